This is an optimization exercise on Yosys and OpenROAD, whose aim is small area, a short achievable clock period and few clock cycles per item, not a production implementation.
At most, simulation tests tie the RTL to the original design; equivalence was not proved.
The runs stand in the order in which they began. Some may have run side by side, so a run need not build on the results above it, and the first need not be the original design.
Not every run is shown, and edits may drop behaviour that the tests do not exercise.
The RTL of runs 1, 2, 8 to 10, 12 to 24, 26, 29 and 30 was laid out without a check of its function.
Power figures rest on the tool's default switching activity, not on a simulated workload.

==> design/flow/design.v <==
module Complex_Multiplier (
	input clk,
	input rst,
	input signed  [7:0] Re_in_1,
	input signed  [7:0] Im_in_1,
	input signed  [7:0] Re_in_2,
	input signed  [7:0] Im_in_2,
	input signed  [1:0] data_valid_in,
	output signed [15:0] Re_out,
	output signed [15:0] Im_out,
	output signed [1:0] data_valid_out
);
reg [15:0] re_q;
reg [15:0] im_q;
reg        vld_q;
wire signed [15:0] re_d = Re_in_1 * Re_in_2 - Im_in_1 * Im_in_2;
wire signed [15:0] im_d = Im_in_1 * Re_in_2 + Re_in_1 * Im_in_2;
always @(posedge clk) begin
	re_q  <= re_d;
	im_q  <= im_d;
	vld_q <= ~rst & (|data_valid_in);
end
assign Re_out = re_q;
assign Im_out = im_q;
assign data_valid_out = {1'b0, vld_q};
endmodule
==> design/flow/run.sh <==
#!/bin/bash
# synth_recipe.tcl (not shown) runs the flow's synth.tcl, then flattens the netlist and writes it again
# the make line also repeats each setting of config.mk as NAME=value (left out here)
make -C /OpenROAD-flow-scripts/flow DESIGN_CONFIG=/design/flow/config.mk WORK_HOME=/design/flow/orfs CLKGATE_MAP_FILE= SYNTH_SCRIPT=/design/flow/synth_recipe.tcl finish
==> design/flow/config.mk <==
export PLATFORM = sky130hd
export DESIGN_NAME = Complex_Multiplier
export DESIGN_NICKNAME = Complex_Multiplier
export VERILOG_FILES = /design/flow/design.v
export SDC_FILE = /design/flow/constraint.sdc
export NUM_CORES = 4
export LEC_CHECK = 0
export CAP_MARGIN = 20
export CORE_MARGIN = 2
export CORE_UTILIZATION = 40
export SLEW_MARGIN = 20
==> design/flow/constraint.sdc <==
create_clock -name core_clock -period 5.0 [get_ports {clk}]
set_input_delay 1.0000 -clock core_clock [delete_from_list [all_inputs] [get_ports {clk}]]
set_output_delay 1.0000 -clock core_clock [all_outputs]
set_load 0.01 [all_outputs]
==> impl_metrics.ini, run 1 <==
[synthesis]
yosysWarnings = 1
synth_flop_cell = dfxtp_1
ys_types = 41
synth.area.top_cells = fa_1 48%, ha_1 12%, inv_1 11%
synth-seq-cells = 33
syn_area_mm2 = 0.0111
async_flop_share_pct = 0
ys_seq_area_share_pct = 5.97
synth_top_area_share_pct = 47.8
synth.largest_area_cell = fa_1
synthCells = 1178
synth_edf_count = 0
syn_nets = 1586
syn_avg_cell_area_um2 = 9.39

[cts]
clockRootBuffer = clkbuf_16
h-tree-depth = 2
cts_buffer_depth = 2
clk_pin_slew_worst_paths_ns = 0.05
numCtsBuffers = 5
cts_sinks = 33
cts_tree = built

[routing]
first_iter_violations = 448
detail-route-antenna-nets = 0
wl_per_cell_um = 15.0
drcViolationCount = 0
via_per_inst = 4.67
dr_total_vias = 8282
wl_mm = 26.5
first_pass_iters = 4

[final_layout]
area_delta_synth_final_pct = 33.6
multi_input_area_mm2 = 0.00967
regArea_um2 = 661
final_common_cell = inv_1
n_antenna_cell = 0
drive_gt1_share_pct = 28.7
final_cell_mix = 296 x inv_1, 248 x fa_1, 147 x buf_4
num-fill-cells = 2464
fin_nets = 1838

[sta]
max_freq_ghz = 0.175
worst_slack_ns = -0.730
min_period_ns = 5.73
finalCritPeriodShare_pct = 115
tns_ns = -7.42
rsz0062_at_grt = true
slew_violations = 0
hold_violations = 0
finalSetupViolations = 17

[run_status]
violations = setup timing
status = complete, but fails checks

[hold_path]
min_path_cells = 2
hold_path.class = in2reg
hold_end = vld_q
min_from = rst

[grt]
grt_start_max_net_pins = 13
grt_first_pass_wirelength_mm = 44.9
grt_pass1_vias = 9178
grt_antenna_before_repair = 0
track_usage_pct = 19.9
grt-ovfl-total = 0

[floorplan]
die-area_mm2 = 0.0290
core_mm2 = 0.0270
rows = 60
io_pins = 70
start_util_pct = 40.9
die-height_um = 170
die_width_um = 170

[place]
io_buffers = 68
gp_congestion = 0.815
dp_hpwl_mm = 20.8
dpl_worst_slack_ns = -1.49

[worst_setup_path]
worstPathMaxFanout = 3
critPathKind = in2reg
critPathLaunchType = input pin
crit_path_end_kind = register
critPathArrivalTime_ns = 5.91
worstPathRequired_ns = 5.18

[flow_run]
maxCapViolCount = 0
[layout make-up]
class                      instances  area share [%]
tap                              341            2.89
sequential                        33            4.47
multi-input combinational        776            65.4
inverter                         333            8.54
clock buffer                       8           0.923
timing repair buffer             281            17.7
[how the worst max path moves through the flow]
stage / start / to / slack (ns) / depth (start not counted)
detailed placement: Im_in_1[5] / im_q[15] / -1.49 / 18
CTS: Re_in_1[3] / im_q[15] / -0.78 / 19
floorplan: Re_in_2[2] / im_q[15] / -0.57 / 18
global route: Re_in_2[4] / im_q[15] / -0.86 / 21
finish: Re_in_2[4] / im_q[15] / -0.73 / 21
global placement: Im_in_1[7] / re_q[13] / -1.46 / 19
[cells in the mapped netlist (all sizes together), types with 5 or more instances]
library cell	number
inv	333
fa	264
and2	148
ha	108
nand2	88
xnor2	42
clkbuf	33
dfxtp	33
nor2	32
o21ai	15
a21oi	14
xor2	11
nand2b	10
a21o	6
nor3	6
o21bai	5
[logic make-up after synthesis]
group	after synthesis	share of synthesized area, %
other	1	0.0339
XOR/XNOR	53	4.20
adder cells (fa/ha/maj)	372	60.0
AND/OR/NAND/NOR	297	14.1
buffers and inverters	369	12.6
AO/OA/AOI/OAI	53	3.03
flip-flops	33	5.97
[worst max-delay path, cell delays in order]
cell and delay, ns:
buf_6 0.10, buf_12 0.12, buf_12 0.12, buf_6 0.11, and2_4 0.13, fa_1 0.49
inv_2 0.05, fa_2 0.58, fa_2 0.44, inv_2 0.07, fa_2 0.43, fa_1 0.55
inv_2 0.04, fa_1 0.51, inv_2 0.05, ha_4 0.16, a21o_1 0.19, a21oi_2 0.15
o211ai_1 0.15, a221o_1 0.36, xnor2_1 0.12
[what timing repair did]
action	CTS	global route
cloned	4	0
gates resized for setup	188	165
hold buffers	0	0
endpoints found under the setup margin	22	21
buffers inserted	48	27
pin swaps	70	92
[state kept, by name, indices dropped and copies added, names as in the netlist]
name	flops
im_q	16
re_q	16
vld_q	1
[metal layers]
layer | vias up | GRT usage [%] | routed length, µm
li1 | 3881 | - | -
met1 | 4203 | 27.3 | 11700
met2 | 173 | 33.4 | 13000
met3 | 25 | 2.95 | 1450
met4 | 0 | 4.50 | 385
met5 | - | 0 | 0
[stage by stage]
stage	hold slack (ns)	utilization (%)	cell area (µm²)	instances
4_1_cts	1.22	53.0	14300	1753
6_report	1.23	54.7	14800	1772
3_3_place_gp	1.52	49.9	13500	1693
2_1_floorplan	1.07	-	11500	1178
3_5_place_dp	1.52	49.9	13500	1693
5_1_grt	1.23	54.7	14800	1772
Power of run 1 is left out: the tool's default activity adds up to more than one toggle a clock period on the data nets, which glitch-free logic cannot reach.
==> inputs of run 2 (changes only) <==
==> design/flow/design.v (replaced) <==
module Complex_Multiplier (
	input clk,
	input rst,
	input signed  [7:0] Re_in_1,
	input signed  [7:0] Im_in_1,
	input signed  [7:0] Re_in_2,
	input signed  [7:0] Im_in_2,
	input signed  [1:0] data_valid_in,
	output signed [15:0] Re_out,
	output signed [15:0] Im_out,
	output signed [1:0] data_valid_out
);
reg signed [7:0] a, b, c, d;
reg        vld_q;
always @(posedge clk) begin
	a <= Re_in_1;
	b <= Im_in_1;
	c <= Re_in_2;
	d <= Im_in_2;
	vld_q <= ~rst & (|data_valid_in);
end
assign Re_out = a * c - b * d;
assign Im_out = b * c + a * d;
assign data_valid_out = {1'b0, vld_q};
endmodule
==> impl_metrics.ini, run 2 <==
[run_status]
status = complete, but fails checks
violations = setup timing

[routing]
highest_layer = met4
drcViolationCount = 0
wl_met1_mm = 11.7
detail-route-antenna-nets = 0
met2_length_mm = 12.5
dr_total_vias = 8141
first_iter_violations = 278
via_per_inst = 4.60
wl_mm = 25.2
first_pass_iters = 4
routed-wl-met3_um = 880
wl_per_cell_um = 14.3

[worst_setup_path]
critPathArrivalTime_ns = 5.53
critPathKind = reg2out
worstPathMaxFanout = 3
critPathLaunchType = register
worstPathRequired_ns = 4.00
crit_path_end_kind = output pin

[cts]
cts_sinks = 33
cts_tree = built
clockRootBuffer = clkbuf_16
clk_pin_slew_worst_paths_ns = 0.06
numCtsBuffers = 5
cts_buffer_depth = 2
h-tree-depth = 2
postCtsHoldBufs = 0

[final_layout]
fin_nets = 1835
n_antenna_cell = 0
final_cell_mix = 289 x inv_1, 246 x fa_1, 153 x buf_4
area_delta_synth_final_pct = 34.7
num-fill-cells = 2430
final_common_cell = inv_1
drive_gt1_share_pct = 31.4

[grt]
grt_first_pass_wirelength_mm = 43.5
grt_antenna_before_repair = 0
track_usage_pct = 18.8
grt-ovfl-total = 0
grt_start_max_net_pins = 17
grt_pass1_vias = 8935

[synthesis]
async_flop_share_pct = 0
ys_top_cells_by_count = 333 x inv_1, 264 x fa_1, 148 x and2_1
yosysMostFrequentCell = inv_1
synth_top_area_share_pct = 47.8
synth_flop_cell = dfxtp_1
synth.largest_area_cell = fa_1
syn_avg_cell_area_um2 = 9.39
ys_types = 41
synth.area.top_cells = fa_1 48%, ha_1 12%, inv_1 11%
synth-seq-cells = 33
synthCells = 1178
ys_seq_area_share_pct = 5.97
syn_area_mm2 = 0.0111
synth_edf_count = 0
syn_nets = 1586
yosysWarnings = 1

[place]
dp_hpwl_mm = 20.4
gp_congestion = 0.815
io_buffers = 68

[sta]
max_freq_ghz = 0.153
finalCritPeriodShare_pct = 131
worst_slack_ns = -1.53
finalSetupViolations = 25
rsz0062_at_grt = true
min_period_ns = 6.53
slew_violations = 0
hold_violations = 0
tns_ns = -24.24

[hold_path]
hold_end = a[2]
hold_path.class = in2reg
min_path_cells = 1
min_from = Re_in_1[2]

[floorplan]
rows = 60
core_mm2 = 0.0270
die_width_um = 170
die-height_um = 170
io_pins = 70
start_util_pct = 40.9
die-area_mm2 = 0.0290

[flow_run]
maxCapViolCount = 0
==> run 2: cell counts after synthesis <==
Identical to the previous run, type by type.
==> run 2: metal layers <==
metal | vias to the layer above | track usage, %
met4 | 0 | 1.30
met3 | 11 | 2.19
li1 | 3877 | -
met1 | 4128 | 27.1
met2 | 125 | 31.9
met5 | - | 0
==> run 2: worst max path at each step <==
stage | start | cells after the start | to | slack [ns]
2_1_floorplan | a[6] | 18 | Im_out[15] | -0.88
3_5_place_dp | b[1] | 18 | Im_out[15] | -1.65
3_3_place_gp | b[4] | 19 | Im_out[15] | -1.64
4_1_cts | b[5] | 19 | Im_out[15] | -1.49
6_report | b[5] | 19 | Im_out[15] | -1.53
5_1_grt | b[4] | 19 | Im_out[15] | -1.69
==> run 2: what timing repair did <==
action / CTS / global route
gates cloned: 0 / 1
setup buffers: 38 / 22
setup endpoints to repair: 26 / 26
pin swaps: 81 / 65
gates resized for setup: 253 / 84
==> run 2: cells by family after synthesis <==
logic type / synth area share (%)
AOI/OAI and AO/OA: 3.03
DFF: 5.97
adders and majority gates: 60.0
other: 0.0339
buffers and inverters: 12.6
and+or+nand+nor: 14.1
xor gates and xnor gates: 4.20
==> run 2: stage by stage <==
stage | cell area [µm²] | std cells | hold WS, ns | util (%) | setup slack, ns
2_1_floorplan | 11600 | 1178 | 1.03 | - | -0.880
3_3_place_gp | 13600 | 1706 | 1.45 | 50.3 | -1.64
3_5_place_dp | 13600 | 1706 | 1.45 | 50.3 | -1.65
4_1_cts | 14500 | 1750 | 1.14 | 53.5 | -1.49
5_1_grt | 14900 | 1769 | 1.14 | 55.1 | -1.69
6_report | 14900 | 1769 | 1.14 | 55.1 | -1.53
==> run 2: layout make-up <==
| type | count | area (µm²) | area share (%) |
|---|---|---|---|
| multi-input cells | 776 | 9860 | 66.2 |
| repair buffers | 278 | 2460 | 16.5 |
| inverters | 333 | 1260 | 8.46 |
| flip-flops and latches | 33 | 747 | 5.01 |
| well taps | 341 | 427 | 2.86 |
| clock buffers | 6 | 129 | 0.865 |
| clock inverters | 2 | 10.0 | 0.0672 |
==> run 2: critical path, cell delays in order (launching register included) <==
cell and delay [ns]:
dfxtp_4 0.36, and2_4 0.16, fa_1 0.54, inv_2 0.04
fa_1 0.53, inv_1 0.05, fa_1 0.54, fa_2 0.44
fa_1 0.48, inv_1 0.05, fa_1 0.48, inv_2 0.04
ha_4 0.16, nor2_2 0.07, o211ai_1 0.16, a21oi_2 0.28
o211ai_1 0.16, a221o_1 0.40, xnor2_2 0.14, buf_2 0.13
Power of run 2 is left out for the same reason.
==> inputs of run 3 (changes only) <==
==> design/flow/design.v (replaced) <==
module Complex_Multiplier (
	input clk,
	input rst,
	input signed  [7:0] Re_in_1,
	input signed  [7:0] Im_in_1,
	input signed  [7:0] Re_in_2,
	input signed  [7:0] Im_in_2,
	input signed  [1:0] data_valid_in,
	output signed [15:0] Re_out,
	output signed [15:0] Im_out,
	output signed [1:0] data_valid_out
);
reg vld_q;
always @(posedge clk) vld_q <= ~rst & (|data_valid_in);
assign data_valid_out = {1'b0, vld_q};
wire cone1, ctwo2, cnz3, cnegn4, cone5, ctwo6, cnz7, cnegn8, cone9, ctwo10, cnz11, cnegn12, cone13, ctwo14, cnz15, cnegn16, done17, dtwo18, dnz19, dnegn20, done21, dtwo22, dnz23, dnegn24, done25, dtwo26, dnz27, dnegn28, done29, dtwo30, dnz31, dnegn32, pp33, pp34, pp35, pp36, pp37, pp38, pp39, pp40, pp41, pp42, pp43, pp44, pp45, pp46, pp47, pp48, pp49, pp50, pp51, pp52, pp53, pp54, pp55, pp56, pp57, pp58, pp59, pp60, pp61, pp62, pp63, pp64, pp65, pp66, pp67, pp68, pp69, pp70, pp71, pp72, pp73, pp74, pp75, pp76, pp77, pp78, pp79, pp80, pp81, pp82, pp83, pp84, pp85, pp86, pp87, pp88, pp89, pp90, pp91, pp92, pp93, pp94, pp95, pp96, pp97, pp98, pp99, pp100, pp101, pp102, pp103, pp104, ci105, ci106, ci107, ci108, res109, rec110, res111, rec112, res113, rec114, res115, rec116, res117, rec118, res119, rec120, res121, rec122, res123, rec124, res125, rec126, res127, rec128, res129, rec130, res131, rec132, res133, rec134, res135, rec136, res137, rec138, res139, rec140, res141, rec142, res143, rec144, res145, rec146, res147, rec148, res149, rec150, res151, rec152, res153, rec154, res155, rec156, res157, rec158, res159, rec160, res161, rec162, res163, rec164, res165, rec166, res167, rec168, res169, rec170, res171, rec172, res173, rec174, res175, rec176, res177, rec178, res179, rec180, res181, rec182, res183, rec184, res185, rec186, res187, rec188, res189, rec190, res191, rec192, res193, rec194, res195, rec196, res197, rec198, res199, rec200, res201, rec202, res203, rec204, res205, rec206, res207, rec208, res209, rec210, res211, rec212, res213, rec214, res215, rec216, res217, rec218, res219, rec220, res221, rec222, res223, rec224, res225, rec226, res227, rec228, res229, rec230, res231, rec232, res233, rec234, res235, rec236, res237, rec238, res239, rec240, res241, rec242, pp243, pp244, pp245, pp246, pp247, pp248, pp249, pp250, pp251, pp252, pp253, pp254, pp255, pp256, pp257, pp258, pp259, pp260, pp261, pp262, pp263, pp264, pp265, pp266, pp267, pp268, pp269, pp270, pp271, pp272, pp273, pp274, pp275, pp276, pp277, pp278, pp279, pp280, pp281, pp282, pp283, pp284, pp285, pp286, pp287, pp288, pp289, pp290, pp291, pp292, pp293, pp294, pp295, pp296, pp297, pp298, pp299, pp300, pp301, pp302, pp303, pp304, pp305, pp306, pp307, pp308, pp309, pp310, pp311, pp312, pp313, pp314, ci315, ci316, ci317, ci318, ims319, imc320, ims321, imc322, ims323, imc324, ims325, imc326, ims327, imc328, ims329, imc330, ims331, imc332, ims333, imc334, ims335, imc336, ims337, imc338, ims339, imc340, ims341, imc342, ims343, imc344, ims345, imc346, ims347, imc348, ims349, imc350, ims351, imc352, ims353, imc354, ims355, imc356, ims357, imc358, ims359, imc360, ims361, imc362, ims363, imc364, ims365, imc366, ims367, imc368, ims369, imc370, ims371, imc372, ims373, imc374, ims375, imc376, ims377, imc378, ims379, imc380, ims381, imc382, ims383, imc384, ims385, imc386, ims387, imc388, ims389, imc390, ims391, imc392, ims393, imc394, ims395, imc396, ims397, imc398, ims399, imc400, ims401, imc402, ims403, imc404, ims405, imc406, ims407, imc408, ims409, imc410, ims411, imc412, ims413, imc414, ims415, imc416, ims417, imc418, ims419, imc420, ims421, imc422, ims423, imc424, ims425, imc426, ims427, imc428, ims429, imc430, ims431, imc432, ims433, imc434, ims435, imc436, ims437, imc438, ims439, imc440, ims441, imc442, ims443, imc444, ims445, imc446, ims447, imc448, ims449, imc450, ims451, imc452;
assign cone1 = Re_in_2[0];
assign ctwo2 = Re_in_2[1] & ~Re_in_2[0];
assign cnz3 = Re_in_2[1] | Re_in_2[0];
assign cnegn4 = ~Re_in_2[1];
assign cone5 = Re_in_2[2] ^ Re_in_2[1];
assign ctwo6 = (Re_in_2[3] & ~Re_in_2[2] & ~Re_in_2[1]) | (~Re_in_2[3] & Re_in_2[2] & Re_in_2[1]);
assign cnz7 = ~(Re_in_2[3] & Re_in_2[2] & Re_in_2[1]) & (Re_in_2[3] | Re_in_2[2] | Re_in_2[1]);
assign cnegn8 = ~Re_in_2[3];
assign cone9 = Re_in_2[4] ^ Re_in_2[3];
assign ctwo10 = (Re_in_2[5] & ~Re_in_2[4] & ~Re_in_2[3]) | (~Re_in_2[5] & Re_in_2[4] & Re_in_2[3]);
assign cnz11 = ~(Re_in_2[5] & Re_in_2[4] & Re_in_2[3]) & (Re_in_2[5] | Re_in_2[4] | Re_in_2[3]);
assign cnegn12 = ~Re_in_2[5];
assign cone13 = Re_in_2[6] ^ Re_in_2[5];
assign ctwo14 = (Re_in_2[7] & ~Re_in_2[6] & ~Re_in_2[5]) | (~Re_in_2[7] & Re_in_2[6] & Re_in_2[5]);
assign cnz15 = ~(Re_in_2[7] & Re_in_2[6] & Re_in_2[5]) & (Re_in_2[7] | Re_in_2[6] | Re_in_2[5]);
assign cnegn16 = ~Re_in_2[7];
assign done17 = Im_in_2[0];
assign dtwo18 = Im_in_2[1] & ~Im_in_2[0];
assign dnz19 = Im_in_2[1] | Im_in_2[0];
assign dnegn20 = ~Im_in_2[1];
assign done21 = Im_in_2[2] ^ Im_in_2[1];
assign dtwo22 = (Im_in_2[3] & ~Im_in_2[2] & ~Im_in_2[1]) | (~Im_in_2[3] & Im_in_2[2] & Im_in_2[1]);
assign dnz23 = ~(Im_in_2[3] & Im_in_2[2] & Im_in_2[1]) & (Im_in_2[3] | Im_in_2[2] | Im_in_2[1]);
assign dnegn24 = ~Im_in_2[3];
assign done25 = Im_in_2[4] ^ Im_in_2[3];
assign dtwo26 = (Im_in_2[5] & ~Im_in_2[4] & ~Im_in_2[3]) | (~Im_in_2[5] & Im_in_2[4] & Im_in_2[3]);
assign dnz27 = ~(Im_in_2[5] & Im_in_2[4] & Im_in_2[3]) & (Im_in_2[5] | Im_in_2[4] | Im_in_2[3]);
assign dnegn28 = ~Im_in_2[5];
assign done29 = Im_in_2[6] ^ Im_in_2[5];
assign dtwo30 = (Im_in_2[7] & ~Im_in_2[6] & ~Im_in_2[5]) | (~Im_in_2[7] & Im_in_2[6] & Im_in_2[5]);
assign dnz31 = ~(Im_in_2[7] & Im_in_2[6] & Im_in_2[5]) & (Im_in_2[7] | Im_in_2[6] | Im_in_2[5]);
assign dnegn32 = ~Im_in_2[7];
cm_bsel1 u_pp33 (.e(cone1), .x(Re_in_1[0]), .n(Re_in_2[1]), .p(pp33));
cm_bsel2 u_pp34 (.e1(cone1), .x1(Re_in_1[1]), .e2(ctwo2), .x2(Re_in_1[0]), .n(Re_in_2[1]), .p(pp34));
cm_bsel2 u_pp35 (.e1(cone1), .x1(Re_in_1[2]), .e2(ctwo2), .x2(Re_in_1[1]), .n(Re_in_2[1]), .p(pp35));
cm_bsel2 u_pp36 (.e1(cone1), .x1(Re_in_1[3]), .e2(ctwo2), .x2(Re_in_1[2]), .n(Re_in_2[1]), .p(pp36));
cm_bsel2 u_pp37 (.e1(cone1), .x1(Re_in_1[4]), .e2(ctwo2), .x2(Re_in_1[3]), .n(Re_in_2[1]), .p(pp37));
cm_bsel2 u_pp38 (.e1(cone1), .x1(Re_in_1[5]), .e2(ctwo2), .x2(Re_in_1[4]), .n(Re_in_2[1]), .p(pp38));
cm_bsel2 u_pp39 (.e1(cone1), .x1(Re_in_1[6]), .e2(ctwo2), .x2(Re_in_1[5]), .n(Re_in_2[1]), .p(pp39));
cm_bsel2 u_pp40 (.e1(cone1), .x1(Re_in_1[7]), .e2(ctwo2), .x2(Re_in_1[6]), .n(Re_in_2[1]), .p(pp40));
cm_bsel1 u_pp41 (.e(cnz3), .x(Re_in_1[7]), .n(cnegn4), .p(pp41));
cm_bsel1 u_pp42 (.e(cone5), .x(Re_in_1[0]), .n(Re_in_2[3]), .p(pp42));
cm_bsel2 u_pp43 (.e1(cone5), .x1(Re_in_1[1]), .e2(ctwo6), .x2(Re_in_1[0]), .n(Re_in_2[3]), .p(pp43));
cm_bsel2 u_pp44 (.e1(cone5), .x1(Re_in_1[2]), .e2(ctwo6), .x2(Re_in_1[1]), .n(Re_in_2[3]), .p(pp44));
cm_bsel2 u_pp45 (.e1(cone5), .x1(Re_in_1[3]), .e2(ctwo6), .x2(Re_in_1[2]), .n(Re_in_2[3]), .p(pp45));
cm_bsel2 u_pp46 (.e1(cone5), .x1(Re_in_1[4]), .e2(ctwo6), .x2(Re_in_1[3]), .n(Re_in_2[3]), .p(pp46));
cm_bsel2 u_pp47 (.e1(cone5), .x1(Re_in_1[5]), .e2(ctwo6), .x2(Re_in_1[4]), .n(Re_in_2[3]), .p(pp47));
cm_bsel2 u_pp48 (.e1(cone5), .x1(Re_in_1[6]), .e2(ctwo6), .x2(Re_in_1[5]), .n(Re_in_2[3]), .p(pp48));
cm_bsel2 u_pp49 (.e1(cone5), .x1(Re_in_1[7]), .e2(ctwo6), .x2(Re_in_1[6]), .n(Re_in_2[3]), .p(pp49));
cm_bsel1 u_pp50 (.e(cnz7), .x(Re_in_1[7]), .n(cnegn8), .p(pp50));
cm_bsel1 u_pp51 (.e(cone9), .x(Re_in_1[0]), .n(Re_in_2[5]), .p(pp51));
cm_bsel2 u_pp52 (.e1(cone9), .x1(Re_in_1[1]), .e2(ctwo10), .x2(Re_in_1[0]), .n(Re_in_2[5]), .p(pp52));
cm_bsel2 u_pp53 (.e1(cone9), .x1(Re_in_1[2]), .e2(ctwo10), .x2(Re_in_1[1]), .n(Re_in_2[5]), .p(pp53));
cm_bsel2 u_pp54 (.e1(cone9), .x1(Re_in_1[3]), .e2(ctwo10), .x2(Re_in_1[2]), .n(Re_in_2[5]), .p(pp54));
cm_bsel2 u_pp55 (.e1(cone9), .x1(Re_in_1[4]), .e2(ctwo10), .x2(Re_in_1[3]), .n(Re_in_2[5]), .p(pp55));
cm_bsel2 u_pp56 (.e1(cone9), .x1(Re_in_1[5]), .e2(ctwo10), .x2(Re_in_1[4]), .n(Re_in_2[5]), .p(pp56));
cm_bsel2 u_pp57 (.e1(cone9), .x1(Re_in_1[6]), .e2(ctwo10), .x2(Re_in_1[5]), .n(Re_in_2[5]), .p(pp57));
cm_bsel2 u_pp58 (.e1(cone9), .x1(Re_in_1[7]), .e2(ctwo10), .x2(Re_in_1[6]), .n(Re_in_2[5]), .p(pp58));
cm_bsel1 u_pp59 (.e(cnz11), .x(Re_in_1[7]), .n(cnegn12), .p(pp59));
cm_bsel1 u_pp60 (.e(cone13), .x(Re_in_1[0]), .n(Re_in_2[7]), .p(pp60));
cm_bsel2 u_pp61 (.e1(cone13), .x1(Re_in_1[1]), .e2(ctwo14), .x2(Re_in_1[0]), .n(Re_in_2[7]), .p(pp61));
cm_bsel2 u_pp62 (.e1(cone13), .x1(Re_in_1[2]), .e2(ctwo14), .x2(Re_in_1[1]), .n(Re_in_2[7]), .p(pp62));
cm_bsel2 u_pp63 (.e1(cone13), .x1(Re_in_1[3]), .e2(ctwo14), .x2(Re_in_1[2]), .n(Re_in_2[7]), .p(pp63));
cm_bsel2 u_pp64 (.e1(cone13), .x1(Re_in_1[4]), .e2(ctwo14), .x2(Re_in_1[3]), .n(Re_in_2[7]), .p(pp64));
cm_bsel2 u_pp65 (.e1(cone13), .x1(Re_in_1[5]), .e2(ctwo14), .x2(Re_in_1[4]), .n(Re_in_2[7]), .p(pp65));
cm_bsel2 u_pp66 (.e1(cone13), .x1(Re_in_1[6]), .e2(ctwo14), .x2(Re_in_1[5]), .n(Re_in_2[7]), .p(pp66));
cm_bsel2 u_pp67 (.e1(cone13), .x1(Re_in_1[7]), .e2(ctwo14), .x2(Re_in_1[6]), .n(Re_in_2[7]), .p(pp67));
cm_bsel1 u_pp68 (.e(cnz15), .x(Re_in_1[7]), .n(cnegn16), .p(pp68));
cm_bsel1 u_pp69 (.e(done17), .x(Im_in_1[0]), .n(dnegn20), .p(pp69));
cm_bsel2 u_pp70 (.e1(done17), .x1(Im_in_1[1]), .e2(dtwo18), .x2(Im_in_1[0]), .n(dnegn20), .p(pp70));
cm_bsel2 u_pp71 (.e1(done17), .x1(Im_in_1[2]), .e2(dtwo18), .x2(Im_in_1[1]), .n(dnegn20), .p(pp71));
cm_bsel2 u_pp72 (.e1(done17), .x1(Im_in_1[3]), .e2(dtwo18), .x2(Im_in_1[2]), .n(dnegn20), .p(pp72));
cm_bsel2 u_pp73 (.e1(done17), .x1(Im_in_1[4]), .e2(dtwo18), .x2(Im_in_1[3]), .n(dnegn20), .p(pp73));
cm_bsel2 u_pp74 (.e1(done17), .x1(Im_in_1[5]), .e2(dtwo18), .x2(Im_in_1[4]), .n(dnegn20), .p(pp74));
cm_bsel2 u_pp75 (.e1(done17), .x1(Im_in_1[6]), .e2(dtwo18), .x2(Im_in_1[5]), .n(dnegn20), .p(pp75));
cm_bsel2 u_pp76 (.e1(done17), .x1(Im_in_1[7]), .e2(dtwo18), .x2(Im_in_1[6]), .n(dnegn20), .p(pp76));
cm_bsel1 u_pp77 (.e(dnz19), .x(Im_in_1[7]), .n(Im_in_2[1]), .p(pp77));
cm_bsel1 u_pp78 (.e(done21), .x(Im_in_1[0]), .n(dnegn24), .p(pp78));
cm_bsel2 u_pp79 (.e1(done21), .x1(Im_in_1[1]), .e2(dtwo22), .x2(Im_in_1[0]), .n(dnegn24), .p(pp79));
cm_bsel2 u_pp80 (.e1(done21), .x1(Im_in_1[2]), .e2(dtwo22), .x2(Im_in_1[1]), .n(dnegn24), .p(pp80));
cm_bsel2 u_pp81 (.e1(done21), .x1(Im_in_1[3]), .e2(dtwo22), .x2(Im_in_1[2]), .n(dnegn24), .p(pp81));
cm_bsel2 u_pp82 (.e1(done21), .x1(Im_in_1[4]), .e2(dtwo22), .x2(Im_in_1[3]), .n(dnegn24), .p(pp82));
cm_bsel2 u_pp83 (.e1(done21), .x1(Im_in_1[5]), .e2(dtwo22), .x2(Im_in_1[4]), .n(dnegn24), .p(pp83));
cm_bsel2 u_pp84 (.e1(done21), .x1(Im_in_1[6]), .e2(dtwo22), .x2(Im_in_1[5]), .n(dnegn24), .p(pp84));
cm_bsel2 u_pp85 (.e1(done21), .x1(Im_in_1[7]), .e2(dtwo22), .x2(Im_in_1[6]), .n(dnegn24), .p(pp85));
cm_bsel1 u_pp86 (.e(dnz23), .x(Im_in_1[7]), .n(Im_in_2[3]), .p(pp86));
cm_bsel1 u_pp87 (.e(done25), .x(Im_in_1[0]), .n(dnegn28), .p(pp87));
cm_bsel2 u_pp88 (.e1(done25), .x1(Im_in_1[1]), .e2(dtwo26), .x2(Im_in_1[0]), .n(dnegn28), .p(pp88));
cm_bsel2 u_pp89 (.e1(done25), .x1(Im_in_1[2]), .e2(dtwo26), .x2(Im_in_1[1]), .n(dnegn28), .p(pp89));
cm_bsel2 u_pp90 (.e1(done25), .x1(Im_in_1[3]), .e2(dtwo26), .x2(Im_in_1[2]), .n(dnegn28), .p(pp90));
cm_bsel2 u_pp91 (.e1(done25), .x1(Im_in_1[4]), .e2(dtwo26), .x2(Im_in_1[3]), .n(dnegn28), .p(pp91));
cm_bsel2 u_pp92 (.e1(done25), .x1(Im_in_1[5]), .e2(dtwo26), .x2(Im_in_1[4]), .n(dnegn28), .p(pp92));
cm_bsel2 u_pp93 (.e1(done25), .x1(Im_in_1[6]), .e2(dtwo26), .x2(Im_in_1[5]), .n(dnegn28), .p(pp93));
cm_bsel2 u_pp94 (.e1(done25), .x1(Im_in_1[7]), .e2(dtwo26), .x2(Im_in_1[6]), .n(dnegn28), .p(pp94));
cm_bsel1 u_pp95 (.e(dnz27), .x(Im_in_1[7]), .n(Im_in_2[5]), .p(pp95));
cm_bsel1 u_pp96 (.e(done29), .x(Im_in_1[0]), .n(dnegn32), .p(pp96));
cm_bsel2 u_pp97 (.e1(done29), .x1(Im_in_1[1]), .e2(dtwo30), .x2(Im_in_1[0]), .n(dnegn32), .p(pp97));
cm_bsel2 u_pp98 (.e1(done29), .x1(Im_in_1[2]), .e2(dtwo30), .x2(Im_in_1[1]), .n(dnegn32), .p(pp98));
cm_bsel2 u_pp99 (.e1(done29), .x1(Im_in_1[3]), .e2(dtwo30), .x2(Im_in_1[2]), .n(dnegn32), .p(pp99));
cm_bsel2 u_pp100 (.e1(done29), .x1(Im_in_1[4]), .e2(dtwo30), .x2(Im_in_1[3]), .n(dnegn32), .p(pp100));
cm_bsel2 u_pp101 (.e1(done29), .x1(Im_in_1[5]), .e2(dtwo30), .x2(Im_in_1[4]), .n(dnegn32), .p(pp101));
cm_bsel2 u_pp102 (.e1(done29), .x1(Im_in_1[6]), .e2(dtwo30), .x2(Im_in_1[5]), .n(dnegn32), .p(pp102));
cm_bsel2 u_pp103 (.e1(done29), .x1(Im_in_1[7]), .e2(dtwo30), .x2(Im_in_1[6]), .n(dnegn32), .p(pp103));
cm_bsel1 u_pp104 (.e(dnz31), .x(Im_in_1[7]), .n(Im_in_2[7]), .p(pp104));
assign ci105 = ~pp49;
assign ci106 = ~pp100;
assign ci107 = ~pp102;
assign ci108 = ~pp104;
cm_ha u_res109 (.a(Re_in_2[7]), .b(dnegn32), .s(res109), .co(rec110));
cm_fa u_res111 (.a(Re_in_2[5]), .b(dnegn28), .c(pp37), .s(res111), .co(rec112));
cm_ha u_res113 (.a(pp38), .b(pp45), .s(res113), .co(rec114));
cm_fa u_res115 (.a(res109), .b(pp39), .c(pp46), .s(res115), .co(rec116));
cm_fa u_res117 (.a(pp53), .b(pp60), .c(pp75), .s(res117), .co(rec118));
cm_fa u_res119 (.a(rec110), .b(pp40), .c(pp47), .s(res119), .co(rec120));
cm_fa u_res121 (.a(pp54), .b(pp61), .c(pp76), .s(res121), .co(rec122));
cm_ha u_res123 (.a(pp83), .b(pp90), .s(res123), .co(rec124));
cm_fa u_res125 (.a(pp41), .b(pp48), .c(pp55), .s(res125), .co(rec126));
cm_fa u_res127 (.a(pp62), .b(pp77), .c(pp84), .s(res127), .co(rec128));
cm_ha u_res129 (.a(pp91), .b(pp98), .s(res129), .co(rec130));
cm_fa u_res131 (.a(pp56), .b(pp63), .c(pp85), .s(res131), .co(rec132));
cm_ha u_res133 (.a(pp92), .b(pp99), .s(res133), .co(rec134));
cm_fa u_res135 (.a(pp49), .b(pp50), .c(pp57), .s(res135), .co(rec136));
cm_ha u_res137 (.a(pp64), .b(pp86), .s(res137), .co(rec138));
cm_ha u_res139 (.a(pp100), .b(pp101), .s(res139), .co(rec140));
cm_fa u_res141 (.a(Re_in_2[3]), .b(dnegn24), .c(pp35), .s(res141), .co(rec142));
cm_ha u_res143 (.a(pp36), .b(pp43), .s(res143), .co(rec144));
cm_fa u_res145 (.a(pp44), .b(pp51), .c(pp73), .s(res145), .co(rec146));
cm_ha u_res147 (.a(pp80), .b(pp87), .s(res147), .co(rec148));
cm_fa u_res149 (.a(pp52), .b(pp74), .c(pp81), .s(res149), .co(rec150));
cm_fa u_res151 (.a(pp88), .b(res113), .c(rec112), .s(res151), .co(rec152));
cm_fa u_res153 (.a(pp82), .b(pp89), .c(pp96), .s(res153), .co(rec154));
cm_fa u_res155 (.a(rec114), .b(res115), .c(res117), .s(res155), .co(rec156));
cm_fa u_res157 (.a(pp97), .b(res123), .c(rec116), .s(res157), .co(rec158));
cm_fa u_res159 (.a(rec118), .b(res119), .c(res121), .s(res159), .co(rec160));
cm_fa u_res161 (.a(rec124), .b(res129), .c(rec120), .s(res161), .co(rec162));
cm_fa u_res163 (.a(rec122), .b(res125), .c(res127), .s(res163), .co(rec164));
cm_fa u_res165 (.a(ci105), .b(rec130), .c(res133), .s(res165), .co(rec166));
cm_fa u_res167 (.a(rec126), .b(rec128), .c(res131), .s(res167), .co(rec168));
cm_fa u_res169 (.a(pp93), .b(ci106), .c(rec134), .s(res169), .co(rec170));
cm_fa u_res171 (.a(res137), .b(rec132), .c(res135), .s(res171), .co(rec172));
cm_fa u_res173 (.a(pp58), .b(pp65), .c(pp94), .s(res173), .co(rec174));
cm_fa u_res175 (.a(rec138), .b(res139), .c(rec136), .s(res175), .co(rec176));
cm_fa u_res177 (.a(pp59), .b(pp66), .c(pp95), .s(res177), .co(rec178));
cm_ha u_res179 (.a(ci107), .b(rec140), .s(res179), .co(rec180));
cm_ha u_res181 (.a(pp102), .b(pp103), .s(res181), .co(rec182));
cm_ha u_res183 (.a(Re_in_2[1]), .b(dnegn20), .s(res183), .co(rec184));
cm_ha u_res185 (.a(pp42), .b(pp71), .s(res185), .co(rec186));
cm_fa u_res187 (.a(pp72), .b(pp79), .c(res143), .s(res187), .co(rec188));
cm_fa u_res189 (.a(rec144), .b(res147), .c(res111), .s(res189), .co(rec190));
cm_fa u_res191 (.a(rec148), .b(rec146), .c(res149), .s(res191), .co(rec192));
cm_fa u_res193 (.a(rec150), .b(res153), .c(rec152), .s(res193), .co(rec194));
cm_fa u_res195 (.a(rec154), .b(rec156), .c(res157), .s(res195), .co(rec196));
cm_fa u_res197 (.a(rec158), .b(rec160), .c(res161), .s(res197), .co(rec198));
cm_fa u_res199 (.a(res165), .b(rec162), .c(rec164), .s(res199), .co(rec200));
cm_fa u_res201 (.a(rec166), .b(res169), .c(rec168), .s(res201), .co(rec202));
cm_fa u_res203 (.a(res173), .b(rec170), .c(rec172), .s(res203), .co(rec204));
cm_fa u_res205 (.a(rec174), .b(res179), .c(res177), .s(res205), .co(rec206));
cm_fa u_res207 (.a(pp67), .b(res181), .c(rec180), .s(res207), .co(rec208));
cm_ha u_res209 (.a(pp68), .b(ci108), .s(res209), .co(rec210));
cm_ha u_res211 (.a(res183), .b(pp33), .s(res211), .co(rec212));
cm_fa u_res213 (.a(rec184), .b(pp34), .c(pp70), .s(res213), .co(rec214));
cm_fa u_res215 (.a(pp78), .b(res185), .c(res141), .s(res215), .co(rec216));
cm_fa u_res217 (.a(rec186), .b(rec142), .c(res187), .s(res217), .co(rec218));
cm_fa u_res219 (.a(res145), .b(rec188), .c(res189), .s(res219), .co(rec220));
cm_fa u_res221 (.a(rec190), .b(res151), .c(res191), .s(res221), .co(rec222));
cm_fa u_res223 (.a(rec192), .b(res155), .c(res193), .s(res223), .co(rec224));
cm_fa u_res225 (.a(res159), .b(rec194), .c(res195), .s(res225), .co(rec226));
cm_fa u_res227 (.a(res163), .b(rec196), .c(res197), .s(res227), .co(rec228));
cm_fa u_res229 (.a(res167), .b(rec198), .c(res199), .s(res229), .co(rec230));
cm_fa u_res231 (.a(res171), .b(rec200), .c(res201), .s(res231), .co(rec232));
cm_fa u_res233 (.a(res175), .b(rec202), .c(res203), .s(res233), .co(rec234));
cm_fa u_res235 (.a(rec176), .b(res205), .c(rec204), .s(res235), .co(rec236));
cm_fa u_res237 (.a(rec178), .b(res207), .c(rec206), .s(res237), .co(rec238));
cm_fa u_res239 (.a(rec182), .b(res209), .c(rec208), .s(res239), .co(rec240));
cm_ha u_res241 (.a(pp104), .b(rec210), .s(res241), .co(rec242));
cm_bsel1 u_pp243 (.e(cone1), .x(Im_in_1[0]), .n(Re_in_2[1]), .p(pp243));
cm_bsel2 u_pp244 (.e1(cone1), .x1(Im_in_1[1]), .e2(ctwo2), .x2(Im_in_1[0]), .n(Re_in_2[1]), .p(pp244));
cm_bsel2 u_pp245 (.e1(cone1), .x1(Im_in_1[2]), .e2(ctwo2), .x2(Im_in_1[1]), .n(Re_in_2[1]), .p(pp245));
cm_bsel2 u_pp246 (.e1(cone1), .x1(Im_in_1[3]), .e2(ctwo2), .x2(Im_in_1[2]), .n(Re_in_2[1]), .p(pp246));
cm_bsel2 u_pp247 (.e1(cone1), .x1(Im_in_1[4]), .e2(ctwo2), .x2(Im_in_1[3]), .n(Re_in_2[1]), .p(pp247));
cm_bsel2 u_pp248 (.e1(cone1), .x1(Im_in_1[5]), .e2(ctwo2), .x2(Im_in_1[4]), .n(Re_in_2[1]), .p(pp248));
cm_bsel2 u_pp249 (.e1(cone1), .x1(Im_in_1[6]), .e2(ctwo2), .x2(Im_in_1[5]), .n(Re_in_2[1]), .p(pp249));
cm_bsel2 u_pp250 (.e1(cone1), .x1(Im_in_1[7]), .e2(ctwo2), .x2(Im_in_1[6]), .n(Re_in_2[1]), .p(pp250));
cm_bsel1 u_pp251 (.e(cnz3), .x(Im_in_1[7]), .n(cnegn4), .p(pp251));
cm_bsel1 u_pp252 (.e(cone5), .x(Im_in_1[0]), .n(Re_in_2[3]), .p(pp252));
cm_bsel2 u_pp253 (.e1(cone5), .x1(Im_in_1[1]), .e2(ctwo6), .x2(Im_in_1[0]), .n(Re_in_2[3]), .p(pp253));
cm_bsel2 u_pp254 (.e1(cone5), .x1(Im_in_1[2]), .e2(ctwo6), .x2(Im_in_1[1]), .n(Re_in_2[3]), .p(pp254));
cm_bsel2 u_pp255 (.e1(cone5), .x1(Im_in_1[3]), .e2(ctwo6), .x2(Im_in_1[2]), .n(Re_in_2[3]), .p(pp255));
cm_bsel2 u_pp256 (.e1(cone5), .x1(Im_in_1[4]), .e2(ctwo6), .x2(Im_in_1[3]), .n(Re_in_2[3]), .p(pp256));
cm_bsel2 u_pp257 (.e1(cone5), .x1(Im_in_1[5]), .e2(ctwo6), .x2(Im_in_1[4]), .n(Re_in_2[3]), .p(pp257));
cm_bsel2 u_pp258 (.e1(cone5), .x1(Im_in_1[6]), .e2(ctwo6), .x2(Im_in_1[5]), .n(Re_in_2[3]), .p(pp258));
cm_bsel2 u_pp259 (.e1(cone5), .x1(Im_in_1[7]), .e2(ctwo6), .x2(Im_in_1[6]), .n(Re_in_2[3]), .p(pp259));
cm_bsel1 u_pp260 (.e(cnz7), .x(Im_in_1[7]), .n(cnegn8), .p(pp260));
cm_bsel1 u_pp261 (.e(cone9), .x(Im_in_1[0]), .n(Re_in_2[5]), .p(pp261));
cm_bsel2 u_pp262 (.e1(cone9), .x1(Im_in_1[1]), .e2(ctwo10), .x2(Im_in_1[0]), .n(Re_in_2[5]), .p(pp262));
cm_bsel2 u_pp263 (.e1(cone9), .x1(Im_in_1[2]), .e2(ctwo10), .x2(Im_in_1[1]), .n(Re_in_2[5]), .p(pp263));
cm_bsel2 u_pp264 (.e1(cone9), .x1(Im_in_1[3]), .e2(ctwo10), .x2(Im_in_1[2]), .n(Re_in_2[5]), .p(pp264));
cm_bsel2 u_pp265 (.e1(cone9), .x1(Im_in_1[4]), .e2(ctwo10), .x2(Im_in_1[3]), .n(Re_in_2[5]), .p(pp265));
cm_bsel2 u_pp266 (.e1(cone9), .x1(Im_in_1[5]), .e2(ctwo10), .x2(Im_in_1[4]), .n(Re_in_2[5]), .p(pp266));
cm_bsel2 u_pp267 (.e1(cone9), .x1(Im_in_1[6]), .e2(ctwo10), .x2(Im_in_1[5]), .n(Re_in_2[5]), .p(pp267));
cm_bsel2 u_pp268 (.e1(cone9), .x1(Im_in_1[7]), .e2(ctwo10), .x2(Im_in_1[6]), .n(Re_in_2[5]), .p(pp268));
cm_bsel1 u_pp269 (.e(cnz11), .x(Im_in_1[7]), .n(cnegn12), .p(pp269));
cm_bsel1 u_pp270 (.e(cone13), .x(Im_in_1[0]), .n(Re_in_2[7]), .p(pp270));
cm_bsel2 u_pp271 (.e1(cone13), .x1(Im_in_1[1]), .e2(ctwo14), .x2(Im_in_1[0]), .n(Re_in_2[7]), .p(pp271));
cm_bsel2 u_pp272 (.e1(cone13), .x1(Im_in_1[2]), .e2(ctwo14), .x2(Im_in_1[1]), .n(Re_in_2[7]), .p(pp272));
cm_bsel2 u_pp273 (.e1(cone13), .x1(Im_in_1[3]), .e2(ctwo14), .x2(Im_in_1[2]), .n(Re_in_2[7]), .p(pp273));
cm_bsel2 u_pp274 (.e1(cone13), .x1(Im_in_1[4]), .e2(ctwo14), .x2(Im_in_1[3]), .n(Re_in_2[7]), .p(pp274));
cm_bsel2 u_pp275 (.e1(cone13), .x1(Im_in_1[5]), .e2(ctwo14), .x2(Im_in_1[4]), .n(Re_in_2[7]), .p(pp275));
cm_bsel2 u_pp276 (.e1(cone13), .x1(Im_in_1[6]), .e2(ctwo14), .x2(Im_in_1[5]), .n(Re_in_2[7]), .p(pp276));
cm_bsel2 u_pp277 (.e1(cone13), .x1(Im_in_1[7]), .e2(ctwo14), .x2(Im_in_1[6]), .n(Re_in_2[7]), .p(pp277));
cm_bsel1 u_pp278 (.e(cnz15), .x(Im_in_1[7]), .n(cnegn16), .p(pp278));
cm_bsel1 u_pp279 (.e(done17), .x(Re_in_1[0]), .n(Im_in_2[1]), .p(pp279));
cm_bsel2 u_pp280 (.e1(done17), .x1(Re_in_1[1]), .e2(dtwo18), .x2(Re_in_1[0]), .n(Im_in_2[1]), .p(pp280));
cm_bsel2 u_pp281 (.e1(done17), .x1(Re_in_1[2]), .e2(dtwo18), .x2(Re_in_1[1]), .n(Im_in_2[1]), .p(pp281));
cm_bsel2 u_pp282 (.e1(done17), .x1(Re_in_1[3]), .e2(dtwo18), .x2(Re_in_1[2]), .n(Im_in_2[1]), .p(pp282));
cm_bsel2 u_pp283 (.e1(done17), .x1(Re_in_1[4]), .e2(dtwo18), .x2(Re_in_1[3]), .n(Im_in_2[1]), .p(pp283));
cm_bsel2 u_pp284 (.e1(done17), .x1(Re_in_1[5]), .e2(dtwo18), .x2(Re_in_1[4]), .n(Im_in_2[1]), .p(pp284));
cm_bsel2 u_pp285 (.e1(done17), .x1(Re_in_1[6]), .e2(dtwo18), .x2(Re_in_1[5]), .n(Im_in_2[1]), .p(pp285));
cm_bsel2 u_pp286 (.e1(done17), .x1(Re_in_1[7]), .e2(dtwo18), .x2(Re_in_1[6]), .n(Im_in_2[1]), .p(pp286));
cm_bsel1 u_pp287 (.e(dnz19), .x(Re_in_1[7]), .n(dnegn20), .p(pp287));
cm_bsel1 u_pp288 (.e(done21), .x(Re_in_1[0]), .n(Im_in_2[3]), .p(pp288));
cm_bsel2 u_pp289 (.e1(done21), .x1(Re_in_1[1]), .e2(dtwo22), .x2(Re_in_1[0]), .n(Im_in_2[3]), .p(pp289));
cm_bsel2 u_pp290 (.e1(done21), .x1(Re_in_1[2]), .e2(dtwo22), .x2(Re_in_1[1]), .n(Im_in_2[3]), .p(pp290));
cm_bsel2 u_pp291 (.e1(done21), .x1(Re_in_1[3]), .e2(dtwo22), .x2(Re_in_1[2]), .n(Im_in_2[3]), .p(pp291));
cm_bsel2 u_pp292 (.e1(done21), .x1(Re_in_1[4]), .e2(dtwo22), .x2(Re_in_1[3]), .n(Im_in_2[3]), .p(pp292));
cm_bsel2 u_pp293 (.e1(done21), .x1(Re_in_1[5]), .e2(dtwo22), .x2(Re_in_1[4]), .n(Im_in_2[3]), .p(pp293));
cm_bsel2 u_pp294 (.e1(done21), .x1(Re_in_1[6]), .e2(dtwo22), .x2(Re_in_1[5]), .n(Im_in_2[3]), .p(pp294));
cm_bsel2 u_pp295 (.e1(done21), .x1(Re_in_1[7]), .e2(dtwo22), .x2(Re_in_1[6]), .n(Im_in_2[3]), .p(pp295));
cm_bsel1 u_pp296 (.e(dnz23), .x(Re_in_1[7]), .n(dnegn24), .p(pp296));
cm_bsel1 u_pp297 (.e(done25), .x(Re_in_1[0]), .n(Im_in_2[5]), .p(pp297));
cm_bsel2 u_pp298 (.e1(done25), .x1(Re_in_1[1]), .e2(dtwo26), .x2(Re_in_1[0]), .n(Im_in_2[5]), .p(pp298));
cm_bsel2 u_pp299 (.e1(done25), .x1(Re_in_1[2]), .e2(dtwo26), .x2(Re_in_1[1]), .n(Im_in_2[5]), .p(pp299));
cm_bsel2 u_pp300 (.e1(done25), .x1(Re_in_1[3]), .e2(dtwo26), .x2(Re_in_1[2]), .n(Im_in_2[5]), .p(pp300));
cm_bsel2 u_pp301 (.e1(done25), .x1(Re_in_1[4]), .e2(dtwo26), .x2(Re_in_1[3]), .n(Im_in_2[5]), .p(pp301));
cm_bsel2 u_pp302 (.e1(done25), .x1(Re_in_1[5]), .e2(dtwo26), .x2(Re_in_1[4]), .n(Im_in_2[5]), .p(pp302));
cm_bsel2 u_pp303 (.e1(done25), .x1(Re_in_1[6]), .e2(dtwo26), .x2(Re_in_1[5]), .n(Im_in_2[5]), .p(pp303));
cm_bsel2 u_pp304 (.e1(done25), .x1(Re_in_1[7]), .e2(dtwo26), .x2(Re_in_1[6]), .n(Im_in_2[5]), .p(pp304));
cm_bsel1 u_pp305 (.e(dnz27), .x(Re_in_1[7]), .n(dnegn28), .p(pp305));
cm_bsel1 u_pp306 (.e(done29), .x(Re_in_1[0]), .n(Im_in_2[7]), .p(pp306));
cm_bsel2 u_pp307 (.e1(done29), .x1(Re_in_1[1]), .e2(dtwo30), .x2(Re_in_1[0]), .n(Im_in_2[7]), .p(pp307));
cm_bsel2 u_pp308 (.e1(done29), .x1(Re_in_1[2]), .e2(dtwo30), .x2(Re_in_1[1]), .n(Im_in_2[7]), .p(pp308));
cm_bsel2 u_pp309 (.e1(done29), .x1(Re_in_1[3]), .e2(dtwo30), .x2(Re_in_1[2]), .n(Im_in_2[7]), .p(pp309));
cm_bsel2 u_pp310 (.e1(done29), .x1(Re_in_1[4]), .e2(dtwo30), .x2(Re_in_1[3]), .n(Im_in_2[7]), .p(pp310));
cm_bsel2 u_pp311 (.e1(done29), .x1(Re_in_1[5]), .e2(dtwo30), .x2(Re_in_1[4]), .n(Im_in_2[7]), .p(pp311));
cm_bsel2 u_pp312 (.e1(done29), .x1(Re_in_1[6]), .e2(dtwo30), .x2(Re_in_1[5]), .n(Im_in_2[7]), .p(pp312));
cm_bsel2 u_pp313 (.e1(done29), .x1(Re_in_1[7]), .e2(dtwo30), .x2(Re_in_1[6]), .n(Im_in_2[7]), .p(pp313));
cm_bsel1 u_pp314 (.e(dnz31), .x(Re_in_1[7]), .n(dnegn32), .p(pp314));
assign ci315 = ~pp259;
assign ci316 = ~pp259;
assign ci317 = ~pp269;
assign ci318 = ~pp278;
cm_ha u_ims319 (.a(Im_in_2[7]), .b(Re_in_2[7]), .s(ims319), .co(imc320));
cm_fa u_ims321 (.a(Im_in_2[5]), .b(Re_in_2[5]), .c(pp247), .s(ims321), .co(imc322));
cm_ha u_ims323 (.a(pp248), .b(pp255), .s(ims323), .co(imc324));
cm_fa u_ims325 (.a(ims319), .b(pp249), .c(pp256), .s(ims325), .co(imc326));
cm_fa u_ims327 (.a(pp263), .b(pp270), .c(pp285), .s(ims327), .co(imc328));
cm_fa u_ims329 (.a(imc320), .b(pp250), .c(pp257), .s(ims329), .co(imc330));
cm_fa u_ims331 (.a(pp264), .b(pp271), .c(pp286), .s(ims331), .co(imc332));
cm_ha u_ims333 (.a(pp293), .b(pp300), .s(ims333), .co(imc334));
cm_fa u_ims335 (.a(pp251), .b(pp258), .c(pp265), .s(ims335), .co(imc336));
cm_fa u_ims337 (.a(pp272), .b(pp287), .c(pp294), .s(ims337), .co(imc338));
cm_ha u_ims339 (.a(pp301), .b(pp308), .s(ims339), .co(imc340));
cm_fa u_ims341 (.a(pp266), .b(pp273), .c(pp295), .s(ims341), .co(imc342));
cm_ha u_ims343 (.a(pp302), .b(pp309), .s(ims343), .co(imc344));
cm_fa u_ims345 (.a(pp260), .b(pp267), .c(pp274), .s(ims345), .co(imc346));
cm_ha u_ims347 (.a(pp296), .b(pp303), .s(ims347), .co(imc348));
cm_ha u_ims349 (.a(pp259), .b(pp268), .s(ims349), .co(imc350));
cm_fa u_ims351 (.a(Im_in_2[3]), .b(Re_in_2[3]), .c(pp245), .s(ims351), .co(imc352));
cm_ha u_ims353 (.a(pp246), .b(pp253), .s(ims353), .co(imc354));
cm_fa u_ims355 (.a(pp254), .b(pp261), .c(pp283), .s(ims355), .co(imc356));
cm_ha u_ims357 (.a(pp290), .b(pp297), .s(ims357), .co(imc358));
cm_fa u_ims359 (.a(pp262), .b(pp284), .c(pp291), .s(ims359), .co(imc360));
cm_fa u_ims361 (.a(pp298), .b(ims323), .c(imc322), .s(ims361), .co(imc362));
cm_fa u_ims363 (.a(pp292), .b(pp299), .c(pp306), .s(ims363), .co(imc364));
cm_fa u_ims365 (.a(imc324), .b(ims325), .c(ims327), .s(ims365), .co(imc366));
cm_fa u_ims367 (.a(pp307), .b(ims333), .c(imc326), .s(ims367), .co(imc368));
cm_fa u_ims369 (.a(imc328), .b(ims329), .c(ims331), .s(ims369), .co(imc370));
cm_fa u_ims371 (.a(imc334), .b(ims339), .c(imc330), .s(ims371), .co(imc372));
cm_fa u_ims373 (.a(imc332), .b(ims335), .c(ims337), .s(ims373), .co(imc374));
cm_fa u_ims375 (.a(ci315), .b(imc340), .c(ims343), .s(ims375), .co(imc376));
cm_fa u_ims377 (.a(imc336), .b(imc338), .c(ims341), .s(ims377), .co(imc378));
cm_fa u_ims379 (.a(pp310), .b(ci316), .c(imc344), .s(ims379), .co(imc380));
cm_fa u_ims381 (.a(ims347), .b(imc342), .c(ims345), .s(ims381), .co(imc382));
cm_fa u_ims383 (.a(pp275), .b(pp304), .c(pp311), .s(ims383), .co(imc384));
cm_fa u_ims385 (.a(imc348), .b(ims349), .c(imc346), .s(ims385), .co(imc386));
cm_fa u_ims387 (.a(pp276), .b(pp305), .c(pp312), .s(ims387), .co(imc388));
cm_ha u_ims389 (.a(ci317), .b(imc350), .s(ims389), .co(imc390));
cm_ha u_ims391 (.a(pp269), .b(pp277), .s(ims391), .co(imc392));
cm_ha u_ims393 (.a(Im_in_2[1]), .b(Re_in_2[1]), .s(ims393), .co(imc394));
cm_ha u_ims395 (.a(pp252), .b(pp281), .s(ims395), .co(imc396));
cm_fa u_ims397 (.a(pp282), .b(pp289), .c(ims353), .s(ims397), .co(imc398));
cm_fa u_ims399 (.a(imc354), .b(ims357), .c(ims321), .s(ims399), .co(imc400));
cm_fa u_ims401 (.a(imc358), .b(imc356), .c(ims359), .s(ims401), .co(imc402));
cm_fa u_ims403 (.a(imc360), .b(ims363), .c(imc362), .s(ims403), .co(imc404));
cm_fa u_ims405 (.a(imc364), .b(imc366), .c(ims367), .s(ims405), .co(imc406));
cm_fa u_ims407 (.a(imc368), .b(imc370), .c(ims371), .s(ims407), .co(imc408));
cm_fa u_ims409 (.a(ims375), .b(imc372), .c(imc374), .s(ims409), .co(imc410));
cm_fa u_ims411 (.a(imc376), .b(ims379), .c(imc378), .s(ims411), .co(imc412));
cm_fa u_ims413 (.a(ims383), .b(imc380), .c(imc382), .s(ims413), .co(imc414));
cm_fa u_ims415 (.a(imc384), .b(ims389), .c(ims387), .s(ims415), .co(imc416));
cm_fa u_ims417 (.a(pp313), .b(ims391), .c(imc390), .s(ims417), .co(imc418));
cm_ha u_ims419 (.a(pp314), .b(ci318), .s(ims419), .co(imc420));
cm_ha u_ims421 (.a(ims393), .b(pp243), .s(ims421), .co(imc422));
cm_fa u_ims423 (.a(imc394), .b(pp244), .c(pp280), .s(ims423), .co(imc424));
cm_fa u_ims425 (.a(pp288), .b(ims395), .c(ims351), .s(ims425), .co(imc426));
cm_fa u_ims427 (.a(imc396), .b(imc352), .c(ims397), .s(ims427), .co(imc428));
cm_fa u_ims429 (.a(ims355), .b(imc398), .c(ims399), .s(ims429), .co(imc430));
cm_fa u_ims431 (.a(imc400), .b(ims361), .c(ims401), .s(ims431), .co(imc432));
cm_fa u_ims433 (.a(imc402), .b(ims365), .c(ims403), .s(ims433), .co(imc434));
cm_fa u_ims435 (.a(ims369), .b(imc404), .c(ims405), .s(ims435), .co(imc436));
cm_fa u_ims437 (.a(ims373), .b(imc406), .c(ims407), .s(ims437), .co(imc438));
cm_fa u_ims439 (.a(ims377), .b(imc408), .c(ims409), .s(ims439), .co(imc440));
cm_fa u_ims441 (.a(ims381), .b(imc410), .c(ims411), .s(ims441), .co(imc442));
cm_fa u_ims443 (.a(ims385), .b(imc412), .c(ims413), .s(ims443), .co(imc444));
cm_fa u_ims445 (.a(imc386), .b(ims415), .c(imc414), .s(ims445), .co(imc446));
cm_fa u_ims447 (.a(imc388), .b(ims417), .c(imc416), .s(ims447), .co(imc448));
cm_fa u_ims449 (.a(imc392), .b(ims419), .c(imc418), .s(ims449), .co(imc450));
cm_ha u_ims451 (.a(pp278), .b(imc420), .s(ims451), .co(imc452));
wire [15:0] re_r0 = {res241, res239, res237, rec234, rec232, rec230, rec228, rec226, rec224, rec222, rec220, rec218, rec216, rec214, rec212, pp69};
wire [15:0] re_r1 = {rec240, rec238, rec236, res235, res233, res231, res229, res227, res225, res223, res221, res219, res217, res215, res213, res211};
reg re_q0_0;
always @(posedge clk) re_q0_0 <= pp69;
reg re_q0_1;
always @(posedge clk) re_q0_1 <= rec212;
reg re_q0_2;
always @(posedge clk) re_q0_2 <= rec214;
reg re_q0_3;
always @(posedge clk) re_q0_3 <= rec216;
reg re_q0_4;
always @(posedge clk) re_q0_4 <= rec218;
reg re_q0_5;
always @(posedge clk) re_q0_5 <= rec220;
reg re_q0_6;
always @(posedge clk) re_q0_6 <= rec222;
reg re_q0_7;
always @(posedge clk) re_q0_7 <= rec224;
reg re_q0_8;
always @(posedge clk) re_q0_8 <= rec226;
reg re_q0_9;
always @(posedge clk) re_q0_9 <= rec228;
reg re_q0_10;
always @(posedge clk) re_q0_10 <= rec230;
reg re_q0_11;
always @(posedge clk) re_q0_11 <= rec232;
reg re_q0_12;
always @(posedge clk) re_q0_12 <= rec234;
reg re_q0_13;
always @(posedge clk) re_q0_13 <= res237;
reg re_q0_14;
always @(posedge clk) re_q0_14 <= res239;
reg re_q0_15;
always @(posedge clk) re_q0_15 <= res241;
reg re_q1_0;
always @(posedge clk) re_q1_0 <= res211;
reg re_q1_1;
always @(posedge clk) re_q1_1 <= res213;
reg re_q1_2;
always @(posedge clk) re_q1_2 <= res215;
reg re_q1_3;
always @(posedge clk) re_q1_3 <= res217;
reg re_q1_4;
always @(posedge clk) re_q1_4 <= res219;
reg re_q1_5;
always @(posedge clk) re_q1_5 <= res221;
reg re_q1_6;
always @(posedge clk) re_q1_6 <= res223;
reg re_q1_7;
always @(posedge clk) re_q1_7 <= res225;
reg re_q1_8;
always @(posedge clk) re_q1_8 <= res227;
reg re_q1_9;
always @(posedge clk) re_q1_9 <= res229;
reg re_q1_10;
always @(posedge clk) re_q1_10 <= res231;
reg re_q1_11;
always @(posedge clk) re_q1_11 <= res233;
reg re_q1_12;
always @(posedge clk) re_q1_12 <= res235;
reg re_q1_13;
always @(posedge clk) re_q1_13 <= rec236;
reg re_q1_14;
always @(posedge clk) re_q1_14 <= rec238;
reg re_q1_15;
always @(posedge clk) re_q1_15 <= rec240;
assign Re_out = {re_q0_15, re_q0_14, re_q0_13, re_q0_12, re_q0_11, re_q0_10, re_q0_9, re_q0_8, re_q0_7, re_q0_6, re_q0_5, re_q0_4, re_q0_3, re_q0_2, re_q0_1, re_q0_0} + {re_q1_15, re_q1_14, re_q1_13, re_q1_12, re_q1_11, re_q1_10, re_q1_9, re_q1_8, re_q1_7, re_q1_6, re_q1_5, re_q1_4, re_q1_3, re_q1_2, re_q1_1, re_q1_0};
wire [15:0] im_r0 = {ims451, ims449, ims447, imc444, imc442, imc440, imc438, imc436, imc434, imc432, imc430, imc428, imc426, imc424, imc422, pp279};
wire [15:0] im_r1 = {imc450, imc448, imc446, ims445, ims443, ims441, ims439, ims437, ims435, ims433, ims431, ims429, ims427, ims425, ims423, ims421};
reg im_q0_0;
always @(posedge clk) im_q0_0 <= pp279;
reg im_q0_1;
always @(posedge clk) im_q0_1 <= imc422;
reg im_q0_2;
always @(posedge clk) im_q0_2 <= imc424;
reg im_q0_3;
always @(posedge clk) im_q0_3 <= imc426;
reg im_q0_4;
always @(posedge clk) im_q0_4 <= imc428;
reg im_q0_5;
always @(posedge clk) im_q0_5 <= imc430;
reg im_q0_6;
always @(posedge clk) im_q0_6 <= imc432;
reg im_q0_7;
always @(posedge clk) im_q0_7 <= imc434;
reg im_q0_8;
always @(posedge clk) im_q0_8 <= imc436;
reg im_q0_9;
always @(posedge clk) im_q0_9 <= imc438;
reg im_q0_10;
always @(posedge clk) im_q0_10 <= imc440;
reg im_q0_11;
always @(posedge clk) im_q0_11 <= imc442;
reg im_q0_12;
always @(posedge clk) im_q0_12 <= imc444;
reg im_q0_13;
always @(posedge clk) im_q0_13 <= ims447;
reg im_q0_14;
always @(posedge clk) im_q0_14 <= ims449;
reg im_q0_15;
always @(posedge clk) im_q0_15 <= ims451;
reg im_q1_0;
always @(posedge clk) im_q1_0 <= ims421;
reg im_q1_1;
always @(posedge clk) im_q1_1 <= ims423;
reg im_q1_2;
always @(posedge clk) im_q1_2 <= ims425;
reg im_q1_3;
always @(posedge clk) im_q1_3 <= ims427;
reg im_q1_4;
always @(posedge clk) im_q1_4 <= ims429;
reg im_q1_5;
always @(posedge clk) im_q1_5 <= ims431;
reg im_q1_6;
always @(posedge clk) im_q1_6 <= ims433;
reg im_q1_7;
always @(posedge clk) im_q1_7 <= ims435;
reg im_q1_8;
always @(posedge clk) im_q1_8 <= ims437;
reg im_q1_9;
always @(posedge clk) im_q1_9 <= ims439;
reg im_q1_10;
always @(posedge clk) im_q1_10 <= ims441;
reg im_q1_11;
always @(posedge clk) im_q1_11 <= ims443;
reg im_q1_12;
always @(posedge clk) im_q1_12 <= ims445;
reg im_q1_13;
always @(posedge clk) im_q1_13 <= imc446;
reg im_q1_14;
always @(posedge clk) im_q1_14 <= imc448;
reg im_q1_15;
always @(posedge clk) im_q1_15 <= imc450;
assign Im_out = {im_q0_15, im_q0_14, im_q0_13, im_q0_12, im_q0_11, im_q0_10, im_q0_9, im_q0_8, im_q0_7, im_q0_6, im_q0_5, im_q0_4, im_q0_3, im_q0_2, im_q0_1, im_q0_0} + {im_q1_15, im_q1_14, im_q1_13, im_q1_12, im_q1_11, im_q1_10, im_q1_9, im_q1_8, im_q1_7, im_q1_6, im_q1_5, im_q1_4, im_q1_3, im_q1_2, im_q1_1, im_q1_0};
endmodule
module cm_fa (input a, input b, input c, output s, output co);
  assign s = a ^ b ^ c;
  assign co = (a & b) | (a & c) | (b & c);
endmodule
module cm_bsel1 (input e, input x, input n, output p);
  assign p = (e & x) ^ n;
endmodule
module cm_bsel2 (input e1, input x1, input e2, input x2, input n, output p);
  assign p = ((e1 & x1) | (e2 & x2)) ^ n;
endmodule
module cm_ha (input a, input b, output s, output co);
  assign s = a ^ b;
  assign co = a & b;
endmodule
==> design/flow/flow/run.sh (new file) <==
#!/bin/bash
# The standard ORFS flow (standard.sh) with two changes:
#  - port buffers are sky130_fd_sc_hd__buf_2 cells instead of the default
#    delay buffers;
#  - before floorplanning, combinational cells start at drive strength 1
#    (flow/downsize.tcl); the flow's repair steps upsize where needed.
# Each tool's log stays under orfs/logs/; make's own output goes to run_make.log.
set -euo pipefail
here=$(pwd)
bash standard.sh \
  "BUFFER_PORTS_ARGS=-buffer_cell sky130_fd_sc_hd__buf_2" \
  "PRE_FLOORPLAN_TCL=$here/flow/downsize.tcl" \
  finish > run_make.log 2>&1
==> design/flow/flow/downsize.tcl (new file) <==
# PRE_FLOORPLAN hook: start every combinational cell of the synthesized netlist
# at drive strength 1; the flow's own repair steps upsize cells where timing
# or slew needs it. Flip-flops keep the cell synthesis gave them.
set n_down 0
foreach inst [get_cells *] {
  set ref [get_property $inst ref_name]
  if { [regexp {^(sky130_fd_sc_hd__[a-z0-9]+)_([0-9]+)$} $ref -> base size] } {
    if { $size <= 1 || [string match "*__df*" $base] || [string match "*__conb*" $base] } {
      continue
    }
    set cand [get_lib_cells -quiet */${base}_1]
    if { [llength $cand] > 0 } {
      replace_cell $inst [lindex $cand 0]
      incr n_down
    }
  }
}
puts "downsize.tcl: $n_down cells set to drive strength 1"
==> design/flow/standard.sh (new file) <==
#!/bin/bash
# synth_recipe.tcl (not shown) runs the flow's synth.tcl, then flattens the netlist and writes it again
# the make line also repeats each setting of config.mk as NAME=value (left out here)
make -C /OpenROAD-flow-scripts/flow DESIGN_CONFIG=/design/flow/config.mk WORK_HOME=/design/flow/orfs CLKGATE_MAP_FILE= SYNTH_SCRIPT=/design/flow/synth_recipe.tcl "${@:-finish}"
--- a/design/flow/config.mk
+++ b/design/flow/config.mk
@@ -11 +11,2 @@
 export SLEW_MARGIN = 20
+export SYNTH_HIERARCHICAL = 1
removed: design/flow/run.sh
==> impl_metrics.ini, run 3 <==
[cts]
clockRootBuffer = clkbuf_16
postCtsHoldBufs = 0
numCtsBuffers = 9
clk_pin_slew_worst_paths_ns = 0.05
ctsResizeCount = 0
cts_tree = built
cts_buffer_depth = 2
h-tree-depth = 3
cts_sinks = 65
cts_setup_buffers = 0

[sta]
hold_violations = 0
min_period_ns = 4.17
fin_hold_ws_ns = 0.805
finalSetupViolations = 0
tns_ns = 0
finalCritPeriodShare_pct = 83.4
max_freq_ghz = 0.240
maxSlewHeadroom_pct = 38.5
rsz0062_at_grt = false
worst_pin_slew_ns = 0.912
slew_violations = 0

[place]
gp_congestion = 0.833
io_buffers = 68
dp_hpwl_mm = 13.4

[worst_setup_path]
crit_path_end_kind = register
worstPathMaxFanout = 8
worstPathRequired_ns = 5.22
critPathArrivalTime_ns = 4.39
setup.worst_path.start = Re_in_2[4]
cp_cell_sequence = buf_2 > nand2b_1 > o21ai_0 > buf_4 > a22oi_1 > xnor2_1 > fa_1 > fa_1 > fa_1 > fa_1
critPathKind = in2reg
cp_slowest_stage_delay_ns = 0.71
critPathLaunchType = input pin
cp_common_cell = fa_1
crit_slowest_cell = o21ai_0

[routing]
first_pass_iters = 5
dr_total_vias = 5935
first_iter_violations = 485
drcViolationCount = 0
wl_mm = 18.1
via_per_inst = 5.58
detail-route-antenna-nets = 0
wl_per_cell_um = 17.0

[floorplan]
core_mm2 = 0.0187
start_util_pct = 40.7
rows = 50
die_width_um = 142
die-height_um = 142
io_pins = 70
die-area_mm2 = 0.0202

[hold_path]
min_from = rst
hold_path.class = in2reg
min_path_cells = 2
hold_end = vld_q

[grt]
track_usage_pct = 18.7
grt_antenna_before_repair = 0
grt_first_pass_wirelength_mm = 29.6
grt_start_max_net_pins = 26
grt_pass1_vias = 5841
grt-ovfl-total = 0

[final_layout]
fin_nets = 1028
final_common_cell = xnor2_1
num-fill-cells = 1798
drive_gt1_share_pct = 12.7
utilization_pct = 46.5
regArea_mm2 = 0.00130
multi_input_area_mm2 = 0.00621
final_cell_mix = 163 x xnor2_1, 112 x a22oi_1, 104 x fa_1
n_antenna_cell = 0

[synthesis]
syn_nets = 932
synthCells = 730
yosysWarnings = 7

[flow_run]
maxCapViolCount = 0

[power_and_ir_drop]
powerDensity_mw_per_mm2 = 594
leakagePower_nw = 3.55
irDropWorstVdd_mv = 0.282
p_total_mw = 5.17

[run_status]
status = finished clean
[run 3: cell count changes in the layout (fill, tap and decap cells not counted), sizes merged, moves of 12 or more]
| cell | change |
|---|---|
| inv | -311 |
| buf | -143 |
| dfxtp | +32 |
| ha | -46 |
| a22oi | +111 |
| and2 | -148 |
| nand3 | +12 |
| xnor2 | +121 |
| nand2 | -48 |
| clkdlybuf4s50 | -42 |
| nor2 | -14 |
| fa | -160 |
[run 3: critical path: cells and delay by family]
family                   cells  cell delay, ns
AO/OA/AOI/OAI                2            0.80
buffers and inverters        2            0.42
XOR/XNOR                     1            0.18
AND/OR/NAND/NOR              1            0.13
adder cells (fa/ha/maj)      4            1.86
[run 3: report_power, final]
part	total, mW	switching, mW	leakage [nW]	internal [mW]
sequential	0.868	0.0692	0.548	0.798
clock	0.628	0.218	0.142	0.410
combinational	3.67	1.99	2.86	1.68
total	5.17	2.28	3.55	2.89
[run 3: cell type report]
type	instances	share of cell area (%)
multi-input cells	636	71.3
clock buffers	13	2.99
repair buffers	92	5.98
clock inverters	2	0.431
flip-flops and latches	65	14.9
inverters	22	0.948
well taps	234	3.36
[run 3: worst max path at each step]
stage	slack, ns	endpoint	cells after the start
4_1_cts	0.82	im_q1_8	10
6_report	0.83	im_q1_8	10
5_1_grt	0.66	im_q1_7	10
3_3_place_gp	0.55	im_q1_8	10
3_5_place_dp	0.46	im_q1_8	10
2_1_floorplan	0.59	im_q1_8	9
[run 3: per-layer routing]
metal  GRT usage [%]  up-vias  wire [µm]  part of all wire [%]
li1                -     2789          -                     -
met1            27.6     2912       8610                    48
met2            27.1      214       7820                    43
met3            4.00       20       1320                   7.3
met4            5.79        0        306                   1.7
met5               0        -          0                     0
[run 3: per-stage QoR]
stage / cell area (µm²) / worst slack (ns) / instances
floorplan: 7620 / 0.590 / 730
global placement: 8410 / 0.552 / 1049
detailed placement: 8410 / 0.458 / 1049
CTS: 8710 / 0.821 / 1064
global route: 8710 / 0.660 / 1064
finish: 8710 / 0.828 / 1064
Testbench counts for the RTL of run 3, summed over its fixed seeds: cycles 2,400, items 2,400.
==> inputs of run 4 (changes only) <==
--- a/design/flow/config.mk
+++ b/design/flow/config.mk
@@ -10,2 +10,3 @@
 export CORE_UTILIZATION = 40
+export CTS_BUF_LIST = sky130_fd_sc_hd__clkbuf_4 sky130_fd_sc_hd__clkbuf_8
 export SLEW_MARGIN = 20
==> impl_metrics.ini, run 4 <==
[run_status]
status = finished clean

[worst_setup_path]
critPathKind = in2reg
critPathArrivalTime_ns = 4.41
worstPathRequired_ns = 5.25
crit_path_end_kind = register
critPathLaunchType = input pin
worstPathMaxFanout = 8

[routing]
first_pass_iters = 6
via_per_inst = 5.53
wl_mm = 18.1
drcViolationCount = 0
detail-route-antenna-nets = 0
first_iter_violations = 417
wl_per_cell_um = 17.0
dr_total_vias = 5889

[final_layout]
n_antenna_cell = 0
layout.cells.non_filler = 1064
fin_nets = 1028
fin_area_mm2 = 0.00861
utilization_pct = 46.0
drive_gt1_share_pct = 12.9
num-fill-cells = 1811
final_common_cell = xnor2_1
final_cell_mix = 163 x xnor2_1, 112 x a22oi_1, 104 x fa_1

[place]
place_area_mm2 = 0.00841
dp_hpwl_mm = 13.4
gp_congestion = 0.833
dp_cells = 1049
io_buffers = 68
dpl_worst_slack_ns = 0.458

[power_and_ir_drop]
powerDensity_mw_per_mm2 = 581
leakagePower_nw = 3.51
irDropWorstVdd_mv = 0.282
p_total_mw = 5.00

[grt]
grt_start_max_net_pins = 26
grt_antenna_before_repair = 0
grt_first_pass_wirelength_mm = 29.6
grt-ovfl-total = 0
track_usage_pct = 18.6
grt_pass1_vias = 5875

[synthesis]
synthCells = 730
yosysWarnings = 7
syn_nets = 932

[sta]
finalCritPeriodShare_pct = 83.3
hold_violations = 0
finalSetupViolations = 0
tns_ns = 0
rsz0062_at_grt = false
maxSlewHeadroom_pct = 36.6
worst_pin_slew_ns = 0.942
max_freq_ghz = 0.240
fin_hold_ws_ns = 0.777
min_period_ns = 4.17
worst_slack_ns = 0.834
slew_violations = 0

[floorplan]
io_pins = 70
die_width_um = 142
core_mm2 = 0.0187
rows = 50
die-height_um = 142
die-area_mm2 = 0.0202
start_util_pct = 40.7

[cts]
h-tree-depth = 3
clockRootBuffer = clkbuf_8
numCtsBuffers = 9
cts_tree = built
clk_pin_slew_worst_paths_ns = 0.07
cts_sinks = 65
cts_buffer_depth = 2
cts_setup_buffers = 0
postCtsHoldBufs = 0
ctsResizeCount = 0

[flow_run]
maxCapViolCount = 0

[hold_path]
hold_path.class = in2reg
run 4: cell count changes in the layout (fill, tap and decap cells not counted):
cell	change
clkbuf_1	-2
clkbuf_16	-9
clkbuf_4	+2
clkbuf_8	+9
run 4: layout make-up:
cell class / instances / area, µm² / area share (%)
Multi-Input combinational cell: 636 / 6210 / 72.1
Inverter: 22 / 82.6 / 0.959
Timing Repair Buffer: 92 / 520 / 6.04
Clock inverter: 2 / 37.5 / 0.436
Tap cell: 234 / 293 / 3.40
Sequential cell: 65 / 1300 / 15.1
Clock buffer: 13 / 166 / 1.93
run 4: worst paths after layout:
check  startpoint       to  slack, ns  cells after the start
min           rst    vld_q       0.78                      2
max    Re_in_2[4]  im_q1_8       0.83                     10
run 4: critical path, stage by stage:
cell and delay, ns:
buf_2 0.13, nand2b_1 0.13, o21ai_0 0.73, buf_4 0.30
a22oi_1 0.09, xnor2_1 0.18, fa_1 0.46, fa_1 0.46
fa_1 0.54, fa_1 0.40
run 4: power breakdown:
group	internal [mW]	leakage [nW]	total, mW	switching, mW
Sequential	0.797	0.548	0.867	0.0694
Combinational	1.68	2.86	3.67	1.99
Clock	0.266	0.103	0.462	0.196
Total	2.74	3.51	5.00	2.26
run 4: metal layers:
layer | global-route usage, % | vias to the layer above | wire [µm]
met5 | 0 | - | 0
met4 | 5.05 | 0 | 291
met3 | 4.07 | 19 | 1520
met2 | 27.3 | 229 | 7850
met1 | 27.5 | 2848 | 8420
li1 | - | 2793 | -
==> inputs of run 5 (changes only) <==
--- a/design/flow/config.mk
+++ b/design/flow/config.mk
@@ -11,2 +11,3 @@
 export CTS_BUF_LIST = sky130_fd_sc_hd__clkbuf_4 sky130_fd_sc_hd__clkbuf_8
+export SETUP_SLACK_MARGIN = 1.2
 export SLEW_MARGIN = 20
==> impl_metrics.ini, run 5 <==
[final_layout]
utilization_pct = 48.2
final_cell_mix = 163 x xnor2_1, 111 x a22oi_1, 104 x fa_1
num-fill-cells = 1769
multi_input_area_mm2 = 0.00646
fin_nets = 1037
drive_gt1_share_pct = 16.9
regArea_mm2 = 0.00130
final_common_cell = xnor2_1

[floorplan]
die-height_um = 142
core_mm2 = 0.0187
rows = 50
die_width_um = 142
io_pins = 70
start_util_pct = 40.7
die-area_mm2 = 0.0202

[routing]
drcViolationCount = 0
dr_total_vias = 6055
first_pass_iters = 5
first_iter_violations = 554
detail-route-antenna-nets = 0
wl_mm = 18.7
wl_per_cell_um = 17.4
via_per_inst = 5.63

[sta]
finalSetupViolations = 0
rsz0062_at_grt = false
min_period_ns = 3.74
max_freq_ghz = 0.268
finalCritPeriodShare_pct = 74.7
worst_pin_slew_ns = 0.542
slew_violations = 0
worst_slack_ns = 1.26
hold_violations = 0
maxSlewHeadroom_pct = 63.8
tns_ns = 0

[place]
io_buffers = 68
dpl_worst_slack_ns = 0.582
dp_hpwl_mm = 13.8
gp_congestion = 0.839

[worst_setup_path]
critical_path.top_delay_family = adder cells
cp_common_cell = fa_1
crit_buf_inv = 2
cp_cell_sequence = buf_2 > nand2b_1 > o21ai_4 > buf_4 > a22oi_2 > xnor2_1 > fa_1 > fa_1 > fa_1 > fa_1
crit_path_end_kind = register
cp_num_cells = 10
critPathLaunchType = input pin
crit_slowest_cell = fa_1
worstPathRequired_ns = 5.24
cp_slowest_stage_delay_ns = 0.50
critPathArrivalTime_ns = 3.98
worstPathMaxFanout = 7
critPathKind = in2reg

[cts]
numCtsBuffers = 9
clockRootBuffer = clkbuf_8
clk_pin_slew_worst_paths_ns = 0.07
cts_tree = built
cts_sinks = 65
h-tree-depth = 3
postCtsHoldBufs = 0
cts_buffer_depth = 2

[grt]
grt_start_max_net_pins = 20
globalRoute.busiestLayer = met2
grt-ovfl-total = 0
grt_first_pass_wirelength_mm = 30.5
track_usage_pct = 19.3
grt_util_met2_pct = 28.5
use_met1_pct = 27.6
grt_pass1_vias = 5942
grt_antenna_before_repair = 2
grt_use_met3_pct = 5.85

[hold_path]
min_path_cells = 2
hold_path.class = in2reg

[synthesis]
yosysWarnings = 7
syn_nets = 932
synthCells = 730

[run_status]
status = finished clean

[power_and_ir_drop]
powerDensity_mw_per_mm2 = 566
leakagePower_nw = 3.62
irDropWorstVdd_mv = 0.223

[flow_run]
maxCapViolCount = 0
run 5: layer usage:
layer,vias to the layer above,wire [µm]
met5,-,0
met4,0,194
met3,15,1480
met2,228,8390
met1,2994,8690
li1,2818,-
run 5: stage by stage:
stage / cell area, µm² / hold WS, ns / power, mW / cells
3_3_place_gp: 8460 / 1.16 / 4.59 / 1037
4_1_cts: 8730 / 0.745 / 5.15 / 1053
5_1_grt: 9020 / 0.760 / 5.74 / 1074
2_1_floorplan: 7770 / 1.07 / 3.55 / 730
3_5_place_dp: 8460 / 1.16 / 4.64 / 1037
6_report: 9020 / 0.783 / 5.11 / 1076
run 5: repair_timing:
action,4_1_cts,5_1_grt
buffers inserted,0,20
gates resized for setup,11,22
gates cloned,0,1
pin swaps,0,11
endpoints found under the setup margin,20,23
run 5: worst paths after layout:
check,endpoint,start,slack [ns]
max,re_q1_11,Re_in_2[4],1.26
min,vld_q,rst,0.78
run 5: report_power, final:
part	internal [mW]	switching, mW	total (mW)
Combinational	1.73	2.03	3.76
Sequential	0.797	0.0718	0.869
Clock	0.270	0.207	0.477
Total	2.80	2.31	5.11
run 5: area by class of cell:
class / count / share of cell area (%)
inverters: 22 / 1.04
well taps: 234 / 3.24
clock inverters: 4 / 0.555
flip-flops and latches: 65 / 14.4
diodes: 2 / 0.0555
clock buffers: 12 / 1.83
multi-input cells: 637 / 71.6
repair buffers: 100 / 7.28
==> inputs of run 6 (changes only) <==
--- a/design/flow/config.mk
+++ b/design/flow/config.mk
@@ -11,3 +11,3 @@
 export CTS_BUF_LIST = sky130_fd_sc_hd__clkbuf_4 sky130_fd_sc_hd__clkbuf_8
-export SETUP_SLACK_MARGIN = 1.2
+export SETUP_SLACK_MARGIN = 1.6
 export SLEW_MARGIN = 20
==> impl_metrics.ini, run 6 <==
[grt]
grt_antenna_before_repair = 1
grt-ovfl-total = 0
track_usage_pct = 20.5
grt_first_pass_wirelength_mm = 32.5
grt_pass1_vias = 6321
grt_start_max_net_pins = 20

[place]
gp_congestion = 0.819
io_buffers = 68
dp_hpwl_mm = 13.8
place_area_mm2 = 0.00863

[synthesis]
yosysWarnings = 7
synthCells = 730
syn_nets = 932

[floorplan]
die-area_mm2 = 0.0202
die_width_um = 142
rows = 50
die-height_um = 142
start_util_pct = 40.7
core_mm2 = 0.0187
io_pins = 70

[sta]
rsz0062_at_grt = true
slew_violations = 0
tns_ns = 0
finalCritPeriodShare_pct = 69.2
min_period_ns = 3.46
finalSetupViolations = 0
hold_violations = 0
max_freq_ghz = 0.289

[worst_setup_path]
crit_slowest_cell = fa_1
worstPathRequired_ns = 5.26
cp_common_cell = fa_2
crit_end = im_q1_8
critPathLaunchType = input pin
critPathKind = in2reg
worstPathMaxFanout = 13
cp_slowest_stage_delay_ns = 0.51
critPathArrivalTime_ns = 3.71
setup.worst_path.start = Re_in_2[5]
crit_path_end_kind = register
cp_cell_sequence = buf_16 > inv_2 > nand3_2 > o21ai_4 > buf_12 > buf_6 > a22oi_2 > xnor2_2 > fa_2 > fa_2 > fa_1 > fa_2

[cts]
cts_buffer_depth = 2
clockRootBuffer = clkbuf_8
cts_tree = built
numCtsBuffers = 9
postCtsHoldBufs = 0
clk_pin_slew_worst_paths_ns = 0.07
h-tree-depth = 3
cts_sinks = 65

[final_layout]
final_cell_mix = 151 x xnor2_1, 87 x a22oi_1, 77 x fa_1
regArea_mm2 = 0.00131
num-fill-cells = 1700
final_common_cell = xnor2_1
drive_gt1_share_pct = 32.0
multi_input_area_mm2 = 0.00695
fin_nets = 1069
fin_area_mm2 = 0.00989

[routing]
wl_per_cell_um = 18.1
first_iter_violations = 431
via_per_inst = 5.64
wl_mm = 20.0
drcViolationCount = 0
dr_total_vias = 6248
detail-route-antenna-nets = 0
first_pass_iters = 5

[power_and_ir_drop]
leakagePower_nw = 3.91
powerDensity_mw_per_mm2 = 558
irDropWorstVdd_mv = 0.300

[flow_run]
maxCapViolCount = 0

[run_status]
status = finished clean

[hold_path]
hold_path.class = in2reg
run 6: critical path, delay by kind of cell:
family	cells	cell delay, ns
AO/OA/AOI/OAI	2	0.25
buffers and inverters	4	0.47
adder cells (fa/ha/maj)	4	1.75
XOR/XNOR	1	0.14
AND/OR/NAND/NOR	1	0.09
run 6: routing by layer:
layer | vias to the layer above | global-route usage (%) | wire (µm)
met5 | - | 0 | 0
met4 | 0 | 4.95 | 299
met3 | 20 | 3.97 | 1450
met2 | 214 | 31.8 | 9200
met1 | 3133 | 29.5 | 9050
li1 | 2881 | - | -
run 6: how the worst min path moves through the flow:
| stage | startpoint | end | slack, ns | cells after the start |
|---|---|---|---|---|
| floorplan | rst | vld_q | 1.07 | 1 |
| global placement | rst | vld_q | 1.16 | 2 |
| detailed placement | rst | vld_q | 1.16 | 2 |
| CTS | rst | vld_q | 0.75 | 2 |
| global route | rst | vld_q | 0.77 | 2 |
| finish | rst | vld_q | 0.77 | 2 |
run 6: final cells by class:
class,instances,share of cell area [%]
Sequential cell,65,13.2
Multi-Input combinational cell,637,70.3
Antenna cell,1,0.0253
Clock inverter,6,0.354
Timing Repair Buffer,132,10.7
Tap cell,234,2.96
Inverter,22,1.14
Clock buffer,10,1.33
run 6: stage by stage:
step                      hold WS, ns  std cells  utilization [%]  total power, mW  worst slack, ns
after detailed placement         1.16       1037             46.1             4.70            0.724
after global placement           1.16       1037             46.1             4.64            0.760
after CTS                       0.755       1098             51.0             5.41             1.56
final                           0.772       1107             52.9             5.52             1.54
after floorplan                  1.07        730                -             3.59             1.28
after global routing            0.766       1106             52.9             6.16             1.45
run 6: what timing repair did:
item                                    4_1_cts  5_1_grt
cloned                                        3        0
buffers inserted                             42        8
endpoints found under the setup margin       42       33
pin swaps                                    58       33
gates resized for setup                      83       59
run 6: power breakdown:
group / switching [mW] / internal (mW)
clock: 0.213 / 0.181
sequential: 0.0791 / 0.799
combinational: 2.25 / 2.00
total: 2.54 / 2.98
==> inputs of run 7 (changes only) <==
--- a/design/flow/design.v
+++ b/design/flow/design.v
@@ -12,37 +12,18 @@
 );
-reg vld_q;
-always @(posedge clk) vld_q <= ~rst & (|data_valid_in);
-assign data_valid_out = {1'b0, vld_q};
-wire cone1, ctwo2, cnz3, cnegn4, cone5, ctwo6, cnz7, cnegn8, cone9, ctwo10, cnz11, cnegn12, cone13, ctwo14, cnz15, cnegn16, done17, dtwo18, dnz19, dnegn20, done21, dtwo22, dnz23, dnegn24, done25, dtwo26, dnz27, dnegn28, done29, dtwo30, dnz31, dnegn32, pp33, pp34, pp35, pp36, pp37, pp38, pp39, pp40, pp41, pp42, pp43, pp44, pp45, pp46, pp47, pp48, pp49, pp50, pp51, pp52, pp53, pp54, pp55, pp56, pp57, pp58, pp59, pp60, pp61, pp62, pp63, pp64, pp65, pp66, pp67, pp68, pp69, pp70, pp71, pp72, pp73, pp74, pp75, pp76, pp77, pp78, pp79, pp80, pp81, pp82, pp83, pp84, pp85, pp86, pp87, pp88, pp89, pp90, pp91, pp92, pp93, pp94, pp95, pp96, pp97, pp98, pp99, pp100, pp101, pp102, pp103, pp104, ci105, ci106, ci107, ci108, res109, rec110, res111, rec112, res113, rec114, res115, rec116, res117, rec118, res119, rec120, res121, rec122, res123, rec124, res125, rec126, res127, rec128, res129, rec130, res131, rec132, res133, rec134, res135, rec136, res137, rec138, res139, rec140, res141, rec142, res143, rec144, res145, rec146, res147, rec148, res149, rec150, res151, rec152, res153, rec154, res155, rec156, res157, rec158, res159, rec160, res161, rec162, res163, rec164, res165, rec166, res167, rec168, res169, rec170, res171, rec172, res173, rec174, res175, rec176, res177, rec178, res179, rec180, res181, rec182, res183, rec184, res185, rec186, res187, rec188, res189, rec190, res191, rec192, res193, rec194, res195, rec196, res197, rec198, res199, rec200, res201, rec202, res203, rec204, res205, rec206, res207, rec208, res209, rec210, res211, rec212, res213, rec214, res215, rec216, res217, rec218, res219, rec220, res221, rec222, res223, rec224, res225, rec226, res227, rec228, res229, rec230, res231, rec232, res233, rec234, res235, rec236, res237, rec238, res239, rec240, res241, rec242, pp243, pp244, pp245, pp246, pp247, pp248, pp249, pp250, pp251, pp252, pp253, pp254, pp255, pp256, pp257, pp258, pp259, pp260, pp261, pp262, pp263, pp264, pp265, pp266, pp267, pp268, pp269, pp270, pp271, pp272, pp273, pp274, pp275, pp276, pp277, pp278, pp279, pp280, pp281, pp282, pp283, pp284, pp285, pp286, pp287, pp288, pp289, pp290, pp291, pp292, pp293, pp294, pp295, pp296, pp297, pp298, pp299, pp300, pp301, pp302, pp303, pp304, pp305, pp306, pp307, pp308, pp309, pp310, pp311, pp312, pp313, pp314, ci315, ci316, ci317, ci318, ims319, imc320, ims321, imc322, ims323, imc324, ims325, imc326, ims327, imc328, ims329, imc330, ims331, imc332, ims333, imc334, ims335, imc336, ims337, imc338, ims339, imc340, ims341, imc342, ims343, imc344, ims345, imc346, ims347, imc348, ims349, imc350, ims351, imc352, ims353, imc354, ims355, imc356, ims357, imc358, ims359, imc360, ims361, imc362, ims363, imc364, ims365, imc366, ims367, imc368, ims369, imc370, ims371, imc372, ims373, imc374, ims375, imc376, ims377, imc378, ims379, imc380, ims381, imc382, ims383, imc384, ims385, imc386, ims387, imc388, ims389, imc390, ims391, imc392, ims393, imc394, ims395, imc396, ims397, imc398, ims399, imc400, ims401, imc402, ims403, imc404, ims405, imc406, ims407, imc408, ims409, imc410, ims411, imc412, ims413, imc414, ims415, imc416, ims417, imc418, ims419, imc420, ims421, imc422, ims423, imc424, ims425, imc426, ims427, imc428, ims429, imc430, ims431, imc432, ims433, imc434, ims435, imc436, ims437, imc438, ims439, imc440, ims441, imc442, ims443, imc444, ims445, imc446, ims447, imc448, ims449, imc450, ims451, imc452;
-assign cone1 = Re_in_2[0];
-assign ctwo2 = Re_in_2[1] & ~Re_in_2[0];
-assign cnz3 = Re_in_2[1] | Re_in_2[0];
+wire cone1, ctwo2, cnz3, cnegn4, cone5, ctwo6, cnz7, cnegn8, cone9, ctwo10, cnz11, cnegn12, cone13, ctwo14, cnz15, cnegn16, done17, dtwo18, dnz19, dnegn20, done21, dtwo22, dnz23, dnegn24, done25, dtwo26, dnz27, dnegn28, done29, dtwo30, dnz31, dnegn32, pp33, pp34, pp35, pp36, pp37, pp38, pp39, pp40, pp41, pp42, pp43, pp44, pp45, pp46, pp47, pp48, pp49, pp50, pp51, pp52, pp53, pp54, pp55, pp56, pp57, pp58, pp59, pp60, pp61, pp62, pp63, pp64, pp65, pp66, pp67, pp68, pp69, pp70, pp71, pp72, pp73, pp74, pp75, pp76, pp77, pp78, pp79, pp80, pp81, pp82, pp83, pp84, pp85, pp86, pp87, pp88, pp89, pp90, pp91, pp92, pp93, pp94, pp95, pp96, pp97, pp98, pp99, pp100, pp101, pp102, pp103, pp104, ci105, ci106, ci107, ci108, res109, rec110, res111, rec112, res113, rec114, res115, rec116, res117, rec118, res119, rec120, res121, rec122, res123, rec124, res125, rec126, res127, rec128, res129, rec130, res131, rec132, res133, rec134, res135, rec136, res137, rec138, res139, rec140, res141, rec142, res143, rec144, res145, rec146, res147, rec148, res149, rec150, res151, rec152, res153, rec154, res155, rec156, res157, rec158, res159, rec160, res161, rec162, res163, rec164, res165, rec166, res167, rec168, res169, rec170, res171, rec172, res173, rec174, res175, rec176, res177, rec178, res179, rec180, res181, rec182, res183, rec184, res185, rec186, res187, rec188, res189, rec190, res191, rec192, res193, rec194, res195, rec196, res197, rec198, res199, rec200, res201, rec202, res203, rec204, res205, rec206, res207, rec208, res209, rec210, res211, rec212, res213, rec214, res215, rec216, res217, rec218, res219, rec220, res221, rec222, res223, rec224, res225, rec226, res227, rec228, res229, rec230, res231, rec232, res233, rec234, res235, rec236, res237, rec238, res239, rec240, res241, rec242, pp243, pp244, pp245, pp246, pp247, pp248, pp249, pp250, pp251, pp252, pp253, pp254, pp255, pp256, pp257, pp258, pp259, pp260, pp261, pp262, pp263, pp264, pp265, pp266, pp267, pp268, pp269, pp270, pp271, pp272, pp273, pp274, pp275, pp276, pp277, pp278, pp279, pp280, pp281, pp282, pp283, pp284, pp285, pp286, pp287, pp288, pp289, pp290, pp291, pp292, pp293, pp294, pp295, pp296, pp297, pp298, pp299, pp300, pp301, pp302, pp303, pp304, pp305, pp306, pp307, pp308, pp309, pp310, pp311, pp312, pp313, pp314, ci315, ci316, ci317, ci318, ims319, imc320, ims321, imc322, ims323, imc324, ims325, imc326, ims327, imc328, ims329, imc330, ims331, imc332, ims333, imc334, ims335, imc336, ims337, imc338, ims339, imc340, ims341, imc342, ims343, imc344, ims345, imc346, ims347, imc348, ims349, imc350, ims351, imc352, ims353, imc354, ims355, imc356, ims357, imc358, ims359, imc360, ims361, imc362, ims363, imc364, ims365, imc366, ims367, imc368, ims369, imc370, ims371, imc372, ims373, imc374, ims375, imc376, ims377, imc378, ims379, imc380, ims381, imc382, ims383, imc384, ims385, imc386, ims387, imc388, ims389, imc390, ims391, imc392, ims393, imc394, ims395, imc396, ims397, imc398, ims399, imc400, ims401, imc402, ims403, imc404, ims405, imc406, ims407, imc408, ims409, imc410, ims411, imc412, ims413, imc414, ims415, imc416, ims417, imc418, ims419, imc420, ims421, imc422, ims423, imc424, ims425, imc426, ims427, imc428, ims429, imc430, ims431, imc432, ims433, imc434, ims435, imc436, ims437, imc438, ims439, imc440, ims441, imc442, ims443, imc444, ims445, imc446, ims447, imc448, ims449, imc450, ims451, imc452, relos453, reloc454, relos455, reloc456, relos457, reloc458, relos459, reloc460, imlos461, imloc462, imlos463, imloc464, imlos465, imloc466, imlos467, imloc468;
+cm_benc0 u_cone1 (.y1(Re_in_2[1]), .y0(Re_in_2[0]), .one(cone1), .two(ctwo2), .nz(cnz3));
 assign cnegn4 = ~Re_in_2[1];
-assign cone5 = Re_in_2[2] ^ Re_in_2[1];
-assign ctwo6 = (Re_in_2[3] & ~Re_in_2[2] & ~Re_in_2[1]) | (~Re_in_2[3] & Re_in_2[2] & Re_in_2[1]);
-assign cnz7 = ~(Re_in_2[3] & Re_in_2[2] & Re_in_2[1]) & (Re_in_2[3] | Re_in_2[2] | Re_in_2[1]);
+cm_benc u_cone5 (.y1(Re_in_2[3]), .y0(Re_in_2[2]), .ym(Re_in_2[1]), .one(cone5), .two(ctwo6), .nz(cnz7));
 assign cnegn8 = ~Re_in_2[3];
-assign cone9 = Re_in_2[4] ^ Re_in_2[3];
-assign ctwo10 = (Re_in_2[5] & ~Re_in_2[4] & ~Re_in_2[3]) | (~Re_in_2[5] & Re_in_2[4] & Re_in_2[3]);
-assign cnz11 = ~(Re_in_2[5] & Re_in_2[4] & Re_in_2[3]) & (Re_in_2[5] | Re_in_2[4] | Re_in_2[3]);
+cm_benc u_cone9 (.y1(Re_in_2[5]), .y0(Re_in_2[4]), .ym(Re_in_2[3]), .one(cone9), .two(ctwo10), .nz(cnz11));
 assign cnegn12 = ~Re_in_2[5];
-assign cone13 = Re_in_2[6] ^ Re_in_2[5];
-assign ctwo14 = (Re_in_2[7] & ~Re_in_2[6] & ~Re_in_2[5]) | (~Re_in_2[7] & Re_in_2[6] & Re_in_2[5]);
-assign cnz15 = ~(Re_in_2[7] & Re_in_2[6] & Re_in_2[5]) & (Re_in_2[7] | Re_in_2[6] | Re_in_2[5]);
+cm_benc u_cone13 (.y1(Re_in_2[7]), .y0(Re_in_2[6]), .ym(Re_in_2[5]), .one(cone13), .two(ctwo14), .nz(cnz15));
 assign cnegn16 = ~Re_in_2[7];
-assign done17 = Im_in_2[0];
-assign dtwo18 = Im_in_2[1] & ~Im_in_2[0];
-assign dnz19 = Im_in_2[1] | Im_in_2[0];
+cm_benc0 u_done17 (.y1(Im_in_2[1]), .y0(Im_in_2[0]), .one(done17), .two(dtwo18), .nz(dnz19));
 assign dnegn20 = ~Im_in_2[1];
-assign done21 = Im_in_2[2] ^ Im_in_2[1];
-assign dtwo22 = (Im_in_2[3] & ~Im_in_2[2] & ~Im_in_2[1]) | (~Im_in_2[3] & Im_in_2[2] & Im_in_2[1]);
-assign dnz23 = ~(Im_in_2[3] & Im_in_2[2] & Im_in_2[1]) & (Im_in_2[3] | Im_in_2[2] | Im_in_2[1]);
+cm_benc u_done21 (.y1(Im_in_2[3]), .y0(Im_in_2[2]), .ym(Im_in_2[1]), .one(done21), .two(dtwo22), .nz(dnz23));
 assign dnegn24 = ~Im_in_2[3];
-assign done25 = Im_in_2[4] ^ Im_in_2[3];
-assign dtwo26 = (Im_in_2[5] & ~Im_in_2[4] & ~Im_in_2[3]) | (~Im_in_2[5] & Im_in_2[4] & Im_in_2[3]);
-assign dnz27 = ~(Im_in_2[5] & Im_in_2[4] & Im_in_2[3]) & (Im_in_2[5] | Im_in_2[4] | Im_in_2[3]);
+cm_benc u_done25 (.y1(Im_in_2[5]), .y0(Im_in_2[4]), .ym(Im_in_2[3]), .one(done25), .two(dtwo26), .nz(dnz27));
 assign dnegn28 = ~Im_in_2[5];
-assign done29 = Im_in_2[6] ^ Im_in_2[5];
-assign dtwo30 = (Im_in_2[7] & ~Im_in_2[6] & ~Im_in_2[5]) | (~Im_in_2[7] & Im_in_2[6] & Im_in_2[5]);
-assign dnz31 = ~(Im_in_2[7] & Im_in_2[6] & Im_in_2[5]) & (Im_in_2[7] | Im_in_2[6] | Im_in_2[5]);
+cm_benc u_done29 (.y1(Im_in_2[7]), .y0(Im_in_2[6]), .ym(Im_in_2[5]), .one(done29), .two(dtwo30), .nz(dnz31));
 assign dnegn32 = ~Im_in_2[7];
@@ -334,12 +315,17 @@
 cm_ha u_ims451 (.a(pp278), .b(imc420), .s(ims451), .co(imc452));
+cm_ha u_relos453 (.a(pp69), .b(res211), .s(relos453), .co(reloc454));
+cm_fa u_relos455 (.a(rec212), .b(res213), .c(reloc454), .s(relos455), .co(reloc456));
+cm_fa u_relos457 (.a(rec214), .b(res215), .c(reloc456), .s(relos457), .co(reloc458));
+cm_fa u_relos459 (.a(rec216), .b(res217), .c(reloc458), .s(relos459), .co(reloc460));
+cm_ha u_imlos461 (.a(pp279), .b(ims421), .s(imlos461), .co(imloc462));
+cm_fa u_imlos463 (.a(imc422), .b(ims423), .c(imloc462), .s(imlos463), .co(imloc464));
+cm_fa u_imlos465 (.a(imc424), .b(ims425), .c(imloc464), .s(imlos465), .co(imloc466));
+cm_fa u_imlos467 (.a(imc426), .b(ims427), .c(imloc466), .s(imlos467), .co(imloc468));
+reg vld_q;
+always @(posedge clk) vld_q <= ~rst & (|data_valid_in);
+assign data_valid_out = {1'b0, vld_q};
 wire [15:0] re_r0 = {res241, res239, res237, rec234, rec232, rec230, rec228, rec226, rec224, rec222, rec220, rec218, rec216, rec214, rec212, pp69};
 wire [15:0] re_r1 = {rec240, rec238, rec236, res235, res233, res231, res229, res227, res225, res223, res221, res219, res217, res215, res213, res211};
-reg re_q0_0;
-always @(posedge clk) re_q0_0 <= pp69;
-reg re_q0_1;
-always @(posedge clk) re_q0_1 <= rec212;
-reg re_q0_2;
-always @(posedge clk) re_q0_2 <= rec214;
-reg re_q0_3;
-always @(posedge clk) re_q0_3 <= rec216;
+reg [3:0] re_lo_q;
+always @(posedge clk) re_lo_q <= {relos459, relos457, relos455, relos453};
 reg re_q0_4;
@@ -368,10 +354,2 @@
 always @(posedge clk) re_q0_15 <= res241;
-reg re_q1_0;
-always @(posedge clk) re_q1_0 <= res211;
-reg re_q1_1;
-always @(posedge clk) re_q1_1 <= res213;
-reg re_q1_2;
-always @(posedge clk) re_q1_2 <= res215;
-reg re_q1_3;
-always @(posedge clk) re_q1_3 <= res217;
 reg re_q1_4;
@@ -400,13 +378,9 @@
 always @(posedge clk) re_q1_15 <= rec240;
-assign Re_out = {re_q0_15, re_q0_14, re_q0_13, re_q0_12, re_q0_11, re_q0_10, re_q0_9, re_q0_8, re_q0_7, re_q0_6, re_q0_5, re_q0_4, re_q0_3, re_q0_2, re_q0_1, re_q0_0} + {re_q1_15, re_q1_14, re_q1_13, re_q1_12, re_q1_11, re_q1_10, re_q1_9, re_q1_8, re_q1_7, re_q1_6, re_q1_5, re_q1_4, re_q1_3, re_q1_2, re_q1_1, re_q1_0};
+reg re_cy_q;
+always @(posedge clk) re_cy_q <= reloc460;
+assign Re_out = {{re_q0_15, re_q0_14, re_q0_13, re_q0_12, re_q0_11, re_q0_10, re_q0_9, re_q0_8, re_q0_7, re_q0_6, re_q0_5, re_q0_4} + {re_q1_15, re_q1_14, re_q1_13, re_q1_12, re_q1_11, re_q1_10, re_q1_9, re_q1_8, re_q1_7, re_q1_6, re_q1_5, re_q1_4} + re_cy_q, re_lo_q};
 wire [15:0] im_r0 = {ims451, ims449, ims447, imc444, imc442, imc440, imc438, imc436, imc434, imc432, imc430, imc428, imc426, imc424, imc422, pp279};
 wire [15:0] im_r1 = {imc450, imc448, imc446, ims445, ims443, ims441, ims439, ims437, ims435, ims433, ims431, ims429, ims427, ims425, ims423, ims421};
-reg im_q0_0;
-always @(posedge clk) im_q0_0 <= pp279;
-reg im_q0_1;
-always @(posedge clk) im_q0_1 <= imc422;
-reg im_q0_2;
-always @(posedge clk) im_q0_2 <= imc424;
-reg im_q0_3;
-always @(posedge clk) im_q0_3 <= imc426;
+reg [3:0] im_lo_q;
+always @(posedge clk) im_lo_q <= {imlos467, imlos465, imlos463, imlos461};
 reg im_q0_4;
@@ -435,10 +409,2 @@
 always @(posedge clk) im_q0_15 <= ims451;
-reg im_q1_0;
-always @(posedge clk) im_q1_0 <= ims421;
-reg im_q1_1;
-always @(posedge clk) im_q1_1 <= ims423;
-reg im_q1_2;
-always @(posedge clk) im_q1_2 <= ims425;
-reg im_q1_3;
-always @(posedge clk) im_q1_3 <= ims427;
 reg im_q1_4;
@@ -467,3 +433,5 @@
 always @(posedge clk) im_q1_15 <= imc450;
-assign Im_out = {im_q0_15, im_q0_14, im_q0_13, im_q0_12, im_q0_11, im_q0_10, im_q0_9, im_q0_8, im_q0_7, im_q0_6, im_q0_5, im_q0_4, im_q0_3, im_q0_2, im_q0_1, im_q0_0} + {im_q1_15, im_q1_14, im_q1_13, im_q1_12, im_q1_11, im_q1_10, im_q1_9, im_q1_8, im_q1_7, im_q1_6, im_q1_5, im_q1_4, im_q1_3, im_q1_2, im_q1_1, im_q1_0};
+reg im_cy_q;
+always @(posedge clk) im_cy_q <= imloc468;
+assign Im_out = {{im_q0_15, im_q0_14, im_q0_13, im_q0_12, im_q0_11, im_q0_10, im_q0_9, im_q0_8, im_q0_7, im_q0_6, im_q0_5, im_q0_4} + {im_q1_15, im_q1_14, im_q1_13, im_q1_12, im_q1_11, im_q1_10, im_q1_9, im_q1_8, im_q1_7, im_q1_6, im_q1_5, im_q1_4} + im_cy_q, im_lo_q};
 endmodule
@@ -479,2 +447,12 @@
 endmodule
+module cm_benc (input y1, input y0, input ym, output one, output two, output nz);
+  assign one = y0 ^ ym;
+  assign two = (y1 & ~y0 & ~ym) | (~y1 & y0 & ym);
+  assign nz = ~(y1 & y0 & ym) & (y1 | y0 | ym);
+endmodule
+module cm_benc0 (input y1, input y0, output one, output two, output nz);
+  assign one = y0;
+  assign two = y1 & ~y0;
+  assign nz = y1 | y0;
+endmodule
 module cm_ha (input a, input b, output s, output co);
--- a/design/flow/config.mk
+++ b/design/flow/config.mk
@@ -11,3 +11,3 @@
 export CTS_BUF_LIST = sky130_fd_sc_hd__clkbuf_4 sky130_fd_sc_hd__clkbuf_8
-export SETUP_SLACK_MARGIN = 1.6
+export SETUP_SLACK_MARGIN = 1.2
 export SLEW_MARGIN = 20
==> impl_metrics.ini, run 7 <==
[sta]
worst_slack_ns = 1.28
rsz0062_at_grt = false
min_period_ns = 3.72
finalSetupViolations = 0
finalCritPeriodShare_pct = 74.5
maxSlewHeadroom_pct = 59.9
slew_violations = 0
max_freq_ghz = 0.269
hold_violations = 0
worst_pin_slew_ns = 0.600
tns_ns = 0

[final_layout]
reg_top3 = im_lo_q: 4 flops, re_lo_q: 4 flops
drive_gt1_share_pct = 18.5
final_common_cell = xnor2_1
fin_area_mm2 = 0.00857
fin_nets = 988
n_antenna_cell = 0
final_cell_mix = 156 x xnor2_1, 112 x a22oi_1, 105 x fa_1
utilization_pct = 47.9
num-fill-cells = 1706

[synthesis]
yosysWarnings = 7
syn_nets = 879
synthCells = 677

[floorplan]
start_util_pct = 40.8
die_width_um = 139
core_mm2 = 0.0179
io_pins = 70
rows = 49
die-area_mm2 = 0.0193
die-height_um = 139

[worst_setup_path]
worstPathRequired_ns = 5.24
cp_slowest_stage_delay_ns = 0.54
critPathLaunchType = input pin
crit_slowest_cell = fa_1
setup.worst_path.start = Re_in_2[3]
critPathArrivalTime_ns = 3.96
crit_path_end_kind = register
worstPathMaxFanout = 10
cp_cell_sequence = buf_6 > buf_8 > nand2b_4 > o21ai_4 > buf_6 > a22oi_1 > xnor2_1 > fa_2 > fa_2 > fa_1 > fa_1
crit_buf_inv = 3
critPathKind = in2reg
critical_path.top_delay_family = adder cells

[routing]
first_pass_iters = 6
first_iter_violations = 462
wl_mm = 18.7
via_per_inst = 5.56
wl_per_cell_um = 18.4
detail-route-antenna-nets = 0
dr_total_vias = 5674
drcViolationCount = 0

[hold_path]
min_from = rst
hold_path.class = in2reg

[power_and_ir_drop]
comb_power_share_pct = 73.5
switching_share_pct = 44.9
clockPowerShare_pct = 8.8
irDropWorstVdd_mv = 0.554
powerDensity_mw_per_mm2 = 546
p_switching_mw = 2.10
seqPwrFrac_pct = 17.7
leakagePower_nw = 3.46
intPower_mw = 2.58

[grt]
track_usage_pct = 19.7
grt_antenna_before_repair = 0
grt_start_max_net_pins = 29
grt-ovfl-total = 0
grt_first_pass_wirelength_mm = 30.3
grt_pass1_vias = 5936

[cts]
cts_buffer_depth = 2
h-tree-depth = 3
clockRootBuffer = clkbuf_8
cts_sinks = 59
cts_tree = built
postCtsHoldBufs = 0
numCtsBuffers = 9
clk_pin_slew_worst_paths_ns = 0.07

[place]
gp_congestion = 0.876
place_area_mm2 = 0.00818
dpl_worst_slack_ns = 0.489
dp_hpwl_mm = 14.0
io_buffers = 68

[run_status]
status = finished clean

[flow_run]
maxCapViolCount = 0
-- run 7: cell count changes in the layout (fill, tap and decap cells not counted), moves of 6 or more --
| cell | delta |
|---|---|
| a22oi_1 | +25 |
| a22oi_2 | -25 |
| inv_1 | +10 |
| nand3b_1 | +6 |
| buf_4 | -19 |
| buf_12 | -8 |
| fa_2 | -20 |
| buf_2 | +8 |
| xnor2_2 | -10 |
| fa_1 | +28 |
-- run 7: what timing repair did --
item	4_1_cts	5_1_grt
endpoints found under the setup margin	22	20
gates cloned	0	1
setup buffers	2	5
pin swaps	1	23
resized for setup	6	27
-- run 7: power by group through the flow --
stage	clock network, mW	logic [mW]	registers (mW)
2_1_floorplan	0	2.40	0.844
3_3_place_gp	0	3.39	0.843
3_5_place_dp	0	3.47	0.845
4_1_cts	0.431	3.49	0.835
5_1_grt	0.452	3.94	0.854
6_report	0.410	3.44	0.829
-- run 7: per-layer routing --
| metal | global-route usage [%] | routed length (µm) |
|---|---|---|
| met1 | 28.4 | 8460 |
| met5 | 0 | 0 |
| met3 | 3.83 | 1430 |
| met2 | 30.6 | 8600 |
| met4 | 5.32 | 248 |
-- run 7: through the flow --
stage / std cells / hold slack, ns / power, mW
after floorplan: 677 / 1.07 / 3.25
after global placement: 996 / 1.16 / 4.23
after detailed placement: 996 / 1.17 / 4.32
after CTS: 1014 / 0.767 / 4.76
after global routing: 1020 / 0.779 / 5.25
final: 1020 / 0.787 / 4.68
-- run 7: final cells by class --
cell class              instances  area [µm²]  area share [%]
flip-flops and latches         59        1180            13.8
well taps                     229         287            3.34
repair buffers                104         647            7.55
clock inverters                 2        10.0           0.117
inverters                      25        93.8            1.09
multi-input cells             587        6180            72.1
clock buffers                  14         174            2.03
-- run 7: final timing paths --
kind | endpoint | slack, ns | cells past startpoint
worst max-delay path | re_q1_9 | 1.28 | 11
worst min-delay path | vld_q | 0.79 | 2
Testbench counts for the RTL of run 7, summed over its fixed seeds: cycles 2,400, items 2,400.
==> inputs of run 8 (changes only) <==
--- a/design/flow/design.v
+++ b/design/flow/design.v
@@ -12,3 +12,3 @@
 );
-wire cone1, ctwo2, cnz3, cnegn4, cone5, ctwo6, cnz7, cnegn8, cone9, ctwo10, cnz11, cnegn12, cone13, ctwo14, cnz15, cnegn16, done17, dtwo18, dnz19, dnegn20, done21, dtwo22, dnz23, dnegn24, done25, dtwo26, dnz27, dnegn28, done29, dtwo30, dnz31, dnegn32, pp33, pp34, pp35, pp36, pp37, pp38, pp39, pp40, pp41, pp42, pp43, pp44, pp45, pp46, pp47, pp48, pp49, pp50, pp51, pp52, pp53, pp54, pp55, pp56, pp57, pp58, pp59, pp60, pp61, pp62, pp63, pp64, pp65, pp66, pp67, pp68, pp69, pp70, pp71, pp72, pp73, pp74, pp75, pp76, pp77, pp78, pp79, pp80, pp81, pp82, pp83, pp84, pp85, pp86, pp87, pp88, pp89, pp90, pp91, pp92, pp93, pp94, pp95, pp96, pp97, pp98, pp99, pp100, pp101, pp102, pp103, pp104, ci105, ci106, ci107, ci108, res109, rec110, res111, rec112, res113, rec114, res115, rec116, res117, rec118, res119, rec120, res121, rec122, res123, rec124, res125, rec126, res127, rec128, res129, rec130, res131, rec132, res133, rec134, res135, rec136, res137, rec138, res139, rec140, res141, rec142, res143, rec144, res145, rec146, res147, rec148, res149, rec150, res151, rec152, res153, rec154, res155, rec156, res157, rec158, res159, rec160, res161, rec162, res163, rec164, res165, rec166, res167, rec168, res169, rec170, res171, rec172, res173, rec174, res175, rec176, res177, rec178, res179, rec180, res181, rec182, res183, rec184, res185, rec186, res187, rec188, res189, rec190, res191, rec192, res193, rec194, res195, rec196, res197, rec198, res199, rec200, res201, rec202, res203, rec204, res205, rec206, res207, rec208, res209, rec210, res211, rec212, res213, rec214, res215, rec216, res217, rec218, res219, rec220, res221, rec222, res223, rec224, res225, rec226, res227, rec228, res229, rec230, res231, rec232, res233, rec234, res235, rec236, res237, rec238, res239, rec240, res241, rec242, pp243, pp244, pp245, pp246, pp247, pp248, pp249, pp250, pp251, pp252, pp253, pp254, pp255, pp256, pp257, pp258, pp259, pp260, pp261, pp262, pp263, pp264, pp265, pp266, pp267, pp268, pp269, pp270, pp271, pp272, pp273, pp274, pp275, pp276, pp277, pp278, pp279, pp280, pp281, pp282, pp283, pp284, pp285, pp286, pp287, pp288, pp289, pp290, pp291, pp292, pp293, pp294, pp295, pp296, pp297, pp298, pp299, pp300, pp301, pp302, pp303, pp304, pp305, pp306, pp307, pp308, pp309, pp310, pp311, pp312, pp313, pp314, ci315, ci316, ci317, ci318, ims319, imc320, ims321, imc322, ims323, imc324, ims325, imc326, ims327, imc328, ims329, imc330, ims331, imc332, ims333, imc334, ims335, imc336, ims337, imc338, ims339, imc340, ims341, imc342, ims343, imc344, ims345, imc346, ims347, imc348, ims349, imc350, ims351, imc352, ims353, imc354, ims355, imc356, ims357, imc358, ims359, imc360, ims361, imc362, ims363, imc364, ims365, imc366, ims367, imc368, ims369, imc370, ims371, imc372, ims373, imc374, ims375, imc376, ims377, imc378, ims379, imc380, ims381, imc382, ims383, imc384, ims385, imc386, ims387, imc388, ims389, imc390, ims391, imc392, ims393, imc394, ims395, imc396, ims397, imc398, ims399, imc400, ims401, imc402, ims403, imc404, ims405, imc406, ims407, imc408, ims409, imc410, ims411, imc412, ims413, imc414, ims415, imc416, ims417, imc418, ims419, imc420, ims421, imc422, ims423, imc424, ims425, imc426, ims427, imc428, ims429, imc430, ims431, imc432, ims433, imc434, ims435, imc436, ims437, imc438, ims439, imc440, ims441, imc442, ims443, imc444, ims445, imc446, ims447, imc448, ims449, imc450, ims451, imc452, relos453, reloc454, relos455, reloc456, relos457, reloc458, relos459, reloc460, imlos461, imloc462, imlos463, imloc464, imlos465, imloc466, imlos467, imloc468;
+wire cone1, ctwo2, cnz3, cnegn4, cone5, ctwo6, cnz7, cnegn8, cone9, ctwo10, cnz11, cnegn12, cone13, ctwo14, cnz15, cnegn16, done17, dtwo18, dnz19, dnegn20, done21, dtwo22, dnz23, dnegn24, done25, dtwo26, dnz27, dnegn28, done29, dtwo30, dnz31, dnegn32, pp33, pp34, pp35, pp36, pp37, pp38, pp39, pp40, pp41, pp42, pp43, pp44, pp45, pp46, pp47, pp48, pp49, pp50, pp51, pp52, pp53, pp54, pp55, pp56, pp57, pp58, pp59, pp60, pp61, pp62, pp63, pp64, pp65, pp66, pp67, pp68, pp69, pp70, pp71, pp72, pp73, pp74, pp75, pp76, pp77, pp78, pp79, pp80, pp81, pp82, pp83, pp84, pp85, pp86, pp87, pp88, pp89, pp90, pp91, pp92, pp93, pp94, pp95, pp96, pp97, pp98, pp99, pp100, pp101, pp102, pp103, pp104, ci105, ci106, ci107, ci108, res109, rec110, res111, rec112, res113, rec114, res115, rec116, res117, rec118, res119, rec120, res121, rec122, res123, rec124, res125, rec126, res127, rec128, res129, rec130, res131, rec132, res133, rec134, res135, rec136, res137, rec138, res139, rec140, res141, rec142, res143, rec144, res145, rec146, res147, rec148, res149, rec150, res151, rec152, res153, rec154, res155, rec156, res157, rec158, res159, rec160, res161, rec162, res163, rec164, res165, rec166, res167, rec168, res169, rec170, res171, rec172, res173, rec174, res175, rec176, res177, rec178, res179, rec180, res181, rec182, res183, rec184, res185, rec186, res187, rec188, res189, rec190, res191, rec192, res193, rec194, res195, rec196, res197, rec198, res199, rec200, res201, rec202, res203, rec204, res205, rec206, res207, rec208, res209, rec210, res211, rec212, res213, rec214, res215, rec216, res217, rec218, res219, rec220, res221, rec222, res223, rec224, res225, rec226, res227, rec228, res229, rec230, res231, rec232, res233, rec234, res235, rec236, res237, rec238, res239, rec240, res241, rec242, pp243, pp244, pp245, pp246, pp247, pp248, pp249, pp250, pp251, pp252, pp253, pp254, pp255, pp256, pp257, pp258, pp259, pp260, pp261, pp262, pp263, pp264, pp265, pp266, pp267, pp268, pp269, pp270, pp271, pp272, pp273, pp274, pp275, pp276, pp277, pp278, pp279, pp280, pp281, pp282, pp283, pp284, pp285, pp286, pp287, pp288, pp289, pp290, pp291, pp292, pp293, pp294, pp295, pp296, pp297, pp298, pp299, pp300, pp301, pp302, pp303, pp304, pp305, pp306, pp307, pp308, pp309, pp310, pp311, pp312, pp313, pp314, ci315, ci316, ci317, ci318, ims319, imc320, ims321, imc322, ims323, imc324, ims325, imc326, ims327, imc328, ims329, imc330, ims331, imc332, ims333, imc334, ims335, imc336, ims337, imc338, ims339, imc340, ims341, imc342, ims343, imc344, ims345, imc346, ims347, imc348, ims349, imc350, ims351, imc352, ims353, imc354, ims355, imc356, ims357, imc358, ims359, imc360, ims361, imc362, ims363, imc364, ims365, imc366, ims367, imc368, ims369, imc370, ims371, imc372, ims373, imc374, ims375, imc376, ims377, imc378, ims379, imc380, ims381, imc382, ims383, imc384, ims385, imc386, ims387, imc388, ims389, imc390, ims391, imc392, ims393, imc394, ims395, imc396, ims397, imc398, ims399, imc400, ims401, imc402, ims403, imc404, ims405, imc406, ims407, imc408, ims409, imc410, ims411, imc412, ims413, imc414, ims415, imc416, ims417, imc418, ims419, imc420, ims421, imc422, ims423, imc424, ims425, imc426, ims427, imc428, ims429, imc430, ims431, imc432, ims433, imc434, ims435, imc436, ims437, imc438, ims439, imc440, ims441, imc442, ims443, imc444, ims445, imc446, ims447, imc448, ims449, imc450, ims451, imc452, relos453, reloc454, relos455, reloc456, relos457, reloc458, relos459, reloc460, relos461, reloc462, relos463, reloc464, imlos465, imloc466, imlos467, imloc468, imlos469, imloc470, imlos471, imloc472, imlos473, imloc474, imlos475, imloc476;
 cm_benc0 u_cone1 (.y1(Re_in_2[1]), .y0(Re_in_2[0]), .one(cone1), .two(ctwo2), .nz(cnz3));
@@ -319,6 +319,10 @@
 cm_fa u_relos459 (.a(rec216), .b(res217), .c(reloc458), .s(relos459), .co(reloc460));
-cm_ha u_imlos461 (.a(pp279), .b(ims421), .s(imlos461), .co(imloc462));
-cm_fa u_imlos463 (.a(imc422), .b(ims423), .c(imloc462), .s(imlos463), .co(imloc464));
-cm_fa u_imlos465 (.a(imc424), .b(ims425), .c(imloc464), .s(imlos465), .co(imloc466));
-cm_fa u_imlos467 (.a(imc426), .b(ims427), .c(imloc466), .s(imlos467), .co(imloc468));
+cm_fa u_relos461 (.a(rec218), .b(res219), .c(reloc460), .s(relos461), .co(reloc462));
+cm_fa u_relos463 (.a(rec220), .b(res221), .c(reloc462), .s(relos463), .co(reloc464));
+cm_ha u_imlos465 (.a(pp279), .b(ims421), .s(imlos465), .co(imloc466));
+cm_fa u_imlos467 (.a(imc422), .b(ims423), .c(imloc466), .s(imlos467), .co(imloc468));
+cm_fa u_imlos469 (.a(imc424), .b(ims425), .c(imloc468), .s(imlos469), .co(imloc470));
+cm_fa u_imlos471 (.a(imc426), .b(ims427), .c(imloc470), .s(imlos471), .co(imloc472));
+cm_fa u_imlos473 (.a(imc428), .b(ims429), .c(imloc472), .s(imlos473), .co(imloc474));
+cm_fa u_imlos475 (.a(imc430), .b(ims431), .c(imloc474), .s(imlos475), .co(imloc476));
 reg vld_q;
@@ -328,8 +332,4 @@
 wire [15:0] re_r1 = {rec240, rec238, rec236, res235, res233, res231, res229, res227, res225, res223, res221, res219, res217, res215, res213, res211};
-reg [3:0] re_lo_q;
-always @(posedge clk) re_lo_q <= {relos459, relos457, relos455, relos453};
-reg re_q0_4;
-always @(posedge clk) re_q0_4 <= rec218;
-reg re_q0_5;
-always @(posedge clk) re_q0_5 <= rec220;
+reg [5:0] re_lo_q;
+always @(posedge clk) re_lo_q <= {relos463, relos461, relos459, relos457, relos455, relos453};
 reg re_q0_6;
@@ -354,6 +354,2 @@
 always @(posedge clk) re_q0_15 <= res241;
-reg re_q1_4;
-always @(posedge clk) re_q1_4 <= res219;
-reg re_q1_5;
-always @(posedge clk) re_q1_5 <= res221;
 reg re_q1_6;
@@ -379,12 +375,8 @@
 reg re_cy_q;
-always @(posedge clk) re_cy_q <= reloc460;
-assign Re_out = {{re_q0_15, re_q0_14, re_q0_13, re_q0_12, re_q0_11, re_q0_10, re_q0_9, re_q0_8, re_q0_7, re_q0_6, re_q0_5, re_q0_4} + {re_q1_15, re_q1_14, re_q1_13, re_q1_12, re_q1_11, re_q1_10, re_q1_9, re_q1_8, re_q1_7, re_q1_6, re_q1_5, re_q1_4} + re_cy_q, re_lo_q};
+always @(posedge clk) re_cy_q <= reloc464;
+assign Re_out = {{re_q0_15, re_q0_14, re_q0_13, re_q0_12, re_q0_11, re_q0_10, re_q0_9, re_q0_8, re_q0_7, re_q0_6} + {re_q1_15, re_q1_14, re_q1_13, re_q1_12, re_q1_11, re_q1_10, re_q1_9, re_q1_8, re_q1_7, re_q1_6} + re_cy_q, re_lo_q};
 wire [15:0] im_r0 = {ims451, ims449, ims447, imc444, imc442, imc440, imc438, imc436, imc434, imc432, imc430, imc428, imc426, imc424, imc422, pp279};
 wire [15:0] im_r1 = {imc450, imc448, imc446, ims445, ims443, ims441, ims439, ims437, ims435, ims433, ims431, ims429, ims427, ims425, ims423, ims421};
-reg [3:0] im_lo_q;
-always @(posedge clk) im_lo_q <= {imlos467, imlos465, imlos463, imlos461};
-reg im_q0_4;
-always @(posedge clk) im_q0_4 <= imc428;
-reg im_q0_5;
-always @(posedge clk) im_q0_5 <= imc430;
+reg [5:0] im_lo_q;
+always @(posedge clk) im_lo_q <= {imlos475, imlos473, imlos471, imlos469, imlos467, imlos465};
 reg im_q0_6;
@@ -409,6 +401,2 @@
 always @(posedge clk) im_q0_15 <= ims451;
-reg im_q1_4;
-always @(posedge clk) im_q1_4 <= ims429;
-reg im_q1_5;
-always @(posedge clk) im_q1_5 <= ims431;
 reg im_q1_6;
@@ -434,4 +422,4 @@
 reg im_cy_q;
-always @(posedge clk) im_cy_q <= imloc468;
-assign Im_out = {{im_q0_15, im_q0_14, im_q0_13, im_q0_12, im_q0_11, im_q0_10, im_q0_9, im_q0_8, im_q0_7, im_q0_6, im_q0_5, im_q0_4} + {im_q1_15, im_q1_14, im_q1_13, im_q1_12, im_q1_11, im_q1_10, im_q1_9, im_q1_8, im_q1_7, im_q1_6, im_q1_5, im_q1_4} + im_cy_q, im_lo_q};
+always @(posedge clk) im_cy_q <= imloc476;
+assign Im_out = {{im_q0_15, im_q0_14, im_q0_13, im_q0_12, im_q0_11, im_q0_10, im_q0_9, im_q0_8, im_q0_7, im_q0_6} + {im_q1_15, im_q1_14, im_q1_13, im_q1_12, im_q1_11, im_q1_10, im_q1_9, im_q1_8, im_q1_7, im_q1_6} + im_cy_q, im_lo_q};
 endmodule
==> impl_metrics.ini, run 8 <==
[worst_setup_path]
crit_path_end_kind = register
critPathLaunchType = input pin
worstPathRequired_ns = 5.24
critPathArrivalTime_ns = 4.14
worstPathMaxFanout = 7
critPathKind = in2reg

[sta]
min_period_ns = 3.91
max_freq_ghz = 0.256
rsz0062_at_grt = true
fin_hold_ws_ns = 0.814
hold_violations = 0
finalCritPeriodShare_pct = 78.1
finalSetupViolations = 0
slew_violations = 0
tns_ns = 0

[floorplan]
start_util_pct = 41.2
core_mm2 = 0.0174
die-area_mm2 = 0.0190
io_pins = 70
die-height_um = 138
rows = 48
die_width_um = 138

[cts]
cts_sinks = 55
cts_buffer_depth = 2
h-tree-depth = 2
cts_tree = built
clk_pin_slew_worst_paths_ns = 0.11
clockRootBuffer = clkbuf_8
numCtsBuffers = 5

[final_layout]
drive_gt1_share_pct = 21.7
regArea_mm2 = 0.00110
multi_input_area_mm2 = 0.00620
reg_top3 = im_lo_q: 6 flops, re_lo_q: 6 flops
final_cell_mix = 154 x xnor2_1, 107 x a22oi_1, 102 x fa_1
n_antenna_cell = 0
fin_nets = 994
final_common_cell = xnor2_1
utilization_pct = 49.9
num-fill-cells = 1623

[routing]
first_iter_violations = 444
wl_per_cell_um = 19.0
first_pass_iters = 5
dr_total_vias = 5546
drcViolationCount = 0
via_per_inst = 5.45
detail-route-antenna-nets = 0
wl_mm = 19.3

[grt]
track_usage_pct = 21.5
grt_pass1_vias = 6087
grt_antenna_before_repair = 1
grt-ovfl-total = 0
grt_first_pass_wirelength_mm = 31.3
grt_start_max_net_pins = 21

[flow_run]
maxCapViolCount = 0

[synthesis]
yosysWarnings = 7
synthCells = 666
syn_nets = 868

[power_and_ir_drop]
irDropWorstVdd_mv = 0.541
leakagePower_nw = 3.53
powerDensity_mw_per_mm2 = 528
p_total_mw = 4.59

[hold_path]
min_path_cells = 2
hold_path.class = in2reg

[place]
dp_hpwl_mm = 14.7
gp_congestion = 0.851
io_buffers = 68

[run_status]
status = finished clean
## run 8: repair_timing
| action | 4_1_cts | 5_1_grt |
|---|---|---|
| setup endpoints to repair | 18 | 16 |
| pin swaps | 14 | 22 |
| resized for setup | 33 | 26 |
| buffers inserted | 14 | 11 |
| hold buffers | 0 | 0 |
## run 8: area by class of cell
| class | instances | share of cell area, % |
|---|---|---|
| flip-flops and latches | 55 | 12.7 |
| well taps | 225 | 3.24 |
| inverters | 32 | 1.43 |
| multi-input cells | 575 | 71.4 |
| repair buffers | 123 | 9.92 |
| clock buffers | 6 | 0.951 |
| clock inverters | 2 | 0.403 |
## run 8: per-stage QoR
stage | worst slack, ns | instances | area, µm²
after detailed placement | 0.293 | 985 | 8130
after floorplan | 0.881 | 666 | 7300
after global placement | 0.393 | 985 | 8130
after CTS | 1.09 | 1007 | 8480
after global routing | 0.985 | 1018 | 8690
final | 1.09 | 1018 | 8690
## run 8: routing by layer
metal  routed length, µm  GRT usage, %  share of wire [%]
met5                   0             0                  0
met3                 811          2.89                4.2
met4                 296          5.33                1.5
met2                9970          39.0                 52
met1                8230          26.9                 43
## run 8: final timing paths
check / to / from / slack (ns)
worst min-delay path: vld_q / rst / 0.81
worst max-delay path: im_lo_q[5] / Re_in_2[1] / 1.09
## run 8: report_power, final
part,total [mW],internal (mW),switching (mW),leakage (nW)
clock network,0.327,0.162,0.164,0.0612
logic,3.48,1.63,1.85,3.01
registers,0.783,0.713,0.0703,0.464
## run 8: worst max-delay path, cell delays in order
cell	delay [ns]
buf_12	0.10
nor2b_4	0.24
buf_6	0.14
a22oi_1	0.07
xnor2_1	0.21
ha_1	0.27
fa_1	0.46
fa_1	0.51
fa_2	0.36
fa_2	0.34
fa_1	0.43
==> inputs of run 9 (changes only) <==
--- a/design/flow/design.v
+++ b/design/flow/design.v
@@ -12,3 +12,3 @@
 );
-wire cone1, ctwo2, cnz3, cnegn4, cone5, ctwo6, cnz7, cnegn8, cone9, ctwo10, cnz11, cnegn12, cone13, ctwo14, cnz15, cnegn16, done17, dtwo18, dnz19, dnegn20, done21, dtwo22, dnz23, dnegn24, done25, dtwo26, dnz27, dnegn28, done29, dtwo30, dnz31, dnegn32, pp33, pp34, pp35, pp36, pp37, pp38, pp39, pp40, pp41, pp42, pp43, pp44, pp45, pp46, pp47, pp48, pp49, pp50, pp51, pp52, pp53, pp54, pp55, pp56, pp57, pp58, pp59, pp60, pp61, pp62, pp63, pp64, pp65, pp66, pp67, pp68, pp69, pp70, pp71, pp72, pp73, pp74, pp75, pp76, pp77, pp78, pp79, pp80, pp81, pp82, pp83, pp84, pp85, pp86, pp87, pp88, pp89, pp90, pp91, pp92, pp93, pp94, pp95, pp96, pp97, pp98, pp99, pp100, pp101, pp102, pp103, pp104, ci105, ci106, ci107, ci108, res109, rec110, res111, rec112, res113, rec114, res115, rec116, res117, rec118, res119, rec120, res121, rec122, res123, rec124, res125, rec126, res127, rec128, res129, rec130, res131, rec132, res133, rec134, res135, rec136, res137, rec138, res139, rec140, res141, rec142, res143, rec144, res145, rec146, res147, rec148, res149, rec150, res151, rec152, res153, rec154, res155, rec156, res157, rec158, res159, rec160, res161, rec162, res163, rec164, res165, rec166, res167, rec168, res169, rec170, res171, rec172, res173, rec174, res175, rec176, res177, rec178, res179, rec180, res181, rec182, res183, rec184, res185, rec186, res187, rec188, res189, rec190, res191, rec192, res193, rec194, res195, rec196, res197, rec198, res199, rec200, res201, rec202, res203, rec204, res205, rec206, res207, rec208, res209, rec210, res211, rec212, res213, rec214, res215, rec216, res217, rec218, res219, rec220, res221, rec222, res223, rec224, res225, rec226, res227, rec228, res229, rec230, res231, rec232, res233, rec234, res235, rec236, res237, rec238, res239, rec240, res241, rec242, pp243, pp244, pp245, pp246, pp247, pp248, pp249, pp250, pp251, pp252, pp253, pp254, pp255, pp256, pp257, pp258, pp259, pp260, pp261, pp262, pp263, pp264, pp265, pp266, pp267, pp268, pp269, pp270, pp271, pp272, pp273, pp274, pp275, pp276, pp277, pp278, pp279, pp280, pp281, pp282, pp283, pp284, pp285, pp286, pp287, pp288, pp289, pp290, pp291, pp292, pp293, pp294, pp295, pp296, pp297, pp298, pp299, pp300, pp301, pp302, pp303, pp304, pp305, pp306, pp307, pp308, pp309, pp310, pp311, pp312, pp313, pp314, ci315, ci316, ci317, ci318, ims319, imc320, ims321, imc322, ims323, imc324, ims325, imc326, ims327, imc328, ims329, imc330, ims331, imc332, ims333, imc334, ims335, imc336, ims337, imc338, ims339, imc340, ims341, imc342, ims343, imc344, ims345, imc346, ims347, imc348, ims349, imc350, ims351, imc352, ims353, imc354, ims355, imc356, ims357, imc358, ims359, imc360, ims361, imc362, ims363, imc364, ims365, imc366, ims367, imc368, ims369, imc370, ims371, imc372, ims373, imc374, ims375, imc376, ims377, imc378, ims379, imc380, ims381, imc382, ims383, imc384, ims385, imc386, ims387, imc388, ims389, imc390, ims391, imc392, ims393, imc394, ims395, imc396, ims397, imc398, ims399, imc400, ims401, imc402, ims403, imc404, ims405, imc406, ims407, imc408, ims409, imc410, ims411, imc412, ims413, imc414, ims415, imc416, ims417, imc418, ims419, imc420, ims421, imc422, ims423, imc424, ims425, imc426, ims427, imc428, ims429, imc430, ims431, imc432, ims433, imc434, ims435, imc436, ims437, imc438, ims439, imc440, ims441, imc442, ims443, imc444, ims445, imc446, ims447, imc448, ims449, imc450, ims451, imc452, relos453, reloc454, relos455, reloc456, relos457, reloc458, relos459, reloc460, relos461, reloc462, relos463, reloc464, imlos465, imloc466, imlos467, imloc468, imlos469, imloc470, imlos471, imloc472, imlos473, imloc474, imlos475, imloc476;
+wire cone1, ctwo2, cnz3, cnegn4, cone5, ctwo6, cnz7, cnegn8, cone9, ctwo10, cnz11, cnegn12, cone13, ctwo14, cnz15, cnegn16, done17, dtwo18, dnz19, dnegn20, done21, dtwo22, dnz23, dnegn24, done25, dtwo26, dnz27, dnegn28, done29, dtwo30, dnz31, dnegn32, pp33, pp34, pp35, pp36, pp37, pp38, pp39, pp40, pp41, pp42, pp43, pp44, pp45, pp46, pp47, pp48, pp49, pp50, pp51, pp52, pp53, pp54, pp55, pp56, pp57, pp58, pp59, pp60, pp61, pp62, pp63, pp64, pp65, pp66, pp67, pp68, pp69, pp70, pp71, pp72, pp73, pp74, pp75, pp76, pp77, pp78, pp79, pp80, pp81, pp82, pp83, pp84, pp85, pp86, pp87, pp88, pp89, pp90, pp91, pp92, pp93, pp94, pp95, pp96, pp97, pp98, pp99, pp100, pp101, pp102, pp103, pp104, ci105, ci106, ci107, ci108, res109, rec110, res111, rec112, res113, rec114, res115, rec116, res117, rec118, res119, rec120, res121, rec122, res123, rec124, res125, rec126, res127, rec128, res129, rec130, res131, rec132, res133, rec134, res135, rec136, res137, rec138, res139, rec140, res141, rec142, res143, rec144, res145, rec146, res147, rec148, res149, rec150, res151, rec152, res153, rec154, res155, rec156, res157, rec158, res159, rec160, res161, rec162, res163, rec164, res165, rec166, res167, rec168, res169, rec170, res171, rec172, res173, rec174, res175, rec176, res177, rec178, res179, rec180, res181, rec182, res183, rec184, res185, rec186, res187, rec188, res189, rec190, res191, rec192, res193, rec194, res195, rec196, res197, rec198, res199, rec200, res201, rec202, res203, rec204, res205, rec206, res207, rec208, res209, rec210, res211, rec212, res213, rec214, res215, rec216, res217, rec218, res219, rec220, res221, rec222, res223, rec224, res225, rec226, res227, rec228, res229, rec230, res231, rec232, res233, rec234, res235, rec236, res237, rec238, res239, rec240, res241, rec242, pp243, pp244, pp245, pp246, pp247, pp248, pp249, pp250, pp251, pp252, pp253, pp254, pp255, pp256, pp257, pp258, pp259, pp260, pp261, pp262, pp263, pp264, pp265, pp266, pp267, pp268, pp269, pp270, pp271, pp272, pp273, pp274, pp275, pp276, pp277, pp278, pp279, pp280, pp281, pp282, pp283, pp284, pp285, pp286, pp287, pp288, pp289, pp290, pp291, pp292, pp293, pp294, pp295, pp296, pp297, pp298, pp299, pp300, pp301, pp302, pp303, pp304, pp305, pp306, pp307, pp308, pp309, pp310, pp311, pp312, pp313, pp314, ci315, ci316, ci317, ci318, ims319, imc320, ims321, imc322, ims323, imc324, ims325, imc326, ims327, imc328, ims329, imc330, ims331, imc332, ims333, imc334, ims335, imc336, ims337, imc338, ims339, imc340, ims341, imc342, ims343, imc344, ims345, imc346, ims347, imc348, ims349, imc350, ims351, imc352, ims353, imc354, ims355, imc356, ims357, imc358, ims359, imc360, ims361, imc362, ims363, imc364, ims365, imc366, ims367, imc368, ims369, imc370, ims371, imc372, ims373, imc374, ims375, imc376, ims377, imc378, ims379, imc380, ims381, imc382, ims383, imc384, ims385, imc386, ims387, imc388, ims389, imc390, ims391, imc392, ims393, imc394, ims395, imc396, ims397, imc398, ims399, imc400, ims401, imc402, ims403, imc404, ims405, imc406, ims407, imc408, ims409, imc410, ims411, imc412, ims413, imc414, ims415, imc416, ims417, imc418, ims419, imc420, ims421, imc422, ims423, imc424, ims425, imc426, ims427, imc428, ims429, imc430, ims431, imc432, ims433, imc434, ims435, imc436, ims437, imc438, ims439, imc440, ims441, imc442, ims443, imc444, ims445, imc446, ims447, imc448, ims449, imc450, ims451, imc452, relos453, reloc454, relos455, reloc456, relos457, reloc458, relos459, reloc460, imlos461, imloc462, imlos463, imloc464, imlos465, imloc466, imlos467, imloc468;
 cm_benc0 u_cone1 (.y1(Re_in_2[1]), .y0(Re_in_2[0]), .one(cone1), .two(ctwo2), .nz(cnz3));
@@ -319,10 +319,6 @@
 cm_fa u_relos459 (.a(rec216), .b(res217), .c(reloc458), .s(relos459), .co(reloc460));
-cm_fa u_relos461 (.a(rec218), .b(res219), .c(reloc460), .s(relos461), .co(reloc462));
-cm_fa u_relos463 (.a(rec220), .b(res221), .c(reloc462), .s(relos463), .co(reloc464));
-cm_ha u_imlos465 (.a(pp279), .b(ims421), .s(imlos465), .co(imloc466));
-cm_fa u_imlos467 (.a(imc422), .b(ims423), .c(imloc466), .s(imlos467), .co(imloc468));
-cm_fa u_imlos469 (.a(imc424), .b(ims425), .c(imloc468), .s(imlos469), .co(imloc470));
-cm_fa u_imlos471 (.a(imc426), .b(ims427), .c(imloc470), .s(imlos471), .co(imloc472));
-cm_fa u_imlos473 (.a(imc428), .b(ims429), .c(imloc472), .s(imlos473), .co(imloc474));
-cm_fa u_imlos475 (.a(imc430), .b(ims431), .c(imloc474), .s(imlos475), .co(imloc476));
+cm_ha u_imlos461 (.a(pp279), .b(ims421), .s(imlos461), .co(imloc462));
+cm_fa u_imlos463 (.a(imc422), .b(ims423), .c(imloc462), .s(imlos463), .co(imloc464));
+cm_fa u_imlos465 (.a(imc424), .b(ims425), .c(imloc464), .s(imlos465), .co(imloc466));
+cm_fa u_imlos467 (.a(imc426), .b(ims427), .c(imloc466), .s(imlos467), .co(imloc468));
 reg vld_q;
@@ -332,4 +328,8 @@
 wire [15:0] re_r1 = {rec240, rec238, rec236, res235, res233, res231, res229, res227, res225, res223, res221, res219, res217, res215, res213, res211};
-reg [5:0] re_lo_q;
-always @(posedge clk) re_lo_q <= {relos463, relos461, relos459, relos457, relos455, relos453};
+reg [3:0] re_lo_q;
+always @(posedge clk) re_lo_q <= {relos459, relos457, relos455, relos453};
+reg re_q0_4;
+always @(posedge clk) re_q0_4 <= rec218;
+reg re_q0_5;
+always @(posedge clk) re_q0_5 <= rec220;
 reg re_q0_6;
@@ -354,2 +354,6 @@
 always @(posedge clk) re_q0_15 <= res241;
+reg re_q1_4;
+always @(posedge clk) re_q1_4 <= res219;
+reg re_q1_5;
+always @(posedge clk) re_q1_5 <= res221;
 reg re_q1_6;
@@ -375,8 +379,12 @@
 reg re_cy_q;
-always @(posedge clk) re_cy_q <= reloc464;
-assign Re_out = {{re_q0_15, re_q0_14, re_q0_13, re_q0_12, re_q0_11, re_q0_10, re_q0_9, re_q0_8, re_q0_7, re_q0_6} + {re_q1_15, re_q1_14, re_q1_13, re_q1_12, re_q1_11, re_q1_10, re_q1_9, re_q1_8, re_q1_7, re_q1_6} + re_cy_q, re_lo_q};
+always @(posedge clk) re_cy_q <= reloc460;
+assign Re_out = {{re_q0_15, re_q0_14, re_q0_13, re_q0_12, re_q0_11, re_q0_10, re_q0_9, re_q0_8, re_q0_7, re_q0_6, re_q0_5, re_q0_4} + {re_q1_15, re_q1_14, re_q1_13, re_q1_12, re_q1_11, re_q1_10, re_q1_9, re_q1_8, re_q1_7, re_q1_6, re_q1_5, re_q1_4} + re_cy_q, re_lo_q};
 wire [15:0] im_r0 = {ims451, ims449, ims447, imc444, imc442, imc440, imc438, imc436, imc434, imc432, imc430, imc428, imc426, imc424, imc422, pp279};
 wire [15:0] im_r1 = {imc450, imc448, imc446, ims445, ims443, ims441, ims439, ims437, ims435, ims433, ims431, ims429, ims427, ims425, ims423, ims421};
-reg [5:0] im_lo_q;
-always @(posedge clk) im_lo_q <= {imlos475, imlos473, imlos471, imlos469, imlos467, imlos465};
+reg [3:0] im_lo_q;
+always @(posedge clk) im_lo_q <= {imlos467, imlos465, imlos463, imlos461};
+reg im_q0_4;
+always @(posedge clk) im_q0_4 <= imc428;
+reg im_q0_5;
+always @(posedge clk) im_q0_5 <= imc430;
 reg im_q0_6;
@@ -401,2 +409,6 @@
 always @(posedge clk) im_q0_15 <= ims451;
+reg im_q1_4;
+always @(posedge clk) im_q1_4 <= ims429;
+reg im_q1_5;
+always @(posedge clk) im_q1_5 <= ims431;
 reg im_q1_6;
@@ -422,4 +434,4 @@
 reg im_cy_q;
-always @(posedge clk) im_cy_q <= imloc476;
-assign Im_out = {{im_q0_15, im_q0_14, im_q0_13, im_q0_12, im_q0_11, im_q0_10, im_q0_9, im_q0_8, im_q0_7, im_q0_6} + {im_q1_15, im_q1_14, im_q1_13, im_q1_12, im_q1_11, im_q1_10, im_q1_9, im_q1_8, im_q1_7, im_q1_6} + im_cy_q, im_lo_q};
+always @(posedge clk) im_cy_q <= imloc468;
+assign Im_out = {{im_q0_15, im_q0_14, im_q0_13, im_q0_12, im_q0_11, im_q0_10, im_q0_9, im_q0_8, im_q0_7, im_q0_6, im_q0_5, im_q0_4} + {im_q1_15, im_q1_14, im_q1_13, im_q1_12, im_q1_11, im_q1_10, im_q1_9, im_q1_8, im_q1_7, im_q1_6, im_q1_5, im_q1_4} + im_cy_q, im_lo_q};
 endmodule
@@ -445,2 +457,11 @@
 endmodule
+module cm_ao21 (input a, input b, input c, output y);
+  assign y = (a & b) | c;
+endmodule
+module cm_and2 (input a, input b, output y);
+  assign y = a & b;
+endmodule
+module cm_xor2 (input a, input b, output y);
+  assign y = a ^ b;
+endmodule
 module cm_ha (input a, input b, output s, output co);
--- a/design/flow/config.mk
+++ b/design/flow/config.mk
@@ -9,5 +9,5 @@
 export CORE_MARGIN = 2
-export CORE_UTILIZATION = 40
+export CORE_UTILIZATION = 60
 export CTS_BUF_LIST = sky130_fd_sc_hd__clkbuf_4 sky130_fd_sc_hd__clkbuf_8
-export SETUP_SLACK_MARGIN = 1.2
+export SETUP_SLACK_MARGIN = 1.0
 export SLEW_MARGIN = 20
==> impl_metrics.ini, run 9 <==
[grt]
grt_antenna_before_repair = 0
grt-ovfl-total = 0
grt_start_max_net_pins = 27
grt_pass1_vias = 5690
track_usage_pct = 29.0
grt_first_pass_wirelength_mm = 29.1

[sta]
hold_violations = 0
worst_pin_slew_ns = 0.728
max_freq_ghz = 0.257
finalCritPeriodShare_pct = 77.7
rsz0062_at_grt = false
min_period_ns = 3.89
fin_hold_ws_ns = 0.789
tns_ns = 0
maxSlewHeadroom_pct = 51.5
slew_violations = 0
finalSetupViolations = 0

[final_layout]
layout.cells.non_filler = 924
multi_input_area_mm2 = 0.00603
n_antenna_cell = 0
reg_top3 = im_lo_q: 4 flops, re_lo_q: 4 flops
fin_nets = 975
drive_gt1_share_pct = 14.2
fin_area_mm2 = 0.00819
regArea_mm2 = 0.00118
final_cell_mix = 157 x xnor2_1, 112 x fa_1, 112 x a22oi_1
num-fill-cells = 1017
final_common_cell = xnor2_1

[cts]
cts_sinks = 59
cts_buffer_depth = 2
numCtsBuffers = 9
cts_tree = built
clk_pin_slew_worst_paths_ns = 0.07
cts_setup_buffers = 0
postCtsHoldBufs = 0
clockRootBuffer = clkbuf_8
h-tree-depth = 3

[floorplan]
rows = 40
start_util_pct = 61.0
core_mm2 = 0.0120
io_pins = 70
die_width_um = 114
die-area_mm2 = 0.0131
die-height_um = 114

[worst_setup_path]
crit_buf_inv = 1
worstPathMaxFanout = 14
critPathKind = in2reg
cp_common_cell = fa_1
crit_path_end_kind = register
cp_cell_sequence = buf_2 > nand2b_1 > o21ai_2 > a22oi_1 > xnor2_1 > ha_1 > fa_1 > fa_1 > fa_1
cp_slowest_stage_delay_ns = 0.57
worstPathRequired_ns = 5.24
critPathLaunchType = input pin
crit_slowest_cell = o21ai_2
critical_path.top_delay_family = adder cells
critPathArrivalTime_ns = 4.12

[run_status]
status = finished clean

[routing]
dr_total_vias = 5664
first_pass_iters = 5
first_iter_violations = 479
wl_mm = 17.7
detail-route-antenna-nets = 0
via_per_inst = 6.13
drcViolationCount = 0
wl_per_cell_um = 19.1

[power_and_ir_drop]
leakagePower_nw = 3.35
irDropWorstVdd_mv = 0.618
seqPwrFrac_pct = 17.9
comb_power_share_pct = 73.1
powerDensity_mw_per_mm2 = 567
clockPowerShare_pct = 9.0
switching_share_pct = 45.0
p_switching_mw = 2.09
intPower_mw = 2.56

[synthesis]
synthCells = 677
syn_nets = 879
yosysWarnings = 7

[place]
dp_cells = 909
gp_congestion = 0.926
dp_hpwl_mm = 13.0
io_buffers = 68
place_area_mm2 = 0.00797

[flow_run]
maxCapViolCount = 0

[hold_path]
hold_path.class = in2reg
## run 9: metrics by stage
stage | util [%] | power [mW] | worst slack (ns)
after detailed placement | 66.6 | 4.27 | 0.384
after floorplan | - | 3.24 | 1.04
after global placement | 66.6 | 4.14 | 0.442
final | 68.5 | 4.65 | 1.11
after CTS | 68.3 | 4.72 | 1.01
after global routing | 68.5 | 5.19 | 1.01
## run 9: layout make-up
class	count	area share [%]
multi-input combinational	587	73.6
sequential	59	14.4
timing repair buffer	91	6.42
tap	147	2.25
clock buffer	9	1.51
inverter	25	1.15
clock inverter	6	0.703
## run 9: repair_timing
action,CTS,global route
endpoints found under the setup margin,24,23
resized for setup,3,7
pin swaps,0,1
## run 9: final timing paths
path	from	slack [ns]	cells after the start	to
max	Im_in_2[3]	1.11	9	im_q1_9
min	rst	0.79	2	vld_q
## run 9: layer usage
layer	global-route usage, %	wire length [µm]	vias to the layer above
met5	0	0	-
met4	7.80	238	0
met3	6.03	1700	20
met2	44.6	8200	290
met1	41.8	7540	2780
li1	-	-	2574
## run 9: power groups by stage
| stage | registers (mW) | logic, mW | clock network [mW] |
|---|---|---|---|
| after CTS | 0.834 | 3.45 | 0.434 |
| after global routing | 0.856 | 3.88 | 0.452 |
| after global placement | 0.837 | 3.31 | 0 |
| final | 0.831 | 3.40 | 0.419 |
| after floorplan | 0.844 | 2.40 | 0 |
| after detailed placement | 0.845 | 3.43 | 0 |
==> inputs of run 10 (changes only) <==
--- a/design/flow/config.mk
+++ b/design/flow/config.mk
@@ -9,5 +9,5 @@
 export CORE_MARGIN = 2
-export CORE_UTILIZATION = 60
+export CORE_UTILIZATION = 75
 export CTS_BUF_LIST = sky130_fd_sc_hd__clkbuf_4 sky130_fd_sc_hd__clkbuf_8
-export SETUP_SLACK_MARGIN = 1.0
+export SETUP_SLACK_MARGIN = 1.2
 export SLEW_MARGIN = 20
==> impl_metrics.ini, run 10 <==
[sta]
slew_violations = 0
finalCritPeriodShare_pct = 78.0
finalSetupViolations = 0
max_freq_ghz = 0.257
tns_ns = 0
min_period_ns = 3.90
worst_pin_slew_ns = 0.771
maxSlewHeadroom_pct = 48.5
rsz0062_at_grt = true
hold_violations = 0

[worst_setup_path]
critPathKind = in2reg
crit_slowest_cell = fa_1
cp_cell_sequence = buf_16 > buf_12 > nand3b_1 > buf_4 > o21ai_4 > a22oi_1 > xnor2_1 > fa_1 > fa_1 > fa_1 > fa_1
critical_path.top_delay_family = adder cells
worstPathRequired_ns = 5.23
worstPathMaxFanout = 13
cp_common_cell = fa_1
critPathLaunchType = input pin
crit_path_end_kind = register
critPathArrivalTime_ns = 4.13
crit_buf_inv = 3
cp_slowest_stage_delay_ns = 0.54

[power_and_ir_drop]
comb_power_share_pct = 72.9
leakagePower_nw = 3.58
seqPwrFrac_pct = 15.9
powerDensity_mw_per_mm2 = 612
irDropWorstVdd_mv = 0.602
switching_share_pct = 46.7
clockPowerShare_pct = 11.2
intPower_mw = 2.83
p_switching_mw = 2.48
p_total_mw = 5.31

[cts]
clockRootBuffer = clkbuf_8
numCtsBuffers = 9
postCtsHoldBufs = 0
clk_pin_slew_worst_paths_ns = 0.08
cts_sinks = 59
h-tree-depth = 3
cts_tree = built
cts_buffer_depth = 2

[grt]
track_usage_pct = 42.3
grt-ovfl-total = 0
grt_first_pass_wirelength_mm = 33.5
grt_antenna_before_repair = 0
grt_start_max_net_pins = 21
grt_pass1_vias = 6761

[floorplan]
rows = 35
start_util_pct = 78.2
die_width_um = 103
die-area_mm2 = 0.0105
core_mm2 = 0.00933
io_pins = 70
die-height_um = 103

[routing]
via_per_inst = 7.36
detail-route-antenna-nets = 0
first_pass_iters = 7
drcViolationCount = 0
first_iter_violations = 1061
wl_per_cell_um = 26.5
wl_mm = 24.6
dr_total_vias = 6848

[final_layout]
regArea_mm2 = 0.00118
n_antenna_cell = 0
drive_gt1_share_pct = 19.0
num-fill-cells = 316
multi_input_area_mm2 = 0.00620
final_common_cell = xnor2_1
reg_top3 = im_lo_q: 4 flops, re_lo_q: 4 flops
fin_nets = 998
final_cell_mix = 154 x xnor2_1, 110 x fa_1, 110 x a22oi_1

[run_status]
status = finished clean

[synthesis]
yosysWarnings = 7
syn_nets = 879
synthCells = 677

[place]
gp_congestion = 0.945
io_buffers = 68
dp_hpwl_mm = 14.3

[hold_path]
hold_path.class = in2reg

[flow_run]
maxCapViolCount = 0
==> run 10: layout make-up <==
type / count / share of cell area, %
Clock buffer: 12 / 1.91
Clock inverter: 4 / 1.10
Inverter: 25 / 1.08
Multi-Input combinational cell: 588 / 71.5
Sequential cell: 59 / 13.6
Tap cell: 129 / 1.86
Timing Repair Buffer: 113 / 8.93
==> run 10: power by group through the flow <==
| stage | registers (mW) | clock network, mW | logic, mW |
|---|---|---|---|
| after floorplan | 0.844 | 0 | 2.40 |
| after global placement | 0.836 | 0 | 3.24 |
| after detailed placement | 0.848 | 0 | 3.51 |
| after CTS | 0.838 | 0.593 | 3.56 |
| after global routing | 0.862 | 0.610 | 4.19 |
| final | 0.843 | 0.596 | 3.87 |
==> run 10: final timing paths <==
kind | startpoint | to | slack [ns] | depth (start not counted)
setup / recovery | Re_in_2[3] | re_q1_7 | 1.10 | 11
hold / removal | rst | vld_q | 0.80 | 2
==> run 10: stage by stage <==
| stage | util [%] | cells | setup WS, ns | hold WS, ns | instance area [µm²] |
|---|---|---|---|---|---|
| floorplan | - | 677 | 1.21 | 1.07 | 7360 |
| global route | 92.9 | 930 | 1.05 | 0.801 | 8670 |
| global placement | 85.8 | 889 | 0.553 | 1.16 | 8000 |
| CTS | 89.9 | 910 | 1.21 | 0.801 | 8380 |
| detailed placement | 85.8 | 889 | 0.304 | 1.17 | 8000 |
| finish | 92.9 | 930 | 1.10 | 0.805 | 8670 |
==> run 10: timing repair <==
| action | CTS | global route |
|---|---|---|
| cloned | 0 | 1 |
| setup endpoints to repair | 30 | 23 |
| setup buffers | 5 | 19 |
| pin swaps | 3 | 15 |
| resized for setup | 14 | 21 |
==> run 10: layer usage <==
layer,track usage (%),part of all wire (%),wire [µm]
met1,51.9,32,7890
met2,68.7,46,11300
met3,8.41,14,3350
met4,26.9,8.3,2040
met5,0,0,0
==> inputs of run 11 (changes only) <==
--- a/design/flow/design.v
+++ b/design/flow/design.v
@@ -457,11 +457,2 @@
 endmodule
-module cm_ao21 (input a, input b, input c, output y);
-  assign y = (a & b) | c;
-endmodule
-module cm_and2 (input a, input b, output y);
-  assign y = a & b;
-endmodule
-module cm_xor2 (input a, input b, output y);
-  assign y = a ^ b;
-endmodule
 module cm_ha (input a, input b, output s, output co);
--- a/design/flow/config.mk
+++ b/design/flow/config.mk
@@ -9,3 +9,3 @@
 export CORE_MARGIN = 2
-export CORE_UTILIZATION = 75
+export CORE_UTILIZATION = 60
 export CTS_BUF_LIST = sky130_fd_sc_hd__clkbuf_4 sky130_fd_sc_hd__clkbuf_8
==> impl_metrics.ini, run 11 <==
[routing]
wl_mm = 18.4
drcViolationCount = 0
first_iter_violations = 451
dr_total_vias = 5725
first_pass_iters = 6
wl_per_cell_um = 19.7
via_per_inst = 6.15
detail-route-antenna-nets = 0

[final_layout]
reg_top3 = im_lo_q: 4 flops, re_lo_q: 4 flops
drive_gt1_share_pct = 16.2
final_common_cell = xnor2_1
final_cell_mix = 157 x xnor2_1, 112 x a22oi_1, 111 x fa_1
num-fill-cells = 952
fin_nets = 981
n_antenna_cell = 0

[synthesis]
synthCells = 677
yosysWarnings = 7
syn_nets = 879

[worst_setup_path]
cp_common_cell = fa_1
critPathArrivalTime_ns = 3.95
critical_path.top_delay_family = adder cells
crit_path_end_kind = register
cp_num_cells = 11
crit_buf_inv = 3
worstPathMaxFanout = 14
critPathKind = in2reg
crit_slowest_cell = fa_1
worstPathRequired_ns = 5.24
cp_slowest_stage_delay_ns = 0.53
critPathLaunchType = input pin
cp_cell_sequence = buf_6 > buf_8 > nand3b_1 > o21ai_2 > buf_6 > a22oi_1 > xnor2_1 > fa_1 > fa_1 > fa_1 > fa_1

[grt]
grt_first_pass_wirelength_mm = 29.6
track_usage_pct = 29.9
grt_antenna_before_repair = 0
grt-ovfl-total = 0
grt_pass1_vias = 5817
grt_start_max_net_pins = 21

[floorplan]
rows = 40
die-area_mm2 = 0.0131
die-height_um = 114
die_width_um = 114
core_mm2 = 0.0120
io_pins = 70
start_util_pct = 61.0

[cts]
postCtsHoldBufs = 0
cts_buffer_depth = 2
h-tree-depth = 3
numCtsBuffers = 9
clockRootBuffer = clkbuf_8
cts_tree = built
cts_sinks = 59
clk_pin_slew_worst_paths_ns = 0.07

[place]
io_buffers = 68
gp_congestion = 0.913
dp_hpwl_mm = 13.6

[sta]
slew_violations = 0
max_freq_ghz = 0.270
rsz0062_at_grt = true
tns_ns = 0
finalSetupViolations = 0
worst_pin_slew_ns = 0.625
maxSlewHeadroom_pct = 58.3
min_period_ns = 3.71
finalCritPeriodShare_pct = 74.2
hold_violations = 0

[power_and_ir_drop]
p_total_mw = 4.74
leakagePower_nw = 3.41
powerDensity_mw_per_mm2 = 566
irDropWorstVdd_mv = 0.466

[flow_run]
maxCapViolCount = 0

[hold_path]
min_path_cells = 2
hold_path.class = in2reg

[run_status]
status = finished clean
==> run 11: timing repair <==
action | in CTS | in global routing
pin swaps | 0 | 7
gates resized for setup | 6 | 12
setup endpoints to repair | 18 | 19
buffers inserted | 0 | 1
==> run 11: cell type report <==
class | instances | area [µm²] | share of cell area (%)
Clock inverter | 7 | 92.6 | 1.10
Inverter | 25 | 93.8 | 1.12
Multi-Input combinational cell | 587 | 6110 | 72.9
Tap cell | 147 | 184 | 2.19
Timing Repair Buffer | 97 | 593 | 7.08
Clock buffer | 9 | 124 | 1.48
Sequential cell | 59 | 1180 | 14.1
==> run 11: metrics by stage <==
| step | instance area [µm²] | hold WS, ns | cells | util, % | worst slack (ns) |
|---|---|---|---|---|---|
| 6_report | 8380 | 0.775 | 931 | 70.1 | 1.29 |
| 5_1_grt | 8380 | 0.755 | 931 | 70.1 | 1.18 |
| 4_1_cts | 8330 | 0.751 | 930 | 69.6 | 1.20 |
| 3_5_place_dp | 8080 | 1.16 | 914 | 67.5 | 0.644 |
| 3_3_place_gp | 8080 | 1.16 | 914 | 67.5 | 0.747 |
| 2_1_floorplan | 7360 | 1.07 | 677 | - | 1.21 |
==> run 11: where the power goes <==
group          leakage (nW)  total [mW]  internal [mW]  switching [mW]
Combinational          2.81        3.42           1.59            1.83
Clock                 0.101       0.488          0.278           0.210
Sequential            0.498       0.831          0.755          0.0768
Total                  3.41        4.74           2.62            2.12
==> run 11: worst paths after layout <==
| kind | start | end | slack (ns) |
|---|---|---|---|
| max | Re_in_2[3] | im_q1_8 | 1.29 |
| min | rst | vld_q | 0.77 |
==> run 11: per-layer routing <==
| layer | vias up | share of wire, % | GRT usage, % |
|---|---|---|---|
| met1 | 2846 | 43 | 41.9 |
| li1 | 2576 | - | - |
| met3 | 25 | 9.3 | 7.46 |
| met5 | - | 0 | 0 |
| met2 | 278 | 46 | 46.3 |
| met4 | 0 | 1.6 | 8.94 |
Testbench counts for the RTL of run 11, summed over its fixed seeds: cycles 2,400, items 2,400.
==> inputs of run 12 (changes only) <==
--- a/design/flow/design.v
+++ b/design/flow/design.v
@@ -12,3 +12,3 @@
 );
-wire cone1, ctwo2, cnz3, cnegn4, cone5, ctwo6, cnz7, cnegn8, cone9, ctwo10, cnz11, cnegn12, cone13, ctwo14, cnz15, cnegn16, done17, dtwo18, dnz19, dnegn20, done21, dtwo22, dnz23, dnegn24, done25, dtwo26, dnz27, dnegn28, done29, dtwo30, dnz31, dnegn32, pp33, pp34, pp35, pp36, pp37, pp38, pp39, pp40, pp41, pp42, pp43, pp44, pp45, pp46, pp47, pp48, pp49, pp50, pp51, pp52, pp53, pp54, pp55, pp56, pp57, pp58, pp59, pp60, pp61, pp62, pp63, pp64, pp65, pp66, pp67, pp68, pp69, pp70, pp71, pp72, pp73, pp74, pp75, pp76, pp77, pp78, pp79, pp80, pp81, pp82, pp83, pp84, pp85, pp86, pp87, pp88, pp89, pp90, pp91, pp92, pp93, pp94, pp95, pp96, pp97, pp98, pp99, pp100, pp101, pp102, pp103, pp104, ci105, ci106, ci107, ci108, res109, rec110, res111, rec112, res113, rec114, res115, rec116, res117, rec118, res119, rec120, res121, rec122, res123, rec124, res125, rec126, res127, rec128, res129, rec130, res131, rec132, res133, rec134, res135, rec136, res137, rec138, res139, rec140, res141, rec142, res143, rec144, res145, rec146, res147, rec148, res149, rec150, res151, rec152, res153, rec154, res155, rec156, res157, rec158, res159, rec160, res161, rec162, res163, rec164, res165, rec166, res167, rec168, res169, rec170, res171, rec172, res173, rec174, res175, rec176, res177, rec178, res179, rec180, res181, rec182, res183, rec184, res185, rec186, res187, rec188, res189, rec190, res191, rec192, res193, rec194, res195, rec196, res197, rec198, res199, rec200, res201, rec202, res203, rec204, res205, rec206, res207, rec208, res209, rec210, res211, rec212, res213, rec214, res215, rec216, res217, rec218, res219, rec220, res221, rec222, res223, rec224, res225, rec226, res227, rec228, res229, rec230, res231, rec232, res233, rec234, res235, rec236, res237, rec238, res239, rec240, res241, rec242, pp243, pp244, pp245, pp246, pp247, pp248, pp249, pp250, pp251, pp252, pp253, pp254, pp255, pp256, pp257, pp258, pp259, pp260, pp261, pp262, pp263, pp264, pp265, pp266, pp267, pp268, pp269, pp270, pp271, pp272, pp273, pp274, pp275, pp276, pp277, pp278, pp279, pp280, pp281, pp282, pp283, pp284, pp285, pp286, pp287, pp288, pp289, pp290, pp291, pp292, pp293, pp294, pp295, pp296, pp297, pp298, pp299, pp300, pp301, pp302, pp303, pp304, pp305, pp306, pp307, pp308, pp309, pp310, pp311, pp312, pp313, pp314, ci315, ci316, ci317, ci318, ims319, imc320, ims321, imc322, ims323, imc324, ims325, imc326, ims327, imc328, ims329, imc330, ims331, imc332, ims333, imc334, ims335, imc336, ims337, imc338, ims339, imc340, ims341, imc342, ims343, imc344, ims345, imc346, ims347, imc348, ims349, imc350, ims351, imc352, ims353, imc354, ims355, imc356, ims357, imc358, ims359, imc360, ims361, imc362, ims363, imc364, ims365, imc366, ims367, imc368, ims369, imc370, ims371, imc372, ims373, imc374, ims375, imc376, ims377, imc378, ims379, imc380, ims381, imc382, ims383, imc384, ims385, imc386, ims387, imc388, ims389, imc390, ims391, imc392, ims393, imc394, ims395, imc396, ims397, imc398, ims399, imc400, ims401, imc402, ims403, imc404, ims405, imc406, ims407, imc408, ims409, imc410, ims411, imc412, ims413, imc414, ims415, imc416, ims417, imc418, ims419, imc420, ims421, imc422, ims423, imc424, ims425, imc426, ims427, imc428, ims429, imc430, ims431, imc432, ims433, imc434, ims435, imc436, ims437, imc438, ims439, imc440, ims441, imc442, ims443, imc444, ims445, imc446, ims447, imc448, ims449, imc450, ims451, imc452, relos453, reloc454, relos455, reloc456, relos457, reloc458, relos459, reloc460, imlos461, imloc462, imlos463, imloc464, imlos465, imloc466, imlos467, imloc468;
+wire cone1, ctwo2, cnz3, cnegn4, cone5, ctwo6, cnz7, cnegn8, cone9, ctwo10, cnz11, cnegn12, cone13, ctwo14, cnz15, cnegn16, done17, dtwo18, dnz19, dnegn20, done21, dtwo22, dnz23, dnegn24, done25, dtwo26, dnz27, dnegn28, done29, dtwo30, dnz31, dnegn32, pp33, pp34, pp35, pp36, pp37, pp38, pp39, pp40, pp41, pp42, pp43, pp44, pp45, pp46, pp47, pp48, pp49, pp50, pp51, pp52, pp53, pp54, pp55, pp56, pp57, pp58, pp59, pp60, pp61, pp62, pp63, pp64, pp65, pp66, pp67, pp68, pp69, pp70, pp71, pp72, pp73, pp74, pp75, pp76, pp77, pp78, pp79, pp80, pp81, pp82, pp83, pp84, pp85, pp86, pp87, pp88, pp89, pp90, pp91, pp92, pp93, pp94, pp95, pp96, pp97, pp98, pp99, pp100, pp101, pp102, pp103, pp104, ci105, ci106, ci107, ci108, res109, rec110, res111, rec112, res113, rec114, res115, rec116, res117, rec118, res119, rec120, res121, rec122, res123, rec124, res125, rec126, res127, rec128, res129, rec130, res131, rec132, res133, rec134, res135, rec136, res137, rec138, res139, rec140, res141, rec142, res143, rec144, res145, rec146, res147, rec148, res149, rec150, res151, rec152, res153, rec154, res155, rec156, res157, rec158, res159, rec160, res161, rec162, res163, rec164, res165, rec166, res167, rec168, res169, rec170, res171, rec172, res173, rec174, res175, rec176, res177, rec178, res179, rec180, res181, rec182, res183, rec184, res185, rec186, res187, rec188, res189, rec190, res191, rec192, res193, rec194, res195, rec196, res197, rec198, res199, rec200, res201, rec202, res203, rec204, res205, rec206, res207, rec208, res209, rec210, res211, rec212, res213, rec214, res215, rec216, res217, rec218, res219, rec220, res221, rec222, res223, rec224, res225, rec226, res227, rec228, res229, rec230, res231, rec232, res233, rec234, res235, rec236, res237, rec238, res239, rec240, res241, rec242, pp243, pp244, pp245, pp246, pp247, pp248, pp249, pp250, pp251, pp252, pp253, pp254, pp255, pp256, pp257, pp258, pp259, pp260, pp261, pp262, pp263, pp264, pp265, pp266, pp267, pp268, pp269, pp270, pp271, pp272, pp273, pp274, pp275, pp276, pp277, pp278, pp279, pp280, pp281, pp282, pp283, pp284, pp285, pp286, pp287, pp288, pp289, pp290, pp291, pp292, pp293, pp294, pp295, pp296, pp297, pp298, pp299, pp300, pp301, pp302, pp303, pp304, pp305, pp306, pp307, pp308, pp309, pp310, pp311, pp312, pp313, pp314, ci315, ci316, ci317, ci318, ims319, imc320, ims321, imc322, ims323, imc324, ims325, imc326, ims327, imc328, ims329, imc330, ims331, imc332, ims333, imc334, ims335, imc336, ims337, imc338, ims339, imc340, ims341, imc342, ims343, imc344, ims345, imc346, ims347, imc348, ims349, imc350, ims351, imc352, ims353, imc354, ims355, imc356, ims357, imc358, ims359, imc360, ims361, imc362, ims363, imc364, ims365, imc366, ims367, imc368, ims369, imc370, ims371, imc372, ims373, imc374, ims375, imc376, ims377, imc378, ims379, imc380, ims381, imc382, ims383, imc384, ims385, imc386, ims387, imc388, ims389, imc390, ims391, imc392, ims393, imc394, ims395, imc396, ims397, imc398, ims399, imc400, ims401, imc402, ims403, imc404, ims405, imc406, ims407, imc408, ims409, imc410, ims411, imc412, ims413, imc414, ims415, imc416, ims417, imc418, ims419, imc420, ims421, imc422, ims423, imc424, ims425, imc426, ims427, imc428, ims429, imc430, ims431, imc432, ims433, imc434, ims435, imc436, ims437, imc438, ims439, imc440, ims441, imc442, ims443, imc444, ims445, imc446, ims447, imc448, ims449, imc450, ims451, imc452, relos453, reloc454, relos455, reloc456, relos457, reloc458, relos459, reloc460, rex15461, imlos462, imloc463, imlos464, imloc465, imlos466, imloc467, imlos468, imloc469, imx15470;
 cm_benc0 u_cone1 (.y1(Re_in_2[1]), .y0(Re_in_2[0]), .one(cone1), .two(ctwo2), .nz(cnz3));
@@ -319,6 +319,8 @@
 cm_fa u_relos459 (.a(rec216), .b(res217), .c(reloc458), .s(relos459), .co(reloc460));
-cm_ha u_imlos461 (.a(pp279), .b(ims421), .s(imlos461), .co(imloc462));
-cm_fa u_imlos463 (.a(imc422), .b(ims423), .c(imloc462), .s(imlos463), .co(imloc464));
-cm_fa u_imlos465 (.a(imc424), .b(ims425), .c(imloc464), .s(imlos465), .co(imloc466));
-cm_fa u_imlos467 (.a(imc426), .b(ims427), .c(imloc466), .s(imlos467), .co(imloc468));
+cm_xor2 u_rex15461 (.a(res241), .b(rec240), .y(rex15461));
+cm_ha u_imlos462 (.a(pp279), .b(ims421), .s(imlos462), .co(imloc463));
+cm_fa u_imlos464 (.a(imc422), .b(ims423), .c(imloc463), .s(imlos464), .co(imloc465));
+cm_fa u_imlos466 (.a(imc424), .b(ims425), .c(imloc465), .s(imlos466), .co(imloc467));
+cm_fa u_imlos468 (.a(imc426), .b(ims427), .c(imloc467), .s(imlos468), .co(imloc469));
+cm_xor2 u_imx15470 (.a(ims451), .b(imc450), .y(imx15470));
 reg vld_q;
@@ -353,3 +355,3 @@
 reg re_q0_15;
-always @(posedge clk) re_q0_15 <= res241;
+always @(posedge clk) re_q0_15 <= rex15461;
 reg re_q1_4;
@@ -376,7 +378,5 @@
 always @(posedge clk) re_q1_14 <= rec238;
-reg re_q1_15;
-always @(posedge clk) re_q1_15 <= rec240;
 reg re_cy_q;
 always @(posedge clk) re_cy_q <= reloc460;
-assign Re_out = {{re_q0_15, re_q0_14, re_q0_13, re_q0_12, re_q0_11, re_q0_10, re_q0_9, re_q0_8, re_q0_7, re_q0_6, re_q0_5, re_q0_4} + {re_q1_15, re_q1_14, re_q1_13, re_q1_12, re_q1_11, re_q1_10, re_q1_9, re_q1_8, re_q1_7, re_q1_6, re_q1_5, re_q1_4} + re_cy_q, re_lo_q};
+assign Re_out = {{re_q0_15, re_q0_14, re_q0_13, re_q0_12, re_q0_11, re_q0_10, re_q0_9, re_q0_8, re_q0_7, re_q0_6, re_q0_5, re_q0_4} + {1'b0, re_q1_14, re_q1_13, re_q1_12, re_q1_11, re_q1_10, re_q1_9, re_q1_8, re_q1_7, re_q1_6, re_q1_5, re_q1_4} + re_cy_q, re_lo_q};
 wire [15:0] im_r0 = {ims451, ims449, ims447, imc444, imc442, imc440, imc438, imc436, imc434, imc432, imc430, imc428, imc426, imc424, imc422, pp279};
@@ -384,3 +384,3 @@
 reg [3:0] im_lo_q;
-always @(posedge clk) im_lo_q <= {imlos467, imlos465, imlos463, imlos461};
+always @(posedge clk) im_lo_q <= {imlos468, imlos466, imlos464, imlos462};
 reg im_q0_4;
@@ -408,3 +408,3 @@
 reg im_q0_15;
-always @(posedge clk) im_q0_15 <= ims451;
+always @(posedge clk) im_q0_15 <= imx15470;
 reg im_q1_4;
@@ -431,7 +431,5 @@
 always @(posedge clk) im_q1_14 <= imc448;
-reg im_q1_15;
-always @(posedge clk) im_q1_15 <= imc450;
 reg im_cy_q;
-always @(posedge clk) im_cy_q <= imloc468;
-assign Im_out = {{im_q0_15, im_q0_14, im_q0_13, im_q0_12, im_q0_11, im_q0_10, im_q0_9, im_q0_8, im_q0_7, im_q0_6, im_q0_5, im_q0_4} + {im_q1_15, im_q1_14, im_q1_13, im_q1_12, im_q1_11, im_q1_10, im_q1_9, im_q1_8, im_q1_7, im_q1_6, im_q1_5, im_q1_4} + im_cy_q, im_lo_q};
+always @(posedge clk) im_cy_q <= imloc469;
+assign Im_out = {{im_q0_15, im_q0_14, im_q0_13, im_q0_12, im_q0_11, im_q0_10, im_q0_9, im_q0_8, im_q0_7, im_q0_6, im_q0_5, im_q0_4} + {1'b0, im_q1_14, im_q1_13, im_q1_12, im_q1_11, im_q1_10, im_q1_9, im_q1_8, im_q1_7, im_q1_6, im_q1_5, im_q1_4} + im_cy_q, im_lo_q};
 endmodule
@@ -457,2 +455,11 @@
 endmodule
+module cm_ao21 (input a, input b, input c, output y);
+  assign y = (a & b) | c;
+endmodule
+module cm_and2 (input a, input b, output y);
+  assign y = a & b;
+endmodule
+module cm_xor2 (input a, input b, output y);
+  assign y = a ^ b;
+endmodule
 module cm_ha (input a, input b, output s, output co);
==> impl_metrics.ini, run 12 <==
[final_layout]
utilization_pct = 70.7
fin_nets = 995
final_common_cell = xnor2_1
num-fill-cells = 940
n_antenna_cell = 0
reg_top3 = im_lo_q: 4 flops, re_lo_q: 4 flops
drive_gt1_share_pct = 17.9
final_cell_mix = 153 x xnor2_1, 112 x a22oi_1, 105 x fa_1

[run_status]
status = finished clean

[sta]
rsz0062_at_grt = false
finalCritPeriodShare_pct = 74.3
worst_pin_slew_ns = 0.618
hold_violations = 0
maxSlewHeadroom_pct = 58.7
finalSetupViolations = 0
max_freq_ghz = 0.269
slew_violations = 0
min_period_ns = 3.72
tns_ns = 0

[grt]
grt_pass1_vias = 5768
grt_start_max_net_pins = 23
track_usage_pct = 29.2
grt-ovfl-total = 0
grt_first_pass_wirelength_mm = 29.0
grt_antenna_before_repair = 0

[worst_setup_path]
setup.worst_path.start = Re_in_2[3]
worstPathRequired_ns = 5.24
critPathArrivalTime_ns = 3.96
worstPathMaxFanout = 11
critPathKind = in2reg
critPathLaunchType = input pin
crit_path_end_kind = register

[place]
gp_congestion = 0.932
dp_hpwl_mm = 13.4
io_buffers = 68

[synthesis]
yosysWarnings = 7
syn_nets = 884
synthCells = 682

[power_and_ir_drop]
leakagePower_nw = 3.44
irDropWorstVdd_mv = 0.548
powerDensity_mw_per_mm2 = 550

[routing]
via_per_inst = 6.13
first_pass_iters = 5
first_iter_violations = 398
wl_mm = 18.1
dr_total_vias = 5785
detail-route-antenna-nets = 0
wl_per_cell_um = 19.2
drcViolationCount = 0

[floorplan]
rows = 40
io_pins = 70
die-height_um = 114
start_util_pct = 61.1
core_mm2 = 0.0119
die-area_mm2 = 0.0130
die_width_um = 114

[cts]
cts_buffer_depth = 2
h-tree-depth = 3
numCtsBuffers = 9
cts_sinks = 57
cts_tree = built
clk_pin_slew_worst_paths_ns = 0.06
clockRootBuffer = clkbuf_8
postCtsHoldBufs = 0

[flow_run]
maxCapViolCount = 0

[hold_path]
hold_path.class = in2reg
min_from = rst
## run 12: final timing paths
| check | cells after the start | slack, ns | end |
|---|---|---|---|
| worst min-delay path | 2 | 0.78 | vld_q |
| worst max-delay path | 11 | 1.28 | im_q1_9 |
## run 12: metal layers
metal	vias to the layer above	wire length (µm)	track usage, %
li1	2616	-	-
met1	2915	8050	41.6
met2	218	8300	44.4
met3	36	1290	6.88
met4	0	453	9.51
met5	-	0	0
## run 12: layout make-up
class / instances / area, µm² / share of cell area (%)
Multi-Input combinational cell: 596 / 6190 / 73.5
Sequential cell: 57 / 1140 / 13.5
Timing Repair Buffer: 105 / 656 / 7.78
Tap cell: 147 / 184 / 2.18
Clock buffer: 11 / 145 / 1.72
Inverter: 24 / 90.1 / 1.07
Clock inverter: 4 / 20.0 / 0.238
## run 12: worst max-delay path, stage by stage
cell and delay [ns]:
buf_6 0.13, buf_12 0.15, nand2b_1 0.15, o21ai_2 0.21
buf_6 0.17, a22oi_1 0.08, xnor2_1 0.27, fa_2 0.47
fa_2 0.36, fa_1 0.54, fa_1 0.40
## run 12: metrics by stage
step                      instance area [µm²]  worst slack [ns]  hold WS, ns  instances  power [mW]
after global placement                   8060             0.520         1.16        920        4.11
after floorplan                          7340              1.21         1.07        682        3.22
after CTS                                8260              1.20        0.772        935        4.66
after detailed placement                 8060             0.422         1.17        920        4.24
final                                    8430              1.28        0.784        944        4.64
after global routing                     8430              1.20        0.774        944        5.16
## run 12: timing repair
item,CTS,global route
endpoints found under the setup margin,29,20
resized for setup,8,23
pin swaps,0,17
gates cloned,0,1
buffers inserted,0,8
hold endpoints to repair,0,0
## run 12: power breakdown
| group | switching (mW) | internal [mW] | leakage (nW) |
|---|---|---|---|
| clock network | 0.194 | 0.192 | 0.0921 |
| registers | 0.0759 | 0.738 | 0.481 |
| logic | 1.85 | 1.59 | 2.87 |
| total | 2.12 | 2.52 | 3.44 |
==> inputs of run 13 (changes only) <==
--- a/design/flow/config.mk
+++ b/design/flow/config.mk
@@ -11,2 +11,4 @@
 export CTS_BUF_LIST = sky130_fd_sc_hd__clkbuf_4 sky130_fd_sc_hd__clkbuf_8
+export CTS_CLUSTER_DIAMETER = 80
+export CTS_CLUSTER_SIZE = 30
 export SETUP_SLACK_MARGIN = 1.2
==> impl_metrics.ini, run 13 <==
[final_layout]
final_cell_mix = 153 x xnor2_1, 112 x a22oi_1, 105 x fa_1
fin_nets = 995
num-fill-cells = 940
n_antenna_cell = 0
regArea_mm2 = 0.00114
final_common_cell = xnor2_1
reg_top3 = im_lo_q: 4 flops, re_lo_q: 4 flops
drive_gt1_share_pct = 17.9
fin_area_mm2 = 0.00843
multi_input_area_mm2 = 0.00619

[worst_setup_path]
crit_end = im_q1_9
worstPathMaxFanout = 11
crit_path_end_kind = register
crit_slowest_cell = fa_1
setup.worst_path.start = Re_in_2[3]
critPathArrivalTime_ns = 3.96
critical_path.top_delay_family = adder cells
cp_cell_sequence = buf_6 > buf_12 > nand2b_1 > o21ai_2 > buf_6 > a22oi_1 > xnor2_1 > fa_2 > fa_2 > fa_1 > fa_1
critPathKind = in2reg
crit_buf_inv = 3
worstPathRequired_ns = 5.24
cp_num_cells = 11
critPathLaunchType = input pin
cp_slowest_stage_delay_ns = 0.54

[place]
gp_congestion = 0.932
place_area_mm2 = 0.00806
io_buffers = 68
dp_hpwl_mm = 13.4

[routing]
first_iter_violations = 398
wl_met1_mm = 8.05
routed-wl-met3_mm = 1.29
first_pass_iters = 5
drcViolationCount = 0
wl_per_cell_um = 19.2
detail-route-antenna-nets = 0
highest_layer = met4
wl_mm = 18.1
dr_total_vias = 5785
via_per_inst = 6.13
met2_length_mm = 8.30

[synthesis]
synthCells = 682
syn_nets = 884
yosysWarnings = 7

[sta]
tns_ns = 0
finalSetupViolations = 0
worst_pin_slew_ns = 0.618
min_period_ns = 3.72
slew_violations = 0
finalCritPeriodShare_pct = 74.3
rsz0062_at_grt = false
max_freq_ghz = 0.269
hold_violations = 0
maxSlewHeadroom_pct = 58.7
fin_hold_ws_ns = 0.784

[cts]
h-tree-depth = 3
clockRootBuffer = clkbuf_8
numCtsBuffers = 9
cts_tree = built
cts_sinks = 57
clk_pin_slew_worst_paths_ns = 0.06
postCtsHoldBufs = 0
cts_buffer_depth = 2

[power_and_ir_drop]
leakagePower_nw = 3.44
powerDensity_mw_per_mm2 = 550
irDropWorstVdd_mv = 0.548

[run_status]
status = finished clean

[floorplan]
die-height_um = 114
die-area_mm2 = 0.0130
start_util_pct = 61.1
rows = 40
core_mm2 = 0.0119
die_width_um = 114
io_pins = 70

[grt]
grt_start_max_net_pins = 23
grt_antenna_before_repair = 0
grt_first_pass_wirelength_mm = 29.0
grt-ovfl-total = 0
grt_pass1_vias = 5768
track_usage_pct = 29.2

[hold_path]
hold_path.class = in2reg

[flow_run]
maxCapViolCount = 0
[run 13: worst min path at each step]
stage | start | end | slack, ns | cells after the start
after global routing | rst | vld_q | 0.77 | 2
final | rst | vld_q | 0.78 | 2
after global placement | rst | vld_q | 1.16 | 2
after CTS | rst | vld_q | 0.77 | 2
after detailed placement | rst | vld_q | 1.17 | 2
after floorplan | rst | vld_q | 1.07 | 1
[run 13: through the flow]
stage	worst slack (ns)	instances	power [mW]	util, %
3_5_place_dp	0.422	920	4.24	67.6
5_1_grt	1.20	944	5.16	70.7
6_report	1.28	944	4.64	70.7
4_1_cts	1.20	935	4.66	69.4
3_3_place_gp	0.520	920	4.11	67.6
2_1_floorplan	1.21	682	3.22	-
[run 13: cell type report]
| class | instances | area share, % |
|---|---|---|
| Sequential cell | 57 | 13.5 |
| Timing Repair Buffer | 105 | 7.78 |
| Inverter | 24 | 1.07 |
| Multi-Input combinational cell | 596 | 73.5 |
| Tap cell | 147 | 2.18 |
| Clock buffer | 11 | 1.72 |
| Clock inverter | 4 | 0.238 |
[run 13: metal layers]
layer / GRT usage, % / vias to the layer above
met5: 0 / -
met4: 9.51 / 0
met3: 6.88 / 36
met2: 44.4 / 218
met1: 41.6 / 2915
li1: - / 2616
[run 13: report_power, final]
part / total [mW] / internal, mW / switching [mW]
Sequential: 0.814 / 0.738 / 0.0759
Combinational: 3.44 / 1.59 / 1.85
Clock: 0.386 / 0.192 / 0.194
[run 13: timing repair]
item	4_1_cts	5_1_grt
gates cloned	0	1
endpoints found under the setup margin	29	20
pin swaps	0	17
resized for setup	8	23
setup buffers	0	8
==> inputs of run 14 (changes only) <==
==> design/flow/design.v: back to that of run 9 <==
--- a/design/flow/config.mk
+++ b/design/flow/config.mk
@@ -11,5 +11,3 @@
 export CTS_BUF_LIST = sky130_fd_sc_hd__clkbuf_4 sky130_fd_sc_hd__clkbuf_8
-export CTS_CLUSTER_DIAMETER = 80
-export CTS_CLUSTER_SIZE = 30
-export SETUP_SLACK_MARGIN = 1.2
+export SETUP_SLACK_MARGIN = 1.1
 export SLEW_MARGIN = 20
==> impl_metrics.ini, run 14 <==
[cts]
cts_sinks = 59
h-tree-depth = 3
cts_tree = built
clockRootBuffer = clkbuf_8
numCtsBuffers = 9
postCtsHoldBufs = 0
cts_buffer_depth = 2
clk_pin_slew_worst_paths_ns = 0.06

[final_layout]
fin_nets = 976
final_cell_mix = 157 x xnor2_1, 112 x fa_1, 112 x a22oi_1
reg_top3 = im_lo_q: 4 flops, re_lo_q: 4 flops
n_antenna_cell = 0
final_common_cell = xnor2_1
drive_gt1_share_pct = 14.9

[worst_setup_path]
crit_buf_inv = 3
worstPathMaxFanout = 19
critical_path.top_delay_family = adder cells
cp_num_cells = 10
cp_cell_sequence = buf_2 > buf_8 > nor2b_1 > buf_4 > a22oi_1 > xnor2_1 > fa_1 > fa_1 > fa_1 > fa_1
crit_slowest_cell = fa_1
critPathArrivalTime_ns = 4.03
crit_path_end_kind = register
critPathLaunchType = input pin
worstPathRequired_ns = 5.24
critPathKind = in2reg
cp_common_cell = fa_1
cp_slowest_stage_delay_ns = 0.55

[hold_path]
min_path_cells = 2
hold_path.class = in2reg

[sta]
rsz0062_at_grt = true
maxSlewHeadroom_pct = 60.5
slew_violations = 0
finalSetupViolations = 0
finalCritPeriodShare_pct = 75.9
tns_ns = 0
worst_slack_ns = 1.21
worst_pin_slew_ns = 0.591
max_freq_ghz = 0.264
hold_violations = 0
min_period_ns = 3.79

[routing]
detail-route-antenna-nets = 0
first_pass_iters = 6
wl_per_cell_um = 19.9
via_per_inst = 6.23
wl_mm = 18.4
dr_total_vias = 5773
drcViolationCount = 0
first_iter_violations = 454

[run_status]
status = finished clean

[floorplan]
rows = 40
start_util_pct = 61.0
io_pins = 70
die-area_mm2 = 0.0131
die-height_um = 114
die_width_um = 114
core_mm2 = 0.0120

[place]
io_buffers = 68
gp_congestion = 0.918
dpl_worst_slack_ns = 0.446
dp_hpwl_mm = 13.3

[power_and_ir_drop]
irDropWorstVdd_mv = 0.523
leakagePower_nw = 3.38
powerDensity_mw_per_mm2 = 567

[flow_run]
maxCapViolCount = 0

[grt]
grt_start_max_net_pins = 20
grt_antenna_before_repair = 0
grt_first_pass_wirelength_mm = 30.1
grt-ovfl-total = 0
track_usage_pct = 30.0
grt_pass1_vias = 5879

[synthesis]
synthCells = 677
syn_nets = 879
yosysWarnings = 7
run 14: worst paths after layout:
check       to        from  slack (ns)
max    re_q1_8  Re_in_2[1]        1.21
min      vld_q         rst        0.79
run 14: power by group:
part	switching, mW	leakage (nW)	internal [mW]
clock network	0.190	0.108	0.266
registers	0.0783	0.498	0.755
logic	1.83	2.78	1.58
total	2.10	3.38	2.60
run 14: routing by layer:
layer / track usage (%) / up-vias / routed length [µm]
met5: 0 / - / 0
met1: 41.7 / 2887 / 7900
met2: 47.7 / 278 / 8620
li1: - / 2578 / -
met4: 9.92 / 0 / 414
met3: 5.61 / 30 / 1470
run 14: area by class of cell:
| cell class | count | area [µm²] |
|---|---|---|
| Tap cell | 147 | 184 |
| Sequential cell | 59 | 1180 |
| Multi-Input combinational cell | 587 | 6070 |
| Clock buffer | 14 | 168 |
| Inverter | 25 | 93.8 |
| Timing Repair Buffer | 92 | 546 |
| Fill cell | 970 | 3680 |
| Clock inverter | 2 | 35.0 |
run 14: repair_timing:
action,CTS,global route
resized for setup,3,10
pin swaps,0,2
endpoints found under the setup margin,21,19
setup buffers,0,1
run 14: through the flow:
| step | cell area [µm²] | hold WS [ns] | util, % | instances | power [mW] |
|---|---|---|---|---|---|
| 4_1_cts | 8230 | 0.771 | 68.8 | 925 | 4.76 |
| 3_5_place_dp | 8010 | 1.16 | 66.9 | 909 | 4.27 |
| 6_report | 8280 | 0.792 | 69.2 | 926 | 4.70 |
| 3_3_place_gp | 8010 | 1.16 | 66.9 | 909 | 4.14 |
| 5_1_grt | 8280 | 0.777 | 69.2 | 926 | 5.23 |
| 2_1_floorplan | 7330 | 1.07 | - | 677 | 3.24 |
==> inputs of run 15 (changes only) <==
--- a/design/flow/config.mk
+++ b/design/flow/config.mk
@@ -11,3 +11,3 @@
 export CTS_BUF_LIST = sky130_fd_sc_hd__clkbuf_4 sky130_fd_sc_hd__clkbuf_8
-export SETUP_SLACK_MARGIN = 1.1
+export SETUP_SLACK_MARGIN = 1.35
 export SLEW_MARGIN = 20
==> impl_metrics.ini, run 15 <==
[routing]
wl_mm = 18.5
wl_per_cell_um = 19.5
first_iter_violations = 502
first_pass_iters = 6
via_per_inst = 6.15
detail-route-antenna-nets = 0
dr_total_vias = 5859
drcViolationCount = 0

[grt]
grt_start_max_net_pins = 24
grt_pass1_vias = 6147
grt-ovfl-total = 0
grt_antenna_before_repair = 0
grt_first_pass_wirelength_mm = 30.6
track_usage_pct = 30.5

[cts]
clk_pin_slew_worst_paths_ns = 0.07
cts_buffer_depth = 2
clockRootBuffer = clkbuf_8
postCtsHoldBufs = 0
cts_sinks = 59
h-tree-depth = 3
numCtsBuffers = 9
cts_tree = built

[worst_setup_path]
crit_path_end_kind = output pin
cp_slowest_stage_delay_ns = 0.39
worstPathMaxFanout = 2
cp_common_cell = fa_2
critPathArrivalTime_ns = 2.58
critPathLaunchType = register
critPathKind = reg2out
cp_cell_sequence = fa_2 > inv_1 > fa_2 > nor2b_1 > o31a_1 > or2_1 > a221o_1 > xor2_1 > buf_2
crit_slowest_cell = fa_2
worstPathRequired_ns = 4.00

[synthesis]
syn_nets = 879
yosysWarnings = 7
synthCells = 677

[floorplan]
die-height_um = 114
rows = 40
die_width_um = 114
core_mm2 = 0.0120
die-area_mm2 = 0.0131
start_util_pct = 61.0
io_pins = 70

[sta]
finalCritPeriodShare_pct = 71.7
finalSetupViolations = 0
worst_slack_ns = 1.42
min_period_ns = 3.58
rsz0062_at_grt = true
worst_pin_slew_ns = 0.648
maxSlewHeadroom_pct = 56.8
slew_violations = 0
tns_ns = 0
fin_hold_ws_ns = 0.788
hold_violations = 0
max_freq_ghz = 0.279

[final_layout]
final_common_cell = xnor2_1
final_cell_mix = 157 x xnor2_1, 111 x a22oi_1, 103 x fa_1
n_antenna_cell = 0
drive_gt1_share_pct = 20.1
reg_top3 = im_lo_q: 4 flops, re_lo_q: 4 flops
fin_nets = 1004
utilization_pct = 73.0

[power_and_ir_drop]
irDropWorstVdd_mv = 0.484
leakagePower_nw = 3.57
powerDensity_mw_per_mm2 = 551
p_total_mw = 4.81

[place]
gp_congestion = 0.905
dpl_worst_slack_ns = 0.481
dp_hpwl_mm = 13.2
io_buffers = 68

[run_status]
status = finished clean

[hold_path]
hold_path.class = in2reg

[flow_run]
maxCapViolCount = 0
[run 15: cell type report]
class | count | area, µm²
flip-flops and latches | 59 | 1180
well taps | 147 | 184
clock buffers | 12 | 165
fillers | 911 | 3230
inverters | 25 | 97.6
clock inverters | 2 | 35.0
repair buffers | 120 | 863
multi-input cells | 587 | 6200
[run 15: per-layer routing]
metal	track usage, %	up-vias	share of wire, %
li1	-	2630	-
met1	41.7	2927	42
met2	47.9	262	47
met3	6.25	40	7.6
met4	12.4	0	3.3
met5	0	-	0
[run 15: stage by stage]
stage	cells	cell area [µm²]
2_1_floorplan	677	7430
3_3_place_gp	904	8060
3_5_place_dp	904	8060
4_1_cts	948	8620
5_1_grt	952	8730
6_report	952	8730
[run 15: repair_timing]
| action | in CTS | in global routing |
|---|---|---|
| setup buffers | 30 | 4 |
| setup endpoints to repair | 32 | 23 |
| gates resized for setup | 18 | 21 |
| pin swaps | 10 | 14 |
[run 15: worst paths after layout]
path,end,slack [ns],cells past startpoint,from
hold / removal,vld_q,0.79,2,rst
setup / recovery,Im_out[12],1.42,9,im_q0_4
[run 15: report_power, final]
part	total [mW]	switching (mW)	internal, mW
clock network	0.456	0.192	0.264
logic	3.52	1.86	1.66
registers	0.835	0.0797	0.755
[run 15: critical path, delay by kind of cell, from the launching register on]
family / cells / cell delay (ns)
AO/OA/AOI/OAI: 2 / 0.64
adder cells (fa/ha/maj): 2 / 0.60
flip-flops: 1 / 0.32
AND/OR/NAND/NOR: 2 / 0.32
buffers and inverters: 2 / 0.23
XOR/XNOR: 1 / 0.14
==> inputs of run 16 (changes only) <==
--- a/design/flow/config.mk
+++ b/design/flow/config.mk
@@ -9,5 +9,5 @@
 export CORE_MARGIN = 2
-export CORE_UTILIZATION = 60
+export CORE_UTILIZATION = 55
 export CTS_BUF_LIST = sky130_fd_sc_hd__clkbuf_4 sky130_fd_sc_hd__clkbuf_8
-export SETUP_SLACK_MARGIN = 1.35
+export SETUP_SLACK_MARGIN = 1.2
 export SLEW_MARGIN = 20
==> impl_metrics.ini, run 16 <==
[sta]
hold_violations = 0
fin_hold_ws_ns = 0.786
finalCritPeriodShare_pct = 74.4
min_period_ns = 3.72
rsz0062_at_grt = true
max_freq_ghz = 0.269
maxSlewHeadroom_pct = 59.2
finalSetupViolations = 0
tns_ns = 0
slew_violations = 0
worst_pin_slew_ns = 0.612

[cts]
clockRootBuffer = clkbuf_8
cts_sinks = 59
h-tree-depth = 3
clk_pin_slew_worst_paths_ns = 0.07
cts_buffer_depth = 2
cts_tree = built
numCtsBuffers = 9

[final_layout]
fin_nets = 991
reg_top3 = im_lo_q: 4 flops, re_lo_q: 4 flops
multi_input_area_mm2 = 0.00613
final_cell_mix = 156 x xnor2_1, 109 x fa_1, 109 x a22oi_1
final_common_cell = xnor2_1
n_antenna_cell = 0
num-fill-cells = 1099
regArea_mm2 = 0.00118
drive_gt1_share_pct = 18.1

[floorplan]
die-area_mm2 = 0.0142
start_util_pct = 55.8
core_mm2 = 0.0131
die_width_um = 119
rows = 42
die-height_um = 119
io_pins = 70

[grt]
grt_antenna_before_repair = 0
grt_first_pass_wirelength_mm = 30.4
grt_pass1_vias = 5933
track_usage_pct = 27.8
grt_start_max_net_pins = 29
grt-ovfl-total = 0

[flow_run]
maxCapViolCount = 0

[routing]
first_pass_iters = 5
dr_total_vias = 5700
wl_mm = 18.2
drcViolationCount = 0
wl_per_cell_um = 18.7
first_iter_violations = 409
detail-route-antenna-nets = 0
via_per_inst = 5.88

[worst_setup_path]
worstPathRequired_ns = 5.23
crit_buf_inv = 3
cp_common_cell = fa_1
critPathArrivalTime_ns = 3.95
cp_cell_sequence = buf_2 > buf_6 > xor2_2 > buf_4 > a22oi_1 > xnor2_1 > ha_1 > fa_1 > fa_1 > fa_1
critical_path.top_delay_family = adder cells
critPathLaunchType = input pin
crit_path_end_kind = register
critPathKind = in2reg
crit_slowest_cell = fa_1
cp_slowest_stage_delay_ns = 0.56
worstPathMaxFanout = 13

[power_and_ir_drop]
p_switching_mw = 2.07
seqPwrFrac_pct = 17.8
intPower_mw = 2.59
powerDensity_mw_per_mm2 = 547
clockPowerShare_pct = 9.4
comb_power_share_pct = 72.8
p_total_mw = 4.66
switching_share_pct = 44.4
irDropWorstVdd_mv = 0.447
leakagePower_nw = 3.48

[synthesis]
syn_nets = 879
yosysWarnings = 7
synthCells = 677

[place]
dp_hpwl_mm = 13.7
gp_congestion = 0.873
io_buffers = 68

[run_status]
status = finished clean

[hold_path]
hold_path.class = in2reg
==> run 16: path summary, 6_finish.rpt <==
path	from	end	slack, ns	cells after the start
worst max-delay path	Im_in_2[3]	re_q1_9	1.28	10
worst min-delay path	rst	vld_q	0.79	2
==> run 16: final cells by class <==
cell class	count	area share [%]
Clock buffer	11	1.70
Inverter	25	1.14
Clock inverter	5	0.616
Multi-Input combinational cell	587	71.9
Sequential cell	59	13.9
Tap cell	176	2.58
Timing Repair Buffer	107	8.22
==> run 16: routing by layer <==
metal	routed length [µm]	vias up	track usage, %
met4	406	0	9.23
met3	1490	26	5.51
met1	7880	2824	39.8
met5	0	-	0
met2	8400	247	42.2
li1	-	2603	-
==> run 16: through the flow <==
stage | utilization [%] | instance area [µm²] | instances | setup WS (ns)
2_1_floorplan | - | 7360 | 677 | 1.21
3_3_place_gp | 62.1 | 8120 | 943 | 0.677
3_5_place_dp | 62.1 | 8120 | 943 | 0.631
4_1_cts | 63.9 | 8370 | 960 | 1.21
5_1_grt | 65.1 | 8520 | 970 | 1.19
6_report | 65.1 | 8520 | 970 | 1.28
==> run 16: what timing repair did <==
item                       in CTS  in global routing
pin swaps                       0                  8
gates resized for setup         4                 19
setup buffers                   0                 10
hold buffers                    0                  0
setup endpoints to repair      25                 17
gates cloned                    1                  0
==> run 16: power by group through the flow <==
| stage | Clock (mW) | Combinational [mW] | Sequential [mW] |
|---|---|---|---|
| 2_1_floorplan | 0 | 2.40 | 0.844 |
| 3_3_place_gp | 0 | 3.34 | 0.838 |
| 3_5_place_dp | 0 | 3.42 | 0.845 |
| 4_1_cts | 0.456 | 3.43 | 0.835 |
| 5_1_grt | 0.478 | 3.89 | 0.853 |
| 6_report | 0.438 | 3.40 | 0.831 |
==> inputs of run 17 (changes only) <==
--- a/design/flow/config.mk
+++ b/design/flow/config.mk
@@ -9,3 +9,3 @@
 export CORE_MARGIN = 2
-export CORE_UTILIZATION = 55
+export CORE_UTILIZATION = 65
 export CTS_BUF_LIST = sky130_fd_sc_hd__clkbuf_4 sky130_fd_sc_hd__clkbuf_8
==> impl_metrics.ini, run 17 <==
[cts]
cts_buffer_depth = 2
cts_sinks = 59
postCtsHoldBufs = 0
clockRootBuffer = clkbuf_8
clk_pin_slew_worst_paths_ns = 0.07
numCtsBuffers = 9
h-tree-depth = 3
cts_tree = built

[final_layout]
drive_gt1_share_pct = 16.6
n_antenna_cell = 0
final_common_cell = xnor2_1
fin_nets = 985
reg_top3 = im_lo_q: 4 flops, re_lo_q: 4 flops
fin_area_mm2 = 0.00839
final_cell_mix = 156 x xnor2_1, 112 x fa_1, 112 x a22oi_1

[floorplan]
core_mm2 = 0.0109
io_pins = 70
die-height_um = 110
die_width_um = 110
start_util_pct = 67.0
rows = 38
die-area_mm2 = 0.0121

[flow_run]
maxCapViolCount = 0

[synthesis]
yosysWarnings = 7
syn_nets = 879
synthCells = 677

[power_and_ir_drop]
p_total_mw = 4.65
leakagePower_nw = 3.45
irDropWorstVdd_mv = 0.600
powerDensity_mw_per_mm2 = 554

[place]
place_area_mm2 = 0.00805
dp_hpwl_mm = 13.4
io_buffers = 68
gp_congestion = 0.928
dpl_worst_slack_ns = 0.599

[routing]
first_pass_iters = 5
drcViolationCount = 0
via_per_inst = 6.22
wl_per_cell_um = 19.6
dr_total_vias = 5762
detail-route-antenna-nets = 0
wl_mm = 18.1
first_iter_violations = 499

[worst_setup_path]
crit_path_end_kind = register
worstPathRequired_ns = 5.23
worstPathMaxFanout = 18
critPathKind = in2reg
critPathArrivalTime_ns = 3.98
critPathLaunchType = input pin

[run_status]
status = finished clean

[grt]
grt_antenna_before_repair = 0
grt_first_pass_wirelength_mm = 29.5
grt_pass1_vias = 5976
grt_start_max_net_pins = 21
grt-ovfl-total = 0
track_usage_pct = 32.8

[sta]
min_period_ns = 3.75
worst_slack_ns = 1.25
tns_ns = 0
hold_violations = 0
rsz0062_at_grt = false
slew_violations = 0
maxSlewHeadroom_pct = 59.9
worst_pin_slew_ns = 0.601
finalCritPeriodShare_pct = 75.0
max_freq_ghz = 0.267
fin_hold_ws_ns = 0.785
finalSetupViolations = 0

[hold_path]
hold_path.class = in2reg
run 17: path summary, 6_finish.rpt:
kind / to / startpoint / slack (ns) / cells past startpoint
worst max-delay path: re_q1_10 / Re_in_2[5] / 1.25 / 10
worst min-delay path: vld_q / rst / 0.78 / 2
run 17: area by class of cell:
class                           instances  area (µm²)
Multi-Input combinational cell        587        6120
Clock inverter                          3        15.0
Timing Repair Buffer                  101         652
Clock buffer                           12         153
Tap cell                              140         175
Inverter                               25        93.8
Fill cell                             785        2500
Sequential cell                        59        1180
run 17: power by group:
group          internal [mW]  switching (mW)  leakage (nW)  total (mW)
combinational           1.60            1.83          2.86        3.43
clock                  0.199           0.187        0.0928       0.386
sequential             0.755          0.0799         0.498       0.835
total                   2.55            2.10          3.45        4.65
run 17: routing by layer:
layer | vias up | part of all wire (%) | GRT usage [%]
met3 | 30 | 8.7 | 7.94
met2 | 291 | 47 | 51.0
met5 | - | 0 | 0
li1 | 2589 | - | -
met1 | 2852 | 42 | 44.7
met4 | 0 | 1.9 | 11.7
run 17: repair_timing:
action                     4_1_cts  5_1_grt
setup endpoints to repair       22       18
buffers inserted                 4        3
gates resized for setup          6       12
pin swaps                        3        6
gates cloned                     0        0
run 17: critical path, cell delays in order:
cell and delay [ns]:
buf_4 0.20, nand2b_1 0.21, o21ai_4 0.19, buf_4 0.19, a22oi_1 0.09, xnor2_1 0.25, fa_1 0.49, fa_1 0.43
fa_1 0.52, fa_1 0.41
run 17: metrics by stage:
| stage | std cells | util [%] |
|---|---|---|
| 6_report | 927 | 77.1 |
| 5_1_grt | 927 | 77.1 |
| 4_1_cts | 924 | 76.4 |
| 3_5_place_dp | 905 | 73.9 |
| 3_3_place_gp | 905 | 73.9 |
| 2_1_floorplan | 677 | - |
==> inputs of run 18 (changes only) <==
==> design/flow/flow/run.sh (replaced) <==
#!/bin/bash
# The standard ORFS flow (standard.sh) with these changes:
#  - port buffers are sky130_fd_sc_hd__buf_2 cells instead of the default
#    delay buffers;
#  - before floorplanning, combinational cells start at drive strength 1
#    (flow/downsize.tcl); the flow's repair steps upsize where needed;
#  - extra make variables, one per line, from flow/make_args.txt if present.
# Each tool's log stays under orfs/logs/; make's own output goes to run_make.log.
set -euo pipefail
here=$(pwd)
extra=()
if [[ -f flow/make_args.txt ]]; then
  while IFS= read -r line; do
    [[ -n "$line" ]] && extra+=("$line")
  done < flow/make_args.txt
fi
bash standard.sh \
  "BUFFER_PORTS_ARGS=-buffer_cell sky130_fd_sc_hd__buf_2" \
  "PRE_FLOORPLAN_TCL=$here/flow/downsize.tcl" \
  "${extra[@]}" \
  finish > run_make.log 2>&1
==> design/flow/flow/make_args.txt (new file) <==
RECOVER_POWER=100
--- a/design/flow/config.mk
+++ b/design/flow/config.mk
@@ -9,3 +9,3 @@
 export CORE_MARGIN = 2
-export CORE_UTILIZATION = 65
+export CORE_UTILIZATION = 60
 export CTS_BUF_LIST = sky130_fd_sc_hd__clkbuf_4 sky130_fd_sc_hd__clkbuf_8
==> impl_metrics.ini, run 18 <==
[routing]
first_iter_violations = 500
wl_per_cell_um = 19.7
dr_total_vias = 5692
first_pass_iters = 6
via_per_inst = 6.11
wl_mm = 18.4
drcViolationCount = 0
detail-route-antenna-nets = 0

[sta]
max_freq_ghz = 0.236
maxSlewHeadroom_pct = 47.0
finalCritPeriodShare_pct = 84.9
hold_violations = 0
finalSetupViolations = 0
min_period_ns = 4.24
rsz0062_at_grt = true
slew_violations = 0
worst_pin_slew_ns = 0.794
tns_ns = 0
worst_slack_ns = 0.756

[floorplan]
start_util_pct = 61.0
die-height_um = 114
die_width_um = 114
die-area_mm2 = 0.0131
rows = 40
io_pins = 70
core_mm2 = 0.0120

[worst_setup_path]
critPathArrivalTime_ns = 4.48
critPathKind = in2reg
worstPathMaxFanout = 12
crit_path_end_kind = register
worstPathRequired_ns = 5.24
critPathLaunchType = input pin

[run_status]
status = finished clean

[final_layout]
final_cell_mix = 158 x xnor2_1, 112 x a22oi_1, 111 x fa_1
layout.cells.non_filler = 931
drive_gt1_share_pct = 11.2
final_common_cell = xnor2_1
fin_area_mm2 = 0.00830
reg_top3 = im_lo_q: 4 flops, re_lo_q: 4 flops
fin_nets = 981
n_antenna_cell = 0

[power_and_ir_drop]
leakagePower_nw = 3.29
powerDensity_mw_per_mm2 = 560
p_total_mw = 4.65
irDropWorstVdd_mv = 0.461

[cts]
cts_sinks = 59
clk_pin_slew_worst_paths_ns = 0.07
clockRootBuffer = clkbuf_8
cts_tree = built
h-tree-depth = 3
numCtsBuffers = 9
cts_buffer_depth = 2

[hold_path]
min_path_cells = 2
hold_path.class = in2reg

[flow_run]
maxCapViolCount = 0

[grt]
grt_pass1_vias = 5817
grt-ovfl-total = 0
grt_first_pass_wirelength_mm = 29.6
grt_antenna_before_repair = 0
grt_start_max_net_pins = 21
track_usage_pct = 29.9

[place]
dp_hpwl_mm = 13.6
place_area_mm2 = 0.00808
dpl_worst_slack_ns = 0.644
gp_congestion = 0.913
io_buffers = 68
dp_cells = 914

[synthesis]
yosysWarnings = 7
syn_nets = 879
synthCells = 677
-- run 18: worst paths after layout --
check                 endpoint  startpoint
worst max-delay path   im_q1_7  Re_in_2[7]
worst min-delay path     vld_q         rst
-- run 18: metrics by stage --
step,utilization [%],hold WS [ns]
after detailed placement,67.5,1.16
after global placement,67.5,1.16
after CTS,69.6,0.751
final,69.4,0.774
after floorplan,-,1.07
after global routing,69.4,0.755
-- run 18: critical path, stage by stage --
cell and delay [ns]:
clkbuf_1 0.58, clkbuf_1 0.63, ha_1 0.39, fa_1 0.52, fa_2 0.39, fa_1 0.54
fa_1 0.42
-- run 18: layout make-up --
class	instances	area, µm²
Clock inverter	7	92.6
Clock buffer	9	124
Inverter	25	93.8
Sequential cell	59	1180
Multi-Input combinational cell	587	6090
Timing Repair Buffer	97	531
Fill cell	976	3660
Tap cell	147	184
-- run 18: power by group --
group | switching, mW | total [mW] | internal, mW
Sequential | 0.0779 | 0.833 | 0.755
Clock | 0.212 | 0.490 | 0.278
Combinational | 1.84 | 3.33 | 1.48
Total | 2.13 | 4.65 | 2.52
-- run 18: what timing repair did --
action	in CTS	in global routing
gates resized for setup	6	12
pin swaps	0	7
setup endpoints to repair	18	19
setup buffers	0	1
hold buffers	0	0
-- run 18: metal layers --
| metal | share of wire (%) | GRT usage [%] | up-vias | wire length, µm |
|---|---|---|---|---|
| met1 | 43 | 41.9 | 2813 | 7910 |
| met2 | 46 | 46.3 | 268 | 8420 |
| li1 | - | - | 2579 | - |
| met3 | 9.2 | 7.46 | 32 | 1700 |
| met5 | 0 | 0 | - | 0 |
| met4 | 1.9 | 8.94 | 0 | 343 |
==> inputs of run 19 (changes only) <==
--- a/design/flow/config.mk
+++ b/design/flow/config.mk
@@ -11,3 +11,3 @@
 export CTS_BUF_LIST = sky130_fd_sc_hd__clkbuf_4 sky130_fd_sc_hd__clkbuf_8
-export SETUP_SLACK_MARGIN = 1.2
+export SETUP_SLACK_MARGIN = 1.5
 export SLEW_MARGIN = 20
==> impl_metrics.ini, run 19 <==
[synthesis]
syn_nets = 879
synthCells = 677
yosysWarnings = 7

[sta]
max_freq_ghz = 0.238
worst_slack_ns = 0.796
worst_pin_slew_ns = 0.969
slew_violations = 0
finalSetupViolations = 0
min_period_ns = 4.20
rsz0062_at_grt = true
finalCritPeriodShare_pct = 84.1
hold_violations = 0
tns_ns = 0
maxSlewHeadroom_pct = 35.4

[grt]
grt_first_pass_wirelength_mm = 31.3
grt_antenna_before_repair = 0
grt-ovfl-total = 0
track_usage_pct = 31.5
grt_pass1_vias = 6178
grt_start_max_net_pins = 21

[routing]
via_per_inst = 6.24
first_pass_iters = 5
drcViolationCount = 0
detail-route-antenna-nets = 0
wl_per_cell_um = 20.8
wl_mm = 20.5
dr_total_vias = 6133
first_iter_violations = 552

[worst_setup_path]
worstPathMaxFanout = 14
crit_path_end_kind = register
critPathKind = in2reg
worstPathRequired_ns = 5.24
critPathLaunchType = input pin
critPathArrivalTime_ns = 4.44
setup.worst_path.start = Im_in_2[7]

[hold_path]
min_path_cells = 2
hold_path.class = in2reg
min_from = rst

[floorplan]
io_pins = 70
die-height_um = 114
rows = 40
die_width_um = 114
core_mm2 = 0.0120
start_util_pct = 61.0
die-area_mm2 = 0.0131

[final_layout]
layout.cells.non_filler = 983
multi_input_area_mm2 = 0.00647
fin_nets = 1033
n_antenna_cell = 0
num-fill-cells = 823
final_common_cell = xnor2_1
regArea_mm2 = 0.00118
drive_gt1_share_pct = 25.0
final_cell_mix = 147 x xnor2_1, 95 x fa_1, 90 x a22oi_1
reg_top3 = im_lo_q: 4 flops, re_lo_q: 4 flops

[place]
io_buffers = 68
dp_cells = 902
gp_congestion = 0.943
dp_hpwl_mm = 13.6
dpl_worst_slack_ns = 0.690

[flow_run]
maxCapViolCount = 0

[power_and_ir_drop]
leakagePower_nw = 3.76
p_total_mw = 4.93
powerDensity_mw_per_mm2 = 531
irDropWorstVdd_mv = 0.466

[run_status]
status = finished clean

[cts]
postCtsHoldBufs = 0
clk_pin_slew_worst_paths_ns = 0.07
cts_tree = built
clockRootBuffer = clkbuf_8
h-tree-depth = 3
cts_buffer_depth = 2
numCtsBuffers = 9
cts_sinks = 59
## run 19: layout make-up
| class | instances | area share, % |
|---|---|---|
| multi-input combinational | 587 | 69.6 |
| sequential | 59 | 12.7 |
| timing repair buffer | 149 | 12.2 |
| tap | 147 | 1.98 |
| clock buffer | 11 | 1.63 |
| inverter | 25 | 1.01 |
| clock inverter | 5 | 0.808 |
## run 19: per-layer routing
layer / up-vias / global-route usage [%] / wire length, µm / share of wire, %
li1: 2697 / - / - / -
met1: 3058 / 42.8 / 8320 / 41
met2: 332 / 50.5 / 9870 / 48
met3: 46 / 7.15 / 1750 / 8.6
met4: 0 / 9.84 / 530 / 2.6
met5: - / 0 / 0 / 0
## run 19: worst paths after layout
check                     end  slack [ns]
worst max-delay path  im_q1_9        0.80
worst min-delay path    vld_q        0.79
## run 19: critical path, cell delays in order
cell      delay, ns
clkbuf_1       0.10
clkbuf_1       0.73
nand3b_1       0.20
o21ai_0        0.11
clkbuf_1       0.19
a22oi_2        0.19
xnor2_1        0.09
ha_1           0.35
fa_1           0.49
fa_1           0.56
fa_1           0.40
## run 19: report_power, final
| group | internal, mW | switching, mW |
|---|---|---|
| registers | 0.756 | 0.0790 |
| clock network | 0.305 | 0.208 |
| logic | 1.67 | 1.92 |
## run 19: stage by stage
stage	utilization [%]	hold slack [ns]	area, µm²
global route	77.7	0.781	9290
global placement	68.5	1.16	8190
detailed placement	68.5	1.16	8190
floorplan	-	1.07	7570
finish	77.7	0.788	9290
CTS	73.6	0.767	8800
## run 19: timing repair
item / CTS / global route
gates resized for setup: 30 / 81
pin swaps: 9 / 48
gates cloned: 0 / 1
buffers inserted: 31 / 33
setup endpoints to repair: 40 / 35
hold endpoints to repair: 0 / 0
==> inputs of run 20 (changes only) <==
--- a/design/flow/design.v
+++ b/design/flow/design.v
@@ -452,2 +452,29 @@
 endmodule
+module cm_bencp (input y1, input y0, input ym, output one, output two, output nz, output ne);
+  assign one = y0 ^ ym;
+  assign two = (y1 & ~y0 & ~ym) | (~y1 & y0 & ym);
+  assign nz = ~(y1 & y0 & ym) & (y1 | y0 | ym);
+  assign ne = y1 & ~(y0 & ym);
+endmodule
+module cm_bencm (input y1, input y0, input ym, output one, output two, output nz, output ne);
+  assign one = y0 ^ ym;
+  assign two = (y1 & ~y0 & ~ym) | (~y1 & y0 & ym);
+  assign nz = ~(y1 & y0 & ym) & (y1 | y0 | ym);
+  assign ne = ~y1 & (y0 | ym);
+endmodule
+module cm_benc0p (input y1, input y0, output one, output two, output nz, output ne);
+  assign one = y0;
+  assign two = y1 & ~y0;
+  assign nz = y1 | y0;
+  assign ne = y1;
+endmodule
+module cm_benc0m (input y1, input y0, output one, output two, output nz, output ne);
+  assign one = y0;
+  assign two = y1 & ~y0;
+  assign nz = y1 | y0;
+  assign ne = ~y1 & y0;
+endmodule
+module cm_bsel1n (input e, input x, input n, output p);
+  assign p = ~((e & x) ^ n);
+endmodule
 module cm_benc0 (input y1, input y0, output one, output two, output nz);
--- a/design/flow/config.mk
+++ b/design/flow/config.mk
@@ -11,3 +11,2 @@
 export CTS_BUF_LIST = sky130_fd_sc_hd__clkbuf_4 sky130_fd_sc_hd__clkbuf_8
-export SETUP_SLACK_MARGIN = 1.5
 export SLEW_MARGIN = 20
removed: design/flow/flow/make_args.txt
==> impl_metrics.ini, run 20 <==
[sta]
finalCritPeriodShare_pct = 85.6
hold_violations = 0
maxSlewHeadroom_pct = 29.8
worst_pin_slew_ns = 1.05
finalSetupViolations = 0
min_period_ns = 4.28
max_freq_ghz = 0.234
tns_ns = 0
slew_violations = 0
rsz0062_at_grt = false

[grt]
grt-ovfl-total = 0
track_usage_pct = 29.0
grt_antenna_before_repair = 0
grt_pass1_vias = 5714
grt_start_max_net_pins = 27
grt_first_pass_wirelength_mm = 29.1

[cts]
cts_tree = built
cts_sinks = 59
clk_pin_slew_worst_paths_ns = 0.07
h-tree-depth = 3
ctsResizeCount = 0
postCtsHoldBufs = 0
numCtsBuffers = 9
cts_setup_buffers = 0
clockRootBuffer = clkbuf_8
cts_buffer_depth = 2

[place]
dp_hpwl_mm = 13.0
gp_congestion = 0.926
io_buffers = 68

[final_layout]
final_common_cell = xnor2_1
reg_top3 = im_lo_q: 4 flops, re_lo_q: 4 flops
fin_nets = 975
drive_gt1_share_pct = 13.8
n_antenna_cell = 0
final_cell_mix = 158 x xnor2_1, 112 x fa_1, 112 x a22oi_1
num-fill-cells = 1021

[routing]
dr_total_vias = 5687
first_iter_violations = 560
drcViolationCount = 0
first_pass_iters = 6
via_per_inst = 6.15
wl_per_cell_um = 19.3
wl_mm = 17.8
detail-route-antenna-nets = 0

[run_status]
status = finished clean

[worst_setup_path]
crit_buf_inv = 1
cp_common_cell = fa_1
critPathLaunchType = input pin
crit_slowest_cell = o21ai_1
critPathKind = in2reg
worstPathMaxFanout = 15
worstPathRequired_ns = 5.24
cp_slowest_stage_delay_ns = 0.78
cp_num_cells = 9
crit_path_end_kind = register
crit_end = im_q1_9
critPathArrivalTime_ns = 4.52
setup.worst_path.start = Re_in_2[5]
critical_path.top_delay_family = adder cells
cp_cell_sequence = buf_2 > nand2b_1 > o21ai_1 > a22oi_1 > xnor2_1 > fa_1 > fa_1 > fa_1 > fa_1

[floorplan]
die_width_um = 114
core_mm2 = 0.0120
start_util_pct = 61.0
die-height_um = 114
rows = 40
io_pins = 70
die-area_mm2 = 0.0131

[synthesis]
syn_nets = 879
yosysWarnings = 7
synthCells = 677

[power_and_ir_drop]
powerDensity_mw_per_mm2 = 570
irDropWorstVdd_mv = 0.617
p_total_mw = 4.65
leakagePower_nw = 3.34

[flow_run]
maxCapViolCount = 0

[hold_path]
hold_path.class = in2reg
[run 20: final cells by class]
cell class / count / area, µm² / share of cell area [%]
multi-input combinational: 587 / 6000 / 73.6
sequential: 59 / 1180 / 14.5
timing repair buffer: 91 / 513 / 6.29
tap: 147 / 184 / 2.25
clock buffer: 9 / 124 / 1.52
inverter: 25 / 93.8 / 1.15
clock inverter: 6 / 57.6 / 0.706
[run 20: metrics by stage]
step                setup WS (ns)  util, %  hold slack [ns]  std cells  cell area, µm²
floorplan                    1.04        -             1.07        677            7300
global placement            0.442     66.6             1.16        909            7970
detailed placement          0.384     66.6             1.16        909            7970
CTS                         0.788     68.2            0.767        924            8150
global route                0.538     68.2            0.770        924            8160
finish                      0.718     68.2            0.789        924            8160
[run 20: worst min path at each step]
stage | start | endpoint | cells past startpoint | slack [ns]
floorplan | rst | vld_q | 1 | 1.07
global placement | rst | vld_q | 2 | 1.16
detailed placement | rst | vld_q | 2 | 1.16
CTS | rst | vld_q | 2 | 0.77
global route | rst | vld_q | 2 | 0.77
finish | rst | vld_q | 2 | 0.79
[run 20: where the power goes]
group / switching (mW) / internal [mW] / leakage (nW) / total, mW
combinational: 1.82 / 1.58 / 2.75 / 3.40
clock: 0.197 / 0.223 / 0.0946 / 0.420
sequential: 0.0757 / 0.755 / 0.498 / 0.830
[run 20: metal layers]
layer	vias to the layer above	global-route usage, %	wire length [µm]
met5	-	0	0
met4	0	8.29	286
met3	29	6.03	1530
met2	284	44.5	8220
met1	2804	41.8	7770
li1	2570	-	-
==> inputs of run 21 (changes only) <==
--- a/design/flow/config.mk
+++ b/design/flow/config.mk
@@ -11,2 +11,4 @@
 export CTS_BUF_LIST = sky130_fd_sc_hd__clkbuf_4 sky130_fd_sc_hd__clkbuf_8
+export PLACE_DENSITY = 0.8
+export SETUP_SLACK_MARGIN = 1.2
 export SLEW_MARGIN = 20
==> impl_metrics.ini, run 21 <==
[run_status]
status = finished clean

[worst_setup_path]
critPathKind = in2reg
crit_end = im_q1_8
cp_num_cells = 10
cp_common_cell = fa_1
critPathArrivalTime_ns = 3.95
cp_cell_sequence = clkbuf_4 > nand3b_1 > o21ai_4 > buf_4 > a22oi_1 > xnor2_1 > fa_1 > fa_1 > fa_1 > fa_1
worstPathMaxFanout = 12
setup.worst_path.start = Re_in_2[7]
crit_path_end_kind = register
crit_buf_inv = 2
worstPathRequired_ns = 5.24
critPathLaunchType = input pin
crit_slowest_cell = fa_1
critical_path.top_delay_family = adder cells
cp_slowest_stage_delay_ns = 0.53

[final_layout]
n_antenna_cell = 0
fin_nets = 982
num-fill-cells = 886
fin_area_mm2 = 0.00841
layout.cells.non_filler = 932
final_cell_mix = 156 x xnor2_1, 112 x fa_1, 112 x a22oi_1
utilization_pct = 70.3
regArea_mm2 = 0.00118
reg_top3 = im_lo_q: 4 flops, re_lo_q: 4 flops
drive_gt1_share_pct = 16.6
final_common_cell = xnor2_1
multi_input_area_mm2 = 0.00612

[sta]
maxSlewHeadroom_pct = 59.4
max_freq_ghz = 0.269
min_period_ns = 3.71
tns_ns = 0
slew_violations = 0
hold_violations = 0
finalCritPeriodShare_pct = 74.3
finalSetupViolations = 0
rsz0062_at_grt = true
worst_pin_slew_ns = 0.609

[floorplan]
die_width_um = 114
start_util_pct = 61.0
io_pins = 70
die-height_um = 114
rows = 40
core_mm2 = 0.0120
die-area_mm2 = 0.0131

[grt]
grt-ovfl-total = 0
grt_first_pass_wirelength_mm = 30.3
grt_antenna_before_repair = 0
track_usage_pct = 30.5
grt_start_max_net_pins = 21
grt_pass1_vias = 6047

[routing]
dr_total_vias = 5878
via_per_inst = 6.31
wl_per_cell_um = 19.9
drcViolationCount = 0
first_pass_iters = 5
first_iter_violations = 421
detail-route-antenna-nets = 0
wl_mm = 18.6

[power_and_ir_drop]
powerDensity_mw_per_mm2 = 579
irDropWorstVdd_mv = 0.397
leakagePower_nw = 3.45

[cts]
h-tree-depth = 3
clockRootBuffer = clkbuf_8
postCtsHoldBufs = 0
clk_pin_slew_worst_paths_ns = 0.07
cts_buffer_depth = 2
cts_tree = built
cts_sinks = 59
numCtsBuffers = 9

[synthesis]
synthCells = 677
yosysWarnings = 7
syn_nets = 879

[place]
io_buffers = 68
dp_hpwl_mm = 13.8
place_area_mm2 = 0.00806
gp_congestion = 0.926
dp_cells = 912

[hold_path]
hold_path.class = in2reg

[flow_run]
maxCapViolCount = 0
run 21: cell type report:
type | count | share of cell area, %
repair buffers | 98 | 6.99
clock inverters | 5 | 1.19
multi-input cells | 587 | 72.8
clock buffers | 11 | 1.72
flip-flops and latches | 59 | 14.0
inverters | 25 | 1.12
well taps | 147 | 2.19
run 21: metrics by stage:
stage	hold slack (ns)	power (mW)	setup slack, ns
final	0.785	4.87	1.29
after global routing	0.781	5.40	1.16
after CTS	0.765	4.93	1.20
after detailed placement	1.17	4.33	0.569
after global placement	1.16	4.15	0.587
after floorplan	1.07	3.25	1.21
run 21: layer usage:
| layer | vias to the layer above | share of wire [%] | GRT usage (%) | wire (µm) |
|---|---|---|---|---|
| met2 | 284 | 47 | 48.0 | 8780 |
| met4 | 0 | 2.4 | 11.8 | 454 |
| met1 | 2964 | 42 | 41.1 | 7850 |
| met3 | 44 | 7.9 | 7.31 | 1470 |
| met5 | - | 0 | 0 | 0 |
| li1 | 2586 | - | - | - |
run 21: worst min path at each step:
| stage | start | to | cells past startpoint |
|---|---|---|---|
| floorplan | rst | vld_q | 1 |
| global placement | rst | vld_q | 2 |
| detailed placement | rst | vld_q | 2 |
| CTS | rst | vld_q | 2 |
| global route | rst | vld_q | 2 |
| finish | rst | vld_q | 2 |
run 21: power by group:
part	switching (mW)	internal (mW)
Sequential	0.0776	0.755
Combinational	1.89	1.60
Clock	0.198	0.348
run 21: repair_timing:
| item | CTS | global route |
|---|---|---|
| pin swaps | 2 | 4 |
| endpoints found under the setup margin | 22 | 20 |
| gates resized for setup | 5 | 13 |
| gates cloned | 0 | 0 |
| buffers inserted | 4 | 0 |
==> inputs of run 22 (changes only) <==
--- a/design/flow/config.mk
+++ b/design/flow/config.mk
@@ -11,3 +11,3 @@
 export CTS_BUF_LIST = sky130_fd_sc_hd__clkbuf_4 sky130_fd_sc_hd__clkbuf_8
-export PLACE_DENSITY = 0.8
+export GPL_ROUTABILITY_DRIVEN = 0
 export SETUP_SLACK_MARGIN = 1.2
==> impl_metrics.ini, run 22 <==
[run_status]
status = finished clean

[cts]
h-tree-depth = 3
clockRootBuffer = clkbuf_8
numCtsBuffers = 9
cts_buffer_depth = 2
cts_tree = built
cts_sinks = 59
postCtsHoldBufs = 0
clk_pin_slew_worst_paths_ns = 0.07

[worst_setup_path]
critPathArrivalTime_ns = 3.97
worstPathMaxFanout = 17
worstPathRequired_ns = 5.25
critPathKind = in2reg
critPathLaunchType = input pin
crit_path_end_kind = register

[sta]
min_period_ns = 3.72
finalSetupViolations = 0
tns_ns = 0
rsz0062_at_grt = true
finalCritPeriodShare_pct = 74.5
max_freq_ghz = 0.269
maxSlewHeadroom_pct = 61.0
hold_violations = 0
worst_pin_slew_ns = 0.585
slew_violations = 0

[final_layout]
fin_nets = 993
reg_top3 = im_lo_q: 4 flops, re_lo_q: 4 flops
n_antenna_cell = 0
drive_gt1_share_pct = 18.2
utilization_pct = 71.3
final_common_cell = xnor2_1
final_cell_mix = 155 x xnor2_1, 111 x fa_1, 111 x a22oi_1

[hold_path]
min_path_cells = 2
hold_path.class = in2reg
min_from = rst
hold_end = vld_q

[floorplan]
start_util_pct = 61.0
die-area_mm2 = 0.0131
die-height_um = 114
core_mm2 = 0.0120
die_width_um = 114
io_pins = 70
rows = 40

[synthesis]
syn_nets = 879
yosysWarnings = 7
synthCells = 677

[grt]
grt_antenna_before_repair = 0
track_usage_pct = 29.2
grt_start_max_net_pins = 19
grt-ovfl-total = 0
grt_pass1_vias = 5836
grt_first_pass_wirelength_mm = 29.2

[power_and_ir_drop]
leakagePower_nw = 3.49
powerDensity_mw_per_mm2 = 554
irDropWorstVdd_mv = 0.491

[routing]
first_pass_iters = 6
detail-route-antenna-nets = 0
via_per_inst = 6.16
wl_mm = 18.4
wl_per_cell_um = 19.5
drcViolationCount = 0
first_iter_violations = 533
dr_total_vias = 5805

[flow_run]
maxCapViolCount = 0

[place]
io_buffers = 68
dp_hpwl_mm = 13.4
## run 22: area by class of cell
class / count / area (µm²)
Clock buffer: 12 / 153
Clock inverter: 4 / 50.0
Fill cell: 957 / 3430
Inverter: 25 / 93.8
Multi-Input combinational cell: 589 / 6190
Sequential cell: 59 / 1180
Tap cell: 147 / 184
Timing Repair Buffer: 107 / 672
## run 22: layer usage
metal | track usage (%) | wire, µm | vias to the layer above
met3 | 5.93 | 1500 | 39
li1 | - | - | 2612
met4 | 11.5 | 532 | 0
met1 | 40.4 | 7750 | 2884
met5 | 0 | 0 | -
met2 | 45.5 | 8580 | 270
## run 22: worst max-delay path by stage
stage | slack, ns | to | from | cells past startpoint
global placement | 0.65 | re_q1_11 | Re_in_2[1] | 9
finish | 1.28 | re_q1_11 | Re_in_2[5] | 11
CTS | 1.20 | re_q1_8 | Re_in_2[7] | 10
global route | 1.17 | re_q1_10 | Re_in_2[5] | 11
floorplan | 1.21 | re_q1_9 | Im_in_2[5] | 8
detailed placement | 0.58 | re_q1_8 | Re_in_2[5] | 10
## run 22: stage by stage
step | setup WS (ns) | cells | power (mW) | cell area (µm²) | hold WS, ns
detailed placement | 0.577 | 910 | 4.29 | 8050 | 1.16
CTS | 1.20 | 928 | 4.78 | 8330 | 0.762
floorplan | 1.21 | 677 | 3.25 | 7360 | 1.07
finish | 1.28 | 943 | 4.72 | 8530 | 0.778
global placement | 0.653 | 910 | 4.14 | 8050 | 1.16
global route | 1.17 | 943 | 5.25 | 8530 | 0.762
## run 22: what timing repair did
action / in CTS / in global routing
endpoints found under the setup margin: 24 / 17
setup buffers: 2 / 13
gates resized for setup: 10 / 18
pin swaps: 1 / 7
cloned: 0 / 2
## run 22: power breakdown
| group | internal, mW | switching [mW] | total (mW) | leakage [nW] |
|---|---|---|---|---|
| Clock | 0.254 | 0.197 | 0.450 | 0.0994 |
| Combinational | 1.61 | 1.83 | 3.44 | 2.90 |
| Sequential | 0.755 | 0.0783 | 0.833 | 0.498 |
| Total | 2.61 | 2.11 | 4.72 | 3.49 |
## run 22: critical path, stage by stage
cell      delay [ns]
buf_8           0.15
buf_8           0.17
nand3b_1        0.22
buf_4           0.18
o21ai_4         0.12
a22oi_1         0.13
xnor2_1         0.20
fa_1            0.46
fa_1            0.41
fa_1            0.52
fa_1            0.40
==> inputs of run 23 (changes only) <==
--- a/design/flow/config.mk
+++ b/design/flow/config.mk
@@ -9,5 +9,5 @@
 export CORE_MARGIN = 2
-export CORE_UTILIZATION = 60
+export CORE_UTILIZATION = 45
 export CTS_BUF_LIST = sky130_fd_sc_hd__clkbuf_4 sky130_fd_sc_hd__clkbuf_8
-export GPL_ROUTABILITY_DRIVEN = 0
+export PLACE_DENSITY = 0.75
 export SETUP_SLACK_MARGIN = 1.2
==> impl_metrics.ini, run 23 <==
[floorplan]
io_pins = 70
die-height_um = 131
die-area_mm2 = 0.0173
core_mm2 = 0.0159
start_util_pct = 45.9
rows = 46
die_width_um = 131

[cts]
cts_tree = built
clk_pin_slew_worst_paths_ns = 0.06
cts_buffer_depth = 2
cts_sinks = 59
h-tree-depth = 3
clockRootBuffer = clkbuf_8
numCtsBuffers = 9

[sta]
finalCritPeriodShare_pct = 74.2
tns_ns = 0
finalSetupViolations = 0
maxSlewHeadroom_pct = 61.4
rsz0062_at_grt = false
slew_violations = 0
worst_pin_slew_ns = 0.579
min_period_ns = 3.71
max_freq_ghz = 0.270
hold_violations = 0

[routing]
first_iter_violations = 390
drcViolationCount = 0
via_per_inst = 5.71
wl_per_cell_um = 17.1
wl_mm = 17.3
dr_total_vias = 5752
detail-route-antenna-nets = 0
first_pass_iters = 6

[grt]
grt_antenna_before_repair = 1
grt_first_pass_wirelength_mm = 28.4
track_usage_pct = 20.3
grt-ovfl-total = 0
grt_start_max_net_pins = 29
grt_pass1_vias = 5795

[power_and_ir_drop]
intPower_mw = 2.56
clockPowerShare_pct = 8.8
comb_power_share_pct = 73.3
irDropWorstVdd_mv = 0.190
seqPwrFrac_pct = 17.9
powerDensity_mw_per_mm2 = 545
leakagePower_nw = 3.45
p_switching_mw = 2.07
switching_share_pct = 44.7

[place]
io_buffers = 68
dp_hpwl_mm = 12.6
place_area_mm2 = 0.00815
gp_congestion = 0.894
dp_cells = 981

[final_layout]
fin_nets = 987
final_cell_mix = 156 x xnor2_1, 112 x fa_1, 111 x a22oi_1
reg_top3 = im_lo_q: 4 flops, re_lo_q: 4 flops
utilization_pct = 53.5
final_common_cell = xnor2_1
drive_gt1_share_pct = 17.1
layout.cells.non_filler = 1007
fin_area_mm2 = 0.00850

[worst_setup_path]
critPathKind = in2reg
worstPathRequired_ns = 5.23
worstPathMaxFanout = 13
critPathLaunchType = input pin
crit_path_end_kind = register
critPathArrivalTime_ns = 3.94

[synthesis]
yosysWarnings = 7
synthCells = 677
syn_nets = 879

[hold_path]
min_path_cells = 2
min_from = rst
hold_path.class = in2reg
hold_end = vld_q

[run_status]
status = finished clean

[flow_run]
maxCapViolCount = 0
[run 23: cell count changes in the layout (fill, tap and decap cells not counted), moves of 2 or more]
| cell | before | now |
|---|---|---|
| buf_8 | 2 | 0 |
| o21ai_4 | 6 | 2 |
| nand2b_1 | 4 | 6 |
| buf_4 | 36 | 34 |
[run 23: final cells by class]
class,instances,area (µm²)
fill,1427,7390
antenna,1,2.50
sequential,59,1180
inverter,25,97.6
clock inverter,2,10.0
clock buffer,14,174
multi-input combinational,587,6130
timing repair buffer,103,633
tap,216,270
[run 23: per-stage QoR]
stage	hold WS [ns]	setup slack [ns]	power (mW)
after CTS	0.793	1.21	4.70
after floorplan	1.07	1.21	3.25
after detailed placement	1.16	0.590	4.27
after global placement	1.16	0.675	4.16
after global routing	0.808	1.20	5.17
final	0.800	1.29	4.63
[run 23: repair_timing]
item / 4_1_cts / 5_1_grt
pin swaps: 0 / 2
gates cloned: 0 / 0
endpoints found under the setup margin: 24 / 20
gates resized for setup: 6 / 13
setup buffers: 0 / 9
hold buffers: 0 / 0
[run 23: power groups by stage]
stage / clock network [mW] / logic, mW / registers (mW)
floorplan: 0 / 2.40 / 0.844
global placement: 0 / 3.32 / 0.837
detailed placement: 0 / 3.43 / 0.843
CTS: 0.416 / 3.45 / 0.833
global route: 0.439 / 3.88 / 0.852
finish: 0.405 / 3.39 / 0.829
[run 23: routing by layer]
metal	GRT usage, %	vias up	routed length (µm)
met5	0	-	0
met4	4.95	0	210
met3	5.44	18	1660
met2	30.9	262	7840
met1	28.9	2884	7570
li1	-	2588	-
[run 23: how the worst max path moves through the flow]
stage	startpoint	end	slack (ns)	cells after the start
after global routing	Re_in_2[3]	re_q1_7	1.20	11
after CTS	Re_in_2[3]	re_q1_11	1.21	11
final	Re_in_2[3]	re_q1_7	1.29	11
after detailed placement	Re_in_2[5]	re_q1_8	0.59	9
after floorplan	Im_in_2[5]	re_q1_9	1.21	8
after global placement	Re_in_2[5]	re_q1_8	0.68	10
[run 23: worst max-delay path, cell delays in order]
cell and delay, ns:
buf_6 0.17, buf_6 0.17, nand3b_1 0.12, o21ai_2 0.07, buf_4 0.16, a22oi_1 0.21, xnor2_1 0.13, fa_1 0.52
fa_1 0.44, fa_1 0.53, fa_1 0.40
==> inputs of run 24 (changes only) <==
--- a/design/flow/flow/run.sh
+++ b/design/flow/flow/run.sh
@@ -2,3 +2,3 @@
 # The standard ORFS flow (standard.sh) with these changes:
-#  - port buffers are sky130_fd_sc_hd__buf_2 cells instead of the default
+#  - port buffers are sky130_fd_sc_hd__buf_1 cells instead of the default
 #    delay buffers;
@@ -17,3 +17,3 @@
 bash standard.sh \
-  "BUFFER_PORTS_ARGS=-buffer_cell sky130_fd_sc_hd__buf_2" \
+  "BUFFER_PORTS_ARGS=-buffer_cell sky130_fd_sc_hd__buf_1" \
   "PRE_FLOORPLAN_TCL=$here/flow/downsize.tcl" \
--- a/design/flow/config.mk
+++ b/design/flow/config.mk
@@ -9,5 +9,4 @@
 export CORE_MARGIN = 2
-export CORE_UTILIZATION = 45
+export CORE_UTILIZATION = 60
 export CTS_BUF_LIST = sky130_fd_sc_hd__clkbuf_4 sky130_fd_sc_hd__clkbuf_8
-export PLACE_DENSITY = 0.75
 export SETUP_SLACK_MARGIN = 1.2
==> impl_metrics.ini, run 24 <==
[run_status]
status = finished clean

[worst_setup_path]
worstPathMaxFanout = 14
cp_common_cell = fa_1
cp_cell_sequence = buf_2 > nand2b_1 > o21ai_2 > buf_4 > a22oi_1 > xnor2_1 > fa_1 > fa_1 > fa_1 > fa_1
crit_path_end_kind = register
worstPathRequired_ns = 5.24
critPathLaunchType = input pin
cp_slowest_stage_delay_ns = 0.53
crit_slowest_cell = fa_1
critPathKind = in2reg
critPathArrivalTime_ns = 3.97

[sta]
max_freq_ghz = 0.268
rsz0062_at_grt = false
finalCritPeriodShare_pct = 74.5
maxSlewHeadroom_pct = 50.2
slew_violations = 0
min_period_ns = 3.73
hold_violations = 0
finalSetupViolations = 0
tns_ns = 0
worst_pin_slew_ns = 0.747

[place]
dp_hpwl_mm = 14.2
dp_cells = 929
place_area_mm2 = 0.00811
io_buffers = 68
gp_congestion = 0.951

[final_layout]
final_cell_mix = 157 x xnor2_1, 112 x a22oi_1, 111 x fa_1
n_antenna_cell = 0
reg_top3 = im_lo_q: 4 flops, re_lo_q: 4 flops
regArea_mm2 = 0.00118
multi_input_area_mm2 = 0.00615
num-fill-cells = 956
layout.cells.non_filler = 958
fin_area_mm2 = 0.00859
drive_gt1_share_pct = 12.1
fin_nets = 1008
final_common_cell = xnor2_1

[routing]
dr_total_vias = 5894
detail-route-antenna-nets = 0
wl_mm = 18.7
drcViolationCount = 0
wl_per_cell_um = 19.6
via_per_inst = 6.15
first_iter_violations = 384
first_pass_iters = 5

[power_and_ir_drop]
p_total_mw = 4.75
leakagePower_nw = 3.43
irDropWorstVdd_mv = 0.538
powerDensity_mw_per_mm2 = 553

[cts]
clk_pin_slew_worst_paths_ns = 0.07
cts_sinks = 59
cts_tree = built
clockRootBuffer = clkbuf_8
h-tree-depth = 3
numCtsBuffers = 9
cts_buffer_depth = 2
postCtsHoldBufs = 0

[grt]
track_usage_pct = 31.0
grt_antenna_before_repair = 0
grt_start_max_net_pins = 19
grt_first_pass_wirelength_mm = 31.0
grt-ovfl-total = 0
grt_pass1_vias = 6053

[synthesis]
yosysWarnings = 7
syn_nets = 879
synthCells = 677

[hold_path]
hold_path.class = in2reg

[flow_run]
maxCapViolCount = 0

[floorplan]
io_pins = 70
die_width_um = 114
die-height_um = 114
rows = 40
die-area_mm2 = 0.0131
start_util_pct = 61.0
core_mm2 = 0.0120
## run 24: metrics by stage
step	setup slack, ns	util, %	hold WS, ns
2_1_floorplan	1.21	-	1.07
3_3_place_gp	0.591	67.8	1.15
3_5_place_dp	0.490	67.8	1.16
4_1_cts	1.21	70.7	0.754
5_1_grt	1.18	71.8	0.763
6_report	1.27	71.8	0.777
## run 24: what timing repair did
item	in CTS	in global routing
gates resized for setup	9	16
endpoints found under the setup margin	30	24
pin swaps	2	8
buffers inserted	5	8
## run 24: layer usage
| layer | part of all wire, % | GRT usage (%) | up-vias | routed length [µm] |
|---|---|---|---|---|
| li1 | - | - | 2637 | - |
| met1 | 43 | 43.2 | 2939 | 8000 |
| met2 | 47 | 48.4 | 282 | 8790 |
| met3 | 7.7 | 6.35 | 36 | 1450 |
| met4 | 2.7 | 11.0 | 0 | 499 |
| met5 | 0 | 0 | - | 0 |
## run 24: worst max-delay path, delay by kind of cell
family / cells / cell delay (ns)
AOI/OAI and AO/OA: 2 / 0.23
xor gates and xnor gates: 1 / 0.27
adders and majority gates: 4 / 1.87
buffers and inverters: 2 / 0.49
and+or+nand+nor: 1 / 0.10
## run 24: cell type report
class                           instances  area share (%)
Clock buffer                           12            1.92
Timing Repair Buffer                  124            8.42
Multi-Input combinational cell        587            71.6
Clock inverter                          4            1.11
Tap cell                              147            2.14
Sequential cell                        59            13.7
Inverter                               25            1.09
## run 24: path summary, 6_finish.rpt
path / from / endpoint / slack (ns) / depth (start not counted)
max: Re_in_2[3] / re_q1_7 / 1.27 / 10
min: rst / vld_q / 0.78 / 2
## run 24: where the power goes
group	switching, mW	internal [mW]
Clock	0.209	0.371
Sequential	0.0772	0.755
Combinational	1.85	1.49
Total	2.14	2.62
==> inputs of run 25 (changes only) <==
--- a/design/flow/design.v
+++ b/design/flow/design.v
@@ -452,29 +452,2 @@
 endmodule
-module cm_bencp (input y1, input y0, input ym, output one, output two, output nz, output ne);
-  assign one = y0 ^ ym;
-  assign two = (y1 & ~y0 & ~ym) | (~y1 & y0 & ym);
-  assign nz = ~(y1 & y0 & ym) & (y1 | y0 | ym);
-  assign ne = y1 & ~(y0 & ym);
-endmodule
-module cm_bencm (input y1, input y0, input ym, output one, output two, output nz, output ne);
-  assign one = y0 ^ ym;
-  assign two = (y1 & ~y0 & ~ym) | (~y1 & y0 & ym);
-  assign nz = ~(y1 & y0 & ym) & (y1 | y0 | ym);
-  assign ne = ~y1 & (y0 | ym);
-endmodule
-module cm_benc0p (input y1, input y0, output one, output two, output nz, output ne);
-  assign one = y0;
-  assign two = y1 & ~y0;
-  assign nz = y1 | y0;
-  assign ne = y1;
-endmodule
-module cm_benc0m (input y1, input y0, output one, output two, output nz, output ne);
-  assign one = y0;
-  assign two = y1 & ~y0;
-  assign nz = y1 | y0;
-  assign ne = ~y1 & y0;
-endmodule
-module cm_bsel1n (input e, input x, input n, output p);
-  assign p = ~((e & x) ^ n);
-endmodule
 module cm_benc0 (input y1, input y0, output one, output two, output nz);
@@ -484,11 +457,2 @@
 endmodule
-module cm_ao21 (input a, input b, input c, output y);
-  assign y = (a & b) | c;
-endmodule
-module cm_and2 (input a, input b, output y);
-  assign y = a & b;
-endmodule
-module cm_xor2 (input a, input b, output y);
-  assign y = a ^ b;
-endmodule
 module cm_ha (input a, input b, output s, output co);
--- a/design/flow/flow/run.sh
+++ b/design/flow/flow/run.sh
@@ -2,3 +2,3 @@
 # The standard ORFS flow (standard.sh) with these changes:
-#  - port buffers are sky130_fd_sc_hd__buf_1 cells instead of the default
+#  - port buffers are sky130_fd_sc_hd__buf_2 cells instead of the default
 #    delay buffers;
@@ -17,3 +17,3 @@
 bash standard.sh \
-  "BUFFER_PORTS_ARGS=-buffer_cell sky130_fd_sc_hd__buf_1" \
+  "BUFFER_PORTS_ARGS=-buffer_cell sky130_fd_sc_hd__buf_2" \
   "PRE_FLOORPLAN_TCL=$here/flow/downsize.tcl" \
==> impl_metrics.ini, run 25 <==
[run_status]
status = finished clean

[final_layout]
reg_top3 = im_lo_q: 4 flops, re_lo_q: 4 flops
num-fill-cells = 952
drive_gt1_share_pct = 16.2
layout.cells.non_filler = 931
regArea_mm2 = 0.00118
final_common_cell = xnor2_1
fin_nets = 981
multi_input_area_mm2 = 0.00611
final_cell_mix = 157 x xnor2_1, 112 x a22oi_1, 111 x fa_1
n_antenna_cell = 0

[routing]
detail-route-antenna-nets = 0
first_pass_iters = 6
wl_per_cell_um = 19.7
via_per_inst = 6.15
dr_total_vias = 5725
drcViolationCount = 0
wl_mm = 18.4
first_iter_violations = 451

[power_and_ir_drop]
switching_share_pct = 44.7
comb_power_share_pct = 72.2
leakagePower_nw = 3.41
intPower_mw = 2.62
seqPwrFrac_pct = 17.5
powerDensity_mw_per_mm2 = 566
irDropWorstVdd_mv = 0.466
clockPowerShare_pct = 10.3
p_switching_mw = 2.12

[place]
io_buffers = 68
dp_cells = 914
dp_hpwl_mm = 13.6
gp_congestion = 0.913

[worst_setup_path]
cp_cell_sequence = buf_6 > buf_8 > nand3b_1 > o21ai_2 > buf_6 > a22oi_1 > xnor2_1 > fa_1 > fa_1 > fa_1 > fa_1
worstPathMaxFanout = 14
worstPathRequired_ns = 5.24
setup.worst_path.start = Re_in_2[3]
critPathKind = in2reg
crit_end = im_q1_8
critPathLaunchType = input pin
crit_path_end_kind = register
cp_common_cell = fa_1
crit_slowest_cell = fa_1
cp_slowest_stage_delay_ns = 0.53
critPathArrivalTime_ns = 3.95

[floorplan]
die_width_um = 114
die-height_um = 114
core_mm2 = 0.0120
rows = 40
die-area_mm2 = 0.0131
start_util_pct = 61.0
io_pins = 70

[grt]
grt-ovfl-total = 0
track_usage_pct = 29.9
grt_pass1_vias = 5817
grt_start_max_net_pins = 21
grt_first_pass_wirelength_mm = 29.6
grt_antenna_before_repair = 0

[sta]
finalCritPeriodShare_pct = 74.2
max_freq_ghz = 0.270
rsz0062_at_grt = true
slew_violations = 0
maxSlewHeadroom_pct = 58.3
tns_ns = 0
min_period_ns = 3.71
hold_violations = 0
finalSetupViolations = 0
worst_pin_slew_ns = 0.625

[hold_path]
min_from = rst
hold_path.class = in2reg

[cts]
cts_buffer_depth = 2
clk_pin_slew_worst_paths_ns = 0.07
numCtsBuffers = 9
cts_sinks = 59
clockRootBuffer = clkbuf_8
h-tree-depth = 3
postCtsHoldBufs = 0
cts_tree = built

[synthesis]
synthCells = 677
yosysWarnings = 7
syn_nets = 879

[flow_run]
maxCapViolCount = 0
run 25: final cells by class:
| class | instances | area share, % |
|---|---|---|
| sequential | 59 | 14.1 |
| clock inverter | 7 | 1.10 |
| multi-input combinational | 587 | 72.9 |
| timing repair buffer | 97 | 7.08 |
| inverter | 25 | 1.12 |
| clock buffer | 9 | 1.48 |
| tap | 147 | 2.19 |
run 25: power by group through the flow:
stage / Sequential (mW) / Combinational, mW / Clock, mW
after global routing: 0.857 / 3.92 / 0.529
after global placement: 0.838 / 3.32 / 0
final: 0.831 / 3.42 / 0.488
after floorplan: 0.844 / 2.40 / 0
after detailed placement: 0.846 / 3.44 / 0
after CTS: 0.836 / 3.46 / 0.505
run 25: what timing repair did:
action,in CTS,in global routing
cloned,0,0
resized for setup,6,12
pin swaps,0,7
endpoints found under the setup margin,18,19
buffers inserted,0,1
run 25: through the flow:
stage                     utilization, %  cell area, µm²  power, mW  setup slack [ns]  hold slack [ns]
after floorplan                        -            7360       3.25              1.21             1.07
after global placement              67.5            8080       4.16             0.747             1.16
after detailed placement            67.5            8080       4.29             0.644             1.16
after CTS                           69.6            8330       4.80              1.20            0.751
after global routing                70.1            8380       5.30              1.18            0.755
final                               70.1            8380       4.74              1.29            0.775
run 25: worst max-delay path, delay by kind of cell:
kind	cells	cell delay (ns)
simple gates	1	0.17
fa+ha+maj	4	1.86
xor+xnor	1	0.25
compound gates	2	0.18
buf+inv	3	0.49
run 25: worst min-delay path by stage:
stage	endpoint	slack, ns	cells past startpoint
after detailed placement	vld_q	1.16	2
after global routing	vld_q	0.75	2
after floorplan	vld_q	1.07	1
final	vld_q	0.77	2
after global placement	vld_q	1.16	2
after CTS	vld_q	0.75	2
run 25: metal layers:
layer / part of all wire [%] / track usage, % / vias to the layer above
met1: 43 / 41.9 / 2846
met3: 9.3 / 7.46 / 25
met5: 0 / 0 / -
met4: 1.6 / 8.94 / 0
met2: 46 / 46.3 / 278
li1: - / - / 2576
Testbench counts for the RTL of run 25, summed over its fixed seeds: cycles 2,400, items 2,400.
==> inputs of run 26 (changes only) <==
--- a/design/flow/design.v
+++ b/design/flow/design.v
@@ -12,3 +12,3 @@
 );
-wire cone1, ctwo2, cnz3, cnegn4, cone5, ctwo6, cnz7, cnegn8, cone9, ctwo10, cnz11, cnegn12, cone13, ctwo14, cnz15, cnegn16, done17, dtwo18, dnz19, dnegn20, done21, dtwo22, dnz23, dnegn24, done25, dtwo26, dnz27, dnegn28, done29, dtwo30, dnz31, dnegn32, pp33, pp34, pp35, pp36, pp37, pp38, pp39, pp40, pp41, pp42, pp43, pp44, pp45, pp46, pp47, pp48, pp49, pp50, pp51, pp52, pp53, pp54, pp55, pp56, pp57, pp58, pp59, pp60, pp61, pp62, pp63, pp64, pp65, pp66, pp67, pp68, pp69, pp70, pp71, pp72, pp73, pp74, pp75, pp76, pp77, pp78, pp79, pp80, pp81, pp82, pp83, pp84, pp85, pp86, pp87, pp88, pp89, pp90, pp91, pp92, pp93, pp94, pp95, pp96, pp97, pp98, pp99, pp100, pp101, pp102, pp103, pp104, ci105, ci106, ci107, ci108, res109, rec110, res111, rec112, res113, rec114, res115, rec116, res117, rec118, res119, rec120, res121, rec122, res123, rec124, res125, rec126, res127, rec128, res129, rec130, res131, rec132, res133, rec134, res135, rec136, res137, rec138, res139, rec140, res141, rec142, res143, rec144, res145, rec146, res147, rec148, res149, rec150, res151, rec152, res153, rec154, res155, rec156, res157, rec158, res159, rec160, res161, rec162, res163, rec164, res165, rec166, res167, rec168, res169, rec170, res171, rec172, res173, rec174, res175, rec176, res177, rec178, res179, rec180, res181, rec182, res183, rec184, res185, rec186, res187, rec188, res189, rec190, res191, rec192, res193, rec194, res195, rec196, res197, rec198, res199, rec200, res201, rec202, res203, rec204, res205, rec206, res207, rec208, res209, rec210, res211, rec212, res213, rec214, res215, rec216, res217, rec218, res219, rec220, res221, rec222, res223, rec224, res225, rec226, res227, rec228, res229, rec230, res231, rec232, res233, rec234, res235, rec236, res237, rec238, res239, rec240, res241, rec242, pp243, pp244, pp245, pp246, pp247, pp248, pp249, pp250, pp251, pp252, pp253, pp254, pp255, pp256, pp257, pp258, pp259, pp260, pp261, pp262, pp263, pp264, pp265, pp266, pp267, pp268, pp269, pp270, pp271, pp272, pp273, pp274, pp275, pp276, pp277, pp278, pp279, pp280, pp281, pp282, pp283, pp284, pp285, pp286, pp287, pp288, pp289, pp290, pp291, pp292, pp293, pp294, pp295, pp296, pp297, pp298, pp299, pp300, pp301, pp302, pp303, pp304, pp305, pp306, pp307, pp308, pp309, pp310, pp311, pp312, pp313, pp314, ci315, ci316, ci317, ci318, ims319, imc320, ims321, imc322, ims323, imc324, ims325, imc326, ims327, imc328, ims329, imc330, ims331, imc332, ims333, imc334, ims335, imc336, ims337, imc338, ims339, imc340, ims341, imc342, ims343, imc344, ims345, imc346, ims347, imc348, ims349, imc350, ims351, imc352, ims353, imc354, ims355, imc356, ims357, imc358, ims359, imc360, ims361, imc362, ims363, imc364, ims365, imc366, ims367, imc368, ims369, imc370, ims371, imc372, ims373, imc374, ims375, imc376, ims377, imc378, ims379, imc380, ims381, imc382, ims383, imc384, ims385, imc386, ims387, imc388, ims389, imc390, ims391, imc392, ims393, imc394, ims395, imc396, ims397, imc398, ims399, imc400, ims401, imc402, ims403, imc404, ims405, imc406, ims407, imc408, ims409, imc410, ims411, imc412, ims413, imc414, ims415, imc416, ims417, imc418, ims419, imc420, ims421, imc422, ims423, imc424, ims425, imc426, ims427, imc428, ims429, imc430, ims431, imc432, ims433, imc434, ims435, imc436, ims437, imc438, ims439, imc440, ims441, imc442, ims443, imc444, ims445, imc446, ims447, imc448, ims449, imc450, ims451, imc452, relos453, reloc454, relos455, reloc456, relos457, reloc458, relos459, reloc460, imlos461, imloc462, imlos463, imloc464, imlos465, imloc466, imlos467, imloc468;
+wire cone1, ctwo2, cnz3, cnegn4, cone5, ctwo6, cnz7, cnegn8, cone9, ctwo10, cnz11, cnegn12, cone13, ctwo14, cnz15, cnegn16, done17, dtwo18, dnz19, dnegn20, done21, dtwo22, dnz23, dnegn24, done25, dtwo26, dnz27, dnegn28, done29, dtwo30, dnz31, dnegn32, pp33, pp34, pp35, pp36, pp37, pp38, pp39, pp40, pp41, pp42, pp43, pp44, pp45, pp46, pp47, pp48, pp49, pp50, pp51, pp52, pp53, pp54, pp55, pp56, pp57, pp58, pp59, pp60, pp61, pp62, pp63, pp64, pp65, pp66, pp67, pp68, pp69, pp70, pp71, pp72, pp73, pp74, pp75, pp76, pp77, pp78, pp79, pp80, pp81, pp82, pp83, pp84, pp85, pp86, pp87, pp88, pp89, pp90, pp91, pp92, pp93, pp94, pp95, pp96, pp97, pp98, pp99, pp100, pp101, pp102, pp103, pp104, ci105, ci106, ci107, ci108, res109, rec110, res111, rec112, res113, rec114, res115, rec116, res117, rec118, res119, rec120, res121, rec122, res123, rec124, res125, rec126, res127, rec128, res129, rec130, res131, rec132, res133, rec134, res135, rec136, res137, rec138, res139, rec140, res141, rec142, res143, rec144, res145, rec146, res147, rec148, res149, rec150, res151, rec152, res153, rec154, res155, rec156, res157, rec158, res159, rec160, res161, rec162, res163, rec164, res165, rec166, res167, rec168, res169, rec170, res171, rec172, res173, rec174, res175, rec176, res177, rec178, res179, rec180, res181, rec182, res183, rec184, res185, rec186, res187, rec188, res189, rec190, res191, rec192, res193, rec194, res195, rec196, res197, rec198, res199, rec200, res201, rec202, res203, rec204, res205, rec206, res207, rec208, res209, rec210, res211, rec212, res213, rec214, res215, rec216, res217, rec218, res219, rec220, res221, rec222, res223, rec224, res225, rec226, res227, rec228, res229, rec230, res231, rec232, res233, rec234, res235, rec236, res237, rec238, res239, rec240, res241, rec242, pp243, pp244, pp245, pp246, pp247, pp248, pp249, pp250, pp251, pp252, pp253, pp254, pp255, pp256, pp257, pp258, pp259, pp260, pp261, pp262, pp263, pp264, pp265, pp266, pp267, pp268, pp269, pp270, pp271, pp272, pp273, pp274, pp275, pp276, pp277, pp278, pp279, pp280, pp281, pp282, pp283, pp284, pp285, pp286, pp287, pp288, pp289, pp290, pp291, pp292, pp293, pp294, pp295, pp296, pp297, pp298, pp299, pp300, pp301, pp302, pp303, pp304, pp305, pp306, pp307, pp308, pp309, pp310, pp311, pp312, pp313, pp314, ci315, ci316, ci317, ci318, ims319, imc320, ims321, imc322, ims323, imc324, ims325, imc326, ims327, imc328, ims329, imc330, ims331, imc332, ims333, imc334, ims335, imc336, ims337, imc338, ims339, imc340, ims341, imc342, ims343, imc344, ims345, imc346, ims347, imc348, ims349, imc350, ims351, imc352, ims353, imc354, ims355, imc356, ims357, imc358, ims359, imc360, ims361, imc362, ims363, imc364, ims365, imc366, ims367, imc368, ims369, imc370, ims371, imc372, ims373, imc374, ims375, imc376, ims377, imc378, ims379, imc380, ims381, imc382, ims383, imc384, ims385, imc386, ims387, imc388, ims389, imc390, ims391, imc392, ims393, imc394, ims395, imc396, ims397, imc398, ims399, imc400, ims401, imc402, ims403, imc404, ims405, imc406, ims407, imc408, ims409, imc410, ims411, imc412, ims413, imc414, ims415, imc416, ims417, imc418, ims419, imc420, ims421, imc422, ims423, imc424, ims425, imc426, ims427, imc428, ims429, imc430, ims431, imc432, ims433, imc434, ims435, imc436, ims437, imc438, ims439, imc440, ims441, imc442, ims443, imc444, ims445, imc446, ims447, imc448, ims449, imc450, ims451, imc452, relos453, reloc454, relos455, reloc456, relos457, reloc458, relos459, reloc460, reapgs461, reapgc462, reapgs463, reapgc464, reapgs465, reapgc466, reapgs467, reapgc468, reapgs469, reapgc470, reapgs471, reapgc472, reapgs473, reapgc474, reapgs475, reapgc476, reapgs477, reapgc478, reapgs479, reapgc480, reapgs481, reapgc482, reapgs483, reapgc484, reaG485, reaG486, reaP487, reaG488, reaP489, reaG490, reaP491, reaG492, reaP493, reaG494, reaP495, reaG496, reaP497, reaG498, reaP499, reaG500, reaP501, reaG502, reaP503, reaG504, reaP505, reaG506, reaP507, reav508, reaG509, reaG510, reaG511, reaP512, reaG513, reaP514, reaG515, reaP516, reaG517, reaP518, reaG519, reaP520, reaG521, reaP522, reaG523, reaP524, reaG525, reaP526, reaG527, reaP528, reaG529, reav530, reaG531, reaG532, reaG533, reaG534, reaP535, reaG536, reaP537, reaG538, reaP539, reaG540, reaP541, reaG542, reaP543, reav544, reaG545, reaG546, reav547, reaG548, reav549, reaG550, reaG551, reaS552, reaS553, reaS554, reaS555, reaS556, reaS557, reaS558, reaS559, reaS560, reaS561, reaS562, reaS563, imlos564, imloc565, imlos566, imloc567, imlos568, imloc569, imlos570, imloc571, imapgs572, imapgc573, imapgs574, imapgc575, imapgs576, imapgc577, imapgs578, imapgc579, imapgs580, imapgc581, imapgs582, imapgc583, imapgs584, imapgc585, imapgs586, imapgc587, imapgs588, imapgc589, imapgs590, imapgc591, imapgs592, imapgc593, imapgs594, imapgc595, imaG596, imaG597, imaP598, imaG599, imaP600, imaG601, imaP602, imaG603, imaP604, imaG605, imaP606, imaG607, imaP608, imaG609, imaP610, imaG611, imaP612, imaG613, imaP614, imaG615, imaP616, imaG617, imaP618, imav619, imaG620, imaG621, imaG622, imaP623, imaG624, imaP625, imaG626, imaP627, imaG628, imaP629, imaG630, imaP631, imaG632, imaP633, imaG634, imaP635, imaG636, imaP637, imaG638, imaP639, imaG640, imav641, imaG642, imaG643, imaG644, imaG645, imaP646, imaG647, imaP648, imaG649, imaP650, imaG651, imaP652, imaG653, imaP654, imav655, imaG656, imaG657, imav658, imaG659, imav660, imaG661, imaG662, imaS663, imaS664, imaS665, imaS666, imaS667, imaS668, imaS669, imaS670, imaS671, imaS672, imaS673, imaS674;
 cm_benc0 u_cone1 (.y1(Re_in_2[1]), .y0(Re_in_2[0]), .one(cone1), .two(ctwo2), .nz(cnz3));
@@ -319,6 +319,188 @@
 cm_fa u_relos459 (.a(rec216), .b(res217), .c(reloc458), .s(relos459), .co(reloc460));
-cm_ha u_imlos461 (.a(pp279), .b(ims421), .s(imlos461), .co(imloc462));
-cm_fa u_imlos463 (.a(imc422), .b(ims423), .c(imloc462), .s(imlos463), .co(imloc464));
-cm_fa u_imlos465 (.a(imc424), .b(ims425), .c(imloc464), .s(imlos465), .co(imloc466));
-cm_fa u_imlos467 (.a(imc426), .b(ims427), .c(imloc466), .s(imlos467), .co(imloc468));
+cm_ha u_reapgs461 (.a(re_q0_4), .b(re_q1_4), .s(reapgs461), .co(reapgc462));
+cm_ha u_reapgs463 (.a(re_q0_5), .b(re_q1_5), .s(reapgs463), .co(reapgc464));
+cm_ha u_reapgs465 (.a(re_q0_6), .b(re_q1_6), .s(reapgs465), .co(reapgc466));
+cm_ha u_reapgs467 (.a(re_q0_7), .b(re_q1_7), .s(reapgs467), .co(reapgc468));
+cm_ha u_reapgs469 (.a(re_q0_8), .b(re_q1_8), .s(reapgs469), .co(reapgc470));
+cm_ha u_reapgs471 (.a(re_q0_9), .b(re_q1_9), .s(reapgs471), .co(reapgc472));
+cm_ha u_reapgs473 (.a(re_q0_10), .b(re_q1_10), .s(reapgs473), .co(reapgc474));
+cm_ha u_reapgs475 (.a(re_q0_11), .b(re_q1_11), .s(reapgs475), .co(reapgc476));
+cm_ha u_reapgs477 (.a(re_q0_12), .b(re_q1_12), .s(reapgs477), .co(reapgc478));
+cm_ha u_reapgs479 (.a(re_q0_13), .b(re_q1_13), .s(reapgs479), .co(reapgc480));
+cm_ha u_reapgs481 (.a(re_q0_14), .b(re_q1_14), .s(reapgs481), .co(reapgc482));
+cm_ha u_reapgs483 (.a(re_q0_15), .b(re_q1_15), .s(reapgs483), .co(reapgc484));
+cm_aoi21 u_reaG485 (.a1(reapgs461), .a2(re_cy_q), .b1(reapgc462), .y(reaG485));
+cm_aoi21 u_reaG486 (.a1(reapgs463), .a2(reapgc462), .b1(reapgc464), .y(reaG486));
+cm_nand2 u_reaP487 (.a(reapgs463), .b(reapgs461), .y(reaP487));
+cm_aoi21 u_reaG488 (.a1(reapgs465), .a2(reapgc464), .b1(reapgc466), .y(reaG488));
+cm_nand2 u_reaP489 (.a(reapgs465), .b(reapgs463), .y(reaP489));
+cm_aoi21 u_reaG490 (.a1(reapgs467), .a2(reapgc466), .b1(reapgc468), .y(reaG490));
+cm_nand2 u_reaP491 (.a(reapgs467), .b(reapgs465), .y(reaP491));
+cm_aoi21 u_reaG492 (.a1(reapgs469), .a2(reapgc468), .b1(reapgc470), .y(reaG492));
+cm_nand2 u_reaP493 (.a(reapgs469), .b(reapgs467), .y(reaP493));
+cm_aoi21 u_reaG494 (.a1(reapgs471), .a2(reapgc470), .b1(reapgc472), .y(reaG494));
+cm_nand2 u_reaP495 (.a(reapgs471), .b(reapgs469), .y(reaP495));
+cm_aoi21 u_reaG496 (.a1(reapgs473), .a2(reapgc472), .b1(reapgc474), .y(reaG496));
+cm_nand2 u_reaP497 (.a(reapgs473), .b(reapgs471), .y(reaP497));
+cm_aoi21 u_reaG498 (.a1(reapgs475), .a2(reapgc474), .b1(reapgc476), .y(reaG498));
+cm_nand2 u_reaP499 (.a(reapgs475), .b(reapgs473), .y(reaP499));
+cm_aoi21 u_reaG500 (.a1(reapgs477), .a2(reapgc476), .b1(reapgc478), .y(reaG500));
+cm_nand2 u_reaP501 (.a(reapgs477), .b(reapgs475), .y(reaP501));
+cm_aoi21 u_reaG502 (.a1(reapgs479), .a2(reapgc478), .b1(reapgc480), .y(reaG502));
+cm_nand2 u_reaP503 (.a(reapgs479), .b(reapgs477), .y(reaP503));
+cm_aoi21 u_reaG504 (.a1(reapgs481), .a2(reapgc480), .b1(reapgc482), .y(reaG504));
+cm_nand2 u_reaP505 (.a(reapgs481), .b(reapgs479), .y(reaP505));
+cm_aoi21 u_reaG506 (.a1(reapgs483), .a2(reapgc482), .b1(reapgc484), .y(reaG506));
+cm_nand2 u_reaP507 (.a(reapgs483), .b(reapgs481), .y(reaP507));
+assign reav508 = ~re_cy_q;
+cm_oai21 u_reaG509 (.a1(reaP487), .a2(reav508), .b1(reaG486), .y(reaG509));
+cm_oai21 u_reaG510 (.a1(reaP489), .a2(reaG485), .b1(reaG488), .y(reaG510));
+cm_oai21 u_reaG511 (.a1(reaP491), .a2(reaG486), .b1(reaG490), .y(reaG511));
+cm_nor2 u_reaP512 (.a(reaP491), .b(reaP487), .y(reaP512));
+cm_oai21 u_reaG513 (.a1(reaP493), .a2(reaG488), .b1(reaG492), .y(reaG513));
+cm_nor2 u_reaP514 (.a(reaP493), .b(reaP489), .y(reaP514));
+cm_oai21 u_reaG515 (.a1(reaP495), .a2(reaG490), .b1(reaG494), .y(reaG515));
+cm_nor2 u_reaP516 (.a(reaP495), .b(reaP491), .y(reaP516));
+cm_oai21 u_reaG517 (.a1(reaP497), .a2(reaG492), .b1(reaG496), .y(reaG517));
+cm_nor2 u_reaP518 (.a(reaP497), .b(reaP493), .y(reaP518));
+cm_oai21 u_reaG519 (.a1(reaP499), .a2(reaG494), .b1(reaG498), .y(reaG519));
+cm_nor2 u_reaP520 (.a(reaP499), .b(reaP495), .y(reaP520));
+cm_oai21 u_reaG521 (.a1(reaP501), .a2(reaG496), .b1(reaG500), .y(reaG521));
+cm_nor2 u_reaP522 (.a(reaP501), .b(reaP497), .y(reaP522));
+cm_oai21 u_reaG523 (.a1(reaP503), .a2(reaG498), .b1(reaG502), .y(reaG523));
+cm_nor2 u_reaP524 (.a(reaP503), .b(reaP499), .y(reaP524));
+cm_oai21 u_reaG525 (.a1(reaP505), .a2(reaG500), .b1(reaG504), .y(reaG525));
+cm_nor2 u_reaP526 (.a(reaP505), .b(reaP501), .y(reaP526));
+cm_oai21 u_reaG527 (.a1(reaP507), .a2(reaG502), .b1(reaG506), .y(reaG527));
+cm_nor2 u_reaP528 (.a(reaP507), .b(reaP503), .y(reaP528));
+cm_aoi21 u_reaG529 (.a1(reaP512), .a2(re_cy_q), .b1(reaG511), .y(reaG529));
+assign reav530 = ~reaG485;
+cm_aoi21 u_reaG531 (.a1(reaP514), .a2(reav530), .b1(reaG513), .y(reaG531));
+cm_aoi21 u_reaG532 (.a1(reaP516), .a2(reaG509), .b1(reaG515), .y(reaG532));
+cm_aoi21 u_reaG533 (.a1(reaP518), .a2(reaG510), .b1(reaG517), .y(reaG533));
+cm_aoi21 u_reaG534 (.a1(reaP520), .a2(reaG511), .b1(reaG519), .y(reaG534));
+cm_nand2 u_reaP535 (.a(reaP520), .b(reaP512), .y(reaP535));
+cm_aoi21 u_reaG536 (.a1(reaP522), .a2(reaG513), .b1(reaG521), .y(reaG536));
+cm_nand2 u_reaP537 (.a(reaP522), .b(reaP514), .y(reaP537));
+cm_aoi21 u_reaG538 (.a1(reaP524), .a2(reaG515), .b1(reaG523), .y(reaG538));
+cm_nand2 u_reaP539 (.a(reaP524), .b(reaP516), .y(reaP539));
+cm_aoi21 u_reaG540 (.a1(reaP526), .a2(reaG517), .b1(reaG525), .y(reaG540));
+cm_nand2 u_reaP541 (.a(reaP526), .b(reaP518), .y(reaP541));
+cm_aoi21 u_reaG542 (.a1(reaP528), .a2(reaG519), .b1(reaG527), .y(reaG542));
+cm_nand2 u_reaP543 (.a(reaP528), .b(reaP520), .y(reaP543));
+assign reav544 = ~re_cy_q;
+cm_oai21 u_reaG545 (.a1(reaP535), .a2(reav544), .b1(reaG534), .y(reaG545));
+cm_oai21 u_reaG546 (.a1(reaP537), .a2(reaG485), .b1(reaG536), .y(reaG546));
+assign reav547 = ~reaG509;
+cm_oai21 u_reaG548 (.a1(reaP539), .a2(reav547), .b1(reaG538), .y(reaG548));
+assign reav549 = ~reaG510;
+cm_oai21 u_reaG550 (.a1(reaP541), .a2(reav549), .b1(reaG540), .y(reaG550));
+cm_oai21 u_reaG551 (.a1(reaP543), .a2(reaG529), .b1(reaG542), .y(reaG551));
+cm_xor2 u_reaS552 (.a(reapgs461), .b(re_cy_q), .y(reaS552));
+cm_xnor2 u_reaS553 (.a(reapgs463), .b(reaG485), .y(reaS553));
+cm_xor2 u_reaS554 (.a(reapgs465), .b(reaG509), .y(reaS554));
+cm_xor2 u_reaS555 (.a(reapgs467), .b(reaG510), .y(reaS555));
+cm_xnor2 u_reaS556 (.a(reapgs469), .b(reaG529), .y(reaS556));
+cm_xnor2 u_reaS557 (.a(reapgs471), .b(reaG531), .y(reaS557));
+cm_xnor2 u_reaS558 (.a(reapgs473), .b(reaG532), .y(reaS558));
+cm_xnor2 u_reaS559 (.a(reapgs475), .b(reaG533), .y(reaS559));
+cm_xor2 u_reaS560 (.a(reapgs477), .b(reaG545), .y(reaS560));
+cm_xor2 u_reaS561 (.a(reapgs479), .b(reaG546), .y(reaS561));
+cm_xor2 u_reaS562 (.a(reapgs481), .b(reaG548), .y(reaS562));
+cm_xor2 u_reaS563 (.a(reapgs483), .b(reaG550), .y(reaS563));
+cm_ha u_imlos564 (.a(pp279), .b(ims421), .s(imlos564), .co(imloc565));
+cm_fa u_imlos566 (.a(imc422), .b(ims423), .c(imloc565), .s(imlos566), .co(imloc567));
+cm_fa u_imlos568 (.a(imc424), .b(ims425), .c(imloc567), .s(imlos568), .co(imloc569));
+cm_fa u_imlos570 (.a(imc426), .b(ims427), .c(imloc569), .s(imlos570), .co(imloc571));
+cm_ha u_imapgs572 (.a(im_q0_4), .b(im_q1_4), .s(imapgs572), .co(imapgc573));
+cm_ha u_imapgs574 (.a(im_q0_5), .b(im_q1_5), .s(imapgs574), .co(imapgc575));
+cm_ha u_imapgs576 (.a(im_q0_6), .b(im_q1_6), .s(imapgs576), .co(imapgc577));
+cm_ha u_imapgs578 (.a(im_q0_7), .b(im_q1_7), .s(imapgs578), .co(imapgc579));
+cm_ha u_imapgs580 (.a(im_q0_8), .b(im_q1_8), .s(imapgs580), .co(imapgc581));
+cm_ha u_imapgs582 (.a(im_q0_9), .b(im_q1_9), .s(imapgs582), .co(imapgc583));
+cm_ha u_imapgs584 (.a(im_q0_10), .b(im_q1_10), .s(imapgs584), .co(imapgc585));
+cm_ha u_imapgs586 (.a(im_q0_11), .b(im_q1_11), .s(imapgs586), .co(imapgc587));
+cm_ha u_imapgs588 (.a(im_q0_12), .b(im_q1_12), .s(imapgs588), .co(imapgc589));
+cm_ha u_imapgs590 (.a(im_q0_13), .b(im_q1_13), .s(imapgs590), .co(imapgc591));
+cm_ha u_imapgs592 (.a(im_q0_14), .b(im_q1_14), .s(imapgs592), .co(imapgc593));
+cm_ha u_imapgs594 (.a(im_q0_15), .b(im_q1_15), .s(imapgs594), .co(imapgc595));
+cm_aoi21 u_imaG596 (.a1(imapgs572), .a2(im_cy_q), .b1(imapgc573), .y(imaG596));
+cm_aoi21 u_imaG597 (.a1(imapgs574), .a2(imapgc573), .b1(imapgc575), .y(imaG597));
+cm_nand2 u_imaP598 (.a(imapgs574), .b(imapgs572), .y(imaP598));
+cm_aoi21 u_imaG599 (.a1(imapgs576), .a2(imapgc575), .b1(imapgc577), .y(imaG599));
+cm_nand2 u_imaP600 (.a(imapgs576), .b(imapgs574), .y(imaP600));
+cm_aoi21 u_imaG601 (.a1(imapgs578), .a2(imapgc577), .b1(imapgc579), .y(imaG601));
+cm_nand2 u_imaP602 (.a(imapgs578), .b(imapgs576), .y(imaP602));
+cm_aoi21 u_imaG603 (.a1(imapgs580), .a2(imapgc579), .b1(imapgc581), .y(imaG603));
+cm_nand2 u_imaP604 (.a(imapgs580), .b(imapgs578), .y(imaP604));
+cm_aoi21 u_imaG605 (.a1(imapgs582), .a2(imapgc581), .b1(imapgc583), .y(imaG605));
+cm_nand2 u_imaP606 (.a(imapgs582), .b(imapgs580), .y(imaP606));
+cm_aoi21 u_imaG607 (.a1(imapgs584), .a2(imapgc583), .b1(imapgc585), .y(imaG607));
+cm_nand2 u_imaP608 (.a(imapgs584), .b(imapgs582), .y(imaP608));
+cm_aoi21 u_imaG609 (.a1(imapgs586), .a2(imapgc585), .b1(imapgc587), .y(imaG609));
+cm_nand2 u_imaP610 (.a(imapgs586), .b(imapgs584), .y(imaP610));
+cm_aoi21 u_imaG611 (.a1(imapgs588), .a2(imapgc587), .b1(imapgc589), .y(imaG611));
+cm_nand2 u_imaP612 (.a(imapgs588), .b(imapgs586), .y(imaP612));
+cm_aoi21 u_imaG613 (.a1(imapgs590), .a2(imapgc589), .b1(imapgc591), .y(imaG613));
+cm_nand2 u_imaP614 (.a(imapgs590), .b(imapgs588), .y(imaP614));
+cm_aoi21 u_imaG615 (.a1(imapgs592), .a2(imapgc591), .b1(imapgc593), .y(imaG615));
+cm_nand2 u_imaP616 (.a(imapgs592), .b(imapgs590), .y(imaP616));
+cm_aoi21 u_imaG617 (.a1(imapgs594), .a2(imapgc593), .b1(imapgc595), .y(imaG617));
+cm_nand2 u_imaP618 (.a(imapgs594), .b(imapgs592), .y(imaP618));
+assign imav619 = ~im_cy_q;
+cm_oai21 u_imaG620 (.a1(imaP598), .a2(imav619), .b1(imaG597), .y(imaG620));
+cm_oai21 u_imaG621 (.a1(imaP600), .a2(imaG596), .b1(imaG599), .y(imaG621));
+cm_oai21 u_imaG622 (.a1(imaP602), .a2(imaG597), .b1(imaG601), .y(imaG622));
+cm_nor2 u_imaP623 (.a(imaP602), .b(imaP598), .y(imaP623));
+cm_oai21 u_imaG624 (.a1(imaP604), .a2(imaG599), .b1(imaG603), .y(imaG624));
+cm_nor2 u_imaP625 (.a(imaP604), .b(imaP600), .y(imaP625));
+cm_oai21 u_imaG626 (.a1(imaP606), .a2(imaG601), .b1(imaG605), .y(imaG626));
+cm_nor2 u_imaP627 (.a(imaP606), .b(imaP602), .y(imaP627));
+cm_oai21 u_imaG628 (.a1(imaP608), .a2(imaG603), .b1(imaG607), .y(imaG628));
+cm_nor2 u_imaP629 (.a(imaP608), .b(imaP604), .y(imaP629));
+cm_oai21 u_imaG630 (.a1(imaP610), .a2(imaG605), .b1(imaG609), .y(imaG630));
+cm_nor2 u_imaP631 (.a(imaP610), .b(imaP606), .y(imaP631));
+cm_oai21 u_imaG632 (.a1(imaP612), .a2(imaG607), .b1(imaG611), .y(imaG632));
+cm_nor2 u_imaP633 (.a(imaP612), .b(imaP608), .y(imaP633));
+cm_oai21 u_imaG634 (.a1(imaP614), .a2(imaG609), .b1(imaG613), .y(imaG634));
+cm_nor2 u_imaP635 (.a(imaP614), .b(imaP610), .y(imaP635));
+cm_oai21 u_imaG636 (.a1(imaP616), .a2(imaG611), .b1(imaG615), .y(imaG636));
+cm_nor2 u_imaP637 (.a(imaP616), .b(imaP612), .y(imaP637));
+cm_oai21 u_imaG638 (.a1(imaP618), .a2(imaG613), .b1(imaG617), .y(imaG638));
+cm_nor2 u_imaP639 (.a(imaP618), .b(imaP614), .y(imaP639));
+cm_aoi21 u_imaG640 (.a1(imaP623), .a2(im_cy_q), .b1(imaG622), .y(imaG640));
+assign imav641 = ~imaG596;
+cm_aoi21 u_imaG642 (.a1(imaP625), .a2(imav641), .b1(imaG624), .y(imaG642));
+cm_aoi21 u_imaG643 (.a1(imaP627), .a2(imaG620), .b1(imaG626), .y(imaG643));
+cm_aoi21 u_imaG644 (.a1(imaP629), .a2(imaG621), .b1(imaG628), .y(imaG644));
+cm_aoi21 u_imaG645 (.a1(imaP631), .a2(imaG622), .b1(imaG630), .y(imaG645));
+cm_nand2 u_imaP646 (.a(imaP631), .b(imaP623), .y(imaP646));
+cm_aoi21 u_imaG647 (.a1(imaP633), .a2(imaG624), .b1(imaG632), .y(imaG647));
+cm_nand2 u_imaP648 (.a(imaP633), .b(imaP625), .y(imaP648));
+cm_aoi21 u_imaG649 (.a1(imaP635), .a2(imaG626), .b1(imaG634), .y(imaG649));
+cm_nand2 u_imaP650 (.a(imaP635), .b(imaP627), .y(imaP650));
+cm_aoi21 u_imaG651 (.a1(imaP637), .a2(imaG628), .b1(imaG636), .y(imaG651));
+cm_nand2 u_imaP652 (.a(imaP637), .b(imaP629), .y(imaP652));
+cm_aoi21 u_imaG653 (.a1(imaP639), .a2(imaG630), .b1(imaG638), .y(imaG653));
+cm_nand2 u_imaP654 (.a(imaP639), .b(imaP631), .y(imaP654));
+assign imav655 = ~im_cy_q;
+cm_oai21 u_imaG656 (.a1(imaP646), .a2(imav655), .b1(imaG645), .y(imaG656));
+cm_oai21 u_imaG657 (.a1(imaP648), .a2(imaG596), .b1(imaG647), .y(imaG657));
+assign imav658 = ~imaG620;
+cm_oai21 u_imaG659 (.a1(imaP650), .a2(imav658), .b1(imaG649), .y(imaG659));
+assign imav660 = ~imaG621;
+cm_oai21 u_imaG661 (.a1(imaP652), .a2(imav660), .b1(imaG651), .y(imaG661));
+cm_oai21 u_imaG662 (.a1(imaP654), .a2(imaG640), .b1(imaG653), .y(imaG662));
+cm_xor2 u_imaS663 (.a(imapgs572), .b(im_cy_q), .y(imaS663));
+cm_xnor2 u_imaS664 (.a(imapgs574), .b(imaG596), .y(imaS664));
+cm_xor2 u_imaS665 (.a(imapgs576), .b(imaG620), .y(imaS665));
+cm_xor2 u_imaS666 (.a(imapgs578), .b(imaG621), .y(imaS666));
+cm_xnor2 u_imaS667 (.a(imapgs580), .b(imaG640), .y(imaS667));
+cm_xnor2 u_imaS668 (.a(imapgs582), .b(imaG642), .y(imaS668));
+cm_xnor2 u_imaS669 (.a(imapgs584), .b(imaG643), .y(imaS669));
+cm_xnor2 u_imaS670 (.a(imapgs586), .b(imaG644), .y(imaS670));
+cm_xor2 u_imaS671 (.a(imapgs588), .b(imaG656), .y(imaS671));
+cm_xor2 u_imaS672 (.a(imapgs590), .b(imaG657), .y(imaS672));
+cm_xor2 u_imaS673 (.a(imapgs592), .b(imaG659), .y(imaS673));
+cm_xor2 u_imaS674 (.a(imapgs594), .b(imaG661), .y(imaS674));
 reg vld_q;
@@ -380,3 +562,3 @@
 always @(posedge clk) re_cy_q <= reloc460;
-assign Re_out = {{re_q0_15, re_q0_14, re_q0_13, re_q0_12, re_q0_11, re_q0_10, re_q0_9, re_q0_8, re_q0_7, re_q0_6, re_q0_5, re_q0_4} + {re_q1_15, re_q1_14, re_q1_13, re_q1_12, re_q1_11, re_q1_10, re_q1_9, re_q1_8, re_q1_7, re_q1_6, re_q1_5, re_q1_4} + re_cy_q, re_lo_q};
+assign Re_out = {{reaS563, reaS562, reaS561, reaS560, reaS559, reaS558, reaS557, reaS556, reaS555, reaS554, reaS553, reaS552}, re_lo_q};
 wire [15:0] im_r0 = {ims451, ims449, ims447, imc444, imc442, imc440, imc438, imc436, imc434, imc432, imc430, imc428, imc426, imc424, imc422, pp279};
@@ -384,3 +566,3 @@
 reg [3:0] im_lo_q;
-always @(posedge clk) im_lo_q <= {imlos467, imlos465, imlos463, imlos461};
+always @(posedge clk) im_lo_q <= {imlos570, imlos568, imlos566, imlos564};
 reg im_q0_4;
@@ -434,4 +616,4 @@
 reg im_cy_q;
-always @(posedge clk) im_cy_q <= imloc468;
-assign Im_out = {{im_q0_15, im_q0_14, im_q0_13, im_q0_12, im_q0_11, im_q0_10, im_q0_9, im_q0_8, im_q0_7, im_q0_6, im_q0_5, im_q0_4} + {im_q1_15, im_q1_14, im_q1_13, im_q1_12, im_q1_11, im_q1_10, im_q1_9, im_q1_8, im_q1_7, im_q1_6, im_q1_5, im_q1_4} + im_cy_q, im_lo_q};
+always @(posedge clk) im_cy_q <= imloc571;
+assign Im_out = {{imaS674, imaS673, imaS672, imaS671, imaS670, imaS669, imaS668, imaS667, imaS666, imaS665, imaS664, imaS663}, im_lo_q};
 endmodule
@@ -457,2 +639,20 @@
 endmodule
+module cm_aoi21 (input a1, input a2, input b1, output y);
+  assign y = ~((a1 & a2) | b1);
+endmodule
+module cm_oai21 (input a1, input a2, input b1, output y);
+  assign y = ~((a1 | a2) & b1);
+endmodule
+module cm_nand2 (input a, input b, output y);
+  assign y = ~(a & b);
+endmodule
+module cm_nor2 (input a, input b, output y);
+  assign y = ~(a | b);
+endmodule
+module cm_xnor2 (input a, input b, output y);
+  assign y = ~(a ^ b);
+endmodule
+module cm_xor2 (input a, input b, output y);
+  assign y = a ^ b;
+endmodule
 module cm_ha (input a, input b, output s, output co);
==> impl_metrics.ini, run 26 <==
[sta]
worst_pin_slew_ns = 0.630
hold_violations = 0
max_freq_ghz = 0.266
finalSetupViolations = 0
slew_violations = 0
finalCritPeriodShare_pct = 75.2
rsz0062_at_grt = true
maxSlewHeadroom_pct = 58.0
tns_ns = 0
worst_slack_ns = 1.24
min_period_ns = 3.76

[synthesis]
yosysWarnings = 7
synthCells = 746
syn_nets = 948

[place]
dp_hpwl_mm = 14.0
gp_congestion = 0.923
io_buffers = 68
dpl_worst_slack_ns = 0.384

[cts]
cts_buffer_depth = 2
numCtsBuffers = 9
clk_pin_slew_worst_paths_ns = 0.07
cts_tree = built
cts_sinks = 59
postCtsHoldBufs = 0
h-tree-depth = 3
clockRootBuffer = clkbuf_8

[routing]
wl_mm = 19.2
dr_total_vias = 6098
wl_per_cell_um = 19.1
drcViolationCount = 0
via_per_inst = 6.09
first_pass_iters = 6
detail-route-antenna-nets = 0
first_iter_violations = 709

[power_and_ir_drop]
powerDensity_mw_per_mm2 = 585
irDropWorstVdd_mv = 0.497
leakagePower_nw = 3.48

[hold_path]
hold_end = vld_q
min_path_cells = 2
min_from = data_valid_in[0]
hold_path.class = in2reg

[floorplan]
core_mm2 = 0.0121
die_width_um = 116
start_util_pct = 61.8
rows = 40
die-area_mm2 = 0.0134
die-height_um = 116
io_pins = 70

[worst_setup_path]
critPathLaunchType = input pin
worstPathRequired_ns = 5.25
critPathArrivalTime_ns = 4.01
crit_path_end_kind = register
cp_common_cell = fa_1
cp_cell_sequence = buf_4 > buf_12 > nand2b_1 > o21ai_2 > buf_6 > buf_8 > a22oi_1 > xnor2_1 > fa_1 > fa_2 > fa_1 > fa_1
worstPathMaxFanout = 12
cp_slowest_stage_delay_ns = 0.50
crit_slowest_cell = fa_1
critPathKind = in2reg

[final_layout]
num-fill-cells = 983
n_antenna_cell = 0
fin_nets = 1031
final_cell_mix = 153 x xnor2_1, 111 x a22oi_1, 104 x fa_1
drive_gt1_share_pct = 16.3
reg_top3 = im_lo_q: 4 flops, re_lo_q: 4 flops
final_common_cell = xnor2_1

[grt]
grt_pass1_vias = 5929
grt_first_pass_wirelength_mm = 30.5
grt_start_max_net_pins = 29
grt_antenna_before_repair = 0
grt-ovfl-total = 0
track_usage_pct = 30.2

[run_status]
status = finished clean

[flow_run]
maxCapViolCount = 0
## run 26: cell type report
cell class	count	area, µm²	share of cell area, %
well taps	168	210	2.44
clock buffers	12	159	1.85
flip-flops and latches	59	1180	13.7
multi-input cells	637	6260	72.8
inverters	23	86.3	1.00
clock inverters	4	72.6	0.844
repair buffers	99	627	7.29
## run 26: power breakdown
part	internal (mW)	switching (mW)
combinational	1.61	2.07
sequential	0.754	0.0782
clock	0.312	0.210
total	2.67	2.36
## run 26: metrics by stage
step	utilization [%]	power (mW)	hold slack [ns]	instances	instance area, µm²
after floorplan	-	3.59	1.12	746	7550
after global placement	67.4	4.36	1.20	976	8160
after detailed placement	67.4	4.49	1.22	976	8160
after CTS	69.5	5.05	0.817	992	8420
after global routing	71.0	5.57	0.822	1002	8600
final	71.0	5.03	0.830	1002	8600
## run 26: timing repair
item | in CTS | in global routing
gates cloned | 0 | 1
setup buffers | 0 | 9
pin swaps | 0 | 13
endpoints found under the setup margin | 27 | 21
gates resized for setup | 7 | 24
## run 26: worst max-delay path by stage
stage | startpoint | to | slack, ns | depth (start not counted)
after global routing | Re_in_2[3] | re_q1_11 | 1.16 | 12
after global placement | Im_in_2[5] | re_q1_9 | 0.52 | 9
after floorplan | Im_in_2[5] | re_q1_9 | 1.21 | 8
final | Re_in_2[3] | re_q1_11 | 1.24 | 12
after CTS | Re_in_2[3] | re_q1_8 | 1.21 | 11
after detailed placement | Im_in_2[5] | re_q1_8 | 0.38 | 9
## run 26: routing by layer
layer | global-route usage (%) | vias up | wire length, µm
met5 | 0 | - | 0
met4 | 10.1 | 0 | 412
met3 | 7.90 | 30 | 1930
met2 | 45.3 | 311 | 8650
met1 | 43.1 | 3020 | 8160
li1 | - | 2737 | -
## run 26: worst max-delay path: cells and delay by family
kind / cells / cell delay (ns)
fa+ha+maj: 4 / 1.72
buf+inv: 4 / 0.66
xor+xnor: 1 / 0.26
compound gates: 2 / 0.23
simple gates: 1 / 0.15
==> inputs of run 27 (changes only) <==
==> design/flow/design.v: back to that of run 7 <==
--- a/design/flow/config.mk
+++ b/design/flow/config.mk
@@ -10,3 +10,3 @@
 export CORE_UTILIZATION = 60
-export CTS_BUF_LIST = sky130_fd_sc_hd__clkbuf_4 sky130_fd_sc_hd__clkbuf_8
+export CTS_BUF_LIST = sky130_fd_sc_hd__clkbuf_2 sky130_fd_sc_hd__clkbuf_4
 export SETUP_SLACK_MARGIN = 1.2
==> impl_metrics.ini, run 27 <==
[cts]
cts_buffer_depth = 2
cts_sinks = 59
clockRootBuffer = clkbuf_4
h-tree-depth = 3
postCtsHoldBufs = 0
cts_tree = built
numCtsBuffers = 9
clk_pin_slew_worst_paths_ns = 0.11

[place]
dp_hpwl_mm = 13.6
dpl_worst_slack_ns = 0.644
io_buffers = 68
gp_congestion = 0.913

[final_layout]
multi_input_area_mm2 = 0.00609
n_antenna_cell = 0
reg_top3 = im_lo_q: 4 flops, re_lo_q: 4 flops
drive_gt1_share_pct = 17.2
final_common_cell = xnor2_1
utilization_pct = 69.6
regArea_mm2 = 0.00118
final_cell_mix = 158 x xnor2_1, 112 x a22oi_1, 108 x fa_1
num-fill-cells = 956
fin_nets = 986

[worst_setup_path]
worstPathMaxFanout = 10
crit_path_end_kind = register
critPathArrivalTime_ns = 4.04
worstPathRequired_ns = 5.33
critPathKind = in2reg
critPathLaunchType = input pin

[routing]
wl_per_cell_um = 19.6
first_iter_violations = 543
detail-route-antenna-nets = 0
first_pass_iters = 6
wl_mm = 18.4
dr_total_vias = 5719
via_per_inst = 6.11
drcViolationCount = 0

[sta]
rsz0062_at_grt = true
worst_pin_slew_ns = 0.624
maxSlewHeadroom_pct = 58.4
min_period_ns = 3.71
finalCritPeriodShare_pct = 74.3
tns_ns = 0
hold_violations = 0
worst_slack_ns = 1.29
max_freq_ghz = 0.269
finalSetupViolations = 0
slew_violations = 0

[synthesis]
yosysWarnings = 7
synthCells = 677
syn_nets = 879

[power_and_ir_drop]
p_total_mw = 4.69
irDropWorstVdd_mv = 0.466
powerDensity_mw_per_mm2 = 564
leakagePower_nw = 3.40

[grt]
grt_antenna_before_repair = 0
grt_start_max_net_pins = 21
grt_first_pass_wirelength_mm = 29.6
track_usage_pct = 30.0
grt-ovfl-total = 0
grt_pass1_vias = 5815

[floorplan]
die-height_um = 114
die-area_mm2 = 0.0131
die_width_um = 114
start_util_pct = 61.0
core_mm2 = 0.0120
io_pins = 70
rows = 40

[hold_path]
hold_path.class = in2reg

[run_status]
status = finished clean

[flow_run]
maxCapViolCount = 0
## run 27: area by class of cell
| type | instances | share of cell area (%) |
|---|---|---|
| clock buffers | 9 | 0.812 |
| repair buffers | 102 | 7.32 |
| flip-flops and latches | 59 | 14.2 |
| multi-input cells | 587 | 73.2 |
| clock inverters | 7 | 1.11 |
| inverters | 25 | 1.13 |
| well taps | 147 | 2.21 |
## run 27: timing repair
action	CTS	global route
gates resized for setup	2	12
pin swaps	0	4
setup endpoints to repair	4	22
setup buffers	0	6
## run 27: metal layers
layer | global-route usage, % | vias up | routed length, µm
met5 | 0 | - | 0
met1 | 42.0 | 2823 | 7900
met2 | 46.1 | 274 | 8400
met4 | 11.1 | 0 | 429
met3 | 6.46 | 32 | 1640
li1 | - | 2590 | -
## run 27: path summary, 6_finish.rpt
check,from,end,slack (ns),cells after the start
setup / recovery,Re_in_2[3],im_q1_7,1.29,11
hold / removal,rst,vld_q,0.67,2
## run 27: power breakdown
part           internal, mW  total (mW)  switching, mW  leakage (nW)
clock                 0.200       0.402          0.202        0.0779
sequential            0.754       0.832         0.0785         0.498
combinational          1.62        3.46           1.84          2.82
total                  2.57        4.69           2.12          3.40
## run 27: worst max-delay path, cell delays in order
cell	delay, ns
buf_4	0.18
buf_4	0.21
nand2b_1	0.16
o21ai_2	0.15
buf_4	0.18
a22oi_1	0.09
xnor2_1	0.25
fa_1	0.44
fa_1	0.42
fa_1	0.54
fa_1	0.42
## run 27: metrics by stage
stage / instance area, µm² / std cells / hold slack [ns]
after global placement: 8080 / 914 / 1.16
after floorplan: 7360 / 677 / 1.07
after CTS: 8250 / 930 / 0.640
after global routing: 8320 / 936 / 0.648
after detailed placement: 8080 / 914 / 1.16
final: 8320 / 936 / 0.672
Testbench counts for the RTL of run 27, summed over its fixed seeds: cycles 2,400, items 2,400.
==> inputs of run 28 (changes only) <==
--- a/design/flow/config.mk
+++ b/design/flow/config.mk
@@ -10,3 +10,3 @@
 export CORE_UTILIZATION = 60
-export CTS_BUF_LIST = sky130_fd_sc_hd__clkbuf_2 sky130_fd_sc_hd__clkbuf_4
+export CTS_BUF_LIST = sky130_fd_sc_hd__clkbuf_8
 export SETUP_SLACK_MARGIN = 1.2
==> impl_metrics.ini, run 28 <==
[cts]
cts_tree = built
numCtsBuffers = 9
cts_sinks = 59
clockRootBuffer = clkbuf_8
postCtsHoldBufs = 0
h-tree-depth = 3
clk_pin_slew_worst_paths_ns = 0.07
cts_buffer_depth = 2

[worst_setup_path]
setup.worst_path.start = Re_in_2[3]
worstPathRequired_ns = 5.24
cp_common_cell = fa_1
crit_path_end_kind = register
critical_path.top_delay_family = adder cells
crit_slowest_cell = fa_1
cp_cell_sequence = buf_6 > buf_8 > nand3b_1 > o21ai_2 > buf_6 > a22oi_1 > xnor2_1 > fa_1 > fa_1 > fa_1 > fa_1
worstPathMaxFanout = 14
crit_buf_inv = 3
critPathLaunchType = input pin
cp_slowest_stage_delay_ns = 0.53
critPathArrivalTime_ns = 3.95
critPathKind = in2reg

[place]
dpl_worst_slack_ns = 0.644
dp_cells = 914
gp_congestion = 0.913
place_area_mm2 = 0.00808
dp_hpwl_mm = 13.6
io_buffers = 68

[final_layout]
multi_input_area_mm2 = 0.00611
final_common_cell = xnor2_1
num-fill-cells = 952
n_antenna_cell = 0
regArea_mm2 = 0.00118
drive_gt1_share_pct = 16.2
fin_nets = 981
final_cell_mix = 157 x xnor2_1, 112 x a22oi_1, 111 x fa_1
utilization_pct = 70.1
layout.cells.non_filler = 931
fin_area_mm2 = 0.00838
reg_top3 = im_lo_q: 4 flops, re_lo_q: 4 flops

[sta]
worst_pin_slew_ns = 0.625
tns_ns = 0
maxSlewHeadroom_pct = 58.3
hold_violations = 0
finalCritPeriodShare_pct = 74.2
worst_slack_ns = 1.29
slew_violations = 0
max_freq_ghz = 0.270
finalSetupViolations = 0
min_period_ns = 3.71
rsz0062_at_grt = true

[routing]
via_per_inst = 6.15
drcViolationCount = 0
detail-route-antenna-nets = 0
wl_mm = 18.4
wl_per_cell_um = 19.7
dr_total_vias = 5725
first_iter_violations = 451
first_pass_iters = 6

[power_and_ir_drop]
powerDensity_mw_per_mm2 = 566
leakagePower_nw = 3.41
irDropWorstVdd_mv = 0.466

[run_status]
status = finished clean

[flow_run]
maxCapViolCount = 0

[floorplan]
die_width_um = 114
die-height_um = 114
rows = 40
die-area_mm2 = 0.0131
core_mm2 = 0.0120
io_pins = 70
start_util_pct = 61.0

[grt]
grt_start_max_net_pins = 21
grt_antenna_before_repair = 0
track_usage_pct = 29.9
grt_first_pass_wirelength_mm = 29.6
grt-ovfl-total = 0
grt_pass1_vias = 5817

[synthesis]
syn_nets = 879
synthCells = 677
yosysWarnings = 7

[hold_path]
hold_path.class = in2reg
min_from = rst
==> run 28: worst paths after layout <==
check	endpoint	slack (ns)	depth (start not counted)
worst max-delay path	im_q1_8	1.29	11
worst min-delay path	vld_q	0.77	2
==> run 28: cell type report <==
class                   instances  share of cell area (%)
clock buffers                   9                    1.48
clock inverters                 7                    1.10
inverters                      25                    1.12
multi-input cells             587                    72.9
flip-flops and latches         59                    14.1
well taps                     147                    2.19
repair buffers                 97                    7.08
==> run 28: timing repair <==
item | 4_1_cts | 5_1_grt
cloned | 0 | 0
buffers inserted | 0 | 1
pin swaps | 0 | 7
endpoints found under the setup margin | 18 | 19
resized for setup | 6 | 12
==> run 28: through the flow <==
step                      total power, mW  hold WS (ns)
after global routing                 5.30         0.755
final                                4.74         0.775
after global placement               4.16          1.16
after floorplan                      3.25          1.07
after detailed placement             4.29          1.16
after CTS                            4.80         0.751
==> run 28: where the power goes <==
part / total (mW) / internal, mW / leakage [nW] / switching (mW)
Combinational: 3.42 / 1.59 / 2.81 / 1.83
Clock: 0.488 / 0.278 / 0.101 / 0.210
Sequential: 0.831 / 0.755 / 0.498 / 0.0768
Total: 4.74 / 2.62 / 3.41 / 2.12
==> run 28: routing by layer <==
| layer | global-route usage [%] | up-vias | share of wire (%) |
|---|---|---|---|
| met5 | 0 | - | 0 |
| li1 | - | 2576 | - |
| met3 | 7.46 | 25 | 9.3 |
| met4 | 8.94 | 0 | 1.6 |
| met1 | 41.9 | 2846 | 43 |
| met2 | 46.3 | 278 | 46 |
==> inputs of run 29 (changes only) <==
--- a/design/flow/design.v
+++ b/design/flow/design.v
@@ -12,3 +12,3 @@
 );
-wire cone1, ctwo2, cnz3, cnegn4, cone5, ctwo6, cnz7, cnegn8, cone9, ctwo10, cnz11, cnegn12, cone13, ctwo14, cnz15, cnegn16, done17, dtwo18, dnz19, dnegn20, done21, dtwo22, dnz23, dnegn24, done25, dtwo26, dnz27, dnegn28, done29, dtwo30, dnz31, dnegn32, pp33, pp34, pp35, pp36, pp37, pp38, pp39, pp40, pp41, pp42, pp43, pp44, pp45, pp46, pp47, pp48, pp49, pp50, pp51, pp52, pp53, pp54, pp55, pp56, pp57, pp58, pp59, pp60, pp61, pp62, pp63, pp64, pp65, pp66, pp67, pp68, pp69, pp70, pp71, pp72, pp73, pp74, pp75, pp76, pp77, pp78, pp79, pp80, pp81, pp82, pp83, pp84, pp85, pp86, pp87, pp88, pp89, pp90, pp91, pp92, pp93, pp94, pp95, pp96, pp97, pp98, pp99, pp100, pp101, pp102, pp103, pp104, ci105, ci106, ci107, ci108, res109, rec110, res111, rec112, res113, rec114, res115, rec116, res117, rec118, res119, rec120, res121, rec122, res123, rec124, res125, rec126, res127, rec128, res129, rec130, res131, rec132, res133, rec134, res135, rec136, res137, rec138, res139, rec140, res141, rec142, res143, rec144, res145, rec146, res147, rec148, res149, rec150, res151, rec152, res153, rec154, res155, rec156, res157, rec158, res159, rec160, res161, rec162, res163, rec164, res165, rec166, res167, rec168, res169, rec170, res171, rec172, res173, rec174, res175, rec176, res177, rec178, res179, rec180, res181, rec182, res183, rec184, res185, rec186, res187, rec188, res189, rec190, res191, rec192, res193, rec194, res195, rec196, res197, rec198, res199, rec200, res201, rec202, res203, rec204, res205, rec206, res207, rec208, res209, rec210, res211, rec212, res213, rec214, res215, rec216, res217, rec218, res219, rec220, res221, rec222, res223, rec224, res225, rec226, res227, rec228, res229, rec230, res231, rec232, res233, rec234, res235, rec236, res237, rec238, res239, rec240, res241, rec242, pp243, pp244, pp245, pp246, pp247, pp248, pp249, pp250, pp251, pp252, pp253, pp254, pp255, pp256, pp257, pp258, pp259, pp260, pp261, pp262, pp263, pp264, pp265, pp266, pp267, pp268, pp269, pp270, pp271, pp272, pp273, pp274, pp275, pp276, pp277, pp278, pp279, pp280, pp281, pp282, pp283, pp284, pp285, pp286, pp287, pp288, pp289, pp290, pp291, pp292, pp293, pp294, pp295, pp296, pp297, pp298, pp299, pp300, pp301, pp302, pp303, pp304, pp305, pp306, pp307, pp308, pp309, pp310, pp311, pp312, pp313, pp314, ci315, ci316, ci317, ci318, ims319, imc320, ims321, imc322, ims323, imc324, ims325, imc326, ims327, imc328, ims329, imc330, ims331, imc332, ims333, imc334, ims335, imc336, ims337, imc338, ims339, imc340, ims341, imc342, ims343, imc344, ims345, imc346, ims347, imc348, ims349, imc350, ims351, imc352, ims353, imc354, ims355, imc356, ims357, imc358, ims359, imc360, ims361, imc362, ims363, imc364, ims365, imc366, ims367, imc368, ims369, imc370, ims371, imc372, ims373, imc374, ims375, imc376, ims377, imc378, ims379, imc380, ims381, imc382, ims383, imc384, ims385, imc386, ims387, imc388, ims389, imc390, ims391, imc392, ims393, imc394, ims395, imc396, ims397, imc398, ims399, imc400, ims401, imc402, ims403, imc404, ims405, imc406, ims407, imc408, ims409, imc410, ims411, imc412, ims413, imc414, ims415, imc416, ims417, imc418, ims419, imc420, ims421, imc422, ims423, imc424, ims425, imc426, ims427, imc428, ims429, imc430, ims431, imc432, ims433, imc434, ims435, imc436, ims437, imc438, ims439, imc440, ims441, imc442, ims443, imc444, ims445, imc446, ims447, imc448, ims449, imc450, ims451, imc452, relos453, reloc454, relos455, reloc456, relos457, reloc458, relos459, reloc460, imlos461, imloc462, imlos463, imloc464, imlos465, imloc466, imlos467, imloc468;
+wire cone1, ctwo2, cnz3, cnegn4, cone5, ctwo6, cnz7, cnegn8, cone9, ctwo10, cnz11, cnegn12, cone13, ctwo14, cnz15, cnegn16, done17, dtwo18, dnz19, dnegn20, done21, dtwo22, dnz23, dnegn24, done25, dtwo26, dnz27, dnegn28, done29, dtwo30, dnz31, dnegn32, pp33, pp34, pp35, pp36, pp37, pp38, pp39, pp40, pp41, pp42, pp43, pp44, pp45, pp46, pp47, pp48, pp49, pp50, pp51, pp52, pp53, pp54, pp55, pp56, pp57, pp58, pp59, pp60, pp61, pp62, pp63, pp64, pp65, pp66, pp67, pp68, pp69, pp70, pp71, pp72, pp73, pp74, pp75, pp76, pp77, pp78, pp79, pp80, pp81, pp82, pp83, pp84, pp85, pp86, pp87, pp88, pp89, pp90, pp91, pp92, pp93, pp94, pp95, pp96, pp97, pp98, pp99, pp100, pp101, pp102, pp103, pp104, ci105, ci106, ci107, ci108, res109, rec110, res111, rec112, res113, rec114, res115, rec116, res117, rec118, res119, rec120, res121, rec122, res123, rec124, res125, rec126, res127, rec128, res129, rec130, res131, rec132, res133, rec134, res135, rec136, res137, rec138, res139, rec140, res141, rec142, res143, rec144, res145, rec146, res147, rec148, res149, rec150, res151, rec152, res153, rec154, res155, rec156, res157, rec158, res159, rec160, res161, rec162, res163, rec164, res165, rec166, res167, rec168, res169, rec170, res171, rec172, res173, rec174, res175, rec176, res177, rec178, res179, rec180, res181, rec182, res183, rec184, res185, rec186, res187, rec188, res189, rec190, res191, rec192, res193, rec194, res195, rec196, res197, rec198, res199, rec200, res201, rec202, res203, rec204, res205, rec206, res207, rec208, res209, rec210, res211, rec212, res213, rec214, res215, rec216, res217, rec218, res219, rec220, res221, rec222, res223, rec224, res225, rec226, res227, rec228, res229, rec230, res231, rec232, res233, rec234, res235, rec236, res237, rec238, res239, rec240, res241, rec242, pp243, pp244, pp245, pp246, pp247, pp248, pp249, pp250, pp251, pp252, pp253, pp254, pp255, pp256, pp257, pp258, pp259, pp260, pp261, pp262, pp263, pp264, pp265, pp266, pp267, pp268, pp269, pp270, pp271, pp272, pp273, pp274, pp275, pp276, pp277, pp278, pp279, pp280, pp281, pp282, pp283, pp284, pp285, pp286, pp287, pp288, pp289, pp290, pp291, pp292, pp293, pp294, pp295, pp296, pp297, pp298, pp299, pp300, pp301, pp302, pp303, pp304, pp305, pp306, pp307, pp308, pp309, pp310, pp311, pp312, pp313, pp314, ci315, ci316, ci317, ci318, ims319, imc320, ims321, imc322, ims323, imc324, ims325, imc326, ims327, imc328, ims329, imc330, ims331, imc332, ims333, imc334, ims335, imc336, ims337, imc338, ims339, imc340, ims341, imc342, ims343, imc344, ims345, imc346, ims347, imc348, ims349, imc350, ims351, imc352, ims353, imc354, ims355, imc356, ims357, imc358, ims359, imc360, ims361, imc362, ims363, imc364, ims365, imc366, ims367, imc368, ims369, imc370, ims371, imc372, ims373, imc374, ims375, imc376, ims377, imc378, ims379, imc380, ims381, imc382, ims383, imc384, ims385, imc386, ims387, imc388, ims389, imc390, ims391, imc392, ims393, imc394, ims395, imc396, ims397, imc398, ims399, imc400, ims401, imc402, ims403, imc404, ims405, imc406, ims407, imc408, ims409, imc410, ims411, imc412, ims413, imc414, ims415, imc416, ims417, imc418, ims419, imc420, ims421, imc422, ims423, imc424, ims425, imc426, ims427, imc428, ims429, imc430, ims431, imc432, ims433, imc434, ims435, imc436, ims437, imc438, ims439, imc440, ims441, imc442, ims443, imc444, ims445, imc446, ims447, imc448, ims449, imc450, ims451, imc452, relos453, reloc454, relos455, reloc456, relos457, reloc458, relos459, reloc460, relos461, reloc462, imlos463, imloc464, imlos465, imloc466, imlos467, imloc468, imlos469, imloc470, imlos471, imloc472;
 cm_benc0 u_cone1 (.y1(Re_in_2[1]), .y0(Re_in_2[0]), .one(cone1), .two(ctwo2), .nz(cnz3));
@@ -319,6 +319,8 @@
 cm_fa u_relos459 (.a(rec216), .b(res217), .c(reloc458), .s(relos459), .co(reloc460));
-cm_ha u_imlos461 (.a(pp279), .b(ims421), .s(imlos461), .co(imloc462));
-cm_fa u_imlos463 (.a(imc422), .b(ims423), .c(imloc462), .s(imlos463), .co(imloc464));
-cm_fa u_imlos465 (.a(imc424), .b(ims425), .c(imloc464), .s(imlos465), .co(imloc466));
-cm_fa u_imlos467 (.a(imc426), .b(ims427), .c(imloc466), .s(imlos467), .co(imloc468));
+cm_fa u_relos461 (.a(rec218), .b(res219), .c(reloc460), .s(relos461), .co(reloc462));
+cm_ha u_imlos463 (.a(pp279), .b(ims421), .s(imlos463), .co(imloc464));
+cm_fa u_imlos465 (.a(imc422), .b(ims423), .c(imloc464), .s(imlos465), .co(imloc466));
+cm_fa u_imlos467 (.a(imc424), .b(ims425), .c(imloc466), .s(imlos467), .co(imloc468));
+cm_fa u_imlos469 (.a(imc426), .b(ims427), .c(imloc468), .s(imlos469), .co(imloc470));
+cm_fa u_imlos471 (.a(imc428), .b(ims429), .c(imloc470), .s(imlos471), .co(imloc472));
 reg vld_q;
@@ -328,6 +330,4 @@
 wire [15:0] re_r1 = {rec240, rec238, rec236, res235, res233, res231, res229, res227, res225, res223, res221, res219, res217, res215, res213, res211};
-reg [3:0] re_lo_q;
-always @(posedge clk) re_lo_q <= {relos459, relos457, relos455, relos453};
-reg re_q0_4;
-always @(posedge clk) re_q0_4 <= rec218;
+reg [4:0] re_lo_q;
+always @(posedge clk) re_lo_q <= {relos461, relos459, relos457, relos455, relos453};
 reg re_q0_5;
@@ -354,4 +354,2 @@
 always @(posedge clk) re_q0_15 <= res241;
-reg re_q1_4;
-always @(posedge clk) re_q1_4 <= res219;
 reg re_q1_5;
@@ -379,10 +377,8 @@
 reg re_cy_q;
-always @(posedge clk) re_cy_q <= reloc460;
-assign Re_out = {{re_q0_15, re_q0_14, re_q0_13, re_q0_12, re_q0_11, re_q0_10, re_q0_9, re_q0_8, re_q0_7, re_q0_6, re_q0_5, re_q0_4} + {re_q1_15, re_q1_14, re_q1_13, re_q1_12, re_q1_11, re_q1_10, re_q1_9, re_q1_8, re_q1_7, re_q1_6, re_q1_5, re_q1_4} + re_cy_q, re_lo_q};
+always @(posedge clk) re_cy_q <= reloc462;
+assign Re_out = {{re_q0_15, re_q0_14, re_q0_13, re_q0_12, re_q0_11, re_q0_10, re_q0_9, re_q0_8, re_q0_7, re_q0_6, re_q0_5} + {re_q1_15, re_q1_14, re_q1_13, re_q1_12, re_q1_11, re_q1_10, re_q1_9, re_q1_8, re_q1_7, re_q1_6, re_q1_5} + re_cy_q, re_lo_q};
 wire [15:0] im_r0 = {ims451, ims449, ims447, imc444, imc442, imc440, imc438, imc436, imc434, imc432, imc430, imc428, imc426, imc424, imc422, pp279};
 wire [15:0] im_r1 = {imc450, imc448, imc446, ims445, ims443, ims441, ims439, ims437, ims435, ims433, ims431, ims429, ims427, ims425, ims423, ims421};
-reg [3:0] im_lo_q;
-always @(posedge clk) im_lo_q <= {imlos467, imlos465, imlos463, imlos461};
-reg im_q0_4;
-always @(posedge clk) im_q0_4 <= imc428;
+reg [4:0] im_lo_q;
+always @(posedge clk) im_lo_q <= {imlos471, imlos469, imlos467, imlos465, imlos463};
 reg im_q0_5;
@@ -409,4 +405,2 @@
 always @(posedge clk) im_q0_15 <= ims451;
-reg im_q1_4;
-always @(posedge clk) im_q1_4 <= ims429;
 reg im_q1_5;
@@ -434,4 +428,4 @@
 reg im_cy_q;
-always @(posedge clk) im_cy_q <= imloc468;
-assign Im_out = {{im_q0_15, im_q0_14, im_q0_13, im_q0_12, im_q0_11, im_q0_10, im_q0_9, im_q0_8, im_q0_7, im_q0_6, im_q0_5, im_q0_4} + {im_q1_15, im_q1_14, im_q1_13, im_q1_12, im_q1_11, im_q1_10, im_q1_9, im_q1_8, im_q1_7, im_q1_6, im_q1_5, im_q1_4} + im_cy_q, im_lo_q};
+always @(posedge clk) im_cy_q <= imloc472;
+assign Im_out = {{im_q0_15, im_q0_14, im_q0_13, im_q0_12, im_q0_11, im_q0_10, im_q0_9, im_q0_8, im_q0_7, im_q0_6, im_q0_5} + {im_q1_15, im_q1_14, im_q1_13, im_q1_12, im_q1_11, im_q1_10, im_q1_9, im_q1_8, im_q1_7, im_q1_6, im_q1_5} + im_cy_q, im_lo_q};
 endmodule
--- a/design/flow/config.mk
+++ b/design/flow/config.mk
@@ -10,3 +10,3 @@
 export CORE_UTILIZATION = 60
-export CTS_BUF_LIST = sky130_fd_sc_hd__clkbuf_8
+export CTS_BUF_LIST = sky130_fd_sc_hd__clkbuf_4 sky130_fd_sc_hd__clkbuf_8
 export SETUP_SLACK_MARGIN = 1.2
==> impl_metrics.ini, run 29 <==
[worst_setup_path]
cp_num_cells = 9
critical_path.top_delay_family = adder cells
crit_buf_inv = 2
cp_cell_sequence = buf_4 > inv_1 > ha_1 > ha_1 > ha_1 > fa_1 > fa_1 > fa_2 > fa_1
crit_slowest_cell = inv_1
critPathLaunchType = input pin
critPathArrivalTime_ns = 4.02
cp_slowest_stage_delay_ns = 0.43
worstPathMaxFanout = 18
crit_path_end_kind = register
critPathKind = in2reg
worstPathRequired_ns = 5.24

[power_and_ir_drop]
p_switching_mw = 2.10
intPower_mw = 2.61
powerDensity_mw_per_mm2 = 557
seqPwrFrac_pct = 17.2
p_total_mw = 4.71
clockPowerShare_pct = 9.5
switching_share_pct = 44.5
comb_power_share_pct = 73.3
leakagePower_nw = 3.45
irDropWorstVdd_mv = 0.671

[final_layout]
reg_top3 = im_lo_q: 5 flops, re_lo_q: 5 flops
n_antenna_cell = 0
fin_area_mm2 = 0.00846
final_cell_mix = 159 x xnor2_1, 112 x a22oi_1, 106 x fa_1
num-fill-cells = 893
final_common_cell = xnor2_1
drive_gt1_share_pct = 18.7
fin_nets = 987
layout.cells.non_filler = 937

[cts]
postCtsHoldBufs = 0
numCtsBuffers = 9
clk_pin_slew_worst_paths_ns = 0.07
clockRootBuffer = clkbuf_8
h-tree-depth = 3
cts_sinks = 57
cts_buffer_depth = 2
cts_tree = built

[grt]
grt_start_max_net_pins = 21
grt_first_pass_wirelength_mm = 30.0
grt-ovfl-total = 0
grt_pass1_vias = 5858
grt_antenna_before_repair = 0
track_usage_pct = 30.6

[routing]
first_pass_iters = 6
first_iter_violations = 406
via_per_inst = 6.00
dr_total_vias = 5624
wl_mm = 18.5
wl_per_cell_um = 19.7
drcViolationCount = 0
detail-route-antenna-nets = 0

[sta]
slew_violations = 0
maxSlewHeadroom_pct = 63.1
min_period_ns = 3.78
finalSetupViolations = 0
finalCritPeriodShare_pct = 75.6
worst_slack_ns = 1.22
worst_pin_slew_ns = 0.552
hold_violations = 0
rsz0062_at_grt = true
tns_ns = 0
max_freq_ghz = 0.265

[floorplan]
core_mm2 = 0.0119
die-area_mm2 = 0.0129
die-height_um = 114
rows = 40
io_pins = 70
die_width_um = 114
start_util_pct = 60.9

[place]
io_buffers = 68
dpl_worst_slack_ns = 0.507
dp_hpwl_mm = 13.6
place_area_mm2 = 0.00799
dp_cells = 902
gp_congestion = 0.885

[synthesis]
synthCells = 669
syn_nets = 871
yosysWarnings = 7

[hold_path]
min_path_cells = 2
hold_path.class = in2reg

[flow_run]
maxCapViolCount = 0

[run_status]
status = finished clean
run 29: metrics by stage:
stage	util, %	hold slack, ns
3_3_place_gp	67.3	1.16
5_1_grt	71.3	0.794
6_report	71.3	0.794
3_5_place_dp	67.3	1.16
4_1_cts	70.4	0.776
2_1_floorplan	-	1.07
run 29: worst paths after layout:
check | startpoint | end | slack [ns]
setup / recovery | Im_in_2[1] | re_lo_q[4] | 1.22
hold / removal | rst | vld_q | 0.79
run 29: per-layer routing:
metal	track usage (%)	routed length, µm	vias to the layer above
li1	-	-	2573
met1	38.8	7670	2831
met2	52.5	9400	183
met3	4.57	916	37
met4	12.9	514	0
met5	0	0	-
run 29: cell type report:
class	count	area (µm²)	area share, %
flip-flops and latches	57	1140	13.5
clock buffers	13	160	1.89
well taps	147	184	2.17
inverters	25	93.8	1.11
multi-input cells	584	6120	72.4
repair buffers	108	713	8.43
clock inverters	3	40.0	0.473
run 29: timing repair:
item	in CTS	in global routing
pin swaps	1	21
hold endpoints to repair	0	0
setup buffers	13	5
endpoints found under the setup margin	24	21
gates cloned	1	0
resized for setup	12	17
run 29: power groups by stage:
stage / combinational, mW / sequential, mW / clock (mW)
floorplan: 2.37 / 0.828 / 0
global placement: 3.31 / 0.817 / 0
detailed placement: 3.42 / 0.821 / 0
CTS: 3.48 / 0.814 / 0.463
global route: 3.94 / 0.830 / 0.476
finish: 3.45 / 0.810 / 0.450
==> inputs of run 30 (changes only) <==
--- a/design/flow/design.v
+++ b/design/flow/design.v
@@ -12,3 +12,3 @@
 );
-wire cone1, ctwo2, cnz3, cnegn4, cone5, ctwo6, cnz7, cnegn8, cone9, ctwo10, cnz11, cnegn12, cone13, ctwo14, cnz15, cnegn16, done17, dtwo18, dnz19, dnegn20, done21, dtwo22, dnz23, dnegn24, done25, dtwo26, dnz27, dnegn28, done29, dtwo30, dnz31, dnegn32, pp33, pp34, pp35, pp36, pp37, pp38, pp39, pp40, pp41, pp42, pp43, pp44, pp45, pp46, pp47, pp48, pp49, pp50, pp51, pp52, pp53, pp54, pp55, pp56, pp57, pp58, pp59, pp60, pp61, pp62, pp63, pp64, pp65, pp66, pp67, pp68, pp69, pp70, pp71, pp72, pp73, pp74, pp75, pp76, pp77, pp78, pp79, pp80, pp81, pp82, pp83, pp84, pp85, pp86, pp87, pp88, pp89, pp90, pp91, pp92, pp93, pp94, pp95, pp96, pp97, pp98, pp99, pp100, pp101, pp102, pp103, pp104, ci105, ci106, ci107, ci108, res109, rec110, res111, rec112, res113, rec114, res115, rec116, res117, rec118, res119, rec120, res121, rec122, res123, rec124, res125, rec126, res127, rec128, res129, rec130, res131, rec132, res133, rec134, res135, rec136, res137, rec138, res139, rec140, res141, rec142, res143, rec144, res145, rec146, res147, rec148, res149, rec150, res151, rec152, res153, rec154, res155, rec156, res157, rec158, res159, rec160, res161, rec162, res163, rec164, res165, rec166, res167, rec168, res169, rec170, res171, rec172, res173, rec174, res175, rec176, res177, rec178, res179, rec180, res181, rec182, res183, rec184, res185, rec186, res187, rec188, res189, rec190, res191, rec192, res193, rec194, res195, rec196, res197, rec198, res199, rec200, res201, rec202, res203, rec204, res205, rec206, res207, rec208, res209, rec210, res211, rec212, res213, rec214, res215, rec216, res217, rec218, res219, rec220, res221, rec222, res223, rec224, res225, rec226, res227, rec228, res229, rec230, res231, rec232, res233, rec234, res235, rec236, res237, rec238, res239, rec240, res241, rec242, pp243, pp244, pp245, pp246, pp247, pp248, pp249, pp250, pp251, pp252, pp253, pp254, pp255, pp256, pp257, pp258, pp259, pp260, pp261, pp262, pp263, pp264, pp265, pp266, pp267, pp268, pp269, pp270, pp271, pp272, pp273, pp274, pp275, pp276, pp277, pp278, pp279, pp280, pp281, pp282, pp283, pp284, pp285, pp286, pp287, pp288, pp289, pp290, pp291, pp292, pp293, pp294, pp295, pp296, pp297, pp298, pp299, pp300, pp301, pp302, pp303, pp304, pp305, pp306, pp307, pp308, pp309, pp310, pp311, pp312, pp313, pp314, ci315, ci316, ci317, ci318, ims319, imc320, ims321, imc322, ims323, imc324, ims325, imc326, ims327, imc328, ims329, imc330, ims331, imc332, ims333, imc334, ims335, imc336, ims337, imc338, ims339, imc340, ims341, imc342, ims343, imc344, ims345, imc346, ims347, imc348, ims349, imc350, ims351, imc352, ims353, imc354, ims355, imc356, ims357, imc358, ims359, imc360, ims361, imc362, ims363, imc364, ims365, imc366, ims367, imc368, ims369, imc370, ims371, imc372, ims373, imc374, ims375, imc376, ims377, imc378, ims379, imc380, ims381, imc382, ims383, imc384, ims385, imc386, ims387, imc388, ims389, imc390, ims391, imc392, ims393, imc394, ims395, imc396, ims397, imc398, ims399, imc400, ims401, imc402, ims403, imc404, ims405, imc406, ims407, imc408, ims409, imc410, ims411, imc412, ims413, imc414, ims415, imc416, ims417, imc418, ims419, imc420, ims421, imc422, ims423, imc424, ims425, imc426, ims427, imc428, ims429, imc430, ims431, imc432, ims433, imc434, ims435, imc436, ims437, imc438, ims439, imc440, ims441, imc442, ims443, imc444, ims445, imc446, ims447, imc448, ims449, imc450, ims451, imc452, relos453, reloc454, relos455, reloc456, relos457, reloc458, relos459, reloc460, relos461, reloc462, imlos463, imloc464, imlos465, imloc466, imlos467, imloc468, imlos469, imloc470, imlos471, imloc472;
+wire cone1, ctwo2, cnz3, cnegn4, cone5, ctwo6, cnz7, cnegn8, cone9, ctwo10, cnz11, cnegn12, cone13, ctwo14, cnz15, cnegn16, done17, dtwo18, dnz19, dnegn20, done21, dtwo22, dnz23, dnegn24, done25, dtwo26, dnz27, dnegn28, done29, dtwo30, dnz31, dnegn32, pp33, pp34, pp35, pp36, pp37, pp38, pp39, pp40, pp41, pp42, pp43, pp44, pp45, pp46, pp47, pp48, pp49, pp50, pp51, pp52, pp53, pp54, pp55, pp56, pp57, pp58, pp59, pp60, pp61, pp62, pp63, pp64, pp65, pp66, pp67, pp68, pp69, pp70, pp71, pp72, pp73, pp74, pp75, pp76, pp77, pp78, pp79, pp80, pp81, pp82, pp83, pp84, pp85, pp86, pp87, pp88, pp89, pp90, pp91, pp92, pp93, pp94, pp95, pp96, pp97, pp98, pp99, pp100, pp101, pp102, pp103, pp104, ci105, ci106, ci107, ci108, res109, rec110, res111, rec112, res113, rec114, res115, rec116, res117, rec118, res119, rec120, res121, rec122, res123, rec124, res125, rec126, res127, rec128, res129, rec130, res131, rec132, res133, rec134, res135, rec136, res137, rec138, res139, rec140, res141, rec142, res143, rec144, res145, rec146, res147, rec148, res149, rec150, res151, rec152, res153, rec154, res155, rec156, res157, rec158, res159, rec160, res161, rec162, res163, rec164, res165, rec166, res167, rec168, res169, rec170, res171, rec172, res173, rec174, res175, rec176, res177, rec178, res179, rec180, res181, rec182, res183, rec184, res185, rec186, res187, rec188, res189, rec190, res191, rec192, res193, rec194, res195, rec196, res197, rec198, res199, rec200, res201, rec202, res203, rec204, res205, rec206, res207, rec208, res209, rec210, res211, rec212, res213, rec214, res215, rec216, res217, rec218, res219, rec220, res221, rec222, res223, rec224, res225, rec226, res227, rec228, res229, rec230, res231, rec232, res233, rec234, res235, rec236, res237, rec238, res239, rec240, res241, rec242, pp243, pp244, pp245, pp246, pp247, pp248, pp249, pp250, pp251, pp252, pp253, pp254, pp255, pp256, pp257, pp258, pp259, pp260, pp261, pp262, pp263, pp264, pp265, pp266, pp267, pp268, pp269, pp270, pp271, pp272, pp273, pp274, pp275, pp276, pp277, pp278, pp279, pp280, pp281, pp282, pp283, pp284, pp285, pp286, pp287, pp288, pp289, pp290, pp291, pp292, pp293, pp294, pp295, pp296, pp297, pp298, pp299, pp300, pp301, pp302, pp303, pp304, pp305, pp306, pp307, pp308, pp309, pp310, pp311, pp312, pp313, pp314, ci315, ci316, ci317, ci318, ims319, imc320, ims321, imc322, ims323, imc324, ims325, imc326, ims327, imc328, ims329, imc330, ims331, imc332, ims333, imc334, ims335, imc336, ims337, imc338, ims339, imc340, ims341, imc342, ims343, imc344, ims345, imc346, ims347, imc348, ims349, imc350, ims351, imc352, ims353, imc354, ims355, imc356, ims357, imc358, ims359, imc360, ims361, imc362, ims363, imc364, ims365, imc366, ims367, imc368, ims369, imc370, ims371, imc372, ims373, imc374, ims375, imc376, ims377, imc378, ims379, imc380, ims381, imc382, ims383, imc384, ims385, imc386, ims387, imc388, ims389, imc390, ims391, imc392, ims393, imc394, ims395, imc396, ims397, imc398, ims399, imc400, ims401, imc402, ims403, imc404, ims405, imc406, ims407, imc408, ims409, imc410, ims411, imc412, ims413, imc414, ims415, imc416, ims417, imc418, ims419, imc420, ims421, imc422, ims423, imc424, ims425, imc426, ims427, imc428, ims429, imc430, ims431, imc432, ims433, imc434, ims435, imc436, ims437, imc438, ims439, imc440, ims441, imc442, ims443, imc444, ims445, imc446, ims447, imc448, ims449, imc450, ims451, imc452, relos453, reloc454, relos455, reloc456, relos457, reloc458, imlos459, imloc460, imlos461, imloc462, imlos463, imloc464;
 cm_benc0 u_cone1 (.y1(Re_in_2[1]), .y0(Re_in_2[0]), .one(cone1), .two(ctwo2), .nz(cnz3));
@@ -318,9 +318,5 @@
 cm_fa u_relos457 (.a(rec214), .b(res215), .c(reloc456), .s(relos457), .co(reloc458));
-cm_fa u_relos459 (.a(rec216), .b(res217), .c(reloc458), .s(relos459), .co(reloc460));
-cm_fa u_relos461 (.a(rec218), .b(res219), .c(reloc460), .s(relos461), .co(reloc462));
-cm_ha u_imlos463 (.a(pp279), .b(ims421), .s(imlos463), .co(imloc464));
-cm_fa u_imlos465 (.a(imc422), .b(ims423), .c(imloc464), .s(imlos465), .co(imloc466));
-cm_fa u_imlos467 (.a(imc424), .b(ims425), .c(imloc466), .s(imlos467), .co(imloc468));
-cm_fa u_imlos469 (.a(imc426), .b(ims427), .c(imloc468), .s(imlos469), .co(imloc470));
-cm_fa u_imlos471 (.a(imc428), .b(ims429), .c(imloc470), .s(imlos471), .co(imloc472));
+cm_ha u_imlos459 (.a(pp279), .b(ims421), .s(imlos459), .co(imloc460));
+cm_fa u_imlos461 (.a(imc422), .b(ims423), .c(imloc460), .s(imlos461), .co(imloc462));
+cm_fa u_imlos463 (.a(imc424), .b(ims425), .c(imloc462), .s(imlos463), .co(imloc464));
 reg vld_q;
@@ -330,4 +326,8 @@
 wire [15:0] re_r1 = {rec240, rec238, rec236, res235, res233, res231, res229, res227, res225, res223, res221, res219, res217, res215, res213, res211};
-reg [4:0] re_lo_q;
-always @(posedge clk) re_lo_q <= {relos461, relos459, relos457, relos455, relos453};
+reg [2:0] re_lo_q;
+always @(posedge clk) re_lo_q <= {relos457, relos455, relos453};
+reg re_q0_3;
+always @(posedge clk) re_q0_3 <= rec216;
+reg re_q0_4;
+always @(posedge clk) re_q0_4 <= rec218;
 reg re_q0_5;
@@ -354,2 +354,6 @@
 always @(posedge clk) re_q0_15 <= res241;
+reg re_q1_3;
+always @(posedge clk) re_q1_3 <= res217;
+reg re_q1_4;
+always @(posedge clk) re_q1_4 <= res219;
 reg re_q1_5;
@@ -377,8 +381,12 @@
 reg re_cy_q;
-always @(posedge clk) re_cy_q <= reloc462;
-assign Re_out = {{re_q0_15, re_q0_14, re_q0_13, re_q0_12, re_q0_11, re_q0_10, re_q0_9, re_q0_8, re_q0_7, re_q0_6, re_q0_5} + {re_q1_15, re_q1_14, re_q1_13, re_q1_12, re_q1_11, re_q1_10, re_q1_9, re_q1_8, re_q1_7, re_q1_6, re_q1_5} + re_cy_q, re_lo_q};
+always @(posedge clk) re_cy_q <= reloc458;
+assign Re_out = {{re_q0_15, re_q0_14, re_q0_13, re_q0_12, re_q0_11, re_q0_10, re_q0_9, re_q0_8, re_q0_7, re_q0_6, re_q0_5, re_q0_4, re_q0_3} + {re_q1_15, re_q1_14, re_q1_13, re_q1_12, re_q1_11, re_q1_10, re_q1_9, re_q1_8, re_q1_7, re_q1_6, re_q1_5, re_q1_4, re_q1_3} + re_cy_q, re_lo_q};
 wire [15:0] im_r0 = {ims451, ims449, ims447, imc444, imc442, imc440, imc438, imc436, imc434, imc432, imc430, imc428, imc426, imc424, imc422, pp279};
 wire [15:0] im_r1 = {imc450, imc448, imc446, ims445, ims443, ims441, ims439, ims437, ims435, ims433, ims431, ims429, ims427, ims425, ims423, ims421};
-reg [4:0] im_lo_q;
-always @(posedge clk) im_lo_q <= {imlos471, imlos469, imlos467, imlos465, imlos463};
+reg [2:0] im_lo_q;
+always @(posedge clk) im_lo_q <= {imlos463, imlos461, imlos459};
+reg im_q0_3;
+always @(posedge clk) im_q0_3 <= imc426;
+reg im_q0_4;
+always @(posedge clk) im_q0_4 <= imc428;
 reg im_q0_5;
@@ -405,2 +413,6 @@
 always @(posedge clk) im_q0_15 <= ims451;
+reg im_q1_3;
+always @(posedge clk) im_q1_3 <= ims427;
+reg im_q1_4;
+always @(posedge clk) im_q1_4 <= ims429;
 reg im_q1_5;
@@ -428,4 +440,4 @@
 reg im_cy_q;
-always @(posedge clk) im_cy_q <= imloc472;
-assign Im_out = {{im_q0_15, im_q0_14, im_q0_13, im_q0_12, im_q0_11, im_q0_10, im_q0_9, im_q0_8, im_q0_7, im_q0_6, im_q0_5} + {im_q1_15, im_q1_14, im_q1_13, im_q1_12, im_q1_11, im_q1_10, im_q1_9, im_q1_8, im_q1_7, im_q1_6, im_q1_5} + im_cy_q, im_lo_q};
+always @(posedge clk) im_cy_q <= imloc464;
+assign Im_out = {{im_q0_15, im_q0_14, im_q0_13, im_q0_12, im_q0_11, im_q0_10, im_q0_9, im_q0_8, im_q0_7, im_q0_6, im_q0_5, im_q0_4, im_q0_3} + {im_q1_15, im_q1_14, im_q1_13, im_q1_12, im_q1_11, im_q1_10, im_q1_9, im_q1_8, im_q1_7, im_q1_6, im_q1_5, im_q1_4, im_q1_3} + im_cy_q, im_lo_q};
 endmodule
==> impl_metrics.ini, run 30 <==
[floorplan]
start_util_pct = 62.0
core_mm2 = 0.0121
rows = 40
die-height_um = 116
die_width_um = 116
die-area_mm2 = 0.0134
io_pins = 70

[grt]
grt_start_max_net_pins = 29
globalRoute.busiestLayer = met2
grt_pass1_vias = 5936
grt-ovfl-total = 0
grt_util_met2_pct = 45.7
use_met1_pct = 42.5
track_usage_pct = 29.4
grt_first_pass_wirelength_mm = 30.1
grt_use_met3_pct = 5.65
grt_antenna_before_repair = 0

[routing]
drcViolationCount = 0
first_pass_iters = 6
wl_mm = 18.4
dr_total_vias = 6075
wl_per_cell_um = 18.5
first_iter_violations = 494
via_per_inst = 6.11
detail-route-antenna-nets = 0

[sta]
slew_violations = 0
finalSetupViolations = 0
max_freq_ghz = 0.269
worst_pin_slew_ns = 0.579
rsz0062_at_grt = true
finalCritPeriodShare_pct = 74.4
maxSlewHeadroom_pct = 61.3
min_period_ns = 3.72
hold_violations = 0
worst_slack_ns = 1.28
tns_ns = 0

[worst_setup_path]
worstPathMaxFanout = 16
critPathLaunchType = input pin
crit_path_end_kind = register
cp_slowest_stage_delay_ns = 0.56
cp_cell_sequence = clkbuf_4 > buf_6 > xor2_2 > buf_4 > a22oi_1 > xnor2_1 > ha_1 > fa_1 > fa_1 > fa_1
crit_slowest_cell = fa_1
worstPathRequired_ns = 5.24
critPathArrivalTime_ns = 3.96
critPathKind = in2reg
cp_common_cell = fa_1

[final_layout]
fin_nets = 1023
n_antenna_cell = 0
drive_gt1_share_pct = 17.1
final_common_cell = xnor2_1
reg_top3 = im_lo_q: 3 flops, re_lo_q: 3 flops
final_cell_mix = 155 x xnor2_1, 112 x a22oi_1, 107 x fa_1

[cts]
cts_buffer_depth = 2
h-tree-depth = 3
postCtsHoldBufs = 0
clockRootBuffer = clkbuf_8
cts_sinks = 61
cts_tree = built
clk_pin_slew_worst_paths_ns = 0.07
numCtsBuffers = 9

[place]
dpl_worst_slack_ns = 0.606
io_buffers = 68
gp_congestion = 0.877
dp_hpwl_mm = 13.6

[power_and_ir_drop]
powerDensity_mw_per_mm2 = 580
irDropWorstVdd_mv = 0.581
leakagePower_nw = 3.55
p_total_mw = 5.03

[synthesis]
yosysWarnings = 7
synthCells = 713
syn_nets = 915

[run_status]
status = finished clean

[hold_path]
hold_path.class = in2reg

[flow_run]
maxCapViolCount = 0
-- run 30: changes by cell type in the layout (fill, tap and decap cells not counted), sizes merged, moves of 7 or more --
cell / before / now
nand2: 39 / 49
nor2: 14 / 23
a21oi: 8 / 20
a21o: 2 / 9
buf: 108 / 100
inv: 25 / 16
-- run 30: final timing paths --
check | from | endpoint | slack (ns) | cells past startpoint
setup / recovery | Im_in_2[3] | re_q1_9 | 1.28 | 10
hold / removal | rst | vld_q | 0.78 | 2
-- run 30: critical path, delay by kind of cell --
kind | cells | cell delay (ns)
AOI/OAI and AO/OA | 1 | 0.13
xor gates and xnor gates | 2 | 0.31
buffers and inverters | 3 | 0.70
adders and majority gates | 4 | 1.81
-- run 30: what timing repair did --
item,CTS,global route
pin swaps,1,6
endpoints found under the setup margin,26,22
setup buffers,0,10
gates resized for setup,8,15
-- run 30: layout make-up --
| class | instances | area, µm² |
|---|---|---|
| flip-flops and latches | 61 | 1220 |
| repair buffers | 102 | 613 |
| fillers | 981 | 3430 |
| clock buffers | 9 | 124 |
| clock inverters | 7 | 75.1 |
| inverters | 15 | 56.3 |
| well taps | 168 | 210 |
| multi-input cells | 632 | 6380 |
-- run 30: metrics by stage --
step	std cells	hold slack [ns]	utilization (%)	instance area, µm²
2_1_floorplan	713	1.07	-	7580
3_3_place_gp	968	1.16	68.4	8290
3_5_place_dp	968	1.16	68.4	8290
4_1_cts	984	0.753	70.4	8520
5_1_grt	994	0.771	71.6	8680
6_report	994	0.776	71.6	8680
-- run 30: layer usage --
layer	share of wire, %	vias up
met5	0	-
met4	1.4	0
met3	8.5	27
met2	46	285
met1	44	3014
li1	-	2749
-- run 30: power by group --
group	switching [mW]	internal [mW]
Clock	0.216	0.231
Combinational	2.02	1.70
Sequential	0.0836	0.773

[what the ideal ports hide]
The flow's constraints put no driver on any port. The routed layouts listed below were extracted and timed again, unchanged, in two steps. Step 1: set_driving_cell puts a clkbuf_16 on clk and a buf_2 on each other input, an assumption about the parent block. Step 2 times the ports against the registers' clock, not the clock port: input delays grow and output delays shrink by t, the midpoint of the rising clock arrivals with the driver on. a / b / c = no drivers / after step 1 / after step 2; a / b = the first two.
run	t, ns	setup slack, ns	worst data-port slew with drivers (ns)
run 1	0.339	-0.730 / -0.715 / -1.054	0.06
run 2	0.326	-1.528 / -1.566 / -1.240	0.04
run 3	0.378	0.828 / 0.842 / 0.464	0.04
run 4	0.396	0.834 / 0.844 / 0.449	0.04
run 5	0.401	1.265 / 1.216 / 0.815	0.11
run 6	0.406	1.541 / 1.487 / 1.081	0.09
run 7	0.394	1.276 / 1.279 / 0.885	0.04
run 8	0.371	1.094 / 1.068 / 0.696	0.08
run 9	0.389	1.113 / 1.127 / 0.738	0.05
run 10	0.381	1.102 / 1.056 / 0.676	0.11
run 11	0.398	1.290 / 1.292 / 0.894	0.05
run 12	0.401	1.284 / 1.287 / 0.886	0.04
run 13	0.401	1.284 / 1.287 / 0.886	0.04
run 14	0.389	1.207 / 1.211 / 0.822	0.05
run 15	0.398	1.417 / 1.381 / 1.011	0.06
run 16	0.393	1.279 / 1.291 / 0.898	0.06
run 17	0.392	1.252 / 1.266 / 0.874	0.05
run 18	0.401	0.756 / 0.766 / 0.365	0.05
run 19	0.397	0.796 / 0.808 / 0.411	0.16
run 20	0.388	0.718 / 0.730 / 0.342	0.05
run 21	0.395	1.285 / 1.293 / 0.898	0.04
run 22	0.398	1.276 / 1.274 / 0.876	0.05
run 23	0.386	1.292 / 1.277 / 0.891	0.06
run 24	0.399	1.273 / 1.271 / 0.872	0.04
run 25	0.398	1.290 / 1.292 / 0.894	0.05
run 26	0.408	1.238 / 1.253 / 0.845	0.04
run 27	0.486	1.287 / 1.296 / 0.809	0.05
run 28	0.398	1.290 / 1.292 / 0.894	0.05
run 29	0.393	1.222 / 1.237 / 0.845	0.07
run 30	0.400	1.281 / 1.263 / 0.891	0.04
The setup slack of run 27, which loses most, moves by +0.009 ns with the drivers and by -0.478 ns with both steps.
